Background: an optimization exercise with open tools, aiming at small area. Do not read the settings as production practice.
At most, simulation tests tie the RTL to the original design; equivalence was not proved.
Runs are listed by start time; runs that overlapped did not see each other's results, and the first one shown may already differ from the original design.
The series may have gaps, and a smaller design here may also do less where the tests do not look.
For run 2, only the layout was checked, not whether the RTL still works.
The flow treats the clock pin as an ideal source, which a real chip does not have.
Power is estimated from default activity; no workload was simulated.

File: design/flow/run.sh
#!/bin/bash
# synth_recipe.tcl (not shown) runs the flow's synth.tcl, then flattens the netlist and writes it again
# the make line also repeats each setting of config.mk as NAME=value (left out here)
make -C /OpenROAD-flow-scripts/flow DESIGN_CONFIG=/design/flow/config.mk WORK_HOME=/design/flow/orfs CLKGATE_MAP_FILE= SYNTH_SCRIPT=/design/flow/synth_recipe.tcl finish
File: design/flow/config.mk
export PLATFORM = sky130hd
export DESIGN_NAME = rms_peak_axis
export DESIGN_NICKNAME = rms_peak_axis
export VERILOG_FILES = /design/flow/design.v
export SDC_FILE = /design/flow/constraint.sdc
export NUM_CORES = 4
export LEC_CHECK = 0
export CAP_MARGIN = 20
export CORE_MARGIN = 2
export CORE_UTILIZATION = 40
export SLEW_MARGIN = 20
File: design/flow/constraint.sdc
create_clock -name core_clock -period 12.0 [get_ports {aclk}]
set_input_delay 2.4000 -clock core_clock [delete_from_list [all_inputs] [get_ports {aclk}]]
set_output_delay 2.4000 -clock core_clock [all_outputs]
set_load 0.01 [all_outputs]
File: design/flow/design.v
`timescale 1 ns / 1 ps
module rms_peak_core #(
    parameter integer DATA_W  = 16,
    parameter integer ALPHA_W = 16    
)(
    input  wire                 clk,
    input  wire                 rst_n,
    input  wire                 en,
    input  wire                 bypass,
    input  wire [ALPHA_W-1:0]   alpha, 
    input  wire signed [DATA_W-1:0] din,
    output reg  [DATA_W-1:0]    dout
);
    localparam signed [DATA_W-1:0] MIN_INT = {1'b1, {(DATA_W-1){1'b0}}};
    localparam signed [DATA_W-1:0] MAX_INT = {1'b0, {(DATA_W-1){1'b1}}};
    reg signed [DATA_W-1:0] abs_val;
    always @(posedge clk) begin
        if (!rst_n) begin
            abs_val <= 0;
        end else if (en) begin
            if (din == MIN_INT)
                abs_val <= MAX_INT;
            else
                abs_val <= (din < 0) ? -din : din;
        end
    end
    reg signed [DATA_W+ALPHA_W-1:0] env_acc;
    wire signed [DATA_W-1:0]       current_env;
    wire signed [DATA_W:0]         diff;
    wire signed [DATA_W+ALPHA_W:0] prod;
    wire signed [DATA_W+ALPHA_W:0] next_acc_calc;
    assign current_env = env_acc[DATA_W+ALPHA_W-1 : ALPHA_W];
    assign diff = abs_val - current_env;
    assign prod = diff * $signed({1'b0, alpha});
    assign next_acc_calc = env_acc + prod;
    always @(posedge clk) begin
        if (!rst_n) begin
            env_acc <= 0;
        end else if (en) begin
            if (next_acc_calc < 0)
                env_acc <= 0;
            else
                env_acc <= next_acc_calc[DATA_W+ALPHA_W-1:0];
        end
    end
    reg [DATA_W-1:0] abs_val_d1;
    always @(posedge clk) begin
        if (!rst_n)
            abs_val_d1 <= 0;
        else if (en)
            abs_val_d1 <= $unsigned(abs_val);
    end
    always @(posedge clk) begin
        if (!rst_n) begin
            dout <= 0;
        end else if (en) begin
            if (bypass)
                dout <= abs_val_d1;           
            else
                dout <= $unsigned(current_env);  
        end
    end
endmodule
`timescale 1 ns / 1 ps
module rms_peak_axis #(
    parameter integer C_S_AXI_DATA_WIDTH = 32,
    parameter integer C_S_AXI_ADDR_WIDTH = 4,
    parameter integer AUDIO_WIDTH        = 16,
    parameter integer ALPHA_WIDTH        = 16,
    parameter integer CORE_LATENCY       = 3 
)(
    input  wire aclk,
    input  wire aresetn,
    input  wire [31:0] s_axis_tdata,
    input  wire        s_axis_tlast,
    input  wire        s_axis_tvalid,
    output wire        s_axis_tready,
    output wire [31:0] m_axis_tdata,
    output wire        m_axis_tlast,
    output wire        m_axis_tvalid,
    input  wire        m_axis_tready,
    input  wire [C_S_AXI_ADDR_WIDTH-1:0] s_axi_awaddr,
    input  wire                          s_axi_awvalid,
    output wire                          s_axi_awready,
    input  wire [C_S_AXI_DATA_WIDTH-1:0] s_axi_wdata,
    input  wire [3:0]                    s_axi_wstrb,
    input  wire                          s_axi_wvalid,
    output wire                          s_axi_wready,
    output wire [1:0]                    s_axi_bresp,
    output wire                          s_axi_bvalid,
    input  wire                          s_axi_bready,
    input  wire [C_S_AXI_ADDR_WIDTH-1:0] s_axi_araddr,
    input  wire                          s_axi_arvalid,
    output wire                          s_axi_arready,
    output wire [C_S_AXI_DATA_WIDTH-1:0] s_axi_rdata,
    output wire [1:0]                    s_axi_rresp,
    output wire                          s_axi_rvalid,
    input  wire                          s_axi_rready
);
    reg [31:0] reg_ctrl;
    reg [31:0] reg_alpha;
    reg        axi_awready, axi_wready, axi_bvalid;
    reg        axi_arready, axi_rvalid;
    reg [31:0] axi_rdata;
    assign s_axi_awready = axi_awready;
    assign s_axi_wready  = axi_wready;
    assign s_axi_bvalid  = axi_bvalid;
    assign s_axi_bresp   = 2'b00;  
    assign s_axi_arready = axi_arready;
    assign s_axi_rvalid  = axi_rvalid;
    assign s_axi_rresp   = 2'b00;  
    assign s_axi_rdata   = axi_rdata;
    always @(posedge aclk) begin
        if (!aresetn) begin
            axi_awready <= 1'b0;
            axi_wready  <= 1'b0;
            axi_bvalid  <= 1'b0;
            reg_ctrl  <= 32'h0000_0001;  
            reg_alpha <= 32'h0000_0800;  
        end else begin
            if (!axi_awready && s_axi_awvalid && s_axi_wvalid) begin
                axi_awready <= 1'b1;
                axi_wready  <= 1'b1;
            end else begin
                axi_awready <= 1'b0;
                axi_wready  <= 1'b0;
            end
            if (axi_awready && axi_wready) begin
                case (s_axi_awaddr[3:2])
                    2'h0: reg_ctrl  <= s_axi_wdata;
                    2'h1: reg_alpha <= s_axi_wdata;
                endcase
            end
            if (axi_awready && axi_wready)
                axi_bvalid <= 1'b1;
            else if (s_axi_bready)
                axi_bvalid <= 1'b0;
        end
    end
    always @(posedge aclk) begin
        if (!aresetn) begin
            axi_arready <= 1'b0;
            axi_rvalid  <= 1'b0;
            axi_rdata   <= 32'b0;
        end else begin
            if (!axi_arready && s_axi_arvalid)
                axi_arready <= 1'b1;
            else
                axi_arready <= 1'b0;
            if (axi_arready && !axi_rvalid) begin
                axi_rvalid <= 1'b1;
                case (s_axi_araddr[3:2])
                    2'h0: axi_rdata <= reg_ctrl;
                    2'h1: axi_rdata <= reg_alpha;
                    default: axi_rdata <= 32'b0;
                endcase
            end else if (s_axi_rready) begin
                axi_rvalid <= 1'b0;
            end
        end
    end
    wire        global_en   = reg_ctrl[0];
    wire        core_bypass = reg_ctrl[1];
    wire [15:0] alpha_val  = reg_alpha[15:0];
    reg [CORE_LATENCY-1:0] valid_pipe;
    reg [CORE_LATENCY-1:0] last_pipe;
    wire core_ce = s_axis_tvalid && m_axis_tready && global_en;
    wire signed [15:0] in_l = s_axis_tdata[15:0];
    wire signed [15:0] in_r = s_axis_tdata[31:16];
    wire [15:0]        out_l, out_r;
    rms_peak_core #(
        .DATA_W (AUDIO_WIDTH),
        .ALPHA_W(ALPHA_WIDTH)
    ) u_rms_l (
        .clk    (aclk),
        .rst_n  (aresetn),
        .en     (core_ce),
        .bypass (core_bypass),
        .alpha  (alpha_val),
        .din    (in_l),
        .dout   (out_l)
    );
    rms_peak_core #(
        .DATA_W (AUDIO_WIDTH),
        .ALPHA_W(ALPHA_WIDTH)
    ) u_rms_r (
        .clk    (aclk),
        .rst_n  (aresetn),
        .en     (core_ce),
        .bypass (core_bypass),
        .alpha  (alpha_val),
        .din    (in_r),
        .dout   (out_r)
    );
    always @(posedge aclk) begin
        if (!aresetn) begin
            valid_pipe <= 0;
            last_pipe  <= 0;
        end else if (m_axis_tready) begin
            valid_pipe <= {valid_pipe[CORE_LATENCY-2:0],
                           s_axis_tvalid && global_en};
            last_pipe  <= {last_pipe[CORE_LATENCY-2:0],
                           s_axis_tlast};
        end
    end
    assign s_axis_tready = m_axis_tready;
    assign m_axis_tdata  = {out_r, out_l};
    assign m_axis_tvalid = valid_pipe[CORE_LATENCY-1];
    assign m_axis_tlast  = last_pipe[CORE_LATENCY-1];
endmodule
==> run notes, run 1 <==
- Fillers: 8979
- Flop pwr share: 16.2%
- Hold slack: between 0.4 and 0.5 ns
- Global-route wire length before repair: 161 mm
- Vias per std cell: 5.19
- Internal Pwr Total: 3.12 mW
- DRT Pass-1 Iters: 6
- Ys flop type: dfxtp_1
- Unrepaired setup endpoints after global routing: false
- Status: finished clean
- Die width: between 300 and 400 um
- Row count: 111
- Setup crit start kind: flop
- Number of CTS-inserted buffers: 35
- Crit path top cell by count: fa_1
- Cells after synthesis: 4193
- GPL Wtd Cong: between 0.8 and 0.9
- Die Area: 94700 um^2
- H-tree depth reported by CTS: 2
- CORE AREA: 91500 um^2
- Max_slew headroom: 26.5%
- Slew Limit Fails: 0
- Hold path startpoint: reg_ctrl[23]
- Final Hold Violating Endpoints: 0
- Finish-stage setup viols: 0
- Fin nets: roughly 5100
- Final WL: 98.4 mm
- Peak supply drop: 0.000123 V
- Clk slew on worst S/H paths: 0.06 ns
- Switching part of the total: between 50% and 60%
- Initial antenna violation count: 6
- WL/cell: 18.2 um
- CTS resizes: 0
- Bufs and invs on worst path: 3
- Clock Tree Buf Depth: 3
- CTS tree: built
- Final setup TNS: 0 ns
- Via Count: 28000
- Remaining global-route overflow: 0
- Post-cts hold buffer count: 0
- Delay-heaviest family, CP: adder cells
- Reg2reg start: u_rms_l.env_acc[18]
- Crit path required time: 12.52 ns
- Asr flop ratio synth: 0%
- Seq/Total Area, Yosys: 14.4%
- Post-CTS setup buffer count: 0
- Max incr delay on CP: 0.93 ns
- Hpwl dp: between 70 and 80 mm
- Initial DRC count: 1628
- FMAX: 100 MHz
- Detailed-route DRC error count: 0
- Avg Inst Size Synth: 8.80 um^2
- Synthesized cell area: ~37000 um^2
- Switching pwr: approximately 3.2 mW
- Type of the worst min-delay path: flop to flop
- Vias in the first global route: 29100
- Synth cell types: between 70 and 80
- Multi-input gate area in the final layout: 27700 um^2
- Power share of the clock group: roughly 17%
- Number of synthesized flops with an enable pin: 0
- Period minus WS final: 9.99 ns
- Root Driver: clkbuf_16
- Max-cap violations: 0
- CP Max Fanout: 32
- Slew @ Worst Pin: 1.09 ns
- Remaining antenna violation count after routing: 0
- Crit path DAT: 10.51 ns
- Num Clock Sinks: roughly 270
- Initial Util: 40.3%
- I/O Pins: 162
- Share of cells above drive strength 1: 4.79%
- Number of synthesized register bits: 266
- Final setup skew: 0.0189 ns
- Height of the die: 308 um
- Layout area overhead: 10.2%
- Clock latency (worst-skew pair): 0.58 ns
- Period utilization: 83.3%
- Largest net degree at the start of global routing: 85
- Setup Crit Path Kind: flop to flop
- FF/Latch Area: 5330 um^2
- Combinational share of power: 67.1%
- Crit path launch: u_rms_l.env_acc[18]
- Slowest cell on crit path: fa_1
- Synthesis warning total: 2
- Pleak: 18.8 nW
- Tot GR Track Use: 21.5%
- CP endpoint kind: flop
- Pwr/cell area: 155 nW/um^2
- PortBufs: 149
==> final timing paths <==
kind / endpoint / slack [ns] / cells past startpoint
setup / recovery: u_rms_l.env_acc[14] / 2.01 / 28
setup reg to reg: u_rms_l.env_acc[14] / 2.01 / 28
hold / removal: reg_ctrl[23] / 0.46 / 2
hold reg to reg: reg_ctrl[23] / 0.46 / 2
==> final cells by class <==
class | count | area share (%)
multi-input cells | 2852 | 68.0
flip-flops and latches | 266 | 13.1
inverters | 827 | 7.63
repair buffers | 211 | 4.81
well taps | 1186 | 3.65
clock buffers | 50 | 2.49
clock inverters | 13 | 0.274
diodes | 3 | 0.0185
==> placed cells by master (no fill, tap or decap), drive strengths merged, types with 58 or more instances in the layout <==
cell type      instances
inv                  827
fa                   614
nand2                466
dfxtp                266
and2                 240
ha                   214
clkdlybuf4s50        148
o21ai                 98
a21boi                97
nor2                  93
xnor2                 89
a21oi                 88
nor2b                 84
xor2                  71
buf                   63
nand3                 58
==> power groups by stage <==
stage,combinational (mW),sequential (mW),clock [mW]
floorplan,2.97,1.01,0
global placement,4.17,1.04,0
detailed placement,4.20,1.04,0
CTS,4.23,1.02,1.09
global route,4.75,1.03,1.12
finish,4.22,1.02,1.05
==> sequential cells by signal (all words and copies together), names as in the netlist, 32 cells and up <==
name,cells
reg_ctrl,32
u_rms_l.env_acc,32
reg_alpha,32
u_rms_r.env_acc,32
axi_rdata,32
==> kinds of logic after synthesis <==
| kind of cell | count (synthesis) | share of synthesized area (%) |
|---|---|---|
| AND/OR/NAND/NOR | 1179 | 16.3 |
| other | 1 | 0.0102 |
| buffers and inverters | 1078 | 11.1 |
| XOR/XNOR | 160 | 3.82 |
| flip-flops | 266 | 14.4 |
| adder cells (fa/ha/maj) | 828 | 40.6 |
| multiplexers | 40 | 1.20 |
| AO/OA/AOI/OAI | 641 | 12.6 |
==> cell usage after synthesis (all sizes together), types with 32 or more instances <==
master  count  area (um^2)
nor3b      35          263
nand2     466         1750
buf        35          195
o311ai     32          280
nor3       34          170
a22o       56          490
mux2       33          372
o21ai      98          494
nand2b     45          282
a22oi      35          263
o211ai     43          328
clkbuf    216          812
fa        614        12300
xor2       71          622
a21boi     97          728
dfxtp     266         5330
a21oi      88          444
nor2b      84          526
ha        214         2680
xnor2      89          787
inv       825         3100
o211a      33          330
nor2       93          349
and2      240         1510
and3       34          213
nand3      58          290
==> layer usage <==
metal	global-route usage (%)	wire length, um	vias up	part of all wire, %
li1	-	-	13200	-
met1	29.2	44300	14100	45
met2	35.8	46600	615	47
met3	3.79	5380	116	5.5
met4	4.61	2020	8	2.1
met5	0	51	-	0.052
==> through the flow <==
| step | utilization [%] | instances | cell area (um^2) | setup WS, ns | total power [mW] |
|---|---|---|---|---|---|
| floorplan | - | 4196 | 36900 | 3.79 | 3.98 |
| global placement | 43.2 | 5342 | 39500 | 2.26 | 5.21 |
| detailed placement | 43.2 | 5342 | 39500 | 2.18 | 5.24 |
| CTS | 44.4 | 5405 | 40600 | 2.11 | 6.33 |
| global route | 44.4 | 5406 | 40700 | 1.48 | 6.90 |
| finish | 44.4 | 5408 | 40700 | 2.01 | 6.28 |
==> worst register-to-register path: cells and delay by family, from the launching register on <==
family,cells,cell delay [ns]
AO/OA/AOI/OAI,8,1.66
XOR/XNOR,2,0.76
adder cells (fa/ha/maj),7,3.84
buffers and inverters,3,0.20
flip-flops,1,0.43
multiplexers,1,0.75
AND/OR/NAND/NOR,7,2.31
==> inputs of run 2 (changes only) <==
==> design/flow/design.v (replaced) <==
`timescale 1 ns / 1 ps
module rms_peak_core (
    input  wire        clk,
    input  wire        rst_n,
    input  wire        en,
    input  wire        bypass,
    input  wire [15:0] alpha,
    input  wire [15:0] din,
    output reg  [14:0] dout
);
    wire        sgn = din[15];
    wire [14:0] mag = (din[14:0] ^ {15{sgn}}) + {14'b0, sgn & (|din[14:0])};
    reg  [14:0] abs_val;
    reg  [30:0] env_acc;
    reg  [14:0] abs_val_d1;
    wire [14:0] env_hi = env_acc[30:16];
    wire s1 = abs_val[0] ^ ~env_acc[16] ^ 1'b1;
    wire c2 = (abs_val[0] & ~env_acc[16]) | (1'b1 & (abs_val[0] ^ ~env_acc[16]));
    wire s3 = abs_val[1] ^ ~env_acc[17] ^ c2;
    wire c4 = (abs_val[1] & ~env_acc[17]) | (c2 & (abs_val[1] ^ ~env_acc[17]));
    wire s5 = abs_val[2] ^ ~env_acc[18] ^ c4;
    wire c6 = (abs_val[2] & ~env_acc[18]) | (c4 & (abs_val[2] ^ ~env_acc[18]));
    wire s7 = abs_val[3] ^ ~env_acc[19] ^ c6;
    wire c8 = (abs_val[3] & ~env_acc[19]) | (c6 & (abs_val[3] ^ ~env_acc[19]));
    wire s9 = abs_val[4] ^ ~env_acc[20] ^ c8;
    wire c10 = (abs_val[4] & ~env_acc[20]) | (c8 & (abs_val[4] ^ ~env_acc[20]));
    wire s11 = abs_val[5] ^ ~env_acc[21] ^ c10;
    wire c12 = (abs_val[5] & ~env_acc[21]) | (c10 & (abs_val[5] ^ ~env_acc[21]));
    wire s13 = abs_val[6] ^ ~env_acc[22] ^ c12;
    wire c14 = (abs_val[6] & ~env_acc[22]) | (c12 & (abs_val[6] ^ ~env_acc[22]));
    wire s15 = abs_val[7] ^ ~env_acc[23] ^ c14;
    wire c16 = (abs_val[7] & ~env_acc[23]) | (c14 & (abs_val[7] ^ ~env_acc[23]));
    wire s17 = abs_val[8] ^ ~env_acc[24] ^ c16;
    wire c18 = (abs_val[8] & ~env_acc[24]) | (c16 & (abs_val[8] ^ ~env_acc[24]));
    wire s19 = abs_val[9] ^ ~env_acc[25] ^ c18;
    wire c20 = (abs_val[9] & ~env_acc[25]) | (c18 & (abs_val[9] ^ ~env_acc[25]));
    wire s21 = abs_val[10] ^ ~env_acc[26] ^ c20;
    wire c22 = (abs_val[10] & ~env_acc[26]) | (c20 & (abs_val[10] ^ ~env_acc[26]));
    wire s23 = abs_val[11] ^ ~env_acc[27] ^ c22;
    wire c24 = (abs_val[11] & ~env_acc[27]) | (c22 & (abs_val[11] ^ ~env_acc[27]));
    wire s25 = abs_val[12] ^ ~env_acc[28] ^ c24;
    wire c26 = (abs_val[12] & ~env_acc[28]) | (c24 & (abs_val[12] ^ ~env_acc[28]));
    wire s27 = abs_val[13] ^ ~env_acc[29] ^ c26;
    wire c28 = (abs_val[13] & ~env_acc[29]) | (c26 & (abs_val[13] ^ ~env_acc[29]));
    wire s29 = abs_val[14] ^ ~env_acc[30] ^ c28;
    wire c30 = (abs_val[14] & ~env_acc[30]) | (c28 & (abs_val[14] ^ ~env_acc[30]));
    wire n31 = ~c30;
    wire [15:0] diff = {n31, s29, s27, s25, s23, s21, s19, s17, s15, s13, s11, s9, s7, s5, s3, s1};
    wire one32 = diff[0] ^ 1'b0;
    wire two33 = (diff[1] & ~diff[0] & ~1'b0) | (~diff[1] & diff[0] & 1'b0);
    wire pp34 = ((one32 & alpha[0])) ^ diff[1];
    wire pp35 = ((one32 & alpha[1]) | (two33 & alpha[0])) ^ diff[1];
    wire pp36 = ((one32 & alpha[2]) | (two33 & alpha[1])) ^ diff[1];
    wire pp37 = ((one32 & alpha[3]) | (two33 & alpha[2])) ^ diff[1];
    wire pp38 = ((one32 & alpha[4]) | (two33 & alpha[3])) ^ diff[1];
    wire pp39 = ((one32 & alpha[5]) | (two33 & alpha[4])) ^ diff[1];
    wire pp40 = ((one32 & alpha[6]) | (two33 & alpha[5])) ^ diff[1];
    wire pp41 = ((one32 & alpha[7]) | (two33 & alpha[6])) ^ diff[1];
    wire pp42 = ((one32 & alpha[8]) | (two33 & alpha[7])) ^ diff[1];
    wire pp43 = ((one32 & alpha[9]) | (two33 & alpha[8])) ^ diff[1];
    wire pp44 = ((one32 & alpha[10]) | (two33 & alpha[9])) ^ diff[1];
    wire pp45 = ((one32 & alpha[11]) | (two33 & alpha[10])) ^ diff[1];
    wire pp46 = ((one32 & alpha[12]) | (two33 & alpha[11])) ^ diff[1];
    wire pp47 = ((one32 & alpha[13]) | (two33 & alpha[12])) ^ diff[1];
    wire pp48 = ((one32 & alpha[14]) | (two33 & alpha[13])) ^ diff[1];
    wire pp49 = ((one32 & alpha[15]) | (two33 & alpha[14])) ^ diff[1];
    wire pp50 = ((two33 & alpha[15])) ^ diff[1];
    wire ns51 = ~diff[1];
    wire one52 = diff[2] ^ diff[1];
    wire two53 = (diff[3] & ~diff[2] & ~diff[1]) | (~diff[3] & diff[2] & diff[1]);
    wire pp54 = ((one52 & alpha[0])) ^ diff[3];
    wire pp55 = ((one52 & alpha[1]) | (two53 & alpha[0])) ^ diff[3];
    wire pp56 = ((one52 & alpha[2]) | (two53 & alpha[1])) ^ diff[3];
    wire pp57 = ((one52 & alpha[3]) | (two53 & alpha[2])) ^ diff[3];
    wire pp58 = ((one52 & alpha[4]) | (two53 & alpha[3])) ^ diff[3];
    wire pp59 = ((one52 & alpha[5]) | (two53 & alpha[4])) ^ diff[3];
    wire pp60 = ((one52 & alpha[6]) | (two53 & alpha[5])) ^ diff[3];
    wire pp61 = ((one52 & alpha[7]) | (two53 & alpha[6])) ^ diff[3];
    wire pp62 = ((one52 & alpha[8]) | (two53 & alpha[7])) ^ diff[3];
    wire pp63 = ((one52 & alpha[9]) | (two53 & alpha[8])) ^ diff[3];
    wire pp64 = ((one52 & alpha[10]) | (two53 & alpha[9])) ^ diff[3];
    wire pp65 = ((one52 & alpha[11]) | (two53 & alpha[10])) ^ diff[3];
    wire pp66 = ((one52 & alpha[12]) | (two53 & alpha[11])) ^ diff[3];
    wire pp67 = ((one52 & alpha[13]) | (two53 & alpha[12])) ^ diff[3];
    wire pp68 = ((one52 & alpha[14]) | (two53 & alpha[13])) ^ diff[3];
    wire pp69 = ((one52 & alpha[15]) | (two53 & alpha[14])) ^ diff[3];
    wire pp70 = ((two53 & alpha[15])) ^ diff[3];
    wire ns71 = ~diff[3];
    wire one72 = diff[4] ^ diff[3];
    wire two73 = (diff[5] & ~diff[4] & ~diff[3]) | (~diff[5] & diff[4] & diff[3]);
    wire pp74 = ((one72 & alpha[0])) ^ diff[5];
    wire pp75 = ((one72 & alpha[1]) | (two73 & alpha[0])) ^ diff[5];
    wire pp76 = ((one72 & alpha[2]) | (two73 & alpha[1])) ^ diff[5];
    wire pp77 = ((one72 & alpha[3]) | (two73 & alpha[2])) ^ diff[5];
    wire pp78 = ((one72 & alpha[4]) | (two73 & alpha[3])) ^ diff[5];
    wire pp79 = ((one72 & alpha[5]) | (two73 & alpha[4])) ^ diff[5];
    wire pp80 = ((one72 & alpha[6]) | (two73 & alpha[5])) ^ diff[5];
    wire pp81 = ((one72 & alpha[7]) | (two73 & alpha[6])) ^ diff[5];
    wire pp82 = ((one72 & alpha[8]) | (two73 & alpha[7])) ^ diff[5];
    wire pp83 = ((one72 & alpha[9]) | (two73 & alpha[8])) ^ diff[5];
    wire pp84 = ((one72 & alpha[10]) | (two73 & alpha[9])) ^ diff[5];
    wire pp85 = ((one72 & alpha[11]) | (two73 & alpha[10])) ^ diff[5];
    wire pp86 = ((one72 & alpha[12]) | (two73 & alpha[11])) ^ diff[5];
    wire pp87 = ((one72 & alpha[13]) | (two73 & alpha[12])) ^ diff[5];
    wire pp88 = ((one72 & alpha[14]) | (two73 & alpha[13])) ^ diff[5];
    wire pp89 = ((one72 & alpha[15]) | (two73 & alpha[14])) ^ diff[5];
    wire pp90 = ((two73 & alpha[15])) ^ diff[5];
    wire ns91 = ~diff[5];
    wire one92 = diff[6] ^ diff[5];
    wire two93 = (diff[7] & ~diff[6] & ~diff[5]) | (~diff[7] & diff[6] & diff[5]);
    wire pp94 = ((one92 & alpha[0])) ^ diff[7];
    wire pp95 = ((one92 & alpha[1]) | (two93 & alpha[0])) ^ diff[7];
    wire pp96 = ((one92 & alpha[2]) | (two93 & alpha[1])) ^ diff[7];
    wire pp97 = ((one92 & alpha[3]) | (two93 & alpha[2])) ^ diff[7];
    wire pp98 = ((one92 & alpha[4]) | (two93 & alpha[3])) ^ diff[7];
    wire pp99 = ((one92 & alpha[5]) | (two93 & alpha[4])) ^ diff[7];
    wire pp100 = ((one92 & alpha[6]) | (two93 & alpha[5])) ^ diff[7];
    wire pp101 = ((one92 & alpha[7]) | (two93 & alpha[6])) ^ diff[7];
    wire pp102 = ((one92 & alpha[8]) | (two93 & alpha[7])) ^ diff[7];
    wire pp103 = ((one92 & alpha[9]) | (two93 & alpha[8])) ^ diff[7];
    wire pp104 = ((one92 & alpha[10]) | (two93 & alpha[9])) ^ diff[7];
    wire pp105 = ((one92 & alpha[11]) | (two93 & alpha[10])) ^ diff[7];
    wire pp106 = ((one92 & alpha[12]) | (two93 & alpha[11])) ^ diff[7];
    wire pp107 = ((one92 & alpha[13]) | (two93 & alpha[12])) ^ diff[7];
    wire pp108 = ((one92 & alpha[14]) | (two93 & alpha[13])) ^ diff[7];
    wire pp109 = ((one92 & alpha[15]) | (two93 & alpha[14])) ^ diff[7];
    wire pp110 = ((two93 & alpha[15])) ^ diff[7];
    wire ns111 = ~diff[7];
    wire one112 = diff[8] ^ diff[7];
    wire two113 = (diff[9] & ~diff[8] & ~diff[7]) | (~diff[9] & diff[8] & diff[7]);
    wire pp114 = ((one112 & alpha[0])) ^ diff[9];
    wire pp115 = ((one112 & alpha[1]) | (two113 & alpha[0])) ^ diff[9];
    wire pp116 = ((one112 & alpha[2]) | (two113 & alpha[1])) ^ diff[9];
    wire pp117 = ((one112 & alpha[3]) | (two113 & alpha[2])) ^ diff[9];
    wire pp118 = ((one112 & alpha[4]) | (two113 & alpha[3])) ^ diff[9];
    wire pp119 = ((one112 & alpha[5]) | (two113 & alpha[4])) ^ diff[9];
    wire pp120 = ((one112 & alpha[6]) | (two113 & alpha[5])) ^ diff[9];
    wire pp121 = ((one112 & alpha[7]) | (two113 & alpha[6])) ^ diff[9];
    wire pp122 = ((one112 & alpha[8]) | (two113 & alpha[7])) ^ diff[9];
    wire pp123 = ((one112 & alpha[9]) | (two113 & alpha[8])) ^ diff[9];
    wire pp124 = ((one112 & alpha[10]) | (two113 & alpha[9])) ^ diff[9];
    wire pp125 = ((one112 & alpha[11]) | (two113 & alpha[10])) ^ diff[9];
    wire pp126 = ((one112 & alpha[12]) | (two113 & alpha[11])) ^ diff[9];
    wire pp127 = ((one112 & alpha[13]) | (two113 & alpha[12])) ^ diff[9];
    wire pp128 = ((one112 & alpha[14]) | (two113 & alpha[13])) ^ diff[9];
    wire pp129 = ((one112 & alpha[15]) | (two113 & alpha[14])) ^ diff[9];
    wire pp130 = ((two113 & alpha[15])) ^ diff[9];
    wire ns131 = ~diff[9];
    wire one132 = diff[10] ^ diff[9];
    wire two133 = (diff[11] & ~diff[10] & ~diff[9]) | (~diff[11] & diff[10] & diff[9]);
    wire pp134 = ((one132 & alpha[0])) ^ diff[11];
    wire pp135 = ((one132 & alpha[1]) | (two133 & alpha[0])) ^ diff[11];
    wire pp136 = ((one132 & alpha[2]) | (two133 & alpha[1])) ^ diff[11];
    wire pp137 = ((one132 & alpha[3]) | (two133 & alpha[2])) ^ diff[11];
    wire pp138 = ((one132 & alpha[4]) | (two133 & alpha[3])) ^ diff[11];
    wire pp139 = ((one132 & alpha[5]) | (two133 & alpha[4])) ^ diff[11];
    wire pp140 = ((one132 & alpha[6]) | (two133 & alpha[5])) ^ diff[11];
    wire pp141 = ((one132 & alpha[7]) | (two133 & alpha[6])) ^ diff[11];
    wire pp142 = ((one132 & alpha[8]) | (two133 & alpha[7])) ^ diff[11];
    wire pp143 = ((one132 & alpha[9]) | (two133 & alpha[8])) ^ diff[11];
    wire pp144 = ((one132 & alpha[10]) | (two133 & alpha[9])) ^ diff[11];
    wire pp145 = ((one132 & alpha[11]) | (two133 & alpha[10])) ^ diff[11];
    wire pp146 = ((one132 & alpha[12]) | (two133 & alpha[11])) ^ diff[11];
    wire pp147 = ((one132 & alpha[13]) | (two133 & alpha[12])) ^ diff[11];
    wire pp148 = ((one132 & alpha[14]) | (two133 & alpha[13])) ^ diff[11];
    wire pp149 = ((one132 & alpha[15]) | (two133 & alpha[14])) ^ diff[11];
    wire pp150 = ((two133 & alpha[15])) ^ diff[11];
    wire ns151 = ~diff[11];
    wire one152 = diff[12] ^ diff[11];
    wire two153 = (diff[13] & ~diff[12] & ~diff[11]) | (~diff[13] & diff[12] & diff[11]);
    wire pp154 = ((one152 & alpha[0])) ^ diff[13];
    wire pp155 = ((one152 & alpha[1]) | (two153 & alpha[0])) ^ diff[13];
    wire pp156 = ((one152 & alpha[2]) | (two153 & alpha[1])) ^ diff[13];
    wire pp157 = ((one152 & alpha[3]) | (two153 & alpha[2])) ^ diff[13];
    wire pp158 = ((one152 & alpha[4]) | (two153 & alpha[3])) ^ diff[13];
    wire pp159 = ((one152 & alpha[5]) | (two153 & alpha[4])) ^ diff[13];
    wire pp160 = ((one152 & alpha[6]) | (two153 & alpha[5])) ^ diff[13];
    wire pp161 = ((one152 & alpha[7]) | (two153 & alpha[6])) ^ diff[13];
    wire pp162 = ((one152 & alpha[8]) | (two153 & alpha[7])) ^ diff[13];
    wire pp163 = ((one152 & alpha[9]) | (two153 & alpha[8])) ^ diff[13];
    wire pp164 = ((one152 & alpha[10]) | (two153 & alpha[9])) ^ diff[13];
    wire pp165 = ((one152 & alpha[11]) | (two153 & alpha[10])) ^ diff[13];
    wire pp166 = ((one152 & alpha[12]) | (two153 & alpha[11])) ^ diff[13];
    wire pp167 = ((one152 & alpha[13]) | (two153 & alpha[12])) ^ diff[13];
    wire pp168 = ((one152 & alpha[14]) | (two153 & alpha[13])) ^ diff[13];
    wire pp169 = ((one152 & alpha[15]) | (two153 & alpha[14])) ^ diff[13];
    wire pp170 = ((two153 & alpha[15])) ^ diff[13];
    wire ns171 = ~diff[13];
    wire one172 = diff[14] ^ diff[13];
    wire two173 = (diff[15] & ~diff[14] & ~diff[13]) | (~diff[15] & diff[14] & diff[13]);
    wire pp174 = ((one172 & alpha[0])) ^ diff[15];
    wire pp175 = ((one172 & alpha[1]) | (two173 & alpha[0])) ^ diff[15];
    wire pp176 = ((one172 & alpha[2]) | (two173 & alpha[1])) ^ diff[15];
    wire pp177 = ((one172 & alpha[3]) | (two173 & alpha[2])) ^ diff[15];
    wire pp178 = ((one172 & alpha[4]) | (two173 & alpha[3])) ^ diff[15];
    wire pp179 = ((one172 & alpha[5]) | (two173 & alpha[4])) ^ diff[15];
    wire pp180 = ((one172 & alpha[6]) | (two173 & alpha[5])) ^ diff[15];
    wire pp181 = ((one172 & alpha[7]) | (two173 & alpha[6])) ^ diff[15];
    wire pp182 = ((one172 & alpha[8]) | (two173 & alpha[7])) ^ diff[15];
    wire pp183 = ((one172 & alpha[9]) | (two173 & alpha[8])) ^ diff[15];
    wire pp184 = ((one172 & alpha[10]) | (two173 & alpha[9])) ^ diff[15];
    wire pp185 = ((one172 & alpha[11]) | (two173 & alpha[10])) ^ diff[15];
    wire pp186 = ((one172 & alpha[12]) | (two173 & alpha[11])) ^ diff[15];
    wire pp187 = ((one172 & alpha[13]) | (two173 & alpha[12])) ^ diff[15];
    wire pp188 = ((one172 & alpha[14]) | (two173 & alpha[13])) ^ diff[15];
    wire pp189 = ((one172 & alpha[15]) | (two173 & alpha[14])) ^ diff[15];
    wire pp190 = ((two173 & alpha[15])) ^ diff[15];
    wire ns191 = ~diff[15];
    wire s192 = pp48 ^ pp66;
    wire c193 = pp48 & pp66;
    wire s194 = pp49 ^ pp67;
    wire c195 = pp49 & pp67;
    wire s196 = pp50 ^ pp68;
    wire c197 = pp50 & pp68;
    wire s198 = ns51 ^ pp69 ^ pp87;
    wire c199 = (ns51 & pp69) | (pp87 & (ns51 ^ pp69));
    wire s200 = pp70 ^ pp88;
    wire c201 = pp70 & pp88;
    wire s202 = pp42 ^ pp60;
    wire c203 = pp42 & pp60;
    wire s204 = pp43 ^ pp61;
    wire c205 = pp43 & pp61;
    wire s206 = pp44 ^ pp62 ^ pp80;
    wire c207 = (pp44 & pp62) | (pp80 & (pp44 ^ pp62));
    wire s208 = pp98 ^ pp116;
    wire c209 = pp98 & pp116;
    wire s210 = pp45 ^ pp63 ^ pp81;
    wire c211 = (pp45 & pp63) | (pp81 & (pp45 ^ pp63));
    wire s212 = pp99 ^ pp117;
    wire c213 = pp99 & pp117;
    wire s214 = pp46 ^ pp64 ^ pp82;
    wire c215 = (pp46 & pp64) | (pp82 & (pp46 ^ pp64));
    wire s216 = pp100 ^ pp118 ^ pp136;
    wire c217 = (pp100 & pp118) | (pp136 & (pp100 ^ pp118));
    wire s218 = pp154 ^ diff[13];
    wire c219 = pp154 & diff[13];
    wire s220 = pp47 ^ pp65 ^ pp83;
    wire c221 = (pp47 & pp65) | (pp83 & (pp47 ^ pp65));
    wire s222 = pp101 ^ pp119 ^ pp137;
    wire c223 = (pp101 & pp119) | (pp137 & (pp101 ^ pp119));
    wire s224 = pp155 ^ env_acc[13];
    wire c225 = pp155 & env_acc[13];
    wire s226 = s192 ^ pp84 ^ pp102;
    wire c227 = (s192 & pp84) | (pp102 & (s192 ^ pp84));
    wire s228 = pp120 ^ pp138 ^ pp156;
    wire c229 = (pp120 & pp138) | (pp156 & (pp120 ^ pp138));
    wire s230 = pp174 ^ diff[15] ^ env_acc[14];
    wire c231 = (pp174 & diff[15]) | (env_acc[14] & (pp174 ^ diff[15]));
    wire s232 = c193 ^ s194 ^ pp85;
    wire c233 = (c193 & s194) | (pp85 & (c193 ^ s194));
    wire s234 = pp103 ^ pp121 ^ pp139;
    wire c235 = (pp103 & pp121) | (pp139 & (pp103 ^ pp121));
    wire s236 = pp157 ^ pp175 ^ env_acc[15];
    wire c237 = (pp157 & pp175) | (env_acc[15] & (pp157 ^ pp175));
    wire s238 = c195 ^ s196 ^ pp86;
    wire c239 = (c195 & s196) | (pp86 & (c195 ^ s196));
    wire s240 = pp104 ^ pp122 ^ pp140;
    wire c241 = (pp104 & pp122) | (pp140 & (pp104 ^ pp122));
    wire s242 = pp158 ^ pp176 ^ env_acc[16];
    wire c243 = (pp158 & pp176) | (env_acc[16] & (pp158 ^ pp176));
    wire s244 = c197 ^ s198 ^ pp105;
    wire c245 = (c197 & s198) | (pp105 & (c197 ^ s198));
    wire s246 = pp123 ^ pp141 ^ pp159;
    wire c247 = (pp123 & pp141) | (pp159 & (pp123 ^ pp141));
    wire s248 = pp177 ^ 1'b1 ^ env_acc[17];
    wire c249 = (pp177 & 1'b1) | (env_acc[17] & (pp177 ^ 1'b1));
    wire s250 = c199 ^ s200 ^ pp106;
    wire c251 = (c199 & s200) | (pp106 & (c199 ^ s200));
    wire s252 = pp124 ^ pp142 ^ pp160;
    wire c253 = (pp124 & pp142) | (pp160 & (pp124 ^ pp142));
    wire s254 = pp178 ^ 1'b1 ^ env_acc[18];
    wire c255 = (pp178 & 1'b1) | (env_acc[18] & (pp178 ^ 1'b1));
    wire s256 = c201 ^ ns71 ^ pp89;
    wire c257 = (c201 & ns71) | (pp89 & (c201 ^ ns71));
    wire s258 = pp107 ^ pp125 ^ pp143;
    wire c259 = (pp107 & pp125) | (pp143 & (pp107 ^ pp125));
    wire s260 = pp161 ^ pp179 ^ env_acc[19];
    wire c261 = (pp161 & pp179) | (env_acc[19] & (pp161 ^ pp179));
    wire s262 = pp90 ^ pp108 ^ pp126;
    wire c263 = (pp90 & pp108) | (pp126 & (pp90 ^ pp108));
    wire s264 = pp144 ^ pp162 ^ pp180;
    wire c265 = (pp144 & pp162) | (pp180 & (pp144 ^ pp162));
    wire s266 = 1'b1 ^ env_acc[20];
    wire c267 = 1'b1 & env_acc[20];
    wire s268 = ns91 ^ pp109 ^ pp127;
    wire c269 = (ns91 & pp109) | (pp127 & (ns91 ^ pp109));
    wire s270 = pp145 ^ pp163 ^ pp181;
    wire c271 = (pp145 & pp163) | (pp181 & (pp145 ^ pp163));
    wire s272 = pp110 ^ pp128 ^ pp146;
    wire c273 = (pp110 & pp128) | (pp146 & (pp110 ^ pp128));
    wire s274 = pp164 ^ pp182;
    wire c275 = pp164 & pp182;
    wire s276 = ns111 ^ pp129 ^ pp147;
    wire c277 = (ns111 & pp129) | (pp147 & (ns111 ^ pp129));
    wire s278 = pp130 ^ pp148;
    wire c279 = pp130 & pp148;
    wire s280 = pp38 ^ pp56;
    wire c281 = pp38 & pp56;
    wire s282 = pp39 ^ pp57;
    wire c283 = pp39 & pp57;
    wire s284 = pp40 ^ pp58 ^ pp76;
    wire c285 = (pp40 & pp58) | (pp76 & (pp40 ^ pp58));
    wire s286 = pp94 ^ diff[7];
    wire c287 = pp94 & diff[7];
    wire s288 = pp41 ^ pp59 ^ pp77;
    wire c289 = (pp41 & pp59) | (pp77 & (pp41 ^ pp59));
    wire s290 = pp95 ^ env_acc[7];
    wire c291 = pp95 & env_acc[7];
    wire s292 = s202 ^ pp78 ^ pp96;
    wire c293 = (s202 & pp78) | (pp96 & (s202 ^ pp78));
    wire s294 = pp114 ^ diff[9] ^ env_acc[8];
    wire c295 = (pp114 & diff[9]) | (env_acc[8] & (pp114 ^ diff[9]));
    wire s296 = c203 ^ s204 ^ pp79;
    wire c297 = (c203 & s204) | (pp79 & (c203 ^ s204));
    wire s298 = pp97 ^ pp115 ^ env_acc[9];
    wire c299 = (pp97 & pp115) | (env_acc[9] & (pp97 ^ pp115));
    wire s300 = c205 ^ s206 ^ s208;
    wire c301 = (c205 & s206) | (s208 & (c205 ^ s206));
    wire s302 = pp134 ^ diff[11] ^ env_acc[10];
    wire c303 = (pp134 & diff[11]) | (env_acc[10] & (pp134 ^ diff[11]));
    wire s304 = c207 ^ c209 ^ s210;
    wire c305 = (c207 & c209) | (s210 & (c207 ^ c209));
    wire s306 = s212 ^ pp135 ^ env_acc[11];
    wire c307 = (s212 & pp135) | (env_acc[11] & (s212 ^ pp135));
    wire s308 = c211 ^ c213 ^ s214;
    wire c309 = (c211 & c213) | (s214 & (c211 ^ c213));
    wire s310 = s216 ^ s218 ^ env_acc[12];
    wire c311 = (s216 & s218) | (env_acc[12] & (s216 ^ s218));
    wire s312 = c215 ^ c217 ^ c219;
    wire c313 = (c215 & c217) | (c219 & (c215 ^ c217));
    wire s314 = s220 ^ s222 ^ s224;
    wire c315 = (s220 & s222) | (s224 & (s220 ^ s222));
    wire s316 = c221 ^ c223 ^ c225;
    wire c317 = (c221 & c223) | (c225 & (c221 ^ c223));
    wire s318 = s226 ^ s228 ^ s230;
    wire c319 = (s226 & s228) | (s230 & (s226 ^ s228));
    wire s320 = c227 ^ c229 ^ c231;
    wire c321 = (c227 & c229) | (c231 & (c227 ^ c229));
    wire s322 = s232 ^ s234 ^ s236;
    wire c323 = (s232 & s234) | (s236 & (s232 ^ s234));
    wire s324 = c233 ^ c235 ^ c237;
    wire c325 = (c233 & c235) | (c237 & (c233 ^ c235));
    wire s326 = s238 ^ s240 ^ s242;
    wire c327 = (s238 & s240) | (s242 & (s238 ^ s240));
    wire s328 = c239 ^ c241 ^ c243;
    wire c329 = (c239 & c241) | (c243 & (c239 ^ c241));
    wire s330 = s244 ^ s246 ^ s248;
    wire c331 = (s244 & s246) | (s248 & (s244 ^ s246));
    wire s332 = c245 ^ c247 ^ c249;
    wire c333 = (c245 & c247) | (c249 & (c245 ^ c247));
    wire s334 = s250 ^ s252 ^ s254;
    wire c335 = (s250 & s252) | (s254 & (s250 ^ s252));
    wire s336 = c251 ^ c253 ^ c255;
    wire c337 = (c251 & c253) | (c255 & (c251 ^ c253));
    wire s338 = s256 ^ s258 ^ s260;
    wire c339 = (s256 & s258) | (s260 & (s256 ^ s258));
    wire s340 = c257 ^ c259 ^ c261;
    wire c341 = (c257 & c259) | (c261 & (c257 ^ c259));
    wire s342 = s262 ^ s264 ^ s266;
    wire c343 = (s262 & s264) | (s266 & (s262 ^ s264));
    wire s344 = c263 ^ c265 ^ c267;
    wire c345 = (c263 & c265) | (c267 & (c263 ^ c265));
    wire s346 = s268 ^ s270 ^ env_acc[21];
    wire c347 = (s268 & s270) | (env_acc[21] & (s268 ^ s270));
    wire s348 = c269 ^ c271 ^ s272;
    wire c349 = (c269 & c271) | (s272 & (c269 ^ c271));
    wire s350 = s274 ^ 1'b1 ^ env_acc[22];
    wire c351 = (s274 & 1'b1) | (env_acc[22] & (s274 ^ 1'b1));
    wire s352 = c273 ^ c275 ^ s276;
    wire c353 = (c273 & c275) | (s276 & (c273 ^ c275));
    wire s354 = pp165 ^ pp183 ^ env_acc[23];
    wire c355 = (pp165 & pp183) | (env_acc[23] & (pp165 ^ pp183));
    wire s356 = c277 ^ s278 ^ pp166;
    wire c357 = (c277 & s278) | (pp166 & (c277 ^ s278));
    wire s358 = pp184 ^ 1'b1 ^ env_acc[24];
    wire c359 = (pp184 & 1'b1) | (env_acc[24] & (pp184 ^ 1'b1));
    wire s360 = c279 ^ ns131 ^ pp149;
    wire c361 = (c279 & ns131) | (pp149 & (c279 ^ ns131));
    wire s362 = pp167 ^ pp185 ^ env_acc[25];
    wire c363 = (pp167 & pp185) | (env_acc[25] & (pp167 ^ pp185));
    wire s364 = pp150 ^ pp168 ^ pp186;
    wire c365 = (pp150 & pp168) | (pp186 & (pp150 ^ pp168));
    wire s366 = 1'b1 ^ env_acc[26];
    wire c367 = 1'b1 & env_acc[26];
    wire s368 = ns151 ^ pp169 ^ pp187;
    wire c369 = (ns151 & pp169) | (pp187 & (ns151 ^ pp169));
    wire s370 = pp170 ^ pp188;
    wire c371 = pp170 & pp188;
    wire s372 = pp36 ^ pp54;
    wire c373 = pp36 & pp54;
    wire s374 = pp37 ^ pp55;
    wire c375 = pp37 & pp55;
    wire s376 = s280 ^ pp74 ^ diff[5];
    wire c377 = (s280 & pp74) | (diff[5] & (s280 ^ pp74));
    wire s378 = c281 ^ s282 ^ pp75;
    wire c379 = (c281 & s282) | (pp75 & (c281 ^ s282));
    wire s380 = c283 ^ s284 ^ s286;
    wire c381 = (c283 & s284) | (s286 & (c283 ^ s284));
    wire s382 = c285 ^ c287 ^ s288;
    wire c383 = (c285 & c287) | (s288 & (c285 ^ c287));
    wire s384 = c289 ^ c291 ^ s292;
    wire c385 = (c289 & c291) | (s292 & (c289 ^ c291));
    wire s386 = c293 ^ c295 ^ s296;
    wire c387 = (c293 & c295) | (s296 & (c293 ^ c295));
    wire s388 = c297 ^ c299 ^ s300;
    wire c389 = (c297 & c299) | (s300 & (c297 ^ c299));
    wire s390 = c301 ^ c303 ^ s304;
    wire c391 = (c301 & c303) | (s304 & (c301 ^ c303));
    wire s392 = c305 ^ c307 ^ s308;
    wire c393 = (c305 & c307) | (s308 & (c305 ^ c307));
    wire s394 = c309 ^ c311 ^ s312;
    wire c395 = (c309 & c311) | (s312 & (c309 ^ c311));
    wire s396 = c313 ^ c315 ^ s316;
    wire c397 = (c313 & c315) | (s316 & (c313 ^ c315));
    wire s398 = c317 ^ c319 ^ s320;
    wire c399 = (c317 & c319) | (s320 & (c317 ^ c319));
    wire s400 = c321 ^ c323 ^ s324;
    wire c401 = (c321 & c323) | (s324 & (c321 ^ c323));
    wire s402 = c325 ^ c327 ^ s328;
    wire c403 = (c325 & c327) | (s328 & (c325 ^ c327));
    wire s404 = c329 ^ c331 ^ s332;
    wire c405 = (c329 & c331) | (s332 & (c329 ^ c331));
    wire s406 = c333 ^ c335 ^ s336;
    wire c407 = (c333 & c335) | (s336 & (c333 ^ c335));
    wire s408 = c337 ^ c339 ^ s340;
    wire c409 = (c337 & c339) | (s340 & (c337 ^ c339));
    wire s410 = c341 ^ c343 ^ s344;
    wire c411 = (c341 & c343) | (s344 & (c341 ^ c343));
    wire s412 = c345 ^ c347 ^ s348;
    wire c413 = (c345 & c347) | (s348 & (c345 ^ c347));
    wire s414 = c349 ^ c351 ^ s352;
    wire c415 = (c349 & c351) | (s352 & (c349 ^ c351));
    wire s416 = c353 ^ c355 ^ s356;
    wire c417 = (c353 & c355) | (s356 & (c353 ^ c355));
    wire s418 = c357 ^ c359 ^ s360;
    wire c419 = (c357 & c359) | (s360 & (c357 ^ c359));
    wire s420 = c361 ^ c363 ^ s364;
    wire c421 = (c361 & c363) | (s364 & (c361 ^ c363));
    wire s422 = c365 ^ c367 ^ s368;
    wire c423 = (c365 & c367) | (s368 & (c365 ^ c367));
    wire s424 = c369 ^ s370 ^ 1'b1;
    wire c425 = (c369 & s370) | (1'b1 & (c369 ^ s370));
    wire s426 = c371 ^ ns171 ^ pp189;
    wire c427 = (c371 & ns171) | (pp189 & (c371 ^ ns171));
    wire s428 = pp190 ^ 1'b1;
    wire c429 = pp190 & 1'b1;
    wire s430 = pp34 ^ diff[1];
    wire c431 = pp34 & diff[1];
    wire s432 = pp35 ^ env_acc[1];
    wire c433 = pp35 & env_acc[1];
    wire s434 = s372 ^ diff[3] ^ env_acc[2];
    wire c435 = (s372 & diff[3]) | (env_acc[2] & (s372 ^ diff[3]));
    wire s436 = c373 ^ s374 ^ env_acc[3];
    wire c437 = (c373 & s374) | (env_acc[3] & (c373 ^ s374));
    wire s438 = c375 ^ s376 ^ env_acc[4];
    wire c439 = (c375 & s376) | (env_acc[4] & (c375 ^ s376));
    wire s440 = c377 ^ s378 ^ env_acc[5];
    wire c441 = (c377 & s378) | (env_acc[5] & (c377 ^ s378));
    wire s442 = c379 ^ s380 ^ env_acc[6];
    wire c443 = (c379 & s380) | (env_acc[6] & (c379 ^ s380));
    wire s444 = c381 ^ s382 ^ s290;
    wire c445 = (c381 & s382) | (s290 & (c381 ^ s382));
    wire s446 = c383 ^ s384 ^ s294;
    wire c447 = (c383 & s384) | (s294 & (c383 ^ s384));
    wire s448 = c385 ^ s386 ^ s298;
    wire c449 = (c385 & s386) | (s298 & (c385 ^ s386));
    wire s450 = c387 ^ s388 ^ s302;
    wire c451 = (c387 & s388) | (s302 & (c387 ^ s388));
    wire s452 = c389 ^ s390 ^ s306;
    wire c453 = (c389 & s390) | (s306 & (c389 ^ s390));
    wire s454 = c391 ^ s392 ^ s310;
    wire c455 = (c391 & s392) | (s310 & (c391 ^ s392));
    wire s456 = c393 ^ s394 ^ s314;
    wire c457 = (c393 & s394) | (s314 & (c393 ^ s394));
    wire s458 = c395 ^ s396 ^ s318;
    wire c459 = (c395 & s396) | (s318 & (c395 ^ s396));
    wire s460 = c397 ^ s398 ^ s322;
    wire c461 = (c397 & s398) | (s322 & (c397 ^ s398));
    wire s462 = c399 ^ s400 ^ s326;
    wire c463 = (c399 & s400) | (s326 & (c399 ^ s400));
    wire s464 = c401 ^ s402 ^ s330;
    wire c465 = (c401 & s402) | (s330 & (c401 ^ s402));
    wire s466 = c403 ^ s404 ^ s334;
    wire c467 = (c403 & s404) | (s334 & (c403 ^ s404));
    wire s468 = c405 ^ s406 ^ s338;
    wire c469 = (c405 & s406) | (s338 & (c405 ^ s406));
    wire s470 = c407 ^ s408 ^ s342;
    wire c471 = (c407 & s408) | (s342 & (c407 ^ s408));
    wire s472 = c409 ^ s410 ^ s346;
    wire c473 = (c409 & s410) | (s346 & (c409 ^ s410));
    wire s474 = c411 ^ s412 ^ s350;
    wire c475 = (c411 & s412) | (s350 & (c411 ^ s412));
    wire s476 = c413 ^ s414 ^ s354;
    wire c477 = (c413 & s414) | (s354 & (c413 ^ s414));
    wire s478 = c415 ^ s416 ^ s358;
    wire c479 = (c415 & s416) | (s358 & (c415 ^ s416));
    wire s480 = c417 ^ s418 ^ s362;
    wire c481 = (c417 & s418) | (s362 & (c417 ^ s418));
    wire s482 = c419 ^ s420 ^ s366;
    wire c483 = (c419 & s420) | (s366 & (c419 ^ s420));
    wire s484 = c421 ^ s422 ^ env_acc[27];
    wire c485 = (c421 & s422) | (env_acc[27] & (c421 ^ s422));
    wire s486 = c423 ^ s424 ^ env_acc[28];
    wire c487 = (c423 & s424) | (env_acc[28] & (c423 ^ s424));
    wire s488 = c425 ^ s426 ^ env_acc[29];
    wire c489 = (c425 & s426) | (env_acc[29] & (c425 ^ s426));
    wire s490 = c427 ^ s428 ^ env_acc[30];
    wire c491 = (c427 & s428) | (env_acc[30] & (c427 ^ s428));
    wire [30:0] ra = {c489, c487, c485, c483, c481, c479, c477, c475, c473, c471, c469, c467, c465, c463, c461, c459, c457, c455, c453, c451, c449, c447, c445, c443, c441, c439, c437, c435, c433, c431, s430};
    wire [30:0] rb = {s490, s488, s486, s484, s482, s480, s478, s476, s474, s472, s470, s468, s466, s464, s462, s460, s458, s456, s454, s452, s450, s448, s446, s444, s442, s440, s438, s436, s434, s432, env_acc[0]};
    wire [30:0] nxt = ra + rb;
    always @(posedge clk) begin
        if (!rst_n) begin
            abs_val    <= 15'd0;
            env_acc    <= 31'd0;
            abs_val_d1 <= 15'd0;
            dout       <= 15'd0;
        end else if (en) begin
            abs_val    <= mag;
            env_acc    <= nxt;
            abs_val_d1 <= abs_val;
            dout       <= bypass ? abs_val_d1 : env_hi;
        end
    end
endmodule
`timescale 1 ns / 1 ps
module rms_peak_axis #(
    parameter integer C_S_AXI_DATA_WIDTH = 32,
    parameter integer C_S_AXI_ADDR_WIDTH = 4,
    parameter integer AUDIO_WIDTH        = 16,
    parameter integer ALPHA_WIDTH        = 16,
    parameter integer CORE_LATENCY       = 3
)(
    input  wire aclk,
    input  wire aresetn,
    input  wire [31:0] s_axis_tdata,
    input  wire        s_axis_tlast,
    input  wire        s_axis_tvalid,
    output wire        s_axis_tready,
    output wire [31:0] m_axis_tdata,
    output wire        m_axis_tlast,
    output wire        m_axis_tvalid,
    input  wire        m_axis_tready,
    input  wire [C_S_AXI_ADDR_WIDTH-1:0] s_axi_awaddr,
    input  wire                          s_axi_awvalid,
    output wire                          s_axi_awready,
    input  wire [C_S_AXI_DATA_WIDTH-1:0] s_axi_wdata,
    input  wire [3:0]                    s_axi_wstrb,
    input  wire                          s_axi_wvalid,
    output wire                          s_axi_wready,
    output wire [1:0]                    s_axi_bresp,
    output wire                          s_axi_bvalid,
    input  wire                          s_axi_bready,
    input  wire [C_S_AXI_ADDR_WIDTH-1:0] s_axi_araddr,
    input  wire                          s_axi_arvalid,
    output wire                          s_axi_arready,
    output wire [C_S_AXI_DATA_WIDTH-1:0] s_axi_rdata,
    output wire [1:0]                    s_axi_rresp,
    output wire                          s_axi_rvalid,
    input  wire                          s_axi_rready
);
    reg [31:0] reg_ctrl;
    reg [31:0] reg_alpha;
    reg        axi_awready, axi_bvalid;
    reg        axi_arready, axi_rvalid;
    reg [31:0] axi_rdata;
    assign s_axi_awready = axi_awready;
    assign s_axi_wready  = axi_awready;
    assign s_axi_bvalid  = axi_bvalid;
    assign s_axi_bresp   = 2'b00;
    assign s_axi_arready = axi_arready;
    assign s_axi_rvalid  = axi_rvalid;
    assign s_axi_rresp   = 2'b00;
    assign s_axi_rdata   = axi_rdata;
    always @(posedge aclk) begin
        if (!aresetn) begin
            axi_awready <= 1'b0;
            axi_bvalid  <= 1'b0;
            reg_ctrl    <= 32'h0000_0001;
            reg_alpha   <= 32'h0000_0800;
        end else begin
            axi_awready <= !axi_awready && s_axi_awvalid && s_axi_wvalid;
            if (axi_awready && s_axi_awaddr[3:2] == 2'h0) reg_ctrl  <= s_axi_wdata;
            if (axi_awready && s_axi_awaddr[3:2] == 2'h1) reg_alpha <= s_axi_wdata;
            if (axi_awready)
                axi_bvalid <= 1'b1;
            else if (s_axi_bready)
                axi_bvalid <= 1'b0;
        end
    end
    always @(posedge aclk) begin
        if (!aresetn) begin
            axi_arready <= 1'b0;
            axi_rvalid  <= 1'b0;
            axi_rdata   <= 32'b0;
        end else begin
            axi_arready <= !axi_arready && s_axi_arvalid;
            if (axi_arready && !axi_rvalid) begin
                axi_rvalid <= 1'b1;
                case (s_axi_araddr[3:2])
                    2'h0:    axi_rdata <= reg_ctrl;
                    2'h1:    axi_rdata <= reg_alpha;
                    default: axi_rdata <= 32'b0;
                endcase
            end else if (s_axi_rready) begin
                axi_rvalid <= 1'b0;
            end
        end
    end
    wire global_en = reg_ctrl[0];
    wire core_ce   = s_axis_tvalid && m_axis_tready && global_en;
    reg [2:0] valid_pipe;
    reg [2:0] last_pipe;
    wire [14:0] out_l, out_r;
    rms_peak_core u_rms_l (
        .clk(aclk), .rst_n(aresetn), .en(core_ce), .bypass(reg_ctrl[1]),
        .alpha(reg_alpha[15:0]), .din(s_axis_tdata[15:0]), .dout(out_l)
    );
    rms_peak_core u_rms_r (
        .clk(aclk), .rst_n(aresetn), .en(core_ce), .bypass(reg_ctrl[1]),
        .alpha(reg_alpha[15:0]), .din(s_axis_tdata[31:16]), .dout(out_r)
    );
    always @(posedge aclk) begin
        if (!aresetn) begin
            valid_pipe <= 3'b0;
            last_pipe  <= 3'b0;
        end else if (m_axis_tready) begin
            valid_pipe <= {valid_pipe[1:0], s_axis_tvalid && global_en};
            last_pipe  <= {last_pipe[1:0], s_axis_tlast};
        end
    end
    assign s_axis_tready = m_axis_tready;
    assign m_axis_tdata  = {1'b0, out_r, 1'b0, out_l};
    assign m_axis_tvalid = valid_pipe[2];
    assign m_axis_tlast  = last_pipe[2];
endmodule
==> run 2 against run 1 <==
Compared with the run above:
- still clean on timing, DRC and antenna
- via count shrank 3.7%
- utilization grew 0.21 points
- routed wire length shrank 11%
- first-iteration DRC count grew 42%
- register-to-register slack lost 1.5 ns
- synthesized cell count shrank 5.4%
- critical endpoint is now u_rms_l.env_acc[30]
- largest cell class unchanged
==> run notes, run 2 <==
- Setup crit start kind: flop
- Mux share of post-synthesis cell area: 2.91% (+1.7 points)
- Share of cells above drive strength 1: 6.30% (+1.5 points)
- Hold endpoint: axi_arready
- Simple-Gate Fraction of Synth Area: 19.1% (+2.8 points)
- Final Hold Violating Endpoints: 0 (unchanged)
- Crit path top cell by count: fa_1
- Clock Tree Buf Depth: 3 (unchanged)
- Number of synthesized register bits: 258 (-3.0%)
- Setup Crit Path Kind: flop to flop
- Slowest cell on crit path: fa_1
- Reg2reg end: u_rms_l.env_acc[30]
- Type of the worst min-delay path: flop to flop
- Post-cts hold buffer count: 0 (unchanged)
- Final WL: 87.6 mm (-11%)
- Cell taking the most area after synthesis: fa_1
- Asr flop ratio synth: 0% (unchanged)
- CP Max Fanout: 13 (-59%)
- Vias per std cell: 5.58 (+7.6%)
- Root Driver: clkbuf_16
- Reg2reg start: u_rms_l.abs_val[0]
- Post-synthesis compound-gate area fraction: 23.7% (+11 points)
- Initial antenna violation count: 5 (-1)
- Detailed-route DRC error count: 0 (unchanged)
- Synth cell types: 83 (+5.1%)
- Post-Layout Cell Count: 4836 (-11%)
- Number of synthesized flops with an enable pin: 0 (unchanged)
- R2r setup slk: 0.55 ns (-1.45 ns)
- Largest net degree at the start of global routing: 100 (+18%)
- Number of CTS-inserted buffers: 29 (-17%)
- Initial Util: 40.3% (-0.063 points)
- Height of the die: 272 um (-12%)
- Layout area overhead: 10.9%
- Slew @ Worst Pin: 1.05 ns (-0.0419 ns)
- CORE AREA: 71100 um^2 (-22%)
- Crit path DAT: 11.89 ns (+1.38 ns)
- Global-route wire length before repair: 142 mm (-12%)
- Share of the synthesized area in the top cell type: 18.2% (-15 points)
- Placed insts: 4782 (-10%)
- Top cells by count, synth: nand2_1 (795), a21oi_1 (439), inv_1 (358), clkbuf_1 (315), nor2_1 (303)
- Synthesis warning total: 2 (unchanged)
- Tot GR Track Use: 23.5% (+2.0 points)
- Clk slew on worst S/H paths: 0.07 ns (about the same)
- Synthesized cell area: 28600 um^2 (-22%)
- Period minus WS final: 11.45 ns (+1.45 ns)
- Max_slew headroom: 29.8% (+3.3 points)
- I/O Pins: 162 (unchanged)
- Largest cells by area after synthesis: fa_1 (18%), dfxtp_1 (18%), nand2_1 (10%)
- Remaining global-route overflow: 0 (unchanged)
- Commonest non-fill, non-tap cells in the layout: nand2_1 (795), a21oi_1 (438), inv_1 (357), nor2_1 (297), fa_1 (259)
- Clock latency (worst-skew pair): 0.58 ns (about the same)
- Ys flop type: dfxtp_1
- Num Clock Sinks: 258 (-3.0%)
- Synth Area in XOR/XNOR: 3.15% (-0.67 points)
- Status: finished clean
- Seq/Total Area, Yosys: 18.0% (+3.6 points)
- R2R cell count: 35 (+25%)
- Final setup skew: 0.0177 ns (-0.00113 ns)
- Row count: 98 (-12%)
- Die Area: 73700 um^2 (-22%)
- GPL Wtd Cong: 0.885 (+6.1%)
- Main combinational cell family by area after synthesis: compound AO/OA/AOI/OAI gates
- Cells after synthesis: 3966 (-5.4%)
- Hpwl dp: 62.2 mm (-15%)
- DRT Pass-1 Iters: 6 (unchanged)
- Max incr delay on CP: 0.71 ns (-0.22 ns)
- Fin nets: 4328 (-15%)
- Max-cap violations: 0 (unchanged)
- Via Count: 27000 (-3.7%)
- PortBufs: 147 (-1.3%)
- ANT cells: 0 (-3)
- Avg Inst Size Synth: 7.22 um^2 (-18%)
- CTS tree: built
- Period utilization: 95.4% (+12 points)
- Final setup TNS: 0 ns (unchanged)
- Vias in the first global route: 25300 (-13%)
- CP endpoint kind: flop
- WL/cell: 18.1 um (-0.44%)
- FMAX: 87.4 MHz (-13%)
- Post-synthesis adder-cell area fraction: 23.3% (-17 points)
- Die width: 272 um (-12%)
- Most frequent cell after synthesis: nand2_1
- Unrepaired setup endpoints after global routing: false
- Biggest regs: axi_rdata (32), reg_alpha (32), reg_ctrl (32)
- Hold path startpoint: axi_arready
- Most common cell after layout, fill and taps aside: nand2_1
- Initial DRC count: 2316 (+42%)
- Slew Limit Fails: 0 (unchanged)
- Remaining antenna violation count after routing: 0 (unchanged)
- Number of cells on the worst hold path: 1 (-1)
- H-tree depth reported by CTS: 1 (-1)
- Finish-stage setup viols: 0 (unchanged)
- Crit path required time: 12.45 ns (-0.07 ns)
==> run 2: how the worst max path moves through the flow <==
stage                                   start                  end  slack, ns  cells after the start
after floorplan           u_rms_r.env_acc[16]  u_rms_r.env_acc[29]       0.62                     40
after global placement     u_rms_r.abs_val[0]  u_rms_r.env_acc[28]       0.39                     38
after detailed placement   u_rms_r.abs_val[0]  u_rms_r.env_acc[28]       0.25                     38
after CTS                  u_rms_r.abs_val[0]  u_rms_r.env_acc[28]       0.24                     38
after global routing       u_rms_r.abs_val[0]  u_rms_r.env_acc[29]       0.02                     38
final                      u_rms_l.abs_val[0]  u_rms_l.env_acc[30]       0.55                     35
==> run 2: kinds of logic after synthesis <==
kind of cell	Yosys count
muxes	77
DFF	258
AOI/OAI and AO/OA	1101
and+or+nand+nor	1313
xor gates and xnor gates	103
other	1
adders and majority gates	378
buffers and inverters	735
==> run 2: what timing repair did <==
action	in CTS	in global routing
setup endpoints to repair	0	13
setup buffers	0	1
resized for setup	0	18
==> run 2: layout make-up <==
cell class              count  area [um^2]
flip-flops and latches    258         5190
repair buffers            239         2160
multi-input cells        2978        20800
well taps                 950         1190
clock inverters            15          224
fillers                  7329        39400
clock buffers              38          820
inverters                 358         1350
==> run 2: critical path: cells and delay by family (launching register included) <==
| family | cells | cell delay [ns] |
|---|---|---|
| AO/OA/AOI/OAI | 4 | 0.76 |
| XOR/XNOR | 1 | 0.26 |
| adder cells (fa/ha/maj) | 20 | 8.16 |
| buffers and inverters | 4 | 0.37 |
| flip-flops | 1 | 0.32 |
| multiplexers | 1 | 0.09 |
| AND/OR/NAND/NOR | 5 | 1.33 |
==> run 2: per-layer routing <==
metal	global-route usage, %	wire, um	vias up
li1	-	-	13000
met1	33.4	39500	12900
met2	37.0	39500	955
met3	3.82	6370	132
met4	5.73	2100	10
met5	0	66	-
==> run 2: per-stage QoR <==
stage | worst slack, ns | hold slack (ns) | instance area [um^2] | utilization (%)
after global placement | 0.389 | 0.422 | 30600 | 43.0
final | 0.554 | 0.431 | 31800 | 44.6
after floorplan | 0.616 | 0.432 | 28700 | -
after CTS | 0.240 | 0.434 | 31700 | 44.5
after detailed placement | 0.255 | 0.426 | 30600 | 43.0
after global routing | 0.0171 | 0.447 | 31800 | 44.6
Power of run 2 is left out: the tool's default activity adds up to more than one toggle a clock period on the data nets, which glitch-free logic cannot reach.
==> inputs of run 3 (changes only) <==
==> design/flow/design.v (replaced) <==
`timescale 1 ns / 1 ps
module rms_peak_core (
    input  wire        clk,
    input  wire        rst_n,
    input  wire        en,
    input  wire        bypass,
    input  wire        a15,
    input  wire [7:0]  bone,
    input  wire [7:0]  btwo,
    input  wire [7:0]  bneg,
    input  wire [15:0] din,
    output reg  [14:0] dout
);
    wire        sgn = din[15];
    wire [14:0] mag = (din[14:0] ^ {15{sgn}}) + {14'b0, sgn & (|din[14:0])};
    reg  [14:0] abs_val;
    reg  [30:0] env_acc;
    reg  [14:0] abs_val_d1;
    wire [14:0] env_hi = env_acc[30:16];
    wire s1 = abs_val[0] ^ ~env_acc[16] ^ 1'b1;
    wire c2 = (abs_val[0] & ~env_acc[16]) | (1'b1 & (abs_val[0] ^ ~env_acc[16]));
    wire s3 = abs_val[1] ^ ~env_acc[17] ^ c2;
    wire c4 = (abs_val[1] & ~env_acc[17]) | (c2 & (abs_val[1] ^ ~env_acc[17]));
    wire s5 = abs_val[2] ^ ~env_acc[18] ^ c4;
    wire c6 = (abs_val[2] & ~env_acc[18]) | (c4 & (abs_val[2] ^ ~env_acc[18]));
    wire s7 = abs_val[3] ^ ~env_acc[19] ^ c6;
    wire c8 = (abs_val[3] & ~env_acc[19]) | (c6 & (abs_val[3] ^ ~env_acc[19]));
    wire s9 = abs_val[4] ^ ~env_acc[20] ^ c8;
    wire c10 = (abs_val[4] & ~env_acc[20]) | (c8 & (abs_val[4] ^ ~env_acc[20]));
    wire s11 = abs_val[5] ^ ~env_acc[21] ^ c10;
    wire c12 = (abs_val[5] & ~env_acc[21]) | (c10 & (abs_val[5] ^ ~env_acc[21]));
    wire s13 = abs_val[6] ^ ~env_acc[22] ^ 1'b0;
    wire c14 = (abs_val[6] & ~env_acc[22]) | (1'b0 & (abs_val[6] ^ ~env_acc[22]));
    wire s15 = abs_val[7] ^ ~env_acc[23] ^ c14;
    wire c16 = (abs_val[7] & ~env_acc[23]) | (c14 & (abs_val[7] ^ ~env_acc[23]));
    wire s17 = abs_val[8] ^ ~env_acc[24] ^ c16;
    wire c18 = (abs_val[8] & ~env_acc[24]) | (c16 & (abs_val[8] ^ ~env_acc[24]));
    wire s19 = abs_val[9] ^ ~env_acc[25] ^ c18;
    wire c20 = (abs_val[9] & ~env_acc[25]) | (c18 & (abs_val[9] ^ ~env_acc[25]));
    wire s21 = abs_val[10] ^ ~env_acc[26] ^ c20;
    wire c22 = (abs_val[10] & ~env_acc[26]) | (c20 & (abs_val[10] ^ ~env_acc[26]));
    wire ci23 = s13 ^ c12;
    wire ci24 = s15 ^ (c12 & s13);
    wire pp_25 = s13 & s15;
    wire ci26 = s17 ^ (c12 & pp_25);
    wire pp_27 = pp_25 & s17;
    wire ci28 = s19 ^ (c12 & pp_27);
    wire pp_29 = pp_27 & s19;
    wire ci30 = s21 ^ (c12 & pp_29);
    wire pp_31 = pp_29 & s21;
    wire cb32 = c22 | (c12 & pp_31);
    wire s33 = abs_val[11] ^ ~env_acc[27] ^ 1'b0;
    wire c34 = (abs_val[11] & ~env_acc[27]) | (1'b0 & (abs_val[11] ^ ~env_acc[27]));
    wire s35 = abs_val[12] ^ ~env_acc[28] ^ c34;
    wire c36 = (abs_val[12] & ~env_acc[28]) | (c34 & (abs_val[12] ^ ~env_acc[28]));
    wire s37 = abs_val[13] ^ ~env_acc[29] ^ c36;
    wire c38 = (abs_val[13] & ~env_acc[29]) | (c36 & (abs_val[13] ^ ~env_acc[29]));
    wire s39 = abs_val[14] ^ ~env_acc[30] ^ c38;
    wire c40 = (abs_val[14] & ~env_acc[30]) | (c38 & (abs_val[14] ^ ~env_acc[30]));
    wire ci41 = s33 ^ cb32;
    wire ci42 = s35 ^ (cb32 & s33);
    wire pp_43 = s33 & s35;
    wire ci44 = s37 ^ (cb32 & pp_43);
    wire pp_45 = pp_43 & s37;
    wire ci46 = s39 ^ (cb32 & pp_45);
    wire pp_47 = pp_45 & s39;
    wire cb48 = c40 | (cb32 & pp_47);
    wire n49 = ~cb48;
    wire [15:0] diff = {n49, ci46, ci44, ci42, ci41, ci30, ci28, ci26, ci24, ci23, s11, s9, s7, s5, s3, s1};
    wire pp50 = ((bone[0] & diff[0]) | (btwo[0] & 1'b0)) ^ bneg[0];
    wire pp51 = ((bone[0] & diff[1]) | (btwo[0] & diff[0])) ^ bneg[0];
    wire pp52 = ((bone[0] & diff[2]) | (btwo[0] & diff[1])) ^ bneg[0];
    wire pp53 = ((bone[0] & diff[3]) | (btwo[0] & diff[2])) ^ bneg[0];
    wire pp54 = ((bone[0] & diff[4]) | (btwo[0] & diff[3])) ^ bneg[0];
    wire pp55 = ((bone[0] & diff[5]) | (btwo[0] & diff[4])) ^ bneg[0];
    wire pp56 = ((bone[0] & diff[6]) | (btwo[0] & diff[5])) ^ bneg[0];
    wire pp57 = ((bone[0] & diff[7]) | (btwo[0] & diff[6])) ^ bneg[0];
    wire pp58 = ((bone[0] & diff[8]) | (btwo[0] & diff[7])) ^ bneg[0];
    wire pp59 = ((bone[0] & diff[9]) | (btwo[0] & diff[8])) ^ bneg[0];
    wire pp60 = ((bone[0] & diff[10]) | (btwo[0] & diff[9])) ^ bneg[0];
    wire pp61 = ((bone[0] & diff[11]) | (btwo[0] & diff[10])) ^ bneg[0];
    wire pp62 = ((bone[0] & diff[12]) | (btwo[0] & diff[11])) ^ bneg[0];
    wire pp63 = ((bone[0] & diff[13]) | (btwo[0] & diff[12])) ^ bneg[0];
    wire pp64 = ((bone[0] & diff[14]) | (btwo[0] & diff[13])) ^ bneg[0];
    wire pp65 = ((bone[0] & diff[15]) | (btwo[0] & diff[14])) ^ bneg[0];
    wire pp66 = ((bone[0] & diff[15]) | (btwo[0] & diff[15])) ^ bneg[0];
    wire ns67 = ~pp66;
    wire pp68 = ((bone[1] & diff[0]) | (btwo[1] & 1'b0)) ^ bneg[1];
    wire pp69 = ((bone[1] & diff[1]) | (btwo[1] & diff[0])) ^ bneg[1];
    wire pp70 = ((bone[1] & diff[2]) | (btwo[1] & diff[1])) ^ bneg[1];
    wire pp71 = ((bone[1] & diff[3]) | (btwo[1] & diff[2])) ^ bneg[1];
    wire pp72 = ((bone[1] & diff[4]) | (btwo[1] & diff[3])) ^ bneg[1];
    wire pp73 = ((bone[1] & diff[5]) | (btwo[1] & diff[4])) ^ bneg[1];
    wire pp74 = ((bone[1] & diff[6]) | (btwo[1] & diff[5])) ^ bneg[1];
    wire pp75 = ((bone[1] & diff[7]) | (btwo[1] & diff[6])) ^ bneg[1];
    wire pp76 = ((bone[1] & diff[8]) | (btwo[1] & diff[7])) ^ bneg[1];
    wire pp77 = ((bone[1] & diff[9]) | (btwo[1] & diff[8])) ^ bneg[1];
    wire pp78 = ((bone[1] & diff[10]) | (btwo[1] & diff[9])) ^ bneg[1];
    wire pp79 = ((bone[1] & diff[11]) | (btwo[1] & diff[10])) ^ bneg[1];
    wire pp80 = ((bone[1] & diff[12]) | (btwo[1] & diff[11])) ^ bneg[1];
    wire pp81 = ((bone[1] & diff[13]) | (btwo[1] & diff[12])) ^ bneg[1];
    wire pp82 = ((bone[1] & diff[14]) | (btwo[1] & diff[13])) ^ bneg[1];
    wire pp83 = ((bone[1] & diff[15]) | (btwo[1] & diff[14])) ^ bneg[1];
    wire pp84 = ((bone[1] & diff[15]) | (btwo[1] & diff[15])) ^ bneg[1];
    wire ns85 = ~pp84;
    wire pp86 = ((bone[2] & diff[0]) | (btwo[2] & 1'b0)) ^ bneg[2];
    wire pp87 = ((bone[2] & diff[1]) | (btwo[2] & diff[0])) ^ bneg[2];
    wire pp88 = ((bone[2] & diff[2]) | (btwo[2] & diff[1])) ^ bneg[2];
    wire pp89 = ((bone[2] & diff[3]) | (btwo[2] & diff[2])) ^ bneg[2];
    wire pp90 = ((bone[2] & diff[4]) | (btwo[2] & diff[3])) ^ bneg[2];
    wire pp91 = ((bone[2] & diff[5]) | (btwo[2] & diff[4])) ^ bneg[2];
    wire pp92 = ((bone[2] & diff[6]) | (btwo[2] & diff[5])) ^ bneg[2];
    wire pp93 = ((bone[2] & diff[7]) | (btwo[2] & diff[6])) ^ bneg[2];
    wire pp94 = ((bone[2] & diff[8]) | (btwo[2] & diff[7])) ^ bneg[2];
    wire pp95 = ((bone[2] & diff[9]) | (btwo[2] & diff[8])) ^ bneg[2];
    wire pp96 = ((bone[2] & diff[10]) | (btwo[2] & diff[9])) ^ bneg[2];
    wire pp97 = ((bone[2] & diff[11]) | (btwo[2] & diff[10])) ^ bneg[2];
    wire pp98 = ((bone[2] & diff[12]) | (btwo[2] & diff[11])) ^ bneg[2];
    wire pp99 = ((bone[2] & diff[13]) | (btwo[2] & diff[12])) ^ bneg[2];
    wire pp100 = ((bone[2] & diff[14]) | (btwo[2] & diff[13])) ^ bneg[2];
    wire pp101 = ((bone[2] & diff[15]) | (btwo[2] & diff[14])) ^ bneg[2];
    wire pp102 = ((bone[2] & diff[15]) | (btwo[2] & diff[15])) ^ bneg[2];
    wire ns103 = ~pp102;
    wire pp104 = ((bone[3] & diff[0]) | (btwo[3] & 1'b0)) ^ bneg[3];
    wire pp105 = ((bone[3] & diff[1]) | (btwo[3] & diff[0])) ^ bneg[3];
    wire pp106 = ((bone[3] & diff[2]) | (btwo[3] & diff[1])) ^ bneg[3];
    wire pp107 = ((bone[3] & diff[3]) | (btwo[3] & diff[2])) ^ bneg[3];
    wire pp108 = ((bone[3] & diff[4]) | (btwo[3] & diff[3])) ^ bneg[3];
    wire pp109 = ((bone[3] & diff[5]) | (btwo[3] & diff[4])) ^ bneg[3];
    wire pp110 = ((bone[3] & diff[6]) | (btwo[3] & diff[5])) ^ bneg[3];
    wire pp111 = ((bone[3] & diff[7]) | (btwo[3] & diff[6])) ^ bneg[3];
    wire pp112 = ((bone[3] & diff[8]) | (btwo[3] & diff[7])) ^ bneg[3];
    wire pp113 = ((bone[3] & diff[9]) | (btwo[3] & diff[8])) ^ bneg[3];
    wire pp114 = ((bone[3] & diff[10]) | (btwo[3] & diff[9])) ^ bneg[3];
    wire pp115 = ((bone[3] & diff[11]) | (btwo[3] & diff[10])) ^ bneg[3];
    wire pp116 = ((bone[3] & diff[12]) | (btwo[3] & diff[11])) ^ bneg[3];
    wire pp117 = ((bone[3] & diff[13]) | (btwo[3] & diff[12])) ^ bneg[3];
    wire pp118 = ((bone[3] & diff[14]) | (btwo[3] & diff[13])) ^ bneg[3];
    wire pp119 = ((bone[3] & diff[15]) | (btwo[3] & diff[14])) ^ bneg[3];
    wire pp120 = ((bone[3] & diff[15]) | (btwo[3] & diff[15])) ^ bneg[3];
    wire ns121 = ~pp120;
    wire pp122 = ((bone[4] & diff[0]) | (btwo[4] & 1'b0)) ^ bneg[4];
    wire pp123 = ((bone[4] & diff[1]) | (btwo[4] & diff[0])) ^ bneg[4];
    wire pp124 = ((bone[4] & diff[2]) | (btwo[4] & diff[1])) ^ bneg[4];
    wire pp125 = ((bone[4] & diff[3]) | (btwo[4] & diff[2])) ^ bneg[4];
    wire pp126 = ((bone[4] & diff[4]) | (btwo[4] & diff[3])) ^ bneg[4];
    wire pp127 = ((bone[4] & diff[5]) | (btwo[4] & diff[4])) ^ bneg[4];
    wire pp128 = ((bone[4] & diff[6]) | (btwo[4] & diff[5])) ^ bneg[4];
    wire pp129 = ((bone[4] & diff[7]) | (btwo[4] & diff[6])) ^ bneg[4];
    wire pp130 = ((bone[4] & diff[8]) | (btwo[4] & diff[7])) ^ bneg[4];
    wire pp131 = ((bone[4] & diff[9]) | (btwo[4] & diff[8])) ^ bneg[4];
    wire pp132 = ((bone[4] & diff[10]) | (btwo[4] & diff[9])) ^ bneg[4];
    wire pp133 = ((bone[4] & diff[11]) | (btwo[4] & diff[10])) ^ bneg[4];
    wire pp134 = ((bone[4] & diff[12]) | (btwo[4] & diff[11])) ^ bneg[4];
    wire pp135 = ((bone[4] & diff[13]) | (btwo[4] & diff[12])) ^ bneg[4];
    wire pp136 = ((bone[4] & diff[14]) | (btwo[4] & diff[13])) ^ bneg[4];
    wire pp137 = ((bone[4] & diff[15]) | (btwo[4] & diff[14])) ^ bneg[4];
    wire pp138 = ((bone[4] & diff[15]) | (btwo[4] & diff[15])) ^ bneg[4];
    wire ns139 = ~pp138;
    wire pp140 = ((bone[5] & diff[0]) | (btwo[5] & 1'b0)) ^ bneg[5];
    wire pp141 = ((bone[5] & diff[1]) | (btwo[5] & diff[0])) ^ bneg[5];
    wire pp142 = ((bone[5] & diff[2]) | (btwo[5] & diff[1])) ^ bneg[5];
    wire pp143 = ((bone[5] & diff[3]) | (btwo[5] & diff[2])) ^ bneg[5];
    wire pp144 = ((bone[5] & diff[4]) | (btwo[5] & diff[3])) ^ bneg[5];
    wire pp145 = ((bone[5] & diff[5]) | (btwo[5] & diff[4])) ^ bneg[5];
    wire pp146 = ((bone[5] & diff[6]) | (btwo[5] & diff[5])) ^ bneg[5];
    wire pp147 = ((bone[5] & diff[7]) | (btwo[5] & diff[6])) ^ bneg[5];
    wire pp148 = ((bone[5] & diff[8]) | (btwo[5] & diff[7])) ^ bneg[5];
    wire pp149 = ((bone[5] & diff[9]) | (btwo[5] & diff[8])) ^ bneg[5];
    wire pp150 = ((bone[5] & diff[10]) | (btwo[5] & diff[9])) ^ bneg[5];
    wire pp151 = ((bone[5] & diff[11]) | (btwo[5] & diff[10])) ^ bneg[5];
    wire pp152 = ((bone[5] & diff[12]) | (btwo[5] & diff[11])) ^ bneg[5];
    wire pp153 = ((bone[5] & diff[13]) | (btwo[5] & diff[12])) ^ bneg[5];
    wire pp154 = ((bone[5] & diff[14]) | (btwo[5] & diff[13])) ^ bneg[5];
    wire pp155 = ((bone[5] & diff[15]) | (btwo[5] & diff[14])) ^ bneg[5];
    wire pp156 = ((bone[5] & diff[15]) | (btwo[5] & diff[15])) ^ bneg[5];
    wire ns157 = ~pp156;
    wire pp158 = ((bone[6] & diff[0]) | (btwo[6] & 1'b0)) ^ bneg[6];
    wire pp159 = ((bone[6] & diff[1]) | (btwo[6] & diff[0])) ^ bneg[6];
    wire pp160 = ((bone[6] & diff[2]) | (btwo[6] & diff[1])) ^ bneg[6];
    wire pp161 = ((bone[6] & diff[3]) | (btwo[6] & diff[2])) ^ bneg[6];
    wire pp162 = ((bone[6] & diff[4]) | (btwo[6] & diff[3])) ^ bneg[6];
    wire pp163 = ((bone[6] & diff[5]) | (btwo[6] & diff[4])) ^ bneg[6];
    wire pp164 = ((bone[6] & diff[6]) | (btwo[6] & diff[5])) ^ bneg[6];
    wire pp165 = ((bone[6] & diff[7]) | (btwo[6] & diff[6])) ^ bneg[6];
    wire pp166 = ((bone[6] & diff[8]) | (btwo[6] & diff[7])) ^ bneg[6];
    wire pp167 = ((bone[6] & diff[9]) | (btwo[6] & diff[8])) ^ bneg[6];
    wire pp168 = ((bone[6] & diff[10]) | (btwo[6] & diff[9])) ^ bneg[6];
    wire pp169 = ((bone[6] & diff[11]) | (btwo[6] & diff[10])) ^ bneg[6];
    wire pp170 = ((bone[6] & diff[12]) | (btwo[6] & diff[11])) ^ bneg[6];
    wire pp171 = ((bone[6] & diff[13]) | (btwo[6] & diff[12])) ^ bneg[6];
    wire pp172 = ((bone[6] & diff[14]) | (btwo[6] & diff[13])) ^ bneg[6];
    wire pp173 = ((bone[6] & diff[15]) | (btwo[6] & diff[14])) ^ bneg[6];
    wire pp174 = ((bone[6] & diff[15]) | (btwo[6] & diff[15])) ^ bneg[6];
    wire ns175 = ~pp174;
    wire pp176 = ((bone[7] & diff[0]) | (btwo[7] & 1'b0)) ^ bneg[7];
    wire pp177 = ((bone[7] & diff[1]) | (btwo[7] & diff[0])) ^ bneg[7];
    wire pp178 = ((bone[7] & diff[2]) | (btwo[7] & diff[1])) ^ bneg[7];
    wire pp179 = ((bone[7] & diff[3]) | (btwo[7] & diff[2])) ^ bneg[7];
    wire pp180 = ((bone[7] & diff[4]) | (btwo[7] & diff[3])) ^ bneg[7];
    wire pp181 = ((bone[7] & diff[5]) | (btwo[7] & diff[4])) ^ bneg[7];
    wire pp182 = ((bone[7] & diff[6]) | (btwo[7] & diff[5])) ^ bneg[7];
    wire pp183 = ((bone[7] & diff[7]) | (btwo[7] & diff[6])) ^ bneg[7];
    wire pp184 = ((bone[7] & diff[8]) | (btwo[7] & diff[7])) ^ bneg[7];
    wire pp185 = ((bone[7] & diff[9]) | (btwo[7] & diff[8])) ^ bneg[7];
    wire pp186 = ((bone[7] & diff[10]) | (btwo[7] & diff[9])) ^ bneg[7];
    wire pp187 = ((bone[7] & diff[11]) | (btwo[7] & diff[10])) ^ bneg[7];
    wire pp188 = ((bone[7] & diff[12]) | (btwo[7] & diff[11])) ^ bneg[7];
    wire pp189 = ((bone[7] & diff[13]) | (btwo[7] & diff[12])) ^ bneg[7];
    wire pp190 = ((bone[7] & diff[14]) | (btwo[7] & diff[13])) ^ bneg[7];
    wire pp191 = ((bone[7] & diff[15]) | (btwo[7] & diff[14])) ^ bneg[7];
    wire pp192 = ((bone[7] & diff[15]) | (btwo[7] & diff[15])) ^ bneg[7];
    wire ns193 = ~pp192;
    wire pp194 = diff[0] & a15;
    wire pp195 = diff[1] & a15;
    wire pp196 = diff[2] & a15;
    wire pp197 = diff[3] & a15;
    wire pp198 = diff[4] & a15;
    wire pp199 = diff[5] & a15;
    wire pp200 = diff[6] & a15;
    wire pp201 = diff[7] & a15;
    wire pp202 = diff[8] & a15;
    wire pp203 = diff[9] & a15;
    wire pp204 = diff[10] & a15;
    wire pp205 = diff[11] & a15;
    wire pp206 = diff[12] & a15;
    wire pp207 = diff[13] & a15;
    wire pp208 = diff[14] & a15;
    wire s209 = pp64 ^ pp80;
    wire c210 = pp64 & pp80;
    wire s211 = pp65 ^ pp81;
    wire c212 = pp65 & pp81;
    wire s213 = ns67 ^ pp82 ^ pp98;
    wire c214 = (ns67 & pp82) | (pp98 & (ns67 ^ pp82));
    wire s215 = pp114 ^ pp130;
    wire c216 = pp114 & pp130;
    wire s217 = pp83 ^ pp99 ^ pp115;
    wire c218 = (pp83 & pp99) | (pp115 & (pp83 ^ pp99));
    wire s219 = pp131 ^ pp147;
    wire c220 = pp131 & pp147;
    wire s221 = ns85 ^ pp100 ^ pp116;
    wire c222 = (ns85 & pp100) | (pp116 & (ns85 ^ pp100));
    wire s223 = pp101 ^ pp117;
    wire c224 = pp101 & pp117;
    wire s225 = pp58 ^ pp74;
    wire c226 = pp58 & pp74;
    wire s227 = pp59 ^ pp75;
    wire c228 = pp59 & pp75;
    wire s229 = pp60 ^ pp76 ^ pp92;
    wire c230 = (pp60 & pp76) | (pp92 & (pp60 ^ pp76));
    wire s231 = pp108 ^ pp124;
    wire c232 = pp108 & pp124;
    wire s233 = pp61 ^ pp77 ^ pp93;
    wire c234 = (pp61 & pp77) | (pp93 & (pp61 ^ pp77));
    wire s235 = pp109 ^ pp125;
    wire c236 = pp109 & pp125;
    wire s237 = pp62 ^ pp78 ^ pp94;
    wire c238 = (pp62 & pp78) | (pp94 & (pp62 ^ pp78));
    wire s239 = pp110 ^ pp126 ^ pp142;
    wire c240 = (pp110 & pp126) | (pp142 & (pp110 ^ pp126));
    wire s241 = pp158 ^ bneg[6];
    wire c242 = pp158 & bneg[6];
    wire s243 = pp63 ^ pp79 ^ pp95;
    wire c244 = (pp63 & pp79) | (pp95 & (pp63 ^ pp79));
    wire s245 = pp111 ^ pp127 ^ pp143;
    wire c246 = (pp111 & pp127) | (pp143 & (pp111 ^ pp127));
    wire s247 = pp159 ^ env_acc[13];
    wire c248 = pp159 & env_acc[13];
    wire s249 = s209 ^ pp96 ^ pp112;
    wire c250 = (s209 & pp96) | (pp112 & (s209 ^ pp96));
    wire s251 = pp128 ^ pp144 ^ pp160;
    wire c252 = (pp128 & pp144) | (pp160 & (pp128 ^ pp144));
    wire s253 = pp176 ^ bneg[7] ^ env_acc[14];
    wire c254 = (pp176 & bneg[7]) | (env_acc[14] & (pp176 ^ bneg[7]));
    wire s255 = c210 ^ s211 ^ pp97;
    wire c256 = (c210 & s211) | (pp97 & (c210 ^ s211));
    wire s257 = pp113 ^ pp129 ^ pp145;
    wire c258 = (pp113 & pp129) | (pp145 & (pp113 ^ pp129));
    wire s259 = pp161 ^ pp177 ^ env_acc[15];
    wire c260 = (pp161 & pp177) | (env_acc[15] & (pp161 ^ pp177));
    wire s261 = c212 ^ s213 ^ s215;
    wire c262 = (c212 & s213) | (s215 & (c212 ^ s213));
    wire s263 = pp146 ^ pp162 ^ pp178;
    wire c264 = (pp146 & pp162) | (pp178 & (pp146 ^ pp162));
    wire s265 = pp194 ^ 1'b1 ^ env_acc[16];
    wire c266 = (pp194 & 1'b1) | (env_acc[16] & (pp194 ^ 1'b1));
    wire s267 = c214 ^ c216 ^ s217;
    wire c268 = (c214 & c216) | (s217 & (c214 ^ c216));
    wire s269 = s219 ^ pp163 ^ pp179;
    wire c270 = (s219 & pp163) | (pp179 & (s219 ^ pp163));
    wire s271 = pp195 ^ 1'b1 ^ env_acc[17];
    wire c272 = (pp195 & 1'b1) | (env_acc[17] & (pp195 ^ 1'b1));
    wire s273 = c218 ^ c220 ^ s221;
    wire c274 = (c218 & c220) | (s221 & (c218 ^ c220));
    wire s275 = pp132 ^ pp148 ^ pp164;
    wire c276 = (pp132 & pp148) | (pp164 & (pp132 ^ pp148));
    wire s277 = pp180 ^ pp196 ^ env_acc[18];
    wire c278 = (pp180 & pp196) | (env_acc[18] & (pp180 ^ pp196));
    wire s279 = c222 ^ s223 ^ pp133;
    wire c280 = (c222 & s223) | (pp133 & (c222 ^ s223));
    wire s281 = pp149 ^ pp165 ^ pp181;
    wire c282 = (pp149 & pp165) | (pp181 & (pp149 ^ pp165));
    wire s283 = pp197 ^ 1'b1 ^ env_acc[19];
    wire c284 = (pp197 & 1'b1) | (env_acc[19] & (pp197 ^ 1'b1));
    wire s285 = c224 ^ ns103 ^ pp118;
    wire c286 = (c224 & ns103) | (pp118 & (c224 ^ ns103));
    wire s287 = pp134 ^ pp150 ^ pp166;
    wire c288 = (pp134 & pp150) | (pp166 & (pp134 ^ pp150));
    wire s289 = pp182 ^ pp198 ^ env_acc[20];
    wire c290 = (pp182 & pp198) | (env_acc[20] & (pp182 ^ pp198));
    wire s291 = pp119 ^ pp135 ^ pp151;
    wire c292 = (pp119 & pp135) | (pp151 & (pp119 ^ pp135));
    wire s293 = pp167 ^ pp183 ^ pp199;
    wire c294 = (pp167 & pp183) | (pp199 & (pp167 ^ pp183));
    wire s295 = 1'b1 ^ env_acc[21];
    wire c296 = 1'b1 & env_acc[21];
    wire s297 = ns121 ^ pp136 ^ pp152;
    wire c298 = (ns121 & pp136) | (pp152 & (ns121 ^ pp136));
    wire s299 = pp168 ^ pp184 ^ pp200;
    wire c300 = (pp168 & pp184) | (pp200 & (pp168 ^ pp184));
    wire s301 = pp137 ^ pp153 ^ pp169;
    wire c302 = (pp137 & pp153) | (pp169 & (pp137 ^ pp153));
    wire s303 = pp185 ^ pp201;
    wire c304 = pp185 & pp201;
    wire s305 = ns139 ^ pp154 ^ pp170;
    wire c306 = (ns139 & pp154) | (pp170 & (ns139 ^ pp154));
    wire s307 = pp155 ^ pp171;
    wire c308 = pp155 & pp171;
    wire s309 = pp54 ^ pp70;
    wire c310 = pp54 & pp70;
    wire s311 = pp55 ^ pp71;
    wire c312 = pp55 & pp71;
    wire s313 = pp56 ^ pp72 ^ pp88;
    wire c314 = (pp56 & pp72) | (pp88 & (pp56 ^ pp72));
    wire s315 = pp104 ^ bneg[3];
    wire c316 = pp104 & bneg[3];
    wire s317 = pp57 ^ pp73 ^ pp89;
    wire c318 = (pp57 & pp73) | (pp89 & (pp57 ^ pp73));
    wire s319 = pp105 ^ env_acc[7];
    wire c320 = pp105 & env_acc[7];
    wire s321 = s225 ^ pp90 ^ pp106;
    wire c322 = (s225 & pp90) | (pp106 & (s225 ^ pp90));
    wire s323 = pp122 ^ bneg[4] ^ env_acc[8];
    wire c324 = (pp122 & bneg[4]) | (env_acc[8] & (pp122 ^ bneg[4]));
    wire s325 = c226 ^ s227 ^ pp91;
    wire c326 = (c226 & s227) | (pp91 & (c226 ^ s227));
    wire s327 = pp107 ^ pp123 ^ env_acc[9];
    wire c328 = (pp107 & pp123) | (env_acc[9] & (pp107 ^ pp123));
    wire s329 = c228 ^ s229 ^ s231;
    wire c330 = (c228 & s229) | (s231 & (c228 ^ s229));
    wire s331 = pp140 ^ bneg[5] ^ env_acc[10];
    wire c332 = (pp140 & bneg[5]) | (env_acc[10] & (pp140 ^ bneg[5]));
    wire s333 = c230 ^ c232 ^ s233;
    wire c334 = (c230 & c232) | (s233 & (c230 ^ c232));
    wire s335 = s235 ^ pp141 ^ env_acc[11];
    wire c336 = (s235 & pp141) | (env_acc[11] & (s235 ^ pp141));
    wire s337 = c234 ^ c236 ^ s237;
    wire c338 = (c234 & c236) | (s237 & (c234 ^ c236));
    wire s339 = s239 ^ s241 ^ env_acc[12];
    wire c340 = (s239 & s241) | (env_acc[12] & (s239 ^ s241));
    wire s341 = c238 ^ c240 ^ c242;
    wire c342 = (c238 & c240) | (c242 & (c238 ^ c240));
    wire s343 = s243 ^ s245 ^ s247;
    wire c344 = (s243 & s245) | (s247 & (s243 ^ s245));
    wire s345 = c244 ^ c246 ^ c248;
    wire c346 = (c244 & c246) | (c248 & (c244 ^ c246));
    wire s347 = s249 ^ s251 ^ s253;
    wire c348 = (s249 & s251) | (s253 & (s249 ^ s251));
    wire s349 = c250 ^ c252 ^ c254;
    wire c350 = (c250 & c252) | (c254 & (c250 ^ c252));
    wire s351 = s255 ^ s257 ^ s259;
    wire c352 = (s255 & s257) | (s259 & (s255 ^ s257));
    wire s353 = c256 ^ c258 ^ c260;
    wire c354 = (c256 & c258) | (c260 & (c256 ^ c258));
    wire s355 = s261 ^ s263 ^ s265;
    wire c356 = (s261 & s263) | (s265 & (s261 ^ s263));
    wire s357 = c262 ^ c264 ^ c266;
    wire c358 = (c262 & c264) | (c266 & (c262 ^ c264));
    wire s359 = s267 ^ s269 ^ s271;
    wire c360 = (s267 & s269) | (s271 & (s267 ^ s269));
    wire s361 = c268 ^ c270 ^ c272;
    wire c362 = (c268 & c270) | (c272 & (c268 ^ c270));
    wire s363 = s273 ^ s275 ^ s277;
    wire c364 = (s273 & s275) | (s277 & (s273 ^ s275));
    wire s365 = c274 ^ c276 ^ c278;
    wire c366 = (c274 & c276) | (c278 & (c274 ^ c276));
    wire s367 = s279 ^ s281 ^ s283;
    wire c368 = (s279 & s281) | (s283 & (s279 ^ s281));
    wire s369 = c280 ^ c282 ^ c284;
    wire c370 = (c280 & c282) | (c284 & (c280 ^ c282));
    wire s371 = s285 ^ s287 ^ s289;
    wire c372 = (s285 & s287) | (s289 & (s285 ^ s287));
    wire s373 = c286 ^ c288 ^ c290;
    wire c374 = (c286 & c288) | (c290 & (c286 ^ c288));
    wire s375 = s291 ^ s293 ^ s295;
    wire c376 = (s291 & s293) | (s295 & (s291 ^ s293));
    wire s377 = c292 ^ c294 ^ c296;
    wire c378 = (c292 & c294) | (c296 & (c292 ^ c294));
    wire s379 = s297 ^ s299 ^ env_acc[22];
    wire c380 = (s297 & s299) | (env_acc[22] & (s297 ^ s299));
    wire s381 = c298 ^ c300 ^ s301;
    wire c382 = (c298 & c300) | (s301 & (c298 ^ c300));
    wire s383 = s303 ^ 1'b1 ^ env_acc[23];
    wire c384 = (s303 & 1'b1) | (env_acc[23] & (s303 ^ 1'b1));
    wire s385 = c302 ^ c304 ^ s305;
    wire c386 = (c302 & c304) | (s305 & (c302 ^ c304));
    wire s387 = pp186 ^ pp202 ^ env_acc[24];
    wire c388 = (pp186 & pp202) | (env_acc[24] & (pp186 ^ pp202));
    wire s389 = c306 ^ s307 ^ pp187;
    wire c390 = (c306 & s307) | (pp187 & (c306 ^ s307));
    wire s391 = pp203 ^ 1'b1 ^ env_acc[25];
    wire c392 = (pp203 & 1'b1) | (env_acc[25] & (pp203 ^ 1'b1));
    wire s393 = c308 ^ ns157 ^ pp172;
    wire c394 = (c308 & ns157) | (pp172 & (c308 ^ ns157));
    wire s395 = pp188 ^ pp204 ^ env_acc[26];
    wire c396 = (pp188 & pp204) | (env_acc[26] & (pp188 ^ pp204));
    wire s397 = pp173 ^ pp189 ^ pp205;
    wire c398 = (pp173 & pp189) | (pp205 & (pp173 ^ pp189));
    wire s399 = 1'b1 ^ env_acc[27];
    wire c400 = 1'b1 & env_acc[27];
    wire s401 = ns175 ^ pp190 ^ pp206;
    wire c402 = (ns175 & pp190) | (pp206 & (ns175 ^ pp190));
    wire s403 = pp191 ^ pp207;
    wire c404 = pp191 & pp207;
    wire s405 = pp52 ^ pp68;
    wire c406 = pp52 & pp68;
    wire s407 = pp53 ^ pp69;
    wire c408 = pp53 & pp69;
    wire s409 = s309 ^ pp86 ^ bneg[2];
    wire c410 = (s309 & pp86) | (bneg[2] & (s309 ^ pp86));
    wire s411 = c310 ^ s311 ^ pp87;
    wire c412 = (c310 & s311) | (pp87 & (c310 ^ s311));
    wire s413 = c312 ^ s313 ^ s315;
    wire c414 = (c312 & s313) | (s315 & (c312 ^ s313));
    wire s415 = c314 ^ c316 ^ s317;
    wire c416 = (c314 & c316) | (s317 & (c314 ^ c316));
    wire s417 = c318 ^ c320 ^ s321;
    wire c418 = (c318 & c320) | (s321 & (c318 ^ c320));
    wire s419 = c322 ^ c324 ^ s325;
    wire c420 = (c322 & c324) | (s325 & (c322 ^ c324));
    wire s421 = c326 ^ c328 ^ s329;
    wire c422 = (c326 & c328) | (s329 & (c326 ^ c328));
    wire s423 = c330 ^ c332 ^ s333;
    wire c424 = (c330 & c332) | (s333 & (c330 ^ c332));
    wire s425 = c334 ^ c336 ^ s337;
    wire c426 = (c334 & c336) | (s337 & (c334 ^ c336));
    wire s427 = c338 ^ c340 ^ s341;
    wire c428 = (c338 & c340) | (s341 & (c338 ^ c340));
    wire s429 = c342 ^ c344 ^ s345;
    wire c430 = (c342 & c344) | (s345 & (c342 ^ c344));
    wire s431 = c346 ^ c348 ^ s349;
    wire c432 = (c346 & c348) | (s349 & (c346 ^ c348));
    wire s433 = c350 ^ c352 ^ s353;
    wire c434 = (c350 & c352) | (s353 & (c350 ^ c352));
    wire s435 = c354 ^ c356 ^ s357;
    wire c436 = (c354 & c356) | (s357 & (c354 ^ c356));
    wire s437 = c358 ^ c360 ^ s361;
    wire c438 = (c358 & c360) | (s361 & (c358 ^ c360));
    wire s439 = c362 ^ c364 ^ s365;
    wire c440 = (c362 & c364) | (s365 & (c362 ^ c364));
    wire s441 = c366 ^ c368 ^ s369;
    wire c442 = (c366 & c368) | (s369 & (c366 ^ c368));
    wire s443 = c370 ^ c372 ^ s373;
    wire c444 = (c370 & c372) | (s373 & (c370 ^ c372));
    wire s445 = c374 ^ c376 ^ s377;
    wire c446 = (c374 & c376) | (s377 & (c374 ^ c376));
    wire s447 = c378 ^ c380 ^ s381;
    wire c448 = (c378 & c380) | (s381 & (c378 ^ c380));
    wire s449 = c382 ^ c384 ^ s385;
    wire c450 = (c382 & c384) | (s385 & (c382 ^ c384));
    wire s451 = c386 ^ c388 ^ s389;
    wire c452 = (c386 & c388) | (s389 & (c386 ^ c388));
    wire s453 = c390 ^ c392 ^ s393;
    wire c454 = (c390 & c392) | (s393 & (c390 ^ c392));
    wire s455 = c394 ^ c396 ^ s397;
    wire c456 = (c394 & c396) | (s397 & (c394 ^ c396));
    wire s457 = c398 ^ c400 ^ s401;
    wire c458 = (c398 & c400) | (s401 & (c398 ^ c400));
    wire s459 = c402 ^ s403 ^ 1'b1;
    wire c460 = (c402 & s403) | (1'b1 & (c402 ^ s403));
    wire s461 = c404 ^ ns193 ^ pp208;
    wire c462 = (c404 & ns193) | (pp208 & (c404 ^ ns193));
    wire s463 = pp50 ^ bneg[0];
    wire c464 = pp50 & bneg[0];
    wire s465 = pp51 ^ env_acc[1];
    wire c466 = pp51 & env_acc[1];
    wire s467 = s405 ^ bneg[1] ^ env_acc[2];
    wire c468 = (s405 & bneg[1]) | (env_acc[2] & (s405 ^ bneg[1]));
    wire s469 = c406 ^ s407 ^ env_acc[3];
    wire c470 = (c406 & s407) | (env_acc[3] & (c406 ^ s407));
    wire s471 = c408 ^ s409 ^ env_acc[4];
    wire c472 = (c408 & s409) | (env_acc[4] & (c408 ^ s409));
    wire s473 = c410 ^ s411 ^ env_acc[5];
    wire c474 = (c410 & s411) | (env_acc[5] & (c410 ^ s411));
    wire s475 = c412 ^ s413 ^ env_acc[6];
    wire c476 = (c412 & s413) | (env_acc[6] & (c412 ^ s413));
    wire s477 = c414 ^ s415 ^ s319;
    wire c478 = (c414 & s415) | (s319 & (c414 ^ s415));
    wire s479 = c416 ^ s417 ^ s323;
    wire c480 = (c416 & s417) | (s323 & (c416 ^ s417));
    wire s481 = c418 ^ s419 ^ s327;
    wire c482 = (c418 & s419) | (s327 & (c418 ^ s419));
    wire s483 = c420 ^ s421 ^ s331;
    wire c484 = (c420 & s421) | (s331 & (c420 ^ s421));
    wire s485 = c422 ^ s423 ^ s335;
    wire c486 = (c422 & s423) | (s335 & (c422 ^ s423));
    wire s487 = c424 ^ s425 ^ s339;
    wire c488 = (c424 & s425) | (s339 & (c424 ^ s425));
    wire s489 = c426 ^ s427 ^ s343;
    wire c490 = (c426 & s427) | (s343 & (c426 ^ s427));
    wire s491 = c428 ^ s429 ^ s347;
    wire c492 = (c428 & s429) | (s347 & (c428 ^ s429));
    wire s493 = c430 ^ s431 ^ s351;
    wire c494 = (c430 & s431) | (s351 & (c430 ^ s431));
    wire s495 = c432 ^ s433 ^ s355;
    wire c496 = (c432 & s433) | (s355 & (c432 ^ s433));
    wire s497 = c434 ^ s435 ^ s359;
    wire c498 = (c434 & s435) | (s359 & (c434 ^ s435));
    wire s499 = c436 ^ s437 ^ s363;
    wire c500 = (c436 & s437) | (s363 & (c436 ^ s437));
    wire s501 = c438 ^ s439 ^ s367;
    wire c502 = (c438 & s439) | (s367 & (c438 ^ s439));
    wire s503 = c440 ^ s441 ^ s371;
    wire c504 = (c440 & s441) | (s371 & (c440 ^ s441));
    wire s505 = c442 ^ s443 ^ s375;
    wire c506 = (c442 & s443) | (s375 & (c442 ^ s443));
    wire s507 = c444 ^ s445 ^ s379;
    wire c508 = (c444 & s445) | (s379 & (c444 ^ s445));
    wire s509 = c446 ^ s447 ^ s383;
    wire c510 = (c446 & s447) | (s383 & (c446 ^ s447));
    wire s511 = c448 ^ s449 ^ s387;
    wire c512 = (c448 & s449) | (s387 & (c448 ^ s449));
    wire s513 = c450 ^ s451 ^ s391;
    wire c514 = (c450 & s451) | (s391 & (c450 ^ s451));
    wire s515 = c452 ^ s453 ^ s395;
    wire c516 = (c452 & s453) | (s395 & (c452 ^ s453));
    wire s517 = c454 ^ s455 ^ s399;
    wire c518 = (c454 & s455) | (s399 & (c454 ^ s455));
    wire s519 = c456 ^ s457 ^ env_acc[28];
    wire c520 = (c456 & s457) | (env_acc[28] & (c456 ^ s457));
    wire s521 = c458 ^ s459 ^ env_acc[29];
    wire c522 = (c458 & s459) | (env_acc[29] & (c458 ^ s459));
    wire s523 = c460 ^ s461 ^ env_acc[30];
    wire c524 = (c460 & s461) | (env_acc[30] & (c460 ^ s461));
    wire s525 = s463 ^ env_acc[0] ^ 1'b0;
    wire c526 = (s463 & env_acc[0]) | (1'b0 & (s463 ^ env_acc[0]));
    wire s527 = c464 ^ s465 ^ c526;
    wire c528 = (c464 & s465) | (c526 & (c464 ^ s465));
    wire s529 = c466 ^ s467 ^ c528;
    wire c530 = (c466 & s467) | (c528 & (c466 ^ s467));
    wire s531 = c468 ^ s469 ^ c530;
    wire c532 = (c468 & s469) | (c530 & (c468 ^ s469));
    wire s533 = c470 ^ s471 ^ c532;
    wire c534 = (c470 & s471) | (c532 & (c470 ^ s471));
    wire s535 = c472 ^ s473 ^ c534;
    wire c536 = (c472 & s473) | (c534 & (c472 ^ s473));
    wire s537 = c474 ^ s475 ^ c536;
    wire c538 = (c474 & s475) | (c536 & (c474 ^ s475));
    wire s539 = c476 ^ s477 ^ c538;
    wire c540 = (c476 & s477) | (c538 & (c476 ^ s477));
    wire s541 = c478 ^ s479 ^ c540;
    wire c542 = (c478 & s479) | (c540 & (c478 ^ s479));
    wire s543 = c480 ^ s481 ^ c542;
    wire c544 = (c480 & s481) | (c542 & (c480 ^ s481));
    wire s545 = c482 ^ s483 ^ c544;
    wire c546 = (c482 & s483) | (c544 & (c482 ^ s483));
    wire s547 = c484 ^ s485 ^ c546;
    wire c548 = (c484 & s485) | (c546 & (c484 ^ s485));
    wire s549 = c486 ^ s487 ^ c548;
    wire c550 = (c486 & s487) | (c548 & (c486 ^ s487));
    wire s551 = c488 ^ s489 ^ c550;
    wire c552 = (c488 & s489) | (c550 & (c488 ^ s489));
    wire s553 = c490 ^ s491 ^ 1'b0;
    wire c554 = (c490 & s491) | (1'b0 & (c490 ^ s491));
    wire s555 = c492 ^ s493 ^ c554;
    wire c556 = (c492 & s493) | (c554 & (c492 ^ s493));
    wire s557 = c494 ^ s495 ^ c556;
    wire c558 = (c494 & s495) | (c556 & (c494 ^ s495));
    wire s559 = c496 ^ s497 ^ c558;
    wire c560 = (c496 & s497) | (c558 & (c496 ^ s497));
    wire s561 = c498 ^ s499 ^ c560;
    wire c562 = (c498 & s499) | (c560 & (c498 ^ s499));
    wire s563 = c500 ^ s501 ^ c562;
    wire c564 = (c500 & s501) | (c562 & (c500 ^ s501));
    wire ci565 = s553 ^ c552;
    wire ci566 = s555 ^ (c552 & s553);
    wire pp_567 = s553 & s555;
    wire ci568 = s557 ^ (c552 & pp_567);
    wire pp_569 = pp_567 & s557;
    wire ci570 = s559 ^ (c552 & pp_569);
    wire pp_571 = pp_569 & s559;
    wire ci572 = s561 ^ (c552 & pp_571);
    wire pp_573 = pp_571 & s561;
    wire ci574 = s563 ^ (c552 & pp_573);
    wire pp_575 = pp_573 & s563;
    wire cb576 = c564 | (c552 & pp_575);
    wire s577 = c502 ^ s503 ^ 1'b0;
    wire c578 = (c502 & s503) | (1'b0 & (c502 ^ s503));
    wire s579 = c504 ^ s505 ^ c578;
    wire c580 = (c504 & s505) | (c578 & (c504 ^ s505));
    wire s581 = c506 ^ s507 ^ c580;
    wire c582 = (c506 & s507) | (c580 & (c506 ^ s507));
    wire s583 = c508 ^ s509 ^ c582;
    wire c584 = (c508 & s509) | (c582 & (c508 ^ s509));
    wire s585 = c510 ^ s511 ^ c584;
    wire c586 = (c510 & s511) | (c584 & (c510 ^ s511));
    wire s587 = c512 ^ s513 ^ c586;
    wire c588 = (c512 & s513) | (c586 & (c512 ^ s513));
    wire ci589 = s577 ^ cb576;
    wire ci590 = s579 ^ (cb576 & s577);
    wire pp_591 = s577 & s579;
    wire ci592 = s581 ^ (cb576 & pp_591);
    wire pp_593 = pp_591 & s581;
    wire ci594 = s583 ^ (cb576 & pp_593);
    wire pp_595 = pp_593 & s583;
    wire ci596 = s585 ^ (cb576 & pp_595);
    wire pp_597 = pp_595 & s585;
    wire ci598 = s587 ^ (cb576 & pp_597);
    wire pp_599 = pp_597 & s587;
    wire cb600 = c588 | (cb576 & pp_599);
    wire s601 = c514 ^ s515 ^ 1'b0;
    wire c602 = (c514 & s515) | (1'b0 & (c514 ^ s515));
    wire s603 = c516 ^ s517 ^ c602;
    wire c604 = (c516 & s517) | (c602 & (c516 ^ s517));
    wire s605 = c518 ^ s519 ^ c604;
    wire c606 = (c518 & s519) | (c604 & (c518 ^ s519));
    wire s607 = c520 ^ s521 ^ c606;
    wire c608 = (c520 & s521) | (c606 & (c520 ^ s521));
    wire s609 = c522 ^ s523 ^ c608;
    wire c610 = (c522 & s523) | (c608 & (c522 ^ s523));
    wire ci611 = s601 ^ cb600;
    wire ci612 = s603 ^ (cb600 & s601);
    wire pp_613 = s601 & s603;
    wire ci614 = s605 ^ (cb600 & pp_613);
    wire pp_615 = pp_613 & s605;
    wire ci616 = s607 ^ (cb600 & pp_615);
    wire pp_617 = pp_615 & s607;
    wire ci618 = s609 ^ (cb600 & pp_617);
    wire pp_619 = pp_617 & s609;
    wire cb620 = c610 | (cb600 & pp_619);
    wire [30:0] nxt = {ci618, ci616, ci614, ci612, ci611, ci598, ci596, ci594, ci592, ci590, ci589, ci574, ci572, ci570, ci568, ci566, ci565, s551, s549, s547, s545, s543, s541, s539, s537, s535, s533, s531, s529, s527, s525};
    always @(posedge clk) begin
        if (!rst_n)
            env_acc <= 31'd0;
        else if (1'b1)
            env_acc <= nxt;
    end
    always @(posedge clk) begin
        if (!rst_n) begin
            abs_val    <= 15'd0;
            abs_val_d1 <= 15'd0;
            dout       <= 15'd0;
        end else if (en) begin
            abs_val    <= mag;
            abs_val_d1 <= abs_val;
            dout       <= bypass ? abs_val_d1 : env_hi;
        end
    end
endmodule
`timescale 1 ns / 1 ps
module rms_peak_axis #(
    parameter integer C_S_AXI_DATA_WIDTH = 32,
    parameter integer C_S_AXI_ADDR_WIDTH = 4,
    parameter integer AUDIO_WIDTH        = 16,
    parameter integer ALPHA_WIDTH        = 16,
    parameter integer CORE_LATENCY       = 3
)(
    input  wire aclk,
    input  wire aresetn,
    input  wire [31:0] s_axis_tdata,
    input  wire        s_axis_tlast,
    input  wire        s_axis_tvalid,
    output wire        s_axis_tready,
    output wire [31:0] m_axis_tdata,
    output wire        m_axis_tlast,
    output wire        m_axis_tvalid,
    input  wire        m_axis_tready,
    input  wire [C_S_AXI_ADDR_WIDTH-1:0] s_axi_awaddr,
    input  wire                          s_axi_awvalid,
    output wire                          s_axi_awready,
    input  wire [C_S_AXI_DATA_WIDTH-1:0] s_axi_wdata,
    input  wire [3:0]                    s_axi_wstrb,
    input  wire                          s_axi_wvalid,
    output wire                          s_axi_wready,
    output wire [1:0]                    s_axi_bresp,
    output wire                          s_axi_bvalid,
    input  wire                          s_axi_bready,
    input  wire [C_S_AXI_ADDR_WIDTH-1:0] s_axi_araddr,
    input  wire                          s_axi_arvalid,
    output wire                          s_axi_arready,
    output wire [C_S_AXI_DATA_WIDTH-1:0] s_axi_rdata,
    output wire [1:0]                    s_axi_rresp,
    output wire                          s_axi_rvalid,
    input  wire                          s_axi_rready
);
    reg [31:0] reg_ctrl;
    reg [31:0] reg_alpha;
    reg        axi_awready, axi_bvalid;
    reg        axi_arready, axi_rvalid;
    reg [31:0] axi_rdata;
    assign s_axi_awready = axi_awready;
    assign s_axi_wready  = axi_awready;
    assign s_axi_bvalid  = axi_bvalid;
    assign s_axi_bresp   = 2'b00;
    assign s_axi_arready = axi_arready;
    assign s_axi_rvalid  = axi_rvalid;
    assign s_axi_rresp   = 2'b00;
    assign s_axi_rdata   = axi_rdata;
    always @(posedge aclk) begin
        if (!aresetn) begin
            axi_awready <= 1'b0;
            axi_bvalid  <= 1'b0;
            reg_ctrl    <= 32'h0000_0001;
            reg_alpha   <= 32'h0000_0800;
        end else begin
            axi_awready <= !axi_awready && s_axi_awvalid && s_axi_wvalid;
            if (axi_awready && s_axi_awaddr[3:2] == 2'h0) reg_ctrl  <= s_axi_wdata;
            if (axi_awready && s_axi_awaddr[3:2] == 2'h1) reg_alpha <= s_axi_wdata;
            if (axi_awready)
                axi_bvalid <= 1'b1;
            else if (s_axi_bready)
                axi_bvalid <= 1'b0;
        end
    end
    always @(posedge aclk) begin
        if (!aresetn) begin
            axi_arready <= 1'b0;
            axi_rvalid  <= 1'b0;
            axi_rdata   <= 32'b0;
        end else begin
            axi_arready <= !axi_arready && s_axi_arvalid;
            if (axi_arready && !axi_rvalid) begin
                axi_rvalid <= 1'b1;
                case (s_axi_araddr[3:2])
                    2'h0:    axi_rdata <= reg_ctrl;
                    2'h1:    axi_rdata <= reg_alpha;
                    default: axi_rdata <= 32'b0;
                endcase
            end else if (s_axi_rready) begin
                axi_rvalid <= 1'b0;
            end
        end
    end
    wire global_en = reg_ctrl[0];
    wire core_ce   = s_axis_tvalid && m_axis_tready && global_en;
    reg [2:0] valid_pipe;
    reg [2:0] last_pipe;
    wire [14:0] out_l, out_r;
    wire [16:0] a_ext = {reg_alpha[15:0], 1'b0};
    wire [7:0]  bone, btwo, bneg;
    genvar k;
    generate
        for (k = 0; k < 8; k = k + 1) begin : g_booth
            wire x2 = (2*k+2 <= 16) ? a_ext[2*k+2] : 1'b0;
            wire x1 = a_ext[2*k+1];
            wire x0 = a_ext[2*k];
            assign bone[k] = (x1 ^ x0) & core_ce;
            assign btwo[k] = ((x2 & ~x1 & ~x0) | (~x2 & x1 & x0)) & core_ce;
            assign bneg[k] = x2 & ~(x1 & x0) & core_ce;
        end
    endgenerate
    wire a15 = reg_alpha[15] & core_ce;
    rms_peak_core u_rms_l (
        .clk(aclk), .rst_n(aresetn), .en(core_ce), .bypass(reg_ctrl[1]),
        .bone(bone), .btwo(btwo), .bneg(bneg), .a15(a15),
        .din(s_axis_tdata[15:0]), .dout(out_l)
    );
    rms_peak_core u_rms_r (
        .clk(aclk), .rst_n(aresetn), .en(core_ce), .bypass(reg_ctrl[1]),
        .bone(bone), .btwo(btwo), .bneg(bneg), .a15(a15),
        .din(s_axis_tdata[31:16]), .dout(out_r)
    );
    always @(posedge aclk) begin
        if (!aresetn) begin
            valid_pipe <= 3'b0;
            last_pipe  <= 3'b0;
        end else if (m_axis_tready) begin
            valid_pipe <= {valid_pipe[1:0], s_axis_tvalid && global_en};
            last_pipe  <= {last_pipe[1:0], s_axis_tlast};
        end
    end
    assign s_axis_tready = m_axis_tready;
    assign m_axis_tdata  = {1'b0, out_r, 1'b0, out_l};
    assign m_axis_tvalid = valid_pipe[2];
    assign m_axis_tlast  = last_pipe[2];
endmodule
--- a/design/flow/config.mk
+++ b/design/flow/config.mk
@@ -5,6 +5,7 @@
 export SDC_FILE = /design/flow/constraint.sdc
 export NUM_CORES = 4
 export LEC_CHECK = 0
+export ABC_AREA = 1
 export CAP_MARGIN = 20
 export CORE_MARGIN = 2
 export CORE_UTILIZATION = 40
==> run 3 against run 2 <==
Compared with the run above:
- cell count fell by 21%
- die area fell by 14%
- area after synthesis fell by 14%
- clock-buffer cell count rose by 3
- sequential share of layout area rose by 2.3 points
- routed wire length fell by 23%
- register-to-register slack improved by 1.2 ns
- utilization rose by 0.99 points
- synthesized cell count fell by 25%
- sequential cell count did not move
- clock skew fell by 0.0028 ns
- highest routed layer is now met4
==> run notes, run 3 <==
- Status: finished clean
- DP Area: 26600 um^2 (-13%)
- Share of the synthesized area in the top cell type: 26.0% (+7.8 points)
- CTS resizes: 0 (unchanged)
- Share of cells above drive strength 1: 4.67% (-1.6 points)
- Ys flop type: dfxtp_1
- Max-cap violations: 0 (unchanged)
- Setup crit start kind: input port
- Clk slew on worst S/H paths: 0.06 ns (about the same)
- Fin nets: 3489 (-19%)
- Global-route wire length before repair: 110 mm (-22%)
- Crit path DAT: 11.17 ns (-0.72 ns)
- Max incr delay on CP: 0.72 ns (about the same)
- Period minus WS final: 10.72 ns (-0.724 ns)
- Delay-heaviest family, CP: adder cells
- Initial antenna violation count: 1 (-4)
- Avg Inst Size Synth: 8.33 um^2 (+15%)
- Hpwl dp: 50.0 mm (-20%)
- CORE AREA: 60600 um^2 (-15%)
- Via Count: 20100 (-26%)
- ANT cells: 0 (unchanged)
- Remaining antenna violation count after routing: 0 (unchanged)
- Initial DRC count: 1365 (-41%)
- Top cells by count, synth: inv_1 (573), fa_1 (320), nand2_1 (299), xor2_1 (275), o22ai_1 (270)
- Type of the worst min-delay path: flop to flop
- Vias in the first global route: 20800 (-18%)
- Post-route cell area: 27700 um^2 (-13%)
- Biggest regs: axi_rdata (32), reg_alpha (32), reg_ctrl (32)
- Die Area: 63500 um^2 (-14%)
- Pwr/cell area: 230 nW/um^2
- Num Clock Sinks: 258 (unchanged)
- Cell taking the most area after synthesis: fa_1
- I/O Pins: 162 (unchanged)
- PortBufs: 147 (unchanged)
- Final Hold Violating Endpoints: 0 (unchanged)
- Cells after synthesis: 2955 (-25%)
- Hold path startpoint: reg_ctrl[14]
- FMAX: 93.3 MHz (+6.8%)
- Most frequent cell after synthesis: inv_1
- Asr flop ratio synth: 0% (unchanged)
- WL/cell: 17.9 um (-1.4%)
- Tot GR Track Use: 21.5% (-2.0 points)
- Number of synthesized register bits: 258 (unchanged)
- GPL Wtd Cong: 0.880 (-0.51%)
- Finish-stage setup viols: 0 (unchanged)
- Final WL: 67.9 mm (-23%)
- CP Max Fanout: 28 (+15)
- Number of synthesized flops with an enable pin: 0 (unchanged)
- Peak supply drop: 0.000166 V
- Crit path top cell by count: fa_1
- Crit path launch: m_axis_tready
- Final Util: 45.6% (+0.99 points)
- Die width: 252 um (-7.2%)
- Bufs and invs on worst path: 6 (+2)
- Synth cell types: 43 (-48%)
- Max_slew headroom: 19.3% (-10 points)
- CTS tree: built
- Synthesized cell area: 24600 um^2 (-14%)
- Period utilization: 89.4% (-6.0 points)
- Fillers: 5968 (-19%)
- Post-CTS setup buffer count: 0 (unchanged)
- Most common cell after layout, fill and taps aside: inv_1
- Largest net degree at the start of global routing: 114 (+14%)
- Detailed-route DRC error count: 0 (unchanged)
- Clock latency (worst-skew pair): 0.59 ns (about the same)
- Vias per std cell: 5.29 (-5.2%)
- CP endpoint kind: flop
- Final setup TNS: 0 ns (unchanged)
- Clock Tree Buf Depth: 3 (unchanged)
- Reg2reg start: u_rms_r.env_acc[16]
- Layout area overhead: 12.3%
- Post-cts hold buffer count: 0 (unchanged)
- DRT Pass-1 Iters: 6 (unchanged)
- Seq/Total Area, Yosys: 21.0% (+2.9 points)
- Row count: 90 (-8.2%)
- Synthesis warning total: 2 (unchanged)
- H-tree depth reported by CTS: 1 (unchanged)
- Slew Limit Fails: 0 (unchanged)
- Slew @ Worst Pin: 1.21 ns (+0.154 ns)
- Remaining global-route overflow: 0 (unchanged)
- Unrepaired setup endpoints after global routing: false
- Height of the die: 252 um (-7.2%)
- Setup Crit Path Kind: input port to flop
- Root Driver: clkbuf_16
- Crit path required time: 12.45 ns (about the same)
- Number of CTS-inserted buffers: 31 (+6.9%)
- Pleak: 11.9 nW
- Initial Util: 40.6% (+0.38 points)
- Final setup skew: 0.0150 ns (-0.00275 ns)
- Slowest cell on crit path: clkdlybuf4s50_1
- Largest cells by area after synthesis: fa_1 (26%), dfxtp_1 (21%), xor2_1 (9.8%)
- Commonest non-fill, non-tap cells in the layout: inv_1 (573), fa_1 (320), nand2_1 (297), xor2_1 (275), o22ai_1 (270)
==> run 3: changes by cell type after synthesis, sizes merged, moves of 51 or more <==
cell	before	now
clkbuf	315	124
nor2	303	88
fa	260	320
inv	358	579
a22oi	135	0
xor2	48	277
a21oi	441	162
o22ai	6	270
a221oi	112	0
mux2	51	0
nand2	795	301
==> run 3: per-layer routing <==
metal	vias up	routed length, um	global-route usage [%]
li1	9458	-	-
met1	9834	28700	27.9
met2	694	32100	36.1
met3	114	5080	4.34
met4	0	1960	6.58
met5	-	0	0
==> run 3: final timing paths <==
path | slack (ns) | endpoint | depth (start not counted)
worst max-delay path | 1.28 | u_rms_l.env_acc[27] | 35
worst min-delay path | 0.45 | reg_ctrl[14] | 2
worst max register to register | 1.78 | u_rms_r.env_acc[27] | 34
worst min register to register | 0.45 | reg_ctrl[14] | 2
==> run 3: worst min-delay path, stage by stage, from the launching register on <==
cell and delay (ns):
dfxtp_1 0.29, inv_1 0.06, a21oi_1 0.05
==> run 3: where the power goes <==
group	leakage, nW	internal, mW	switching [mW]
sequential	2.11	0.989	0.0819
combinational	9.29	1.65	2.67
clock	0.490	0.549	0.402
==> run 3: cells by family (layout without fill, tap and decap cells) <==
kind of cell / count (synthesis) / in the layout / synth area share [%]
buffers and inverters: 783 / 840 / 12.4
AND/OR/NAND/NOR: 485 / 485 / 8.44
adder cells (fa/ha/maj): 409 / 409 / 30.5
multiplexers: 6 / 6 / 0.244
AO/OA/AOI/OAI: 696 / 696 / 16.0
other: 1 / 6 / 0.0152
flip-flops: 258 / 258 / 21.0
XOR/XNOR: 317 / 317 / 11.3
==> run 3: cell type report <==
type | count | area (um^2) | area share, %
sequential | 258 | 5160 | 18.7
clock inverter | 15 | 154 | 0.557
multi-input combinational | 1919 | 16400 | 59.4
tap | 782 | 978 | 3.54
clock buffer | 41 | 863 | 3.12
inverter | 585 | 2200 | 7.95
timing repair buffer | 199 | 1860 | 6.72
==> run 3: through the flow <==
stage                     power [mW]  hold slack, ns  worst slack [ns]  cells
final                           6.35           0.451              1.28   3799
after global routing            7.02           0.468             0.676   3799
after CTS                       6.39           0.455              1.24   3799
after detailed placement        5.39           0.444             0.642   3743
after global placement          5.29           0.436             0.731   3743
after floorplan                 4.31           0.430              2.42   2960
==> inputs of run 4 (changes only) <==
--- a/design/flow/config.mk
+++ b/design/flow/config.mk
@@ -8,5 +8,6 @@
 export ABC_AREA = 1
 export CAP_MARGIN = 20
 export CORE_MARGIN = 2
-export CORE_UTILIZATION = 40
+export CORE_UTILIZATION = 60
+export CTS_BUF_LIST = sky130_fd_sc_hd__clkbuf_4
 export SLEW_MARGIN = 20
==> run 4 against run 3 <==
Compared with the run above:
- first-iteration DRC count increased by 11%
- non-clock buffer count decreased by 7
- sequential share of layout area increased by 0.28 points
- utilization increased by 21 points
- still clean
- maximum frequency increased by 1.7%
- area after synthesis unchanged
- clock power decreased by 12%
- clock skew increased by 0.056 ns
- via count increased by 1.9%
- worst setup slack improved by 0.18 ns
- hold slack improved by 0.0011 ns
==> run notes, run 4 <==
- Number of cells on the worst hold path: 2 (unchanged)
- Switching pwr: 3.15 mW (-0.22%)
- Ys flop type: dfxtp_1
- Hold path startpoint: reg_alpha[23]
- Most common cell after layout, fill and taps aside: inv_1
- Max-cap violations: 0 (unchanged)
- Final Hold Violating Endpoints: 0 (unchanged)
- Type of the worst min-delay path: flop to flop
- Max_slew headroom: 27.9% (+8.5 points)
- Die width: 207 um (-18%)
- Max incr delay on CP: 0.82 ns (+0.10 ns)
- Slew Limit Fails: 0 (unchanged)
- CTS tree: built
- Share of cells above drive strength 1: 6.23% (+1.6 points)
- Multi-input gate area in the final layout: 16400 um^2 (about the same)
- Synth Area in XOR/XNOR: 11.3% (unchanged)
- I/O Pins: 162 (unchanged)
- Setup crit start kind: input port
- Number of synthesized register bits: 258 (unchanged)
- Number of synthesized flops with an enable pin: 0 (unchanged)
- Clk slew on worst S/H paths: 0.07 ns (about the same)
- Vias in the first global route: 20600 (-1.0%)
- CTS resizes: 0 (unchanged)
- Power share of the clock group: 13.5% (-1.5 points)
- Slew @ Worst Pin: 1.08 ns (-0.128 ns)
- Post-synthesis adder-cell area fraction: 30.5% (unchanged)
- Reg2reg end: u_rms_r.env_acc[27]
- Largest net degree at the start of global routing: 102 (-11%)
- Unrepaired setup endpoints after global routing: false
- Row count: 74 (-18%)
- Num Clock Sinks: 258 (unchanged)
- DRT Pass-1 Iters: 6 (unchanged)
- CORE AREA: 40600 um^2 (-33%)
- Status: finished clean
- Mux share of post-synthesis cell area: 0.244% (unchanged)
- Initial Util: 60.6% (+20 points)
- Switching part of the total: 50.8% (+1.0 points)
- Remaining global-route overflow: 0 (unchanged)
- Period utilization: 87.9% (-1.5 points)
- Asr flop ratio synth: 0% (unchanged)
- Final setup skew: 0.0706 ns (+0.0556 ns)
- Post-CTS setup buffer count: 0 (unchanged)
- Post-cts hold buffer count: 0 (unchanged)
- Finish-stage setup viols: 0 (unchanged)
- Global-route wire length before repair: 105 mm (-4.4%)
- Setup Crit Path Kind: input port to flop
- Height of the die: 207 um (-18%)
- Peak supply drop: 0.000195 V (+18%)
- Largest cells by area after synthesis: fa_1 (26%), dfxtp_1 (21%), xor2_1 (9.8%)
- Synthesized cell area: 24600 um^2 (unchanged)
- Cell taking the most area after synthesis: fa_1
- Tot GR Track Use: 31.4% (+9.9 points)
- H-tree depth reported by CTS: 3 (+2)
- Layout area overhead: 10.7%
- Remaining antenna violation count after routing: 0 (unchanged)
- Biggest regs: axi_rdata (32), reg_alpha (32), reg_ctrl (32)
- Post-synthesis compound-gate area fraction: 16.0% (unchanged)
- Pleak: 11.9 nW (+0.26%)
- CP Max Fanout: 20 (-29%)
- Vias per std cell: 5.67 (+7.1%)
- Main combinational cell family by area after synthesis: adder cells
- Crit path top cell by count: fa_1
- Cells after synthesis: 2955 (unchanged)
- R2r setup slk: 1.87 ns (+0.09 ns)
- R2R cell count: 34 (unchanged)
- Total Power: 6.20 mW (-2.3%)
- WL/cell: 17.9 um (about the same)
- Detailed-route DRC error count: 0 (unchanged)
- Clock Tree Buf Depth: 3 (unchanged)
- Via Count: 20500 (+1.9%)
- Reg2reg start: u_rms_r.env_acc[16]
- Top cells by count, synth: inv_1 (573), fa_1 (320), nand2_1 (299), xor2_1 (275), o22ai_1 (270)
- Internal Pwr Total: 3.05 mW (-4.3%)
- Placed insts: 3484 (-6.9%)
- Seq/Total Area, Yosys: 21.0% (unchanged)
- Crit path required time: 12.65 ns (+0.20 ns)
- GPL Wtd Cong: 0.908 (+3.1%)
- Most frequent cell after synthesis: inv_1
- Hold endpoint: reg_alpha[23]
- Post-Layout Cell Count: 3615 (-4.8%)
- Initial antenna violation count: 4 (+3)
- CP endpoint kind: flop
- Synthesis warning total: 2 (unchanged)
- Crit path DAT: 11.20 ns (+0.03 ns)
- Clock latency (worst-skew pair): 0.83 ns (+0.24 ns)
- PortBufs: 147 (unchanged)
- Combinational share of power: 69.2% (+1.1 points)
- Fin nets: 3524 (+1.0%)
- Final setup TNS: 0 ns (unchanged)
- Number of CTS-inserted buffers: 73 (+140%)
- Commonest non-fill, non-tap cells in the layout: inv_1 (572), fa_1 (320), nand2_1 (297), xor2_1 (275), o22ai_1 (270)
- Final WL: 64.5 mm (-4.9%)
- Synth cell types: 43 (unchanged)
- Hpwl dp: 46.6 mm (-6.7%)
- Root Driver: clkbuf_4
- Hold slack: 0.453 ns (+0.00106 ns)
- Initial DRC count: 1520 (+11%)
- Period minus WS final: 10.54 ns (-0.177 ns)
- Die Area: 42700 um^2 (-33%)
- Simple-Gate Fraction of Synth Area: 8.44% (unchanged)
- FMAX: 94.8 MHz (+1.7%)
- Share of the synthesized area in the top cell type: 26.0% (unchanged)
- Fillers: 3547 (-41%)
- FF/Latch Area: 5160 um^2 (unchanged)
- Slowest cell on crit path: clkdlybuf4s50_1
- Avg Inst Size Synth: 8.33 um^2 (unchanged)
- Pwr/cell area: 228 nW/um^2 (-0.80%)
- Flop pwr share: 17.3% (+0.4 points)
## run 4: cell counts after synthesis
Identical to the previous run, type by type.
## run 4: power groups by stage
| stage | Combinational, mW | Clock [mW] | Sequential, mW |
|---|---|---|---|
| 3_5_place_dp | 4.24 | 0 | 1.09 |
| 3_3_place_gp | 4.15 | 0 | 1.09 |
| 6_report | 4.29 | 0.837 | 1.07 |
| 2_1_floorplan | 3.25 | 0 | 1.06 |
| 5_1_grt | 4.95 | 0.912 | 1.08 |
| 4_1_cts | 4.29 | 0.867 | 1.07 |
## run 4: final cells by class
class,instances,share of cell area (%)
timing repair buffer,192,6.78
clock inverter,28,0.712
sequential,258,19.0
multi-input combinational,1919,60.3
clock buffer,99,2.73
inverter,585,8.06
antenna,2,0.0184
tap,532,2.44
## run 4: worst max-delay path, delay by kind of cell
| kind | cells | cell delay, ns |
|---|---|---|
| adders and majority gates | 13 | 4.71 |
| and+or+nand+nor | 11 | 1.79 |
| buffers and inverters | 6 | 1.62 |
| xor gates and xnor gates | 3 | 0.48 |
| AOI/OAI and AO/OA | 1 | 0.16 |
## run 4: kinds of logic after synthesis
kind of cell / Yosys count
buffers and inverters: 783
AOI/OAI and AO/OA: 696
and+or+nand+nor: 485
adders and majority gates: 409
xor gates and xnor gates: 317
DFF: 258
muxes: 6
other: 1
## run 4: metrics by stage
step | setup WS (ns) | utilization [%] | instance area [um^2]
after detailed placement | 0.698 | 64.6 | 26200
after CTS | 1.57 | 66.9 | 27200
after global placement | 0.788 | 64.6 | 26200
after global routing | 1.03 | 67.0 | 27200
after floorplan | 2.42 | - | 24600
final | 1.46 | 67.0 | 27200
## run 4: worst max-delay path by stage
stage / startpoint / end / depth (start not counted)
2_1_floorplan: s_axis_tvalid / u_rms_l.env_acc[27] / 36
3_3_place_gp: m_axis_tready / u_rms_r.env_acc[27] / 32
3_5_place_dp: m_axis_tready / u_rms_r.env_acc[27] / 34
4_1_cts: m_axis_tready / u_rms_l.env_acc[27] / 32
5_1_grt: m_axis_tready / u_rms_l.env_acc[27] / 35
6_report: m_axis_tready / u_rms_r.env_acc[27] / 34
## run 4: layer usage
| layer | global-route usage (%) | wire length, um | vias up |
|---|---|---|---|
| li1 | - | - | 9596 |
| met1 | 41.9 | 27900 | 10000 |
| met2 | 50.1 | 29600 | 717 |
| met3 | 5.84 | 4190 | 174 |
| met4 | 13.7 | 2800 | 4 |
| met5 | 0 | 22 | - |
==> inputs of run 5 (changes only) <==
==> design/flow/flow/run.sh (new file) <==
#!/bin/bash
# Standard ORFS layout (standard.sh, standard synthesis unchanged) with
# three changes: port buffers are the smallest buffer (buf_1) instead of the
# delay cell buffer_ports picks by default, CTS uses sky130_fd_sc_hd__clkbuf_8 and inserts no dummy
# clock loads. Each make step logs to orfs/logs/...; make's own output goes to
# flow_make.log.
set -euo pipefail
bash standard.sh \
  'BUFFER_PORTS_ARGS=-buffer_cell sky130_fd_sc_hd__buf_1' \
  'CTS_ARGS=-sink_clustering_enable -repair_clock_nets -dont_use_dummy_load -buf_list sky130_fd_sc_hd__clkbuf_8' \
  finish > flow_make.log 2>&1
==> design/flow/standard.sh (new file) <==
#!/bin/bash
# synth_recipe.tcl (not shown) runs the flow's synth.tcl, then flattens the netlist and writes it again
# the make line also repeats each setting of config.mk as NAME=value (left out here)
make -C /OpenROAD-flow-scripts/flow DESIGN_CONFIG=/design/flow/config.mk WORK_HOME=/design/flow/orfs CLKGATE_MAP_FILE= SYNTH_SCRIPT=/design/flow/synth_recipe.tcl "${@:-finish}"
--- a/design/flow/config.mk
+++ b/design/flow/config.mk
@@ -9,5 +9,4 @@
 export CAP_MARGIN = 20
 export CORE_MARGIN = 2
 export CORE_UTILIZATION = 60
-export CTS_BUF_LIST = sky130_fd_sc_hd__clkbuf_4
 export SLEW_MARGIN = 20
removed: design/flow/run.sh
==> run 5 against run 4 <==
Compared with the run above:
- die area unchanged
- sequential power about the same
- register-to-register slack better by 0.05 ns
- still clean on timing, DRC and antenna
- critical path type unchanged
- via count down 1.7%
- combinational power about the same
==> run notes, run 5 <==
- Status: finished clean
- Setup Crit Path Kind: input port to flop
- Type of the worst min-delay path: flop to flop
- Final Hold Violating Endpoints: 0 (unchanged)
- Slew Limit Fails: 0 (unchanged)
- Root Driver: clkbuf_8
- Slew @ Worst Pin: 1.17 ns (+0.0886 ns)
- Pwr/cell area: 231 nW/um^2 (+1.6%)
- Power share of the clock group: 11.2% (-2.3 points)
- Remaining antenna violation count after routing: 0 (unchanged)
- Share of cells above drive strength 1: 4.20% (-2.0 points)
- Synthesis warning total: 2 (unchanged)
- Slowest cell on crit path: fa_1
- Via Count: 20100 (-1.7%)
- FMAX: 94.1 MHz (-0.78%)
- Avg Inst Size Synth: 8.33 um^2 (unchanged)
- Global-route wire length before repair: 105 mm (-0.58%)
- Top cells by count, synth: inv_1 (573), fa_1 (320), nand2_1 (299), xor2_1 (275), o22ai_1 (270)
- Post-cts hold buffer count: 0 (unchanged)
- Cell taking the most area after synthesis: fa_1
- Combinational share of power: 71.0% (+1.8 points)
- Most frequent cell after synthesis: inv_1
- Flop pwr share: 17.9% (+0.6 points)
- Commonest non-fill, non-tap cells in the layout: inv_1 (573), fa_1 (320), nand2_1 (297), xor2_1 (275), o22ai_1 (270)
- Num Clock Sinks: 258 (unchanged)
- Setup crit end: u_rms_l.env_acc[27]
- Finish-stage setup viols: 0 (unchanged)
- Crit path required time: 12.45 ns (-0.20 ns)
- CP Max Fanout: 12 (-40%)
- H-tree depth reported by CTS: 2 (-1)
- Detailed-route DRC error count: 0 (unchanged)
- Final setup TNS: 0 ns (unchanged)
- Crit path launch: m_axis_tready
- Most common cell after layout, fill and taps aside: inv_1
- Vias per std cell: 5.71 (+0.70%)
- Row count: 74 (unchanged)
- Number of synthesized flops with an enable pin: 0 (unchanged)
- Crit path top cell by count: fa_1
- Layout area overhead: 5.47%
- Multi-input gate area in the final layout: 16400 um^2 (about the same)
- Switching part of the total: 51.4% (+0.58 points)
- FF/Latch Area: 5160 um^2 (unchanged)
- Final WL: 63.3 mm (-2.0%)
- Crit path DAT: 11.08 ns (-0.12 ns)
- CP endpoint kind: flop
- DRT Pass-1 Iters: 8 (+2)
- Vias in the first global route: 20200 (-1.9%)
- WL/cell: 17.9 um (+0.43%)
- Ys flop type: dfxtp_1
- Synthesized cell area: 24600 um^2 (unchanged)
- Synth cell types: 43 (unchanged)
- Initial Util: 60.6% (unchanged)
- Hold slack: 0.452 ns (-0.000226 ns)
- Reg2reg start: u_rms_l.env_acc[16]
- ANT cells: 0 (-2)
- Remaining global-route overflow: 0 (unchanged)
- Clock latency (worst-skew pair): 0.64 ns (-0.19 ns)
- Total Power: 6.01 mW (-3.2%)
- Post-route cell area: 26000 um^2 (-4.7%)
- Max_slew headroom: 21.9% (-5.9 points)
- I/O Pins: 162 (unchanged)
- Post-Layout Cell Count: 3529 (-2.4%)
- Pleak: 11.3 nW (-5.1%)
- CTS resizes: 0 (unchanged)
- Fillers: 3637 (+2.5%)
- Tot GR Track Use: 31.0% (-0.42 points)
- CTS tree: built
- Reg2reg end: u_rms_l.env_acc[27]
- Hpwl dp: 46.0 mm (-1.4%)
- Largest net degree at the start of global routing: 102 (unchanged)
- Asr flop ratio synth: 0% (unchanged)
- Die width: 207 um (unchanged)
- Period minus WS final: 10.63 ns (+0.0828 ns)
- Fin nets: 3494 (-0.85%)
- Number of CTS-inserted buffers: 46 (-37%)
- R2r setup slk: 1.92 ns (+0.05 ns)
- PortBufs: 147 (unchanged)
- R2R cell count: 35 (+2.9%)
- Cells after synthesis: 2955 (unchanged)
- Seq/Total Area, Yosys: 21.0% (unchanged)
- Setup crit start kind: input port
- Unrepaired setup endpoints after global routing: false
- DP Area: 25300 um^2 (-3.5%)
- GPL Wtd Cong: 0.882 (-2.9%)
- Die Area: 42700 um^2 (unchanged)
- Number of synthesized register bits: 258 (unchanged)
- Clk slew on worst S/H paths: 0.05 ns (-0.02 ns)
- Initial DRC count: 1419 (-6.6%)
- Initial antenna violation count: 0 (-4)
- Max-cap violations: 0 (unchanged)
- Period utilization: 88.6% (+0.69 points)
- Peak supply drop: 0.000268 V (+37%)
- Clock Tree Buf Depth: 3 (unchanged)
- Post-CTS setup buffer count: 0 (unchanged)
- Biggest regs: axi_rdata (32), reg_alpha (32), reg_ctrl (32)
- Max incr delay on CP: 0.71 ns (-0.11 ns)
- Internal Pwr Total: 2.92 mW (-4.3%)
- Largest cells by area after synthesis: fa_1 (26%), dfxtp_1 (21%), xor2_1 (9.8%)
- Share of the synthesized area in the top cell type: 26.0% (unchanged)
- CORE AREA: 40600 um^2 (unchanged)
- Switching pwr: 3.09 mW (-2.1%)
- Final setup skew: 0.0870 ns (+0.0164 ns)
- Placed insts: 3483 (-0.029%)
- Height of the die: 207 um (unchanged)
[run 5: logic make-up (layout without fill, tap and decap cells)]
kind of cell             Yosys count  count (layout)  synth area share (%)
AND/OR/NAND/NOR                  485             485                  8.44
adder cells (fa/ha/maj)          409             409                  30.5
other                              1               6                0.0152
buffers and inverters            783             820                  12.4
multiplexers                       6               6                 0.244
flip-flops                       258             258                  21.0
AO/OA/AOI/OAI                    696             696                  16.0
XOR/XNOR                         317             317                  11.3
[run 5: worst min path at each step]
stage,startpoint,end,slack [ns],cells after the start
after global routing,reg_ctrl[11],reg_ctrl[11],0.47,2
after floorplan,reg_alpha[16],reg_alpha[16],0.43,2
final,reg_ctrl[13],reg_ctrl[13],0.45,2
after CTS,reg_ctrl[14],reg_ctrl[14],0.45,2
after detailed placement,reg_ctrl[14],reg_ctrl[14],0.45,2
after global placement,axi_arready,axi_arready,0.43,1
[run 5: area by class of cell]
| cell class | instances | area share, % |
|---|---|---|
| inverters | 585 | 8.46 |
| flip-flops and latches | 258 | 19.9 |
| repair buffers | 189 | 3.35 |
| clock buffers | 46 | 2.44 |
| multi-input cells | 1919 | 63.3 |
| well taps | 532 | 2.56 |
[run 5: power groups by stage]
stage	Combinational [mW]	Sequential (mW)	Clock (mW)
6_report	4.26	1.07	0.671
5_1_grt	4.92	1.08	0.721
3_3_place_gp	4.13	1.09	0
4_1_cts	4.25	1.07	0.694
2_1_floorplan	3.25	1.06	0
3_5_place_dp	4.21	1.09	0
[run 5: per-stage QoR]
stage               setup WS, ns  util (%)
detailed placement         0.814      62.3
floorplan                   2.42         -
CTS                         1.43      63.9
global placement           0.903      62.3
global route               0.968      63.9
finish                      1.37      63.9
[run 5: critical path, delay by kind of cell]
kind,cells,cell delay (ns)
adder cells (fa/ha/maj),14,5.23
AND/OR/NAND/NOR,11,1.99
buffers and inverters,5,1.26
XOR/XNOR,1,0.15
[run 5: per-layer routing]
metal / vias to the layer above / part of all wire, % / wire (um) / GRT usage (%)
met5: - / 0 / 0 / 0
met4: 0 / 3.1 / 1970 / 11.2
met3: 137 / 6.9 / 4350 / 4.79
met2: 756 / 47 / 29700 / 50.2
met1: 9815 / 43 / 27300 / 42.3
li1: 9435 / - / - / -
==> inputs of run 6 (changes only) <==
==> design/flow/flow/run.sh (replaced) <==
#!/bin/bash
# Standard ORFS layout (standard.sh, standard synthesis unchanged) with
# three changes: port buffers are the smallest buffer (buf_1) instead of the
# delay cell buffer_ports picks by default, CTS uses sky130_fd_sc_hd__clkbuf_4 and inserts no dummy
# clock loads. Each make step logs to orfs/logs/...; make's own output goes to
# flow_make.log.
set -euo pipefail
bash standard.sh \
  'BUFFER_PORTS_ARGS=-buffer_cell sky130_fd_sc_hd__buf_1' \
  'CTS_ARGS=-sink_clustering_enable -repair_clock_nets -dont_use_dummy_load -buf_list sky130_fd_sc_hd__clkbuf_4' \
  finish > flow_make.log 2>&1
==> run 6 against run 5 <==
Compared with the run above:
- design area shrank 0.33%
- via count grew 0.49%
- area after synthesis is the same
- clock-buffer cell count grew 26
- die area is the same
- hold slack lost 0.00070 ns
- critical endpoint unchanged
- total power shrank 1.1%
- still clean
==> run notes, run 6 <==
- Delay-heaviest family, CP: adder cells
- Synthesis warning total: 2 (unchanged)
- Pleak: 11.3 nW (about the same)
- Crit path required time: 12.61 ns (+0.16 ns)
- Cells after synthesis: 2955 (unchanged)
- Detailed-route DRC error count: 0 (unchanged)
- Final Worst Setup Slack: 1.55 ns (+0.173 ns)
- Synth cell types: 43 (unchanged)
- R2r setup slk: 1.90 ns (-0.02 ns)
- WL/cell: 17.8 um (-0.59%)
- Pwr/cell area: 230 nW/um^2 (-0.78%)
- Final setup skew: 0.0755 ns (-0.0115 ns)
- Die width: 207 um (unchanged)
- Number of synthesized register bits: 258 (unchanged)
- Avg Inst Size Synth: 8.33 um^2 (unchanged)
- Crit path launch: m_axis_tready
- Biggest regs: axi_rdata (32), reg_alpha (32), reg_ctrl (32)
- Post-synthesis adder-cell area fraction: 30.5% (unchanged)
- Layout area overhead: 5.12%
- CP endpoint kind: flop
- Unrepaired setup endpoints after global routing: false
- H-tree depth reported by CTS: 3 (+1)
- Number of cells on the worst hold path: 2 (unchanged)
- Mux share of post-synthesis cell area: 0.244% (unchanged)
- Met3 Routed Length: 4.10 mm (-5.9%)
- Wl on met1: 27.7 mm (+1.6%)
- CORE AREA: 40600 um^2 (unchanged)
- Most frequent cell after synthesis: inv_1
- Crit path top cell by count: fa_1
- Top cells by count, synth: inv_1 (573), fa_1 (320), nand2_1 (299), xor2_1 (275), o22ai_1 (270)
- Final Hold Violating Endpoints: 0 (unchanged)
- Hold slack: 0.452 ns (-0.000699 ns)
- Peak supply drop: 0.000268 V (-0.14%)
- Slowest cell on crit path: fa_1
- Fin nets: 3520 (+0.74%)
- Period utilization: 87.1% (-1.4 points)
- Final WL: 63.4 mm (+0.23%)
- Synth Area in XOR/XNOR: 11.3% (unchanged)
- Crit path DAT: 11.07 ns (about the same)
- Clock latency (worst-skew pair): 0.78 ns (+0.14 ns)
- Largest net degree at the start of global routing: 102 (unchanged)
- Period minus WS final: 10.45 ns (-0.173 ns)
- Type of the worst min-delay path: flop to flop
- Clock Tree Buf Depth: 3 (unchanged)
- Vias per std cell: 5.69 (-0.33%)
- Hpwl dp: 46.0 mm (unchanged)
- Seq/Total Area, Yosys: 21.0% (unchanged)
- CTS resizes: 0 (unchanged)
- Final Util: 63.7% (-0.21 points)
- Finish-stage setup viols: 0 (unchanged)
- Max_slew headroom: 22.1% (+0.13 points)
- Initial antenna violation count: 2 (+2)
- DP Area: 25300 um^2 (unchanged)
- Remaining global-route overflow: 0 (unchanged)
- Met2 Wirelength: 29.5 mm (-0.59%)
- Commonest non-fill, non-tap cells in the layout: inv_1 (573), fa_1 (320), nand2_1 (297), xor2_1 (275), o22ai_1 (270)
- Setup Crit Path Kind: input port to flop
- Initial DRC count: 1531 (+7.9%)
- Top Layer Used: met4
- Synthesized cell area: 24600 um^2 (unchanged)
- Hold path startpoint: reg_ctrl[26]
- DRT Pass-1 Iters: 6 (-2)
- Placed insts: 3483 (unchanged)
- Via Count: 20200 (+0.49%)
- Num Clock Sinks: 258 (unchanged)
- Bufs and invs on worst path: 5 (unchanged)
- Number of CTS-inserted buffers: 72 (+57%)
- Tot GR Track Use: 31.2% (+0.23 points)
- Post-synthesis compound-gate area fraction: 16.0% (unchanged)
- Clk slew on worst S/H paths: 0.06 ns (about the same)
- CP Max Fanout: 12 (unchanged)
- Place WS: 0.814 ns (unchanged)
- GPL Wtd Cong: 0.882 (unchanged)
- Slew @ Worst Pin: 1.17 ns (-0.00187 ns)
- Ys flop type: dfxtp_1
- Fillers: 3641 (+0.11%)
- Share of cells above drive strength 1: 5.03% (+0.82 points)
- WP depth: 31 (unchanged)
- Cell taking the most area after synthesis: fa_1
- Slew Limit Fails: 0 (unchanged)
- Post-Layout Cell Count: 3558 (+0.82%)
- I/O Pins: 162 (unchanged)
- FMAX: 95.6 MHz (+1.7%)
- Reg2reg start: u_rms_l.env_acc[16]
- Initial Util: 60.6% (unchanged)
- Vias in the first global route: 20500 (+1.4%)
- Post-CTS setup buffer count: 0 (unchanged)
- Status: finished clean
- Setup crit start kind: input port
- Reg2reg end: u_rms_l.env_acc[27]
- Row count: 74 (unchanged)
- Total Power: 5.94 mW (-1.1%)
- Post-route cell area: 25900 um^2 (-0.33%)
- CTS tree: built
- Max incr delay on CP: 0.71 ns (about the same)
- PortBufs: 147 (unchanged)
- Hold endpoint: reg_ctrl[26]
- Root Driver: clkbuf_4
- Largest cells by area after synthesis: fa_1 (26%), dfxtp_1 (21%), xor2_1 (9.8%)
- Max-cap violations: 0 (unchanged)
- Final setup TNS: 0 ns (unchanged)
- Remaining antenna violation count after routing: 0 (unchanged)
- Main combinational cell family by area after synthesis: adder cells
- R2R cell count: 35 (unchanged)
- Simple-Gate Fraction of Synth Area: 8.44% (unchanged)
- Share of the synthesized area in the top cell type: 26.0% (unchanged)
- FF/Latch Area: 5160 um^2 (unchanged)
- Most common cell after layout, fill and taps aside: inv_1
- Height of the die: 207 um (unchanged)
- Post-cts hold buffer count: 0 (unchanged)
- Global-route wire length before repair: 105 mm (+0.37%)
- Multi-input gate area in the final layout: 16400 um^2 (unchanged)
- Number of synthesized flops with an enable pin: 0 (unchanged)
- Die Area: 42700 um^2 (unchanged)
- Asr flop ratio synth: 0% (unchanged)
[run 6: kinds of logic (layout without fill, tap and decap cells)]
family,after synthesis,after routing
mux,6,6
compound gates,696,696
flops,258,258
buf+inv,783,846
simple gates,485,485
fa+ha+maj,409,409
other cells,1,9
xor+xnor,317,317
[run 6: cell type report]
type	instances	share of cell area, %
inverter	585	8.49
timing repair buffer	189	3.36
tap	532	2.57
sequential	258	20.0
antenna	3	0.0290
multi-input combinational	1919	63.5
clock buffer	72	2.09
[run 6: worst max path at each step]
stage | slack (ns) | endpoint
after detailed placement | 0.81 | u_rms_l.env_acc[27]
final | 1.55 | u_rms_l.env_acc[27]
after global placement | 0.90 | u_rms_r.env_acc[27]
after floorplan | 2.42 | u_rms_l.env_acc[27]
after CTS | 1.61 | u_rms_l.env_acc[27]
after global routing | 1.16 | u_rms_r.env_acc[27]
[run 6: layer usage]
| layer | GRT usage, % | vias to the layer above |
|---|---|---|
| li1 | - | 9520 |
| met5 | 0 | - |
| met2 | 50.1 | 704 |
| met4 | 11.8 | 0 |
| met3 | 6.06 | 139 |
| met1 | 42.0 | 9878 |
[run 6: tightest hold or removal path, stage by stage, from the launching register on]
cell and delay, ns:
dfxtp_1 0.30, inv_1 0.06, a21oi_1 0.05
[run 6: report_power, final]
part	switching [mW]	total, mW	internal [mW]
clock network	0.333	0.604	0.271
registers	0.0824	1.07	0.990
logic	2.67	4.27	1.60
--- run 7: outline of the changes from run 6 ---
design/flow/design.v: 786 -> 1002 lines; modules unchanged: 0
  rms_peak_core: edited, 658 -> 830 lines, shown in part
  rms_fa: new, 10 lines
  rms_pp: new, 10 lines
  rms_pp3: new, 11 lines
  rms_ha: new, 9 lines
  rms_peak_axis: edited, 126 -> 130 lines
==> module rms_peak_core as of run 7, first 44 of 830 lines <==
module rms_peak_core (
    input  wire        clk,
    input  wire        rst_n,
    input  wire        en,
    input  wire        bypass,
    input  wire [7:0]  sel1,
    input  wire [7:0]  sel2,
    input  wire [7:0]  sel3,
    input  wire [15:0] din,
    output reg  [14:0] dout
);
    wire        sgn = din[15];
    wire [14:0] mag = (din[14:0] ^ {15{sgn}}) + {14'b0, sgn & (|din[14:0])};
    reg  [14:0] abs_val;
    reg  [30:0] env_acc;
    reg  [14:0] abs_val_d1;
    wire [14:0] env_hi = env_acc[30:16];
    wire s1 = env_acc[16] ^ ~abs_val[0] ^ 1'b1;
    wire c2 = (env_acc[16] & ~abs_val[0]) | (1'b1 & (env_acc[16] ^ ~abs_val[0]));
    wire s3, c4;
    rms_fa u_s3 (.a(env_acc[17]), .b(~abs_val[1]), .c(c2), .s(s3), .co(c4));
    wire s5, c6;
    rms_fa u_s5 (.a(env_acc[18]), .b(~abs_val[2]), .c(c4), .s(s5), .co(c6));
    wire s7 = env_acc[19] ^ ~abs_val[3] ^ 1'b0;
    wire c8 = (env_acc[19] & ~abs_val[3]) | (1'b0 & (env_acc[19] ^ ~abs_val[3]));
    wire s9, c10;
    rms_fa u_s9 (.a(env_acc[20]), .b(~abs_val[4]), .c(c8), .s(s9), .co(c10));
    wire s11, c12;
    rms_fa u_s11 (.a(env_acc[21]), .b(~abs_val[5]), .c(c10), .s(s11), .co(c12));
    wire ci13 = s7 ^ c6;
    wire ci14 = s9 ^ (c6 & s7);
    wire pp_15 = s7 & s9;
    wire ci16 = s11 ^ (c6 & pp_15);
    wire pp_17 = pp_15 & s11;
    wire cb18 = c12 | (c6 & pp_17);
    wire s19 = env_acc[22] ^ ~abs_val[6] ^ 1'b0;
    wire c20 = (env_acc[22] & ~abs_val[6]) | (1'b0 & (env_acc[22] ^ ~abs_val[6]));
    wire s21, c22;
    rms_fa u_s21 (.a(env_acc[23]), .b(~abs_val[7]), .c(c20), .s(s21), .co(c22));
    wire s23, c24;
    rms_fa u_s23 (.a(env_acc[24]), .b(~abs_val[8]), .c(c22), .s(s23), .co(c24));
    wire ci25 = s19 ^ cb18;
    wire ci26 = s21 ^ (cb18 & s19);
    wire pp_27 = s19 & s21;
==> module rms_fa as of run 7 <==
module rms_fa (
    input  wire a,
    input  wire b,
    input  wire c,
    output wire s,
    output wire co
);
    assign s  = ~(~a ^ ~b ^ ~c);
    assign co = ~((~a & ~b) | (~a & ~c) | (~b & ~c));
endmodule
==> module rms_pp as of run 7 <==
module rms_pp (
    input  wire one,
    input  wire two,
    input  wire neg,
    input  wire a,
    input  wire b,
    output wire p
);
    assign p = ((one & a) | (two & b)) ^ neg;
endmodule
==> module rms_pp3 as of run 7 <==
module rms_pp3 (
    input  wire s1,
    input  wire s2,
    input  wire s3,
    input  wire a,
    input  wire b,
    input  wire c,
    output wire p
);
    assign p = ~((s1 & a) | (s2 & b) | (s3 & c));
endmodule
==> module rms_ha as of run 7 <==
module rms_ha (
    input  wire a,
    input  wire b,
    output wire s,
    output wire co
);
    assign s  = a ^ b;
    assign co = a & b;
endmodule
==> module rms_peak_axis, changes in run 7 <==
@@ -66,48 +66,52 @@
         if (!aresetn) begin
             axi_arready <= 1'b0;
             axi_rvalid  <= 1'b0;
-            axi_rdata   <= 32'b0;
         end else begin
             axi_arready <= !axi_arready && s_axi_arvalid;
-            if (axi_arready && !axi_rvalid) begin
+            if (axi_arready && !axi_rvalid)
                 axi_rvalid <= 1'b1;
-                case (s_axi_araddr[3:2])
-                    2'h0:    axi_rdata <= reg_ctrl;
-                    2'h1:    axi_rdata <= reg_alpha;
-                    default: axi_rdata <= 32'b0;
-                endcase
-            end else if (s_axi_rready) begin
+            else if (s_axi_rready)
                 axi_rvalid <= 1'b0;
-            end
         end
     end
+    wire        rd_load = axi_arready && !axi_rvalid;
+    wire        rd_c    = aresetn && rd_load && s_axi_araddr[3:2] == 2'h0;
+    wire        rd_a    = aresetn && rd_load && s_axi_araddr[3:2] == 2'h1;
+    wire        rd_h    = aresetn && !rd_load;
+    wire [31:0] rd_n;
+    genvar r;
+    generate
+        for (r = 0; r < 32; r = r + 1) begin : g_rd
+            rms_pp3 u_rd (.s1(rd_c), .s2(rd_a), .s3(rd_h),
+                          .a(reg_ctrl[r]), .b(reg_alpha[r]), .c(axi_rdata[r]),
+                          .p(rd_n[r]));
+        end
+    endgenerate
+    always @(posedge aclk)
+        axi_rdata <= ~rd_n;
     wire global_en = reg_ctrl[0];
     wire core_ce   = s_axis_tvalid && m_axis_tready && global_en;
     reg [2:0] valid_pipe;
     reg [2:0] last_pipe;
     wire [14:0] out_l, out_r;
-    wire [16:0] a_ext = {reg_alpha[15:0], 1'b0};
-    wire [7:0]  bone, btwo, bneg;
+    wire [7:0] sel1, sel2, sel3;
     genvar k;
     generate
-        for (k = 0; k < 8; k = k + 1) begin : g_booth
-            wire x2 = (2*k+2 <= 16) ? a_ext[2*k+2] : 1'b0;
-            wire x1 = a_ext[2*k+1];
-            wire x0 = a_ext[2*k];
-            assign bone[k] = (x1 ^ x0) & core_ce;
-            assign btwo[k] = ((x2 & ~x1 & ~x0) | (~x2 & x1 & x0)) & core_ce;
-            assign bneg[k] = x2 & ~(x1 & x0) & core_ce;
+        for (k = 0; k < 8; k = k + 1) begin : g_dig
+            wire [1:0] d = reg_alpha[2*k+1:2*k];
+            assign sel1[k] = (d == 2'd1) & core_ce;
+            assign sel2[k] = (d == 2'd2) & core_ce;
+            assign sel3[k] = (d == 2'd3) & core_ce;
         end
     endgenerate
-    wire a15 = reg_alpha[15] & core_ce;
     rms_peak_core u_rms_l (
         .clk(aclk), .rst_n(aresetn), .en(core_ce), .bypass(reg_ctrl[1]),
-        .bone(bone), .btwo(btwo), .bneg(bneg), .a15(a15),
+        .sel1(sel1), .sel2(sel2), .sel3(sel3),
         .din(s_axis_tdata[15:0]), .dout(out_l)
     );
     rms_peak_core u_rms_r (
         .clk(aclk), .rst_n(aresetn), .en(core_ce), .bypass(reg_ctrl[1]),
-        .bone(bone), .btwo(btwo), .bneg(bneg), .a15(a15),
+        .sel1(sel1), .sel2(sel2), .sel3(sel3),
         .din(s_axis_tdata[31:16]), .dout(out_r)
     );
     always @(posedge aclk) begin
==> design/flow/flow/run.sh (replaced) <==
#!/bin/bash
# Standard ORFS layout through standard.sh (standard synthesis
# unchanged) with three changes: port buffers are the smallest buffer (buf_1)
# instead of the delay cell buffer_ports picks by default; CTS builds smaller
# leaf clusters of clkbuf cells without dummy clock loads; and detailed
# placement keeps a free site beside each a222oi_1 cell (flow/pad.tcl) so the
# router can reach its pins.
# Each ORFS step logs to orfs/logs/...; make's own output goes to flow_make.log.
set -euo pipefail
PAD="$(pwd)/flow/pad.tcl"
bash standard.sh \
  'BUFFER_PORTS_ARGS=-buffer_cell sky130_fd_sc_hd__buf_1' \
  'CTS_ARGS=-sink_clustering_enable -repair_clock_nets -dont_use_dummy_load -buf_list sky130_fd_sc_hd__clkbuf_4 -sink_clustering_size 8 -sink_clustering_max_diameter 50' \
  "PRE_DETAIL_PLACE_TCL=$PAD" "PRE_CTS_TCL=$PAD" "PRE_GLOBAL_ROUTE_TCL=$PAD" "PRE_REPAIR_TIMING_POST_PLACE_TCL=$PAD" \
  finish > flow_make.log 2>&1
==> design/flow/flow/pad.tcl (new file) <==
# Keep one free site on each side of every AND-OR-INVERT a222oi_1 cell: its
# pins are hard for the detailed router to reach when neighbours abut it.
set_placement_padding -masters [get_lib_cells sky130_fd_sc_hd__a222oi_1] -left 1 -right 1
--- a/design/flow/config.mk
+++ b/design/flow/config.mk
@@ -5,8 +5,9 @@
 export SDC_FILE = /design/flow/constraint.sdc
 export NUM_CORES = 4
 export LEC_CHECK = 0
-export ABC_AREA = 1
+export ABC_AREA = 0
 export CAP_MARGIN = 20
 export CORE_MARGIN = 2
-export CORE_UTILIZATION = 60
+export CORE_UTILIZATION = 50
 export SLEW_MARGIN = 20
+export SYNTH_HIERARCHICAL = 1
==> run 7 against run 6 <==
Compared with the run above:
- the run now fails in 3_5_place_dp
- area after synthesis decreased by 7.2%
- synthesized cell count fell by 29%
==> run notes, run 7 <==
- Number of synthesized register bits: 258 (unchanged)
- Largest cells by area after synthesis: fa_1 (29%), dfxtp_1 (23%), a222oi_1 (13%)
- Stop err: [ERROR DPL-0039] "_0007f9b5327f0000_p_LibertyCell" did not match any masters.
- Top cells by count, synth: fa_1 (326), a222oi_1 (288), dfxtp_1 (258), inv_1 (167), nor2_1 (155)
- Status: did not finish
- Ys flop type: dfxtp_1
- Initial Util: 50.5% (-10 points)
- Die width: 218 um (+5.4%)
- Most frequent cell after synthesis: fa_1
- PortBufs: 147 (unchanged)
- GPL Wtd Cong: 0.893 (+1.3%)
- Cells after synthesis: 2103 (-29%)
- Stopped at: 3_5_place_dp
- Cell taking the most area after synthesis: fa_1
- Number of synthesized flops with an enable pin: 0 (unchanged)
- Asr flop ratio synth: 0% (unchanged)
- Share of the synthesized area in the top cell type: 28.6% (+2.5 points)
- I/O Pins: 162 (unchanged)
- Synthesized cell area: 22800 um^2 (-7.2%)
- Height of the die: 218 um (+5.4%)
- Seq/Total Area, Yosys: 22.6% (+1.6 points)
- Row count: 78 (+5.4%)
- Synthesis warning total: 8 (+6)
- Avg Inst Size Synth: 10.9 um^2 (+30%)
- Synth cell types: 73 (+70%)
-- run 7: cell count changes after synthesis, moves of 142 or more --
cell / previous run / this run
o21ai_0: 199 / 38
inv_1: 573 / 167
a222oi_1: 0 / 288
a21oi_1: 162 / 20
o22ai_1: 270 / 0
xor2_1: 275 / 40
nand2_1: 299 / 134
-- run 7: kinds of logic after synthesis --
| group | count (synthesis) | synth area share (%) |
|---|---|---|
| AO/OA/AOI/OAI | 457 | 18.2 |
| XOR/XNOR | 84 | 3.22 |
| adder cells (fa/ha/maj) | 440 | 34.8 |
| buffers and inverters | 251 | 4.81 |
| flip-flops | 258 | 22.6 |
| multiplexers | 143 | 6.26 |
| other | 1 | 0.0164 |
| AND/OR/NAND/NOR | 469 | 10.1 |
-- run 7: how the worst min path moves through the flow --
| stage | cells past startpoint | start | endpoint | slack [ns] |
|---|---|---|---|---|
| 3_3_place_gp | 1 | axi_arready | axi_arready | 0.43 |
| 2_1_floorplan | 2 | reg_alpha[16] | axi_rdata[16] | 0.43 |
-- run 7: per-module statistics from Yosys (local to each module, per instance) --
module         times used  cell area [um^2]  cells
rms_peak_core           2              4550    535
rms_ha                 36              12.5      1
rms_pp3               288              10.0      1
rms_peak_axis           1              3880    383
rms_fa                326              20.0      1
-- run 7: metrics by stage --
stage | worst slack [ns] | std cells | instance area, um^2 | hold slack, ns
global placement | 1.15 | 2854 | 24400 | 0.435
floorplan | 1.20 | 2108 | 22900 | 0.433
==> inputs of run 8 (changes only) <==
==> design/flow/design.v: back to that of run 3 <==
==> design/flow/flow/run.sh (replaced) <==
#!/bin/bash
# Standard ORFS layout (standard.sh, standard synthesis unchanged) with
# three changes: port buffers are the smallest buffer (buf_1) instead of the
# delay cell buffer_ports picks by default, CTS uses clkbuf_4 in leaf clusters of at most 8 sinks and inserts no dummy
# clock loads. Each make step logs to orfs/logs/...; make's own output goes to
# flow_make.log.
set -euo pipefail
bash standard.sh \
  'BUFFER_PORTS_ARGS=-buffer_cell sky130_fd_sc_hd__buf_1' \
  'CTS_ARGS=-sink_clustering_enable -repair_clock_nets -dont_use_dummy_load -buf_list sky130_fd_sc_hd__clkbuf_4 -sink_clustering_size 8 -sink_clustering_max_diameter 50' \
  finish > flow_make.log 2>&1
==> design/flow/config.mk (replaced) <==
export PLATFORM = sky130hd
export DESIGN_NAME = rms_peak_axis
export DESIGN_NICKNAME = rms_peak_axis
export VERILOG_FILES = /design/flow/design.v
export SDC_FILE = /design/flow/constraint.sdc
export NUM_CORES = 4
export LEC_CHECK = 0
export ABC_AREA = 1
export CAP_MARGIN = 20
export CORE_MARGIN = 2
export CORE_UTILIZATION = 60
export SLEW_MARGIN = 20
removed: design/flow/flow/pad.tcl
==> run 8 against run 7 <==
Compared with the run above:
- area after synthesis is 7.7% higher
- synthesized cell count grew 41%
- now clean on timing, DRC and antenna
==> run notes, run 8 <==
- Post-synthesis compound-gate area fraction: 16.0% (-2.2 points)
- Largest net degree at the start of global routing: 102
- Switching part of the total: ~53%
- Num Clock Sinks: roughly 260
- Post-cts hold buffer count: 0
- Most frequent cell after synthesis: inv_1
- Synth cell types: 43 (-41%)
- Final setup TNS: 0 ns
- Slowest cell on crit path: fa_1
- CTS resizes: 0
- Share of the synthesized area in the top cell type: 26.0% (-2.5 points)
- Tot GR Track Use: 30.9%
- Vias per std cell: around 5.7
- Switching pwr: 3.06 mW
- Simple-Gate Fraction of Synth Area: 8.44% (-1.7 points)
- Peak supply drop: 0.000265 V
- Die width: 207 um (-5.1%)
- Status: finished clean
- Flop pwr share: 18.5%
- Max-cap violations: 0
- Main combinational cell family by area after synthesis: adder cells
- Remaining antenna violation count after routing: 0
- Detailed-route DRC error count: 0
- Power share of the clock group: 7.9%
- Period minus WS final: between 10 and 15 ns
- Row count: 74 (-5.1%)
- R2r setup slk: 1.86 ns
- Number of synthesized flops with an enable pin: 0 (unchanged)
- H-tree depth reported by CTS: 2
- Root Driver: clkbuf_4
- Crit path top cell by count: fa_1
- Ys flop type: dfxtp_1
- GPL Wtd Cong: 0.882 (-1.3%)
- Number of synthesized register bits: 258 (unchanged)
- Synthesis warning total: 2 (-6)
- Hpwl dp: 46.0 mm
- Synth Area in XOR/XNOR: 11.3% (+8.1 points)
- Remaining global-route overflow: 0
- Unrepaired setup endpoints after global routing: false
- Pleak: 11.2 nW
- Die Area: 42700 um^2
- Seq/Total Area, Yosys: 21.0% (-1.6 points)
- Post-CTS setup buffer count: 0
- Cells after synthesis: 2955 (+41%)
- Final setup skew: 0.0515 ns
- Combinational share of power: roughly three quarters
- Slew Limit Fails: 0
- Clk slew on worst S/H paths: 0.09 ns
- Share of cells above drive strength 1: 4.04%
- Most common cell after layout, fill and taps aside: inv_1
- Initial antenna violation count: 1
- Clock latency (worst-skew pair): 0.75 ns
- Layout area overhead: 4.16%
- Synthesized cell area: 24600 um^2 (+7.7%)
- CP Max Fanout: 12
- Crit path DAT: 11.04 ns
- Crit path required time: 12.59 ns
- Initial Util: 60.6% (+10 points)
- R2R cell count: 35
- Max incr delay on CP: 0.71 ns
- Pwr/cell area: roughly 230 nW/um^2
- CORE AREA: 40600 um^2
- FMAX: ~96 MHz
- Slew @ Worst Pin: 1.17 ns
- Height of the die: 207 um (-5.1%)
- Top cells by count, synth: inv_1 (573), fa_1 (320), nand2_1 (299), xor2_1 (275), o22ai_1 (270)
- Initial DRC count: 1531
- Mux share of post-synthesis cell area: 0.244% (-6.0 points)
- Vias in the first global route: 20100
- I/O Pins: 162 (unchanged)
- Cell taking the most area after synthesis: fa_1
- Number of CTS-inserted buffers: 41
- CTS tree: built
- Largest cells by area after synthesis: fa_1 (26%), dfxtp_1 (21%), xor2_1 (9.8%)
- Max_slew headroom: 22.0%
- Biggest regs: axi_rdata (32), reg_alpha (32), reg_ctrl (32)
- Final WL: around 63 mm
- Finish-stage setup viols: 0
- Hold slack: 0.456 ns
- WL/cell: 17.9 um
- Global-route wire length before repair: between 100 and 150 mm
- Avg Inst Size Synth: 8.33 um^2 (-23%)
- Period utilization: 87.1%
- Asr flop ratio synth: 0% (unchanged)
- Final Hold Violating Endpoints: 0
- PortBufs: 147 (unchanged)
- Clock Tree Buf Depth: 3
- Via Count: 20000
- Type of the worst min-delay path: flop to flop
- Setup Crit Path Kind: input port to flop
- Setup crit start kind: input port
- CP endpoint kind: flop
- Internal Pwr Total: about 2.7 mW
- Post-synthesis adder-cell area fraction: 30.5% (-4.3 points)
- Commonest non-fill, non-tap cells in the layout: inv_1 (573), fa_1 (320), nand2_1 (297), xor2_1 (275), o22ai_1 (270)
- DRT Pass-1 Iters: 6
- Number of cells on the worst hold path: 2
- Fin nets: 3489
## run 8: final cells by class
type / count / area (um^2)
clock buffers: 41 / 308
multi-input cells: 1919 / 16400
fillers: 3662 / 15000
diodes: 1 / 2.50
well taps: 532 / 666
inverters: 585 / 2200
flip-flops and latches: 258 / 5160
repair buffers: 189 / 871
## run 8: per-stage QoR
| stage | setup slack, ns | instances | cell area, um^2 | util, % | total power [mW] |
|---|---|---|---|---|---|
| final | 1.55 | 3525 | 25600 | 63.1 | 5.80 |
| after global routing | 1.12 | 3525 | 25600 | 63.1 | 6.51 |
| after CTS | 1.59 | 3524 | 25600 | 63.1 | 5.80 |
| after detailed placement | 0.814 | 3483 | 25300 | 62.3 | 5.30 |
| after global placement | 0.903 | 3483 | 25300 | 62.3 | 5.22 |
| after floorplan | 2.42 | 2960 | 24600 | - | 4.31 |
## run 8: path summary, 6_finish.rpt
check / from / to
min: reg_ctrl[26] / reg_ctrl[26]
max reg2reg: u_rms_l.env_acc[16] / u_rms_l.env_acc[27]
min reg2reg: reg_ctrl[26] / reg_ctrl[26]
max: m_axis_tready / u_rms_l.env_acc[27]
## run 8: logic make-up after synthesis
kind of cell | after synthesis
flops | 258
compound gates | 696
buf+inv | 783
mux | 6
xor+xnor | 317
fa+ha+maj | 409
simple gates | 485
other cells | 1
## run 8: power by group through the flow
stage | Sequential, mW | Combinational (mW) | Clock, mW
after floorplan | 1.06 | 3.25 | 0
after CTS | 1.07 | 4.25 | 0.481
after global placement | 1.09 | 4.13 | 0
after detailed placement | 1.09 | 4.21 | 0
final | 1.07 | 4.27 | 0.461
after global routing | 1.08 | 4.92 | 0.508
## run 8: metal layers
metal	routed length [um]	GRT usage, %	up-vias
li1	-	-	9433
met1	27400	42.4	9766
met2	29500	50.1	707
met3	4040	4.32	129
met4	2050	11.3	0
met5	0	0	-
## run 8: worst max-delay path: cells and delay by family
kind                     cells  cell delay (ns)
XOR/XNOR                     1             0.15
AND/OR/NAND/NOR             11             1.97
adder cells (fa/ha/maj)     14             5.23
buffers and inverters        5             1.25
==> inputs of run 9 (changes only) <==
==> design/flow/design.v: back to that of run 7 <==
==> design/flow/flow/run.sh (replaced) <==
#!/bin/bash
# Standard ORFS layout through standard.sh (standard synthesis
# unchanged) with two changes: port buffers are the smallest buffer (buf_1)
# instead of the delay cell buffer_ports picks by default, and CTS builds
# smaller leaf clusters of clkbuf cells without dummy clock loads.
# Each ORFS step logs to orfs/logs/...; make's own output goes to flow_make.log.
set -euo pipefail
bash standard.sh \
  'BUFFER_PORTS_ARGS=-buffer_cell sky130_fd_sc_hd__buf_1' \
  'CTS_ARGS=-sink_clustering_enable -repair_clock_nets -dont_use_dummy_load -buf_list sky130_fd_sc_hd__clkbuf_4 -sink_clustering_size 8 -sink_clustering_max_diameter 50' \
  finish > flow_make.log 2>&1
--- a/design/flow/config.mk
+++ b/design/flow/config.mk
@@ -5,8 +5,9 @@
 export SDC_FILE = /design/flow/constraint.sdc
 export NUM_CORES = 4
 export LEC_CHECK = 0
-export ABC_AREA = 1
+export ABC_AREA = 0
 export CAP_MARGIN = 20
 export CORE_MARGIN = 2
-export CORE_UTILIZATION = 60
+export CORE_UTILIZATION = 50
 export SLEW_MARGIN = 20
+export SYNTH_HIERARCHICAL = 1
==> run 9 against run 8 <==
Compared with the run above:
- register-to-register slack got worse by 0.84 ns
- utilization fell by 8.4 points
- design area is 3.4% lower
- die area increased by 11%
- clock skew rose by 0.067 ns
- cell count fell by 18%
- global-route usage shrank 4.0 points
- area after synthesis is 7.2% lower
- critical path type is now flop to flop
==> run notes, run 9 <==
- Number of synthesized register bits: 258 (unchanged)
- Final WL: 63.0 mm (about the same)
- Max-cap violations: 0 (unchanged)
- Vias in the first global route: 19200 (-4.6%)
- Slew @ Worst Pin: 0.985 ns (-0.180 ns)
- Remaining antenna violation count after routing: 0 (unchanged)
- FF/Latch Area: 5170 um^2 (about the same)
- DRT Pass-1 Iters: 22 (+16)
- Num Clock Sinks: 258 (unchanged)
- Synth cell types: 73 (+70%)
- Seq/Total Area, Yosys: 22.6% (+1.6 points)
- Initial Util: 50.5% (-10 points)
- CORE AREA: 45300 um^2 (+11%)
- Multi-input gate area in the final layout: 16700 um^2 (+1.7%)
- Largest net degree at the start of global routing: 76 (-25%)
- Detailed-route DRC error count: 0 (unchanged)
- Die Area: 47400 um^2 (+11%)
- Cell taking the most area after synthesis: fa_1
- Root Driver: clkbuf_4
- Height of the die: 218 um (+5.4%)
- Crit path top cell by count: fa_1
- Remaining global-route overflow: 0 (unchanged)
- Post-CTS setup buffer count: 0 (unchanged)
- WP depth: 31 (unchanged)
- Share of cells above drive strength 1: 7.57% (+3.5 points)
- FMAX: 91.1 MHz (-4.8%)
- Commonest non-fill, non-tap cells in the layout: fa_1 (326), a222oi_1 (288), dfxtp_1 (257), inv_1 (164), nor2_1 (155)
- Crit path required time: 12.63 ns (+0.04 ns)
- Bufs and invs on worst path: 2 (-3)
- Fin nets: 2827 (-19%)
- Layout area overhead: 8.43%
- Setup Crit Path Kind: flop to flop
- Largest cells by area after synthesis: fa_1 (29%), dfxtp_1 (23%), a222oi_1 (13%)
- Setup crit start kind: flop
- Tot GR Track Use: 26.9% (-4.0 points)
- Via Count: 19000 (-5.0%)
- Share of the synthesized area in the top cell type: 28.6% (+2.5 points)
- Synthesized cell area: 22800 um^2 (-7.2%)
- GPL Wtd Cong: 0.893 (+1.3%)
- Crit path DAT: 11.61 ns (+0.57 ns)
- Slew Limit Fails: 0 (unchanged)
- Number of synthesized flops with an enable pin: 0 (unchanged)
- CP Max Fanout: 9 (-3)
- Most common cell after layout, fill and taps aside: fa_1
- DP Area: 24400 um^2 (-3.5%)
- PortBufs: 147 (unchanged)
- Type of the worst min-delay path: flop to flop
- Finish-stage setup viols: 0 (unchanged)
- Avg Inst Size Synth: 10.9 um^2 (+30%)
- Initial antenna violation count: 2 (+1)
- Top cells by count, synth: fa_1 (326), a222oi_1 (288), dfxtp_1 (258), inv_1 (167), nor2_1 (155)
- Period minus WS final: 10.98 ns (+0.530 ns)
- Number of cells on the worst hold path: 2 (unchanged)
- Asr flop ratio synth: 0% (unchanged)
- Delay-heaviest family, CP: adder cells
- Post-cts hold buffer count: 0 (unchanged)
- I/O Pins: 162 (unchanged)
- Biggest regs: axi_rdata (32), reg_alpha (32), reg_ctrl (32)
- Global-route wire length before repair: 102 mm (-2.0%)
- Clock latency (worst-skew pair): 0.78 ns (+0.03 ns)
- R2R cell count: 31 (-11%)
- Synthesis warning total: 8 (+6)
- Die width: 218 um (+5.4%)
- Period utilization: 91.5% (+4.4 points)
- Initial DRC count: 3579 (+130%)
- Max incr delay on CP: 0.56 ns (-0.15 ns)
- Row count: 78 (+5.4%)
- Fillers: 4153 (+13%)
- Final setup skew: 0.118 ns (+0.0668 ns)
- Slowest cell on crit path: fa_1
- Post-route cell area: 24800 um^2 (-3.4%)
- Vias per std cell: 6.57 (+16%)
- Max_slew headroom: 33.8% (+12 points)
- Hpwl dp: 44.7 mm (-2.9%)
- Status: finished clean
- WL/cell: 21.7 um (+22%)
- Clock Tree Buf Depth: 3 (unchanged)
- CP endpoint kind: flop
- Final setup TNS: 0 ns (unchanged)
- Clk slew on worst S/H paths: 0.09 ns (about the same)
- Final Hold Violating Endpoints: 0 (unchanged)
- H-tree depth reported by CTS: 2 (unchanged)
- Ys flop type: dfxtp_1
- Most frequent cell after synthesis: fa_1
- CTS resizes: 0 (unchanged)
- CTS tree: built
- Number of CTS-inserted buffers: 45 (+9.8%)
- Cells after synthesis: 2103 (-29%)
- Unrepaired setup endpoints after global routing: false
==> run 9: path summary, 6_finish.rpt <==
path	start	end	slack (ns)
max	u_rms_l.abs_val[3]	u_rms_l.env_acc[30]	1.02
min	reg_alpha[20]	axi_rdata[20]	0.40
max reg2reg	u_rms_l.abs_val[3]	u_rms_l.env_acc[30]	1.02
min reg2reg	reg_alpha[20]	axi_rdata[20]	0.40
==> run 9: area by class of cell <==
class / instances / area share (%)
antenna: 1 / 0.0101
clock buffer: 45 / 1.36
inverter: 169 / 2.58
multi-input combinational: 1599 / 67.5
sequential: 258 / 20.9
tap: 600 / 3.03
timing repair buffer: 228 / 4.70
==> run 9: metal layers <==
layer	global-route usage (%)	vias up	part of all wire, %
met1	37.2	9363	41
met2	42.4	1137	46
met4	9.64	0	3.4
met5	0	-	0
met3	5.05	162	9.7
li1	-	8379	-
==> run 9: tightest hold or removal path: cells and delay by family (launching register included) <==
kind            cells  cell delay (ns)
compound gates      1             0.06
buf+inv             1             0.05
flops               1             0.33
==> run 9: modules after synthesis, one instance, submodules excluded <==
| module | flip-flops and latches | area [um^2] |
|---|---|---|
| rms_ha | 0 | 12.5 |
| rms_peak_axis | 106 | 3880 |
| rms_peak_core | 76 | 4550 |
| rms_pp3 | 0 | 10.0 |
| rms_fa | 0 | 20.0 |
==> run 9: metrics by stage <==
stage          std cells  hold WS, ns  setup slack, ns  util [%]
2_1_floorplan       2108        0.433             1.20         -
3_3_place_gp        2854        0.435             1.15      54.0
3_5_place_dp        2854        0.449             1.00      54.0
4_1_cts             2899        0.407            0.977      54.7
5_1_grt             2900        0.442            0.410      54.7
6_report            2900        0.396             1.02      54.7
==> run 9: cells by family (layout without fill, tap and decap cells) <==
logic type      count (synthesis)  count (layout)  synth area share (%)
buf+inv                       251             442                  4.81
flops                         258             258                  22.6
other cells                     1               7                0.0164
compound gates                457             457                  18.2
simple gates                  469             469                  10.1
fa+ha+maj                     440             440                  34.8
xor+xnor                       84              84                  3.22
mux                           143             143                  6.26
Power of run 9 is left out: the tool's default activity adds up to more than one toggle a clock period on the data nets, which glitch-free logic cannot reach.
==> inputs of run 10 (changes only) <==
==> design/flow/design.v (replaced) <==
`timescale 1 ns / 1 ps
module rms_peak_core (
    input  wire        clk,
    input  wire        rst_n,
    input  wire        en,
    input  wire        bypass,
    input  wire [7:0]  sel1,
    input  wire [7:0]  sel2,
    input  wire [7:0]  sel3,
    input  wire [15:0] din,
    output reg  [14:0] dout
);
    wire        sgn = din[15];
    wire [14:0] mag = (din[14:0] ^ {15{sgn}}) + {14'b0, sgn & (|din[14:0])};
    reg  [14:0] abs_val;
    reg  [30:0] env_acc;
    reg  [14:0] abs_val_d1;
    wire [14:0] env_hi = env_acc[30:16];
    wire s1 = env_acc[16] ^ ~abs_val[0] ^ 1'b1;
    wire c2 = (env_acc[16] & ~abs_val[0]) | (1'b1 & (env_acc[16] ^ ~abs_val[0]));
    wire s3 = env_acc[17] ^ ~abs_val[1] ^ c2;
    wire c4 = (env_acc[17] & ~abs_val[1]) | (c2 & (env_acc[17] ^ ~abs_val[1]));
    wire s5 = env_acc[18] ^ ~abs_val[2] ^ c4;
    wire c6 = (env_acc[18] & ~abs_val[2]) | (c4 & (env_acc[18] ^ ~abs_val[2]));
    wire s7 = env_acc[19] ^ ~abs_val[3] ^ c6;
    wire c8 = (env_acc[19] & ~abs_val[3]) | (c6 & (env_acc[19] ^ ~abs_val[3]));
    wire s9 = env_acc[20] ^ ~abs_val[4] ^ 1'b0;
    wire c10 = (env_acc[20] & ~abs_val[4]) | (1'b0 & (env_acc[20] ^ ~abs_val[4]));
    wire s11 = env_acc[21] ^ ~abs_val[5] ^ c10;
    wire c12 = (env_acc[21] & ~abs_val[5]) | (c10 & (env_acc[21] ^ ~abs_val[5]));
    wire s13 = env_acc[22] ^ ~abs_val[6] ^ c12;
    wire c14 = (env_acc[22] & ~abs_val[6]) | (c12 & (env_acc[22] ^ ~abs_val[6]));
    wire s15 = env_acc[23] ^ ~abs_val[7] ^ c14;
    wire c16 = (env_acc[23] & ~abs_val[7]) | (c14 & (env_acc[23] ^ ~abs_val[7]));
    wire ci17 = s9 ^ c8;
    wire ci18 = s11 ^ (c8 & s9);
    wire pp_19 = s9 & s11;
    wire ci20 = s13 ^ (c8 & pp_19);
    wire pp_21 = pp_19 & s13;
    wire ci22 = s15 ^ (c8 & pp_21);
    wire pp_23 = pp_21 & s15;
    wire cb24 = c16 | (c8 & pp_23);
    wire s25 = env_acc[24] ^ ~abs_val[8] ^ 1'b0;
    wire c26 = (env_acc[24] & ~abs_val[8]) | (1'b0 & (env_acc[24] ^ ~abs_val[8]));
    wire s27 = env_acc[25] ^ ~abs_val[9] ^ c26;
    wire c28 = (env_acc[25] & ~abs_val[9]) | (c26 & (env_acc[25] ^ ~abs_val[9]));
    wire s29 = env_acc[26] ^ ~abs_val[10] ^ c28;
    wire c30 = (env_acc[26] & ~abs_val[10]) | (c28 & (env_acc[26] ^ ~abs_val[10]));
    wire s31 = env_acc[27] ^ ~abs_val[11] ^ c30;
    wire c32 = (env_acc[27] & ~abs_val[11]) | (c30 & (env_acc[27] ^ ~abs_val[11]));
    wire ci33 = s25 ^ cb24;
    wire ci34 = s27 ^ (cb24 & s25);
    wire pp_35 = s25 & s27;
    wire ci36 = s29 ^ (cb24 & pp_35);
    wire pp_37 = pp_35 & s29;
    wire ci38 = s31 ^ (cb24 & pp_37);
    wire pp_39 = pp_37 & s31;
    wire cb40 = c32 | (cb24 & pp_39);
    wire s41 = env_acc[28] ^ ~abs_val[12] ^ 1'b0;
    wire c42 = (env_acc[28] & ~abs_val[12]) | (1'b0 & (env_acc[28] ^ ~abs_val[12]));
    wire s43 = env_acc[29] ^ ~abs_val[13] ^ c42;
    wire c44 = (env_acc[29] & ~abs_val[13]) | (c42 & (env_acc[29] ^ ~abs_val[13]));
    wire s45 = env_acc[30] ^ ~abs_val[14] ^ c44;
    wire c46 = (env_acc[30] & ~abs_val[14]) | (c44 & (env_acc[30] ^ ~abs_val[14]));
    wire ci47 = s41 ^ cb40;
    wire ci48 = s43 ^ (cb40 & s41);
    wire pp_49 = s41 & s43;
    wire ci50 = s45 ^ (cb40 & pp_49);
    wire pp_51 = pp_49 & s45;
    wire cb52 = c46 | (cb40 & pp_51);
    wire n53 = ~cb52;
    wire [15:0] dn = {n53, ci50, ci48, ci47, ci38, ci36, ci34, ci33, ci22, ci20, ci18, ci17, s7, s5, s3, s1};
    wire s54 = dn[1] ^ dn[0] ^ 1'b0;
    wire c55 = (dn[1] & dn[0]) | (1'b0 & (dn[1] ^ dn[0]));
    wire s56 = dn[2] ^ dn[1] ^ c55;
    wire c57 = (dn[2] & dn[1]) | (c55 & (dn[2] ^ dn[1]));
    wire s58 = dn[3] ^ dn[2] ^ c57;
    wire c59 = (dn[3] & dn[2]) | (c57 & (dn[3] ^ dn[2]));
    wire s60 = dn[4] ^ dn[3] ^ c59;
    wire c61 = (dn[4] & dn[3]) | (c59 & (dn[4] ^ dn[3]));
    wire s62 = dn[5] ^ dn[4] ^ 1'b0;
    wire c63 = (dn[5] & dn[4]) | (1'b0 & (dn[5] ^ dn[4]));
    wire s64 = dn[6] ^ dn[5] ^ c63;
    wire c65 = (dn[6] & dn[5]) | (c63 & (dn[6] ^ dn[5]));
    wire s66 = dn[7] ^ dn[6] ^ c65;
    wire c67 = (dn[7] & dn[6]) | (c65 & (dn[7] ^ dn[6]));
    wire s68 = dn[8] ^ dn[7] ^ c67;
    wire c69 = (dn[8] & dn[7]) | (c67 & (dn[8] ^ dn[7]));
    wire ci70 = s62 ^ c61;
    wire ci71 = s64 ^ (c61 & s62);
    wire pp_72 = s62 & s64;
    wire ci73 = s66 ^ (c61 & pp_72);
    wire pp_74 = pp_72 & s66;
    wire ci75 = s68 ^ (c61 & pp_74);
    wire pp_76 = pp_74 & s68;
    wire cb77 = c69 | (c61 & pp_76);
    wire s78 = dn[9] ^ dn[8] ^ 1'b0;
    wire c79 = (dn[9] & dn[8]) | (1'b0 & (dn[9] ^ dn[8]));
    wire s80 = dn[10] ^ dn[9] ^ c79;
    wire c81 = (dn[10] & dn[9]) | (c79 & (dn[10] ^ dn[9]));
    wire s82 = dn[11] ^ dn[10] ^ c81;
    wire c83 = (dn[11] & dn[10]) | (c81 & (dn[11] ^ dn[10]));
    wire s84 = dn[12] ^ dn[11] ^ c83;
    wire c85 = (dn[12] & dn[11]) | (c83 & (dn[12] ^ dn[11]));
    wire ci86 = s78 ^ cb77;
    wire ci87 = s80 ^ (cb77 & s78);
    wire pp_88 = s78 & s80;
    wire ci89 = s82 ^ (cb77 & pp_88);
    wire pp_90 = pp_88 & s82;
    wire ci91 = s84 ^ (cb77 & pp_90);
    wire pp_92 = pp_90 & s84;
    wire cb93 = c85 | (cb77 & pp_92);
    wire s94 = dn[13] ^ dn[12] ^ 1'b0;
    wire c95 = (dn[13] & dn[12]) | (1'b0 & (dn[13] ^ dn[12]));
    wire s96 = dn[14] ^ dn[13] ^ c95;
    wire c97 = (dn[14] & dn[13]) | (c95 & (dn[14] ^ dn[13]));
    wire s98 = dn[15] ^ dn[14] ^ c97;
    wire c99 = (dn[15] & dn[14]) | (c97 & (dn[15] ^ dn[14]));
    wire s100 = dn[15] ^ dn[15] ^ c99;
    wire c101 = (dn[15] & dn[15]) | (c99 & (dn[15] ^ dn[15]));
    wire s102 = dn[15] ^ dn[15] ^ c101;
    wire c103 = (dn[15] & dn[15]) | (c101 & (dn[15] ^ dn[15]));
    wire ci104 = s94 ^ cb93;
    wire ci105 = s96 ^ (cb93 & s94);
    wire pp_106 = s94 & s96;
    wire ci107 = s98 ^ (cb93 & pp_106);
    wire pp_108 = pp_106 & s98;
    wire ci109 = s100 ^ (cb93 & pp_108);
    wire pp_110 = pp_108 & s100;
    wire ci111 = s102 ^ (cb93 & pp_110);
    wire pp_112 = pp_110 & s102;
    wire cb113 = c103 | (cb93 & pp_112);
    wire [17:0] t3 = {ci111, ci109, ci107, ci105, ci104, ci91, ci89, ci87, ci86, ci75, ci73, ci71, ci70, s60, s58, s56, s54, dn[0]};
    wire pp114 = ~((sel1[0] & dn[0]) | (sel2[0] & 1'b0) | (sel3[0] & t3[0]));
    wire pp115 = ~((sel1[0] & dn[1]) | (sel2[0] & dn[0]) | (sel3[0] & t3[1]));
    wire pp116 = ~((sel1[0] & dn[2]) | (sel2[0] & dn[1]) | (sel3[0] & t3[2]));
    wire pp117 = ~((sel1[0] & dn[3]) | (sel2[0] & dn[2]) | (sel3[0] & t3[3]));
    wire pp118 = ~((sel1[0] & dn[4]) | (sel2[0] & dn[3]) | (sel3[0] & t3[4]));
    wire pp119 = ~((sel1[0] & dn[5]) | (sel2[0] & dn[4]) | (sel3[0] & t3[5]));
    wire pp120 = ~((sel1[0] & dn[6]) | (sel2[0] & dn[5]) | (sel3[0] & t3[6]));
    wire pp121 = ~((sel1[0] & dn[7]) | (sel2[0] & dn[6]) | (sel3[0] & t3[7]));
    wire pp122 = ~((sel1[0] & dn[8]) | (sel2[0] & dn[7]) | (sel3[0] & t3[8]));
    wire pp123 = ~((sel1[0] & dn[9]) | (sel2[0] & dn[8]) | (sel3[0] & t3[9]));
    wire pp124 = ~((sel1[0] & dn[10]) | (sel2[0] & dn[9]) | (sel3[0] & t3[10]));
    wire pp125 = ~((sel1[0] & dn[11]) | (sel2[0] & dn[10]) | (sel3[0] & t3[11]));
    wire pp126 = ~((sel1[0] & dn[12]) | (sel2[0] & dn[11]) | (sel3[0] & t3[12]));
    wire pp127 = ~((sel1[0] & dn[13]) | (sel2[0] & dn[12]) | (sel3[0] & t3[13]));
    wire pp128 = ~((sel1[0] & dn[14]) | (sel2[0] & dn[13]) | (sel3[0] & t3[14]));
    wire pp129 = ~((sel1[0] & dn[15]) | (sel2[0] & dn[14]) | (sel3[0] & t3[15]));
    wire pp130 = ~((sel1[0] & dn[15]) | (sel2[0] & dn[15]) | (sel3[0] & t3[16]));
    wire ps131 = (sel1[0] & dn[15]) | (sel2[0] & dn[15]) | (sel3[0] & t3[17]);
    wire pp132 = ~((sel1[1] & dn[0]) | (sel2[1] & 1'b0) | (sel3[1] & t3[0]));
    wire pp133 = ~((sel1[1] & dn[1]) | (sel2[1] & dn[0]) | (sel3[1] & t3[1]));
    wire pp134 = ~((sel1[1] & dn[2]) | (sel2[1] & dn[1]) | (sel3[1] & t3[2]));
    wire pp135 = ~((sel1[1] & dn[3]) | (sel2[1] & dn[2]) | (sel3[1] & t3[3]));
    wire pp136 = ~((sel1[1] & dn[4]) | (sel2[1] & dn[3]) | (sel3[1] & t3[4]));
    wire pp137 = ~((sel1[1] & dn[5]) | (sel2[1] & dn[4]) | (sel3[1] & t3[5]));
    wire pp138 = ~((sel1[1] & dn[6]) | (sel2[1] & dn[5]) | (sel3[1] & t3[6]));
    wire pp139 = ~((sel1[1] & dn[7]) | (sel2[1] & dn[6]) | (sel3[1] & t3[7]));
    wire pp140 = ~((sel1[1] & dn[8]) | (sel2[1] & dn[7]) | (sel3[1] & t3[8]));
    wire pp141 = ~((sel1[1] & dn[9]) | (sel2[1] & dn[8]) | (sel3[1] & t3[9]));
    wire pp142 = ~((sel1[1] & dn[10]) | (sel2[1] & dn[9]) | (sel3[1] & t3[10]));
    wire pp143 = ~((sel1[1] & dn[11]) | (sel2[1] & dn[10]) | (sel3[1] & t3[11]));
    wire pp144 = ~((sel1[1] & dn[12]) | (sel2[1] & dn[11]) | (sel3[1] & t3[12]));
    wire pp145 = ~((sel1[1] & dn[13]) | (sel2[1] & dn[12]) | (sel3[1] & t3[13]));
    wire pp146 = ~((sel1[1] & dn[14]) | (sel2[1] & dn[13]) | (sel3[1] & t3[14]));
    wire pp147 = ~((sel1[1] & dn[15]) | (sel2[1] & dn[14]) | (sel3[1] & t3[15]));
    wire pp148 = ~((sel1[1] & dn[15]) | (sel2[1] & dn[15]) | (sel3[1] & t3[16]));
    wire ps149 = (sel1[1] & dn[15]) | (sel2[1] & dn[15]) | (sel3[1] & t3[17]);
    wire pp150 = ~((sel1[2] & dn[0]) | (sel2[2] & 1'b0) | (sel3[2] & t3[0]));
    wire pp151 = ~((sel1[2] & dn[1]) | (sel2[2] & dn[0]) | (sel3[2] & t3[1]));
    wire pp152 = ~((sel1[2] & dn[2]) | (sel2[2] & dn[1]) | (sel3[2] & t3[2]));
    wire pp153 = ~((sel1[2] & dn[3]) | (sel2[2] & dn[2]) | (sel3[2] & t3[3]));
    wire pp154 = ~((sel1[2] & dn[4]) | (sel2[2] & dn[3]) | (sel3[2] & t3[4]));
    wire pp155 = ~((sel1[2] & dn[5]) | (sel2[2] & dn[4]) | (sel3[2] & t3[5]));
    wire pp156 = ~((sel1[2] & dn[6]) | (sel2[2] & dn[5]) | (sel3[2] & t3[6]));
    wire pp157 = ~((sel1[2] & dn[7]) | (sel2[2] & dn[6]) | (sel3[2] & t3[7]));
    wire pp158 = ~((sel1[2] & dn[8]) | (sel2[2] & dn[7]) | (sel3[2] & t3[8]));
    wire pp159 = ~((sel1[2] & dn[9]) | (sel2[2] & dn[8]) | (sel3[2] & t3[9]));
    wire pp160 = ~((sel1[2] & dn[10]) | (sel2[2] & dn[9]) | (sel3[2] & t3[10]));
    wire pp161 = ~((sel1[2] & dn[11]) | (sel2[2] & dn[10]) | (sel3[2] & t3[11]));
    wire pp162 = ~((sel1[2] & dn[12]) | (sel2[2] & dn[11]) | (sel3[2] & t3[12]));
    wire pp163 = ~((sel1[2] & dn[13]) | (sel2[2] & dn[12]) | (sel3[2] & t3[13]));
    wire pp164 = ~((sel1[2] & dn[14]) | (sel2[2] & dn[13]) | (sel3[2] & t3[14]));
    wire pp165 = ~((sel1[2] & dn[15]) | (sel2[2] & dn[14]) | (sel3[2] & t3[15]));
    wire pp166 = ~((sel1[2] & dn[15]) | (sel2[2] & dn[15]) | (sel3[2] & t3[16]));
    wire ps167 = (sel1[2] & dn[15]) | (sel2[2] & dn[15]) | (sel3[2] & t3[17]);
    wire pp168 = ~((sel1[3] & dn[0]) | (sel2[3] & 1'b0) | (sel3[3] & t3[0]));
    wire pp169 = ~((sel1[3] & dn[1]) | (sel2[3] & dn[0]) | (sel3[3] & t3[1]));
    wire pp170 = ~((sel1[3] & dn[2]) | (sel2[3] & dn[1]) | (sel3[3] & t3[2]));
    wire pp171 = ~((sel1[3] & dn[3]) | (sel2[3] & dn[2]) | (sel3[3] & t3[3]));
    wire pp172 = ~((sel1[3] & dn[4]) | (sel2[3] & dn[3]) | (sel3[3] & t3[4]));
    wire pp173 = ~((sel1[3] & dn[5]) | (sel2[3] & dn[4]) | (sel3[3] & t3[5]));
    wire pp174 = ~((sel1[3] & dn[6]) | (sel2[3] & dn[5]) | (sel3[3] & t3[6]));
    wire pp175 = ~((sel1[3] & dn[7]) | (sel2[3] & dn[6]) | (sel3[3] & t3[7]));
    wire pp176 = ~((sel1[3] & dn[8]) | (sel2[3] & dn[7]) | (sel3[3] & t3[8]));
    wire pp177 = ~((sel1[3] & dn[9]) | (sel2[3] & dn[8]) | (sel3[3] & t3[9]));
    wire pp178 = ~((sel1[3] & dn[10]) | (sel2[3] & dn[9]) | (sel3[3] & t3[10]));
    wire pp179 = ~((sel1[3] & dn[11]) | (sel2[3] & dn[10]) | (sel3[3] & t3[11]));
    wire pp180 = ~((sel1[3] & dn[12]) | (sel2[3] & dn[11]) | (sel3[3] & t3[12]));
    wire pp181 = ~((sel1[3] & dn[13]) | (sel2[3] & dn[12]) | (sel3[3] & t3[13]));
    wire pp182 = ~((sel1[3] & dn[14]) | (sel2[3] & dn[13]) | (sel3[3] & t3[14]));
    wire pp183 = ~((sel1[3] & dn[15]) | (sel2[3] & dn[14]) | (sel3[3] & t3[15]));
    wire pp184 = ~((sel1[3] & dn[15]) | (sel2[3] & dn[15]) | (sel3[3] & t3[16]));
    wire ps185 = (sel1[3] & dn[15]) | (sel2[3] & dn[15]) | (sel3[3] & t3[17]);
    wire pp186 = ~((sel1[4] & dn[0]) | (sel2[4] & 1'b0) | (sel3[4] & t3[0]));
    wire pp187 = ~((sel1[4] & dn[1]) | (sel2[4] & dn[0]) | (sel3[4] & t3[1]));
    wire pp188 = ~((sel1[4] & dn[2]) | (sel2[4] & dn[1]) | (sel3[4] & t3[2]));
    wire pp189 = ~((sel1[4] & dn[3]) | (sel2[4] & dn[2]) | (sel3[4] & t3[3]));
    wire pp190 = ~((sel1[4] & dn[4]) | (sel2[4] & dn[3]) | (sel3[4] & t3[4]));
    wire pp191 = ~((sel1[4] & dn[5]) | (sel2[4] & dn[4]) | (sel3[4] & t3[5]));
    wire pp192 = ~((sel1[4] & dn[6]) | (sel2[4] & dn[5]) | (sel3[4] & t3[6]));
    wire pp193 = ~((sel1[4] & dn[7]) | (sel2[4] & dn[6]) | (sel3[4] & t3[7]));
    wire pp194 = ~((sel1[4] & dn[8]) | (sel2[4] & dn[7]) | (sel3[4] & t3[8]));
    wire pp195 = ~((sel1[4] & dn[9]) | (sel2[4] & dn[8]) | (sel3[4] & t3[9]));
    wire pp196 = ~((sel1[4] & dn[10]) | (sel2[4] & dn[9]) | (sel3[4] & t3[10]));
    wire pp197 = ~((sel1[4] & dn[11]) | (sel2[4] & dn[10]) | (sel3[4] & t3[11]));
    wire pp198 = ~((sel1[4] & dn[12]) | (sel2[4] & dn[11]) | (sel3[4] & t3[12]));
    wire pp199 = ~((sel1[4] & dn[13]) | (sel2[4] & dn[12]) | (sel3[4] & t3[13]));
    wire pp200 = ~((sel1[4] & dn[14]) | (sel2[4] & dn[13]) | (sel3[4] & t3[14]));
    wire pp201 = ~((sel1[4] & dn[15]) | (sel2[4] & dn[14]) | (sel3[4] & t3[15]));
    wire pp202 = ~((sel1[4] & dn[15]) | (sel2[4] & dn[15]) | (sel3[4] & t3[16]));
    wire ps203 = (sel1[4] & dn[15]) | (sel2[4] & dn[15]) | (sel3[4] & t3[17]);
    wire pp204 = ~((sel1[5] & dn[0]) | (sel2[5] & 1'b0) | (sel3[5] & t3[0]));
    wire pp205 = ~((sel1[5] & dn[1]) | (sel2[5] & dn[0]) | (sel3[5] & t3[1]));
    wire pp206 = ~((sel1[5] & dn[2]) | (sel2[5] & dn[1]) | (sel3[5] & t3[2]));
    wire pp207 = ~((sel1[5] & dn[3]) | (sel2[5] & dn[2]) | (sel3[5] & t3[3]));
    wire pp208 = ~((sel1[5] & dn[4]) | (sel2[5] & dn[3]) | (sel3[5] & t3[4]));
    wire pp209 = ~((sel1[5] & dn[5]) | (sel2[5] & dn[4]) | (sel3[5] & t3[5]));
    wire pp210 = ~((sel1[5] & dn[6]) | (sel2[5] & dn[5]) | (sel3[5] & t3[6]));
    wire pp211 = ~((sel1[5] & dn[7]) | (sel2[5] & dn[6]) | (sel3[5] & t3[7]));
    wire pp212 = ~((sel1[5] & dn[8]) | (sel2[5] & dn[7]) | (sel3[5] & t3[8]));
    wire pp213 = ~((sel1[5] & dn[9]) | (sel2[5] & dn[8]) | (sel3[5] & t3[9]));
    wire pp214 = ~((sel1[5] & dn[10]) | (sel2[5] & dn[9]) | (sel3[5] & t3[10]));
    wire pp215 = ~((sel1[5] & dn[11]) | (sel2[5] & dn[10]) | (sel3[5] & t3[11]));
    wire pp216 = ~((sel1[5] & dn[12]) | (sel2[5] & dn[11]) | (sel3[5] & t3[12]));
    wire pp217 = ~((sel1[5] & dn[13]) | (sel2[5] & dn[12]) | (sel3[5] & t3[13]));
    wire pp218 = ~((sel1[5] & dn[14]) | (sel2[5] & dn[13]) | (sel3[5] & t3[14]));
    wire pp219 = ~((sel1[5] & dn[15]) | (sel2[5] & dn[14]) | (sel3[5] & t3[15]));
    wire pp220 = ~((sel1[5] & dn[15]) | (sel2[5] & dn[15]) | (sel3[5] & t3[16]));
    wire ps221 = (sel1[5] & dn[15]) | (sel2[5] & dn[15]) | (sel3[5] & t3[17]);
    wire pp222 = ~((sel1[6] & dn[0]) | (sel2[6] & 1'b0) | (sel3[6] & t3[0]));
    wire pp223 = ~((sel1[6] & dn[1]) | (sel2[6] & dn[0]) | (sel3[6] & t3[1]));
    wire pp224 = ~((sel1[6] & dn[2]) | (sel2[6] & dn[1]) | (sel3[6] & t3[2]));
    wire pp225 = ~((sel1[6] & dn[3]) | (sel2[6] & dn[2]) | (sel3[6] & t3[3]));
    wire pp226 = ~((sel1[6] & dn[4]) | (sel2[6] & dn[3]) | (sel3[6] & t3[4]));
    wire pp227 = ~((sel1[6] & dn[5]) | (sel2[6] & dn[4]) | (sel3[6] & t3[5]));
    wire pp228 = ~((sel1[6] & dn[6]) | (sel2[6] & dn[5]) | (sel3[6] & t3[6]));
    wire pp229 = ~((sel1[6] & dn[7]) | (sel2[6] & dn[6]) | (sel3[6] & t3[7]));
    wire pp230 = ~((sel1[6] & dn[8]) | (sel2[6] & dn[7]) | (sel3[6] & t3[8]));
    wire pp231 = ~((sel1[6] & dn[9]) | (sel2[6] & dn[8]) | (sel3[6] & t3[9]));
    wire pp232 = ~((sel1[6] & dn[10]) | (sel2[6] & dn[9]) | (sel3[6] & t3[10]));
    wire pp233 = ~((sel1[6] & dn[11]) | (sel2[6] & dn[10]) | (sel3[6] & t3[11]));
    wire pp234 = ~((sel1[6] & dn[12]) | (sel2[6] & dn[11]) | (sel3[6] & t3[12]));
    wire pp235 = ~((sel1[6] & dn[13]) | (sel2[6] & dn[12]) | (sel3[6] & t3[13]));
    wire pp236 = ~((sel1[6] & dn[14]) | (sel2[6] & dn[13]) | (sel3[6] & t3[14]));
    wire pp237 = ~((sel1[6] & dn[15]) | (sel2[6] & dn[14]) | (sel3[6] & t3[15]));
    wire pp238 = ~((sel1[6] & dn[15]) | (sel2[6] & dn[15]) | (sel3[6] & t3[16]));
    wire ps239 = (sel1[6] & dn[15]) | (sel2[6] & dn[15]) | (sel3[6] & t3[17]);
    wire pp240 = ~((sel1[7] & dn[0]) | (sel2[7] & 1'b0) | (sel3[7] & t3[0]));
    wire pp241 = ~((sel1[7] & dn[1]) | (sel2[7] & dn[0]) | (sel3[7] & t3[1]));
    wire pp242 = ~((sel1[7] & dn[2]) | (sel2[7] & dn[1]) | (sel3[7] & t3[2]));
    wire pp243 = ~((sel1[7] & dn[3]) | (sel2[7] & dn[2]) | (sel3[7] & t3[3]));
    wire pp244 = ~((sel1[7] & dn[4]) | (sel2[7] & dn[3]) | (sel3[7] & t3[4]));
    wire pp245 = ~((sel1[7] & dn[5]) | (sel2[7] & dn[4]) | (sel3[7] & t3[5]));
    wire pp246 = ~((sel1[7] & dn[6]) | (sel2[7] & dn[5]) | (sel3[7] & t3[6]));
    wire pp247 = ~((sel1[7] & dn[7]) | (sel2[7] & dn[6]) | (sel3[7] & t3[7]));
    wire pp248 = ~((sel1[7] & dn[8]) | (sel2[7] & dn[7]) | (sel3[7] & t3[8]));
    wire pp249 = ~((sel1[7] & dn[9]) | (sel2[7] & dn[8]) | (sel3[7] & t3[9]));
    wire pp250 = ~((sel1[7] & dn[10]) | (sel2[7] & dn[9]) | (sel3[7] & t3[10]));
    wire pp251 = ~((sel1[7] & dn[11]) | (sel2[7] & dn[10]) | (sel3[7] & t3[11]));
    wire pp252 = ~((sel1[7] & dn[12]) | (sel2[7] & dn[11]) | (sel3[7] & t3[12]));
    wire pp253 = ~((sel1[7] & dn[13]) | (sel2[7] & dn[12]) | (sel3[7] & t3[13]));
    wire pp254 = ~((sel1[7] & dn[14]) | (sel2[7] & dn[13]) | (sel3[7] & t3[14]));
    wire pp255 = ~((sel1[7] & dn[15]) | (sel2[7] & dn[14]) | (sel3[7] & t3[15]));
    wire pp256 = ~((sel1[7] & dn[15]) | (sel2[7] & dn[15]) | (sel3[7] & t3[16]));
    wire s257 = pp128 ^ pp144;
    wire c258 = pp128 & pp144;
    wire s259 = pp129 ^ pp145;
    wire c260 = pp129 & pp145;
    wire s261 = pp130 ^ pp146;
    wire c262 = pp130 & pp146;
    wire s263 = ps131 ^ pp147 ^ pp163;
    wire c264 = (ps131 & pp147) | (pp163 & (ps131 ^ pp147));
    wire s265 = pp148 ^ pp164;
    wire c266 = pp148 & pp164;
    wire s267 = pp122 ^ pp138;
    wire c268 = pp122 & pp138;
    wire s269 = pp123 ^ pp139;
    wire c270 = pp123 & pp139;
    wire s271 = pp124 ^ pp140 ^ pp156;
    wire c272 = (pp124 & pp140) | (pp156 & (pp124 ^ pp140));
    wire s273 = pp172 ^ pp188;
    wire c274 = pp172 & pp188;
    wire s275 = pp125 ^ pp141 ^ pp157;
    wire c276 = (pp125 & pp141) | (pp157 & (pp125 ^ pp141));
    wire s277 = pp173 ^ pp189;
    wire c278 = pp173 & pp189;
    wire s279 = pp126 ^ pp142 ^ pp158;
    wire c280 = (pp126 & pp142) | (pp158 & (pp126 ^ pp142));
    wire s281 = pp174 ^ pp190 ^ pp206;
    wire c282 = (pp174 & pp190) | (pp206 & (pp174 ^ pp190));
    wire s283 = pp222 ^ 1'b1;
    wire c284 = pp222 & 1'b1;
    wire s285 = pp127 ^ pp143 ^ pp159;
    wire c286 = (pp127 & pp143) | (pp159 & (pp127 ^ pp143));
    wire s287 = pp175 ^ pp191 ^ pp207;
    wire c288 = (pp175 & pp191) | (pp207 & (pp175 ^ pp191));
    wire s289 = pp223 ^ env_acc[13];
    wire c290 = pp223 & env_acc[13];
    wire s291 = s257 ^ pp160 ^ pp176;
    wire c292 = (s257 & pp160) | (pp176 & (s257 ^ pp160));
    wire s293 = pp192 ^ pp208 ^ pp224;
    wire c294 = (pp192 & pp208) | (pp224 & (pp192 ^ pp208));
    wire s295 = pp240 ^ 1'b1 ^ env_acc[14];
    wire c296 = (pp240 & 1'b1) | (env_acc[14] & (pp240 ^ 1'b1));
    wire s297 = c258 ^ s259 ^ pp161;
    wire c298 = (c258 & s259) | (pp161 & (c258 ^ s259));
    wire s299 = pp177 ^ pp193 ^ pp209;
    wire c300 = (pp177 & pp193) | (pp209 & (pp177 ^ pp193));
    wire s301 = pp225 ^ pp241 ^ env_acc[15];
    wire c302 = (pp225 & pp241) | (env_acc[15] & (pp225 ^ pp241));
    wire s303 = c260 ^ s261 ^ pp162;
    wire c304 = (c260 & s261) | (pp162 & (c260 ^ s261));
    wire s305 = pp178 ^ pp194 ^ pp210;
    wire c306 = (pp178 & pp194) | (pp210 & (pp178 ^ pp194));
    wire s307 = pp226 ^ pp242 ^ env_acc[16];
    wire c308 = (pp226 & pp242) | (env_acc[16] & (pp226 ^ pp242));
    wire s309 = c262 ^ s263 ^ pp179;
    wire c310 = (c262 & s263) | (pp179 & (c262 ^ s263));
    wire s311 = pp195 ^ pp211 ^ pp227;
    wire c312 = (pp195 & pp211) | (pp227 & (pp195 ^ pp211));
    wire s313 = pp243 ^ 1'b1 ^ env_acc[17];
    wire c314 = (pp243 & 1'b1) | (env_acc[17] & (pp243 ^ 1'b1));
    wire s315 = c264 ^ s265 ^ pp180;
    wire c316 = (c264 & s265) | (pp180 & (c264 ^ s265));
    wire s317 = pp196 ^ pp212 ^ pp228;
    wire c318 = (pp196 & pp212) | (pp228 & (pp196 ^ pp212));
    wire s319 = pp244 ^ 1'b1 ^ env_acc[18];
    wire c320 = (pp244 & 1'b1) | (env_acc[18] & (pp244 ^ 1'b1));
    wire s321 = c266 ^ ps149 ^ pp165;
    wire c322 = (c266 & ps149) | (pp165 & (c266 ^ ps149));
    wire s323 = pp181 ^ pp197 ^ pp213;
    wire c324 = (pp181 & pp197) | (pp213 & (pp181 ^ pp197));
    wire s325 = pp229 ^ pp245 ^ env_acc[19];
    wire c326 = (pp229 & pp245) | (env_acc[19] & (pp229 ^ pp245));
    wire s327 = pp166 ^ pp182 ^ pp198;
    wire c328 = (pp166 & pp182) | (pp198 & (pp166 ^ pp182));
    wire s329 = pp214 ^ pp230 ^ pp246;
    wire c330 = (pp214 & pp230) | (pp246 & (pp214 ^ pp230));
    wire s331 = 1'b1 ^ env_acc[20];
    wire c332 = 1'b1 & env_acc[20];
    wire s333 = ps167 ^ pp183 ^ pp199;
    wire c334 = (ps167 & pp183) | (pp199 & (ps167 ^ pp183));
    wire s335 = pp215 ^ pp231 ^ pp247;
    wire c336 = (pp215 & pp231) | (pp247 & (pp215 ^ pp231));
    wire s337 = pp184 ^ pp200 ^ pp216;
    wire c338 = (pp184 & pp200) | (pp216 & (pp184 ^ pp200));
    wire s339 = pp232 ^ pp248;
    wire c340 = pp232 & pp248;
    wire s341 = ps185 ^ pp201 ^ pp217;
    wire c342 = (ps185 & pp201) | (pp217 & (ps185 ^ pp201));
    wire s343 = pp202 ^ pp218;
    wire c344 = pp202 & pp218;
    wire s345 = pp118 ^ pp134;
    wire c346 = pp118 & pp134;
    wire s347 = pp119 ^ pp135;
    wire c348 = pp119 & pp135;
    wire s349 = pp120 ^ pp136 ^ pp152;
    wire c350 = (pp120 & pp136) | (pp152 & (pp120 ^ pp136));
    wire s351 = pp168 ^ 1'b1;
    wire c352 = pp168 & 1'b1;
    wire s353 = pp121 ^ pp137 ^ pp153;
    wire c354 = (pp121 & pp137) | (pp153 & (pp121 ^ pp137));
    wire s355 = pp169 ^ env_acc[7];
    wire c356 = pp169 & env_acc[7];
    wire s357 = s267 ^ pp154 ^ pp170;
    wire c358 = (s267 & pp154) | (pp170 & (s267 ^ pp154));
    wire s359 = pp186 ^ 1'b1 ^ env_acc[8];
    wire c360 = (pp186 & 1'b1) | (env_acc[8] & (pp186 ^ 1'b1));
    wire s361 = c268 ^ s269 ^ pp155;
    wire c362 = (c268 & s269) | (pp155 & (c268 ^ s269));
    wire s363 = pp171 ^ pp187 ^ env_acc[9];
    wire c364 = (pp171 & pp187) | (env_acc[9] & (pp171 ^ pp187));
    wire s365 = c270 ^ s271 ^ s273;
    wire c366 = (c270 & s271) | (s273 & (c270 ^ s271));
    wire s367 = pp204 ^ 1'b1 ^ env_acc[10];
    wire c368 = (pp204 & 1'b1) | (env_acc[10] & (pp204 ^ 1'b1));
    wire s369 = c272 ^ c274 ^ s275;
    wire c370 = (c272 & c274) | (s275 & (c272 ^ c274));
    wire s371 = s277 ^ pp205 ^ env_acc[11];
    wire c372 = (s277 & pp205) | (env_acc[11] & (s277 ^ pp205));
    wire s373 = c276 ^ c278 ^ s279;
    wire c374 = (c276 & c278) | (s279 & (c276 ^ c278));
    wire s375 = s281 ^ s283 ^ env_acc[12];
    wire c376 = (s281 & s283) | (env_acc[12] & (s281 ^ s283));
    wire s377 = c280 ^ c282 ^ c284;
    wire c378 = (c280 & c282) | (c284 & (c280 ^ c282));
    wire s379 = s285 ^ s287 ^ s289;
    wire c380 = (s285 & s287) | (s289 & (s285 ^ s287));
    wire s381 = c286 ^ c288 ^ c290;
    wire c382 = (c286 & c288) | (c290 & (c286 ^ c288));
    wire s383 = s291 ^ s293 ^ s295;
    wire c384 = (s291 & s293) | (s295 & (s291 ^ s293));
    wire s385 = c292 ^ c294 ^ c296;
    wire c386 = (c292 & c294) | (c296 & (c292 ^ c294));
    wire s387 = s297 ^ s299 ^ s301;
    wire c388 = (s297 & s299) | (s301 & (s297 ^ s299));
    wire s389 = c298 ^ c300 ^ c302;
    wire c390 = (c298 & c300) | (c302 & (c298 ^ c300));
    wire s391 = s303 ^ s305 ^ s307;
    wire c392 = (s303 & s305) | (s307 & (s303 ^ s305));
    wire s393 = c304 ^ c306 ^ c308;
    wire c394 = (c304 & c306) | (c308 & (c304 ^ c306));
    wire s395 = s309 ^ s311 ^ s313;
    wire c396 = (s309 & s311) | (s313 & (s309 ^ s311));
    wire s397 = c310 ^ c312 ^ c314;
    wire c398 = (c310 & c312) | (c314 & (c310 ^ c312));
    wire s399 = s315 ^ s317 ^ s319;
    wire c400 = (s315 & s317) | (s319 & (s315 ^ s317));
    wire s401 = c316 ^ c318 ^ c320;
    wire c402 = (c316 & c318) | (c320 & (c316 ^ c318));
    wire s403 = s321 ^ s323 ^ s325;
    wire c404 = (s321 & s323) | (s325 & (s321 ^ s323));
    wire s405 = c322 ^ c324 ^ c326;
    wire c406 = (c322 & c324) | (c326 & (c322 ^ c324));
    wire s407 = s327 ^ s329 ^ s331;
    wire c408 = (s327 & s329) | (s331 & (s327 ^ s329));
    wire s409 = c328 ^ c330 ^ c332;
    wire c410 = (c328 & c330) | (c332 & (c328 ^ c330));
    wire s411 = s333 ^ s335 ^ env_acc[21];
    wire c412 = (s333 & s335) | (env_acc[21] & (s333 ^ s335));
    wire s413 = c334 ^ c336 ^ s337;
    wire c414 = (c334 & c336) | (s337 & (c334 ^ c336));
    wire s415 = s339 ^ 1'b1 ^ env_acc[22];
    wire c416 = (s339 & 1'b1) | (env_acc[22] & (s339 ^ 1'b1));
    wire s417 = c338 ^ c340 ^ s341;
    wire c418 = (c338 & c340) | (s341 & (c338 ^ c340));
    wire s419 = pp233 ^ pp249 ^ env_acc[23];
    wire c420 = (pp233 & pp249) | (env_acc[23] & (pp233 ^ pp249));
    wire s421 = c342 ^ s343 ^ pp234;
    wire c422 = (c342 & s343) | (pp234 & (c342 ^ s343));
    wire s423 = pp250 ^ 1'b1 ^ env_acc[24];
    wire c424 = (pp250 & 1'b1) | (env_acc[24] & (pp250 ^ 1'b1));
    wire s425 = c344 ^ ps203 ^ pp219;
    wire c426 = (c344 & ps203) | (pp219 & (c344 ^ ps203));
    wire s427 = pp235 ^ pp251 ^ env_acc[25];
    wire c428 = (pp235 & pp251) | (env_acc[25] & (pp235 ^ pp251));
    wire s429 = pp220 ^ pp236 ^ pp252;
    wire c430 = (pp220 & pp236) | (pp252 & (pp220 ^ pp236));
    wire s431 = 1'b1 ^ env_acc[26];
    wire c432 = 1'b1 & env_acc[26];
    wire s433 = ps221 ^ pp237 ^ pp253;
    wire c434 = (ps221 & pp237) | (pp253 & (ps221 ^ pp237));
    wire s435 = pp238 ^ pp254;
    wire c436 = pp238 & pp254;
    wire s437 = pp116 ^ pp132;
    wire c438 = pp116 & pp132;
    wire s439 = pp117 ^ pp133;
    wire c440 = pp117 & pp133;
    wire s441 = s345 ^ pp150 ^ 1'b1;
    wire c442 = (s345 & pp150) | (1'b1 & (s345 ^ pp150));
    wire s443 = c346 ^ s347 ^ pp151;
    wire c444 = (c346 & s347) | (pp151 & (c346 ^ s347));
    wire s445 = c348 ^ s349 ^ s351;
    wire c446 = (c348 & s349) | (s351 & (c348 ^ s349));
    wire s447 = c350 ^ c352 ^ s353;
    wire c448 = (c350 & c352) | (s353 & (c350 ^ c352));
    wire s449 = c354 ^ c356 ^ s357;
    wire c450 = (c354 & c356) | (s357 & (c354 ^ c356));
    wire s451 = c358 ^ c360 ^ s361;
    wire c452 = (c358 & c360) | (s361 & (c358 ^ c360));
    wire s453 = c362 ^ c364 ^ s365;
    wire c454 = (c362 & c364) | (s365 & (c362 ^ c364));
    wire s455 = c366 ^ c368 ^ s369;
    wire c456 = (c366 & c368) | (s369 & (c366 ^ c368));
    wire s457 = c370 ^ c372 ^ s373;
    wire c458 = (c370 & c372) | (s373 & (c370 ^ c372));
    wire s459 = c374 ^ c376 ^ s377;
    wire c460 = (c374 & c376) | (s377 & (c374 ^ c376));
    wire s461 = c378 ^ c380 ^ s381;
    wire c462 = (c378 & c380) | (s381 & (c378 ^ c380));
    wire s463 = c382 ^ c384 ^ s385;
    wire c464 = (c382 & c384) | (s385 & (c382 ^ c384));
    wire s465 = c386 ^ c388 ^ s389;
    wire c466 = (c386 & c388) | (s389 & (c386 ^ c388));
    wire s467 = c390 ^ c392 ^ s393;
    wire c468 = (c390 & c392) | (s393 & (c390 ^ c392));
    wire s469 = c394 ^ c396 ^ s397;
    wire c470 = (c394 & c396) | (s397 & (c394 ^ c396));
    wire s471 = c398 ^ c400 ^ s401;
    wire c472 = (c398 & c400) | (s401 & (c398 ^ c400));
    wire s473 = c402 ^ c404 ^ s405;
    wire c474 = (c402 & c404) | (s405 & (c402 ^ c404));
    wire s475 = c406 ^ c408 ^ s409;
    wire c476 = (c406 & c408) | (s409 & (c406 ^ c408));
    wire s477 = c410 ^ c412 ^ s413;
    wire c478 = (c410 & c412) | (s413 & (c410 ^ c412));
    wire s479 = c414 ^ c416 ^ s417;
    wire c480 = (c414 & c416) | (s417 & (c414 ^ c416));
    wire s481 = c418 ^ c420 ^ s421;
    wire c482 = (c418 & c420) | (s421 & (c418 ^ c420));
    wire s483 = c422 ^ c424 ^ s425;
    wire c484 = (c422 & c424) | (s425 & (c422 ^ c424));
    wire s485 = c426 ^ c428 ^ s429;
    wire c486 = (c426 & c428) | (s429 & (c426 ^ c428));
    wire s487 = c430 ^ c432 ^ s433;
    wire c488 = (c430 & c432) | (s433 & (c430 ^ c432));
    wire s489 = c434 ^ s435 ^ 1'b1;
    wire c490 = (c434 & s435) | (1'b1 & (c434 ^ s435));
    wire s491 = c436 ^ ps239 ^ pp255;
    wire c492 = (c436 & ps239) | (pp255 & (c436 ^ ps239));
    wire s493 = pp256 ^ 1'b1;
    wire c494 = pp256 & 1'b1;
    wire s495 = pp114 ^ 1'b1;
    wire c496 = pp114 & 1'b1;
    wire s497 = pp115 ^ env_acc[1];
    wire c498 = pp115 & env_acc[1];
    wire s499 = s437 ^ 1'b1 ^ env_acc[2];
    wire c500 = (s437 & 1'b1) | (env_acc[2] & (s437 ^ 1'b1));
    wire s501 = c438 ^ s439 ^ env_acc[3];
    wire c502 = (c438 & s439) | (env_acc[3] & (c438 ^ s439));
    wire s503 = c440 ^ s441 ^ env_acc[4];
    wire c504 = (c440 & s441) | (env_acc[4] & (c440 ^ s441));
    wire s505 = c442 ^ s443 ^ env_acc[5];
    wire c506 = (c442 & s443) | (env_acc[5] & (c442 ^ s443));
    wire s507 = c444 ^ s445 ^ env_acc[6];
    wire c508 = (c444 & s445) | (env_acc[6] & (c444 ^ s445));
    wire s509 = c446 ^ s447 ^ s355;
    wire c510 = (c446 & s447) | (s355 & (c446 ^ s447));
    wire s511 = c448 ^ s449 ^ s359;
    wire c512 = (c448 & s449) | (s359 & (c448 ^ s449));
    wire s513 = c450 ^ s451 ^ s363;
    wire c514 = (c450 & s451) | (s363 & (c450 ^ s451));
    wire s515 = c452 ^ s453 ^ s367;
    wire c516 = (c452 & s453) | (s367 & (c452 ^ s453));
    wire s517 = c454 ^ s455 ^ s371;
    wire c518 = (c454 & s455) | (s371 & (c454 ^ s455));
    wire s519 = c456 ^ s457 ^ s375;
    wire c520 = (c456 & s457) | (s375 & (c456 ^ s457));
    wire s521 = c458 ^ s459 ^ s379;
    wire c522 = (c458 & s459) | (s379 & (c458 ^ s459));
    wire s523 = c460 ^ s461 ^ s383;
    wire c524 = (c460 & s461) | (s383 & (c460 ^ s461));
    wire s525 = c462 ^ s463 ^ s387;
    wire c526 = (c462 & s463) | (s387 & (c462 ^ s463));
    wire s527 = c464 ^ s465 ^ s391;
    wire c528 = (c464 & s465) | (s391 & (c464 ^ s465));
    wire s529 = c466 ^ s467 ^ s395;
    wire c530 = (c466 & s467) | (s395 & (c466 ^ s467));
    wire s531 = c468 ^ s469 ^ s399;
    wire c532 = (c468 & s469) | (s399 & (c468 ^ s469));
    wire s533 = c470 ^ s471 ^ s403;
    wire c534 = (c470 & s471) | (s403 & (c470 ^ s471));
    wire s535 = c472 ^ s473 ^ s407;
    wire c536 = (c472 & s473) | (s407 & (c472 ^ s473));
    wire s537 = c474 ^ s475 ^ s411;
    wire c538 = (c474 & s475) | (s411 & (c474 ^ s475));
    wire s539 = c476 ^ s477 ^ s415;
    wire c540 = (c476 & s477) | (s415 & (c476 ^ s477));
    wire s541 = c478 ^ s479 ^ s419;
    wire c542 = (c478 & s479) | (s419 & (c478 ^ s479));
    wire s543 = c480 ^ s481 ^ s423;
    wire c544 = (c480 & s481) | (s423 & (c480 ^ s481));
    wire s545 = c482 ^ s483 ^ s427;
    wire c546 = (c482 & s483) | (s427 & (c482 ^ s483));
    wire s547 = c484 ^ s485 ^ s431;
    wire c548 = (c484 & s485) | (s431 & (c484 ^ s485));
    wire s549 = c486 ^ s487 ^ env_acc[27];
    wire c550 = (c486 & s487) | (env_acc[27] & (c486 ^ s487));
    wire s551 = c488 ^ s489 ^ env_acc[28];
    wire c552 = (c488 & s489) | (env_acc[28] & (c488 ^ s489));
    wire s553 = c490 ^ s491 ^ env_acc[29];
    wire c554 = (c490 & s491) | (env_acc[29] & (c490 ^ s491));
    wire s555 = c492 ^ s493 ^ env_acc[30];
    wire c556 = (c492 & s493) | (env_acc[30] & (c492 ^ s493));
    wire s557 = s495 ^ env_acc[0] ^ 1'b0;
    wire c558 = (s495 & env_acc[0]) | (1'b0 & (s495 ^ env_acc[0]));
    wire s559 = c496 ^ s497 ^ c558;
    wire c560 = (c496 & s497) | (c558 & (c496 ^ s497));
    wire s561 = c498 ^ s499 ^ c560;
    wire c562 = (c498 & s499) | (c560 & (c498 ^ s499));
    wire s563 = c500 ^ s501 ^ c562;
    wire c564 = (c500 & s501) | (c562 & (c500 ^ s501));
    wire s565 = c502 ^ s503 ^ c564;
    wire c566 = (c502 & s503) | (c564 & (c502 ^ s503));
    wire s567 = c504 ^ s505 ^ c566;
    wire c568 = (c504 & s505) | (c566 & (c504 ^ s505));
    wire s569 = c506 ^ s507 ^ c568;
    wire c570 = (c506 & s507) | (c568 & (c506 ^ s507));
    wire s571 = c508 ^ s509 ^ c570;
    wire c572 = (c508 & s509) | (c570 & (c508 ^ s509));
    wire s573 = c510 ^ s511 ^ c572;
    wire c574 = (c510 & s511) | (c572 & (c510 ^ s511));
    wire s575 = c512 ^ s513 ^ c574;
    wire c576 = (c512 & s513) | (c574 & (c512 ^ s513));
    wire s577 = c514 ^ s515 ^ c576;
    wire c578 = (c514 & s515) | (c576 & (c514 ^ s515));
    wire s579 = c516 ^ s517 ^ c578;
    wire c580 = (c516 & s517) | (c578 & (c516 ^ s517));
    wire s581 = c518 ^ s519 ^ 1'b0;
    wire c582 = (c518 & s519) | (1'b0 & (c518 ^ s519));
    wire s583 = c520 ^ s521 ^ c582;
    wire c584 = (c520 & s521) | (c582 & (c520 ^ s521));
    wire s585 = c522 ^ s523 ^ c584;
    wire c586 = (c522 & s523) | (c584 & (c522 ^ s523));
    wire s587 = c524 ^ s525 ^ c586;
    wire c588 = (c524 & s525) | (c586 & (c524 ^ s525));
    wire s589 = c526 ^ s527 ^ c588;
    wire c590 = (c526 & s527) | (c588 & (c526 ^ s527));
    wire s591 = c528 ^ s529 ^ c590;
    wire c592 = (c528 & s529) | (c590 & (c528 ^ s529));
    wire ci593 = s581 ^ c580;
    wire ci594 = s583 ^ (c580 & s581);
    wire pp_595 = s581 & s583;
    wire ci596 = s585 ^ (c580 & pp_595);
    wire pp_597 = pp_595 & s585;
    wire ci598 = s587 ^ (c580 & pp_597);
    wire pp_599 = pp_597 & s587;
    wire ci600 = s589 ^ (c580 & pp_599);
    wire pp_601 = pp_599 & s589;
    wire ci602 = s591 ^ (c580 & pp_601);
    wire pp_603 = pp_601 & s591;
    wire cb604 = c592 | (c580 & pp_603);
    wire s605 = c530 ^ s531 ^ 1'b0;
    wire c606 = (c530 & s531) | (1'b0 & (c530 ^ s531));
    wire s607 = c532 ^ s533 ^ c606;
    wire c608 = (c532 & s533) | (c606 & (c532 ^ s533));
    wire s609 = c534 ^ s535 ^ c608;
    wire c610 = (c534 & s535) | (c608 & (c534 ^ s535));
    wire s611 = c536 ^ s537 ^ c610;
    wire c612 = (c536 & s537) | (c610 & (c536 ^ s537));
    wire s613 = c538 ^ s539 ^ c612;
    wire c614 = (c538 & s539) | (c612 & (c538 ^ s539));
    wire s615 = c540 ^ s541 ^ c614;
    wire c616 = (c540 & s541) | (c614 & (c540 ^ s541));
    wire ci617 = s605 ^ cb604;
    wire ci618 = s607 ^ (cb604 & s605);
    wire pp_619 = s605 & s607;
    wire ci620 = s609 ^ (cb604 & pp_619);
    wire pp_621 = pp_619 & s609;
    wire ci622 = s611 ^ (cb604 & pp_621);
    wire pp_623 = pp_621 & s611;
    wire ci624 = s613 ^ (cb604 & pp_623);
    wire pp_625 = pp_623 & s613;
    wire ci626 = s615 ^ (cb604 & pp_625);
    wire pp_627 = pp_625 & s615;
    wire cb628 = c616 | (cb604 & pp_627);
    wire s629 = c542 ^ s543 ^ 1'b0;
    wire c630 = (c542 & s543) | (1'b0 & (c542 ^ s543));
    wire s631 = c544 ^ s545 ^ c630;
    wire c632 = (c544 & s545) | (c630 & (c544 ^ s545));
    wire s633 = c546 ^ s547 ^ c632;
    wire c634 = (c546 & s547) | (c632 & (c546 ^ s547));
    wire s635 = c548 ^ s549 ^ c634;
    wire c636 = (c548 & s549) | (c634 & (c548 ^ s549));
    wire s637 = c550 ^ s551 ^ c636;
    wire c638 = (c550 & s551) | (c636 & (c550 ^ s551));
    wire s639 = c552 ^ s553 ^ c638;
    wire c640 = (c552 & s553) | (c638 & (c552 ^ s553));
    wire s641 = c554 ^ s555 ^ c640;
    wire c642 = (c554 & s555) | (c640 & (c554 ^ s555));
    wire ci643 = s629 ^ cb628;
    wire ci644 = s631 ^ (cb628 & s629);
    wire pp_645 = s629 & s631;
    wire ci646 = s633 ^ (cb628 & pp_645);
    wire pp_647 = pp_645 & s633;
    wire ci648 = s635 ^ (cb628 & pp_647);
    wire pp_649 = pp_647 & s635;
    wire ci650 = s637 ^ (cb628 & pp_649);
    wire pp_651 = pp_649 & s637;
    wire ci652 = s639 ^ (cb628 & pp_651);
    wire pp_653 = pp_651 & s639;
    wire ci654 = s641 ^ (cb628 & pp_653);
    wire pp_655 = pp_653 & s641;
    wire cb656 = c642 | (cb628 & pp_655);
    wire [30:0] nxt = {ci654, ci652, ci650, ci648, ci646, ci644, ci643, ci626, ci624, ci622, ci620, ci618, ci617, ci602, ci600, ci598, ci596, ci594, ci593, s579, s577, s575, s573, s571, s569, s567, s565, s563, s561, s559, s557};
    always @(posedge clk) begin
        if (!rst_n)
            env_acc <= 31'd0;
        else if (1'b1)
            env_acc <= nxt;
    end
    always @(posedge clk) begin
        if (!rst_n) begin
            abs_val    <= 15'd0;
            abs_val_d1 <= 15'd0;
            dout       <= 15'd0;
        end else if (en) begin
            abs_val    <= mag;
            abs_val_d1 <= abs_val;
            dout       <= bypass ? abs_val_d1 : env_hi;
        end
    end
endmodule
`timescale 1 ns / 1 ps
module rms_peak_axis #(
    parameter integer C_S_AXI_DATA_WIDTH = 32,
    parameter integer C_S_AXI_ADDR_WIDTH = 4,
    parameter integer AUDIO_WIDTH        = 16,
    parameter integer ALPHA_WIDTH        = 16,
    parameter integer CORE_LATENCY       = 3
)(
    input  wire aclk,
    input  wire aresetn,
    input  wire [31:0] s_axis_tdata,
    input  wire        s_axis_tlast,
    input  wire        s_axis_tvalid,
    output wire        s_axis_tready,
    output wire [31:0] m_axis_tdata,
    output wire        m_axis_tlast,
    output wire        m_axis_tvalid,
    input  wire        m_axis_tready,
    input  wire [C_S_AXI_ADDR_WIDTH-1:0] s_axi_awaddr,
    input  wire                          s_axi_awvalid,
    output wire                          s_axi_awready,
    input  wire [C_S_AXI_DATA_WIDTH-1:0] s_axi_wdata,
    input  wire [3:0]                    s_axi_wstrb,
    input  wire                          s_axi_wvalid,
    output wire                          s_axi_wready,
    output wire [1:0]                    s_axi_bresp,
    output wire                          s_axi_bvalid,
    input  wire                          s_axi_bready,
    input  wire [C_S_AXI_ADDR_WIDTH-1:0] s_axi_araddr,
    input  wire                          s_axi_arvalid,
    output wire                          s_axi_arready,
    output wire [C_S_AXI_DATA_WIDTH-1:0] s_axi_rdata,
    output wire [1:0]                    s_axi_rresp,
    output wire                          s_axi_rvalid,
    input  wire                          s_axi_rready
);
    reg [31:0] reg_ctrl;
    reg [31:0] reg_alpha;
    reg        axi_awready, axi_bvalid;
    reg        axi_arready, axi_rvalid;
    reg [31:0] axi_rdata;
    assign s_axi_awready = axi_awready;
    assign s_axi_wready  = axi_awready;
    assign s_axi_bvalid  = axi_bvalid;
    assign s_axi_bresp   = 2'b00;
    assign s_axi_arready = axi_arready;
    assign s_axi_rvalid  = axi_rvalid;
    assign s_axi_rresp   = 2'b00;
    assign s_axi_rdata   = axi_rdata;
    always @(posedge aclk) begin
        if (!aresetn) begin
            axi_awready <= 1'b0;
            axi_bvalid  <= 1'b0;
            reg_ctrl    <= 32'h0000_0001;
            reg_alpha   <= 32'h0000_0800;
        end else begin
            axi_awready <= !axi_awready && s_axi_awvalid && s_axi_wvalid;
            if (axi_awready && s_axi_awaddr[3:2] == 2'h0) reg_ctrl  <= s_axi_wdata;
            if (axi_awready && s_axi_awaddr[3:2] == 2'h1) reg_alpha <= s_axi_wdata;
            if (axi_awready)
                axi_bvalid <= 1'b1;
            else if (s_axi_bready)
                axi_bvalid <= 1'b0;
        end
    end
    always @(posedge aclk) begin
        if (!aresetn) begin
            axi_arready <= 1'b0;
            axi_rvalid  <= 1'b0;
            axi_rdata   <= 32'b0;
        end else begin
            axi_arready <= !axi_arready && s_axi_arvalid;
            if (axi_arready && !axi_rvalid) begin
                axi_rvalid <= 1'b1;
                case (s_axi_araddr[3:2])
                    2'h0:    axi_rdata <= reg_ctrl;
                    2'h1:    axi_rdata <= reg_alpha;
                    default: axi_rdata <= 32'b0;
                endcase
            end else if (s_axi_rready) begin
                axi_rvalid <= 1'b0;
            end
        end
    end
    wire global_en = reg_ctrl[0];
    wire core_ce   = s_axis_tvalid && m_axis_tready && global_en;
    reg [2:0] valid_pipe;
    reg [2:0] last_pipe;
    wire [14:0] out_l, out_r;
    wire [7:0] sel1, sel2, sel3;
    genvar k;
    generate
        for (k = 0; k < 8; k = k + 1) begin : g_dig
            wire [1:0] d = reg_alpha[2*k+1:2*k];
            assign sel1[k] = (d == 2'd1) & core_ce;
            assign sel2[k] = (d == 2'd2) & core_ce;
            assign sel3[k] = (d == 2'd3) & core_ce;
        end
    endgenerate
    rms_peak_core u_rms_l (
        .clk(aclk), .rst_n(aresetn), .en(core_ce), .bypass(reg_ctrl[1]),
        .sel1(sel1), .sel2(sel2), .sel3(sel3),
        .din(s_axis_tdata[15:0]), .dout(out_l)
    );
    rms_peak_core u_rms_r (
        .clk(aclk), .rst_n(aresetn), .en(core_ce), .bypass(reg_ctrl[1]),
        .sel1(sel1), .sel2(sel2), .sel3(sel3),
        .din(s_axis_tdata[31:16]), .dout(out_r)
    );
    always @(posedge aclk) begin
        if (!aresetn) begin
            valid_pipe <= 3'b0;
            last_pipe  <= 3'b0;
        end else if (m_axis_tready) begin
            valid_pipe <= {valid_pipe[1:0], s_axis_tvalid && global_en};
            last_pipe  <= {last_pipe[1:0], s_axis_tlast};
        end
    end
    assign s_axis_tready = m_axis_tready;
    assign m_axis_tdata  = {1'b0, out_r, 1'b0, out_l};
    assign m_axis_tvalid = valid_pipe[2];
    assign m_axis_tlast  = last_pipe[2];
endmodule
==> design/flow/config.mk (replaced) <==
export PLATFORM = sky130hd
export DESIGN_NAME = rms_peak_axis
export DESIGN_NICKNAME = rms_peak_axis
export VERILOG_FILES = /design/flow/design.v
export SDC_FILE = /design/flow/constraint.sdc
export NUM_CORES = 4
export LEC_CHECK = 0
export ABC_AREA = 1
export CAP_MARGIN = 20
export CORE_MARGIN = 2
export CORE_UTILIZATION = 60
export SLEW_MARGIN = 20
==> run 10 against run 9 <==
Compared with the run above:
- clock-buffer cell count down 3
- area after synthesis rose by 6.6%
- design area rose by 3.2%
- critical path type unchanged
- critical endpoint is now u_rms_r.env_acc[25]
- via count grew 13%
- sequential share of layout area shrank 0.65 points
==> run notes, run 10 <==
- Status: finished clean
- Setup Crit Path Kind: flop to flop
- Clk slew on worst S/H paths: 0.09 ns (about the same)
- Reg2reg start: u_rms_r.abs_val[4]
- Period utilization: 94.5% (+2.9 points)
- Crit path DAT: 12.03 ns (+0.42 ns)
- Final Hold Violating Endpoints: 0 (unchanged)
- PortBufs: 147 (unchanged)
- Top cells by count, synth: inv_1 (613), nand2_1 (415), fa_1 (326), a21oi_1 (270), dfxtp_1 (258)
- GPL Wtd Cong: 0.986 (+10%)
- Vias per std cell: 6.02 (-8.4%)
- Initial Util: 61.0% (+11 points)
- FF/Latch Area: 5160 um^2 (about the same)
- Seq/Total Area, Yosys: 21.2% (-1.4 points)
- Layout area overhead: 4.94%
- CTS tree: built
- Hold path startpoint: reg_ctrl[17]
- Die width: 205 um (-5.6%)
- Slowest cell on crit path: xnor2_1
- Num Clock Sinks: 258 (unchanged)
- Crit path top cell by count: fa_1
- Reg2reg end: u_rms_r.env_acc[25]
- Cell taking the most area after synthesis: fa_1
- I/O Pins: 162 (unchanged)
- Share of cells above drive strength 1: 5.67% (-1.9 points)
- Post-CTS setup buffer count: 0 (unchanged)
- Max incr delay on CP: 0.71 ns (+0.15 ns)
- Height of the die: 205 um (-5.6%)
- Most frequent cell after synthesis: inv_1
- Crit path required time: 12.69 ns (+0.06 ns)
- CP Max Fanout: 8 (-1)
- CP endpoint kind: flop
- Number of synthesized register bits: 258 (unchanged)
- Delay-heaviest family, CP: adder cells
- Finish-stage setup viols: 0 (unchanged)
- Vias in the first global route: 21500 (+12%)
- Most common cell after layout, fill and taps aside: inv_1
- Bufs and invs on worst path: 9 (+7)
- Slew Limit Fails: 0 (unchanged)
- R2r setup slk: 0.67 ns (-0.35 ns)
- Share of the synthesized area in the top cell type: 26.8% (-1.8 points)
- Max-cap violations: 0 (unchanged)
- FMAX: 88.2 MHz (-3.1%)
- Synthesis warning total: 2 (-6)
- Fin nets: 3568 (+26%)
- Initial antenna violation count: 1 (-1)
- Number of CTS-inserted buffers: 42 (-6.7%)
- Type of the worst min-delay path: flop to flop
- Max_slew headroom: 28.5% (-5.4 points)
- Cells after synthesis: 2987 (+42%)
- Biggest regs: axi_rdata (32), reg_alpha (32), reg_ctrl (32)
- Post-cts hold buffer count: 0 (unchanged)
- Unrepaired setup endpoints after global routing: false
- Asr flop ratio synth: 0% (unchanged)
- H-tree depth reported by CTS: 2 (unchanged)
- WL/cell: 20.6 um (-5.3%)
- Synth cell types: 48 (-34%)
- Fillers: 3550 (-15%)
- Final setup skew: 0.0907 ns (-0.0276 ns)
- CORE AREA: 39900 um^2 (-12%)
- Final WL: 73.6 mm (+17%)
- Global-route wire length before repair: 117 mm (+14%)
- Tot GR Track Use: 35.9% (+8.9 points)
- Multi-input gate area in the final layout: 16000 um^2 (-4.0%)
- Hold endpoint: reg_ctrl[17]
- Die Area: 42200 um^2 (-11%)
- Avg Inst Size Synth: 8.16 um^2 (-25%)
- Synthesized cell area: 24400 um^2 (+6.6%)
- Detailed-route DRC error count: 0 (unchanged)
- Remaining global-route overflow: 0 (unchanged)
- Largest cells by area after synthesis: fa_1 (27%), dfxtp_1 (21%), inv_1 (9.4%)
- Hpwl dp: 54.6 mm (+22%)
- Number of synthesized flops with an enable pin: 0 (unchanged)
- Largest net degree at the start of global routing: 121 (+59%)
- Row count: 73 (-6.4%)
- Final setup TNS: 0 ns (unchanged)
- Number of cells on the worst hold path: 2 (unchanged)
- Commonest non-fill, non-tap cells in the layout: inv_1 (612), nand2_1 (413), fa_1 (326), a21oi_1 (270), dfxtp_1 (258)
- Clock latency (worst-skew pair): 0.76 ns (-0.02 ns)
- Period minus WS final: 11.33 ns (+0.353 ns)
- R2R cell count: 44 (+42%)
- Via Count: 21500 (+13%)
- DRT Pass-1 Iters: 12 (-45%)
- Clock Tree Buf Depth: 3 (unchanged)
- Remaining antenna violation count after routing: 0 (unchanged)
- Slew @ Worst Pin: 1.07 ns (+0.0876 ns)
- CTS resizes: 0 (unchanged)
- Ys flop type: dfxtp_1
- Setup crit start kind: flop
- Root Driver: clkbuf_4
- Initial DRC count: 1989 (-44%)
## run 10: final cells by class
class	instances	area share, %
antenna	1	0.00979
clock buffer	42	1.23
inverter	627	9.21
multi-input combinational	1916	62.8
sequential	258	20.2
tap	525	2.57
timing repair buffer	209	3.99
## run 10: per-stage QoR
step                setup WS (ns)  util, %  std cells  cell area, um^2  hold slack (ns)
floorplan                    1.48        -       2992            24400            0.430
global placement            0.924     63.2       3535            25200            0.437
detailed placement          0.694     63.2       3535            25200            0.446
CTS                         0.699     64.0       3577            25600            0.457
global route              0.00734     64.0       3578            25600            0.478
finish                      0.666     64.0       3578            25600            0.457
## run 10: how the worst max path moves through the flow
stage,startpoint,endpoint,slack [ns],cells after the start
after floorplan,u_rms_l.abs_val[4],u_rms_l.env_acc[25],1.48,42
after global placement,u_rms_r.env_acc[20],u_rms_r.env_acc[25],0.92,43
after detailed placement,u_rms_r.env_acc[20],u_rms_r.env_acc[25],0.69,43
after CTS,u_rms_r.abs_val[4],u_rms_r.env_acc[25],0.70,44
after global routing,u_rms_r.abs_val[4],u_rms_r.env_acc[25],0.007,44
final,u_rms_r.abs_val[4],u_rms_r.env_acc[25],0.67,44
## run 10: worst register-to-register path: cells and delay by family (launching register included)
family / cells / cell delay (ns)
compound gates: 3 / 0.37
xor+xnor: 2 / 0.87
fa+ha+maj: 22 / 7.89
buf+inv: 9 / 0.75
flops: 1 / 0.32
simple gates: 8 / 1.02
## run 10: layer usage
metal	GRT usage (%)	vias up	part of all wire [%]
li1	-	9834	-
met1	48.3	10400	41
met2	54.1	1081	44
met3	9.30	251	9.9
met4	16.8	0	5.3
met5	0	-	0
## run 10: cells by family after synthesis
group	share of synthesized area (%)
XOR/XNOR	2.96
AO/OA/AOI/OAI	20.1
buffers and inverters	13.1
adder cells (fa/ha/maj)	32.0
AND/OR/NAND/NOR	10.6
other	0.0154
flip-flops	21.2
Power of run 10 is left out for the same reason.
==> inputs of run 11 (changes only) <==
==> design/flow/design.v (replaced) <==
`timescale 1 ns / 1 ps
module rms_peak_core (
    input  wire        clk,
    input  wire        rst_n,
    input  wire        en,
    input  wire        bypass,
    input  wire [7:0]  sel1,
    input  wire [7:0]  sel2,
    input  wire [7:0]  sel3,
    input  wire [15:0] din,
    output reg  [14:0] dout
);
    wire        sgn = din[15];
    wire [14:0] mag = (din[14:0] ^ {15{sgn}}) + {14'b0, sgn & (|din[14:0])};
    reg  [14:0] abs_val;
    reg  [30:0] env_acc;
    reg  [14:0] abs_val_d1;
    wire [14:0] env_hi = env_acc[30:16];
    wire s1, c2;
    rms_fa u_s1 (.a(env_acc[16]), .b(~abs_val[0]), .c(1'b1), .s(s1), .co(c2));
    wire s3, c4;
    rms_fa u_s3 (.a(env_acc[17]), .b(~abs_val[1]), .c(c2), .s(s3), .co(c4));
    wire s5, c6;
    rms_fa u_s5 (.a(env_acc[18]), .b(~abs_val[2]), .c(c4), .s(s5), .co(c6));
    wire s7, c8;
    rms_ha u_s7 (.a(env_acc[19]), .b(~abs_val[3]), .s(s7), .co(c8));
    wire s9, c10;
    rms_fa u_s9 (.a(env_acc[20]), .b(~abs_val[4]), .c(c8), .s(s9), .co(c10));
    wire s11, c12;
    rms_fa u_s11 (.a(env_acc[21]), .b(~abs_val[5]), .c(c10), .s(s11), .co(c12));
    wire ci13 = s7 ^ c6;
    wire ci14 = s9 ^ (c6 & s7);
    wire pp_15 = s7 & s9;
    wire ci16 = s11 ^ (c6 & pp_15);
    wire pp_17 = pp_15 & s11;
    wire cb18 = c12 | (c6 & pp_17);
    wire s19, c20;
    rms_ha u_s19 (.a(env_acc[22]), .b(~abs_val[6]), .s(s19), .co(c20));
    wire s21, c22;
    rms_fa u_s21 (.a(env_acc[23]), .b(~abs_val[7]), .c(c20), .s(s21), .co(c22));
    wire s23, c24;
    rms_fa u_s23 (.a(env_acc[24]), .b(~abs_val[8]), .c(c22), .s(s23), .co(c24));
    wire ci25 = s19 ^ cb18;
    wire ci26 = s21 ^ (cb18 & s19);
    wire pp_27 = s19 & s21;
    wire ci28 = s23 ^ (cb18 & pp_27);
    wire pp_29 = pp_27 & s23;
    wire cb30 = c24 | (cb18 & pp_29);
    wire s31, c32;
    rms_ha u_s31 (.a(env_acc[25]), .b(~abs_val[9]), .s(s31), .co(c32));
    wire s33, c34;
    rms_fa u_s33 (.a(env_acc[26]), .b(~abs_val[10]), .c(c32), .s(s33), .co(c34));
    wire s35, c36;
    rms_fa u_s35 (.a(env_acc[27]), .b(~abs_val[11]), .c(c34), .s(s35), .co(c36));
    wire ci37 = s31 ^ cb30;
    wire ci38 = s33 ^ (cb30 & s31);
    wire pp_39 = s31 & s33;
    wire ci40 = s35 ^ (cb30 & pp_39);
    wire pp_41 = pp_39 & s35;
    wire cb42 = c36 | (cb30 & pp_41);
    wire s43, c44;
    rms_ha u_s43 (.a(env_acc[28]), .b(~abs_val[12]), .s(s43), .co(c44));
    wire s45, c46;
    rms_fa u_s45 (.a(env_acc[29]), .b(~abs_val[13]), .c(c44), .s(s45), .co(c46));
    wire s47, c48;
    rms_fa u_s47 (.a(env_acc[30]), .b(~abs_val[14]), .c(c46), .s(s47), .co(c48));
    wire ci49 = s43 ^ cb42;
    wire ci50 = s45 ^ (cb42 & s43);
    wire pp_51 = s43 & s45;
    wire ci52 = s47 ^ (cb42 & pp_51);
    wire pp_53 = pp_51 & s47;
    wire cb54 = c48 | (cb42 & pp_53);
    wire n55 = ~cb54;
    wire [15:0] dn = {n55, ci52, ci50, ci49, ci40, ci38, ci37, ci28, ci26, ci25, ci16, ci14, ci13, s5, s3, s1};
    wire s56, c57;
    rms_ha u_s56 (.a(dn[1]), .b(dn[0]), .s(s56), .co(c57));
    wire s58, c59;
    rms_fa u_s58 (.a(dn[2]), .b(dn[1]), .c(c57), .s(s58), .co(c59));
    wire s60, c61;
    rms_fa u_s60 (.a(dn[3]), .b(dn[2]), .c(c59), .s(s60), .co(c61));
    wire s62, c63;
    rms_ha u_s62 (.a(dn[4]), .b(dn[3]), .s(s62), .co(c63));
    wire s64, c65;
    rms_fa u_s64 (.a(dn[5]), .b(dn[4]), .c(c63), .s(s64), .co(c65));
    wire s66, c67;
    rms_fa u_s66 (.a(dn[6]), .b(dn[5]), .c(c65), .s(s66), .co(c67));
    wire ci68 = s62 ^ c61;
    wire ci69 = s64 ^ (c61 & s62);
    wire pp_70 = s62 & s64;
    wire ci71 = s66 ^ (c61 & pp_70);
    wire pp_72 = pp_70 & s66;
    wire cb73 = c67 | (c61 & pp_72);
    wire s74, c75;
    rms_ha u_s74 (.a(dn[7]), .b(dn[6]), .s(s74), .co(c75));
    wire s76, c77;
    rms_fa u_s76 (.a(dn[8]), .b(dn[7]), .c(c75), .s(s76), .co(c77));
    wire s78, c79;
    rms_fa u_s78 (.a(dn[9]), .b(dn[8]), .c(c77), .s(s78), .co(c79));
    wire ci80 = s74 ^ cb73;
    wire ci81 = s76 ^ (cb73 & s74);
    wire pp_82 = s74 & s76;
    wire ci83 = s78 ^ (cb73 & pp_82);
    wire pp_84 = pp_82 & s78;
    wire cb85 = c79 | (cb73 & pp_84);
    wire s86, c87;
    rms_ha u_s86 (.a(dn[10]), .b(dn[9]), .s(s86), .co(c87));
    wire s88, c89;
    rms_fa u_s88 (.a(dn[11]), .b(dn[10]), .c(c87), .s(s88), .co(c89));
    wire s90, c91;
    rms_fa u_s90 (.a(dn[12]), .b(dn[11]), .c(c89), .s(s90), .co(c91));
    wire ci92 = s86 ^ cb85;
    wire ci93 = s88 ^ (cb85 & s86);
    wire pp_94 = s86 & s88;
    wire ci95 = s90 ^ (cb85 & pp_94);
    wire pp_96 = pp_94 & s90;
    wire cb97 = c91 | (cb85 & pp_96);
    wire s98, c99;
    rms_ha u_s98 (.a(dn[13]), .b(dn[12]), .s(s98), .co(c99));
    wire s100, c101;
    rms_fa u_s100 (.a(dn[14]), .b(dn[13]), .c(c99), .s(s100), .co(c101));
    wire s102, c103;
    rms_fa u_s102 (.a(dn[15]), .b(dn[14]), .c(c101), .s(s102), .co(c103));
    wire ci104 = s98 ^ cb97;
    wire ci105 = s100 ^ (cb97 & s98);
    wire pp_106 = s98 & s100;
    wire ci107 = s102 ^ (cb97 & pp_106);
    wire pp_108 = pp_106 & s102;
    wire cb109 = c103 | (cb97 & pp_108);
    wire s110, c111;
    rms_ha u_s110 (.a(dn[15]), .b(dn[15]), .s(s110), .co(c111));
    wire s112, c113;
    rms_fa u_s112 (.a(dn[15]), .b(dn[15]), .c(c111), .s(s112), .co(c113));
    wire ci114 = s110 ^ cb109;
    wire ci115 = s112 ^ (cb109 & s110);
    wire pp_116 = s110 & s112;
    wire cb117 = c113 | (cb109 & pp_116);
    wire [17:0] t3 = {ci115, ci114, ci107, ci105, ci104, ci95, ci93, ci92, ci83, ci81, ci80, ci71, ci69, ci68, s60, s58, s56, dn[0]};
    wire pp118 = ~((sel1[0] & dn[0]) | (sel2[0] & 1'b0) | (sel3[0] & t3[0]));
    wire pp119;
    rms_pp3 u_pp119 (.s1(sel1[0]), .s2(sel2[0]), .s3(sel3[0]), .a(dn[1]), .b(dn[0]), .c(t3[1]), .p(pp119));
    wire pp120;
    rms_pp3 u_pp120 (.s1(sel1[0]), .s2(sel2[0]), .s3(sel3[0]), .a(dn[2]), .b(dn[1]), .c(t3[2]), .p(pp120));
    wire pp121;
    rms_pp3 u_pp121 (.s1(sel1[0]), .s2(sel2[0]), .s3(sel3[0]), .a(dn[3]), .b(dn[2]), .c(t3[3]), .p(pp121));
    wire pp122;
    rms_pp3 u_pp122 (.s1(sel1[0]), .s2(sel2[0]), .s3(sel3[0]), .a(dn[4]), .b(dn[3]), .c(t3[4]), .p(pp122));
    wire pp123;
    rms_pp3 u_pp123 (.s1(sel1[0]), .s2(sel2[0]), .s3(sel3[0]), .a(dn[5]), .b(dn[4]), .c(t3[5]), .p(pp123));
    wire pp124;
    rms_pp3 u_pp124 (.s1(sel1[0]), .s2(sel2[0]), .s3(sel3[0]), .a(dn[6]), .b(dn[5]), .c(t3[6]), .p(pp124));
    wire pp125;
    rms_pp3 u_pp125 (.s1(sel1[0]), .s2(sel2[0]), .s3(sel3[0]), .a(dn[7]), .b(dn[6]), .c(t3[7]), .p(pp125));
    wire pp126;
    rms_pp3 u_pp126 (.s1(sel1[0]), .s2(sel2[0]), .s3(sel3[0]), .a(dn[8]), .b(dn[7]), .c(t3[8]), .p(pp126));
    wire pp127;
    rms_pp3 u_pp127 (.s1(sel1[0]), .s2(sel2[0]), .s3(sel3[0]), .a(dn[9]), .b(dn[8]), .c(t3[9]), .p(pp127));
    wire pp128;
    rms_pp3 u_pp128 (.s1(sel1[0]), .s2(sel2[0]), .s3(sel3[0]), .a(dn[10]), .b(dn[9]), .c(t3[10]), .p(pp128));
    wire pp129;
    rms_pp3 u_pp129 (.s1(sel1[0]), .s2(sel2[0]), .s3(sel3[0]), .a(dn[11]), .b(dn[10]), .c(t3[11]), .p(pp129));
    wire pp130;
    rms_pp3 u_pp130 (.s1(sel1[0]), .s2(sel2[0]), .s3(sel3[0]), .a(dn[12]), .b(dn[11]), .c(t3[12]), .p(pp130));
    wire pp131;
    rms_pp3 u_pp131 (.s1(sel1[0]), .s2(sel2[0]), .s3(sel3[0]), .a(dn[13]), .b(dn[12]), .c(t3[13]), .p(pp131));
    wire pp132;
    rms_pp3 u_pp132 (.s1(sel1[0]), .s2(sel2[0]), .s3(sel3[0]), .a(dn[14]), .b(dn[13]), .c(t3[14]), .p(pp132));
    wire pp133;
    rms_pp3 u_pp133 (.s1(sel1[0]), .s2(sel2[0]), .s3(sel3[0]), .a(dn[15]), .b(dn[14]), .c(t3[15]), .p(pp133));
    wire pp134;
    rms_pp3 u_pp134 (.s1(sel1[0]), .s2(sel2[0]), .s3(sel3[0]), .a(dn[15]), .b(dn[15]), .c(t3[16]), .p(pp134));
    wire ps135 = (sel1[0] & dn[15]) | (sel2[0] & dn[15]) | (sel3[0] & t3[17]);
    wire pp136 = ~((sel1[1] & dn[0]) | (sel2[1] & 1'b0) | (sel3[1] & t3[0]));
    wire pp137;
    rms_pp3 u_pp137 (.s1(sel1[1]), .s2(sel2[1]), .s3(sel3[1]), .a(dn[1]), .b(dn[0]), .c(t3[1]), .p(pp137));
    wire pp138;
    rms_pp3 u_pp138 (.s1(sel1[1]), .s2(sel2[1]), .s3(sel3[1]), .a(dn[2]), .b(dn[1]), .c(t3[2]), .p(pp138));
    wire pp139;
    rms_pp3 u_pp139 (.s1(sel1[1]), .s2(sel2[1]), .s3(sel3[1]), .a(dn[3]), .b(dn[2]), .c(t3[3]), .p(pp139));
    wire pp140;
    rms_pp3 u_pp140 (.s1(sel1[1]), .s2(sel2[1]), .s3(sel3[1]), .a(dn[4]), .b(dn[3]), .c(t3[4]), .p(pp140));
    wire pp141;
    rms_pp3 u_pp141 (.s1(sel1[1]), .s2(sel2[1]), .s3(sel3[1]), .a(dn[5]), .b(dn[4]), .c(t3[5]), .p(pp141));
    wire pp142;
    rms_pp3 u_pp142 (.s1(sel1[1]), .s2(sel2[1]), .s3(sel3[1]), .a(dn[6]), .b(dn[5]), .c(t3[6]), .p(pp142));
    wire pp143;
    rms_pp3 u_pp143 (.s1(sel1[1]), .s2(sel2[1]), .s3(sel3[1]), .a(dn[7]), .b(dn[6]), .c(t3[7]), .p(pp143));
    wire pp144;
    rms_pp3 u_pp144 (.s1(sel1[1]), .s2(sel2[1]), .s3(sel3[1]), .a(dn[8]), .b(dn[7]), .c(t3[8]), .p(pp144));
    wire pp145;
    rms_pp3 u_pp145 (.s1(sel1[1]), .s2(sel2[1]), .s3(sel3[1]), .a(dn[9]), .b(dn[8]), .c(t3[9]), .p(pp145));
    wire pp146;
    rms_pp3 u_pp146 (.s1(sel1[1]), .s2(sel2[1]), .s3(sel3[1]), .a(dn[10]), .b(dn[9]), .c(t3[10]), .p(pp146));
    wire pp147;
    rms_pp3 u_pp147 (.s1(sel1[1]), .s2(sel2[1]), .s3(sel3[1]), .a(dn[11]), .b(dn[10]), .c(t3[11]), .p(pp147));
    wire pp148;
    rms_pp3 u_pp148 (.s1(sel1[1]), .s2(sel2[1]), .s3(sel3[1]), .a(dn[12]), .b(dn[11]), .c(t3[12]), .p(pp148));
    wire pp149;
    rms_pp3 u_pp149 (.s1(sel1[1]), .s2(sel2[1]), .s3(sel3[1]), .a(dn[13]), .b(dn[12]), .c(t3[13]), .p(pp149));
    wire pp150;
    rms_pp3 u_pp150 (.s1(sel1[1]), .s2(sel2[1]), .s3(sel3[1]), .a(dn[14]), .b(dn[13]), .c(t3[14]), .p(pp150));
    wire pp151;
    rms_pp3 u_pp151 (.s1(sel1[1]), .s2(sel2[1]), .s3(sel3[1]), .a(dn[15]), .b(dn[14]), .c(t3[15]), .p(pp151));
    wire pp152;
    rms_pp3 u_pp152 (.s1(sel1[1]), .s2(sel2[1]), .s3(sel3[1]), .a(dn[15]), .b(dn[15]), .c(t3[16]), .p(pp152));
    wire ps153 = (sel1[1] & dn[15]) | (sel2[1] & dn[15]) | (sel3[1] & t3[17]);
    wire pp154 = ~((sel1[2] & dn[0]) | (sel2[2] & 1'b0) | (sel3[2] & t3[0]));
    wire pp155;
    rms_pp3 u_pp155 (.s1(sel1[2]), .s2(sel2[2]), .s3(sel3[2]), .a(dn[1]), .b(dn[0]), .c(t3[1]), .p(pp155));
    wire pp156;
    rms_pp3 u_pp156 (.s1(sel1[2]), .s2(sel2[2]), .s3(sel3[2]), .a(dn[2]), .b(dn[1]), .c(t3[2]), .p(pp156));
    wire pp157;
    rms_pp3 u_pp157 (.s1(sel1[2]), .s2(sel2[2]), .s3(sel3[2]), .a(dn[3]), .b(dn[2]), .c(t3[3]), .p(pp157));
    wire pp158;
    rms_pp3 u_pp158 (.s1(sel1[2]), .s2(sel2[2]), .s3(sel3[2]), .a(dn[4]), .b(dn[3]), .c(t3[4]), .p(pp158));
    wire pp159;
    rms_pp3 u_pp159 (.s1(sel1[2]), .s2(sel2[2]), .s3(sel3[2]), .a(dn[5]), .b(dn[4]), .c(t3[5]), .p(pp159));
    wire pp160;
    rms_pp3 u_pp160 (.s1(sel1[2]), .s2(sel2[2]), .s3(sel3[2]), .a(dn[6]), .b(dn[5]), .c(t3[6]), .p(pp160));
    wire pp161;
    rms_pp3 u_pp161 (.s1(sel1[2]), .s2(sel2[2]), .s3(sel3[2]), .a(dn[7]), .b(dn[6]), .c(t3[7]), .p(pp161));
    wire pp162;
    rms_pp3 u_pp162 (.s1(sel1[2]), .s2(sel2[2]), .s3(sel3[2]), .a(dn[8]), .b(dn[7]), .c(t3[8]), .p(pp162));
    wire pp163;
    rms_pp3 u_pp163 (.s1(sel1[2]), .s2(sel2[2]), .s3(sel3[2]), .a(dn[9]), .b(dn[8]), .c(t3[9]), .p(pp163));
    wire pp164;
    rms_pp3 u_pp164 (.s1(sel1[2]), .s2(sel2[2]), .s3(sel3[2]), .a(dn[10]), .b(dn[9]), .c(t3[10]), .p(pp164));
    wire pp165;
    rms_pp3 u_pp165 (.s1(sel1[2]), .s2(sel2[2]), .s3(sel3[2]), .a(dn[11]), .b(dn[10]), .c(t3[11]), .p(pp165));
    wire pp166;
    rms_pp3 u_pp166 (.s1(sel1[2]), .s2(sel2[2]), .s3(sel3[2]), .a(dn[12]), .b(dn[11]), .c(t3[12]), .p(pp166));
    wire pp167;
    rms_pp3 u_pp167 (.s1(sel1[2]), .s2(sel2[2]), .s3(sel3[2]), .a(dn[13]), .b(dn[12]), .c(t3[13]), .p(pp167));
    wire pp168;
    rms_pp3 u_pp168 (.s1(sel1[2]), .s2(sel2[2]), .s3(sel3[2]), .a(dn[14]), .b(dn[13]), .c(t3[14]), .p(pp168));
    wire pp169;
    rms_pp3 u_pp169 (.s1(sel1[2]), .s2(sel2[2]), .s3(sel3[2]), .a(dn[15]), .b(dn[14]), .c(t3[15]), .p(pp169));
    wire pp170;
    rms_pp3 u_pp170 (.s1(sel1[2]), .s2(sel2[2]), .s3(sel3[2]), .a(dn[15]), .b(dn[15]), .c(t3[16]), .p(pp170));
    wire ps171 = (sel1[2] & dn[15]) | (sel2[2] & dn[15]) | (sel3[2] & t3[17]);
    wire pp172 = ~((sel1[3] & dn[0]) | (sel2[3] & 1'b0) | (sel3[3] & t3[0]));
    wire pp173;
    rms_pp3 u_pp173 (.s1(sel1[3]), .s2(sel2[3]), .s3(sel3[3]), .a(dn[1]), .b(dn[0]), .c(t3[1]), .p(pp173));
    wire pp174;
    rms_pp3 u_pp174 (.s1(sel1[3]), .s2(sel2[3]), .s3(sel3[3]), .a(dn[2]), .b(dn[1]), .c(t3[2]), .p(pp174));
    wire pp175;
    rms_pp3 u_pp175 (.s1(sel1[3]), .s2(sel2[3]), .s3(sel3[3]), .a(dn[3]), .b(dn[2]), .c(t3[3]), .p(pp175));
    wire pp176;
    rms_pp3 u_pp176 (.s1(sel1[3]), .s2(sel2[3]), .s3(sel3[3]), .a(dn[4]), .b(dn[3]), .c(t3[4]), .p(pp176));
    wire pp177;
    rms_pp3 u_pp177 (.s1(sel1[3]), .s2(sel2[3]), .s3(sel3[3]), .a(dn[5]), .b(dn[4]), .c(t3[5]), .p(pp177));
    wire pp178;
    rms_pp3 u_pp178 (.s1(sel1[3]), .s2(sel2[3]), .s3(sel3[3]), .a(dn[6]), .b(dn[5]), .c(t3[6]), .p(pp178));
    wire pp179;
    rms_pp3 u_pp179 (.s1(sel1[3]), .s2(sel2[3]), .s3(sel3[3]), .a(dn[7]), .b(dn[6]), .c(t3[7]), .p(pp179));
    wire pp180;
    rms_pp3 u_pp180 (.s1(sel1[3]), .s2(sel2[3]), .s3(sel3[3]), .a(dn[8]), .b(dn[7]), .c(t3[8]), .p(pp180));
    wire pp181;
    rms_pp3 u_pp181 (.s1(sel1[3]), .s2(sel2[3]), .s3(sel3[3]), .a(dn[9]), .b(dn[8]), .c(t3[9]), .p(pp181));
    wire pp182;
    rms_pp3 u_pp182 (.s1(sel1[3]), .s2(sel2[3]), .s3(sel3[3]), .a(dn[10]), .b(dn[9]), .c(t3[10]), .p(pp182));
    wire pp183;
    rms_pp3 u_pp183 (.s1(sel1[3]), .s2(sel2[3]), .s3(sel3[3]), .a(dn[11]), .b(dn[10]), .c(t3[11]), .p(pp183));
    wire pp184;
    rms_pp3 u_pp184 (.s1(sel1[3]), .s2(sel2[3]), .s3(sel3[3]), .a(dn[12]), .b(dn[11]), .c(t3[12]), .p(pp184));
    wire pp185;
    rms_pp3 u_pp185 (.s1(sel1[3]), .s2(sel2[3]), .s3(sel3[3]), .a(dn[13]), .b(dn[12]), .c(t3[13]), .p(pp185));
    wire pp186;
    rms_pp3 u_pp186 (.s1(sel1[3]), .s2(sel2[3]), .s3(sel3[3]), .a(dn[14]), .b(dn[13]), .c(t3[14]), .p(pp186));
    wire pp187;
    rms_pp3 u_pp187 (.s1(sel1[3]), .s2(sel2[3]), .s3(sel3[3]), .a(dn[15]), .b(dn[14]), .c(t3[15]), .p(pp187));
    wire pp188;
    rms_pp3 u_pp188 (.s1(sel1[3]), .s2(sel2[3]), .s3(sel3[3]), .a(dn[15]), .b(dn[15]), .c(t3[16]), .p(pp188));
    wire ps189 = (sel1[3] & dn[15]) | (sel2[3] & dn[15]) | (sel3[3] & t3[17]);
    wire pp190 = ~((sel1[4] & dn[0]) | (sel2[4] & 1'b0) | (sel3[4] & t3[0]));
    wire pp191;
    rms_pp3 u_pp191 (.s1(sel1[4]), .s2(sel2[4]), .s3(sel3[4]), .a(dn[1]), .b(dn[0]), .c(t3[1]), .p(pp191));
    wire pp192;
    rms_pp3 u_pp192 (.s1(sel1[4]), .s2(sel2[4]), .s3(sel3[4]), .a(dn[2]), .b(dn[1]), .c(t3[2]), .p(pp192));
    wire pp193;
    rms_pp3 u_pp193 (.s1(sel1[4]), .s2(sel2[4]), .s3(sel3[4]), .a(dn[3]), .b(dn[2]), .c(t3[3]), .p(pp193));
    wire pp194;
    rms_pp3 u_pp194 (.s1(sel1[4]), .s2(sel2[4]), .s3(sel3[4]), .a(dn[4]), .b(dn[3]), .c(t3[4]), .p(pp194));
    wire pp195;
    rms_pp3 u_pp195 (.s1(sel1[4]), .s2(sel2[4]), .s3(sel3[4]), .a(dn[5]), .b(dn[4]), .c(t3[5]), .p(pp195));
    wire pp196;
    rms_pp3 u_pp196 (.s1(sel1[4]), .s2(sel2[4]), .s3(sel3[4]), .a(dn[6]), .b(dn[5]), .c(t3[6]), .p(pp196));
    wire pp197;
    rms_pp3 u_pp197 (.s1(sel1[4]), .s2(sel2[4]), .s3(sel3[4]), .a(dn[7]), .b(dn[6]), .c(t3[7]), .p(pp197));
    wire pp198;
    rms_pp3 u_pp198 (.s1(sel1[4]), .s2(sel2[4]), .s3(sel3[4]), .a(dn[8]), .b(dn[7]), .c(t3[8]), .p(pp198));
    wire pp199;
    rms_pp3 u_pp199 (.s1(sel1[4]), .s2(sel2[4]), .s3(sel3[4]), .a(dn[9]), .b(dn[8]), .c(t3[9]), .p(pp199));
    wire pp200;
    rms_pp3 u_pp200 (.s1(sel1[4]), .s2(sel2[4]), .s3(sel3[4]), .a(dn[10]), .b(dn[9]), .c(t3[10]), .p(pp200));
    wire pp201;
    rms_pp3 u_pp201 (.s1(sel1[4]), .s2(sel2[4]), .s3(sel3[4]), .a(dn[11]), .b(dn[10]), .c(t3[11]), .p(pp201));
    wire pp202;
    rms_pp3 u_pp202 (.s1(sel1[4]), .s2(sel2[4]), .s3(sel3[4]), .a(dn[12]), .b(dn[11]), .c(t3[12]), .p(pp202));
    wire pp203;
    rms_pp3 u_pp203 (.s1(sel1[4]), .s2(sel2[4]), .s3(sel3[4]), .a(dn[13]), .b(dn[12]), .c(t3[13]), .p(pp203));
    wire pp204;
    rms_pp3 u_pp204 (.s1(sel1[4]), .s2(sel2[4]), .s3(sel3[4]), .a(dn[14]), .b(dn[13]), .c(t3[14]), .p(pp204));
    wire pp205;
    rms_pp3 u_pp205 (.s1(sel1[4]), .s2(sel2[4]), .s3(sel3[4]), .a(dn[15]), .b(dn[14]), .c(t3[15]), .p(pp205));
    wire pp206;
    rms_pp3 u_pp206 (.s1(sel1[4]), .s2(sel2[4]), .s3(sel3[4]), .a(dn[15]), .b(dn[15]), .c(t3[16]), .p(pp206));
    wire ps207 = (sel1[4] & dn[15]) | (sel2[4] & dn[15]) | (sel3[4] & t3[17]);
    wire pp208 = ~((sel1[5] & dn[0]) | (sel2[5] & 1'b0) | (sel3[5] & t3[0]));
    wire pp209;
    rms_pp3 u_pp209 (.s1(sel1[5]), .s2(sel2[5]), .s3(sel3[5]), .a(dn[1]), .b(dn[0]), .c(t3[1]), .p(pp209));
    wire pp210;
    rms_pp3 u_pp210 (.s1(sel1[5]), .s2(sel2[5]), .s3(sel3[5]), .a(dn[2]), .b(dn[1]), .c(t3[2]), .p(pp210));
    wire pp211;
    rms_pp3 u_pp211 (.s1(sel1[5]), .s2(sel2[5]), .s3(sel3[5]), .a(dn[3]), .b(dn[2]), .c(t3[3]), .p(pp211));
    wire pp212;
    rms_pp3 u_pp212 (.s1(sel1[5]), .s2(sel2[5]), .s3(sel3[5]), .a(dn[4]), .b(dn[3]), .c(t3[4]), .p(pp212));
    wire pp213;
    rms_pp3 u_pp213 (.s1(sel1[5]), .s2(sel2[5]), .s3(sel3[5]), .a(dn[5]), .b(dn[4]), .c(t3[5]), .p(pp213));
    wire pp214;
    rms_pp3 u_pp214 (.s1(sel1[5]), .s2(sel2[5]), .s3(sel3[5]), .a(dn[6]), .b(dn[5]), .c(t3[6]), .p(pp214));
    wire pp215;
    rms_pp3 u_pp215 (.s1(sel1[5]), .s2(sel2[5]), .s3(sel3[5]), .a(dn[7]), .b(dn[6]), .c(t3[7]), .p(pp215));
    wire pp216;
    rms_pp3 u_pp216 (.s1(sel1[5]), .s2(sel2[5]), .s3(sel3[5]), .a(dn[8]), .b(dn[7]), .c(t3[8]), .p(pp216));
    wire pp217;
    rms_pp3 u_pp217 (.s1(sel1[5]), .s2(sel2[5]), .s3(sel3[5]), .a(dn[9]), .b(dn[8]), .c(t3[9]), .p(pp217));
    wire pp218;
    rms_pp3 u_pp218 (.s1(sel1[5]), .s2(sel2[5]), .s3(sel3[5]), .a(dn[10]), .b(dn[9]), .c(t3[10]), .p(pp218));
    wire pp219;
    rms_pp3 u_pp219 (.s1(sel1[5]), .s2(sel2[5]), .s3(sel3[5]), .a(dn[11]), .b(dn[10]), .c(t3[11]), .p(pp219));
    wire pp220;
    rms_pp3 u_pp220 (.s1(sel1[5]), .s2(sel2[5]), .s3(sel3[5]), .a(dn[12]), .b(dn[11]), .c(t3[12]), .p(pp220));
    wire pp221;
    rms_pp3 u_pp221 (.s1(sel1[5]), .s2(sel2[5]), .s3(sel3[5]), .a(dn[13]), .b(dn[12]), .c(t3[13]), .p(pp221));
    wire pp222;
    rms_pp3 u_pp222 (.s1(sel1[5]), .s2(sel2[5]), .s3(sel3[5]), .a(dn[14]), .b(dn[13]), .c(t3[14]), .p(pp222));
    wire pp223;
    rms_pp3 u_pp223 (.s1(sel1[5]), .s2(sel2[5]), .s3(sel3[5]), .a(dn[15]), .b(dn[14]), .c(t3[15]), .p(pp223));
    wire pp224;
    rms_pp3 u_pp224 (.s1(sel1[5]), .s2(sel2[5]), .s3(sel3[5]), .a(dn[15]), .b(dn[15]), .c(t3[16]), .p(pp224));
    wire ps225 = (sel1[5] & dn[15]) | (sel2[5] & dn[15]) | (sel3[5] & t3[17]);
    wire pp226 = ~((sel1[6] & dn[0]) | (sel2[6] & 1'b0) | (sel3[6] & t3[0]));
    wire pp227;
    rms_pp3 u_pp227 (.s1(sel1[6]), .s2(sel2[6]), .s3(sel3[6]), .a(dn[1]), .b(dn[0]), .c(t3[1]), .p(pp227));
    wire pp228;
    rms_pp3 u_pp228 (.s1(sel1[6]), .s2(sel2[6]), .s3(sel3[6]), .a(dn[2]), .b(dn[1]), .c(t3[2]), .p(pp228));
    wire pp229;
    rms_pp3 u_pp229 (.s1(sel1[6]), .s2(sel2[6]), .s3(sel3[6]), .a(dn[3]), .b(dn[2]), .c(t3[3]), .p(pp229));
    wire pp230;
    rms_pp3 u_pp230 (.s1(sel1[6]), .s2(sel2[6]), .s3(sel3[6]), .a(dn[4]), .b(dn[3]), .c(t3[4]), .p(pp230));
    wire pp231;
    rms_pp3 u_pp231 (.s1(sel1[6]), .s2(sel2[6]), .s3(sel3[6]), .a(dn[5]), .b(dn[4]), .c(t3[5]), .p(pp231));
    wire pp232;
    rms_pp3 u_pp232 (.s1(sel1[6]), .s2(sel2[6]), .s3(sel3[6]), .a(dn[6]), .b(dn[5]), .c(t3[6]), .p(pp232));
    wire pp233;
    rms_pp3 u_pp233 (.s1(sel1[6]), .s2(sel2[6]), .s3(sel3[6]), .a(dn[7]), .b(dn[6]), .c(t3[7]), .p(pp233));
    wire pp234;
    rms_pp3 u_pp234 (.s1(sel1[6]), .s2(sel2[6]), .s3(sel3[6]), .a(dn[8]), .b(dn[7]), .c(t3[8]), .p(pp234));
    wire pp235;
    rms_pp3 u_pp235 (.s1(sel1[6]), .s2(sel2[6]), .s3(sel3[6]), .a(dn[9]), .b(dn[8]), .c(t3[9]), .p(pp235));
    wire pp236;
    rms_pp3 u_pp236 (.s1(sel1[6]), .s2(sel2[6]), .s3(sel3[6]), .a(dn[10]), .b(dn[9]), .c(t3[10]), .p(pp236));
    wire pp237;
    rms_pp3 u_pp237 (.s1(sel1[6]), .s2(sel2[6]), .s3(sel3[6]), .a(dn[11]), .b(dn[10]), .c(t3[11]), .p(pp237));
    wire pp238;
    rms_pp3 u_pp238 (.s1(sel1[6]), .s2(sel2[6]), .s3(sel3[6]), .a(dn[12]), .b(dn[11]), .c(t3[12]), .p(pp238));
    wire pp239;
    rms_pp3 u_pp239 (.s1(sel1[6]), .s2(sel2[6]), .s3(sel3[6]), .a(dn[13]), .b(dn[12]), .c(t3[13]), .p(pp239));
    wire pp240;
    rms_pp3 u_pp240 (.s1(sel1[6]), .s2(sel2[6]), .s3(sel3[6]), .a(dn[14]), .b(dn[13]), .c(t3[14]), .p(pp240));
    wire pp241;
    rms_pp3 u_pp241 (.s1(sel1[6]), .s2(sel2[6]), .s3(sel3[6]), .a(dn[15]), .b(dn[14]), .c(t3[15]), .p(pp241));
    wire pp242;
    rms_pp3 u_pp242 (.s1(sel1[6]), .s2(sel2[6]), .s3(sel3[6]), .a(dn[15]), .b(dn[15]), .c(t3[16]), .p(pp242));
    wire ps243 = (sel1[6] & dn[15]) | (sel2[6] & dn[15]) | (sel3[6] & t3[17]);
    wire pp244 = ~((sel1[7] & dn[0]) | (sel2[7] & 1'b0) | (sel3[7] & t3[0]));
    wire pp245;
    rms_pp3 u_pp245 (.s1(sel1[7]), .s2(sel2[7]), .s3(sel3[7]), .a(dn[1]), .b(dn[0]), .c(t3[1]), .p(pp245));
    wire pp246;
    rms_pp3 u_pp246 (.s1(sel1[7]), .s2(sel2[7]), .s3(sel3[7]), .a(dn[2]), .b(dn[1]), .c(t3[2]), .p(pp246));
    wire pp247;
    rms_pp3 u_pp247 (.s1(sel1[7]), .s2(sel2[7]), .s3(sel3[7]), .a(dn[3]), .b(dn[2]), .c(t3[3]), .p(pp247));
    wire pp248;
    rms_pp3 u_pp248 (.s1(sel1[7]), .s2(sel2[7]), .s3(sel3[7]), .a(dn[4]), .b(dn[3]), .c(t3[4]), .p(pp248));
    wire pp249;
    rms_pp3 u_pp249 (.s1(sel1[7]), .s2(sel2[7]), .s3(sel3[7]), .a(dn[5]), .b(dn[4]), .c(t3[5]), .p(pp249));
    wire pp250;
    rms_pp3 u_pp250 (.s1(sel1[7]), .s2(sel2[7]), .s3(sel3[7]), .a(dn[6]), .b(dn[5]), .c(t3[6]), .p(pp250));
    wire pp251;
    rms_pp3 u_pp251 (.s1(sel1[7]), .s2(sel2[7]), .s3(sel3[7]), .a(dn[7]), .b(dn[6]), .c(t3[7]), .p(pp251));
    wire pp252;
    rms_pp3 u_pp252 (.s1(sel1[7]), .s2(sel2[7]), .s3(sel3[7]), .a(dn[8]), .b(dn[7]), .c(t3[8]), .p(pp252));
    wire pp253;
    rms_pp3 u_pp253 (.s1(sel1[7]), .s2(sel2[7]), .s3(sel3[7]), .a(dn[9]), .b(dn[8]), .c(t3[9]), .p(pp253));
    wire pp254;
    rms_pp3 u_pp254 (.s1(sel1[7]), .s2(sel2[7]), .s3(sel3[7]), .a(dn[10]), .b(dn[9]), .c(t3[10]), .p(pp254));
    wire pp255;
    rms_pp3 u_pp255 (.s1(sel1[7]), .s2(sel2[7]), .s3(sel3[7]), .a(dn[11]), .b(dn[10]), .c(t3[11]), .p(pp255));
    wire pp256;
    rms_pp3 u_pp256 (.s1(sel1[7]), .s2(sel2[7]), .s3(sel3[7]), .a(dn[12]), .b(dn[11]), .c(t3[12]), .p(pp256));
    wire pp257;
    rms_pp3 u_pp257 (.s1(sel1[7]), .s2(sel2[7]), .s3(sel3[7]), .a(dn[13]), .b(dn[12]), .c(t3[13]), .p(pp257));
    wire pp258;
    rms_pp3 u_pp258 (.s1(sel1[7]), .s2(sel2[7]), .s3(sel3[7]), .a(dn[14]), .b(dn[13]), .c(t3[14]), .p(pp258));
    wire pp259;
    rms_pp3 u_pp259 (.s1(sel1[7]), .s2(sel2[7]), .s3(sel3[7]), .a(dn[15]), .b(dn[14]), .c(t3[15]), .p(pp259));
    wire pp260;
    rms_pp3 u_pp260 (.s1(sel1[7]), .s2(sel2[7]), .s3(sel3[7]), .a(dn[15]), .b(dn[15]), .c(t3[16]), .p(pp260));
    wire s261, c262;
    rms_ha u_s261 (.a(pp132), .b(pp148), .s(s261), .co(c262));
    wire s263, c264;
    rms_ha u_s263 (.a(pp133), .b(pp149), .s(s263), .co(c264));
    wire s265, c266;
    rms_ha u_s265 (.a(pp134), .b(pp150), .s(s265), .co(c266));
    wire s267, c268;
    rms_fa u_s267 (.a(ps135), .b(pp151), .c(pp167), .s(s267), .co(c268));
    wire s269, c270;
    rms_ha u_s269 (.a(pp152), .b(pp168), .s(s269), .co(c270));
    wire s271, c272;
    rms_ha u_s271 (.a(pp126), .b(pp142), .s(s271), .co(c272));
    wire s273, c274;
    rms_ha u_s273 (.a(pp127), .b(pp143), .s(s273), .co(c274));
    wire s275, c276;
    rms_fa u_s275 (.a(pp128), .b(pp144), .c(pp160), .s(s275), .co(c276));
    wire s277, c278;
    rms_ha u_s277 (.a(pp176), .b(pp192), .s(s277), .co(c278));
    wire s279, c280;
    rms_fa u_s279 (.a(pp129), .b(pp145), .c(pp161), .s(s279), .co(c280));
    wire s281, c282;
    rms_ha u_s281 (.a(pp177), .b(pp193), .s(s281), .co(c282));
    wire s283, c284;
    rms_fa u_s283 (.a(pp130), .b(pp146), .c(pp162), .s(s283), .co(c284));
    wire s285, c286;
    rms_fa u_s285 (.a(pp178), .b(pp194), .c(pp210), .s(s285), .co(c286));
    wire s287 = ~pp226;
    wire s288, c289;
    rms_fa u_s288 (.a(pp131), .b(pp147), .c(pp163), .s(s288), .co(c289));
    wire s290, c291;
    rms_fa u_s290 (.a(pp179), .b(pp195), .c(pp211), .s(s290), .co(c291));
    wire s292, c293;
    rms_ha u_s292 (.a(pp227), .b(env_acc[13]), .s(s292), .co(c293));
    wire s294, c295;
    rms_fa u_s294 (.a(s261), .b(pp164), .c(pp180), .s(s294), .co(c295));
    wire s296, c297;
    rms_fa u_s296 (.a(pp196), .b(pp212), .c(pp228), .s(s296), .co(c297));
    wire s298, c299;
    rms_fa u_s298 (.a(pp244), .b(env_acc[14]), .c(1'b1), .s(s298), .co(c299));
    wire s300, c301;
    rms_fa u_s300 (.a(c262), .b(s263), .c(pp165), .s(s300), .co(c301));
    wire s302, c303;
    rms_fa u_s302 (.a(pp181), .b(pp197), .c(pp213), .s(s302), .co(c303));
    wire s304, c305;
    rms_fa u_s304 (.a(pp229), .b(pp245), .c(env_acc[15]), .s(s304), .co(c305));
    wire s306, c307;
    rms_fa u_s306 (.a(c264), .b(s265), .c(pp166), .s(s306), .co(c307));
    wire s308, c309;
    rms_fa u_s308 (.a(pp182), .b(pp198), .c(pp214), .s(s308), .co(c309));
    wire s310, c311;
    rms_fa u_s310 (.a(pp230), .b(pp246), .c(env_acc[16]), .s(s310), .co(c311));
    wire s312, c313;
    rms_fa u_s312 (.a(c266), .b(s267), .c(pp183), .s(s312), .co(c313));
    wire s314, c315;
    rms_fa u_s314 (.a(pp199), .b(pp215), .c(pp231), .s(s314), .co(c315));
    wire s316, c317;
    rms_fa u_s316 (.a(pp247), .b(env_acc[17]), .c(1'b1), .s(s316), .co(c317));
    wire s318, c319;
    rms_fa u_s318 (.a(c268), .b(s269), .c(pp184), .s(s318), .co(c319));
    wire s320, c321;
    rms_fa u_s320 (.a(pp200), .b(pp216), .c(pp232), .s(s320), .co(c321));
    wire s322, c323;
    rms_fa u_s322 (.a(pp248), .b(env_acc[18]), .c(1'b1), .s(s322), .co(c323));
    wire s324, c325;
    rms_fa u_s324 (.a(c270), .b(ps153), .c(pp169), .s(s324), .co(c325));
    wire s326, c327;
    rms_fa u_s326 (.a(pp185), .b(pp201), .c(pp217), .s(s326), .co(c327));
    wire s328, c329;
    rms_fa u_s328 (.a(pp233), .b(pp249), .c(env_acc[19]), .s(s328), .co(c329));
    wire s330, c331;
    rms_fa u_s330 (.a(pp170), .b(pp186), .c(pp202), .s(s330), .co(c331));
    wire s332, c333;
    rms_fa u_s332 (.a(pp218), .b(pp234), .c(pp250), .s(s332), .co(c333));
    wire s334 = ~env_acc[20];
    wire s335, c336;
    rms_fa u_s335 (.a(ps171), .b(pp187), .c(pp203), .s(s335), .co(c336));
    wire s337, c338;
    rms_fa u_s337 (.a(pp219), .b(pp235), .c(pp251), .s(s337), .co(c338));
    wire s339, c340;
    rms_fa u_s339 (.a(pp188), .b(pp204), .c(pp220), .s(s339), .co(c340));
    wire s341, c342;
    rms_ha u_s341 (.a(pp236), .b(pp252), .s(s341), .co(c342));
    wire s343, c344;
    rms_fa u_s343 (.a(ps189), .b(pp205), .c(pp221), .s(s343), .co(c344));
    wire s345, c346;
    rms_ha u_s345 (.a(pp206), .b(pp222), .s(s345), .co(c346));
    wire s347, c348;
    rms_ha u_s347 (.a(pp122), .b(pp138), .s(s347), .co(c348));
    wire s349, c350;
    rms_ha u_s349 (.a(pp123), .b(pp139), .s(s349), .co(c350));
    wire s351, c352;
    rms_fa u_s351 (.a(pp124), .b(pp140), .c(pp156), .s(s351), .co(c352));
    wire s353 = ~pp172;
    wire s354, c355;
    rms_fa u_s354 (.a(pp125), .b(pp141), .c(pp157), .s(s354), .co(c355));
    wire s356, c357;
    rms_ha u_s356 (.a(pp173), .b(env_acc[7]), .s(s356), .co(c357));
    wire s358, c359;
    rms_fa u_s358 (.a(s271), .b(pp158), .c(pp174), .s(s358), .co(c359));
    wire s360, c361;
    rms_fa u_s360 (.a(pp190), .b(env_acc[8]), .c(1'b1), .s(s360), .co(c361));
    wire s362, c363;
    rms_fa u_s362 (.a(c272), .b(s273), .c(pp159), .s(s362), .co(c363));
    wire s364, c365;
    rms_fa u_s364 (.a(pp175), .b(pp191), .c(env_acc[9]), .s(s364), .co(c365));
    wire s366, c367;
    rms_fa u_s366 (.a(c274), .b(s275), .c(s277), .s(s366), .co(c367));
    wire s368, c369;
    rms_fa u_s368 (.a(pp208), .b(env_acc[10]), .c(1'b1), .s(s368), .co(c369));
    wire s370, c371;
    rms_fa u_s370 (.a(c276), .b(c278), .c(s279), .s(s370), .co(c371));
    wire s372, c373;
    rms_fa u_s372 (.a(s281), .b(pp209), .c(env_acc[11]), .s(s372), .co(c373));
    wire s374, c375;
    rms_fa u_s374 (.a(c280), .b(c282), .c(s283), .s(s374), .co(c375));
    wire s376, c377;
    rms_fa u_s376 (.a(s285), .b(s287), .c(env_acc[12]), .s(s376), .co(c377));
    wire s378, c379;
    rms_fa u_s378 (.a(c284), .b(c286), .c(pp226), .s(s378), .co(c379));
    wire s380, c381;
    rms_fa u_s380 (.a(s288), .b(s290), .c(s292), .s(s380), .co(c381));
    wire s382, c383;
    rms_fa u_s382 (.a(c289), .b(c291), .c(c293), .s(s382), .co(c383));
    wire s384, c385;
    rms_fa u_s384 (.a(s294), .b(s296), .c(s298), .s(s384), .co(c385));
    wire s386, c387;
    rms_fa u_s386 (.a(c295), .b(c297), .c(c299), .s(s386), .co(c387));
    wire s388, c389;
    rms_fa u_s388 (.a(s300), .b(s302), .c(s304), .s(s388), .co(c389));
    wire s390, c391;
    rms_fa u_s390 (.a(c301), .b(c303), .c(c305), .s(s390), .co(c391));
    wire s392, c393;
    rms_fa u_s392 (.a(s306), .b(s308), .c(s310), .s(s392), .co(c393));
    wire s394, c395;
    rms_fa u_s394 (.a(c307), .b(c309), .c(c311), .s(s394), .co(c395));
    wire s396, c397;
    rms_fa u_s396 (.a(s312), .b(s314), .c(s316), .s(s396), .co(c397));
    wire s398, c399;
    rms_fa u_s398 (.a(c313), .b(c315), .c(c317), .s(s398), .co(c399));
    wire s400, c401;
    rms_fa u_s400 (.a(s318), .b(s320), .c(s322), .s(s400), .co(c401));
    wire s402, c403;
    rms_fa u_s402 (.a(c319), .b(c321), .c(c323), .s(s402), .co(c403));
    wire s404, c405;
    rms_fa u_s404 (.a(s324), .b(s326), .c(s328), .s(s404), .co(c405));
    wire s406, c407;
    rms_fa u_s406 (.a(c325), .b(c327), .c(c329), .s(s406), .co(c407));
    wire s408, c409;
    rms_fa u_s408 (.a(s330), .b(s332), .c(s334), .s(s408), .co(c409));
    wire s410, c411;
    rms_fa u_s410 (.a(c331), .b(c333), .c(env_acc[20]), .s(s410), .co(c411));
    wire s412, c413;
    rms_fa u_s412 (.a(s335), .b(s337), .c(env_acc[21]), .s(s412), .co(c413));
    wire s414, c415;
    rms_fa u_s414 (.a(c336), .b(c338), .c(s339), .s(s414), .co(c415));
    wire s416, c417;
    rms_fa u_s416 (.a(s341), .b(env_acc[22]), .c(1'b1), .s(s416), .co(c417));
    wire s418, c419;
    rms_fa u_s418 (.a(c340), .b(c342), .c(s343), .s(s418), .co(c419));
    wire s420, c421;
    rms_fa u_s420 (.a(pp237), .b(pp253), .c(env_acc[23]), .s(s420), .co(c421));
    wire s422, c423;
    rms_fa u_s422 (.a(c344), .b(s345), .c(pp238), .s(s422), .co(c423));
    wire s424, c425;
    rms_fa u_s424 (.a(pp254), .b(env_acc[24]), .c(1'b1), .s(s424), .co(c425));
    wire s426, c427;
    rms_fa u_s426 (.a(c346), .b(ps207), .c(pp223), .s(s426), .co(c427));
    wire s428, c429;
    rms_fa u_s428 (.a(pp239), .b(pp255), .c(env_acc[25]), .s(s428), .co(c429));
    wire s430, c431;
    rms_fa u_s430 (.a(pp224), .b(pp240), .c(pp256), .s(s430), .co(c431));
    wire s432 = ~env_acc[26];
    wire s433, c434;
    rms_fa u_s433 (.a(ps225), .b(pp241), .c(pp257), .s(s433), .co(c434));
    wire s435, c436;
    rms_ha u_s435 (.a(pp242), .b(pp258), .s(s435), .co(c436));
    wire s437, c438;
    rms_ha u_s437 (.a(pp120), .b(pp136), .s(s437), .co(c438));
    wire s439, c440;
    rms_ha u_s439 (.a(pp121), .b(pp137), .s(s439), .co(c440));
    wire s441, c442;
    rms_fa u_s441 (.a(s347), .b(pp154), .c(1'b1), .s(s441), .co(c442));
    wire s443, c444;
    rms_fa u_s443 (.a(c348), .b(s349), .c(pp155), .s(s443), .co(c444));
    wire s445, c446;
    rms_fa u_s445 (.a(c350), .b(s351), .c(s353), .s(s445), .co(c446));
    wire s447, c448;
    rms_fa u_s447 (.a(c352), .b(pp172), .c(s354), .s(s447), .co(c448));
    wire s449, c450;
    rms_fa u_s449 (.a(c355), .b(c357), .c(s358), .s(s449), .co(c450));
    wire s451, c452;
    rms_fa u_s451 (.a(c359), .b(c361), .c(s362), .s(s451), .co(c452));
    wire s453, c454;
    rms_fa u_s453 (.a(c363), .b(c365), .c(s366), .s(s453), .co(c454));
    wire s455, c456;
    rms_fa u_s455 (.a(c367), .b(c369), .c(s370), .s(s455), .co(c456));
    wire s457, c458;
    rms_fa u_s457 (.a(c371), .b(c373), .c(s374), .s(s457), .co(c458));
    wire s459, c460;
    rms_fa u_s459 (.a(c375), .b(c377), .c(s378), .s(s459), .co(c460));
    wire s461, c462;
    rms_fa u_s461 (.a(c379), .b(c381), .c(s382), .s(s461), .co(c462));
    wire s463, c464;
    rms_fa u_s463 (.a(c383), .b(c385), .c(s386), .s(s463), .co(c464));
    wire s465, c466;
    rms_fa u_s465 (.a(c387), .b(c389), .c(s390), .s(s465), .co(c466));
    wire s467, c468;
    rms_fa u_s467 (.a(c391), .b(c393), .c(s394), .s(s467), .co(c468));
    wire s469, c470;
    rms_fa u_s469 (.a(c395), .b(c397), .c(s398), .s(s469), .co(c470));
    wire s471, c472;
    rms_fa u_s471 (.a(c399), .b(c401), .c(s402), .s(s471), .co(c472));
    wire s473, c474;
    rms_fa u_s473 (.a(c403), .b(c405), .c(s406), .s(s473), .co(c474));
    wire s475, c476;
    rms_fa u_s475 (.a(c407), .b(c409), .c(s410), .s(s475), .co(c476));
    wire s477, c478;
    rms_fa u_s477 (.a(c411), .b(c413), .c(s414), .s(s477), .co(c478));
    wire s479, c480;
    rms_fa u_s479 (.a(c415), .b(c417), .c(s418), .s(s479), .co(c480));
    wire s481, c482;
    rms_fa u_s481 (.a(c419), .b(c421), .c(s422), .s(s481), .co(c482));
    wire s483, c484;
    rms_fa u_s483 (.a(c423), .b(c425), .c(s426), .s(s483), .co(c484));
    wire s485, c486;
    rms_fa u_s485 (.a(c427), .b(c429), .c(s430), .s(s485), .co(c486));
    wire s487, c488;
    rms_fa u_s487 (.a(c431), .b(env_acc[26]), .c(s433), .s(s487), .co(c488));
    wire s489, c490;
    rms_fa u_s489 (.a(c434), .b(s435), .c(1'b1), .s(s489), .co(c490));
    wire s491, c492;
    rms_fa u_s491 (.a(c436), .b(ps243), .c(pp259), .s(s491), .co(c492));
    wire s493 = ~pp260;
    wire s494 = ~pp118;
    wire s495, c496;
    rms_ha u_s495 (.a(pp119), .b(env_acc[1]), .s(s495), .co(c496));
    wire s497, c498;
    rms_fa u_s497 (.a(s437), .b(env_acc[2]), .c(1'b1), .s(s497), .co(c498));
    wire s499, c500;
    rms_fa u_s499 (.a(c438), .b(s439), .c(env_acc[3]), .s(s499), .co(c500));
    wire s501, c502;
    rms_fa u_s501 (.a(c440), .b(s441), .c(env_acc[4]), .s(s501), .co(c502));
    wire s503, c504;
    rms_fa u_s503 (.a(c442), .b(s443), .c(env_acc[5]), .s(s503), .co(c504));
    wire s505, c506;
    rms_fa u_s505 (.a(c444), .b(s445), .c(env_acc[6]), .s(s505), .co(c506));
    wire s507, c508;
    rms_fa u_s507 (.a(c446), .b(s447), .c(s356), .s(s507), .co(c508));
    wire s509, c510;
    rms_fa u_s509 (.a(c448), .b(s449), .c(s360), .s(s509), .co(c510));
    wire s511, c512;
    rms_fa u_s511 (.a(c450), .b(s451), .c(s364), .s(s511), .co(c512));
    wire s513, c514;
    rms_fa u_s513 (.a(c452), .b(s453), .c(s368), .s(s513), .co(c514));
    wire s515, c516;
    rms_fa u_s515 (.a(c454), .b(s455), .c(s372), .s(s515), .co(c516));
    wire s517, c518;
    rms_fa u_s517 (.a(c456), .b(s457), .c(s376), .s(s517), .co(c518));
    wire s519, c520;
    rms_fa u_s519 (.a(c458), .b(s459), .c(s380), .s(s519), .co(c520));
    wire s521, c522;
    rms_fa u_s521 (.a(c460), .b(s461), .c(s384), .s(s521), .co(c522));
    wire s523, c524;
    rms_fa u_s523 (.a(c462), .b(s463), .c(s388), .s(s523), .co(c524));
    wire s525, c526;
    rms_fa u_s525 (.a(c464), .b(s465), .c(s392), .s(s525), .co(c526));
    wire s527, c528;
    rms_fa u_s527 (.a(c466), .b(s467), .c(s396), .s(s527), .co(c528));
    wire s529, c530;
    rms_fa u_s529 (.a(c468), .b(s469), .c(s400), .s(s529), .co(c530));
    wire s531, c532;
    rms_fa u_s531 (.a(c470), .b(s471), .c(s404), .s(s531), .co(c532));
    wire s533, c534;
    rms_fa u_s533 (.a(c472), .b(s473), .c(s408), .s(s533), .co(c534));
    wire s535, c536;
    rms_fa u_s535 (.a(c474), .b(s475), .c(s412), .s(s535), .co(c536));
    wire s537, c538;
    rms_fa u_s537 (.a(c476), .b(s477), .c(s416), .s(s537), .co(c538));
    wire s539, c540;
    rms_fa u_s539 (.a(c478), .b(s479), .c(s420), .s(s539), .co(c540));
    wire s541, c542;
    rms_fa u_s541 (.a(c480), .b(s481), .c(s424), .s(s541), .co(c542));
    wire s543, c544;
    rms_fa u_s543 (.a(c482), .b(s483), .c(s428), .s(s543), .co(c544));
    wire s545, c546;
    rms_fa u_s545 (.a(c484), .b(s485), .c(s432), .s(s545), .co(c546));
    wire s547, c548;
    rms_fa u_s547 (.a(c486), .b(s487), .c(env_acc[27]), .s(s547), .co(c548));
    wire s549, c550;
    rms_fa u_s549 (.a(c488), .b(s489), .c(env_acc[28]), .s(s549), .co(c550));
    wire s551, c552;
    rms_fa u_s551 (.a(c490), .b(s491), .c(env_acc[29]), .s(s551), .co(c552));
    wire s553, c554;
    rms_fa u_s553 (.a(c492), .b(s493), .c(env_acc[30]), .s(s553), .co(c554));
    wire s555, c556;
    rms_ha u_s555 (.a(s494), .b(env_acc[0]), .s(s555), .co(c556));
    wire s557, c558;
    rms_fa u_s557 (.a(pp118), .b(s495), .c(c556), .s(s557), .co(c558));
    wire s559, c560;
    rms_fa u_s559 (.a(c496), .b(s497), .c(c558), .s(s559), .co(c560));
    wire s561, c562;
    rms_fa u_s561 (.a(c498), .b(s499), .c(c560), .s(s561), .co(c562));
    wire s563, c564;
    rms_fa u_s563 (.a(c500), .b(s501), .c(c562), .s(s563), .co(c564));
    wire s565, c566;
    rms_fa u_s565 (.a(c502), .b(s503), .c(c564), .s(s565), .co(c566));
    wire s567, c568;
    rms_fa u_s567 (.a(c504), .b(s505), .c(c566), .s(s567), .co(c568));
    wire s569, c570;
    rms_fa u_s569 (.a(c506), .b(s507), .c(c568), .s(s569), .co(c570));
    wire s571, c572;
    rms_fa u_s571 (.a(c508), .b(s509), .c(c570), .s(s571), .co(c572));
    wire s573, c574;
    rms_fa u_s573 (.a(c510), .b(s511), .c(c572), .s(s573), .co(c574));
    wire s575, c576;
    rms_ha u_s575 (.a(c512), .b(s513), .s(s575), .co(c576));
    wire s577, c578;
    rms_fa u_s577 (.a(c514), .b(s515), .c(c576), .s(s577), .co(c578));
    wire s579, c580;
    rms_fa u_s579 (.a(c516), .b(s517), .c(c578), .s(s579), .co(c580));
    wire s581, c582;
    rms_fa u_s581 (.a(c518), .b(s519), .c(c580), .s(s581), .co(c582));
    wire s583, c584;
    rms_fa u_s583 (.a(c520), .b(s521), .c(c582), .s(s583), .co(c584));
    wire s585, c586;
    rms_fa u_s585 (.a(c522), .b(s523), .c(c584), .s(s585), .co(c586));
    wire ci587 = s575 ^ c574;
    wire ci588 = s577 ^ (c574 & s575);
    wire pp_589 = s575 & s577;
    wire ci590 = s579 ^ (c574 & pp_589);
    wire pp_591 = pp_589 & s579;
    wire ci592 = s581 ^ (c574 & pp_591);
    wire pp_593 = pp_591 & s581;
    wire ci594 = s583 ^ (c574 & pp_593);
    wire pp_595 = pp_593 & s583;
    wire ci596 = s585 ^ (c574 & pp_595);
    wire pp_597 = pp_595 & s585;
    wire cb598 = c586 | (c574 & pp_597);
    wire s599, c600;
    rms_ha u_s599 (.a(c524), .b(s525), .s(s599), .co(c600));
    wire s601, c602;
    rms_fa u_s601 (.a(c526), .b(s527), .c(c600), .s(s601), .co(c602));
    wire s603, c604;
    rms_fa u_s603 (.a(c528), .b(s529), .c(c602), .s(s603), .co(c604));
    wire s605, c606;
    rms_fa u_s605 (.a(c530), .b(s531), .c(c604), .s(s605), .co(c606));
    wire s607, c608;
    rms_fa u_s607 (.a(c532), .b(s533), .c(c606), .s(s607), .co(c608));
    wire s609, c610;
    rms_fa u_s609 (.a(c534), .b(s535), .c(c608), .s(s609), .co(c610));
    wire ci611 = s599 ^ cb598;
    wire ci612 = s601 ^ (cb598 & s599);
    wire pp_613 = s599 & s601;
    wire ci614 = s603 ^ (cb598 & pp_613);
    wire pp_615 = pp_613 & s603;
    wire ci616 = s605 ^ (cb598 & pp_615);
    wire pp_617 = pp_615 & s605;
    wire ci618 = s607 ^ (cb598 & pp_617);
    wire pp_619 = pp_617 & s607;
    wire ci620 = s609 ^ (cb598 & pp_619);
    wire pp_621 = pp_619 & s609;
    wire cb622 = c610 | (cb598 & pp_621);
    wire s623, c624;
    rms_ha u_s623 (.a(c536), .b(s537), .s(s623), .co(c624));
    wire s625, c626;
    rms_fa u_s625 (.a(c538), .b(s539), .c(c624), .s(s625), .co(c626));
    wire s627, c628;
    rms_fa u_s627 (.a(c540), .b(s541), .c(c626), .s(s627), .co(c628));
    wire s629, c630;
    rms_fa u_s629 (.a(c542), .b(s543), .c(c628), .s(s629), .co(c630));
    wire s631, c632;
    rms_fa u_s631 (.a(c544), .b(s545), .c(c630), .s(s631), .co(c632));
    wire ci633 = s623 ^ cb622;
    wire ci634 = s625 ^ (cb622 & s623);
    wire pp_635 = s623 & s625;
    wire ci636 = s627 ^ (cb622 & pp_635);
    wire pp_637 = pp_635 & s627;
    wire ci638 = s629 ^ (cb622 & pp_637);
    wire pp_639 = pp_637 & s629;
    wire ci640 = s631 ^ (cb622 & pp_639);
    wire pp_641 = pp_639 & s631;
    wire cb642 = c632 | (cb622 & pp_641);
    wire s643, c644;
    rms_ha u_s643 (.a(c546), .b(s547), .s(s643), .co(c644));
    wire s645, c646;
    rms_fa u_s645 (.a(c548), .b(s549), .c(c644), .s(s645), .co(c646));
    wire s647, c648;
    rms_fa u_s647 (.a(c550), .b(s551), .c(c646), .s(s647), .co(c648));
    wire s649, c650;
    rms_fa u_s649 (.a(c552), .b(s553), .c(c648), .s(s649), .co(c650));
    wire ci651 = s643 ^ cb642;
    wire ci652 = s645 ^ (cb642 & s643);
    wire pp_653 = s643 & s645;
    wire ci654 = s647 ^ (cb642 & pp_653);
    wire pp_655 = pp_653 & s647;
    wire ci656 = s649 ^ (cb642 & pp_655);
    wire pp_657 = pp_655 & s649;
    wire cb658 = c650 | (cb642 & pp_657);
    wire [30:0] nxt = {ci656, ci654, ci652, ci651, ci640, ci638, ci636, ci634, ci633, ci620, ci618, ci616, ci614, ci612, ci611, ci596, ci594, ci592, ci590, ci588, ci587, s573, s571, s569, s567, s565, s563, s561, s559, s557, s555};
    always @(posedge clk) begin
        if (!rst_n)
            env_acc <= 31'd0;
        else if (1'b1)
            env_acc <= nxt;
    end
    wire        ld = rst_n & en;
    wire        hd = rst_n & ~en;
    wire [14:0] abs_nx, absd_nx;
    genvar q;
    generate
        for (q = 0; q < 15; q = q + 1) begin : g_pipe
            rms_ao22s u_a (.s1(ld), .s2(hd), .a(mag[q]), .b(abs_val[q]), .p(abs_nx[q]));
            rms_ao22s u_d (.s1(ld), .s2(hd), .a(abs_val[q]), .b(abs_val_d1[q]), .p(absd_nx[q]));
        end
    endgenerate
    always @(posedge clk) begin
        abs_val    <= abs_nx;
        abs_val_d1 <= absd_nx;
    end
    wire        bp  = bypass;
    wire        nbp = ~bypass;
    wire [14:0] dsel, dout_nx;
    generate
        for (q = 0; q < 15; q = q + 1) begin : g_dout
            rms_ao22s u_s (.s1(bp), .s2(nbp), .a(abs_val_d1[q]), .b(env_hi[q]), .p(dsel[q]));
            rms_ao22s u_o (.s1(ld), .s2(hd), .a(dsel[q]), .b(dout[q]), .p(dout_nx[q]));
        end
    endgenerate
    always @(posedge clk)
        dout <= dout_nx;
endmodule
module rms_fa (
    input  wire a,
    input  wire b,
    input  wire c,
    output wire s,
    output wire co
);
    assign s  = ~(~a ^ ~b ^ ~c);
    assign co = ~((~a & ~b) | (~a & ~c) | (~b & ~c));
endmodule
module rms_pp (
    input  wire one,
    input  wire two,
    input  wire neg,
    input  wire a,
    input  wire b,
    output wire p
);
    assign p = ((one & a) | (two & b)) ^ neg;
endmodule
module rms_pp3 (
    input  wire s1,
    input  wire s2,
    input  wire s3,
    input  wire a,
    input  wire b,
    input  wire c,
    output wire p
);
    assign p = ~((s1 & a) | (s2 & b) | (s3 & c));
endmodule
module rms_pp3b (
    input  wire s1,
    input  wire s2,
    input  wire s3,
    input  wire a,
    input  wire b,
    input  wire c,
    output wire p
);
    wire x;
    rms_ao22 u_x (.s1(s1), .s2(s2), .a(a), .b(b), .x(x));
    assign p = ~(x | (s3 & c));
endmodule
module rms_ao22 (
    input  wire s1,
    input  wire s2,
    input  wire a,
    input  wire b,
    output wire x
);
    assign x = (s1 & a) | (s2 & b);
endmodule
module rms_fa1 (
    input  wire a,
    input  wire b,
    output wire s,
    output wire co
);
    assign s  = ~(a ^ b);
    assign co = a | b;
endmodule
module rms_ao22s (
    input  wire s1,
    input  wire s2,
    input  wire a,
    input  wire b,
    output wire p
);
    assign p = (s1 & a) | (s2 & b);
endmodule
module rms_ha (
    input  wire a,
    input  wire b,
    output wire s,
    output wire co
);
    assign s  = a ^ b;
    assign co = a & b;
endmodule
`timescale 1 ns / 1 ps
module rms_peak_axis #(
    parameter integer C_S_AXI_DATA_WIDTH = 32,
    parameter integer C_S_AXI_ADDR_WIDTH = 4,
    parameter integer AUDIO_WIDTH        = 16,
    parameter integer ALPHA_WIDTH        = 16,
    parameter integer CORE_LATENCY       = 3
)(
    input  wire aclk,
    input  wire aresetn,
    input  wire [31:0] s_axis_tdata,
    input  wire        s_axis_tlast,
    input  wire        s_axis_tvalid,
    output wire        s_axis_tready,
    output wire [31:0] m_axis_tdata,
    output wire        m_axis_tlast,
    output wire        m_axis_tvalid,
    input  wire        m_axis_tready,
    input  wire [C_S_AXI_ADDR_WIDTH-1:0] s_axi_awaddr,
    input  wire                          s_axi_awvalid,
    output wire                          s_axi_awready,
    input  wire [C_S_AXI_DATA_WIDTH-1:0] s_axi_wdata,
    input  wire [3:0]                    s_axi_wstrb,
    input  wire                          s_axi_wvalid,
    output wire                          s_axi_wready,
    output wire [1:0]                    s_axi_bresp,
    output wire                          s_axi_bvalid,
    input  wire                          s_axi_bready,
    input  wire [C_S_AXI_ADDR_WIDTH-1:0] s_axi_araddr,
    input  wire                          s_axi_arvalid,
    output wire                          s_axi_arready,
    output wire [C_S_AXI_DATA_WIDTH-1:0] s_axi_rdata,
    output wire [1:0]                    s_axi_rresp,
    output wire                          s_axi_rvalid,
    input  wire                          s_axi_rready
);
    reg [31:0] reg_ctrl;
    reg [31:0] reg_alpha;
    reg        axi_awready, axi_bvalid;
    reg        axi_arready, axi_rvalid;
    reg [31:0] axi_rdata;
    assign s_axi_awready = axi_awready;
    assign s_axi_wready  = axi_awready;
    assign s_axi_bvalid  = axi_bvalid;
    assign s_axi_bresp   = 2'b00;
    assign s_axi_arready = axi_arready;
    assign s_axi_rvalid  = axi_rvalid;
    assign s_axi_rresp   = 2'b00;
    assign s_axi_rdata   = axi_rdata;
    wire        wr_c = aresetn && axi_awready && s_axi_awaddr[3:2] == 2'h0;
    wire        wr_a = aresetn && axi_awready && s_axi_awaddr[3:2] == 2'h1;
    wire        hd_c = aresetn && !wr_c;
    wire        hd_a = aresetn && !wr_a;
    wire [31:0] ctrl_d, alpha_d;
    genvar w;
    generate
        for (w = 0; w < 32; w = w + 1) begin : g_wr
            rms_ao22s u_c (.s1(wr_c), .s2(hd_c), .a(s_axi_wdata[w]), .b(reg_ctrl[w]),
                           .p(ctrl_d[w]));
            rms_ao22s u_a (.s1(wr_a), .s2(hd_a), .a(s_axi_wdata[w]), .b(reg_alpha[w]),
                           .p(alpha_d[w]));
        end
    endgenerate
    always @(posedge aclk) begin
        reg_ctrl  <= ctrl_d  | {31'b0, !aresetn};
        reg_alpha <= alpha_d | {20'b0, !aresetn, 11'b0};
    end
    always @(posedge aclk) begin
        if (!aresetn) begin
            axi_awready <= 1'b0;
            axi_bvalid  <= 1'b0;
        end else begin
            axi_awready <= !axi_awready && s_axi_awvalid && s_axi_wvalid;
            if (axi_awready)
                axi_bvalid <= 1'b1;
            else if (s_axi_bready)
                axi_bvalid <= 1'b0;
        end
    end
    always @(posedge aclk) begin
        if (!aresetn) begin
            axi_arready <= 1'b0;
            axi_rvalid  <= 1'b0;
        end else begin
            axi_arready <= !axi_arready && s_axi_arvalid;
            if (axi_arready && !axi_rvalid)
                axi_rvalid <= 1'b1;
            else if (s_axi_rready)
                axi_rvalid <= 1'b0;
        end
    end
    wire        rd_load = axi_arready && !axi_rvalid;
    wire        rd_c    = aresetn && rd_load && s_axi_araddr[3:2] == 2'h0;
    wire        rd_a    = aresetn && rd_load && s_axi_araddr[3:2] == 2'h1;
    wire        rd_h    = aresetn && !rd_load;
    wire [31:0] rd_n;
    genvar r;
    generate
        for (r = 0; r < 32; r = r + 1) begin : g_rd
            rms_pp3 u_rd (.s1(rd_c), .s2(rd_a), .s3(rd_h),
                          .a(reg_ctrl[r]), .b(reg_alpha[r]), .c(axi_rdata[r]),
                          .p(rd_n[r]));
        end
    endgenerate
    always @(posedge aclk)
        axi_rdata <= ~rd_n;
    wire global_en = reg_ctrl[0];
    wire core_ce   = s_axis_tvalid && m_axis_tready && global_en;
    reg [2:0] valid_pipe;
    reg [2:0] last_pipe;
    wire [14:0] out_l, out_r;
    wire [7:0] sel1, sel2, sel3;
    genvar k;
    generate
        for (k = 0; k < 8; k = k + 1) begin : g_dig
            wire [1:0] d = reg_alpha[2*k+1:2*k];
            assign sel1[k] = (d == 2'd1) & core_ce;
            assign sel2[k] = (d == 2'd2) & core_ce;
            assign sel3[k] = (d == 2'd3) & core_ce;
        end
    endgenerate
    rms_peak_core u_rms_l (
        .clk(aclk), .rst_n(aresetn), .en(core_ce), .bypass(reg_ctrl[1]),
        .sel1(sel1), .sel2(sel2), .sel3(sel3),
        .din(s_axis_tdata[15:0]), .dout(out_l)
    );
    rms_peak_core u_rms_r (
        .clk(aclk), .rst_n(aresetn), .en(core_ce), .bypass(reg_ctrl[1]),
        .sel1(sel1), .sel2(sel2), .sel3(sel3),
        .din(s_axis_tdata[31:16]), .dout(out_r)
    );
    always @(posedge aclk) begin
        if (!aresetn) begin
            valid_pipe <= 3'b0;
            last_pipe  <= 3'b0;
        end else if (m_axis_tready) begin
            valid_pipe <= {valid_pipe[1:0], s_axis_tvalid && global_en};
            last_pipe  <= {last_pipe[1:0], s_axis_tlast};
        end
    end
    assign s_axis_tready = m_axis_tready;
    assign m_axis_tdata  = {1'b0, out_r, 1'b0, out_l};
    assign m_axis_tvalid = valid_pipe[2];
    assign m_axis_tlast  = last_pipe[2];
endmodule
--- a/design/flow/config.mk
+++ b/design/flow/config.mk
@@ -5,8 +5,9 @@
 export SDC_FILE = /design/flow/constraint.sdc
 export NUM_CORES = 4
 export LEC_CHECK = 0
-export ABC_AREA = 1
+export ABC_AREA = 0
 export CAP_MARGIN = 20
 export CORE_MARGIN = 2
-export CORE_UTILIZATION = 60
+export CORE_UTILIZATION = 50
 export SLEW_MARGIN = 20
+export SYNTH_HIERARCHICAL = 1
==> run 11 against run 10 <==
Compared with the run above:
- area after synthesis is 10% lower
- non-clock buffer count increased by 28
- global-route usage shrank 8.3 points
- clock-buffer cell count rose by 1
- sequential share of layout area increased by 1.1 points
- critical path depth is 11 lower
- first-iteration DRC count rose by 66%
- cell count decreased by 26%
- routed wire length decreased by 15%
- largest cell class unchanged
- clock skew grew 0.043 ns
- still clean
- utilization fell by 7.8 points
==> run notes, run 11 <==
- Synth cell types: 63 (+31%)
- Crit path required time: 12.57 ns (-0.12 ns)
- Period utilization: 95.8% (+1.4 points)
- DRT Pass-1 Iters: 17 (+5)
- Asr flop ratio synth: 0% (unchanged)
- Vias in the first global route: 18000 (-17%)
- Via Count: 18000 (-16%)
- Global-route wire length before repair: 98.3 mm (-16%)
- Largest cells by area after synthesis: fa_1 (32%), dfxtp_1 (24%), a222oi_1 (13%)
- Setup crit start kind: flop
- Finish-stage setup viols: 0 (unchanged)
- Remaining antenna violation count after routing: 0 (unchanged)
- Setup Crit Path Kind: flop to flop
- Most frequent cell after synthesis: fa_1
- Row count: 76 (+4.1%)
- CORE AREA: 43100 um^2 (+7.9%)
- Avg Inst Size Synth: 12.2 um^2 (+50%)
- Final WL: 62.3 mm (-15%)
- Reg2reg start: u_rms_r.abs_val[0]
- Placed insts: 2601 (-26%)
- Period minus WS final: 11.50 ns (+0.167 ns)
- Number of synthesized register bits: 258 (unchanged)
- Fillers: 3823 (+7.7%)
- Tot GR Track Use: 27.6% (-8.3 points)
- Clock Tree Buf Depth: 3 (unchanged)
- Final Hold Violating Endpoints: 0 (unchanged)
- Max-cap violations: 0 (unchanged)
- Synthesized cell area: 21900 um^2 (-10%)
- Final setup TNS: 0 ns (unchanged)
- Seq/Total Area, Yosys: 23.6% (+2.4 points)
- Num Clock Sinks: 258 (unchanged)
- Number of CTS-inserted buffers: 43 (+2.4%)
- Initial antenna violation count: 1 (unchanged)
- H-tree depth reported by CTS: 2 (unchanged)
- Crit path launch: u_rms_r.abs_val[0]
- Slew Limit Fails: 0 (unchanged)
- Post-cts hold buffer count: 0 (unchanged)
- Crit path top cell by count: fa_1
- Max incr delay on CP: 0.65 ns (-0.06 ns)
- DP Area: 23900 um^2 (-5.4%)
- Vias per std cell: 6.81 (+13%)
- Initial Util: 50.7% (-10 points)
- Die Area: 45400 um^2 (+7.5%)
- Post-route cell area: 24200 um^2 (-5.3%)
- Largest net degree at the start of global routing: 50 (-59%)
- Share of the synthesized area in the top cell type: 31.9% (+5.1 points)
- I/O Pins: 162 (unchanged)
- Status: finished clean
- Synthesis warning total: 8 (+6)
- Commonest non-fill, non-tap cells in the layout: fa_1 (348), a222oi_1 (288), dfxtp_1 (258), a22o_1 (186), buf_1 (146)
- Unrepaired setup endpoints after global routing: false
- Fin nets: 2591 (-27%)
- Number of synthesized flops with an enable pin: 0 (unchanged)
- Ys flop type: dfxtp_1
- Clk slew on worst S/H paths: 0.09 ns (about the same)
- Most common cell after layout, fill and taps aside: fa_1
- CP Max Fanout: 8 (unchanged)
- Detailed-route DRC error count: 0 (unchanged)
- FMAX: 86.9 MHz (-1.5%)
- Layout area overhead: 10.8%
- Top cells by count, synth: fa_1 (348), a222oi_1 (288), dfxtp_1 (258), a22o_1 (186), ha_1 (96)
- Type of the worst min-delay path: flop to flop
- Share of cells above drive strength 1: 8.84% (+3.2 points)
- Cells after synthesis: 1785 (-40%)
- Crit path DAT: 12.07 ns (+0.04 ns)
- Post-Layout Cell Count: 2645 (-26%)
- CTS resizes: 0 (unchanged)
- Post-CTS setup buffer count: 0 (unchanged)
- GPL Wtd Cong: 0.918 (-7.0%)
- Slew @ Worst Pin: 1.17 ns (+0.0966 ns)
- Remaining global-route overflow: 0 (unchanged)
- Cell taking the most area after synthesis: fa_1
- Biggest regs: axi_rdata (32), reg_alpha (32), reg_ctrl (32)
- Hold slack: 0.468 ns (+0.0107 ns)
- WL/cell: 23.5 um (+14%)
- CTS tree: built
- CP endpoint kind: flop
- Max_slew headroom: 21.9% (-6.5 points)
- Clock latency (worst-skew pair): 0.76 ns (about the same)
- Hold path startpoint: reg_alpha[31]
- Root Driver: clkbuf_4
- Die width: 213 um (+3.7%)
- Final setup skew: 0.134 ns (+0.0431 ns)
- Slowest cell on crit path: xor2_1
- Hpwl dp: 44.7 mm (-18%)
- Height of the die: 213 um (+3.7%)
- PortBufs: 147 (unchanged)
- Initial DRC count: 3308 (+66%)
==> run 11: cell count changes after synthesis, moves of 28 or more <==
cell / before / now
buf_2: 32 / 4
o221ai_1: 168 / 0
a22o_1: 0 / 186
clkbuf_1: 133 / 12
o22ai_1: 104 / 4
and2_1: 0 / 59
o21ai_0: 193 / 20
inv_1: 613 / 81
nor2_1: 78 / 27
a31oi_1: 33 / 0
a222oi_1: 0 / 288
nand2_1: 415 / 34
a21oi_1: 270 / 8
==> run 11: routing by layer <==
metal	part of all wire [%]	GRT usage, %
met1	41	38.5
met2	45	42.3
met3	9.8	5.50
met4	3.7	10.8
met5	0	0
==> run 11: cells by family (layout without fill, tap and decap cells) <==
kind of cell / count (synthesis) / after routing / synth area share (%)
adder cells (fa/ha/maj): 444 / 444 / 37.4
AND/OR/NAND/NOR: 259 / 259 / 7.44
AO/OA/AOI/OAI: 601 / 601 / 25.0
buffers and inverters: 113 / 362 / 2.18
XOR/XNOR: 98 / 98 / 3.93
other: 3 / 29 / 0.0515
flip-flops: 258 / 258 / 23.6
multiplexers: 9 / 9 / 0.412
==> run 11: worst paths after layout <==
check	cells past startpoint	slack, ns	end
min	2	0.47	axi_rdata[31]
max reg2reg	33	0.50	u_rms_r.env_acc[28]
max	33	0.50	u_rms_r.env_acc[28]
min reg2reg	2	0.47	axi_rdata[31]
==> run 11: worst max-delay path, delay by kind of cell (launching register included) <==
kind	cells	cell delay (ns)
AOI/OAI and AO/OA	5	1.13
xor gates and xnor gates	2	0.71
adders and majority gates	19	7.63
buffers and inverters	2	0.27
DFF	1	0.36
and+or+nand+nor	5	1.18
==> run 11: final cells by class <==
type | count | area (um^2) | area share, %
Tap cell | 585 | 732 | 3.02
Inverter | 82 | 308 | 1.27
Timing Repair Buffer | 237 | 1230 | 5.08
Multi-Input combinational cell | 1439 | 16500 | 68.0
Clock buffer | 43 | 323 | 1.33
Antenna cell | 1 | 2.50 | 0.0103
Sequential cell | 258 | 5160 | 21.3
==> run 11: modules after synthesis, one instance, submodules excluded <==
module         area, um^2  times used
rms_peak_core        3380           2
rms_peak_axis        2800           1
rms_fa               20.0         348
rms_ha               12.5          66
rms_pp3              10.0         288
rms_ao22s            8.76         184
==> run 11: stage by stage <==
stage	utilization (%)	setup slack (ns)
final	56.2	0.499
after global routing	56.2	0.0517
after detailed placement	55.4	0.660
after floorplan	-	1.23
after CTS	56.2	0.552
after global placement	55.4	0.786
Power of run 11 is left out for the same reason.
==> inputs of run 12 (changes only) <==
--- a/design/flow/design.v
+++ b/design/flow/design.v
@@ -16,8 +16,8 @@
     reg  [30:0] env_acc;
     reg  [14:0] abs_val_d1;
     wire [14:0] env_hi = env_acc[30:16];
-    wire s1, c2;
-    rms_fa u_s1 (.a(env_acc[16]), .b(~abs_val[0]), .c(1'b1), .s(s1), .co(c2));
+    wire s1 = env_acc[16] ^ ~abs_val[0] ^ 1'b1;
+    wire c2 = (env_acc[16] & ~abs_val[0]) | (1'b1 & (env_acc[16] ^ ~abs_val[0]));
     wire s3, c4;
     rms_fa u_s3 (.a(env_acc[17]), .b(~abs_val[1]), .c(c2), .s(s3), .co(c4));
     wire s5, c6;
@@ -443,8 +443,8 @@
     rms_fa u_s294 (.a(s261), .b(pp164), .c(pp180), .s(s294), .co(c295));
     wire s296, c297;
     rms_fa u_s296 (.a(pp196), .b(pp212), .c(pp228), .s(s296), .co(c297));
-    wire s298, c299;
-    rms_fa u_s298 (.a(pp244), .b(env_acc[14]), .c(1'b1), .s(s298), .co(c299));
+    wire s298 = pp244 ^ 1'b1 ^ env_acc[14];
+    wire c299 = (pp244 & 1'b1) | (env_acc[14] & (pp244 ^ 1'b1));
     wire s300, c301;
     rms_fa u_s300 (.a(c262), .b(s263), .c(pp165), .s(s300), .co(c301));
     wire s302, c303;
@@ -461,14 +461,14 @@
     rms_fa u_s312 (.a(c266), .b(s267), .c(pp183), .s(s312), .co(c313));
     wire s314, c315;
     rms_fa u_s314 (.a(pp199), .b(pp215), .c(pp231), .s(s314), .co(c315));
-    wire s316, c317;
-    rms_fa u_s316 (.a(pp247), .b(env_acc[17]), .c(1'b1), .s(s316), .co(c317));
+    wire s316 = pp247 ^ 1'b1 ^ env_acc[17];
+    wire c317 = (pp247 & 1'b1) | (env_acc[17] & (pp247 ^ 1'b1));
     wire s318, c319;
     rms_fa u_s318 (.a(c268), .b(s269), .c(pp184), .s(s318), .co(c319));
     wire s320, c321;
     rms_fa u_s320 (.a(pp200), .b(pp216), .c(pp232), .s(s320), .co(c321));
-    wire s322, c323;
-    rms_fa u_s322 (.a(pp248), .b(env_acc[18]), .c(1'b1), .s(s322), .co(c323));
+    wire s322 = pp248 ^ 1'b1 ^ env_acc[18];
+    wire c323 = (pp248 & 1'b1) | (env_acc[18] & (pp248 ^ 1'b1));
     wire s324, c325;
     rms_fa u_s324 (.a(c270), .b(ps153), .c(pp169), .s(s324), .co(c325));
     wire s326, c327;
@@ -505,16 +505,16 @@
     rms_ha u_s356 (.a(pp173), .b(env_acc[7]), .s(s356), .co(c357));
     wire s358, c359;
     rms_fa u_s358 (.a(s271), .b(pp158), .c(pp174), .s(s358), .co(c359));
-    wire s360, c361;
-    rms_fa u_s360 (.a(pp190), .b(env_acc[8]), .c(1'b1), .s(s360), .co(c361));
+    wire s360 = pp190 ^ 1'b1 ^ env_acc[8];
+    wire c361 = (pp190 & 1'b1) | (env_acc[8] & (pp190 ^ 1'b1));
     wire s362, c363;
     rms_fa u_s362 (.a(c272), .b(s273), .c(pp159), .s(s362), .co(c363));
     wire s364, c365;
     rms_fa u_s364 (.a(pp175), .b(pp191), .c(env_acc[9]), .s(s364), .co(c365));
     wire s366, c367;
     rms_fa u_s366 (.a(c274), .b(s275), .c(s277), .s(s366), .co(c367));
-    wire s368, c369;
-    rms_fa u_s368 (.a(pp208), .b(env_acc[10]), .c(1'b1), .s(s368), .co(c369));
+    wire s368 = pp208 ^ 1'b1 ^ env_acc[10];
+    wire c369 = (pp208 & 1'b1) | (env_acc[10] & (pp208 ^ 1'b1));
     wire s370, c371;
     rms_fa u_s370 (.a(c276), .b(c278), .c(s279), .s(s370), .co(c371));
     wire s372, c373;
@@ -561,16 +561,16 @@
     rms_fa u_s412 (.a(s335), .b(s337), .c(env_acc[21]), .s(s412), .co(c413));
     wire s414, c415;
     rms_fa u_s414 (.a(c336), .b(c338), .c(s339), .s(s414), .co(c415));
-    wire s416, c417;
-    rms_fa u_s416 (.a(s341), .b(env_acc[22]), .c(1'b1), .s(s416), .co(c417));
+    wire s416 = s341 ^ 1'b1 ^ env_acc[22];
+    wire c417 = (s341 & 1'b1) | (env_acc[22] & (s341 ^ 1'b1));
     wire s418, c419;
     rms_fa u_s418 (.a(c340), .b(c342), .c(s343), .s(s418), .co(c419));
     wire s420, c421;
     rms_fa u_s420 (.a(pp237), .b(pp253), .c(env_acc[23]), .s(s420), .co(c421));
     wire s422, c423;
     rms_fa u_s422 (.a(c344), .b(s345), .c(pp238), .s(s422), .co(c423));
-    wire s424, c425;
-    rms_fa u_s424 (.a(pp254), .b(env_acc[24]), .c(1'b1), .s(s424), .co(c425));
+    wire s424 = pp254 ^ 1'b1 ^ env_acc[24];
+    wire c425 = (pp254 & 1'b1) | (env_acc[24] & (pp254 ^ 1'b1));
     wire s426, c427;
     rms_fa u_s426 (.a(c346), .b(ps207), .c(pp223), .s(s426), .co(c427));
     wire s428, c429;
@@ -586,8 +586,8 @@
     rms_ha u_s437 (.a(pp120), .b(pp136), .s(s437), .co(c438));
     wire s439, c440;
     rms_ha u_s439 (.a(pp121), .b(pp137), .s(s439), .co(c440));
-    wire s441, c442;
-    rms_fa u_s441 (.a(s347), .b(pp154), .c(1'b1), .s(s441), .co(c442));
+    wire s441 = s347 ^ pp154 ^ 1'b1;
+    wire c442 = (s347 & pp154) | (1'b1 & (s347 ^ pp154));
     wire s443, c444;
     rms_fa u_s443 (.a(c348), .b(s349), .c(pp155), .s(s443), .co(c444));
     wire s445, c446;
@@ -634,16 +634,16 @@
     rms_fa u_s485 (.a(c427), .b(c429), .c(s430), .s(s485), .co(c486));
     wire s487, c488;
     rms_fa u_s487 (.a(c431), .b(env_acc[26]), .c(s433), .s(s487), .co(c488));
-    wire s489, c490;
-    rms_fa u_s489 (.a(c434), .b(s435), .c(1'b1), .s(s489), .co(c490));
+    wire s489 = c434 ^ s435 ^ 1'b1;
+    wire c490 = (c434 & s435) | (1'b1 & (c434 ^ s435));
     wire s491, c492;
     rms_fa u_s491 (.a(c436), .b(ps243), .c(pp259), .s(s491), .co(c492));
     wire s493 = ~pp260;
     wire s494 = ~pp118;
     wire s495, c496;
     rms_ha u_s495 (.a(pp119), .b(env_acc[1]), .s(s495), .co(c496));
-    wire s497, c498;
-    rms_fa u_s497 (.a(s437), .b(env_acc[2]), .c(1'b1), .s(s497), .co(c498));
+    wire s497 = s437 ^ 1'b1 ^ env_acc[2];
+    wire c498 = (s437 & 1'b1) | (env_acc[2] & (s437 ^ 1'b1));
     wire s499, c500;
     rms_fa u_s499 (.a(c438), .b(s439), .c(env_acc[3]), .s(s499), .co(c500));
     wire s501, c502;
==> run 12 against run 11 <==
Compared with the run above:
- still clean
- hold slack improved by 0.0049 ns
- critical path depth did not move
- clock skew fell by 0.022 ns
- cell count rose by 2.6%
- routed wire length rose by 1.7%
- first-iteration DRC count rose by 18%
- non-clock buffer count fell by 4
- design area fell by 0.30%
- sequential cell count did not move
- critical path type unchanged
- highest routed layer is now met5
==> run notes, run 12 <==
- Initial Util: 50.7% (about the same)
- DRT Pass-1 Iters: 19 (+2)
- Largest net degree at the start of global routing: 60 (+20%)
- Vias in the first global route: 18500 (+2.9%)
- Biggest regs: axi_rdata (32), reg_alpha (32), reg_ctrl (32)
- I/O Pins: 162 (unchanged)
- Die width: 213 um (about the same)
- Via Count: 18400 (+2.2%)
- Number of synthesized register bits: 258 (unchanged)
- Initial antenna violation count: 3 (+2)
- Max_slew headroom: 23.6% (+1.7 points)
- CP Max Fanout: 10 (+2)
- Seq/Total Area, Yosys: 23.6% (-0.030 points)
- Asr flop ratio synth: 0% (unchanged)
- CTS resizes: 0 (unchanged)
- Max incr delay on CP: 0.70 ns (+0.05 ns)
- Final Hold Violating Endpoints: 0 (unchanged)
- Delay-heaviest family, CP: adder cells
- Number of CTS-inserted buffers: 41 (-4.7%)
- R2r setup slk: 0.52 ns (+0.02 ns)
- Cells after synthesis: 1875 (+5.0%)
- Unrepaired setup endpoints after global routing: false
- Fin nets: 2659 (+2.6%)
- Crit path launch: u_rms_r.env_acc[19]
- Number of synthesized flops with an enable pin: 0 (unchanged)
- Most common cell after layout, fill and taps aside: fa_1
- Type of the worst min-delay path: flop to flop
- Top cells by count, synth: fa_1 (326), a222oi_1 (288), dfxtp_1 (258), a22o_1 (184), inv_1 (167)
- Setup crit start kind: flop
- Synth cell types: 64 (+1.6%)
- Initial DRC count: 3912 (+18%)
- Hpwl dp: 44.8 mm (+0.12%)
- Placed insts: 2671 (+2.7%)
- Final WL: 63.3 mm (+1.7%)
- Layout area overhead: 10.3%
- Max-cap violations: 0 (unchanged)
- Vias per std cell: 6.78 (-0.38%)
- Height of the die: 213 um (about the same)
- Final setup skew: 0.112 ns (-0.0223 ns)
- WP depth: 33 (unchanged)
- Synthesis warning total: 8 (unchanged)
- Final setup TNS: 0 ns (unchanged)
- WL/cell: 23.3 um (-0.88%)
- Clk slew on worst S/H paths: 0.10 ns (about the same)
- Status: finished clean
- PortBufs: 147 (unchanged)
- Slowest cell on crit path: xor2_1
- Bufs and invs on worst path: 2 (unchanged)
- Root Driver: clkbuf_4
- Most frequent cell after synthesis: fa_1
- Row count: 76 (unchanged)
- Cell taking the most area after synthesis: fa_1
- Num Clock Sinks: 258 (unchanged)
- CTS tree: built
- Post-Layout Cell Count: 2713 (+2.6%)
- Setup crit end: u_rms_r.env_acc[27]
- GPL Wtd Cong: 0.905 (-1.4%)
- Post-cts hold buffer count: 0 (unchanged)
- Commonest non-fill, non-tap cells in the layout: fa_1 (326), a222oi_1 (288), dfxtp_1 (258), a22o_1 (184), inv_1 (167)
- Finish-stage setup viols: 0 (unchanged)
- Remaining global-route overflow: 0 (unchanged)
- Share of the synthesized area in the top cell type: 29.8% (-2.1 points)
- Crit path required time: 12.58 ns (about the same)
- Reg2reg end: u_rms_r.env_acc[27]
- Clock Tree Buf Depth: 3 (unchanged)
- R2R cell count: 33 (unchanged)
- Clock latency (worst-skew pair): 0.76 ns (about the same)
- FMAX: 87.1 MHz (+0.22%)
- Share of cells above drive strength 1: 8.51% (-0.33 points)
- Synthesized cell area: 21900 um^2 (+0.13%)
- H-tree depth reported by CTS: 2 (unchanged)
- Reg2reg start: u_rms_r.env_acc[19]
- Die Area: 45400 um^2 (+0.12%)
- Slew @ Worst Pin: 1.14 ns (-0.0282 ns)
- Remaining antenna violation count after routing: 0 (unchanged)
- Post-CTS setup buffer count: 0 (unchanged)
- Detailed-route DRC error count: 0 (unchanged)
- Tot GR Track Use: 28.0% (+0.40 points)
- Crit path top cell by count: fa_1
- Period minus WS final: 11.48 ns (-0.0248 ns)
- CP endpoint kind: flop
- Global-route wire length before repair: 101 mm (+2.7%)
- CORE AREA: 43200 um^2 (+0.22%)
- Largest cells by area after synthesis: fa_1 (30%), dfxtp_1 (24%), a222oi_1 (13%)
- Slew Limit Fails: 0 (unchanged)
- Crit path DAT: 12.05 ns (-0.02 ns)
- Setup Crit Path Kind: flop to flop
- Ys flop type: dfxtp_1
- Avg Inst Size Synth: 11.7 um^2 (-4.7%)
- Period utilization: 95.6% (-0.21 points)
==> run 12: cell count changes after synthesis, sizes merged, moves of 8 or more <==
cell    previous run  this run
and2              59        33
fa               348       326
ha                96       118
inv               82       168
nand2             34        42
nand2b            11        19
nor2              27        83
o211ai            12         2
o21a              16         0
==> run 12: worst register-to-register path, delay by kind of cell, from the launching register on <==
| kind | cells | cell delay (ns) |
|---|---|---|
| AND/OR/NAND/NOR | 4 | 0.83 |
| AO/OA/AOI/OAI | 6 | 1.37 |
| adder cells (fa/ha/maj) | 20 | 7.77 |
| flip-flops | 1 | 0.36 |
| buffers and inverters | 2 | 0.27 |
| XOR/XNOR | 1 | 0.70 |
==> run 12: worst min path at each step <==
stage                  startpoint            end  slack (ns)  cells past startpoint
finish                axi_arready    axi_arready        0.47                      1
global route          reg_ctrl[9]    reg_ctrl[9]        0.49                      1
CTS                 reg_alpha[27]  axi_rdata[27]        0.47                      2
detailed placement  reg_alpha[31]  axi_rdata[31]        0.45                      2
global placement      axi_arready    axi_arready        0.44                      1
floorplan           reg_alpha[16]  axi_rdata[16]        0.43                      2
==> run 12: cell type report <==
cell class / count / area [um^2]
diodes: 1 / 2.50
clock buffers: 41 / 308
fillers: 3894 / 19000
inverters: 168 / 631
multi-input cells: 1427 / 16100
flip-flops and latches: 258 / 5160
well taps: 585 / 732
repair buffers: 233 / 1210
==> run 12: layer usage <==
layer	GRT usage [%]	wire length, um
met4	9.53	2080
met1	40.1	26100
met5	0.222	13
met3	5.21	6360
met2	42.6	28700
==> run 12: Yosys stat by module, one instance, submodules excluded <==
module | cells | flops+latches | copies in the design
rms_fa | 1 | 0 | 326
rms_pp3 | 1 | 0 | 288
rms_peak_axis | 207 | 106 | 1
rms_ao22s | 1 | 0 | 184
rms_ha | 1 | 0 | 66
rms_peak_core | 402 | 76 | 2
==> run 12: through the flow <==
stage          hold WS [ns]  cell area [um^2]  util (%)  worst slack, ns
2_1_floorplan         0.434             21900         -             1.29
3_3_place_gp          0.437             23800      55.2            0.737
3_5_place_dp          0.451             23800      55.2            0.690
4_1_cts               0.469             24100      55.9            0.574
5_1_grt               0.486             24100      55.9           0.0270
6_report              0.473             24100      55.9            0.524
==> run 12: kinds of logic after synthesis <==
kind of cell / Yosys count / synth area share (%)
XOR/XNOR: 100 / 4.00
AO/OA/AOI/OAI: 573 / 24.4
adder cells (fa/ha/maj): 444 / 36.6
buffers and inverters: 195 / 3.58
multiplexers: 9 / 0.412
other: 1 / 0.0171
flip-flops: 258 / 23.6
AND/OR/NAND/NOR: 295 / 7.45
Power of run 12 is left out for the same reason.

-- what the ideal ports hide --
The flow's constraints put no driver on any port. The routed layouts listed below were extracted and timed again, unchanged, in two steps.
Step 1 sets driving cells, clkbuf_16 on the clock port and buf_2 on the other inputs (assumed; they add their load-dependent delay and slew).
Step 2 also shifts input and output timing later by t, the mid clock arrival at the registers, as if the neighbouring blocks saw the same clock.
a / b / c = no drivers / after step 1 / after step 2; a / b = the first two.
run	shift t [ns]	setup slack, ns	pins driven straight from the clock port
run 1	0.633	2.007 / 2.007 / 2.007	1
run 2	0.633	0.554 / 0.554 / 0.554	1
run 3	0.647	1.278 / 1.315 / 0.668	1
run 4	0.843	1.455 / 1.481 / 0.638	1
run 5	0.651	1.372 / 1.405 / 0.754	1
run 6	0.798	1.545 / 1.575 / 0.776	1
run 8	0.779	1.549 / 1.576 / 0.797	1
run 9	0.777	1.019 / 1.019 / 1.019	1
run 10	0.773	0.666 / 0.666 / 0.666	1
run 11	0.741	0.499 / 0.499 / 0.499	1
run 12	0.760	0.524 / 0.524 / 0.524	1
After both steps every run listed still meets setup and hold. For run 4, which loses most, drivers alone change the setup slack by +0.026 ns; drivers and shift together by -0.817 ns.
